Source: an optimization exercise on an open RTL-to-GDS flow (aim: small area, a short achievable clock period and few clock cycles per item). Production flows keep margins and buffers that such runs may drop.
RTL that was checked went through simulation tests only; none was proved equivalent to the original.
Order is by start time. A run may have started before the one above it ended, and the first run may already hold edits.
Not every run is shown, and edits may drop behaviour that the tests do not exercise.
The RTL of runs 2 to 9, 12 to 15, 17, 18, 27, 28 and 34 was laid out without a check of its function.
No activity file was given, so power comes from the tool's default toggle rates.

$ cat flow/design.v
module hyperbolic_exp_cordic (
    input rstn,
    input clk,
    input signed [NUM_W - 1:0] z0,
    input in_valid,
    output reg in_ready,
    output reg signed [NUM_W - 1:0] w,
    output reg out_valid,
    input out_ready
);
    localparam NUM_W = 16;
    localparam ITERATION_COUNT = NUM_W;
    localparam NUM_W_BITS = $clog2(ITERATION_COUNT+1);
    localparam state_idle = 0;
    localparam state_iterating = 1;
    localparam state_done = 2;
    localparam signed CORDIC_FACTOR = 19784;
    reg [NUM_W_BITS-1:0] iteration_no;
    reg [1:0] state;
    reg signed [NUM_W-1:0] z;
    function [NUM_W - 1:0] STATE_INDEXES(input [NUM_W_BITS-1:0] k);
        case (k)
            0: STATE_INDEXES = 1;
            1: STATE_INDEXES = 2;
            2: STATE_INDEXES = 3;
            3: STATE_INDEXES = 4;
            4: STATE_INDEXES = 4;
            5: STATE_INDEXES = 5;
            6: STATE_INDEXES = 6;
            7: STATE_INDEXES = 7;
            8: STATE_INDEXES = 8;
            9: STATE_INDEXES = 9;
            10: STATE_INDEXES = 10;
            11: STATE_INDEXES = 11;
            12: STATE_INDEXES = 12;
            13: STATE_INDEXES = 13;
            14: STATE_INDEXES = 13;
            15: STATE_INDEXES = 14;
            default: STATE_INDEXES = 0;
        endcase
    endfunction
    function signed [NUM_W:1] ATANH_2_TO_THE_MINUS_I(input [NUM_W - 1:0] k);
        case (k)
            1: ATANH_2_TO_THE_MINUS_I = 9000;
            2: ATANH_2_TO_THE_MINUS_I = 4185;
            3: ATANH_2_TO_THE_MINUS_I = 2059;
            4: ATANH_2_TO_THE_MINUS_I = 1025;
            5: ATANH_2_TO_THE_MINUS_I = 512;
            6: ATANH_2_TO_THE_MINUS_I = 256;
            7: ATANH_2_TO_THE_MINUS_I = 128;
            8: ATANH_2_TO_THE_MINUS_I = 64;
            9: ATANH_2_TO_THE_MINUS_I = 32;
            10: ATANH_2_TO_THE_MINUS_I = 16;
            11: ATANH_2_TO_THE_MINUS_I = 8;
            12: ATANH_2_TO_THE_MINUS_I = 4;
            13: ATANH_2_TO_THE_MINUS_I = 2;
            14: ATANH_2_TO_THE_MINUS_I = 1;
            default: ATANH_2_TO_THE_MINUS_I = 0;
        endcase
    endfunction
    always @(posedge clk) begin
        if (!rstn) begin
            in_ready <= 1;
            out_valid <= 0;
            iteration_no <= 0;
            state <= state_idle;
            z <= 0;
            w <= 0;
        end else begin 
            if (state == state_idle) begin
                if (in_ready && in_valid) begin
                    z <= z0;
                    w <= CORDIC_FACTOR;
                    state <= state_iterating;
                    iteration_no <= 0;
                    in_ready <= 0;
                end
            end else if (state == state_iterating) begin
                iteration_no <= iteration_no + 1;
                z <= z - (({NUM_W{z[NUM_W-1]}} ^ ATANH_2_TO_THE_MINUS_I(STATE_INDEXES(iteration_no))) + z[NUM_W-1]);
                w <= w + ({NUM_W{z[NUM_W-1]}} ^ (w >> STATE_INDEXES(iteration_no))) + z[NUM_W-1];
                if (iteration_no == ITERATION_COUNT - 1) begin
                    state <= state_done;
                    out_valid <= 1;
                end
            end else if (state == state_done) begin
                if (out_ready && out_valid) begin
                    state <= state_idle;
                    out_valid <= 0;
                    in_ready <= 1;
                end
            end
        end
    end
endmodule
$ cat flow/run.sh
#!/bin/bash
# synth_recipe.tcl (not shown) runs the flow's synth.tcl, then flattens the netlist and writes it again
# the make line also repeats each setting of config.mk as NAME=value (left out here)
make -C /OpenROAD-flow-scripts/flow DESIGN_CONFIG=/design/flow/config.mk WORK_HOME=/design/flow/orfs CLKGATE_MAP_FILE= SYNTH_SCRIPT=/design/flow/synth_recipe.tcl finish
$ cat flow/config.mk
export PLATFORM = sky130hd
export DESIGN_NAME = hyperbolic_exp_cordic
export DESIGN_NICKNAME = hyperbolic_exp_cordic
export VERILOG_FILES = /design/flow/design.v
export SDC_FILE = /design/flow/constraint.sdc
export NUM_CORES = 4
export LEC_CHECK = 0
export CAP_MARGIN = 20
export CORE_MARGIN = 2
export CORE_UTILIZATION = 40
export SLEW_MARGIN = 20
$ cat flow/constraint.sdc
create_clock -name core_clock -period 5.5 [get_ports {clk}]
set_input_delay 1.1000 -clock core_clock [delete_from_list [all_inputs] [get_ports {clk}]]
set_output_delay 1.1000 -clock core_clock [all_outputs]
set_load 0.01 [all_outputs]
==> results by group, run 1 <==
Drt
  • WL/cell: 17.1 µm
  • WL met1: 6420 µm
  • Pre-antenna DRT Iters: 5
  • Routed wire length: 13,600 µm
  • Initial DRC Count: 341
  • Length of routed met2 wiring: 6250 µm
  • Post-route ant nets: 0
  • Metal3 WL: 688 µm
  • Post-route DRC violation count: 0
  • Via density: 5.77
  • Max Used Layer: met4
  • Vias: 4,576

Place
  • Dpl hpwl: 9950 µm
  • Routability congestion estimate: 0.945
  • I/O Buffers: 37

CTS
  • CTS tree: built
  • Clock transition at path regs: 0.07 ns
  • Root buffer cell: clkbuf_16
  • # hold bufs at CTS: 0
  • Cts bufs inserted: 5
  • H-tree depth: 2
  • Clock tree buffer depth: 2
  • Skew-Pair Late Insertion Delay: 0.31 ns
  • Clock sink total: 45
  • Post-CTS Setup Bufs: 0
  • Cts repair resizes: 0

GRT
  • Total GRT Usage: 21.8%
  • Largest net degree at the start of global routing: 35
  • Gr ovfl total: 0
  • Global-route wire length before repair: 22,200 µm
  • Number of global-route vias before repair: 4,367
  • Initial antenna violation count: 0

Final layout
  • Synthesis-to-layout area growth: 14.1%
  • Share of cells above drive strength 1: 5.23%
  • Most frequent cells in the layout: nand2_1, a21oi_1, nor2_1, inv_1, ha_1
  • NumNets Final: 720
  • Footprint of the multi-input gates: 3470 µm²
  • Layout filler cell count: 1,158
  • Antenna diode count: 0
  • Register area: 902 µm²
  • Commonest non-fill, non-tap cell in the layout: nand2_1

Worst setup path
  • CP max FO: 16
  • CP cell instances: nor2b_1 -> buf_4 -> mux4_2 -> nand2_1 -> o31ai_1 -> a221oi_1 -> xnor2_1 -> ha_1 -> a21o_1 -> a21oi_1 -> nor2b_1 -> o21a_1 -> o211ai_1 -> nand3b_1 -> a21oi_1 -> xor2_1 -> o32ai_1
  • Worst path max stage delay: 0.69 ns
  • Arrival @ worst endpoint: 4.77 ns
  • WP buf/inv: 1
  • Critical path type: reg2reg
  • Startpoint types: flop
  • Type of destination of the critical path: flop
  • Slowest-stage cell, CP: dfxtp_1
  • Req. time, crit path: 5.68 ns
  • Stages on the worst setup path: 17
  • Crit path max-delay family: compound AO/OA/AOI/OAI gates
  • Reg2Reg Depth: 17

Die
  • Initial Utilization: 41.0%
  • Core area: 11,500 µm²
  • Ports: 38
  • Die W: 112 µm
  • Die Area: 12,600 µm²
  • Row cnt: 39
  • Die H: 112 µm

Yosys
  • Post-synth ARST share: 0%
  • Yosys warns: 1
  • Ys flop type: dfxtp_1
  • Post-synth cell types: 61
  • Mapped Area: 4700 µm²
  • Post-Syn Nets: 696
  • Largest area contributor in the netlist: dfxtp_1
  • Cell count after synthesis: 625
  • Number of synthesized flops with an enable pin: 0
  • Yosys top cell area share: 19.2%
  • FF+latch count, synth: 45
  • Top post-synthesis cells by area: dfxtp_1, ha_1, a21oi_1, xnor2_1, nand2_1
  • Sequential area share after synthesis: 19.2%
  • Avg Inst Size Synth: 7.53 µm²

STA
  • Max-slew headroom: 34.5%
  • Final min period: 4.59 ns
  • Setup TNS: 0 ns
  • Period utilisation layout: 83.5%
  • Fin. Hold Viols: 0
  • Least-Margin Pin Slew: 0.980 ns
  • Max Slew Vio Count: 0
  • Worst Skew: 0.00670 ns
  • Fin Hold WS: 0.459 ns
  • RSZ-0062 raised after global routing: no
  • Count of final setup violators: 0
  • Fmax: 218 MHz

Flow run
  • Maxcap violations: 0

Power and ir drop
  • Leakage: 2.36 nW
  • PwrDens: 355 nW/µm²
  • Max IR drop VDD: 213 µV

Outcome
  • Outcome: no timing/DRC/antenna violations

Hold path
  • Hold Path Class: reg2reg
  • Number of cells on the worst hold path: 2
registers in the layout, indices dropped and copies added, names as in the netlist, named ones only:
| name | flops |
|---|---|
| w | 16 |
| z | 16 |
| iteration_no | 5 |
| state | 2 |
| in_ready | 1 |
| out_valid | 1 |
tightest hold or removal path, cell delays in order, from the launching register on:
cell	delay, ns
dfxtp_1	0.31
nand2_1	0.05
a21oi_1	0.05
routing by layer:
layer / track usage, % / vias up
li1: - / 2272
met1: 30.4 / 2154
met2: 35.0 / 128
met3: 3.24 / 22
met4: 6.67 / 0
met5: 0 / -
logic make-up (layout without fill, tap and decap cells):
family          count (synthesis)  count (layout)  share of synthesized area, %
mux                            26              26                          7.55
flops                          45              45                          19.2
buf+inv                        84             109                          7.10
fa+ha+maj                      51              51                          13.9
xor+xnor                       54              54                          10.1
simple gates                  190             190                          18.6
compound gates                175             175                          23.7
power breakdown:
part | switching [mW] | total, mW | internal, mW | leakage [nW]
Combinational | 0.618 | 1.12 | 0.499 | 1.91
Sequential | 0.0622 | 0.427 | 0.365 | 0.368
Clock | 0.145 | 0.361 | 0.216 | 0.0810
Total | 0.825 | 1.90 | 1.08 | 2.36
per-stage QoR:
stage                     instance area (µm²)  instances  total power, mW  setup slack [ns]  util, %
after CTS                                5370        793             1.91             0.980     46.8
after detailed placement                 5200        785             1.55             0.998     45.3
final                                    5370        793             1.90             0.907     46.8
after floorplan                          4700        625             1.29              1.56        -
after global routing                     5370        793             2.07             0.600     46.8
after global placement                   5200        785             1.52              1.20     45.3
Yosys cell counts, types with 3 or more instances:
cell / number
nand2_1: 66
a21oi_1: 58
nor2_1: 52
inv_1: 50
ha_1: 49
dfxtp_1: 45
o21ai_0: 35
xnor2_1: 30
xor2_1: 24
clkbuf_1: 22
a21o_1: 16
mux2i_1: 15
nand3_1: 15
nor3_1: 14
a31oi_1: 11
and3_1: 10
a211oi_1: 7
mux4_2: 7
nor4_1: 6
nand2b_1: 5
o21bai_1: 5
o31ai_1: 5
a221oi_1: 4
nor2b_1: 4
nor3b_1: 4
o211ai_1: 4
o21a_1: 4
or3_1: 4
a22oi_1: 3
a41oi_1: 3
and2_1: 3
buf_1: 3
buf_2: 3
nand4_1: 3
cell type report:
cell class / instances / share of cell area (%)
tap: 143 / 3.33
multi-input combinational: 496 / 64.6
clock buffer: 6 / 2.40
timing repair buffer: 47 / 8.30
sequential: 45 / 16.8
clock inverter: 2 / 0.723
inverter: 54 / 3.78
worst paths after layout:
kind         startpoint  slack [ns]  endpoint
max                flop        0.91     w[12]
min                z[0]        0.46      z[0]
max reg2reg        flop        0.91     w[12]
min reg2reg        z[0]        0.46      z[0]
Testbench counts, summed over its fixed seeds: cycles 18,432, items 1,024.
==> run 2: changes to the inputs <==
==> flow/design.v (replaced) <==
module hyperbolic_exp_cordic (
    input rstn,
    input clk,
    input signed [NUM_W - 1:0] z0,
    input in_valid,
    output in_ready,
    output reg signed [NUM_W - 1:0] w,
    output reg out_valid,
    input out_ready
);
    localparam NUM_W = 16;
    function [15:0] w_init(input [5:0] d);
        case (d)
            6'd0: w_init = 16'd48582;
            6'd1: w_init = 16'd16192;
            6'd2: w_init = 16'd29148;
            6'd3: w_init = 16'd9715;
            6'd4: w_init = 16'd37787;
            6'd5: w_init = 16'd12595;
            6'd6: w_init = 16'd22672;
            6'd7: w_init = 16'd7557;
            6'd8: w_init = 16'd42867;
            6'd9: w_init = 16'd14289;
            6'd10: w_init = 16'd25721;
            6'd11: w_init = 16'd8573;
            6'd12: w_init = 16'd33342;
            6'd13: w_init = 16'd11114;
            6'd14: w_init = 16'd20005;
            6'd15: w_init = 16'd6669;
            6'd16: w_init = 16'd42867;
            6'd17: w_init = 16'd14289;
            6'd18: w_init = 16'd25720;
            6'd19: w_init = 16'd8572;
            6'd20: w_init = 16'd33342;
            6'd21: w_init = 16'd11114;
            6'd22: w_init = 16'd20005;
            6'd23: w_init = 16'd6668;
            6'd24: w_init = 16'd37824;
            6'd25: w_init = 16'd12608;
            6'd26: w_init = 16'd22695;
            6'd27: w_init = 16'd7565;
            6'd28: w_init = 16'd29421;
            6'd29: w_init = 16'd9807;
            6'd30: w_init = 16'd17651;
            6'd31: w_init = 16'd5885;
            6'd32: w_init = 16'd45638;
            6'd33: w_init = 16'd15212;
            6'd34: w_init = 16'd27382;
            6'd35: w_init = 16'd9127;
            6'd36: w_init = 16'd35497;
            6'd37: w_init = 16'd11833;
            6'd38: w_init = 16'd21298;
            6'd39: w_init = 16'd7099;
            6'd40: w_init = 16'd40269;
            6'd41: w_init = 16'd13423;
            6'd42: w_init = 16'd24163;
            6'd43: w_init = 16'd8055;
            6'd44: w_init = 16'd31322;
            6'd45: w_init = 16'd10442;
            6'd46: w_init = 16'd18793;
            6'd47: w_init = 16'd6265;
            6'd48: w_init = 16'd40269;
            6'd49: w_init = 16'd13423;
            6'd50: w_init = 16'd24162;
            6'd51: w_init = 16'd8054;
            6'd52: w_init = 16'd31322;
            6'd53: w_init = 16'd10442;
            6'd54: w_init = 16'd18793;
            6'd55: w_init = 16'd6264;
            6'd56: w_init = 16'd35532;
            6'd57: w_init = 16'd11844;
            6'd58: w_init = 16'd21321;
            6'd59: w_init = 16'd7107;
            6'd60: w_init = 16'd27639;
            6'd61: w_init = 16'd9213;
            6'd62: w_init = 16'd16583;
            6'd63: w_init = 16'd5529;
            default: w_init = 16'd0;
        endcase
    endfunction
    wire adv = !out_valid || out_ready;
    assign in_ready = adv;
    wire s0_d0 = z0[15];
    wire [15:0] s0_z1 = s0_d0 ? z0 + 16'd9000 : z0 - 16'd9000;
    reg v_0;
    always @(posedge clk) if (!rstn) v_0 <= 1'b0; else if (adv) v_0 <= in_valid;
    reg [14:0] z_0;
    wire s0_ovf = s0_z1[15:14] != {2{s0_z1[15]}};
    wire [14:0] s0_zs = s0_ovf ? {s0_z1[15], {14{~s0_z1[15]}}} : s0_z1[14:0];
    always @(posedge clk) if (adv) z_0 <= s0_zs;
    reg [0:0] d_0;
    always @(posedge clk) if (adv) d_0 <= {s0_d0};
    wire s1_d1 = z_0[14];
    wire [14:0] s1_z2 = s1_d1 ? z_0 + 15'd4185 : z_0 - 15'd4185;
    reg v_1;
    always @(posedge clk) if (!rstn) v_1 <= 1'b0; else if (adv) v_1 <= v_0;
    reg [13:0] z_1;
    wire s1_ovf = s1_z2[14:13] != {2{s1_z2[14]}};
    wire [13:0] s1_zs = s1_ovf ? {s1_z2[14], {13{~s1_z2[14]}}} : s1_z2[13:0];
    always @(posedge clk) if (adv) z_1 <= s1_zs;
    reg [1:0] d_1;
    always @(posedge clk) if (adv) d_1 <= {s1_d1,d_0[0]};
    wire s2_d2 = z_1[13];
    wire [13:0] s2_z3 = s2_d2 ? z_1 + 14'd2059 : z_1 - 14'd2059;
    reg v_2;
    always @(posedge clk) if (!rstn) v_2 <= 1'b0; else if (adv) v_2 <= v_1;
    reg [12:0] z_2;
    wire s2_ovf = s2_z3[13:12] != {2{s2_z3[13]}};
    wire [12:0] s2_zs = s2_ovf ? {s2_z3[13], {12{~s2_z3[13]}}} : s2_z3[12:0];
    always @(posedge clk) if (adv) z_2 <= s2_zs;
    reg [2:0] d_2;
    always @(posedge clk) if (adv) d_2 <= {s2_d2,d_1[1],d_1[0]};
    wire s3_d3 = z_2[12];
    wire [12:0] s3_z4 = s3_d3 ? z_2 + 13'd1025 : z_2 - 13'd1025;
    reg v_3;
    always @(posedge clk) if (!rstn) v_3 <= 1'b0; else if (adv) v_3 <= v_2;
    reg [12:0] z_3;
    always @(posedge clk) if (adv) z_3 <= s3_z4;
    reg [3:0] d_3;
    always @(posedge clk) if (adv) d_3 <= {s3_d3,d_2[2],d_2[1],d_2[0]};
    wire s4_d4 = z_3[12];
    wire [12:0] s4_z5 = s4_d4 ? z_3 + 13'd1025 : z_3 - 13'd1025;
    wire s4_ok = s4_z5[12:10] == {3{s4_z5[12]}};
    wire s4_d5 = s4_z5[12];
    wire s4_d6 = s4_ok ? ~s4_z5[9] : s4_z5[12];
    wire s4_d7 = s4_ok ? ~s4_z5[8] : s4_z5[12];
    wire s4_d8 = s4_ok ? ~s4_z5[7] : s4_z5[12];
    wire s4_d9 = s4_ok ? ~s4_z5[6] : s4_z5[12];
    wire s4_d10 = s4_ok ? ~s4_z5[5] : s4_z5[12];
    wire s4_d11 = s4_ok ? ~s4_z5[4] : s4_z5[12];
    wire s4_d12 = s4_ok ? ~s4_z5[3] : s4_z5[12];
    wire s4_d13 = s4_ok ? ~s4_z5[2] : s4_z5[12];
    wire s4_d14 = s4_ok ? ~s4_z5[1] : s4_z5[12];
    wire s4_d15 = s4_ok ? s4_z5[1] : s4_z5[12];
    reg v_4;
    always @(posedge clk) if (!rstn) v_4 <= 1'b0; else if (adv) v_4 <= v_3;
    reg [15:0] d_4;
    always @(posedge clk) if (adv) d_4 <= {s4_d15,s4_d14,s4_d13,s4_d12,s4_d11,s4_d10,s4_d9,s4_d8,s4_d7,s4_d6,s4_d5,s4_d4,d_3[3],d_3[2],d_3[1],d_3[0]};
    wire [15:0] s5_w6 = w_init({d_4[5],d_4[4],d_4[3],d_4[2],d_4[1],d_4[0]});
    reg v_5;
    always @(posedge clk) if (!rstn) v_5 <= 1'b0; else if (adv) v_5 <= v_4;
    reg [9:0] d_5;
    always @(posedge clk) if (adv) d_5 <= {d_4[15],d_4[14],d_4[13],d_4[12],d_4[11],d_4[10],d_4[9],d_4[8],d_4[7],d_4[6]};
    reg [15:0] w_5;
    always @(posedge clk) if (adv) w_5 <= s5_w6;
    wire [15:0] s6_w7 = w_5 + ({16{d_5[0]}} ^ (w_5 >> 6)) + d_5[0];
    reg v_6;
    always @(posedge clk) if (!rstn) v_6 <= 1'b0; else if (adv) v_6 <= v_5;
    reg [8:0] d_6;
    always @(posedge clk) if (adv) d_6 <= {d_5[9],d_5[8],d_5[7],d_5[6],d_5[5],d_5[4],d_5[3],d_5[2],d_5[1]};
    reg [15:0] w_6;
    always @(posedge clk) if (adv) w_6 <= s6_w7;
    wire [15:0] s7_w8 = w_6 + ({16{d_6[0]}} ^ (w_6 >> 7)) + d_6[0];
    reg v_7;
    always @(posedge clk) if (!rstn) v_7 <= 1'b0; else if (adv) v_7 <= v_6;
    reg [7:0] d_7;
    always @(posedge clk) if (adv) d_7 <= {d_6[8],d_6[7],d_6[6],d_6[5],d_6[4],d_6[3],d_6[2],d_6[1]};
    reg [15:0] w_7;
    always @(posedge clk) if (adv) w_7 <= s7_w8;
    wire [15:0] s8_w9 = w_7 + ({16{d_7[0]}} ^ (w_7 >> 8)) + d_7[0];
    reg v_8;
    always @(posedge clk) if (!rstn) v_8 <= 1'b0; else if (adv) v_8 <= v_7;
    reg [6:0] d_8;
    always @(posedge clk) if (adv) d_8 <= {d_7[7],d_7[6],d_7[5],d_7[4],d_7[3],d_7[2],d_7[1]};
    reg [15:0] w_8;
    always @(posedge clk) if (adv) w_8 <= s8_w9;
    wire [15:0] s9_w10 = w_8 + ({16{d_8[0]}} ^ (w_8 >> 9)) + d_8[0];
    reg v_9;
    always @(posedge clk) if (!rstn) v_9 <= 1'b0; else if (adv) v_9 <= v_8;
    reg [5:0] d_9;
    always @(posedge clk) if (adv) d_9 <= {d_8[6],d_8[5],d_8[4],d_8[3],d_8[2],d_8[1]};
    reg [15:0] w_9;
    always @(posedge clk) if (adv) w_9 <= s9_w10;
    wire [15:0] s10_w11 = w_9 + ({16{d_9[0]}} ^ (w_9 >> 10)) + d_9[0];
    reg v_10;
    always @(posedge clk) if (!rstn) v_10 <= 1'b0; else if (adv) v_10 <= v_9;
    reg [4:0] d_10;
    always @(posedge clk) if (adv) d_10 <= {d_9[5],d_9[4],d_9[3],d_9[2],d_9[1]};
    reg [15:0] w_10;
    always @(posedge clk) if (adv) w_10 <= s10_w11;
    wire [15:0] s11_w12 = w_10 + ({16{d_10[0]}} ^ (w_10 >> 11)) + d_10[0];
    reg v_11;
    always @(posedge clk) if (!rstn) v_11 <= 1'b0; else if (adv) v_11 <= v_10;
    reg [3:0] d_11;
    always @(posedge clk) if (adv) d_11 <= {d_10[4],d_10[3],d_10[2],d_10[1]};
    reg [15:0] w_11;
    always @(posedge clk) if (adv) w_11 <= s11_w12;
    wire [15:0] s12_w13 = w_11 + ({16{d_11[0]}} ^ (w_11 >> 12)) + d_11[0];
    reg v_12;
    always @(posedge clk) if (!rstn) v_12 <= 1'b0; else if (adv) v_12 <= v_11;
    reg [2:0] d_12;
    always @(posedge clk) if (adv) d_12 <= {d_11[3],d_11[2],d_11[1]};
    reg [15:0] w_12;
    always @(posedge clk) if (adv) w_12 <= s12_w13;
    wire [15:0] s13_w14 = w_12 + ({16{d_12[0]}} ^ (w_12 >> 13)) + d_12[0];
    reg v_13;
    always @(posedge clk) if (!rstn) v_13 <= 1'b0; else if (adv) v_13 <= v_12;
    reg [1:0] d_13;
    always @(posedge clk) if (adv) d_13 <= {d_12[2],d_12[1]};
    reg [15:0] w_13;
    always @(posedge clk) if (adv) w_13 <= s13_w14;
    wire [15:0] s14_w15 = w_13 + ({16{d_13[0]}} ^ (w_13 >> 13)) + d_13[0];
    reg v_14;
    always @(posedge clk) if (!rstn) v_14 <= 1'b0; else if (adv) v_14 <= v_13;
    reg [0:0] d_14;
    always @(posedge clk) if (adv) d_14 <= {d_13[1]};
    reg [15:0] w_14;
    always @(posedge clk) if (adv) w_14 <= s14_w15;
    wire [15:0] s15_w16 = w_14 + ({16{d_14[0]}} ^ (w_14 >> 14)) + d_14[0];
    always @(posedge clk) if (adv) w <= s15_w16;
    always @(posedge clk) if (!rstn) out_valid <= 1'b0; else if (adv) out_valid <= v_14;
endmodule
==> run 2 against run 1 <==
  * Register-to-register slack gained 0.90 ns
  * Clock skew up 0.022 ns
  * Worst hold slack got worse by 0.060 ns
  * Sequential share of layout area is 22 points higher
  * Final area grew to 4.6 times the previous value
  * Non-clock buffer count down 3
  * Worst setup slack better by 0.32 ns
  * Final cell count grew to 3.8 times the previous value
  * Global-route usage decreased by 5.7 points
  * Area after synthesis grew to 4.8 times the previous value
  * First-iteration DRC count increased to 3.0 times the previous value
  * Critical path type is now in2reg
  * Highest routed layer unchanged
==> results by group, run 2 <==
STA
  • Least-Margin Pin Slew: 0.953 ns (-0.0274 ns)
  • Worst Skew: 0.0286 ns (+0.0219 ns)
  • Count of final setup violators: 0 (unchanged)
  • RSZ-0062 raised after global routing: no
  • Setup TNS: 0 ns (unchanged)
  • Max-slew headroom: 36.0% (+1.5 points)
  • Period utilisation layout: 77.7% (-5.8 points)
  • Final min period: 4.28 ns (-0.318 ns)
  • Fmax: 234 MHz (+7.4%)
  • Max Slew Vio Count: 0 (unchanged)
  • Fin. Hold Viols: 0 (unchanged)

Drt
  • WL met1: 21,000 µm (+230%)
  • Post-route DRC violation count: 0 (unchanged)
  • Routed wire length: 46,400 µm (+240%)
  • Post-route ant nets: 0 (unchanged)
  • Max Used Layer: met4
  • Vias: 16,619 (+260%)
  • Metal3 WL: 1590 µm (+130%)
  • Via density: 5.52 (-4.3%)
  • Pre-antenna DRT Iters: 6 (+1)
  • WL/cell: 15.4 µm (-10%)
  • Length of routed met2 wiring: 22,800 µm (+260%)
  • Initial DRC Count: 1,022 (+200%)

CTS
  • Clock sink total: 328 (+630%)
  • Cts repair resizes: 0 (unchanged)
  • # hold bufs at CTS: 0 (unchanged)
  • Cts bufs inserted: 40 (+35)
  • CTS tree: built
  • Post-CTS Setup Bufs: 0 (unchanged)
  • Clock transition at path regs: 0.06 ns (about the same)
  • Clock tree buffer depth: 3 (+1)
  • Root buffer cell: clkbuf_16
  • Skew-Pair Late Insertion Delay: 0.56 ns (+0.25 ns)
  • H-tree depth: 2 (unchanged)

GRT
  • Global-route wire length before repair: 77,000 µm (+250%)
  • Number of global-route vias before repair: 16,020 (+270%)
  • Total GRT Usage: 16.1% (-5.7 points)
  • Largest net degree at the start of global routing: 177 (+410%)
  • Initial antenna violation count: 0 (unchanged)
  • Gr ovfl total: 0 (unchanged)

Final layout
  • Non-filler cells, final: 3,010 (+280%)
  • Most frequent cells in the layout: edfxtp_1, ha_1, nor2_1, a21oi_1, nand2_1
  • Layout filler cell count: 5,121 (+340%)
  • Register area: 9690 µm² (+970%)
  • NumNets Final: 2,479 (+240%)
  • Commonest non-fill, non-tap cell in the layout: edfxtp_1
  • Share of cells above drive strength 1: 4.47% (-0.77 points)
  • Antenna diode count: 0 (unchanged)
  • Synthesis-to-layout area growth: 10.8%
  • Footprint of the multi-input gates: 12,100 µm² (+250%)

Yosys
  • Avg Inst Size Synth: 10.2 µm² (+35%)
  • Ys flop type: edfxtp_1
  • FF+latch count, synth: 328 (+630%)
  • Yosys top cell area share: 41.9% (+23 points)
  • Top post-synthesis cells by area: edfxtp_1, ha_1, xnor2_1, a21oi_1, o21ai_0
  • Count leader, synth: edfxtp_1
  • Synth top cells by count: edfxtp_1, ha_1, nor2_1
  • Mapped Area: 22,400 µm² (+380%)
  • Post-Syn Nets: 2,446 (+250%)
  • Sequential area share after synthesis: 43.3% (+24 points)
  • Cell count after synthesis: 2,199 (+250%)
  • Post-synth ARST share: 0% (unchanged)
  • Yosys warns: 1 (unchanged)
  • Post-synth cell types: 73 (+20%)
  • Largest area contributor in the netlist: edfxtp_1
  • Number of synthesized flops with an enable pin: 312 (+312)

Worst setup path
  • Arrival @ worst endpoint: 4.58 ns (-0.19 ns)
  • Critical path launch point: z0[15]
  • Critical path type: in2reg
  • Req. time, crit path: 5.81 ns (+0.13 ns)
  • Reg2Reg Launch Point: d_11[0]
  • Startpoint types: input port
  • Type of destination of the critical path: flop
  • CP max FO: 13 (-3)

Die
  • Row cnt: 86 (+120%)
  • Ports: 38 (unchanged)
  • Die H: 241 µm (+110%)
  • Core area: 55,200 µm² (+380%)
  • Die W: 241 µm (+110%)
  • Die Area: 57,900 µm² (+360%)
  • Initial Utilization: 40.6% (-0.46 points)

Flow run
  • Maxcap violations: 0 (unchanged)

Hold path
  • Hold Path Class: reg2reg
  • Hold Path Origin: d_8[4]

Outcome
  • Outcome: no timing/DRC/antenna violations

Place
  • Dpl hpwl: 33,900 µm (+240%)
  • Placed cell count: 2,938 (+270%)
  • Routability congestion estimate: 0.850 (-10%)
  • I/O Buffers: 37 (unchanged)
-- run 2: cell count changes in the layout (fill, tap and decap cells not counted), sizes merged, moves of 117 or more --
cell	before	now
a21oi	58	183
o21ai	36	153
edfxtp	0	312
ha	49	212
nor2	52	195
-- run 2: per-stage QoR --
step                instance area [µm²]  hold slack (ns)  setup slack (ns)  utilization (%)
floorplan                         22400            0.400             0.633                -
global placement                  23600            0.401             0.686             42.7
detailed placement                23600            0.405             0.608             42.7
CTS                               24800            0.396              1.20             44.9
global route                      24800            0.416             0.980             44.9
finish                            24800            0.399              1.22             44.9
-- run 2: cell type report --
type / count / share of cell area [%]
Multi-Input combinational cell: 1707 / 48.7
Sequential cell: 328 / 39.1
Clock buffer: 50 / 4.36
Tap cell: 748 / 3.77
Timing Repair Buffer: 44 / 1.76
Inverter: 111 / 1.71
Clock inverter: 22 / 0.631
-- run 2: per-layer routing --
| metal | vias up | track usage, % |
|---|---|---|
| met2 | 278 | 28.3 |
| met5 | - | 0 |
| met1 | 7881 | 20.4 |
| li1 | 8388 | - |
| met3 | 72 | 2.44 |
| met4 | 0 | 4.74 |
-- run 2: worst max-delay path: stages --
cell and delay [ns]:
clkdlybuf4s50_1 0.61, inv_1 0.24, ha_1 0.33, a21o_1 0.15
a21o_1 0.20, a2111o_1 0.49, a211o_2 0.36, a2111oi_0 0.55
a31oi_2 0.25, a31o_1 0.30
-- run 2: final timing paths --
check / endpoint / slack (ns) / cells past startpoint
min reg2reg: d_9[3] / 0.40 / 0
max reg2reg: w_12[14] / 1.81 / 10
max: z_0[12] / 1.22 / 10
min: d_9[3] / 0.40 / 0
-- run 2: cells by family after synthesis --
group	count (synthesis)	synth area share [%]
muxes	28	1.44
xor gates and xnor gates	157	6.14
and+or+nand+nor	580	12.0
DFF	328	43.3
adders and majority gates	244	14.0
AOI/OAI and AO/OA	698	20.4
buffers and inverters	164	2.76
Power of run 2 is not shown: default switching activity piles up to over one toggle a cycle in this logic, so the estimate is an artifact.
==> run 3: changes to the inputs <==
--- a/flow/config.mk
+++ b/flow/config.mk
@@ -8,4 +8,5 @@
 export CAP_MARGIN = 20
 export CORE_MARGIN = 2
 export CORE_UTILIZATION = 40
+export SETUP_SLACK_MARGIN = 2.0
 export SLEW_MARGIN = 20
==> run 3 against run 2 <==
  * Still clean
  * Worst hold slack worse by 0.0074 ns
  * Sequential cell count unchanged
  * Count of clock-buffer cells in the layout down 3
  * Clock skew down 0.00095 ns
  * First-iteration DRC count up 2.6%
  * Utilization up 1.0 points
  * Register-to-register slack better by 0.35 ns
  * Synthesized cell count unchanged
  * Critical endpoint is now z_0[3]
==> results by group, run 3 <==
Worst setup path
  • Worst path max stage delay: 0.48 ns (-0.13 ns)
  • Type of destination of the critical path: flop
  • CP max FO: 8 (-5)
  • CP cell instances: clkdlybuf4s50_1 -> ha_1 -> a21o_1 -> a2111o_1 -> a2111o_1 -> and3_4 -> a2111oi_4 -> buf_6 -> o21a_1
  • Slowest-stage cell, CP: a2111o_1
  • Arrival @ worst endpoint: 3.81 ns (-0.77 ns)
  • Most common cell on crit path: a2111o_1
  • Req. time, crit path: 5.92 ns (+0.11 ns)
  • Startpoint types: input port
  • Critical path type: in2reg

Die
  • Row cnt: 86 (unchanged)
  • Core area: 55,200 µm² (unchanged)
  • Ports: 38 (unchanged)
  • Die Area: 57,900 µm² (unchanged)
  • Die H: 241 µm (unchanged)
  • Initial Utilization: 40.6% (unchanged)
  • Die W: 241 µm (unchanged)

STA
  • Setup TNS: 0 ns (unchanged)
  • Fin. Hold Viols: 0 (unchanged)
  • Fmax: 296 MHz (+26%)
  • Max-slew headroom: 38.5% (+2.5 points)
  • Least-Margin Pin Slew: 0.922 ns (-0.0301 ns)
  • RSZ-0062 raised after global routing: yes
  • Count of final setup violators: 0 (unchanged)
  • Fin Hold WS: 0.392 ns (-0.00738 ns)
  • Final min period: 3.38 ns (-0.893 ns)
  • Max Slew Vio Count: 0 (unchanged)
  • Worst Skew: 0.0277 ns (-0.000948 ns)
  • Period utilisation layout: 61.5% (-16 points)

Drt
  • Post-route ant nets: 0 (unchanged)
  • Via density: 5.51 (-0.28%)
  • WL/cell: 15.8 µm (+2.7%)
  • Vias: 16,760 (+0.85%)
  • Initial DRC Count: 1,049 (+2.6%)
  • Routed wire length: 48,200 µm (+3.9%)
  • Pre-antenna DRT Iters: 6 (unchanged)
  • Post-route DRC violation count: 0 (unchanged)

Yosys
  • Largest area contributor in the netlist: edfxtp_1
  • Ys flop type: edfxtp_1
  • Yosys top cell area share: 41.9% (unchanged)
  • Synth top cells by count: edfxtp_1, ha_1, nor2_1
  • Post-synth ARST share: 0% (unchanged)
  • Yosys warns: 1 (unchanged)
  • Number of synthesized flops with an enable pin: 312 (unchanged)
  • Top post-synthesis cells by area: edfxtp_1, ha_1, xnor2_1, a21oi_1, o21ai_0
  • Avg Inst Size Synth: 10.2 µm² (unchanged)
  • Cell count after synthesis: 2,199 (unchanged)
  • Sequential area share after synthesis: 43.3% (unchanged)
  • Count leader, synth: edfxtp_1
  • FF+latch count, synth: 328 (unchanged)
  • Post-Syn Nets: 2,446 (unchanged)
  • Post-synth cell types: 73 (unchanged)
  • Mapped Area: 22,400 µm² (unchanged)

CTS
  • # hold bufs at CTS: 0 (unchanged)
  • Clock transition at path regs: 0.06 ns (about the same)
  • Clock tree buffer depth: 3 (unchanged)
  • Skew-Pair Late Insertion Delay: 0.56 ns (about the same)
  • Cts bufs inserted: 39 (-2.5%)
  • Clock sink total: 328 (unchanged)
  • H-tree depth: 2 (unchanged)
  • Root buffer cell: clkbuf_16
  • CTS tree: built

Final layout
  • Share of cells above drive strength 1: 7.36% (+2.9 points)
  • Commonest non-fill, non-tap cell in the layout: edfxtp_1
  • Synthesis-to-layout area growth: 13.3%
  • Most frequent cells in the layout: edfxtp_1, ha_1, nor2_1, a21oi_1, nand2_1
  • Antenna diode count: 0 (unchanged)
  • NumNets Final: 2,512 (+1.3%)
  • Layout filler cell count: 5,099 (-0.43%)

GRT
  • Largest net degree at the start of global routing: 134 (-24%)
  • Number of global-route vias before repair: 15,923 (-0.61%)
  • Total GRT Usage: 16.4% (+0.28 points)
  • Initial antenna violation count: 0 (unchanged)
  • Global-route wire length before repair: 78,100 µm (+1.4%)
  • Gr ovfl total: 0 (unchanged)

Flow run
  • Maxcap violations: 0 (unchanged)

Outcome
  • Outcome: no timing/DRC/antenna violations

Place
  • Routability congestion estimate: 0.850 (about the same)
  • Dpl hpwl: 34,200 µm (+0.84%)
  • I/O Buffers: 37 (unchanged)

Hold path
  • Hold Path Class: reg2reg
run 3: critical path, delay by kind of cell:
kind	cells	cell delay [ns]
buf+inv	2	0.59
compound gates	5	1.57
fa+ha+maj	1	0.33
simple gates	1	0.22
run 3: through the flow:
stage	instances	utilization [%]	worst slack, ns	cell area, µm²
floorplan	2199	-	1.94	22400
CTS	3022	45.5	1.97	25100
finish	3044	45.9	2.12	25400
global route	3044	45.9	1.91	25400
detailed placement	2938	42.7	0.497	23600
global placement	2938	42.7	0.623	23600
run 3: layout make-up:
cell class / instances / area (µm²) / share of cell area [%]
clock buffer: 47 / 1050 / 4.13
clock inverter: 25 / 278 / 1.10
inverter: 111 / 450 / 1.78
multi-input combinational: 1707 / 12300 / 48.4
sequential: 328 / 9690 / 38.2
tap: 748 / 936 / 3.69
timing repair buffer: 76 / 676 / 2.66
timing repair inverter: 2 / 17.5 / 0.0691
run 3: worst paths after layout:
check	slack, ns	cells past startpoint	endpoint	startpoint
min reg2reg	0.39	0	d_8[1]	d_7[2]
min	0.39	0	d_8[1]	d_7[2]
max reg2reg	2.16	10	w_8[12]	d_7[0]
max	2.12	9	z_0[3]	z0[5]
run 3: layer usage:
metal / track usage [%] / share of wire [%] / wire length [µm] / up-vias
li1: - / - / - / 8417
met1: 21.1 / 45 / 21700 / 7950
met2: 28.7 / 49 / 23800 / 334
met3: 2.07 / 3.6 / 1710 / 59
met4: 4.95 / 2.1 / 1020 / 0
met5: 0 / 0 / 0 / -
run 3: cells by family after synthesis:
| logic type | count (synthesis) | synth area share, % |
|---|---|---|
| AOI/OAI and AO/OA | 698 | 20.4 |
| and+or+nand+nor | 580 | 12.0 |
| DFF | 328 | 43.3 |
| adders and majority gates | 244 | 14.0 |
| buffers and inverters | 164 | 2.76 |
| xor gates and xnor gates | 157 | 6.14 |
| muxes | 28 | 1.44 |
run 3: repair_timing:
action	4_1_cts	5_1_grt
resized for setup	22	26
buffers inserted	10	22
gates cloned	2	0
pin swaps	1	4
setup endpoints to repair	40	62
Power of run 3 is left out for the same reason.
==> run 4: changes to the inputs <==
==> flow/design.v (replaced) <==
module hyperbolic_exp_cordic (
    input rstn,
    input clk,
    input signed [NUM_W - 1:0] z0,
    input in_valid,
    output in_ready,
    output reg signed [NUM_W - 1:0] w,
    output reg out_valid,
    input out_ready
);
    localparam NUM_W = 16;
    function [15:0] w_init(input [5:0] d);
        case (d)
            6'd0: w_init = 16'd48582;
            6'd1: w_init = 16'd16192;
            6'd2: w_init = 16'd29148;
            6'd3: w_init = 16'd9715;
            6'd4: w_init = 16'd37787;
            6'd5: w_init = 16'd12595;
            6'd6: w_init = 16'd22672;
            6'd7: w_init = 16'd7557;
            6'd8: w_init = 16'd42867;
            6'd9: w_init = 16'd14289;
            6'd10: w_init = 16'd25721;
            6'd11: w_init = 16'd8573;
            6'd12: w_init = 16'd33342;
            6'd13: w_init = 16'd11114;
            6'd14: w_init = 16'd20005;
            6'd15: w_init = 16'd6669;
            6'd16: w_init = 16'd42867;
            6'd17: w_init = 16'd14289;
            6'd18: w_init = 16'd25720;
            6'd19: w_init = 16'd8572;
            6'd20: w_init = 16'd33342;
            6'd21: w_init = 16'd11114;
            6'd22: w_init = 16'd20005;
            6'd23: w_init = 16'd6668;
            6'd24: w_init = 16'd37824;
            6'd25: w_init = 16'd12608;
            6'd26: w_init = 16'd22695;
            6'd27: w_init = 16'd7565;
            6'd28: w_init = 16'd29421;
            6'd29: w_init = 16'd9807;
            6'd30: w_init = 16'd17651;
            6'd31: w_init = 16'd5885;
            6'd32: w_init = 16'd45638;
            6'd33: w_init = 16'd15212;
            6'd34: w_init = 16'd27382;
            6'd35: w_init = 16'd9127;
            6'd36: w_init = 16'd35497;
            6'd37: w_init = 16'd11833;
            6'd38: w_init = 16'd21298;
            6'd39: w_init = 16'd7099;
            6'd40: w_init = 16'd40269;
            6'd41: w_init = 16'd13423;
            6'd42: w_init = 16'd24163;
            6'd43: w_init = 16'd8055;
            6'd44: w_init = 16'd31322;
            6'd45: w_init = 16'd10442;
            6'd46: w_init = 16'd18793;
            6'd47: w_init = 16'd6265;
            6'd48: w_init = 16'd40269;
            6'd49: w_init = 16'd13423;
            6'd50: w_init = 16'd24162;
            6'd51: w_init = 16'd8054;
            6'd52: w_init = 16'd31322;
            6'd53: w_init = 16'd10442;
            6'd54: w_init = 16'd18793;
            6'd55: w_init = 16'd6264;
            6'd56: w_init = 16'd35532;
            6'd57: w_init = 16'd11844;
            6'd58: w_init = 16'd21321;
            6'd59: w_init = 16'd7107;
            6'd60: w_init = 16'd27639;
            6'd61: w_init = 16'd9213;
            6'd62: w_init = 16'd16583;
            6'd63: w_init = 16'd5529;
            default: w_init = 16'd0;
        endcase
    endfunction
    wire adv = !out_valid || out_ready;
    assign in_ready = adv;
    reg v_0;
    always @(posedge clk) if (!rstn) v_0 <= 1'b0; else if (adv) v_0 <= in_valid;
    reg [15:0] z_0;
    always @(posedge clk) if (adv) z_0 <= z0;
    wire s1_d0 = z_0[15];
    wire [15:0] s1_z1 = s1_d0 ? z_0 + 16'd9000 : z_0 - 16'd9000;
    reg v_1;
    always @(posedge clk) if (!rstn) v_1 <= 1'b0; else if (adv) v_1 <= v_0;
    reg [14:0] z_1;
    wire s1_ovf = s1_z1[15:14] != {2{s1_z1[15]}};
    wire [14:0] s1_zs = s1_ovf ? {s1_z1[15], {14{~s1_z1[15]}}} : s1_z1[14:0];
    always @(posedge clk) if (adv) z_1 <= s1_zs;
    reg [0:0] d_1;
    always @(posedge clk) if (adv) d_1 <= {s1_d0};
    wire s2_d1 = z_1[14];
    wire [14:0] s2_z2 = s2_d1 ? z_1 + 15'd4185 : z_1 - 15'd4185;
    reg v_2;
    always @(posedge clk) if (!rstn) v_2 <= 1'b0; else if (adv) v_2 <= v_1;
    reg [13:0] z_2;
    wire s2_ovf = s2_z2[14:13] != {2{s2_z2[14]}};
    wire [13:0] s2_zs = s2_ovf ? {s2_z2[14], {13{~s2_z2[14]}}} : s2_z2[13:0];
    always @(posedge clk) if (adv) z_2 <= s2_zs;
    reg [1:0] d_2;
    always @(posedge clk) if (adv) d_2 <= {s2_d1,d_1[0]};
    wire s3_d2 = z_2[13];
    wire [13:0] s3_z3 = s3_d2 ? z_2 + 14'd2059 : z_2 - 14'd2059;
    reg v_3;
    always @(posedge clk) if (!rstn) v_3 <= 1'b0; else if (adv) v_3 <= v_2;
    reg [12:0] z_3;
    wire s3_ovf = s3_z3[13:12] != {2{s3_z3[13]}};
    wire [12:0] s3_zs = s3_ovf ? {s3_z3[13], {12{~s3_z3[13]}}} : s3_z3[12:0];
    always @(posedge clk) if (adv) z_3 <= s3_zs;
    reg [2:0] d_3;
    always @(posedge clk) if (adv) d_3 <= {s3_d2,d_2[1],d_2[0]};
    wire s4_d3 = z_3[12];
    wire [12:0] s4_z4 = s4_d3 ? z_3 + 13'd1025 : z_3 - 13'd1025;
    reg v_4;
    always @(posedge clk) if (!rstn) v_4 <= 1'b0; else if (adv) v_4 <= v_3;
    reg [12:0] z_4;
    always @(posedge clk) if (adv) z_4 <= s4_z4;
    reg [3:0] d_4;
    always @(posedge clk) if (adv) d_4 <= {s4_d3,d_3[2],d_3[1],d_3[0]};
    wire s5_d4 = z_4[12];
    wire [12:0] s5_z5 = s5_d4 ? z_4 + 13'd1025 : z_4 - 13'd1025;
    wire s5_ok = s5_z5[12:10] == {3{s5_z5[12]}};
    wire s5_d5 = s5_z5[12];
    wire s5_d6 = s5_ok ? ~s5_z5[9] : s5_z5[12];
    wire s5_d7 = s5_ok ? ~s5_z5[8] : s5_z5[12];
    wire s5_d8 = s5_ok ? ~s5_z5[7] : s5_z5[12];
    wire s5_d9 = s5_ok ? ~s5_z5[6] : s5_z5[12];
    wire s5_d10 = s5_ok ? ~s5_z5[5] : s5_z5[12];
    wire s5_d11 = s5_ok ? ~s5_z5[4] : s5_z5[12];
    wire s5_d12 = s5_ok ? ~s5_z5[3] : s5_z5[12];
    wire s5_d13 = s5_ok ? ~s5_z5[2] : s5_z5[12];
    wire s5_d14 = s5_ok ? ~s5_z5[1] : s5_z5[12];
    wire s5_d15 = s5_ok ? s5_z5[1] : s5_z5[12];
    reg v_5;
    always @(posedge clk) if (!rstn) v_5 <= 1'b0; else if (adv) v_5 <= v_4;
    reg [15:0] d_5;
    always @(posedge clk) if (adv) d_5 <= {s5_d15,s5_d14,s5_d13,s5_d12,s5_d11,s5_d10,s5_d9,s5_d8,s5_d7,s5_d6,s5_d5,s5_d4,d_4[3],d_4[2],d_4[1],d_4[0]};
    wire [15:0] s6_w6 = w_init({d_5[5],d_5[4],d_5[3],d_5[2],d_5[1],d_5[0]});
    reg v_6;
    always @(posedge clk) if (!rstn) v_6 <= 1'b0; else if (adv) v_6 <= v_5;
    reg [9:0] d_6;
    always @(posedge clk) if (adv) d_6 <= {d_5[15],d_5[14],d_5[13],d_5[12],d_5[11],d_5[10],d_5[9],d_5[8],d_5[7],d_5[6]};
    reg [15:0] w_6;
    always @(posedge clk) if (adv) w_6 <= s6_w6;
    wire [15:0] s7_w7 = w_6 + ({16{d_6[0]}} ^ (w_6 >> 6)) + d_6[0];
    reg v_7;
    always @(posedge clk) if (!rstn) v_7 <= 1'b0; else if (adv) v_7 <= v_6;
    reg [8:0] d_7;
    always @(posedge clk) if (adv) d_7 <= {d_6[9],d_6[8],d_6[7],d_6[6],d_6[5],d_6[4],d_6[3],d_6[2],d_6[1]};
    reg [15:0] w_7;
    always @(posedge clk) if (adv) w_7 <= s7_w7;
    wire [15:0] s8_w8 = w_7 + ({16{d_7[0]}} ^ (w_7 >> 7)) + d_7[0];
    reg v_8;
    always @(posedge clk) if (!rstn) v_8 <= 1'b0; else if (adv) v_8 <= v_7;
    reg [7:0] d_8;
    always @(posedge clk) if (adv) d_8 <= {d_7[8],d_7[7],d_7[6],d_7[5],d_7[4],d_7[3],d_7[2],d_7[1]};
    reg [15:0] w_8;
    always @(posedge clk) if (adv) w_8 <= s8_w8;
    wire [15:0] s9_w9 = w_8 + ({16{d_8[0]}} ^ (w_8 >> 8)) + d_8[0];
    reg v_9;
    always @(posedge clk) if (!rstn) v_9 <= 1'b0; else if (adv) v_9 <= v_8;
    reg [6:0] d_9;
    always @(posedge clk) if (adv) d_9 <= {d_8[7],d_8[6],d_8[5],d_8[4],d_8[3],d_8[2],d_8[1]};
    reg [15:0] w_9;
    always @(posedge clk) if (adv) w_9 <= s9_w9;
    wire [15:0] s10_w10 = w_9 + ({16{d_9[0]}} ^ (w_9 >> 9)) + d_9[0];
    reg v_10;
    always @(posedge clk) if (!rstn) v_10 <= 1'b0; else if (adv) v_10 <= v_9;
    reg [5:0] d_10;
    always @(posedge clk) if (adv) d_10 <= {d_9[6],d_9[5],d_9[4],d_9[3],d_9[2],d_9[1]};
    reg [15:0] w_10;
    always @(posedge clk) if (adv) w_10 <= s10_w10;
    wire [15:0] s11_w11 = w_10 + ({16{d_10[0]}} ^ (w_10 >> 10)) + d_10[0];
    reg v_11;
    always @(posedge clk) if (!rstn) v_11 <= 1'b0; else if (adv) v_11 <= v_10;
    reg [4:0] d_11;
    always @(posedge clk) if (adv) d_11 <= {d_10[5],d_10[4],d_10[3],d_10[2],d_10[1]};
    reg [15:0] w_11;
    always @(posedge clk) if (adv) w_11 <= s11_w11;
    wire [15:0] s12_w12 = w_11 + ({16{d_11[0]}} ^ (w_11 >> 11)) + d_11[0];
    reg v_12;
    always @(posedge clk) if (!rstn) v_12 <= 1'b0; else if (adv) v_12 <= v_11;
    reg [3:0] d_12;
    always @(posedge clk) if (adv) d_12 <= {d_11[4],d_11[3],d_11[2],d_11[1]};
    reg [15:0] w_12;
    always @(posedge clk) if (adv) w_12 <= s12_w12;
    wire [15:0] s13_w13 = w_12 + ({16{d_12[0]}} ^ (w_12 >> 12)) + d_12[0];
    reg v_13;
    always @(posedge clk) if (!rstn) v_13 <= 1'b0; else if (adv) v_13 <= v_12;
    reg [2:0] d_13;
    always @(posedge clk) if (adv) d_13 <= {d_12[3],d_12[2],d_12[1]};
    reg [15:0] w_13;
    always @(posedge clk) if (adv) w_13 <= s13_w13;
    wire [15:0] s14_w14 = w_13 + ({16{d_13[0]}} ^ (w_13 >> 13)) + d_13[0];
    reg v_14;
    always @(posedge clk) if (!rstn) v_14 <= 1'b0; else if (adv) v_14 <= v_13;
    reg [1:0] d_14;
    always @(posedge clk) if (adv) d_14 <= {d_13[2],d_13[1]};
    reg [15:0] w_14;
    always @(posedge clk) if (adv) w_14 <= s14_w14;
    wire [15:0] s15_w15 = w_14 + ({16{d_14[0]}} ^ (w_14 >> 13)) + d_14[0];
    reg v_15;
    always @(posedge clk) if (!rstn) v_15 <= 1'b0; else if (adv) v_15 <= v_14;
    reg [0:0] d_15;
    always @(posedge clk) if (adv) d_15 <= {d_14[1]};
    reg [15:0] w_15;
    always @(posedge clk) if (adv) w_15 <= s15_w15;
    wire [15:0] s16_w16 = w_15 + ({16{d_15[0]}} ^ (w_15 >> 14)) + d_15[0];
    always @(posedge clk) if (adv) w <= s16_w16;
    always @(posedge clk) if (!rstn) out_valid <= 1'b0; else if (adv) out_valid <= v_15;
endmodule
--- a/flow/config.mk
+++ b/flow/config.mk
@@ -8,5 +8,5 @@
 export CAP_MARGIN = 20
 export CORE_MARGIN = 2
 export CORE_UTILIZATION = 40
-export SETUP_SLACK_MARGIN = 2.0
+export SETUP_SLACK_MARGIN = 2.5
 export SLEW_MARGIN = 20
==> run 4 against run 3 <==
  * Still clean
  * Die area down 1.7%
  * Final cell count down 6.1%
  * Clock skew down 0.0042 ns
  * Critical path depth unchanged
  * Global-route usage down 0.37 points
  * Count of clock-buffer cells in the layout up 9
  * Final area up 1.1%
  * Sequential share of layout area up 1.5 points
  * Sequential cell count up 17
  * Fmax up 11%
  * First-iteration DRC count down 4.4%
  * Critical endpoint is now z_1[11]
  * Highest routed layer unchanged
==> results by group, run 4 <==
Worst setup path
  • CP max FO: 8 (unchanged)
  • Critical path type: reg2reg
  • Req. time, crit path: 5.79 ns (-0.13 ns)
  • R2r setup slk: 2.46 ns (+0.30 ns)
  • Arrival @ worst endpoint: 3.34 ns (-0.47 ns)
  • Startpoint types: flop
  • Type of destination of the critical path: flop

Drt
  • Vias: 15,619 (-6.8%)
  • Post-route ant nets: 0 (unchanged)
  • Routed wire length: 46,500 µm (-3.6%)
  • Via density: 5.46 (-0.78%)
  • WL/cell: 16.3 µm (+2.6%)
  • Post-route DRC violation count: 0 (unchanged)
  • Pre-antenna DRT Iters: 5 (-1)
  • Initial DRC Count: 1,003 (-4.4%)

Final layout
  • Commonest non-fill, non-tap cell in the layout: edfxtp_1
  • Most frequent cells in the layout: edfxtp_1, ha_1, a21oi_1, nor2_1, xnor2_1
  • Share of cells above drive strength 1: 12.5% (+5.1 points)
  • Utilization after layout: 47.4% (+1.4 points)
  • Fin area: 25,600 µm² (+1.1%)
  • Footprint of the multi-input gates: 12,000 µm² (-2.2%)
  • NumNets Final: 2,380 (-5.3%)
  • Antenna diode count: 0 (unchanged)
  • Register area: 10,200 µm² (+5.2%)
  • Synthesis-to-layout area growth: 16.6%
  • Layout filler cell count: 4,853 (-4.8%)

Place
  • Placed Instance Area: 23,100 µm² (-2.0%)
  • Routability congestion estimate: 0.825 (-2.9%)
  • Pre-CTS setup slack: 1.33 ns (+0.829 ns)
  • Dpl hpwl: 31,400 µm (-8.2%)
  • I/O Buffers: 37 (unchanged)

Die
  • Die W: 238 µm (-0.86%)
  • Initial Utilization: 40.6% (+0.076 points)
  • Die H: 238 µm (-0.86%)
  • Row cnt: 85 (-1.2%)
  • Die Area: 56,900 µm² (-1.7%)
  • Ports: 38 (unchanged)
  • Core area: 54,100 µm² (-1.9%)

Hold path
  • Hold Path Class: reg2reg

CTS
  • Clock transition at path regs: 0.06 ns (about the same)
  • Root buffer cell: clkbuf_16
  • # hold bufs at CTS: 0 (unchanged)
  • Clock sink total: 345 (+5.2%)
  • Skew-Pair Late Insertion Delay: 0.56 ns (about the same)
  • Clock tree buffer depth: 3 (unchanged)
  • H-tree depth: 2 (unchanged)
  • CTS tree: built
  • Cts bufs inserted: 41 (+5.1%)

Yosys
  • Number of synthesized flops with an enable pin: 328 (+5.1%)
  • Cell count after synthesis: 2,021 (-8.1%)
  • Post-synth ARST share: 0% (unchanged)
  • Avg Inst Size Synth: 10.9 µm² (+6.9%)
  • Synth top cells by count: edfxtp_1, ha_1, a21oi_1
  • Yosys warns: 1 (unchanged)
  • Largest area contributor in the netlist: edfxtp_1
  • Yosys top cell area share: 44.8% (+2.9 points)
  • Mapped Area: 22,000 µm² (-1.7%)
  • Sequential area share after synthesis: 46.3% (+3.0 points)
  • Top post-synthesis cells by area: edfxtp_1, ha_1, xnor2_1, a21oi_1, nor2_1
  • FF+latch count, synth: 345 (+5.2%)
  • Count leader, synth: edfxtp_1
  • Post-Syn Nets: 2,268 (-7.3%)
  • Post-synth cell types: 76 (+4.1%)
  • Ys flop type: edfxtp_1

GRT
  • Gr ovfl total: 0 (unchanged)
  • Initial antenna violation count: 0 (unchanged)
  • Global-route wire length before repair: 75,200 µm (-3.8%)
  • Total GRT Usage: 16.0% (-0.37 points)
  • Number of global-route vias before repair: 15,229 (-4.4%)
  • Largest net degree at the start of global routing: 204 (+52%)

STA
  • Fmax: 329 MHz (+11%)
  • Period utilisation layout: 55.3% (-6.2 points)
  • RSZ-0062 raised after global routing: yes
  • Least-Margin Pin Slew: 1.07 ns (+0.149 ns)
  • Fin. Hold Viols: 0 (unchanged)
  • Count of final setup violators: 0 (unchanged)
  • Final min period: 3.04 ns (-0.342 ns)
  • Worst Skew: 0.0235 ns (-0.00419 ns)
  • Setup TNS: 0 ns (unchanged)
  • Slack of the critical path: 2.46 ns (+0.342 ns)
  • Max-slew headroom: 28.6% (-9.9 points)
  • Max Slew Vio Count: 0 (unchanged)

Outcome
  • Outcome: no timing/DRC/antenna violations

Flow run
  • Maxcap violations: 0 (unchanged)
-- run 4: cell families (layout without fill, tap and decap cells) --
kind of cell    after synthesis  in the layout  share of synthesized area [%]
compound gates              618            618                           18.2
xor+xnor                    200            200                           7.96
fa+ha+maj                   242            242                           14.1
buf+inv                     141            279                           2.50
flops                       345            345                           46.3
mux                          25             25                           1.33
simple gates                450            454                           9.56
-- run 4: metal layers --
layer / vias to the layer above / GRT usage (%) / part of all wire [%]
met1: 7502 / 20.9 / 46
met4: 0 / 4.66 / 2.1
met5: - / 0 / 0
li1: 7801 / - / -
met3: 78 / 2.16 / 3.2
met2: 238 / 27.7 / 49
-- run 4: critical path, stage by stage (launching register included) --
cell and delay [ns]:
edfxtp_1 0.54, clkinvlp_4 0.31, fa_2 0.44, a211o_1 0.32, a21oi_2 0.16, o21bai_1 0.11, o31a_1 0.34, or2_4 0.34
a21oi_4 0.17, nor3_2 0.05
-- run 4: timing repair --
item                                    in CTS  in global routing
gates resized for setup                     49                126
buffers inserted                            29                 33
endpoints found under the setup margin      85                 81
gates cloned                                 2                  5
pin swaps                                    3                 36
-- run 4: final timing paths --
kind / startpoint / to / cells after the start
min reg2reg: d_8[3] / d_9[2] / 0
max reg2reg: z_0[15] / z_1[11] / 9
min: d_8[3] / d_9[2] / 0
max: z_0[15] / z_1[11] / 9
-- run 4: layout make-up --
cell class	count	share of cell area, %
Clock buffer	56	4.51
Clock inverter	17	0.332
Timing Repair inverter	2	0.0683
Sequential cell	345	39.7
Inverter	96	1.52
Timing Repair Buffer	108	3.64
Tap cell	696	3.40
Multi-Input combinational cell	1539	46.8
-- run 4: per-stage QoR --
step	instances	hold WS, ns
5_1_grt	2859	0.413
2_1_floorplan	2021	0.400
6_report	2859	0.409
3_5_place_dp	2717	0.405
4_1_cts	2821	0.404
3_3_place_gp	2717	0.400
Power of run 4 is left out for the same reason.
==> run 5: changes to the inputs <==
--- a/flow/config.mk
+++ b/flow/config.mk
@@ -8,5 +8,5 @@
 export CAP_MARGIN = 20
 export CORE_MARGIN = 2
 export CORE_UTILIZATION = 40
-export SETUP_SLACK_MARGIN = 2.5
+export SETUP_SLACK_MARGIN = 3.5
 export SLEW_MARGIN = 20
==> run 5 against run 4 <==
  * Count of clock-buffer cells in the layout increased by 1
  * Fmax increased by 8.6%
  * Worst hold slack improved by 0.0015 ns
  * Global-route usage increased by 2.2 points
  * Final area increased by 23%
  * Critical endpoint is now z_1[9]
  * Largest cell class unchanged
  * Highest routed layer unchanged
==> results by group, run 5 <==
Outcome
  • Outcome: no timing/DRC/antenna violations

Hold path
  • Hold Path Origin: d_4[0]
  • Hold Path Class: reg2reg
  • Hold Path End: d_5[0]
  • Number of cells on the worst hold path: 0 (unchanged)

Yosys
  • Top post-synthesis cells by area: edfxtp_1, ha_1, xnor2_1, a21oi_1, nor2_1
  • Avg Inst Size Synth: 10.9 µm² (unchanged)
  • Synth top cells by count: edfxtp_1, ha_1, a21oi_1
  • Largest area contributor in the netlist: edfxtp_1
  • FF+latch count, synth: 345 (unchanged)
  • Cell count after synthesis: 2,021 (unchanged)
  • Post-synth ARST share: 0% (unchanged)
  • Ys flop type: edfxtp_1
  • Post-Syn Nets: 2,268 (unchanged)
  • Mapped Area: 22,000 µm² (unchanged)
  • Number of synthesized flops with an enable pin: 328 (unchanged)
  • Count leader, synth: edfxtp_1
  • Sequential area share after synthesis: 46.3% (unchanged)
  • Yosys warns: 1 (unchanged)
  • Yosys top cell area share: 44.8% (unchanged)
  • Post-synth cell types: 76 (unchanged)

Die
  • Die Area: 56,900 µm² (unchanged)
  • Die H: 238 µm (unchanged)
  • Die W: 238 µm (unchanged)
  • Ports: 38 (unchanged)
  • Row cnt: 85 (unchanged)
  • Core area: 54,100 µm² (unchanged)
  • Initial Utilization: 40.6% (unchanged)

Worst setup path
  • Type of destination of the critical path: flop
  • CP cell instances: inv_4 -> fa_2 -> a211o_1 -> a21oi_2 -> o21bai_1 -> o31a_1 -> buf_4 -> or2_4 -> nor2_1 -> nor3_1
  • CP max FO: 6 (-2)
  • Arrival @ worst endpoint: 3.11 ns (-0.23 ns)
  • Startpoint types: flop
  • Worst path max stage delay: 0.54 ns (about the same)
  • RR Endpoint: z_1[9]
  • Critical path type: reg2reg
  • WP buf/inv: 2 (+1)
  • Slowest-stage cell, CP: edfxtp_1
  • Reg2Reg Depth: 10 (+1)
  • Reg2Reg Launch Point: z_0[15]
  • Crit path max-delay family: compound AO/OA/AOI/OAI gates
  • Critical path launch point: z_0[15]
  • R2r setup slk: 2.70 ns (+0.24 ns)
  • Req. time, crit path: 5.81 ns (+0.02 ns)

Drt
  • Routed wire length: 54,600 µm (+18%)
  • WL/cell: 17.4 µm (+7.2%)
  • Post-route DRC violation count: 0 (unchanged)
  • Pre-antenna DRT Iters: 5 (unchanged)
  • Initial DRC Count: 1,057 (+5.4%)
  • Via density: 5.46 (-0.12%)
  • Vias: 17,106 (+9.5%)
  • Post-route ant nets: 0 (unchanged)

CTS
  • Clock sink total: 345 (unchanged)
  • Cts bufs inserted: 40 (-2.4%)
  • Clock transition at path regs: 0.06 ns (about the same)
  • Root buffer cell: clkbuf_16
  • H-tree depth: 2 (unchanged)
  • CTS tree: built
  • Skew-Pair Late Insertion Delay: 0.56 ns (about the same)
  • Clock tree buffer depth: 3 (unchanged)

GRT
  • Largest net degree at the start of global routing: 94 (-54%)
  • Number of global-route vias before repair: 16,958 (+11%)
  • Global-route wire length before repair: 84,400 µm (+12%)
  • Gr ovfl total: 0 (unchanged)
  • Total GRT Usage: 18.2% (+2.2 points)
  • Initial antenna violation count: 0 (unchanged)

STA
  • Max-slew headroom: 52.1% (+24 points)
  • Count of final setup violators: 0 (unchanged)
  • Max Slew Vio Count: 0 (unchanged)
  • Fin. Hold Viols: 0 (unchanged)
  • Fmax: 357 MHz (+8.6%)
  • Worst Skew: 0.0287 ns (+0.00521 ns)
  • Period utilisation layout: 50.9% (-4.4 points)
  • Final min period: 2.80 ns (-0.240 ns)
  • Setup TNS: 0 ns (unchanged)
  • RSZ-0062 raised after global routing: yes
  • Least-Margin Pin Slew: 0.718 ns (-0.353 ns)

Flow run
  • Maxcap violations: 0 (unchanged)

Place
  • Dpl hpwl: 31,800 µm (+1.4%)
  • I/O Buffers: 37 (unchanged)
  • Routability congestion estimate: 0.845 (+2.4%)

Final layout
  • Most frequent cells in the layout: edfxtp_1, buf_4, nor2_1, xnor2_1, ha_4
  • Share of cells above drive strength 1: 40.1% (+28 points)
  • Synthesis-to-layout area growth: 43.1%
  • Register area: 10,200 µm² (about the same)
  • Commonest non-fill, non-tap cell in the layout: edfxtp_1
  • Layout filler cell count: 4,216 (-13%)
  • Footprint of the multi-input gates: 15,100 µm² (+26%)
  • Antenna diode count: 0 (unchanged)
  • NumNets Final: 2,658 (+12%)
==> run 5: cell counts after synthesis <==
No cell type changed its count.
==> run 5: final cells by class <==
type                    count  share of cell area, %
clock buffers              57                   3.52
clock inverters            13                  0.612
inverters                  96                   1.36
multi-input cells        1540                   47.9
flip-flops and latches    345                   32.4
well taps                 696                   2.77
repair buffers            383                   11.3
repair inverters            5                  0.151
==> run 5: metrics by stage <==
step                std cells  setup WS, ns  hold WS (ns)  util, %  area, µm²
floorplan                2021          2.15         0.400        -      23300
global placement         2717          1.35         0.401     45.0      24400
detailed placement       2717          1.35         0.405     45.0      24400
CTS                      3032          2.75         0.413     54.4      29500
global route             3135          2.63         0.419     58.1      31500
finish                   3135          2.70         0.411     58.1      31500
==> run 5: layer usage <==
metal	GRT usage, %	part of all wire, %	vias up
li1	-	-	8378
met2	32.6	51	288
met4	5.42	2.8	0
met5	0	0	-
met3	3.12	3.6	103
met1	22.3	42	8337
==> run 5: what timing repair did <==
item | 4_1_cts | 5_1_grt
pin swaps | 236 | 197
cloned | 14 | 1
buffers inserted | 231 | 102
hold buffers | 0 | 0
gates resized for setup | 460 | 248
endpoints found under the setup margin | 568 | 319
==> run 5: cells by family after synthesis <==
kind of cell               synth area share [%]
xor gates and xnor gates                   7.96
buffers and inverters                      2.50
DFF                                        46.3
and+or+nand+nor                            9.56
AOI/OAI and AO/OA                          18.2
muxes                                      1.33
adders and majority gates                  14.1
==> run 5: worst max-delay path by stage <==
stage | endpoint | slack (ns) | depth (start not counted)
after floorplan | in_ready | 2.15 | 4
after detailed placement | in_ready | 1.35 | 4
after global placement | in_ready | 1.35 | 4
after CTS | in_ready | 2.75 | 4
final | z_1[9] | 2.70 | 10
after global routing | z_1[1] | 2.63 | 10
Power of run 5 is left out for the same reason.
==> run 6: changes to the inputs <==
--- a/flow/config.mk
+++ b/flow/config.mk
@@ -8,5 +8,5 @@
 export CAP_MARGIN = 20
 export CORE_MARGIN = 2
 export CORE_UTILIZATION = 40
-export SETUP_SLACK_MARGIN = 3.5
+export SETUP_SLACK_MARGIN = 3.0
 export SLEW_MARGIN = 20
==> run 6 against run 5 <==
  * Still clean on timing, DRC and antenna
  * Fmax up 0.89%
  * Non-clock buffer count down 93
  * Via count down 2.9%
  * First-iteration DRC count down 3.9%
  * Die area unchanged
  * Critical path depth up 1
  * Utilization down 2.9 points
  * Register-to-register slack better by 0.02 ns
  * Worst setup slack better by 0.025 ns
  * Area after synthesis unchanged
  * Highest routed layer unchanged
==> results by group, run 6 <==
Outcome
  • Outcome: no timing/DRC/antenna violations

Yosys
  • Synth top cells by count: edfxtp_1, ha_1, a21oi_1
  • FF+latch count, synth: 345 (unchanged)
  • Avg Inst Size Synth: 10.9 µm² (unchanged)
  • Cell count after synthesis: 2,021 (unchanged)
  • Top post-synthesis cells by area: edfxtp_1, ha_1, xnor2_1, a21oi_1, nor2_1
  • Post-synth cell types: 76 (unchanged)
  • Count leader, synth: edfxtp_1
  • Largest area contributor in the netlist: edfxtp_1
  • Yosys warns: 1 (unchanged)
  • Number of synthesized flops with an enable pin: 328 (unchanged)
  • Sequential area share after synthesis: 46.3% (unchanged)
  • Ys flop type: edfxtp_1
  • Post-Syn Nets: 2,268 (unchanged)
  • Mapped Area: 22,000 µm² (unchanged)
  • Post-synth ARST share: 0% (unchanged)
  • Yosys top cell area share: 44.8% (unchanged)

Die
  • Initial Utilization: 40.6% (unchanged)
  • Die Area: 56,900 µm² (unchanged)
  • Ports: 38 (unchanged)
  • Die W: 238 µm (unchanged)
  • Die H: 238 µm (unchanged)
  • Row cnt: 85 (unchanged)
  • Core area: 54,100 µm² (unchanged)

GRT
  • Largest net degree at the start of global routing: 169 (+80%)
  • Initial antenna violation count: 0 (unchanged)
  • Gr ovfl total: 0 (unchanged)
  • Total GRT Usage: 17.5% (-0.66 points)
  • Number of global-route vias before repair: 16,329 (-3.7%)
  • Global-route wire length before repair: 81,800 µm (-3.1%)

Drt
  • Vias: 16,609 (-2.9%)
  • Post-route ant nets: 0 (unchanged)
  • WL/cell: 17.2 µm (-1.3%)
  • Via density: 5.45 (about the same)
  • Initial DRC Count: 1,016 (-3.9%)
  • Post-route DRC violation count: 0 (unchanged)
  • Routed wire length: 52,400 µm (-4.1%)
  • Pre-antenna DRT Iters: 5 (unchanged)

Worst setup path
  • Slowest-stage cell, CP: edfxtp_1
  • Req. time, crit path: 5.92 ns (+0.11 ns)
  • WP buf/inv: 3 (+1)
  • Type of destination of the critical path: flop
  • Worst path max stage delay: 0.48 ns (-0.06 ns)
  • CP max FO: 6 (unchanged)
  • CP cell instances: buf_6 -> inv_8 -> ha_2 -> nand2_1 -> a21oi_1 -> a2111oi_4 -> o21bai_1 -> xor2_2 -> buf_4 -> nand2_8 -> a21oi_2
  • Critical path type: reg2reg
  • Crit path max-delay family: compound AO/OA/AOI/OAI gates
  • Arrival @ worst endpoint: 3.19 ns (+0.08 ns)
  • Startpoint types: flop

Final layout
  • Share of cells above drive strength 1: 33.2% (-6.9 points)
  • Synthesis-to-layout area growth: 36.0%
  • Most frequent cells in the layout: edfxtp_1, buf_4, nor2_1, xnor2_1, a21oi_1
  • Commonest non-fill, non-tap cell in the layout: edfxtp_1
  • NumNets Final: 2,566 (-3.5%)
  • Utilization after layout: 55.3% (-2.9 points)
  • Antenna diode count: 0 (unchanged)

Place
  • Routability congestion estimate: 0.841 (-0.43%)
  • Pre-CTS setup slack: 1.30 ns (-0.0498 ns)
  • I/O Buffers: 37 (unchanged)
  • Dpl hpwl: 31,500 µm (-1.1%)

STA
  • Max-slew headroom: 33.9% (-18 points)
  • Fin. Hold Viols: 0 (unchanged)
  • Period utilisation layout: 50.5% (-0.45 points)
  • Least-Margin Pin Slew: 0.991 ns (+0.273 ns)
  • RSZ-0062 raised after global routing: yes
  • Final min period: 2.78 ns (-0.0246 ns)
  • Worst Skew: 0.0242 ns (-0.00452 ns)
  • Slack of the critical path: 2.72 ns (+0.0246 ns)
  • Count of final setup violators: 0 (unchanged)
  • Max Slew Vio Count: 0 (unchanged)
  • Setup TNS: 0 ns (unchanged)
  • Fmax: 360 MHz (+0.89%)

CTS
  • H-tree depth: 2 (unchanged)
  • Clock sink total: 345 (unchanged)
  • Root buffer cell: clkbuf_16
  • Cts bufs inserted: 40 (unchanged)
  • Clock transition at path regs: 0.07 ns (about the same)
  • CTS tree: built
  • Skew-Pair Late Insertion Delay: 0.57 ns (about the same)
  • Clock tree buffer depth: 3 (unchanged)

Flow run
  • Maxcap violations: 0 (unchanged)

Hold path
  • Hold Path Class: reg2reg
## run 6: cell counts after synthesis
Identical to the previous run, type by type.
## run 6: worst paths after layout
path           start  endpoint  slack (ns)  cells after the start
min           d_2[1]    d_3[1]        0.41                      0
max          z_1[14]    z_2[0]        2.72                     11
max reg2reg  z_1[14]    z_2[0]        2.72                     11
min reg2reg   d_2[1]    d_3[1]        0.41                      0
## run 6: area by class of cell
cell class / count / area (µm²)
timing repair inverter: 5 / 41.3
inverter: 96 / 415
tap: 696 / 871
fill: 4415 / 24200
clock inverter: 23 / 194
multi-input combinational: 1541 / 14500
timing repair buffer: 290 / 2610
clock buffer: 50 / 1130
sequential: 345 / 10200
## run 6: metrics by stage
step	std cells	hold WS [ns]	cell area (µm²)
finish	3046	0.411	29900
global route	3046	0.416	29900
CTS	2958	0.411	28000
detailed placement	2717	0.405	23900
global placement	2717	0.401	23900
floorplan	2021	0.400	22800
## run 6: repair_timing
item	in CTS	in global routing
setup buffers	155	87
hold buffers	0	0
gates cloned	13	1
pin swaps	137	202
gates resized for setup	311	242
endpoints found under the setup margin	418	185
## run 6: kinds of logic (layout without fill, tap and decap cells)
group	Yosys count	after routing	synth area share (%)
compound gates	618	618	18.2
flops	345	345	46.3
xor+xnor	200	200	7.96
fa+ha+maj	242	242	14.1
mux	25	25	1.33
buf+inv	141	464	2.50
simple gates	450	456	9.56
## run 6: layer usage
| metal | global-route usage, % | vias up | share of wire, % |
|---|---|---|---|
| met5 | 0 | - | 0 |
| met4 | 6.17 | 0 | 2.9 |
| met3 | 2.23 | 93 | 2.8 |
| li1 | - | 8181 | - |
| met1 | 22.2 | 8073 | 43 |
| met2 | 30.7 | 262 | 51 |
Power of run 6 is left out for the same reason.
==> run 7: changes to the inputs <==
==> flow/design.v (replaced) <==
module hyperbolic_exp_cordic (
    input rstn,
    input clk,
    input signed [NUM_W - 1:0] z0,
    input in_valid,
    output in_ready,
    output reg signed [NUM_W - 1:0] w,
    output reg out_valid,
    input out_ready
);
    localparam NUM_W = 16;
    wire adv = !out_valid || out_ready;
    assign in_ready = adv;
    function [15:0] w_init(input [5:0] d);
        case (d)
            6'd0: w_init = 16'd48582;
            6'd1: w_init = 16'd16192;
            6'd2: w_init = 16'd29148;
            6'd3: w_init = 16'd9715;
            6'd4: w_init = 16'd37787;
            6'd5: w_init = 16'd12595;
            6'd6: w_init = 16'd22672;
            6'd7: w_init = 16'd7557;
            6'd8: w_init = 16'd42867;
            6'd9: w_init = 16'd14289;
            6'd10: w_init = 16'd25721;
            6'd11: w_init = 16'd8573;
            6'd12: w_init = 16'd33342;
            6'd13: w_init = 16'd11114;
            6'd14: w_init = 16'd20005;
            6'd15: w_init = 16'd6669;
            6'd16: w_init = 16'd42867;
            6'd17: w_init = 16'd14289;
            6'd18: w_init = 16'd25720;
            6'd19: w_init = 16'd8572;
            6'd20: w_init = 16'd33342;
            6'd21: w_init = 16'd11114;
            6'd22: w_init = 16'd20005;
            6'd23: w_init = 16'd6668;
            6'd24: w_init = 16'd37824;
            6'd25: w_init = 16'd12608;
            6'd26: w_init = 16'd22695;
            6'd27: w_init = 16'd7565;
            6'd28: w_init = 16'd29421;
            6'd29: w_init = 16'd9807;
            6'd30: w_init = 16'd17651;
            6'd31: w_init = 16'd5885;
            6'd32: w_init = 16'd45638;
            6'd33: w_init = 16'd15212;
            6'd34: w_init = 16'd27382;
            6'd35: w_init = 16'd9127;
            6'd36: w_init = 16'd35497;
            6'd37: w_init = 16'd11833;
            6'd38: w_init = 16'd21298;
            6'd39: w_init = 16'd7099;
            6'd40: w_init = 16'd40269;
            6'd41: w_init = 16'd13423;
            6'd42: w_init = 16'd24163;
            6'd43: w_init = 16'd8055;
            6'd44: w_init = 16'd31322;
            6'd45: w_init = 16'd10442;
            6'd46: w_init = 16'd18793;
            6'd47: w_init = 16'd6265;
            6'd48: w_init = 16'd40269;
            6'd49: w_init = 16'd13423;
            6'd50: w_init = 16'd24162;
            6'd51: w_init = 16'd8054;
            6'd52: w_init = 16'd31322;
            6'd53: w_init = 16'd10442;
            6'd54: w_init = 16'd18793;
            6'd55: w_init = 16'd6264;
            6'd56: w_init = 16'd35532;
            6'd57: w_init = 16'd11844;
            6'd58: w_init = 16'd21321;
            6'd59: w_init = 16'd7107;
            6'd60: w_init = 16'd27639;
            6'd61: w_init = 16'd9213;
            6'd62: w_init = 16'd16583;
            6'd63: w_init = 16'd5529;
            default: w_init = 16'd0;
        endcase
    endfunction
    reg v0;
    reg [15:0] z_0;
    reg d1_0;
    wire s0_d1 = z0[15] ? ($signed(z0) < -16'sd9000) : ($signed(z0) < 16'sd9000);
    always @(posedge clk) if (!rstn) v0 <= 1'b0; else if (adv) v0 <= in_valid;
    always @(posedge clk) if (adv) begin z_0 <= z0; d1_0 <= s0_d1; end
    reg v1;
    reg [13:0] z_1;
    reg [1:0] d_1;
    wire s1_d0 = z_0[15];
    wire [15:0] s1_c = s1_d0 ? (d1_0 ? 16'd13185 : 16'd4815) : (d1_0 ? -16'd4815 : -16'd13185);
    wire [15:0] s1_z2 = z_0 + s1_c;
    wire s1_ovf = s1_z2[15:13] != {3{s1_z2[15]}};
    wire [13:0] s1_zs = s1_ovf ? {s1_z2[15], {13{~s1_z2[15]}}} : s1_z2[13:0];
    always @(posedge clk) if (!rstn) v1 <= 1'b0; else if (adv) v1 <= v0;
    always @(posedge clk) if (adv) begin z_1 <= s1_zs; d_1 <= {d1_0, s1_d0}; end
    reg v2;
    reg [12:0] z_2;
    reg [2:0] d_2;
    wire s2_d2 = z_1[13];
    wire [13:0] s2_z3 = s2_d2 ? z_1 + 14'd2059 : z_1 - 14'd2059;
    wire s2_ovf = s2_z3[13:12] != {2{s2_z3[13]}};
    wire [12:0] s2_zs = s2_ovf ? {s2_z3[13], {12{~s2_z3[13]}}} : s2_z3[12:0];
    always @(posedge clk) if (!rstn) v2 <= 1'b0; else if (adv) v2 <= v1;
    always @(posedge clk) if (adv) begin z_2 <= s2_zs; d_2 <= {s2_d2, d_1}; end
    reg v3;
    reg [12:0] z_3;
    reg [3:0] d_3;
    wire s3_d3 = z_2[12];
    wire [12:0] s3_z4 = s3_d3 ? z_2 + 13'd1025 : z_2 - 13'd1025;
    always @(posedge clk) if (!rstn) v3 <= 1'b0; else if (adv) v3 <= v2;
    always @(posedge clk) if (adv) begin z_3 <= s3_z4[12:0]; d_3 <= {s3_d3, d_2}; end
    reg v4;
    reg [15:0] w_4;
    reg [9:0] d_4;
    wire s4_d4 = z_3[12];
    wire [12:0] s4_z5 = s4_d4 ? z_3 + 13'd1025 : z_3 - 13'd1025;
    wire s4_sg = s4_z5[12];
    wire s4_ok = s4_z5[12:10] == {3{s4_sg}};
    wire [10:0] s4_d = s4_ok ? {s4_z5[1], ~s4_z5[1], ~s4_z5[2], ~s4_z5[3], ~s4_z5[4], ~s4_z5[5], ~s4_z5[6], ~s4_z5[7], ~s4_z5[8], ~s4_z5[9], s4_sg} : {11{s4_sg}};   
    always @(posedge clk) if (!rstn) v4 <= 1'b0; else if (adv) v4 <= v3;
    always @(posedge clk) if (adv) begin w_4 <= w_init({s4_d[0], s4_d4, d_3}); d_4 <= s4_d[10:1]; end
    reg v5;
    reg [15:0] w_5;
    reg [8:0] d_5;
    always @(posedge clk) if (!rstn) v5 <= 1'b0; else if (adv) v5 <= v4;
    always @(posedge clk) if (adv) begin w_5 <= w_4 + ({16{d_4[0]}} ^ (w_4 >> 6)) + d_4[0]; d_5 <= d_4[9:1]; end
    reg v6;
    reg [15:0] w_6;
    reg [7:0] d_6;
    always @(posedge clk) if (!rstn) v6 <= 1'b0; else if (adv) v6 <= v5;
    always @(posedge clk) if (adv) begin w_6 <= w_5 + ({16{d_5[0]}} ^ (w_5 >> 7)) + d_5[0]; d_6 <= d_5[8:1]; end
    reg v7;
    reg [15:0] w_7;
    reg [6:0] d_7;
    always @(posedge clk) if (!rstn) v7 <= 1'b0; else if (adv) v7 <= v6;
    always @(posedge clk) if (adv) begin w_7 <= w_6 + ({16{d_6[0]}} ^ (w_6 >> 8)) + d_6[0]; d_7 <= d_6[7:1]; end
    reg v8;
    reg [15:0] w_8;
    reg [5:0] d_8;
    always @(posedge clk) if (!rstn) v8 <= 1'b0; else if (adv) v8 <= v7;
    always @(posedge clk) if (adv) begin w_8 <= w_7 + ({16{d_7[0]}} ^ (w_7 >> 9)) + d_7[0]; d_8 <= d_7[6:1]; end
    reg v9;
    reg [15:0] w_9;
    reg [4:0] d_9;
    always @(posedge clk) if (!rstn) v9 <= 1'b0; else if (adv) v9 <= v8;
    always @(posedge clk) if (adv) begin w_9 <= w_8 + ({16{d_8[0]}} ^ (w_8 >> 10)) + d_8[0]; d_9 <= d_8[5:1]; end
    reg v10;
    reg [15:0] w_10;
    reg [3:0] d_10;
    always @(posedge clk) if (!rstn) v10 <= 1'b0; else if (adv) v10 <= v9;
    always @(posedge clk) if (adv) begin w_10 <= w_9 + ({16{d_9[0]}} ^ (w_9 >> 11)) + d_9[0]; d_10 <= d_9[4:1]; end
    reg v11;
    reg [15:0] w_11;
    reg [2:0] d_11;
    always @(posedge clk) if (!rstn) v11 <= 1'b0; else if (adv) v11 <= v10;
    always @(posedge clk) if (adv) begin w_11 <= w_10 + ({16{d_10[0]}} ^ (w_10 >> 12)) + d_10[0]; d_11 <= d_10[3:1]; end
    reg v12;
    reg [15:0] w_12;
    reg [1:0] d_12;
    always @(posedge clk) if (!rstn) v12 <= 1'b0; else if (adv) v12 <= v11;
    always @(posedge clk) if (adv) begin w_12 <= w_11 + ({16{d_11[0]}} ^ (w_11 >> 13)) + d_11[0]; d_12 <= d_11[2:1]; end
    reg v13;
    reg [15:0] w_13;
    reg [0:0] d_13;
    always @(posedge clk) if (!rstn) v13 <= 1'b0; else if (adv) v13 <= v12;
    always @(posedge clk) if (adv) begin w_13 <= w_12 + ({16{d_12[0]}} ^ (w_12 >> 13)) + d_12[0]; d_13 <= d_12[1:1]; end
    always @(posedge clk) if (!rstn) out_valid <= 1'b0; else if (adv) out_valid <= v13;
    always @(posedge clk) if (adv) w <= w_13 + ({16{d_13[0]}} ^ (w_13 >> 14)) + d_13[0];
endmodule
--- a/flow/config.mk
+++ b/flow/config.mk
@@ -8,5 +8,5 @@
 export CAP_MARGIN = 20
 export CORE_MARGIN = 2
 export CORE_UTILIZATION = 40
-export SETUP_SLACK_MARGIN = 3.0
+export SETUP_SLACK_MARGIN = 2.5
 export SLEW_MARGIN = 20
==> run 7 against run 6 <==
  * Register-to-register slack got worse by 0.14 ns
  * Utilization down 8.0 points
  * Area after synthesis is 11% lower
  * Worst setup slack worse by 0.14 ns
  * Clock skew is 0.0044 ns higher
  * Count of clock-buffer cells in the layout shrank 6
  * Die area shrank 10%
  * Critical path type unchanged
  * Largest cell class unchanged
==> results by group, run 7 <==
Outcome
  • Outcome: no timing/DRC/antenna violations

Yosys
  • Mapped Area: 19,600 µm² (-11%)
  • Synth top cells by count: edfxtp_1, ha_1, a21oi_1
  • Cell count after synthesis: 1,766 (-13%)
  • Sequential area share after synthesis: 46.9% (+0.59 points)
  • Largest area contributor in the netlist: edfxtp_1
  • Post-Syn Nets: 2,002 (-12%)
  • Post-synth cell types: 81 (+6.6%)
  • Count leader, synth: edfxtp_1
  • Ys flop type: edfxtp_1
  • Avg Inst Size Synth: 11.1 µm² (+2.2%)
  • Yosys warns: 1 (unchanged)
  • FF+latch count, synth: 312 (-9.6%)
  • Number of synthesized flops with an enable pin: 297 (-9.5%)
  • Post-synth ARST share: 0% (unchanged)
  • Top post-synthesis cells by area: edfxtp_1, ha_1, xnor2_1, a21oi_1, xor2_1
  • Yosys top cell area share: 45.4% (+0.61 points)

Final layout
  • Commonest non-fill, non-tap cell in the layout: edfxtp_1
  • Synthesis-to-layout area growth: 17.2%
  • Register area: 9220 µm² (-9.5%)
  • Share of cells above drive strength 1: 12.2% (-21 points)
  • Antenna diode count: 0 (unchanged)
  • NumNets Final: 2,130 (-17%)
  • Footprint of the multi-input gates: 10,300 µm² (-29%)
  • Most frequent cells in the layout: edfxtp_1, ha_1, a21oi_1, xnor2_1, nor2_1
  • Layout filler cell count: 4,387 (-0.63%)

CTS
  • CTS tree: built
  • Clock sink total: 312 (-9.6%)
  • Clock transition at path regs: 0.06 ns (about the same)
  • Clock tree buffer depth: 3 (unchanged)
  • Skew-Pair Late Insertion Delay: 0.55 ns (-0.02 ns)
  • Root buffer cell: clkbuf_16
  • H-tree depth: 2 (unchanged)
  • Cts bufs inserted: 37 (-7.5%)

STA
  • Period utilisation layout: 53.0% (+2.5 points)
  • Least-Margin Pin Slew: 0.756 ns (-0.235 ns)
  • RSZ-0062 raised after global routing: yes
  • Count of final setup violators: 0 (unchanged)
  • Fmax: 343 MHz (-4.7%)
  • Worst Skew: 0.0286 ns (+0.00439 ns)
  • Max Slew Vio Count: 0 (unchanged)
  • Max-slew headroom: 49.6% (+16 points)
  • Fin. Hold Viols: 0 (unchanged)
  • Final min period: 2.91 ns (+0.137 ns)
  • Setup TNS: 0 ns (unchanged)

Hold path
  • Hold Path Origin: d_4[8]
  • Hold Path Class: reg2reg
  • Number of cells on the worst hold path: 0 (unchanged)
  • Hold Path End: d_5[7]

Drt
  • Pre-antenna DRT Iters: 5 (unchanged)
  • Via density: 5.19 (-4.8%)
  • Post-route DRC violation count: 0 (unchanged)
  • Routed wire length: 38,600 µm (-26%)
  • Initial DRC Count: 676 (-33%)
  • WL/cell: 14.9 µm (-13%)
  • Vias: 13,414 (-19%)
  • Post-route ant nets: 0 (unchanged)

GRT
  • Largest net degree at the start of global routing: 209 (+24%)
  • Gr ovfl total: 0 (unchanged)
  • Global-route wire length before repair: 63,200 µm (-23%)
  • Total GRT Usage: 15.1% (-2.5 points)
  • Initial antenna violation count: 0 (unchanged)
  • Number of global-route vias before repair: 13,161 (-19%)

Worst setup path
  • CP max FO: 5 (-1)
  • Critical path type: reg2reg
  • Reg2Reg Depth: 12 (+1)
  • Worst path max stage delay: 0.41 ns (-0.07 ns)
  • WP buf/inv: 2 (-1)
  • Req. time, crit path: 5.80 ns (-0.12 ns)
  • Slowest-stage cell, CP: edfxtp_1
  • CP cell instances: buf_6 -> buf_6 -> ha_4 -> ha_4 -> nor2b_4 -> o21ai_2 -> nand2b_1 -> a21o_1 -> a31o_1 -> a221o_1 -> o41ai_2 -> xnor2_1
  • Type of destination of the critical path: flop
  • RR Endpoint: w_11[14]
  • Reg2Reg Launch Point: d_10[0]
  • Startpoint types: flop
  • Arrival @ worst endpoint: 3.21 ns (+0.02 ns)
  • Crit path max-delay family: compound AO/OA/AOI/OAI gates
  • R2r setup slk: 2.59 ns (-0.14 ns)

Place
  • Routability congestion estimate: 0.830 (-1.4%)
  • Dpl hpwl: 25,600 µm (-19%)
  • I/O Buffers: 37 (unchanged)

Die
  • Core area: 48,700 µm² (-9.9%)
  • Die Area: 50,900 µm² (-10%)
  • Row cnt: 81 (-4.7%)
  • Die W: 226 µm (-5.4%)
  • Initial Utilization: 40.3% (-0.32 points)
  • Die H: 226 µm (-5.4%)
  • Ports: 38 (unchanged)

Flow run
  • Maxcap violations: 0 (unchanged)
[run 7: worst max path at each step]
stage / start / endpoint / slack, ns / cells past startpoint
finish: d_10[0] / w_11[14] / 2.59 / 12
CTS: out_ready / in_ready / 2.39 / 5
detailed placement: out_ready / in_ready / 1.47 / 5
floorplan: out_ready / in_ready / 2.22 / 4
global route: z_2[12] / z_3[11] / 2.44 / 10
global placement: out_ready / in_ready / 1.46 / 5
[run 7: final cells by class]
| type | instances | share of cell area (%) |
|---|---|---|
| timing repair buffer | 115 | 4.54 |
| clock inverter | 21 | 0.821 |
| sequential | 312 | 40.0 |
| tap | 664 | 3.61 |
| clock buffer | 44 | 4.27 |
| inverter | 94 | 1.73 |
| multi-input combinational | 1331 | 44.8 |
| timing repair inverter | 3 | 0.212 |
[run 7: what timing repair did]
item	4_1_cts	5_1_grt
hold buffers	0	0
buffers inserted	32	38
hold endpoints to repair	0	0
setup endpoints to repair	77	64
gates cloned	4	1
pin swaps	7	29
gates resized for setup	48	54
[run 7: kinds of logic after synthesis]
group                    after synthesis  share of synthesized area, %
flip-flops                           312                          46.9
adder cells (fa/ha/maj)              221                          14.6
AND/OR/NAND/NOR                      380                          9.05
XOR/XNOR                             206                          9.22
multiplexers                          15                         0.866
AO/OA/AOI/OAI                        508                          16.9
buffers and inverters                124                          2.48
[run 7: metal layers]
layer | GRT usage, % | share of wire [%] | vias to the layer above
met5 | 0 | 0 | -
met4 | 5.34 | 2.5 | 0
met3 | 2.25 | 2.9 | 67
met2 | 25.9 | 49 | 192
met1 | 19.3 | 46 | 6360
li1 | - | - | 6795
[run 7: per-stage QoR]
step	worst slack, ns	instances	hold WS (ns)	instance area (µm²)	utilization, %
2_1_floorplan	2.22	1766	0.400	19700	-
3_3_place_gp	1.46	2443	0.402	20800	42.6
3_5_place_dp	1.47	2443	0.405	20800	42.6
4_1_cts	2.39	2544	0.415	22400	46.1
5_1_grt	2.44	2584	0.418	23000	47.2
6_report	2.59	2584	0.415	23000	47.2
Power of run 7 is left out for the same reason.
==> run 8: changes to the inputs <==
--- a/flow/config.mk
+++ b/flow/config.mk
@@ -8,5 +8,5 @@
 export CAP_MARGIN = 20
 export CORE_MARGIN = 2
 export CORE_UTILIZATION = 40
-export SETUP_SLACK_MARGIN = 2.5
+export SETUP_SLACK_MARGIN = 2.0
 export SLEW_MARGIN = 20
==> run 8 against run 7 <==
  * Highest routed layer unchanged
  * Wire length fell by 4.3%
  * Largest cell class unchanged
  * Synthesized cell count did not move
  * Area after synthesis did not move
  * Register-to-register slack got worse by 0.35 ns
  * Die area did not move
  * Final area fell by 2.6%
  * Fmax fell by 11%
  * Global-route usage fell by 0.39 points
  * Final cell count fell by 2.1%
  * Sequential share of layout area rose by 1.1 points
==> results by group, run 8 <==
STA
  • Fin. Hold Viols: 0 (unchanged)
  • RSZ-0062 raised after global routing: no
  • Worst Skew: 0.0223 ns (-0.00629 ns)
  • Period utilisation layout: 59.3% (+6.3 points)
  • Final min period: 3.26 ns (+0.349 ns)
  • Least-Margin Pin Slew: 0.997 ns (+0.241 ns)
  • Count of final setup violators: 0 (unchanged)
  • Setup TNS: 0 ns (unchanged)
  • Max-slew headroom: 33.5% (-16 points)
  • Max Slew Vio Count: 0 (unchanged)
  • Fmax: 307 MHz (-11%)

Drt
  • Post-route ant nets: 0 (unchanged)
  • Initial DRC Count: 755 (+12%)
  • WL/cell: 14.6 µm (-2.3%)
  • Post-route DRC violation count: 0 (unchanged)
  • Via density: 5.21 (+0.42%)
  • Vias: 13,194 (-1.6%)
  • Routed wire length: 36,900 µm (-4.3%)
  • Pre-antenna DRT Iters: 5 (unchanged)

Worst setup path
  • CP cell instances: ha_1 -> ha_1 -> nor2b_1 -> o21ai_1 -> nand2b_1 -> a21o_1 -> a31o_1 -> a221o_1 -> o41ai_2 -> xnor2_1
  • R2r setup slk: 2.24 ns (-0.35 ns)
  • Worst path max stage delay: 0.62 ns (+0.21 ns)
  • RR Endpoint: w_11[14]
  • Slowest-stage cell, CP: edfxtp_1
  • CP max FO: 14 (+9)
  • Type of destination of the critical path: flop
  • WP buf/inv: 0 (-2)
  • Reg2Reg Launch Point: d_10[0]
  • Critical path type: reg2reg
  • Req. time, crit path: 5.79 ns (about the same)
  • Crit path max-delay family: compound AO/OA/AOI/OAI gates
  • Most common cell on crit path: ha_1
  • Startpoint types: flop
  • Reg2Reg Depth: 10 (-2)
  • Arrival @ worst endpoint: 3.56 ns (+0.35 ns)

Hold path
  • Hold Path Origin: d_5[6]
  • Number of cells on the worst hold path: 0 (unchanged)
  • Hold Path End: d_6[5]
  • Hold Path Class: reg2reg

Yosys
  • Largest area contributor in the netlist: edfxtp_1
  • FF+latch count, synth: 312 (unchanged)
  • Post-synth ARST share: 0% (unchanged)
  • Post-synth cell types: 81 (unchanged)
  • Post-Syn Nets: 2,002 (unchanged)
  • Top post-synthesis cells by area: edfxtp_1, ha_1, xnor2_1, a21oi_1, xor2_1
  • Number of synthesized flops with an enable pin: 297 (unchanged)
  • Ys flop type: edfxtp_1
  • Mapped Area: 19,600 µm² (unchanged)
  • Sequential area share after synthesis: 46.9% (unchanged)
  • Cell count after synthesis: 1,766 (unchanged)
  • Avg Inst Size Synth: 11.1 µm² (unchanged)
  • Count leader, synth: edfxtp_1
  • Yosys warns: 1 (unchanged)
  • Synth top cells by count: edfxtp_1, ha_1, a21oi_1
  • Yosys top cell area share: 45.4% (unchanged)

Die
  • Die W: 226 µm (unchanged)
  • Core area: 48,700 µm² (unchanged)
  • Initial Utilization: 40.3% (unchanged)
  • Ports: 38 (unchanged)
  • Row cnt: 81 (unchanged)
  • Die Area: 50,900 µm² (unchanged)
  • Die H: 226 µm (unchanged)

CTS
  • Cts bufs inserted: 38 (+2.7%)
  • Root buffer cell: clkbuf_16
  • Skew-Pair Late Insertion Delay: 0.55 ns (about the same)
  • H-tree depth: 2 (unchanged)
  • Clock tree buffer depth: 3 (unchanged)
  • Clock transition at path regs: 0.06 ns (about the same)
  • CTS tree: built
  • Clock sink total: 312 (unchanged)

GRT
  • Number of global-route vias before repair: 12,778 (-2.9%)
  • Initial antenna violation count: 0 (unchanged)
  • Total GRT Usage: 14.7% (-0.39 points)
  • Global-route wire length before repair: 61,900 µm (-2.0%)
  • Gr ovfl total: 0 (unchanged)
  • Largest net degree at the start of global routing: 198 (-5.3%)

Place
  • Dpl hpwl: 25,900 µm (+0.93%)
  • Routability congestion estimate: 0.832 (+0.27%)
  • I/O Buffers: 37 (unchanged)

Flow run
  • Maxcap violations: 0 (unchanged)

Outcome
  • Outcome: no timing/DRC/antenna violations

Final layout
  • Layout filler cell count: 4,411 (+0.55%)
  • NumNets Final: 2,074 (-2.6%)
  • Synthesis-to-layout area growth: 14.1%
  • Share of cells above drive strength 1: 7.39% (-4.8 points)
  • Most frequent cells in the layout: edfxtp_1, ha_1, a21oi_1, xnor2_1, nor2_1
  • Commonest non-fill, non-tap cell in the layout: edfxtp_1
  • Antenna diode count: 0 (unchanged)
[run 8: stage by stage]
stage / setup WS, ns / hold slack [ns] / cell area (µm²) / instances / util, %
3_3_place_gp: 1.40 / 0.402 / 20800 / 2444 / 42.6
3_5_place_dp: 1.35 / 0.405 / 20800 / 2444 / 42.6
2_1_floorplan: 2.05 / 0.400 / 19700 / 1766 / -
6_report: 2.24 / 0.402 / 22400 / 2531 / 46.0
5_1_grt: 2.03 / 0.413 / 22400 / 2531 / 46.0
4_1_cts: 2.02 / 0.398 / 22300 / 2516 / 45.6
[run 8: metal layers]
layer  track usage [%]  vias up  routed length [µm]
met5                 0        -                   0
met4              3.95        0                 808
met3              2.62       63                1160
met2              25.1      157               17700
met1              19.2     6270               17300
li1                  -     6704                   -
[run 8: final cells by class]
| type | instances | area [µm²] | area share [%] |
|---|---|---|---|
| sequential | 312 | 9220 | 41.1 |
| clock buffer | 42 | 987 | 4.41 |
| inverter | 94 | 380 | 1.70 |
| timing repair inverter | 2 | 17.5 | 0.0782 |
| tap | 664 | 831 | 3.71 |
| timing repair buffer | 60 | 566 | 2.52 |
| clock inverter | 27 | 437 | 1.95 |
| multi-input combinational | 1330 | 9970 | 44.5 |
[run 8: worst max-delay path by stage]
stage               endpoint  startpoint  depth (start not counted)
finish              w_11[14]     d_10[0]                         10
detailed placement    w_5[5]   out_ready                          6
CTS                 in_ready   out_ready                          5
global placement     w_12[3]   out_ready                          6
global route         w_8[14]      d_7[0]                         10
floorplan           in_ready   out_ready                          4
[run 8: kinds of logic (layout without fill, tap and decap cells)]
kind of cell	after synthesis	after routing	synth area share, %
flops	312	312	46.9
buf+inv	124	225	2.48
mux	15	15	0.866
simple gates	380	380	9.05
compound gates	508	508	16.9
xor+xnor	206	206	9.22
fa+ha+maj	221	221	14.6
[run 8: timing repair]
action,CTS,global route
buffers inserted,1,15
gates cloned,2,0
hold buffers,0,0
resized for setup,5,12
endpoints found under the setup margin,216,43
Power of run 8 is not shown: the default activity estimate is doubtful for this run.
==> run 9: changes to the inputs <==
==> flow/flow/run.sh (new file) <==
#!/bin/bash
# Standard layout, logging each tool's output to its own file here.
set -euo pipefail
bash standard.sh > standard.log 2>&1
==> flow/standard.sh (new file) <==
#!/bin/bash
# synth_recipe.tcl (not shown) runs the flow's synth.tcl, then flattens the netlist and writes it again
# the make line also repeats each setting of config.mk as NAME=value (left out here)
make -C /OpenROAD-flow-scripts/flow DESIGN_CONFIG=/design/flow/config.mk WORK_HOME=/design/flow/orfs CLKGATE_MAP_FILE= SYNTH_SCRIPT=/design/flow/synth_recipe.tcl "${@:-finish}"
--- a/flow/config.mk
+++ b/flow/config.mk
@@ -8,5 +8,5 @@
 export CAP_MARGIN = 20
 export CORE_MARGIN = 2
 export CORE_UTILIZATION = 40
-export SETUP_SLACK_MARGIN = 2.0
+export SETUP_SLACK_MARGIN = 2.5
 export SLEW_MARGIN = 20
removed: flow/run.sh
==> run 9 against run 8 <==
  * Die area unchanged
  * Count of clock-buffer cells in the layout increased by 2
  * Highest routed layer unchanged
  * Final cell count increased by 2.1%
  * Sequential share of layout area decreased by 1.1 points
  * Utilization increased by 1.3 points
  * Register-to-register slack improved by 0.35 ns
  * Fmax increased by 12%
  * Via count increased by 1.7%
  * Still clean on timing, DRC and antenna
  * Synthesized cell count unchanged
==> results by group, run 9 <==
Outcome
  • Outcome: no timing/DRC/antenna violations

STA
  • Count of final setup violators: 0 (unchanged)
  • Fin. Hold Viols: 0 (unchanged)
  • Fmax: 343 MHz (+12%)
  • Worst Skew: 0.0286 ns (+0.00629 ns)
  • Max Slew Vio Count: 0 (unchanged)
  • Final min period: 2.91 ns (-0.349 ns)
  • Period utilisation layout: 53.0% (-6.3 points)
  • Max-slew headroom: 49.6% (+16 points)
  • RSZ-0062 raised after global routing: yes
  • Fin Hold WS: 0.415 ns (+0.0124 ns)
  • Least-Margin Pin Slew: 0.756 ns (-0.241 ns)
  • Setup TNS: 0 ns (unchanged)

Worst setup path
  • Reg2Reg Depth: 12 (+2)
  • Worst path max stage delay: 0.41 ns (-0.21 ns)
  • Startpoint types: flop
  • Reg2Reg Launch Point: d_10[0]
  • Critical path type: reg2reg
  • Crit path max-delay family: compound AO/OA/AOI/OAI gates
  • WP buf/inv: 2 (+2)
  • Arrival @ worst endpoint: 3.21 ns (-0.35 ns)
  • Req. time, crit path: 5.80 ns (about the same)
  • R2r setup slk: 2.59 ns (+0.35 ns)
  • Slowest-stage cell, CP: edfxtp_1
  • Critical path launch point: d_10[0]
  • RR Endpoint: w_11[14]
  • CP max FO: 5 (-9)
  • Type of destination of the critical path: flop
  • CP cell instances: buf_6 -> buf_6 -> ha_4 -> ha_4 -> nor2b_4 -> o21ai_2 -> nand2b_1 -> a21o_1 -> a31o_1 -> a221o_1 -> o41ai_2 -> xnor2_1

Yosys
  • Top post-synthesis cells by area: edfxtp_1, ha_1, xnor2_1, a21oi_1, xor2_1
  • Ys flop type: edfxtp_1
  • Post-synth cell types: 81 (unchanged)
  • Yosys warns: 1 (unchanged)
  • Avg Inst Size Synth: 11.1 µm² (unchanged)
  • Largest area contributor in the netlist: edfxtp_1
  • Cell count after synthesis: 1,766 (unchanged)
  • Yosys top cell area share: 45.4% (unchanged)
  • Post-Syn Nets: 2,002 (unchanged)
  • Count leader, synth: edfxtp_1
  • Number of synthesized flops with an enable pin: 297 (unchanged)
  • FF+latch count, synth: 312 (unchanged)
  • Post-synth ARST share: 0% (unchanged)
  • Mapped Area: 19,600 µm² (unchanged)
  • Synth top cells by count: edfxtp_1, ha_1, a21oi_1
  • Sequential area share after synthesis: 46.9% (unchanged)

Final layout
  • Antenna diode count: 0 (unchanged)
  • Most frequent cells in the layout: edfxtp_1, ha_1, a21oi_1, xnor2_1, nor2_1
  • Share of cells above drive strength 1: 12.2% (+4.8 points)
  • Commonest non-fill, non-tap cell in the layout: edfxtp_1
  • Synthesis-to-layout area growth: 17.2%
  • NumNets Final: 2,130 (+2.7%)

GRT
  • Gr ovfl total: 0 (unchanged)
  • Global-route wire length before repair: 63,200 µm (+2.1%)
  • Largest net degree at the start of global routing: 209 (+5.6%)
  • Initial antenna violation count: 0 (unchanged)
  • Total GRT Usage: 15.1% (+0.39 points)
  • Number of global-route vias before repair: 13,161 (+3.0%)

Drt
  • Length of routed met2 wiring: 18,900 µm (+6.7%)
  • Post-route DRC violation count: 0 (unchanged)
  • Vias: 13,414 (+1.7%)
  • Max Used Layer: met4
  • WL met1: 17,600 µm (+1.9%)
  • WL/cell: 14.9 µm (+2.4%)
  • Metal3 WL: 1120 µm (-3.1%)
  • Pre-antenna DRT Iters: 5 (unchanged)
  • Routed wire length: 38,600 µm (+4.5%)
  • Initial DRC Count: 676 (-10%)
  • Via density: 5.19 (-0.42%)
  • Post-route ant nets: 0 (unchanged)

Flow run
  • Maxcap violations: 0 (unchanged)

Place
  • Dpl hpwl: 25,600 µm (-0.92%)
  • I/O Buffers: 37 (unchanged)
  • Routability congestion estimate: 0.830 (-0.26%)

CTS
  • Clock tree buffer depth: 3 (unchanged)
  • Clock transition at path regs: 0.06 ns (about the same)
  • Root buffer cell: clkbuf_16
  • H-tree depth: 2 (unchanged)
  • # hold bufs at CTS: 0 (unchanged)
  • Clock sink total: 312 (unchanged)
  • Skew-Pair Late Insertion Delay: 0.55 ns (about the same)
  • Cts bufs inserted: 37 (-2.6%)
  • CTS tree: built

Hold path
  • Hold Path Origin: d_4[8]
  • Hold Path End: d_5[7]
  • Number of cells on the worst hold path: 0 (unchanged)
  • Hold Path Class: reg2reg

Die
  • Initial Utilization: 40.3% (unchanged)
  • Die W: 226 µm (unchanged)
  • Ports: 38 (unchanged)
  • Die H: 226 µm (unchanged)
  • Row cnt: 81 (unchanged)
  • Core area: 48,700 µm² (unchanged)
  • Die Area: 50,900 µm² (unchanged)
## run 9: layout make-up
class	count	area, µm²
fillers	4387	25700
multi-input cells	1331	10300
flip-flops and latches	312	9220
repair buffers	115	1040
clock buffers	44	983
well taps	664	831
inverters	94	398
clock inverters	21	189
repair inverters	3	48.8
## run 9: through the flow
stage / std cells / util (%) / instance area [µm²] / worst slack (ns)
floorplan: 1766 / - / 19700 / 2.22
global placement: 2443 / 42.6 / 20800 / 1.46
detailed placement: 2443 / 42.6 / 20800 / 1.47
CTS: 2544 / 46.1 / 22400 / 2.39
global route: 2584 / 47.2 / 23000 / 2.44
finish: 2584 / 47.2 / 23000 / 2.59
## run 9: cell families (layout without fill, tap and decap cells)
group	Yosys count	after routing	synth area share [%]
AO/OA/AOI/OAI	508	509	16.9
flip-flops	312	312	46.9
buffers and inverters	124	277	2.48
multiplexers	15	15	0.866
XOR/XNOR	206	206	9.22
AND/OR/NAND/NOR	380	380	9.05
adder cells (fa/ha/maj)	221	221	14.6
## run 9: worst max-delay path by stage
stage                          end  slack, ns  cells after the start
after global placement    in_ready       1.46                      5
after floorplan           in_ready       2.22                      4
final                     w_11[14]       2.59                     12
after detailed placement  in_ready       1.47                      5
after global routing       z_3[11]       2.44                     10
after CTS                 in_ready       2.39                      5
## run 9: layer usage
metal	up-vias	GRT usage (%)
met5	-	0
met4	0	5.34
met3	67	2.25
met2	192	25.9
met1	6360	19.3
li1	6795	-
## run 9: timing repair
action                                  4_1_cts  5_1_grt
pin swaps                                     7       29
endpoints found under the setup margin       77       64
buffers inserted                             32       38
cloned                                        4        1
gates resized for setup                      48       54
Power of run 9 is not shown: default switching activity piles up to over one toggle a cycle in this logic, so the estimate is an artifact.
==> run 10: changes to the inputs <==
--- a/flow/design.v
+++ b/flow/design.v
@@ -83,7 +83,7 @@
     reg v0;
     reg [15:0] z_0;
     reg d1_0;
-    wire s0_d1 = z0[15] ? ($signed(z0) < -16'sd9000) : ($signed(z0) < 16'sd9000);
+    wire s0_d1 = z0[15] ? (z0 < -16'sd9000) : (z0 < 16'sd9000);
     always @(posedge clk) if (!rstn) v0 <= 1'b0; else if (adv) v0 <= in_valid;
     always @(posedge clk) if (adv) begin z_0 <= z0; d1_0 <= s0_d1; end
     reg v1;
==> flow/run.sh (new file) <==
#!/bin/bash
# synth_recipe.tcl (not shown) runs the flow's synth.tcl, then flattens the netlist and writes it again
# the make line also repeats each setting of config.mk as NAME=value (left out here)
make -C /OpenROAD-flow-scripts/flow DESIGN_CONFIG=/design/flow/config.mk WORK_HOME=/design/flow/orfs CLKGATE_MAP_FILE= SYNTH_SCRIPT=/design/flow/synth_recipe.tcl finish
removed: flow/flow/run.sh
removed: flow/standard.sh
==> run 10 against run 9 <==
  * Still clean
  * Highest routed layer unchanged
  * Area after synthesis did not move
  * Global-route usage did not move
  * Sequential cell count did not move
==> results by group, run 10 <==
Outcome
  • Outcome: no timing/DRC/antenna violations

Yosys
  • Yosys warns: 1 (unchanged)
  • Synth top cells by count: edfxtp_1, ha_1, a21oi_1
  • Count leader, synth: edfxtp_1
  • Cell count after synthesis: 1,766 (unchanged)
  • Ys flop type: edfxtp_1
  • Simple-gate share of the synthesized area: 9.05% (unchanged)
  • Number of synthesized flops with an enable pin: 297 (unchanged)
  • Mapped Area: 19,600 µm² (unchanged)
  • Avg Inst Size Synth: 11.1 µm² (unchanged)
  • Yosys top cell area share: 45.4% (unchanged)
  • Sequential area share after synthesis: 46.9% (unchanged)
  • Synth Area in Adders: 14.6% (unchanged)
  • Mux cell area share after synthesis: 0.866% (unchanged)
  • Compound-Gate Fraction of Synth Area: 16.9% (unchanged)
  • Largest family of logic cells by synthesized area: compound AO/OA/AOI/OAI gates
  • Post-Syn Nets: 2,002 (unchanged)
  • Synth Area in XOR/XNOR: 9.22% (unchanged)
  • Largest area contributor in the netlist: edfxtp_1
  • Post-synth cell types: 81 (unchanged)
  • Top post-synthesis cells by area: edfxtp_1, ha_1, xnor2_1, a21oi_1, xor2_1
  • FF+latch count, synth: 312 (unchanged)
  • Post-synth ARST share: 0% (unchanged)

Worst setup path
  • R2r setup slk: 2.59 ns (about the same)
  • Arrival @ worst endpoint: 3.21 ns (about the same)
  • Startpoint types: flop
  • CP max FO: 5 (unchanged)
  • CP Capture Point: w_11[14]
  • RR Endpoint: w_11[14]
  • Reg2Reg Depth: 12 (unchanged)
  • Req. time, crit path: 5.80 ns (about the same)
  • Critical path type: reg2reg
  • Critical path launch point: d_10[0]
  • Reg2Reg Launch Point: d_10[0]
  • Type of destination of the critical path: flop

STA
  • Count of final setup violators: 0 (unchanged)
  • Worst Skew: 0.0286 ns (unchanged)
  • Fin Hold WS: 0.415 ns (unchanged)
  • Fin. Hold Viols: 0 (unchanged)
  • RSZ-0062 raised after global routing: yes
  • Fmax: 343 MHz (unchanged)
  • Period utilisation layout: 53.0% (unchanged)
  • Least-Margin Pin Slew: 0.756 ns (unchanged)
  • Final min period: 2.91 ns (unchanged)
  • Setup TNS: 0 ns (unchanged)
  • Max Slew Vio Count: 0 (unchanged)
  • Max-slew headroom: 49.6% (unchanged)

GRT
  • Number of global-route vias before repair: 13,161 (unchanged)
  • Gr ovfl total: 0 (unchanged)
  • Total GRT Usage: 15.1% (unchanged)
  • Global-route wire length before repair: 63,200 µm (unchanged)
  • Largest net degree at the start of global routing: 209 (unchanged)
  • Initial antenna violation count: 0 (unchanged)

CTS
  • Root buffer cell: clkbuf_16
  • # hold bufs at CTS: 0 (unchanged)
  • Clock sink total: 312 (unchanged)
  • Clock transition at path regs: 0.06 ns (about the same)
  • CTS tree: built
  • Clock tree buffer depth: 3 (unchanged)
  • Skew-Pair Late Insertion Delay: 0.55 ns (about the same)
  • H-tree depth: 2 (unchanged)
  • Cts bufs inserted: 37 (unchanged)

Final layout
  • Synthesis-to-layout area growth: 17.2% (unchanged)
  • Antenna diode count: 0 (unchanged)
  • Share of cells above drive strength 1: 12.2% (unchanged)
  • Non-filler cells, final: 2,584 (unchanged)
  • Commonest non-fill, non-tap cell in the layout: edfxtp_1
  • Layout filler cell count: 4,387 (unchanged)
  • NumNets Final: 2,130 (unchanged)
  • Most frequent cells in the layout: edfxtp_1, ha_1, a21oi_1, xnor2_1, nor2_1

Die
  • Initial Utilization: 40.3% (unchanged)
  • Die H: 226 µm (unchanged)
  • Die W: 226 µm (unchanged)
  • Ports: 38 (unchanged)
  • Row cnt: 81 (unchanged)
  • Die Area: 50,900 µm² (unchanged)
  • Core area: 48,700 µm² (unchanged)

Place
  • Placed cell count: 2,443 (unchanged)
  • Dpl hpwl: 25,600 µm (unchanged)
  • Routability congestion estimate: 0.830 (unchanged)
  • I/O Buffers: 37 (unchanged)

Flow run
  • Maxcap violations: 0 (unchanged)

Drt
  • WL/cell: 14.9 µm (unchanged)
  • Routed wire length: 38,600 µm (unchanged)
  • Post-route DRC violation count: 0 (unchanged)
  • Initial DRC Count: 676 (unchanged)
  • Via density: 5.19 (unchanged)
  • Pre-antenna DRT Iters: 5 (unchanged)
  • Post-route ant nets: 0 (unchanged)
  • Vias: 13,414 (unchanged)

Hold path
  • Hold Path Class: reg2reg
-- run 10: cell counts after synthesis --
No cell type changed its count.
-- run 10: how the worst min path moves through the flow --
stage	startpoint	to	slack (ns)	cells past startpoint
after floorplan	d_9[1]	d_10[0]	0.40	0
after global placement	d_2[0]	d_3[0]	0.40	0
after detailed placement	d_1[0]	d_2[0]	0.40	0
after CTS	d_4[5]	d_5[4]	0.42	0
after global routing	d_5[2]	d_6[1]	0.42	0
final	d_4[8]	d_5[7]	0.41	0
-- run 10: final cells by class --
| class | count | area (µm²) | area share, % |
|---|---|---|---|
| timing repair inverter | 3 | 48.8 | 0.212 |
| multi-input combinational | 1331 | 10300 | 44.8 |
| inverter | 94 | 398 | 1.73 |
| tap | 664 | 831 | 3.61 |
| clock buffer | 44 | 983 | 4.27 |
| timing repair buffer | 115 | 1040 | 4.54 |
| sequential | 312 | 9220 | 40.0 |
| clock inverter | 21 | 189 | 0.821 |
-- run 10: critical path: stages, from the launching register on --
cell      delay (ns)
edfxtp_1        0.41
buf_6           0.15
buf_6           0.11
ha_4            0.24
ha_4            0.26
nor2b_4         0.13
o21ai_2         0.13
nand2b_1        0.10
a21o_1          0.20
a31o_1          0.20
a221o_1         0.36
o41ai_2         0.27
xnor2_1         0.11
-- run 10: logic make-up (layout without fill, tap and decap cells) --
logic type      count (synthesis)  in the layout
mux                            15             15
compound gates                508            509
simple gates                  380            380
buf+inv                       124            277
xor+xnor                      206            206
fa+ha+maj                     221            221
flops                         312            312
-- run 10: stage by stage --
step | utilization (%) | setup WS (ns) | cell area [µm²]
4_1_cts | 46.1 | 2.39 | 22400
3_5_place_dp | 42.6 | 1.47 | 20800
6_report | 47.2 | 2.59 | 23000
2_1_floorplan | - | 2.22 | 19700
5_1_grt | 47.2 | 2.44 | 23000
3_3_place_gp | 42.6 | 1.46 | 20800
-- run 10: routing by layer --
metal / part of all wire (%) / global-route usage [%] / vias to the layer above
li1: - / - / 6795
met1: 46 / 19.3 / 6360
met2: 49 / 25.9 / 192
met3: 2.9 / 2.25 / 67
met4: 2.5 / 5.34 / 0
met5: 0 / 0 / -
-- run 10: timing repair --
| item | 4_1_cts | 5_1_grt |
|---|---|---|
| endpoints found under the setup margin | 77 | 64 |
| cloned | 4 | 1 |
| pin swaps | 7 | 29 |
| setup buffers | 32 | 38 |
| gates resized for setup | 48 | 54 |
Testbench counts for the RTL of run 10, summed over its fixed seeds: cycles 1,144, items 1,024.
Power of run 10 is left out for the same reason.
==> run 11: changes to the inputs <==
--- a/flow/config.mk
+++ b/flow/config.mk
@@ -8,5 +8,6 @@
 export CAP_MARGIN = 20
 export CORE_MARGIN = 2
 export CORE_UTILIZATION = 40
+export CTS_BUF_LIST = sky130_fd_sc_hd__clkbuf_4 sky130_fd_sc_hd__clkbuf_8
 export SETUP_SLACK_MARGIN = 2.5
 export SLEW_MARGIN = 20
==> run 11 against run 10 <==
  * Wire length up 0.51%
  * Fmax is 2.1% lower
  * Non-clock buffer count did not move
  * Sequential cell count stayed put
  * Clock skew up 0.013 ns
  * Sequential share of layout area barely moved
  * Worst hold slack got worse by 0.019 ns
  * Final cell count is 1.4% higher
  * Register-to-register slack lost 0.06 ns
  * Synthesized cell count stayed put
  * First-iteration DRC count increased by 11%
  * Count of clock-buffer cells in the layout grew 29
  * Critical path type unchanged
  * Critical endpoint unchanged
  * Highest routed layer unchanged
==> results by group, run 11 <==
Yosys
  • Largest area contributor in the netlist: edfxtp_1
  • Post-Syn Nets: 2,002 (unchanged)
  • Top post-synthesis cells by area: edfxtp_1, ha_1, xnor2_1, a21oi_1, xor2_1
  • Sequential area share after synthesis: 46.9% (unchanged)
  • Count leader, synth: edfxtp_1
  • Number of synthesized flops with an enable pin: 297 (unchanged)
  • FF+latch count, synth: 312 (unchanged)
  • Cell count after synthesis: 1,766 (unchanged)
  • Post-synth ARST share: 0% (unchanged)
  • Post-synth cell types: 81 (unchanged)
  • Ys flop type: edfxtp_1
  • Avg Inst Size Synth: 11.1 µm² (unchanged)
  • Yosys top cell area share: 45.4% (unchanged)
  • Yosys warns: 1 (unchanged)
  • Mapped Area: 19,600 µm² (unchanged)
  • Synth top cells by count: edfxtp_1, ha_1, a21oi_1

Drt
  • Metal3 WL: 1360 µm (+21%)
  • Pre-antenna DRT Iters: 5 (unchanged)
  • Max Used Layer: met4
  • Initial DRC Count: 747 (+11%)
  • Vias: 13,487 (+0.54%)
  • Length of routed met2 wiring: 18,800 µm (-0.30%)
  • WL met1: 17,500 µm (-0.56%)
  • Routed wire length: 38,800 µm (+0.51%)
  • Post-route DRC violation count: 0 (unchanged)
  • Via density: 5.15 (-0.88%)
  • Post-route ant nets: 0 (unchanged)
  • WL/cell: 14.8 µm (-0.91%)

CTS
  • Root buffer cell: clkbuf_8
  • H-tree depth: 2 (unchanged)
  • Skew-Pair Late Insertion Delay: 0.63 ns (+0.08 ns)
  • CTS tree: built
  • Clock sink total: 312 (unchanged)
  • Clock tree buffer depth: 3 (unchanged)
  • Clock transition at path regs: 0.06 ns (about the same)
  • Cts bufs inserted: 55 (+49%)

GRT
  • Largest net degree at the start of global routing: 209 (unchanged)
  • Gr ovfl total: 0 (unchanged)
  • Global-route wire length before repair: 63,700 µm (+0.90%)
  • Number of global-route vias before repair: 13,364 (+1.5%)
  • Total GRT Usage: 15.2% (+0.10 points)
  • Initial antenna violation count: 0 (unchanged)

Worst setup path
  • Req. time, crit path: 5.88 ns (+0.08 ns)
  • Type of destination of the critical path: flop
  • Critical path launch point: d_10[0]
  • Reg2Reg Launch Point: d_10[0]
  • R2r setup slk: 2.53 ns (-0.06 ns)
  • Startpoint types: flop
  • Arrival @ worst endpoint: 3.36 ns (+0.15 ns)
  • RR Endpoint: w_11[14]
  • Critical path type: reg2reg
  • CP max FO: 5 (unchanged)
  • Reg2Reg Depth: 11 (-1)
  • CP Capture Point: w_11[14]

Final layout
  • NumNets Final: 2,149 (+0.89%)
  • Most frequent cells in the layout: edfxtp_1, ha_1, a21oi_1, xnor2_1, nor2_1
  • Layout filler cell count: 4,387 (unchanged)
  • Non-filler cells, final: 2,621 (+1.4%)
  • Synthesis-to-layout area growth: 17.1% (about the same)
  • Register area: 9220 µm² (unchanged)
  • Antenna diode count: 0 (unchanged)
  • Commonest non-fill, non-tap cell in the layout: edfxtp_1
  • Share of cells above drive strength 1: 13.4% (+1.2 points)
  • Footprint of the multi-input gates: 10,300 µm² (-0.33%)

STA
  • Count of final setup violators: 0 (unchanged)
  • Fin Hold WS: 0.396 ns (-0.0189 ns)
  • Max Slew Vio Count: 0 (unchanged)
  • Max-slew headroom: 50.9% (+1.3 points)
  • Worst Skew: 0.0414 ns (+0.0128 ns)
  • RSZ-0062 raised after global routing: yes
  • Least-Margin Pin Slew: 0.737 ns (-0.0189 ns)
  • Fmax: 336 MHz (-2.1%)
  • Final min period: 2.97 ns (+0.0619 ns)
  • Setup TNS: 0 ns (unchanged)
  • Period utilisation layout: 54.1% (+1.1 points)
  • Fin. Hold Viols: 0 (unchanged)
  • Slack of the critical path: 2.53 ns (-0.0619 ns)

Flow run
  • Maxcap violations: 0 (unchanged)

Outcome
  • Outcome: no timing/DRC/antenna violations

Hold path
  • Hold Path Class: reg2reg

Die
  • Die W: 226 µm (unchanged)
  • Row cnt: 81 (unchanged)
  • Initial Utilization: 40.3% (unchanged)
  • Die Area: 50,900 µm² (unchanged)
  • Ports: 38 (unchanged)
  • Core area: 48,700 µm² (unchanged)
  • Die H: 226 µm (unchanged)

Place
  • Dpl hpwl: 25,600 µm (unchanged)
  • Pre-CTS setup slack: 1.47 ns (unchanged)
  • Placed cell count: 2,443 (unchanged)
  • Routability congestion estimate: 0.830 (unchanged)
  • I/O Buffers: 37 (unchanged)
[run 11: layer usage]
layer  global-route usage (%)  up-vias
li1                         -     6854
met1                     19.1     6344
met2                     26.0      203
met3                     2.62       86
met4                     5.75        0
met5                        0        -
[run 11: stage by stage]
step,utilization [%],area [µm²]
after floorplan,-,19700
after detailed placement,42.6,20800
final,47.2,23000
after CTS,46.1,22500
after global routing,47.2,23000
after global placement,42.6,20800
[run 11: final cells by class]
| cell class | instances | share of cell area [%] |
|---|---|---|
| inverters | 94 | 1.73 |
| repair buffers | 115 | 4.55 |
| clock inverters | 28 | 1.19 |
| clock buffers | 73 | 3.96 |
| flip-flops and latches | 312 | 40.1 |
| multi-input cells | 1331 | 44.6 |
| repair inverters | 4 | 0.261 |
| well taps | 664 | 3.61 |
[run 11: cells by family after synthesis]
| logic type | after synthesis | synth area share, % |
|---|---|---|
| xor+xnor | 206 | 9.22 |
| simple gates | 380 | 9.05 |
| fa+ha+maj | 221 | 14.6 |
| buf+inv | 124 | 2.48 |
| flops | 312 | 46.9 |
| compound gates | 508 | 16.9 |
| mux | 15 | 0.866 |
[run 11: how the worst min path moves through the flow]
stage	start	to	slack (ns)	cells past startpoint
after detailed placement	d_1[0]	d_2[0]	0.40	0
after global routing	d_5[2]	d_6[1]	0.40	0
after floorplan	d_9[1]	d_10[0]	0.40	0
final	d_4[5]	d_5[4]	0.40	0
after global placement	d_2[0]	d_3[0]	0.40	0
after CTS	d_5[5]	d_6[4]	0.38	0
[run 11: worst max-delay path, cell delays in order, from the launching register on]
cell      delay, ns
edfxtp_1       0.45
buf_4          0.18
ha_4           0.29
ha_4           0.22
nor2b_1        0.13
o21ai_1        0.14
nand2b_1       0.11
a21o_1         0.21
a31o_1         0.21
a221o_1        0.34
o41ai_2        0.34
xnor2_1        0.10
[run 11: repair_timing]
| action | 4_1_cts | 5_1_grt |
|---|---|---|
| cloned | 5 | 1 |
| hold endpoints to repair | 0 | 0 |
| buffers inserted | 31 | 39 |
| pin swaps | 8 | 12 |
| gates resized for setup | 46 | 44 |
| setup endpoints to repair | 78 | 72 |
| hold buffers | 0 | 0 |
Power of run 11 is not shown: the default activity estimate is doubtful for this run.
==> run 12: changes to the inputs <==
==> flow/design.v (replaced) <==
module hyperbolic_exp_cordic (
    input rstn,
    input clk,
    input signed [NUM_W - 1:0] z0,
    input in_valid,
    output in_ready,
    output reg signed [NUM_W - 1:0] w,
    output reg out_valid,
    input out_ready
);
    localparam NUM_W = 16;
    wire adv = !out_valid || out_ready;
    assign in_ready = adv;
    function [15:0] w_init(input [5:0] d);
        case (d)
            6'd0: w_init = 16'd48582;
            6'd1: w_init = 16'd16192;
            6'd2: w_init = 16'd29148;
            6'd3: w_init = 16'd9715;
            6'd4: w_init = 16'd37787;
            6'd5: w_init = 16'd12595;
            6'd6: w_init = 16'd22672;
            6'd7: w_init = 16'd7557;
            6'd8: w_init = 16'd42867;
            6'd9: w_init = 16'd14289;
            6'd10: w_init = 16'd25721;
            6'd11: w_init = 16'd8573;
            6'd12: w_init = 16'd33342;
            6'd13: w_init = 16'd11114;
            6'd14: w_init = 16'd20005;
            6'd15: w_init = 16'd6669;
            6'd16: w_init = 16'd42867;
            6'd17: w_init = 16'd14289;
            6'd18: w_init = 16'd25720;
            6'd19: w_init = 16'd8572;
            6'd20: w_init = 16'd33342;
            6'd21: w_init = 16'd11114;
            6'd22: w_init = 16'd20005;
            6'd23: w_init = 16'd6668;
            6'd24: w_init = 16'd37824;
            6'd25: w_init = 16'd12608;
            6'd26: w_init = 16'd22695;
            6'd27: w_init = 16'd7565;
            6'd28: w_init = 16'd29421;
            6'd29: w_init = 16'd9807;
            6'd30: w_init = 16'd17651;
            6'd31: w_init = 16'd5885;
            6'd32: w_init = 16'd45638;
            6'd33: w_init = 16'd15212;
            6'd34: w_init = 16'd27382;
            6'd35: w_init = 16'd9127;
            6'd36: w_init = 16'd35497;
            6'd37: w_init = 16'd11833;
            6'd38: w_init = 16'd21298;
            6'd39: w_init = 16'd7099;
            6'd40: w_init = 16'd40269;
            6'd41: w_init = 16'd13423;
            6'd42: w_init = 16'd24163;
            6'd43: w_init = 16'd8055;
            6'd44: w_init = 16'd31322;
            6'd45: w_init = 16'd10442;
            6'd46: w_init = 16'd18793;
            6'd47: w_init = 16'd6265;
            6'd48: w_init = 16'd40269;
            6'd49: w_init = 16'd13423;
            6'd50: w_init = 16'd24162;
            6'd51: w_init = 16'd8054;
            6'd52: w_init = 16'd31322;
            6'd53: w_init = 16'd10442;
            6'd54: w_init = 16'd18793;
            6'd55: w_init = 16'd6264;
            6'd56: w_init = 16'd35532;
            6'd57: w_init = 16'd11844;
            6'd58: w_init = 16'd21321;
            6'd59: w_init = 16'd7107;
            6'd60: w_init = 16'd27639;
            6'd61: w_init = 16'd9213;
            6'd62: w_init = 16'd16583;
            6'd63: w_init = 16'd5529;
            default: w_init = 16'd0;
        endcase
    endfunction
    reg v0;
    reg [15:0] z_0;
    reg [3:0] dc_0;   
    wire [14:0] s0_u = z0[14:0] ^ {15{z0[15]}};
    wire s0_e1 = (s0_u < 15'd9000);
    wire s0_e2 = (s0_e1 ? (s0_u < 15'd4815) : (s0_u < 15'd13185));
    wire s0_e3 = (s0_e1 ? (s0_e2 ? (s0_u < 15'd2756) : (s0_u < 15'd6874)) : (s0_e2 ? (s0_u < 15'd11126) : (s0_u < 15'd15244)));
    wire s0_e4 = (s0_e1 ? (s0_e2 ? (s0_e3 ? (s0_u < 15'd1731) : (s0_u < 15'd3781)) : (s0_e3 ? (s0_u < 15'd5849) : (s0_u < 15'd7899))) : (s0_e2 ? (s0_e3 ? (s0_u < 15'd10101) : (s0_u < 15'd12151)) : (s0_e3 ? (s0_u < 15'd14219) : (s0_u < 15'd16269))));
    always @(posedge clk) if (!rstn) v0 <= 1'b0; else if (adv) v0 <= in_valid;
    always @(posedge clk) if (adv) begin z_0 <= z0; dc_0 <= {s0_e4, s0_e3, s0_e2, s0_e1} ^ {4{z0[15]}}; end
    function [15:0] c5(input [4:0] d);   
        case (d)
            5'd0: c5 = 16'd48242;
            5'd1: c5 = 16'd706;
            5'd2: c5 = 16'd56612;
            5'd3: c5 = 16'd9076;
            5'd4: c5 = 16'd52360;
            5'd5: c5 = 16'd4824;
            5'd6: c5 = 16'd60730;
            5'd7: c5 = 16'd13194;
            5'd8: c5 = 16'd50292;
            5'd9: c5 = 16'd2756;
            5'd10: c5 = 16'd58662;
            5'd11: c5 = 16'd11126;
            5'd12: c5 = 16'd54410;
            5'd13: c5 = 16'd6874;
            5'd14: c5 = 16'd62780;
            5'd15: c5 = 16'd15244;
            5'd16: c5 = 16'd50292;
            5'd17: c5 = 16'd2756;
            5'd18: c5 = 16'd58662;
            5'd19: c5 = 16'd11126;
            5'd20: c5 = 16'd54410;
            5'd21: c5 = 16'd6874;
            5'd22: c5 = 16'd62780;
            5'd23: c5 = 16'd15244;
            5'd24: c5 = 16'd52342;
            5'd25: c5 = 16'd4806;
            5'd26: c5 = 16'd60712;
            5'd27: c5 = 16'd13176;
            5'd28: c5 = 16'd56460;
            5'd29: c5 = 16'd8924;
            5'd30: c5 = 16'd64830;
            5'd31: c5 = 16'd17294;
            default: c5 = 16'd0;
        endcase
    endfunction
    reg v2;
    reg [15:0] w_2;
    reg [9:0] d_2;
    wire [4:0] s1_dp = {dc_0, z_0[15]};   
    wire [15:0] s4_z5 = z_0 + c5(s1_dp);
    wire s4_sg = s4_z5[15];
    wire s4_ok = s4_z5[15:10] == {6{s4_sg}};
    wire [10:0] s4_d = s4_ok ? {s4_z5[1], ~s4_z5[1], ~s4_z5[2], ~s4_z5[3], ~s4_z5[4], ~s4_z5[5], ~s4_z5[6], ~s4_z5[7], ~s4_z5[8], ~s4_z5[9], s4_sg} : {11{s4_sg}};   
    always @(posedge clk) if (!rstn) v2 <= 1'b0; else if (adv) v2 <= v0;
    always @(posedge clk) if (adv) begin w_2 <= w_init({s4_d[0], s1_dp}); d_2 <= s4_d[10:1]; end
    reg v3;
    reg [15:0] w_3;
    reg [8:0] d_3;
    always @(posedge clk) if (!rstn) v3 <= 1'b0; else if (adv) v3 <= v2;
    always @(posedge clk) if (adv) begin w_3 <= w_2 + ({16{d_2[0]}} ^ (w_2 >> 6)) + d_2[0]; d_3 <= d_2[9:1]; end
    reg v4;
    reg [15:0] w_4;
    reg [7:0] d_4;
    always @(posedge clk) if (!rstn) v4 <= 1'b0; else if (adv) v4 <= v3;
    always @(posedge clk) if (adv) begin w_4 <= w_3 + ({16{d_3[0]}} ^ (w_3 >> 7)) + d_3[0]; d_4 <= d_3[8:1]; end
    reg v5;
    reg [15:0] w_5;
    reg [6:0] d_5;
    always @(posedge clk) if (!rstn) v5 <= 1'b0; else if (adv) v5 <= v4;
    always @(posedge clk) if (adv) begin w_5 <= w_4 + ({16{d_4[0]}} ^ (w_4 >> 8)) + d_4[0]; d_5 <= d_4[7:1]; end
    reg v6;
    reg [15:0] w_6;
    reg [5:0] d_6;
    always @(posedge clk) if (!rstn) v6 <= 1'b0; else if (adv) v6 <= v5;
    always @(posedge clk) if (adv) begin w_6 <= w_5 + ({16{d_5[0]}} ^ (w_5 >> 9)) + d_5[0]; d_6 <= d_5[6:1]; end
    reg v7;
    reg [15:0] w_7;
    reg [4:0] d_7;
    always @(posedge clk) if (!rstn) v7 <= 1'b0; else if (adv) v7 <= v6;
    always @(posedge clk) if (adv) begin w_7 <= w_6 + ({16{d_6[0]}} ^ (w_6 >> 10)) + d_6[0]; d_7 <= d_6[5:1]; end
    reg v8;
    reg [15:0] w_8;
    reg [3:0] d_8;
    always @(posedge clk) if (!rstn) v8 <= 1'b0; else if (adv) v8 <= v7;
    always @(posedge clk) if (adv) begin w_8 <= w_7 + ({16{d_7[0]}} ^ (w_7 >> 11)) + d_7[0]; d_8 <= d_7[4:1]; end
    reg v9;
    reg [15:0] w_9;
    reg [2:0] d_9;
    always @(posedge clk) if (!rstn) v9 <= 1'b0; else if (adv) v9 <= v8;
    always @(posedge clk) if (adv) begin w_9 <= w_8 + ({16{d_8[0]}} ^ (w_8 >> 12)) + d_8[0]; d_9 <= d_8[3:1]; end
    reg v10;
    reg [15:0] w_10;
    reg [1:0] d_10;
    always @(posedge clk) if (!rstn) v10 <= 1'b0; else if (adv) v10 <= v9;
    always @(posedge clk) if (adv) begin w_10 <= w_9 + ({16{d_9[0]}} ^ (w_9 >> 13)) + d_9[0]; d_10 <= d_9[2:1]; end
    reg v11;
    reg [15:0] w_11;
    reg [0:0] d_11;
    always @(posedge clk) if (!rstn) v11 <= 1'b0; else if (adv) v11 <= v10;
    always @(posedge clk) if (adv) begin w_11 <= w_10 + ({16{d_10[0]}} ^ (w_10 >> 13)) + d_10[0]; d_11 <= d_10[1:1]; end
    always @(posedge clk) if (!rstn) out_valid <= 1'b0; else if (adv) out_valid <= v11;
    always @(posedge clk) if (adv) w <= w_11 + ({16{d_11[0]}} ^ (w_11 >> 14)) + d_11[0];
endmodule
--- a/flow/config.mk
+++ b/flow/config.mk
@@ -8,6 +8,5 @@
 export CAP_MARGIN = 20
 export CORE_MARGIN = 2
 export CORE_UTILIZATION = 40
-export CTS_BUF_LIST = sky130_fd_sc_hd__clkbuf_4 sky130_fd_sc_hd__clkbuf_8
 export SETUP_SLACK_MARGIN = 2.5
 export SLEW_MARGIN = 20
==> run 12 against run 11 <==
  * Worst setup slack lost 0.53 ns
  * Die area shrank 7.3%
  * Non-clock buffer count grew 109
  * Wire length grew 15%
  * Sequential share of layout area shrank 5.8 points
  * Synthesized cell count shrank 3.9%
  * Fmax shrank 15%
  * Critical endpoint is now w_2[13]
  * Still clean on timing, DRC and antenna
  * Critical path depth grew 3
==> results by group, run 12 <==
Die
  • Die Area: 47,200 µm² (-7.3%)
  • Ports: 38 (unchanged)
  • Initial Utilization: 40.3% (+0.041 points)
  • Die H: 217 µm (-3.7%)
  • Row cnt: 78 (-3.7%)
  • Die W: 217 µm (-3.7%)
  • Core area: 45,100 µm² (-7.5%)

Yosys
  • Largest area contributor in the netlist: edfxtp_1
  • Post-synth ARST share: 0% (unchanged)
  • Mapped Area: 18,200 µm² (-7.4%)
  • Sequential area share after synthesis: 44.1% (-2.8 points)
  • Avg Inst Size Synth: 10.7 µm² (-3.7%)
  • Synth Area in Adders: 13.4% (-1.2 points)
  • Compound-Gate Fraction of Synth Area: 18.2% (+1.3 points)
  • Simple-gate share of the synthesized area: 10.3% (+1.3 points)
  • FF+latch count, synth: 276 (-12%)
  • Synth top cells by count: edfxtp_1, ha_1, a21oi_1
  • Post-synth cell types: 98 (+21%)
  • Synth Area in XOR/XNOR: 9.33% (+0.11 points)
  • Yosys top cell area share: 41.3% (-4.1 points)
  • Mux cell area share after synthesis: 1.55% (+0.68 points)
  • Top post-synthesis cells by area: edfxtp_1, ha_1, xnor2_1, a21oi_1, dfxtp_1
  • Ys flop type: edfxtp_1
  • Largest family of logic cells by synthesized area: compound AO/OA/AOI/OAI gates
  • Cell count after synthesis: 1,698 (-3.9%)
  • Number of synthesized flops with an enable pin: 250 (-16%)
  • Post-Syn Nets: 1,905 (-4.8%)
  • Yosys warns: 1 (unchanged)
  • Count leader, synth: edfxtp_1

CTS
  • Skew-Pair Late Insertion Delay: 0.54 ns (-0.09 ns)
  • Clock tree buffer depth: 3 (unchanged)
  • CTS tree: built
  • H-tree depth: 2 (unchanged)
  • Cts bufs inserted: 34 (-38%)
  • Root buffer cell: clkbuf_16
  • Clock sink total: 276 (-12%)
  • Clock transition at path regs: 0.06 ns (about the same)

STA
  • RSZ-0062 raised after global routing: yes
  • Max-slew headroom: 30.9% (-20 points)
  • Period utilisation layout: 63.7% (+9.7 points)
  • Fin. Hold Viols: 0 (unchanged)
  • Fin Hold WS: 0.411 ns (+0.0156 ns)
  • Slack of the critical path: 1.99 ns (-0.531 ns)
  • Least-Margin Pin Slew: 1.04 ns (+0.299 ns)
  • Count of final setup violators: 0 (unchanged)
  • Fmax: 285 MHz (-15%)
  • Max Slew Vio Count: 0 (unchanged)
  • Setup TNS: 0 ns (unchanged)
  • Final min period: 3.51 ns (+0.531 ns)
  • Worst Skew: 0.0124 ns (-0.0290 ns)

GRT
  • Largest net degree at the start of global routing: 89 (-57%)
  • Total GRT Usage: 18.6% (+3.4 points)
  • Initial antenna violation count: 1 (+1)
  • Number of global-route vias before repair: 13,542 (+1.3%)
  • Gr ovfl total: 0 (unchanged)
  • Global-route wire length before repair: 70,300 µm (+10%)

Drt
  • Post-route ant nets: 0 (unchanged)
  • Pre-antenna DRT Iters: 5 (unchanged)
  • WL/cell: 17.6 µm (+19%)
  • Initial DRC Count: 774 (+3.6%)
  • Routed wire length: 44,600 µm (+15%)
  • Vias: 13,697 (+1.6%)
  • Post-route DRC violation count: 0 (unchanged)
  • Via density: 5.42 (+5.3%)

Worst setup path
  • Arrival @ worst endpoint: 3.78 ns (+0.42 ns)
  • CP max FO: 3 (-2)
  • CP Capture Point: w_2[13]
  • Req. time, crit path: 5.77 ns (-0.11 ns)
  • RR Endpoint: w_2[13]
  • Startpoint types: flop
  • Type of destination of the critical path: flop
  • Reg2Reg Depth: 14 (+3)
  • Reg2Reg Launch Point: z_0[1]
  • R2r setup slk: 1.99 ns (-0.53 ns)
  • Critical path type: reg2reg
  • Critical path launch point: z_0[1]

Place
  • Pre-CTS setup slack: 0.837 ns (-0.630 ns)
  • Routability congestion estimate: 0.869 (+4.7%)
  • I/O Buffers: 37 (unchanged)
  • Dpl hpwl: 28,500 µm (+11%)

Final layout
  • Most frequent cells in the layout: edfxtp_1, buf_4, ha_1, xnor2_1, nand2_1
  • Commonest non-fill, non-tap cell in the layout: edfxtp_1
  • Share of cells above drive strength 1: 29.0% (+16 points)
  • NumNets Final: 2,112 (-1.7%)
  • Layout filler cell count: 3,895 (-11%)
  • Antenna diode count: 0 (unchanged)
  • Synthesis-to-layout area growth: 28.8%
  • Utilization after layout: 52.0% (+4.8 points)

Outcome
  • Outcome: no timing/DRC/antenna violations

Hold path
  • Hold Path Origin: d_5[4]
  • Hold Path Class: reg2reg

Flow run
  • Maxcap violations: 0 (unchanged)
[run 12: changes by cell type after synthesis, moves of 17 or more]
cell / delta
edfxtp_1: -47
clkbuf_1: +18
nand3_1: +18
nor2_1: -26
o21ai_1: -17
nor3_1: +19
ha_1: -26
inv_1: -17
nor2b_1: -25
[run 12: how the worst min path moves through the flow]
stage                     cells past startpoint  endpoint
after floorplan                               0   d_10[0]
after global placement                        0    d_7[0]
final                                         0    d_6[3]
after CTS                                     0    d_6[3]
after global routing                          0    d_7[2]
after detailed placement                      0      d_11
[run 12: what timing repair did]
item                                    4_1_cts  5_1_grt
pin swaps                                   103      125
endpoints found under the setup margin      219       74
setup buffers                               109       63
hold buffers                                  0        0
gates cloned                                  8        0
gates resized for setup                     255      115
[run 12: logic make-up (layout without fill, tap and decap cells)]
logic type	after synthesis	count (layout)
fa+ha+maj	188	188
xor+xnor	193	193
flops	276	276
simple gates	387	387
buf+inv	138	367
compound gates	491	493
mux	25	25
[run 12: area by class of cell]
class / count / area (µm²) / area share [%]
timing repair buffer: 224 / 2000 / 8.55
timing repair inverter: 3 / 26.3 / 0.112
multi-input combinational: 1286 / 11200 / 47.9
inverter: 80 / 322 / 1.37
clock inverter: 21 / 198 / 0.843
sequential: 276 / 8030 / 34.3
clock buffer: 39 / 890 / 3.80
tap: 600 / 751 / 3.20
[run 12: per-stage QoR]
stage               instance area (µm²)  instances
global route                      23400       2529
detailed placement                19600       2289
floorplan                         18800       1698
finish                            23400       2529
CTS                               22400       2466
global placement                  19600       2289
[run 12: critical path, stage by stage, from the launching register on]
cell	delay [ns]
edfxtp_1	0.44
ha_2	0.21
fa_2	0.36
a21oi_2	0.14
o21bai_2	0.11
a2111oi_4	0.36
o31ai_2	0.12
o41ai_2	0.20
buf_4	0.18
mux2i_4	0.25
a2111oi_2	0.07
buf_4	0.18
maj3_2	0.35
mux2i_1	0.18
a21oi_1	0.08
[run 12: per-layer routing]
| metal | up-vias | global-route usage (%) | routed length, µm |
|---|---|---|---|
| li1 | 6767 | - | - |
| met1 | 6569 | 23.2 | 19300 |
| met2 | 254 | 31.7 | 22000 |
| met3 | 105 | 2.91 | 1430 |
| met4 | 2 | 8.29 | 1870 |
| met5 | - | 0 | 10 |
Power of run 12 is not shown: the default activity estimate is doubtful for this run.
==> run 13: changes to the inputs <==
--- a/flow/config.mk
+++ b/flow/config.mk
@@ -7,6 +7,6 @@
 export LEC_CHECK = 0
 export CAP_MARGIN = 20
 export CORE_MARGIN = 2
-export CORE_UTILIZATION = 40
+export CORE_UTILIZATION = 60
 export SETUP_SLACK_MARGIN = 2.5
 export SLEW_MARGIN = 20
==> run 13 against run 12 <==
  * Critical endpoint is now w_2[9]
  * Clock skew grew 0.011 ns
  * Die area shrank 33%
  * Area after synthesis is the same
  * Count of clock-buffer cells in the layout grew 1
  * Register-to-register slack lost 0.05 ns
  * Fmax shrank 1.3%
  * Worst setup slack lost 0.047 ns
  * Wire length is essentially flat
  * Sequential cell count is the same
  * Final area grew 0.40%
  * First-iteration DRC count grew 36%
==> results by group, run 13 <==
Die
  • Initial Utilization: 61.2% (+21 points)
  • Row cnt: 63 (-19%)
  • Die Area: 31,700 µm² (-33%)
  • Core area: 29,700 µm² (-34%)
  • Die H: 178 µm (-18%)
  • Ports: 38 (unchanged)
  • Die W: 178 µm (-18%)

CTS
  • Clock transition at path regs: 0.06 ns (about the same)
  • Root buffer cell: clkbuf_16
  • CTS tree: built
  • H-tree depth: 1 (-1)
  • Skew-Pair Late Insertion Delay: 0.56 ns (+0.02 ns)
  • Clock tree buffer depth: 3 (unchanged)
  • Cts bufs inserted: 31 (-8.8%)
  • Clock sink total: 276 (unchanged)
  • # hold bufs at CTS: 0 (unchanged)

Yosys
  • Largest area contributor in the netlist: edfxtp_1
  • Mapped Area: 18,200 µm² (unchanged)
  • Post-Syn Nets: 1,905 (unchanged)
  • Post-synth cell types: 98 (unchanged)
  • Yosys warns: 1 (unchanged)
  • Ys flop type: edfxtp_1
  • Avg Inst Size Synth: 10.7 µm² (unchanged)
  • Post-synth ARST share: 0% (unchanged)
  • Number of synthesized flops with an enable pin: 250 (unchanged)
  • Sequential area share after synthesis: 44.1% (unchanged)
  • Synth top cells by count: edfxtp_1, ha_1, a21oi_1
  • Yosys top cell area share: 41.3% (unchanged)
  • Top post-synthesis cells by area: edfxtp_1, ha_1, xnor2_1, a21oi_1, dfxtp_1
  • FF+latch count, synth: 276 (unchanged)
  • Count leader, synth: edfxtp_1
  • Cell count after synthesis: 1,698 (unchanged)

Worst setup path
  • Req. time, crit path: 5.80 ns (+0.03 ns)
  • Critical path type: reg2reg
  • Reg2Reg Depth: 15 (+1)
  • Arrival @ worst endpoint: 3.85 ns (+0.07 ns)
  • Startpoint types: flop
  • CP max FO: 8 (+5)
  • Type of destination of the critical path: flop

Final layout
  • NumNets Final: 2,135 (+1.1%)
  • Share of cells above drive strength 1: 30.3% (+1.3 points)
  • Register area: 8030 µm² (unchanged)
  • Antenna diode count: 0 (unchanged)
  • Utilization after layout: 79.2% (+27 points)
  • Most frequent cells in the layout: edfxtp_1, buf_4, ha_1, xnor2_1, nand2_1
  • Synthesis-to-layout area growth: 29.4%
  • Layout filler cell count: 1,801 (-54%)
  • Commonest non-fill, non-tap cell in the layout: edfxtp_1
  • Footprint of the multi-input gates: 11,400 µm² (+1.2%)

STA
  • Count of final setup violators: 0 (unchanged)
  • Fin. Hold Viols: 0 (unchanged)
  • Final min period: 3.55 ns (+0.0468 ns)
  • Period utilisation layout: 64.6% (+0.85 points)
  • Max-slew headroom: 30.5% (-0.40 points)
  • Max Slew Vio Count: 0 (unchanged)
  • Worst Skew: 0.0238 ns (+0.0114 ns)
  • Setup TNS: 0 ns (unchanged)
  • RSZ-0062 raised after global routing: yes
  • Fin Hold WS: 0.408 ns (-0.00309 ns)
  • Least-Margin Pin Slew: 1.04 ns (+0.00599 ns)
  • Fmax: 282 MHz (-1.3%)

Drt
  • Post-route ant nets: 0 (unchanged)
  • Post-route DRC violation count: 0 (unchanged)
  • Vias: 14,149 (+3.3%)
  • Pre-antenna DRT Iters: 5 (unchanged)
  • WL/cell: 19.0 µm (+8.0%)
  • Via density: 6.04 (+12%)
  • Routed wire length: 44,600 µm (about the same)
  • Initial DRC Count: 1,049 (+36%)

Place
  • Routability congestion estimate: 0.921 (+6.0%)
  • Dpl hpwl: 26,600 µm (-6.8%)
  • I/O Buffers: 37 (unchanged)

GRT
  • GR peak layer: met2
  • Global-route wire length before repair: 68,700 µm (-2.2%)
  • Number of global-route vias before repair: 13,686 (+1.1%)
  • Met3 Use GR: 2.43% (-0.48 points)
  • M1 GR Usage: 35.0% (+12 points)
  • Met2 Use GR: 47.9% (+16 points)
  • Gr ovfl total: 0 (unchanged)
  • Total GRT Usage: 26.9% (+8.3 points)
  • Largest net degree at the start of global routing: 193 (+120%)
  • Initial antenna violation count: 0 (-1)

Hold path
  • Number of cells on the worst hold path: 0 (unchanged)
  • Hold Path Class: reg2reg

Flow run
  • Maxcap violations: 0 (unchanged)

Outcome
  • Outcome: no timing/DRC/antenna violations
[run 13: timing repair]
| item | CTS | global route |
|---|---|---|
| setup endpoints to repair | 98 | 79 |
| setup buffers | 117 | 75 |
| pin swaps | 103 | 139 |
| resized for setup | 231 | 151 |
| cloned | 12 | 1 |
[run 13: layer usage]
| layer | wire [µm] | part of all wire, % |
|---|---|---|
| met5 | 0 | 0 |
| met2 | 22700 | 51 |
| met3 | 1560 | 3.5 |
| met1 | 19100 | 43 |
| met4 | 1170 | 2.6 |
[run 13: cell families (layout without fill, tap and decap cells)]
group	count (synthesis)	in the layout	share of synthesized area (%)
buffers and inverters	138	389	3.16
adder cells (fa/ha/maj)	188	188	13.4
AO/OA/AOI/OAI	491	493	18.2
XOR/XNOR	193	193	9.33
AND/OR/NAND/NOR	387	387	10.3
multiplexers	25	25	1.55
flip-flops	276	276	44.1
[run 13: final timing paths]
| path | slack [ns] | endpoint | start |
|---|---|---|---|
| setup / recovery | 1.95 | w_2[9] | z_0[1] |
| hold / removal | 0.41 | d_7[2] | d_6[3] |
| setup reg to reg | 1.95 | w_2[9] | z_0[1] |
| hold reg to reg | 0.41 | d_7[2] | d_6[3] |
[run 13: metrics by stage]
stage	std cells	setup WS (ns)	area (µm²)
floorplan	1698	1.90	18800
global placement	2080	0.814	19400
CTS	2265	1.99	22200
finish	2341	1.95	23500
detailed placement	2080	0.796	19400
global route	2341	1.75	23500
[run 13: layout make-up]
type,count,share of cell area (%)
flip-flops and latches,276,34.1
multi-input cells,1286,48.3
repair inverters,2,0.0744
clock buffers,40,3.53
inverters,80,1.42
repair buffers,251,9.83
well taps,390,2.07
clock inverters,16,0.686
[run 13: worst max-delay path, cell delays in order (launching register included)]
cell	delay, ns
edfxtp_1	0.40
ha_2	0.21
fa_2	0.38
a21oi_4	0.17
o21bai_4	0.11
a2111oi_4	0.36
o31ai_2	0.14
o41ai_2	0.30
mux2i_1	0.33
a2111oi_2	0.08
buf_4	0.18
buf_4	0.13
buf_6	0.11
buf_12	0.13
a2111oi_4	0.23
a21oi_2	0.04
Power of run 13 is not shown: the default activity estimate is doubtful for this run.
==> run 14: changes to the inputs <==
==> flow/design.v (replaced) <==
module hyperbolic_exp_cordic (
    input rstn,
    input clk,
    input signed [NUM_W - 1:0] z0,
    input in_valid,
    output in_ready,
    output reg signed [NUM_W - 1:0] w,
    output reg out_valid,
    input out_ready
);
    localparam NUM_W = 16;
    wire adv = !out_valid || out_ready;
    assign in_ready = adv;
    reg v0;
    reg [15:0] z_0;
    reg [3:0] dc_0;   
    wire [14:0] s0_u = z0[14:0] ^ {15{z0[15]}};
    wire s0_e1 = (s0_u < 15'd9000);
    wire s0_e2 = (s0_e1 ? (s0_u < 15'd4815) : (s0_u < 15'd13185));
    wire s0_e3 = (s0_e1 ? (s0_e2 ? (s0_u < 15'd2756) : (s0_u < 15'd6874)) : (s0_e2 ? (s0_u < 15'd11126) : (s0_u < 15'd15244)));
    wire s0_e4 = (s0_e1 ? (s0_e2 ? (s0_e3 ? (s0_u < 15'd1731) : (s0_u < 15'd3781)) : (s0_e3 ? (s0_u < 15'd5849) : (s0_u < 15'd7899))) : (s0_e2 ? (s0_e3 ? (s0_u < 15'd10101) : (s0_u < 15'd12151)) : (s0_e3 ? (s0_u < 15'd14219) : (s0_u < 15'd16269))));
    always @(posedge clk) if (!rstn) v0 <= 1'b0; else if (adv) v0 <= in_valid;
    always @(posedge clk) if (adv) begin z_0 <= z0; dc_0 <= {s0_e4, s0_e3, s0_e2, s0_e1} ^ {4{z0[15]}}; end
    reg v1;
    reg [15:0] w_1;
    reg [9:0] d_1;   
    wire [15:0] s1_c = (dc_0[3] ? (dc_0[2] ? (dc_0[1] ? (dc_0[0] ? (z_0[15] ? 16'd17294 : 16'd64830) : (z_0[15] ? 16'd8924 : 16'd56460)) : (dc_0[0] ? (z_0[15] ? 16'd13176 : 16'd60712) : (z_0[15] ? 16'd4806 : 16'd52342))) : (dc_0[1] ? (dc_0[0] ? (z_0[15] ? 16'd15244 : 16'd62780) : (z_0[15] ? 16'd6874 : 16'd54410)) : (dc_0[0] ? (z_0[15] ? 16'd11126 : 16'd58662) : (z_0[15] ? 16'd2756 : 16'd50292)))) : (dc_0[2] ? (dc_0[1] ? (dc_0[0] ? (z_0[15] ? 16'd15244 : 16'd62780) : (z_0[15] ? 16'd6874 : 16'd54410)) : (dc_0[0] ? (z_0[15] ? 16'd11126 : 16'd58662) : (z_0[15] ? 16'd2756 : 16'd50292))) : (dc_0[1] ? (dc_0[0] ? (z_0[15] ? 16'd13194 : 16'd60730) : (z_0[15] ? 16'd4824 : 16'd52360)) : (dc_0[0] ? (z_0[15] ? 16'd9076 : 16'd56612) : (z_0[15] ? 16'd706 : 16'd48242)))));
    wire [15:0] s1_z5 = z_0 + s1_c;
    wire s1_d5 = s1_z5[15];
    wire s1_ok = s1_z5[15:10] == {6{s1_d5}};
    wire [9:0] s1_d = s1_ok ? {s1_z5[1], ~s1_z5[1], ~s1_z5[2], ~s1_z5[3], ~s1_z5[4], ~s1_z5[5], ~s1_z5[6], ~s1_z5[7], ~s1_z5[8], ~s1_z5[9]} : {10{s1_d5}};
    wire [15:0] s1_w6p = (dc_0[3] ? (dc_0[2] ? (dc_0[1] ? (dc_0[0] ? (z_0[15] ? 16'd5885 : 16'd17651) : (z_0[15] ? 16'd9807 : 16'd29421)) : (dc_0[0] ? (z_0[15] ? 16'd7565 : 16'd22695) : (z_0[15] ? 16'd12608 : 16'd37824))) : (dc_0[1] ? (dc_0[0] ? (z_0[15] ? 16'd6668 : 16'd20005) : (z_0[15] ? 16'd11114 : 16'd33342)) : (dc_0[0] ? (z_0[15] ? 16'd8572 : 16'd25720) : (z_0[15] ? 16'd14289 : 16'd42867)))) : (dc_0[2] ? (dc_0[1] ? (dc_0[0] ? (z_0[15] ? 16'd6669 : 16'd20005) : (z_0[15] ? 16'd11114 : 16'd33342)) : (dc_0[0] ? (z_0[15] ? 16'd8573 : 16'd25721) : (z_0[15] ? 16'd14289 : 16'd42867))) : (dc_0[1] ? (dc_0[0] ? (z_0[15] ? 16'd7557 : 16'd22672) : (z_0[15] ? 16'd12595 : 16'd37787)) : (dc_0[0] ? (z_0[15] ? 16'd9715 : 16'd29148) : (z_0[15] ? 16'd16192 : 16'd48582)))));   
    wire [15:0] s1_w6m = (dc_0[3] ? (dc_0[2] ? (dc_0[1] ? (dc_0[0] ? (z_0[15] ? 16'd5529 : 16'd16583) : (z_0[15] ? 16'd9213 : 16'd27639)) : (dc_0[0] ? (z_0[15] ? 16'd7107 : 16'd21321) : (z_0[15] ? 16'd11844 : 16'd35532))) : (dc_0[1] ? (dc_0[0] ? (z_0[15] ? 16'd6264 : 16'd18793) : (z_0[15] ? 16'd10442 : 16'd31322)) : (dc_0[0] ? (z_0[15] ? 16'd8054 : 16'd24162) : (z_0[15] ? 16'd13423 : 16'd40269)))) : (dc_0[2] ? (dc_0[1] ? (dc_0[0] ? (z_0[15] ? 16'd6265 : 16'd18793) : (z_0[15] ? 16'd10442 : 16'd31322)) : (dc_0[0] ? (z_0[15] ? 16'd8055 : 16'd24163) : (z_0[15] ? 16'd13423 : 16'd40269))) : (dc_0[1] ? (dc_0[0] ? (z_0[15] ? 16'd7099 : 16'd21298) : (z_0[15] ? 16'd11833 : 16'd35497)) : (dc_0[0] ? (z_0[15] ? 16'd9127 : 16'd27382) : (z_0[15] ? 16'd15212 : 16'd45638)))));   
    always @(posedge clk) if (!rstn) v1 <= 1'b0; else if (adv) v1 <= v0;
    always @(posedge clk) if (adv) begin w_1 <= s1_d5 ? s1_w6m : s1_w6p; d_1 <= s1_d; end
    reg v2;
    reg [15:0] w_2;
    reg [8:0] d_2;
    always @(posedge clk) if (!rstn) v2 <= 1'b0; else if (adv) v2 <= v1;
    always @(posedge clk) if (adv) begin w_2 <= w_1 + ({16{d_1[0]}} ^ (w_1 >> 6)) + d_1[0]; d_2 <= d_1[9:1]; end
    reg v3;
    reg [15:0] w_3;
    reg [7:0] d_3;
    always @(posedge clk) if (!rstn) v3 <= 1'b0; else if (adv) v3 <= v2;
    always @(posedge clk) if (adv) begin w_3 <= w_2 + ({16{d_2[0]}} ^ (w_2 >> 7)) + d_2[0]; d_3 <= d_2[8:1]; end
    reg v4;
    reg [15:0] w_4;
    reg [6:0] d_4;
    always @(posedge clk) if (!rstn) v4 <= 1'b0; else if (adv) v4 <= v3;
    always @(posedge clk) if (adv) begin w_4 <= w_3 + ({16{d_3[0]}} ^ (w_3 >> 8)) + d_3[0]; d_4 <= d_3[7:1]; end
    reg v5;
    reg [15:0] w_5;
    reg [5:0] d_5;
    always @(posedge clk) if (!rstn) v5 <= 1'b0; else if (adv) v5 <= v4;
    always @(posedge clk) if (adv) begin w_5 <= w_4 + ({16{d_4[0]}} ^ (w_4 >> 9)) + d_4[0]; d_5 <= d_4[6:1]; end
    reg v6;
    reg [15:0] w_6;
    reg [4:0] d_6;
    always @(posedge clk) if (!rstn) v6 <= 1'b0; else if (adv) v6 <= v5;
    always @(posedge clk) if (adv) begin w_6 <= w_5 + ({16{d_5[0]}} ^ (w_5 >> 10)) + d_5[0]; d_6 <= d_5[5:1]; end
    reg v7;
    reg [15:0] w_7;
    reg [3:0] d_7;
    always @(posedge clk) if (!rstn) v7 <= 1'b0; else if (adv) v7 <= v6;
    always @(posedge clk) if (adv) begin w_7 <= w_6 + ({16{d_6[0]}} ^ (w_6 >> 11)) + d_6[0]; d_7 <= d_6[4:1]; end
    reg v8;
    reg [15:0] w_8;
    reg [2:0] d_8;
    always @(posedge clk) if (!rstn) v8 <= 1'b0; else if (adv) v8 <= v7;
    always @(posedge clk) if (adv) begin w_8 <= w_7 + ({16{d_7[0]}} ^ (w_7 >> 12)) + d_7[0]; d_8 <= d_7[3:1]; end
    reg v9;
    reg [15:0] w_9;
    reg [1:0] d_9;
    always @(posedge clk) if (!rstn) v9 <= 1'b0; else if (adv) v9 <= v8;
    always @(posedge clk) if (adv) begin w_9 <= w_8 + ({16{d_8[0]}} ^ (w_8 >> 13)) + d_8[0]; d_9 <= d_8[2:1]; end
    reg v10;
    reg [15:0] w_10;
    reg [0:0] d_10;
    always @(posedge clk) if (!rstn) v10 <= 1'b0; else if (adv) v10 <= v9;
    always @(posedge clk) if (adv) begin w_10 <= w_9 + ({16{d_9[0]}} ^ (w_9 >> 13)) + d_9[0]; d_10 <= d_9[1:1]; end
    always @(posedge clk) if (!rstn) out_valid <= 1'b0; else if (adv) out_valid <= v10;
    always @(posedge clk) if (adv) w <= w_10 + ({16{d_10[0]}} ^ (w_10 >> 14)) + d_10[0];
endmodule
--- a/flow/config.mk
+++ b/flow/config.mk
@@ -7,6 +7,6 @@
 export LEC_CHECK = 0
 export CAP_MARGIN = 20
 export CORE_MARGIN = 2
-export CORE_UTILIZATION = 60
+export CORE_UTILIZATION = 40
 export SETUP_SLACK_MARGIN = 2.5
 export SLEW_MARGIN = 20
==> run 14 against run 13 <==
  * Area after synthesis shrank 2.2%
  * First-iteration DRC count shrank 0.19%
  * Sequential cell count decreased by 14
  * Clock skew is 0.0074 ns lower
==> results by group, run 14 <==
Place
  • I/O Buffers: 37 (unchanged)
  • Pre-CTS setup slack: 1.15 ns (+0.351 ns)
  • Dpl hpwl: 28,200 µm (+6.0%)
  • Placed Instance Area: 19,100 µm² (-1.6%)
  • Routability congestion estimate: 0.916 (-0.63%)

GRT
  • Gr ovfl total: 0 (unchanged)
  • Number of global-route vias before repair: 13,476 (-1.5%)
  • Total GRT Usage: 17.8% (-9.1 points)
  • Global-route wire length before repair: 68,200 µm (-0.72%)
  • Largest net degree at the start of global routing: 137 (-29%)
  • Initial antenna violation count: 0 (unchanged)

Worst setup path
  • Crit path max-delay family: simple AND/OR/NAND/NOR gates
  • Req. time, crit path: 5.82 ns (+0.02 ns)
  • WP buf/inv: 3 (-1)
  • Arrival @ worst endpoint: 4.12 ns (+0.27 ns)
  • RR Endpoint: d_1[5]
  • CP cell instances: clkinv_4 -> buf_6 -> ha_4 -> inv_2 -> ha_4 -> nor2_2 -> o21ai_1 -> nor2_1 -> a21oi_2 -> ha_4 -> nand3_2 -> or3_4 -> o21a_1 -> a2111oi_4 -> nor4_4 -> xnor2_2 -> and2_4 -> a21oi_1
  • Reg2Reg Launch Point: dc_0[0]
  • Startpoint types: flop
  • Type of destination of the critical path: flop
  • Slowest-stage cell, CP: edfxtp_1
  • Reg2Reg Depth: 18 (+3)
  • Most common cell on crit path: ha_4
  • CP max FO: 7 (-1)
  • R2r setup slk: 1.69 ns (-0.25 ns)
  • Critical path type: reg2reg
  • Worst path max stage delay: 0.48 ns (+0.08 ns)

Yosys
  • Count leader, synth: edfxtp_1
  • Avg Inst Size Synth: 10.4 µm² (-2.6%)
  • Yosys top cell area share: 42.2% (+0.92 points)
  • Post-synth ARST share: 0% (unchanged)
  • Mapped Area: 17,800 µm² (-2.2%)
  • Number of synthesized flops with an enable pin: 250 (unchanged)
  • Synth top cells by count: edfxtp_1, ha_1, a21oi_1
  • Largest area contributor in the netlist: edfxtp_1
  • Yosys warns: 1 (unchanged)
  • Ys flop type: edfxtp_1
  • Post-Syn Nets: 1,910 (+0.26%)
  • Sequential area share after synthesis: 43.5% (-0.59 points)
  • Post-synth cell types: 77 (-21%)
  • FF+latch count, synth: 262 (-5.1%)
  • Top post-synthesis cells by area: edfxtp_1, ha_1, xnor2_1, a21oi_1, nor2_1
  • Cell count after synthesis: 1,705 (+0.41%)

Hold path
  • Hold Path Class: reg2reg
  • Hold Path Origin: d_4[6]
  • Number of cells on the worst hold path: 0 (unchanged)
  • Hold Path End: d_5[5]

Die
  • Initial Utilization: 40.4% (-21 points)
  • Core area: 44,000 µm² (+48%)
  • Ports: 38 (unchanged)
  • Die Area: 46,200 µm² (+46%)
  • Row cnt: 77 (+22%)
  • Die H: 215 µm (+21%)
  • Die W: 215 µm (+21%)

Final layout
  • Register area: 7750 µm² (-3.5%)
  • NumNets Final: 2,075 (-2.8%)
  • Share of cells above drive strength 1: 23.2% (-7.1 points)
  • Footprint of the multi-input gates: 10,800 µm² (-5.0%)
  • Antenna diode count: 0 (unchanged)
  • Synthesis-to-layout area growth: 24.6%
  • Fin area: 22,200 µm² (-5.8%)
  • Layout filler cell count: 3,874 (+120%)
  • Commonest non-fill, non-tap cell in the layout: edfxtp_1
  • Most frequent cells in the layout: edfxtp_1, xnor2_1, ha_1, nor2_1, buf_4

Drt
  • Post-route ant nets: 0 (unchanged)
  • Via density: 5.56 (-8.1%)
  • Pre-antenna DRT Iters: 7 (+2)
  • Routed wire length: 42,200 µm (-5.4%)
  • WL/cell: 17.0 µm (-11%)
  • Vias: 13,819 (-2.3%)
  • Initial DRC Count: 1,047 (-0.19%)
  • Post-route DRC violation count: 0 (unchanged)

CTS
  • Clock sink total: 262 (-5.1%)
  • H-tree depth: 1 (unchanged)
  • Cts bufs inserted: 31 (unchanged)
  • Skew-Pair Late Insertion Delay: 0.57 ns (about the same)
  • Clock transition at path regs: 0.06 ns (about the same)
  • # hold bufs at CTS: 0 (unchanged)
  • Root buffer cell: clkbuf_16
  • Clock tree buffer depth: 3 (unchanged)
  • CTS tree: built

STA
  • RSZ-0062 raised after global routing: yes
  • Setup TNS: 0 ns (unchanged)
  • Worst Skew: 0.0164 ns (-0.00739 ns)
  • Fin. Hold Viols: 0 (unchanged)
  • Least-Margin Pin Slew: 0.814 ns (-0.228 ns)
  • Max Slew Vio Count: 0 (unchanged)
  • Fmax: 263 MHz (-6.7%)
  • Count of final setup violators: 0 (unchanged)
  • Final min period: 3.81 ns (+0.253 ns)
  • Slack of the critical path: 1.69 ns (-0.253 ns)
  • Max-slew headroom: 45.8% (+15 points)
  • Period utilisation layout: 69.2% (+4.6 points)

Outcome
  • Outcome: no timing/DRC/antenna violations

Flow run
  • Maxcap violations: 0 (unchanged)
==> run 14: worst reg2reg max path, stage by stage (launching register included) <==
cell and delay, ns:
edfxtp_1 0.48, clkinv_4 0.17, buf_6 0.16, ha_4 0.27
inv_2 0.04, ha_4 0.15, nor2_2 0.07, o21ai_1 0.06
nor2_1 0.15, a21oi_2 0.07, ha_4 0.29, nand3_2 0.07
or3_4 0.41, o21a_1 0.23, a2111oi_4 0.25, nor4_4 0.09
xnor2_2 0.27, and2_4 0.24, a21oi_1 0.07
==> run 14: cells by family after synthesis <==
logic type / count (synthesis) / share of synthesized area, %
adder cells (fa/ha/maj): 186 / 13.6
AO/OA/AOI/OAI: 486 / 17.7
AND/OR/NAND/NOR: 457 / 12.4
flip-flops: 262 / 43.5
multiplexers: 23 / 1.39
XOR/XNOR: 182 / 9.00
buffers and inverters: 109 / 2.39
==> run 14: cell type report <==
cell class | instances | share of cell area (%)
multi-input cells | 1334 | 48.7
clock buffers | 46 | 4.17
flip-flops and latches | 262 | 35.0
repair buffers | 184 | 7.25
well taps | 592 | 3.34
inverters | 55 | 1.07
clock inverters | 12 | 0.463
repair inverters | 2 | 0.0790
==> run 14: through the flow <==
step	utilization [%]	cells	hold slack (ns)
global route	50.3	2487	0.422
detailed placement	43.3	2294	0.405
CTS	48.6	2437	0.416
global placement	43.3	2294	0.405
finish	50.3	2487	0.414
floorplan	-	1705	0.400
==> run 14: routing by layer <==
layer | share of wire, % | vias to the layer above | GRT usage [%]
met5 | 0 | - | 0
met1 | 45 | 6648 | 23.9
li1 | - | 6755 | -
met2 | 48 | 322 | 29.8
met4 | 3.2 | 0 | 6.11
met3 | 4.2 | 94 | 2.07
==> run 14: worst max-delay path by stage <==
stage                     startpoint  endpoint  slack [ns]  cells past startpoint
after detailed placement      z0[15]   dc_0[3]        1.15                     11
after global routing         dc_0[0]    d_1[7]        1.59                     18
final                        dc_0[0]    d_1[5]        1.69                     18
after floorplan              dc_0[0]    d_1[0]        1.69                     17
after global placement       z_0[15]   w_1[13]        1.22                     15
after CTS                    dc_0[0]    d_1[4]        1.80                     14
==> run 14: what timing repair did <==
item                                    CTS  global route
setup buffers                            81            50
resized for setup                       193           103
endpoints found under the setup margin  142           119
pin swaps                                46            87
gates cloned                              4             0
Power of run 14 is not shown: the default activity estimate is doubtful for this run.
==> run 15: changes to the inputs <==
--- a/flow/config.mk
+++ b/flow/config.mk
@@ -5,6 +5,7 @@
 export SDC_FILE = /design/flow/constraint.sdc
 export NUM_CORES = 4
 export LEC_CHECK = 0
+export ABC_AREA = 1
 export CAP_MARGIN = 20
 export CORE_MARGIN = 2
 export CORE_UTILIZATION = 40
==> run 15 against run 14 <==
  * Utilization shrank 1.0 points
  * Critical path type unchanged
  * Area after synthesis is 1.8% lower
  * Sequential share of layout area increased by 1.5 points
  * Critical endpoint is now d_1[9]
  * Still clean on timing, DRC and antenna
==> results by group, run 15 <==
Outcome
  • Outcome: no timing/DRC/antenna violations

Drt
  • Routed wire length: 40,400 µm (-4.2%)
  • Via density: 5.12 (-7.9%)
  • Post-route DRC violation count: 0 (unchanged)
  • Post-route ant nets: 0 (unchanged)
  • Initial DRC Count: 1,001 (-4.4%)
  • WL/cell: 15.5 µm (-8.6%)
  • Vias: 13,337 (-3.5%)
  • Pre-antenna DRT Iters: 6 (-1)

Yosys
  • Largest area contributor in the netlist: edfxtp_1
  • Yosys warns: 1 (unchanged)
  • Ys flop type: edfxtp_1
  • Number of synthesized flops with an enable pin: 250 (unchanged)
  • Avg Inst Size Synth: 9.48 µm² (-9.2%)
  • Post-synth cell types: 51 (-34%)
  • Mapped Area: 17,500 µm² (-1.8%)
  • Yosys top cell area share: 42.9% (+0.75 points)
  • Synth top cells by count: nand2_1, edfxtp_1, ha_1
  • Count leader, synth: nand2_1
  • Cell count after synthesis: 1,845 (+8.2%)
  • Post-synth ARST share: 0% (unchanged)
  • FF+latch count, synth: 262 (unchanged)
  • Sequential area share after synthesis: 44.3% (+0.78 points)
  • Top post-synthesis cells by area: edfxtp_1, ha_1, xor2_1, nand2_1, a21oi_1
  • Post-Syn Nets: 2,050 (+7.3%)

STA
  • Final min period: 3.25 ns (-0.551 ns)
  • Least-Margin Pin Slew: 0.844 ns (+0.0300 ns)
  • Max-slew headroom: 43.8% (-2.0 points)
  • RSZ-0062 raised after global routing: yes
  • Fmax: 307 MHz (+17%)
  • Worst Skew: 0.0124 ns (-0.00402 ns)
  • Max Slew Vio Count: 0 (unchanged)
  • Fin. Hold Viols: 0 (unchanged)
  • Setup TNS: 0 ns (unchanged)
  • Count of final setup violators: 0 (unchanged)
  • Slack of the critical path: 2.25 ns (+0.551 ns)
  • Period utilisation layout: 59.2% (-10 points)

GRT
  • Global-route wire length before repair: 64,600 µm (-5.3%)
  • GR peak layer: met2
  • Met2 Use GR: 29.8% (+0.048 points)
  • Gr ovfl total: 0 (unchanged)
  • Largest net degree at the start of global routing: 153 (+12%)
  • Met3 Use GR: 2.54% (+0.48 points)
  • Total GRT Usage: 17.7% (-0.054 points)
  • M1 GR Usage: 23.4% (-0.56 points)
  • Initial antenna violation count: 1 (+1)
  • Number of global-route vias before repair: 13,016 (-3.4%)

Worst setup path
  • Critical path type: reg2reg
  • Reg2Reg Launch Point: dc_0[0]
  • Worst path max stage delay: 0.33 ns (-0.15 ns)
  • Type of destination of the critical path: flop
  • Critical path launch point: dc_0[0]
  • Arrival @ worst endpoint: 3.58 ns (-0.54 ns)
  • Req. time, crit path: 5.83 ns (about the same)
  • CP cell instances: buf_6 -> clkinv_8 -> ha_4 -> nor2_4 -> inv_4 -> nand2_2 -> inv_2 -> nor2_2 -> nor2_1 -> o22ai_1 -> inv_1 -> ha_4 -> a21oi_4 -> o31ai_4 -> a21oi_2 -> nand3b_1 -> nand2_4 -> buf_6 -> xnor2_4 -> buf_4 -> nand4_1 -> nand2_2
  • Slowest-stage cell, CP: edfxtp_1
  • Crit path max-delay family: buffers and inverters
  • R2r setup slk: 2.25 ns (+0.55 ns)
  • WP buf/inv: 7 (+4)
  • Startpoint types: flop
  • CP max FO: 10 (+3)

Die
  • Die H: 213 µm (-0.87%)
  • Core area: 43,100 µm² (-2.2%)
  • Initial Utilization: 40.6% (+0.17 points)
  • Die W: 213 µm (-0.87%)
  • Ports: 38 (unchanged)
  • Die Area: 45,400 µm² (-1.7%)
  • Row cnt: 76 (-1.3%)

CTS
  • # hold bufs at CTS: 0 (unchanged)
  • CTS tree: built
  • Root buffer cell: clkbuf_16
  • Skew-Pair Late Insertion Delay: 0.58 ns (about the same)
  • H-tree depth: 1 (unchanged)
  • Clock sink total: 262 (unchanged)
  • Clock transition at path regs: 0.06 ns (about the same)
  • Clock tree buffer depth: 3 (unchanged)
  • Cts bufs inserted: 31 (unchanged)

Final layout
  • Non-filler cells, final: 2,607 (+4.8%)
  • Most frequent cells in the layout: nand2_1, edfxtp_1, ha_1, inv_1, xor2_1
  • Commonest non-fill, non-tap cell in the layout: nand2_1
  • Synthesis-to-layout area growth: 21.6%
  • NumNets Final: 2,203 (+6.2%)
  • Share of cells above drive strength 1: 16.5% (-6.7 points)
  • Utilization after layout: 49.3% (-1.0 points)
  • Antenna diode count: 0 (unchanged)

Place
  • Routability congestion estimate: 0.912 (-0.43%)
  • Dpl hpwl: 28,300 µm (+0.61%)
  • Pre-CTS setup slack: 0.855 ns (-0.293 ns)
  • Placed cell count: 2,452 (+6.9%)
  • I/O Buffers: 37 (unchanged)

Flow run
  • Maxcap violations: 0 (unchanged)

Hold path
  • Hold Path Class: reg2reg
  • Hold Path Origin: d_3[4]
run 15: cell types whose count changed in the layout (fill, tap and decap cells not counted), moves of 25 or more:
cell     before  now
a21o_1       35   10
a21oi_1     101  142
a21oi_2      41   12
buf_4       122   81
inv_1        47  150
nand2_1     109  323
nand2_2       4   40
nand3_1      31   77
nor3_1       52   10
o21ai_0      68  104
xnor2_1     134   39
xor2_1       41  145
run 15: final timing paths:
kind | endpoint | cells after the start
worst min register to register | d_4[3] | 0
worst max-delay path | d_1[9] | 22
worst max register to register | d_1[9] | 22
worst min-delay path | d_4[3] | 0
run 15: logic make-up after synthesis:
group | Yosys count | synth area share, %
adder cells (fa/ha/maj) | 185 | 13.8
AND/OR/NAND/NOR | 632 | 15.5
XOR/XNOR | 195 | 9.90
AO/OA/AOI/OAI | 372 | 11.9
flip-flops | 262 | 44.3
buffers and inverters | 199 | 4.57
run 15: worst register-to-register path: stages, from the launching register on:
cell and delay, ns:
edfxtp_1 0.33, buf_6 0.16, clkinv_8 0.10, ha_4 0.18
nor2_4 0.14, inv_4 0.06, nand2_2 0.06, inv_2 0.04
nor2_2 0.09, nor2_1 0.05, o22ai_1 0.12, inv_1 0.10
ha_4 0.33, a21oi_4 0.09, o31ai_4 0.25, a21oi_2 0.06
nand3b_1 0.14, nand2_4 0.11, buf_6 0.14, xnor2_4 0.13
buf_4 0.18, nand4_1 0.09, nand2_2 0.05
run 15: cell type report:
cell class / instances / area [µm²]
clock inverters: 12 / 138
well taps: 585 / 732
clock buffers: 45 / 858
multi-input cells: 1385 / 9690
flip-flops and latches: 262 / 7750
repair inverters: 1 / 6.26
repair buffers: 142 / 1350
inverters: 175 / 727
fillers: 3920 / 21800
run 15: repair_timing:
item                                    4_1_cts  5_1_grt
gates cloned                                  3        2
endpoints found under the setup margin       41       43
pin swaps                                    45       17
setup buffers                                72       21
gates resized for setup                     132      104
endpoints found under the hold margin         0        0
run 15: stage by stage:
stage	instance area, µm²	hold slack, ns
6_report	21300	0.414
5_1_grt	21300	0.413
4_1_cts	20700	0.411
3_5_place_dp	18600	0.405
3_3_place_gp	18600	0.402
2_1_floorplan	17600	0.400
run 15: metal layers:
metal  part of all wire [%]  routed length [µm]
met5                      0                   0
met3                    4.3                1720
met2                     47               19000
met4                    3.4                1360
met1                     45               18300
Power of run 15 is not shown: the default activity estimate is doubtful for this run.
==> run 16: changes to the inputs <==
--- a/flow/design.v
+++ b/flow/design.v
@@ -22,22 +22,26 @@
     always @(posedge clk) if (!rstn) v0 <= 1'b0; else if (adv) v0 <= in_valid;
     always @(posedge clk) if (adv) begin z_0 <= z0; dc_0 <= {s0_e4, s0_e3, s0_e2, s0_e1} ^ {4{z0[15]}}; end
     reg v1;
-    reg [15:0] w_1;
-    reg [9:0] d_1;   
-    wire [15:0] s1_c = (dc_0[3] ? (dc_0[2] ? (dc_0[1] ? (dc_0[0] ? (z_0[15] ? 16'd17294 : 16'd64830) : (z_0[15] ? 16'd8924 : 16'd56460)) : (dc_0[0] ? (z_0[15] ? 16'd13176 : 16'd60712) : (z_0[15] ? 16'd4806 : 16'd52342))) : (dc_0[1] ? (dc_0[0] ? (z_0[15] ? 16'd15244 : 16'd62780) : (z_0[15] ? 16'd6874 : 16'd54410)) : (dc_0[0] ? (z_0[15] ? 16'd11126 : 16'd58662) : (z_0[15] ? 16'd2756 : 16'd50292)))) : (dc_0[2] ? (dc_0[1] ? (dc_0[0] ? (z_0[15] ? 16'd15244 : 16'd62780) : (z_0[15] ? 16'd6874 : 16'd54410)) : (dc_0[0] ? (z_0[15] ? 16'd11126 : 16'd58662) : (z_0[15] ? 16'd2756 : 16'd50292))) : (dc_0[1] ? (dc_0[0] ? (z_0[15] ? 16'd13194 : 16'd60730) : (z_0[15] ? 16'd4824 : 16'd52360)) : (dc_0[0] ? (z_0[15] ? 16'd9076 : 16'd56612) : (z_0[15] ? 16'd706 : 16'd48242)))));
-    wire [15:0] s1_z5 = z_0 + s1_c;
-    wire s1_d5 = s1_z5[15];
-    wire s1_ok = s1_z5[15:10] == {6{s1_d5}};
-    wire [9:0] s1_d = s1_ok ? {s1_z5[1], ~s1_z5[1], ~s1_z5[2], ~s1_z5[3], ~s1_z5[4], ~s1_z5[5], ~s1_z5[6], ~s1_z5[7], ~s1_z5[8], ~s1_z5[9]} : {10{s1_d5}};
-    wire [15:0] s1_w6p = (dc_0[3] ? (dc_0[2] ? (dc_0[1] ? (dc_0[0] ? (z_0[15] ? 16'd5885 : 16'd17651) : (z_0[15] ? 16'd9807 : 16'd29421)) : (dc_0[0] ? (z_0[15] ? 16'd7565 : 16'd22695) : (z_0[15] ? 16'd12608 : 16'd37824))) : (dc_0[1] ? (dc_0[0] ? (z_0[15] ? 16'd6668 : 16'd20005) : (z_0[15] ? 16'd11114 : 16'd33342)) : (dc_0[0] ? (z_0[15] ? 16'd8572 : 16'd25720) : (z_0[15] ? 16'd14289 : 16'd42867)))) : (dc_0[2] ? (dc_0[1] ? (dc_0[0] ? (z_0[15] ? 16'd6669 : 16'd20005) : (z_0[15] ? 16'd11114 : 16'd33342)) : (dc_0[0] ? (z_0[15] ? 16'd8573 : 16'd25721) : (z_0[15] ? 16'd14289 : 16'd42867))) : (dc_0[1] ? (dc_0[0] ? (z_0[15] ? 16'd7557 : 16'd22672) : (z_0[15] ? 16'd12595 : 16'd37787)) : (dc_0[0] ? (z_0[15] ? 16'd9715 : 16'd29148) : (z_0[15] ? 16'd16192 : 16'd48582)))));   
-    wire [15:0] s1_w6m = (dc_0[3] ? (dc_0[2] ? (dc_0[1] ? (dc_0[0] ? (z_0[15] ? 16'd5529 : 16'd16583) : (z_0[15] ? 16'd9213 : 16'd27639)) : (dc_0[0] ? (z_0[15] ? 16'd7107 : 16'd21321) : (z_0[15] ? 16'd11844 : 16'd35532))) : (dc_0[1] ? (dc_0[0] ? (z_0[15] ? 16'd6264 : 16'd18793) : (z_0[15] ? 16'd10442 : 16'd31322)) : (dc_0[0] ? (z_0[15] ? 16'd8054 : 16'd24162) : (z_0[15] ? 16'd13423 : 16'd40269)))) : (dc_0[2] ? (dc_0[1] ? (dc_0[0] ? (z_0[15] ? 16'd6265 : 16'd18793) : (z_0[15] ? 16'd10442 : 16'd31322)) : (dc_0[0] ? (z_0[15] ? 16'd8055 : 16'd24163) : (z_0[15] ? 16'd13423 : 16'd40269))) : (dc_0[1] ? (dc_0[0] ? (z_0[15] ? 16'd7099 : 16'd21298) : (z_0[15] ? 16'd11833 : 16'd35497)) : (dc_0[0] ? (z_0[15] ? 16'd9127 : 16'd27382) : (z_0[15] ? 16'd15212 : 16'd45638)))));   
+    reg [4:0] d_1;    
+    reg [8:0] y_1;    
+    reg ok_1, sg_1;
+    wire [15:0] s1_c = (dc_0[3] ? (dc_0[2] ? (dc_0[1] ? (dc_0[0] ? (z_0[15] ? 16'd18318 : 16'd318) : (z_0[15] ? 16'd9948 : 16'd57484)) : (dc_0[0] ? (z_0[15] ? 16'd14200 : 16'd61736) : (z_0[15] ? 16'd5830 : 16'd53366))) : (dc_0[1] ? (dc_0[0] ? (z_0[15] ? 16'd16268 : 16'd63804) : (z_0[15] ? 16'd7898 : 16'd55434)) : (dc_0[0] ? (z_0[15] ? 16'd12150 : 16'd59686) : (z_0[15] ? 16'd3780 : 16'd51316)))) : (dc_0[2] ? (dc_0[1] ? (dc_0[0] ? (z_0[15] ? 16'd16268 : 16'd63804) : (z_0[15] ? 16'd7898 : 16'd55434)) : (dc_0[0] ? (z_0[15] ? 16'd12150 : 16'd59686) : (z_0[15] ? 16'd3780 : 16'd51316))) : (dc_0[1] ? (dc_0[0] ? (z_0[15] ? 16'd14218 : 16'd61754) : (z_0[15] ? 16'd5848 : 16'd53384)) : (dc_0[0] ? (z_0[15] ? 16'd10100 : 16'd57636) : (z_0[15] ? 16'd1730 : 16'd49266)))));
+    wire [15:0] s1_y = z_0 + s1_c;
+    wire s1_ok = ~|s1_y[15:11];
     always @(posedge clk) if (!rstn) v1 <= 1'b0; else if (adv) v1 <= v0;
-    always @(posedge clk) if (adv) begin w_1 <= s1_d5 ? s1_w6m : s1_w6p; d_1 <= s1_d; end
+    always @(posedge clk) if (adv) begin
+        d_1 <= {dc_0, z_0[15]};
+        y_1 <= s1_y[9:1];
+        ok_1 <= s1_ok;
+        sg_1 <= s1_ok ? ~s1_y[10] : s1_y[15];
+    end
     reg v2;
     reg [15:0] w_2;
-    reg [8:0] d_2;
+    reg [8:0] d_2;   
+    wire [10:0] s2_d = ok_1 ? {y_1[0], ~y_1[0], ~y_1[1], ~y_1[2], ~y_1[3], ~y_1[4], ~y_1[5], ~y_1[6], ~y_1[7], ~y_1[8], sg_1} : {11{sg_1}};   
+    wire [15:0] s2_w = (s2_d[1] ? (s2_d[0] ? (d_1[4] ? (d_1[3] ? (d_1[2] ? (d_1[1] ? (d_1[0] ? 16'd5443 : 16'd16324) : (d_1[0] ? 16'd9070 : 16'd27208)) : (d_1[1] ? (d_1[0] ? 16'd6996 : 16'd20988) : (d_1[0] ? 16'd11659 : 16'd34977))) : (d_1[2] ? (d_1[1] ? (d_1[0] ? 16'd6167 : 16'd18500) : (d_1[0] ? 16'd10279 : 16'd30833)) : (d_1[1] ? (d_1[0] ? 16'd7929 : 16'd23785) : (d_1[0] ? 16'd13214 : 16'd39640)))) : (d_1[3] ? (d_1[2] ? (d_1[1] ? (d_1[0] ? 16'd6168 : 16'd18500) : (d_1[0] ? 16'd10279 : 16'd30833)) : (d_1[1] ? (d_1[0] ? 16'd7930 : 16'd23786) : (d_1[0] ? 16'd13214 : 16'd39640))) : (d_1[2] ? (d_1[1] ? (d_1[0] ? 16'd6989 : 16'd20966) : (d_1[0] ? 16'd11649 : 16'd34943)) : (d_1[1] ? (d_1[0] ? 16'd8985 : 16'd26955) : (d_1[0] ? 16'd14975 : 16'd44925))))) : (d_1[4] ? (d_1[3] ? (d_1[2] ? (d_1[1] ? (d_1[0] ? 16'd5794 : 16'd17376) : (d_1[0] ? 16'd9654 : 16'd28962)) : (d_1[1] ? (d_1[0] ? 16'd7447 : 16'd22341) : (d_1[0] ? 16'd12411 : 16'd37233))) : (d_1[2] ? (d_1[1] ? (d_1[0] ? 16'd6564 : 16'd19693) : (d_1[0] ? 16'd10941 : 16'd32822)) : (d_1[1] ? (d_1[0] ? 16'd8439 : 16'd25319) : (d_1[0] ? 16'd14066 : 16'd42198)))) : (d_1[3] ? (d_1[2] ? (d_1[1] ? (d_1[0] ? 16'd6565 : 16'd19693) : (d_1[0] ? 16'd10941 : 16'd32822)) : (d_1[1] ? (d_1[0] ? 16'd8440 : 16'd25320) : (d_1[0] ? 16'd14066 : 16'd42198))) : (d_1[2] ? (d_1[1] ? (d_1[0] ? 16'd7439 : 16'd22318) : (d_1[0] ? 16'd12399 : 16'd37197)) : (d_1[1] ? (d_1[0] ? 16'd9564 : 16'd28693) : (d_1[0] ? 16'd15939 : 16'd47823)))))) : (s2_d[0] ? (d_1[4] ? (d_1[3] ? (d_1[2] ? (d_1[1] ? (d_1[0] ? 16'd5615 : 16'd16842) : (d_1[0] ? 16'd9356 : 16'd28070)) : (d_1[1] ? (d_1[0] ? 16'd7218 : 16'd21654) : (d_1[0] ? 16'd12029 : 16'd36087))) : (d_1[2] ? (d_1[1] ? (d_1[0] ? 16'd6361 : 16'd19086) : (d_1[0] ? 16'd10605 : 16'd31811)) : (d_1[1] ? (d_1[0] ? 16'd8179 : 16'd24539) : (d_1[0] ? 16'd13632 : 16'd40898)))) : (d_1[3] ? (d_1[2] ? (d_1[1] ? (d_1[0] ? 16'd6362 : 16'd19086) : (d_1[0] ? 16'd10605 : 16'd31811)) : (d_1[1] ? (d_1[0] ? 16'd8180 : 16'd24540) : (d_1[0] ? 16'd13632 : 16'd40898))) : (d_1[2] ? (d_1[1] ? (d_1[0] ? 16'd7209 : 16'd21630) : (d_1[0] ? 16'd12017 : 16'd36051)) : (d_1[1] ? (d_1[0] ? 16'd9269 : 16'd27809) : (d_1[0] ? 16'd15449 : 16'd46351))))) : (d_1[4] ? (d_1[3] ? (d_1[2] ? (d_1[1] ? (d_1[0] ? 16'd5976 : 16'd17926) : (d_1[0] ? 16'd9960 : 16'd29880)) : (d_1[1] ? (d_1[0] ? 16'd7683 : 16'd23049) : (d_1[0] ? 16'd12805 : 16'd38415))) : (d_1[2] ? (d_1[1] ? (d_1[0] ? 16'd6772 : 16'd20317) : (d_1[0] ? 16'd11287 : 16'd33862)) : (d_1[1] ? (d_1[0] ? 16'd8705 : 16'd26121) : (d_1[0] ? 16'd14512 : 16'd43536)))) : (d_1[3] ? (d_1[2] ? (d_1[1] ? (d_1[0] ? 16'd6773 : 16'd20317) : (d_1[0] ? 16'd11287 : 16'd33862)) : (d_1[1] ? (d_1[0] ? 16'd8706 : 16'd26122) : (d_1[0] ? 16'd14512 : 16'd43536))) : (d_1[2] ? (d_1[1] ? (d_1[0] ? 16'd7675 : 16'd23026) : (d_1[0] ? 16'd12791 : 16'd38377)) : (d_1[1] ? (d_1[0] ? 16'd9866 : 16'd29603) : (d_1[0] ? 16'd16445 : 16'd49341)))))));
     always @(posedge clk) if (!rstn) v2 <= 1'b0; else if (adv) v2 <= v1;
-    always @(posedge clk) if (adv) begin w_2 <= w_1 + ({16{d_1[0]}} ^ (w_1 >> 6)) + d_1[0]; d_2 <= d_1[9:1]; end
+    always @(posedge clk) if (adv) begin w_2 <= s2_w; d_2 <= s2_d[10:2]; end
     reg v3;
     reg [15:0] w_3;
     reg [7:0] d_3;
--- a/flow/config.mk
+++ b/flow/config.mk
@@ -5,7 +5,6 @@
 export SDC_FILE = /design/flow/constraint.sdc
 export NUM_CORES = 4
 export LEC_CHECK = 0
-export ABC_AREA = 1
 export CAP_MARGIN = 20
 export CORE_MARGIN = 2
 export CORE_UTILIZATION = 40
==> run 16 against run 15 <==
  * Still clean on timing, DRC and antenna
  * Synthesized cell count grew 0.60%
  * Sequential share of layout area down 3.3 points
  * Area after synthesis rose by 3.3%
  * Fmax fell by 5.0%
  * Sequential cell count decreased by 10
  * Utilization rose by 1.3 points
  * Clock skew up 0.025 ns
  * Via count grew 12%
  * Critical path depth fell by 7
  * Largest cell class unchanged
==> results by group, run 16 <==
STA
  • Count of final setup violators: 0 (unchanged)
  • Fin. Hold Viols: 0 (unchanged)
  • Period utilisation layout: 62.3% (+3.1 points)
  • Max Slew Vio Count: 0 (unchanged)
  • Setup TNS: 0 ns (unchanged)
  • Max-slew headroom: 31.2% (-13 points)
  • RSZ-0062 raised after global routing: yes
  • Worst Skew: 0.0371 ns (+0.0247 ns)
  • Least-Margin Pin Slew: 1.03 ns (+0.189 ns)
  • Fmax: 292 MHz (-5.0%)
  • Final min period: 3.42 ns (+0.170 ns)

CTS
  • Clock transition at path regs: 0.06 ns (about the same)
  • Cts bufs inserted: 30 (-3.2%)
  • H-tree depth: 1 (unchanged)
  • Skew-Pair Late Insertion Delay: 0.60 ns (+0.02 ns)
  • Clock tree buffer depth: 3 (unchanged)
  • Root buffer cell: clkbuf_16
  • # hold bufs at CTS: 0 (unchanged)
  • Clock sink total: 252 (-3.8%)
  • CTS tree: built

Die
  • Core area: 44,400 µm² (+3.1%)
  • Die W: 216 µm (+1.6%)
  • Die H: 216 µm (+1.6%)
  • Row cnt: 77 (+1.3%)
  • Die Area: 46,800 µm² (+3.2%)
  • Initial Utilization: 40.6% (+0.065 points)
  • Ports: 38 (unchanged)

Drt
  • Initial DRC Count: 1,229 (+23%)
  • Routed wire length: 46,900 µm (+16%)
  • Post-route ant nets: 0 (unchanged)
  • Post-route DRC violation count: 0 (unchanged)
  • Pre-antenna DRT Iters: 6 (unchanged)
  • Vias: 14,997 (+12%)
  • Via density: 5.72 (+12%)
  • WL/cell: 17.9 µm (+15%)

Yosys
  • Largest area contributor in the netlist: edfxtp_1
  • Mapped Area: 18,100 µm² (+3.3%)
  • Sequential area share after synthesis: 41.3% (-3.1 points)
  • Avg Inst Size Synth: 9.73 µm² (+2.7%)
  • Post-synth cell types: 85 (+67%)
  • Top post-synthesis cells by area: edfxtp_1, ha_1, xnor2_1, a21oi_1, nand2_1
  • FF+latch count, synth: 252 (-3.8%)
  • Post-synth ARST share: 0% (unchanged)
  • Count leader, synth: edfxtp_1
  • Yosys warns: 1 (unchanged)
  • Cell count after synthesis: 1,856 (+0.60%)
  • Synth top cells by count: edfxtp_1, ha_1, a21oi_1
  • Yosys top cell area share: 39.9% (-3.0 points)
  • Post-Syn Nets: 2,048 (-0.098%)
  • Ys flop type: edfxtp_1
  • Number of synthesized flops with an enable pin: 240 (-4.0%)

Worst setup path
  • Critical path type: reg2reg
  • Startpoint types: flop
  • Type of destination of the critical path: flop
  • Req. time, crit path: 5.82 ns (about the same)
  • CP max FO: 4 (-6)
  • Arrival @ worst endpoint: 3.74 ns (+0.16 ns)

GRT
  • Total GRT Usage: 19.0% (+1.3 points)
  • Global-route wire length before repair: 73,600 µm (+14%)
  • Largest net degree at the start of global routing: 195 (+27%)
  • Initial antenna violation count: 0 (-1)
  • Number of global-route vias before repair: 14,481 (+11%)
  • Gr ovfl total: 0 (unchanged)

Final layout
  • Most frequent cells in the layout: edfxtp_1, nand2_1, nor2_1, buf_4, ha_1
  • Synthesis-to-layout area growth: 24.5%
  • NumNets Final: 2,196 (-0.32%)
  • Commonest non-fill, non-tap cell in the layout: edfxtp_1
  • Share of cells above drive strength 1: 22.4% (+5.9 points)
  • Antenna diode count: 0 (unchanged)

Hold path
  • Hold Path Class: reg2reg

Outcome
  • Outcome: no timing/DRC/antenna violations

Place
  • Dpl hpwl: 29,200 µm (+3.0%)
  • I/O Buffers: 37 (unchanged)
  • Routability congestion estimate: 0.931 (+2.1%)

Flow run
  • Maxcap violations: 0 (unchanged)
## run 16: changes by cell type in the layout (fill, tap and decap cells not counted), sizes merged, moves of 19 or more
cell    previous run  this run
xor2             151        36
buf              103       172
a21o              10        33
a31oi             13        34
nand2            373       154
nor3              14        56
inv              173        63
nand3             89        52
o21bai             8        27
nor2             121       153
xnor2             44       120
o211ai             5        27
nand4             32         9
## run 16: path summary, 6_finish.rpt
path | from | end | slack (ns) | depth (start not counted)
max reg2reg | dc_0[1] | sg_1 | 2.08 | 15
min reg2reg | d_2[8] | d_3[7] | 0.39 | 0
max | dc_0[1] | sg_1 | 2.08 | 15
min | d_2[8] | d_3[7] | 0.39 | 0
## run 16: critical path, cell delays in order (launching register included)
cell and delay (ns):
edfxtp_1 0.50, inv_6 0.12, ha_4 0.21, xnor2_2 0.16, ha_2 0.21, inv_2 0.04, fa_2 0.37, nor2b_2 0.13
o21ai_2 0.07, a21boi_2 0.19, o31ai_2 0.10, a211o_1 0.37, and2_4 0.18, nor4b_4 0.13, o311ai_2 0.28, o21bai_1 0.11
## run 16: area by class of cell
| cell class | count | area (µm²) |
|---|---|---|
| fillers | 3951 | 21900 |
| multi-input cells | 1444 | 11200 |
| flip-flops and latches | 252 | 7450 |
| repair buffers | 207 | 1780 |
| clock buffers | 36 | 773 |
| well taps | 592 | 741 |
| inverters | 67 | 285 |
| clock inverters | 20 | 194 |
| repair inverters | 2 | 17.5 |
## run 16: stage by stage
| step | worst slack [ns] | hold slack (ns) | cell area [µm²] | instances | utilization (%) |
|---|---|---|---|---|---|
| finish | 2.08 | 0.391 | 22500 | 2620 | 50.6 |
| global route | 1.95 | 0.400 | 22500 | 2620 | 50.6 |
| CTS | 2.11 | 0.394 | 21600 | 2568 | 48.5 |
| detailed placement | 1.00 | 0.405 | 19200 | 2412 | 43.2 |
| global placement | 1.04 | 0.402 | 19200 | 2412 | 43.2 |
| floorplan | 2.00 | 0.400 | 18300 | 1856 | - |
## run 16: routing by layer
layer | global-route usage [%] | up-vias | part of all wire [%]
met5 | 0 | - | 0
met4 | 6.46 | 0 | 3.1
met3 | 2.32 | 88 | 4.9
met2 | 32.4 | 417 | 48
met1 | 24.9 | 7196 | 44
li1 | - | 7296 | -
## run 16: cell families (layout without fill, tap and decap cells)
| kind of cell | Yosys count | after routing | synth area share [%] |
|---|---|---|---|
| AOI/OAI and AO/OA | 572 | 572 | 20.7 |
| xor gates and xnor gates | 156 | 156 | 7.57 |
| adders and majority gates | 173 | 173 | 12.4 |
| buffers and inverters | 160 | 332 | 3.44 |
| DFF | 252 | 252 | 41.3 |
| muxes | 15 | 15 | 1.05 |
| and+or+nand+nor | 528 | 528 | 13.6 |
## run 16: what timing repair did
item | in CTS | in global routing
gates cloned | 5 | 2
pin swaps | 62 | 89
gates resized for setup | 154 | 134
setup endpoints to repair | 62 | 45
setup buffers | 95 | 50
Testbench counts for the RTL of run 16, summed over its fixed seeds: cycles 1,120, items 1,024.
Power of run 16 is not shown: the default activity estimate is doubtful for this run.
==> run 17: changes to the inputs <==
==> flow/design.v (replaced) <==
module hyperbolic_exp_cordic (
    input rstn,
    input clk,
    input signed [NUM_W - 1:0] z0,
    input in_valid,
    output in_ready,
    output reg signed [NUM_W - 1:0] w,
    output reg out_valid,
    input out_ready
);
    localparam NUM_W = 16;
    wire adv = !out_valid || out_ready;
    assign in_ready = adv;
    reg v0;
    reg [15:0] z_0;
    reg [3:0] dc_0;   
    wire [14:0] s0_u = z0[14:0] ^ {15{z0[15]}};
    wire s0_e1 = (s0_u < 15'd9000);
    wire s0_e2 = (s0_e1 ? (s0_u < 15'd4815) : (s0_u < 15'd13185));
    wire s0_e3 = (s0_e1 ? (s0_e2 ? (s0_u < 15'd2756) : (s0_u < 15'd6874)) : (s0_e2 ? (s0_u < 15'd11126) : (s0_u < 15'd15244)));
    wire s0_e4 = (s0_e1 ? (s0_e2 ? (s0_e3 ? (s0_u < 15'd1731) : (s0_u < 15'd3781)) : (s0_e3 ? (s0_u < 15'd5849) : (s0_u < 15'd7899))) : (s0_e2 ? (s0_e3 ? (s0_u < 15'd10101) : (s0_u < 15'd12151)) : (s0_e3 ? (s0_u < 15'd14219) : (s0_u < 15'd16269))));
    always @(posedge clk) if (!rstn) v0 <= 1'b0; else if (adv) v0 <= in_valid;
    always @(posedge clk) if (adv) begin z_0 <= z0; dc_0 <= {s0_e4, s0_e3, s0_e2, s0_e1} ^ {4{z0[15]}}; end
    reg v1;
    reg [4:0] d_1;    
    reg [8:0] y_1;    
    reg ok_1, sg_1;
    wire [15:0] s1_c = (dc_0[3] ? (dc_0[2] ? (dc_0[1] ? (dc_0[0] ? (z_0[15] ? 16'd18318 : 16'd318) : (z_0[15] ? 16'd9948 : 16'd57484)) : (dc_0[0] ? (z_0[15] ? 16'd14200 : 16'd61736) : (z_0[15] ? 16'd5830 : 16'd53366))) : (dc_0[1] ? (dc_0[0] ? (z_0[15] ? 16'd16268 : 16'd63804) : (z_0[15] ? 16'd7898 : 16'd55434)) : (dc_0[0] ? (z_0[15] ? 16'd12150 : 16'd59686) : (z_0[15] ? 16'd3780 : 16'd51316)))) : (dc_0[2] ? (dc_0[1] ? (dc_0[0] ? (z_0[15] ? 16'd16268 : 16'd63804) : (z_0[15] ? 16'd7898 : 16'd55434)) : (dc_0[0] ? (z_0[15] ? 16'd12150 : 16'd59686) : (z_0[15] ? 16'd3780 : 16'd51316))) : (dc_0[1] ? (dc_0[0] ? (z_0[15] ? 16'd14218 : 16'd61754) : (z_0[15] ? 16'd5848 : 16'd53384)) : (dc_0[0] ? (z_0[15] ? 16'd10100 : 16'd57636) : (z_0[15] ? 16'd1730 : 16'd49266)))));
    wire [15:0] s1_y = z_0 + s1_c;
    wire s1_ok = ~|s1_y[15:11];
    always @(posedge clk) if (!rstn) v1 <= 1'b0; else if (adv) v1 <= v0;
    always @(posedge clk) if (adv) begin
        d_1 <= {dc_0, z_0[15]};
        y_1 <= s1_y[9:1];
        ok_1 <= s1_ok;
        sg_1 <= s1_ok ? ~s1_y[10] : s1_y[15];
    end
    reg v2;
    reg [15:0] w_2;
    reg [9:0] d_2;   
    wire [10:0] s2_d = ok_1 ? {y_1[0], ~y_1[0], ~y_1[1], ~y_1[2], ~y_1[3], ~y_1[4], ~y_1[5], ~y_1[6], ~y_1[7], ~y_1[8], sg_1} : {11{sg_1}};   
    wire [15:0] s2_w = (s2_d[0] ? (d_1[4] ? (d_1[3] ? (d_1[2] ? (d_1[1] ? (d_1[0] ? 16'd5529 : 16'd16583) : (d_1[0] ? 16'd9213 : 16'd27639)) : (d_1[1] ? (d_1[0] ? 16'd7107 : 16'd21321) : (d_1[0] ? 16'd11844 : 16'd35532))) : (d_1[2] ? (d_1[1] ? (d_1[0] ? 16'd6264 : 16'd18793) : (d_1[0] ? 16'd10442 : 16'd31322)) : (d_1[1] ? (d_1[0] ? 16'd8054 : 16'd24162) : (d_1[0] ? 16'd13423 : 16'd40269)))) : (d_1[3] ? (d_1[2] ? (d_1[1] ? (d_1[0] ? 16'd6265 : 16'd18793) : (d_1[0] ? 16'd10442 : 16'd31322)) : (d_1[1] ? (d_1[0] ? 16'd8055 : 16'd24163) : (d_1[0] ? 16'd13423 : 16'd40269))) : (d_1[2] ? (d_1[1] ? (d_1[0] ? 16'd7099 : 16'd21298) : (d_1[0] ? 16'd11833 : 16'd35497)) : (d_1[1] ? (d_1[0] ? 16'd9127 : 16'd27382) : (d_1[0] ? 16'd15212 : 16'd45638))))) : (d_1[4] ? (d_1[3] ? (d_1[2] ? (d_1[1] ? (d_1[0] ? 16'd5885 : 16'd17651) : (d_1[0] ? 16'd9807 : 16'd29421)) : (d_1[1] ? (d_1[0] ? 16'd7565 : 16'd22695) : (d_1[0] ? 16'd12608 : 16'd37824))) : (d_1[2] ? (d_1[1] ? (d_1[0] ? 16'd6668 : 16'd20005) : (d_1[0] ? 16'd11114 : 16'd33342)) : (d_1[1] ? (d_1[0] ? 16'd8572 : 16'd25720) : (d_1[0] ? 16'd14289 : 16'd42867)))) : (d_1[3] ? (d_1[2] ? (d_1[1] ? (d_1[0] ? 16'd6669 : 16'd20005) : (d_1[0] ? 16'd11114 : 16'd33342)) : (d_1[1] ? (d_1[0] ? 16'd8573 : 16'd25721) : (d_1[0] ? 16'd14289 : 16'd42867))) : (d_1[2] ? (d_1[1] ? (d_1[0] ? 16'd7557 : 16'd22672) : (d_1[0] ? 16'd12595 : 16'd37787)) : (d_1[1] ? (d_1[0] ? 16'd9715 : 16'd29148) : (d_1[0] ? 16'd16192 : 16'd48582))))));
    always @(posedge clk) if (!rstn) v2 <= 1'b0; else if (adv) v2 <= v1;
    always @(posedge clk) if (adv) begin w_2 <= s2_w; d_2 <= s2_d[10:1]; end
    reg v3;
    reg [15:0] w_3;
    reg [8:0] d_3;
    always @(posedge clk) if (!rstn) v3 <= 1'b0; else if (adv) v3 <= v2;
    always @(posedge clk) if (adv) begin w_3 <= w_2 + ({16{d_2[0]}} ^ (w_2 >> 6)) + d_2[0]; d_3 <= d_2[9:1]; end
    reg v4;
    reg [15:0] w_4;
    reg [7:0] d_4;
    always @(posedge clk) if (!rstn) v4 <= 1'b0; else if (adv) v4 <= v3;
    always @(posedge clk) if (adv) begin w_4 <= w_3 + ({16{d_3[0]}} ^ (w_3 >> 7)) + d_3[0]; d_4 <= d_3[8:1]; end
    reg v5;
    reg [15:0] w_5;
    reg [6:0] d_5;
    always @(posedge clk) if (!rstn) v5 <= 1'b0; else if (adv) v5 <= v4;
    always @(posedge clk) if (adv) begin w_5 <= w_4 + ({16{d_4[0]}} ^ (w_4 >> 8)) + d_4[0]; d_5 <= d_4[7:1]; end
    reg v6;
    reg [15:0] w_6;
    reg [5:0] d_6;
    always @(posedge clk) if (!rstn) v6 <= 1'b0; else if (adv) v6 <= v5;
    always @(posedge clk) if (adv) begin w_6 <= w_5 + ({16{d_5[0]}} ^ (w_5 >> 9)) + d_5[0]; d_6 <= d_5[6:1]; end
    reg v7;
    reg [15:0] w_7;
    reg [4:0] d_7;
    always @(posedge clk) if (!rstn) v7 <= 1'b0; else if (adv) v7 <= v6;
    always @(posedge clk) if (adv) begin w_7 <= w_6 + ({16{d_6[0]}} ^ (w_6 >> 10)) + d_6[0]; d_7 <= d_6[5:1]; end
    reg v8;
    reg [15:0] w_8;
    reg [3:0] d_8;
    always @(posedge clk) if (!rstn) v8 <= 1'b0; else if (adv) v8 <= v7;
    always @(posedge clk) if (adv) begin w_8 <= w_7 + ({16{d_7[0]}} ^ (w_7 >> 11)) + d_7[0]; d_8 <= d_7[4:1]; end
    reg v9;
    reg [15:0] w_9;
    reg [2:0] d_9;
    always @(posedge clk) if (!rstn) v9 <= 1'b0; else if (adv) v9 <= v8;
    always @(posedge clk) if (adv) begin w_9 <= w_8 + ({16{d_8[0]}} ^ (w_8 >> 12)) + d_8[0]; d_9 <= d_8[3:1]; end
    reg v10;
    reg [15:0] w_10;
    reg [1:0] d_10;
    always @(posedge clk) if (!rstn) v10 <= 1'b0; else if (adv) v10 <= v9;
    always @(posedge clk) if (adv) begin w_10 <= w_9 + ({16{d_9[0]}} ^ (w_9 >> 13)) + d_9[0]; d_10 <= d_9[2:1]; end
    reg v11;
    reg [15:0] w_11;
    reg [0:0] d_11;
    always @(posedge clk) if (!rstn) v11 <= 1'b0; else if (adv) v11 <= v10;
    always @(posedge clk) if (adv) begin w_11 <= w_10 + ({16{d_10[0]}} ^ (w_10 >> 13)) + d_10[0]; d_11 <= d_10[1:1]; end
    always @(posedge clk) if (!rstn) out_valid <= 1'b0; else if (adv) out_valid <= v11;
    always @(posedge clk) if (adv) w <= w_11 + ({16{d_11[0]}} ^ (w_11 >> 14)) + d_11[0];
endmodule
--- a/flow/config.mk
+++ b/flow/config.mk
@@ -5,6 +5,7 @@
 export SDC_FILE = /design/flow/constraint.sdc
 export NUM_CORES = 4
 export LEC_CHECK = 0
+export ABC_AREA = 1
 export CAP_MARGIN = 20
 export CORE_MARGIN = 2
 export CORE_UTILIZATION = 40
==> run 17 against run 16 <==
  * Wire length decreased by 17%
  * Non-clock buffer count is 110 lower
  * Sequential cell count increased by 27
  * Largest cell class unchanged
  * Register-to-register slack better by 0.35 ns
  * Final cell count fell by 4.0%
==> results by group, run 17 <==
Final layout
  • Commonest non-fill, non-tap cell in the layout: nand2_1
  • Utilization after layout: 47.6% (-3.0 points)
  • Antenna diode count: 0 (unchanged)
  • Most frequent cells in the layout: nand2_1, edfxtp_1, a21oi_1, ha_1, inv_1
  • Non-filler cells, final: 2,515 (-4.0%)
  • Share of cells above drive strength 1: 10.2% (-12 points)
  • NumNets Final: 2,118 (-3.6%)
  • Layout filler cell count: 4,079 (+3.2%)
  • Synthesis-to-layout area growth: 17.0%

Yosys
  • Top post-synthesis cells by area: edfxtp_1, ha_1, nand2_1, xor2_1, a21oi_1
  • Number of synthesized flops with an enable pin: 266 (+11%)
  • Synth top cells by count: nand2_1, edfxtp_1, a21oi_1, ha_1, inv_1
  • Avg Inst Size Synth: 9.82 µm² (+0.98%)
  • Post-Syn Nets: 1,999 (-2.4%)
  • FF+latch count, synth: 279 (+11%)
  • Largest area contributor in the netlist: edfxtp_1
  • Mapped Area: 17,600 µm² (-2.6%)
  • Yosys warns: 1 (unchanged)
  • Ys flop type: edfxtp_1
  • Post-synth ARST share: 0% (unchanged)
  • Count leader, synth: nand2_1
  • Post-synth cell types: 48 (-44%)
  • Yosys top cell area share: 45.4% (+5.5 points)
  • Sequential area share after synthesis: 46.9% (+5.6 points)
  • Cell count after synthesis: 1,791 (-3.5%)

Hold path
  • Hold Path Class: reg2reg
  • Hold Path End: d_4[4]
  • Number of cells on the worst hold path: 0 (unchanged)
  • Hold Path Origin: d_3[5]

STA
  • Fmax: 326 MHz (+11%)
  • Period utilisation layout: 55.9% (-6.4 points)
  • Final min period: 3.07 ns (-0.352 ns)
  • Least-Margin Pin Slew: 0.915 ns (-0.117 ns)
  • Fin. Hold Viols: 0 (unchanged)
  • Count of final setup violators: 0 (unchanged)
  • Setup TNS: 0 ns (unchanged)
  • RSZ-0062 raised after global routing: yes
  • Worst Skew: 0.0109 ns (-0.0262 ns)
  • Max-slew headroom: 39.0% (+7.8 points)
  • Max Slew Vio Count: 0 (unchanged)
  • Slack of the critical path: 2.43 ns (+0.352 ns)

Drt
  • Post-route ant nets: 0 (unchanged)
  • Routed wire length: 39,100 µm (-17%)
  • Vias: 12,813 (-15%)
  • Post-route DRC violation count: 0 (unchanged)
  • Via density: 5.09 (-11%)
  • Initial DRC Count: 909 (-26%)
  • WL/cell: 15.5 µm (-13%)
  • Pre-antenna DRT Iters: 5 (-1)

CTS
  • Clock transition at path regs: 0.06 ns (about the same)
  • H-tree depth: 2 (+1)
  • Root buffer cell: clkbuf_16
  • # hold bufs at CTS: 0 (unchanged)
  • Clock tree buffer depth: 3 (unchanged)
  • CTS tree: built
  • Clock sink total: 279 (+11%)
  • Cts bufs inserted: 35 (+17%)
  • Skew-Pair Late Insertion Delay: 0.52 ns (-0.08 ns)

Place
  • Routability congestion estimate: 0.843 (-9.4%)
  • Placed cell count: 2,401 (-0.46%)
  • I/O Buffers: 37 (unchanged)
  • Pre-CTS setup slack: 1.33 ns (+0.329 ns)
  • Dpl hpwl: 27,400 µm (-6.2%)

Worst setup path
  • CP max FO: 2 (-2)
  • Critical path type: reg2reg
  • Arrival @ worst endpoint: 3.41 ns (-0.33 ns)
  • Req. time, crit path: 5.84 ns (+0.02 ns)
  • RR Endpoint: sg_1
  • Reg2Reg Depth: 15 (unchanged)
  • Type of destination of the critical path: flop
  • Startpoint types: flop
  • Reg2Reg Launch Point: dc_0[1]
  • R2r setup slk: 2.43 ns (+0.35 ns)

Die
  • Die H: 214 µm (-1.3%)
  • Die W: 214 µm (-1.3%)
  • Ports: 38 (unchanged)
  • Row cnt: 76 (-1.3%)
  • Core area: 43,300 µm² (-2.6%)
  • Die Area: 45,700 µm² (-2.5%)
  • Initial Utilization: 40.7% (about the same)

Outcome
  • Outcome: no timing/DRC/antenna violations

GRT
  • Total GRT Usage: 17.3% (-1.7 points)
  • Number of global-route vias before repair: 12,600 (-13%)
  • Initial antenna violation count: 1 (+1)
  • Global-route wire length before repair: 63,100 µm (-14%)
  • Gr ovfl total: 0 (unchanged)
  • Largest net degree at the start of global routing: 165 (-15%)

Flow run
  • Maxcap violations: 0 (unchanged)
## run 17: cell count changes after synthesis, sizes merged, moves of 31 or more
cell    delta
nand3     +31
nor3      -42
xor2     +104
clkbuf    -58
nand2    +169
inv       +94
xnor2     -61
## run 17: cell type report
type	count	area [µm²]	area share, %
clock inverter	12	114	0.553
inverter	158	606	2.94
timing repair buffer	97	872	4.24
multi-input combinational	1337	9000	43.7
tap	585	732	3.56
clock buffer	45	987	4.80
timing repair inverter	2	17.5	0.0851
sequential	279	8250	40.1
## run 17: repair_timing
item | CTS | global route
gates resized for setup | 39 | 92
endpoints found under the hold margin | 0 | 0
endpoints found under the setup margin | 37 | 37
pin swaps | 14 | 25
gates cloned | 2 | 0
buffers inserted | 45 | 10
## run 17: layer usage
| metal | GRT usage, % | part of all wire [%] |
|---|---|---|
| met2 | 30.2 | 48 |
| met5 | 0 | 0 |
| met4 | 5.44 | 2.2 |
| met1 | 22.3 | 46 |
| met3 | 2.48 | 3.5 |
## run 17: how the worst max path moves through the flow
stage	start	endpoint	slack, ns	depth (start not counted)
global placement	z0[15]	dc_0[3]	1.33	18
CTS	out_ready	in_ready	2.24	4
finish	dc_0[1]	sg_1	2.43	15
floorplan	out_ready	in_ready	2.44	3
detailed placement	z0[15]	dc_0[3]	1.33	18
global route	dc_0[1]	sg_1	2.26	15
## run 17: kinds of logic (layout without fill, tap and decap cells)
kind of cell	count (synthesis)	after routing	share of synthesized area, %
DFF	279	279	46.9
adders and majority gates	188	188	13.8
buffers and inverters	175	314	3.89
AOI/OAI and AO/OA	371	371	11.9
xor gates and xnor gates	199	199	10.1
and+or+nand+nor	579	579	13.4
## run 17: worst max-delay path, cell delays in order, from the launching register on
cell and delay (ns):
edfxtp_1 0.49, inv_2 0.14, ha_4 0.22, xnor2_2 0.15, ha_2 0.22, inv_2 0.04, fa_2 0.33, nand3b_1 0.18
nand2_2 0.12, a21boi_4 0.07, o21ai_2 0.14, nand2_1 0.09, a21oi_2 0.15, xnor2_1 0.15, nand4_1 0.17, o21bai_1 0.25
## run 17: stage by stage
| step | hold WS, ns | cell area (µm²) |
|---|---|---|
| 4_1_cts | 0.415 | 20200 |
| 3_3_place_gp | 0.400 | 18700 |
| 5_1_grt | 0.421 | 20600 |
| 2_1_floorplan | 0.400 | 17600 |
| 3_5_place_dp | 0.405 | 18700 |
| 6_report | 0.412 | 20600 |
Power of run 17 is not shown: default switching activity piles up to over one toggle a cycle in this logic, so the estimate is an artifact.
==> run 18: changes to the inputs <==
--- a/flow/design.v
+++ b/flow/design.v
@@ -23,22 +23,17 @@
     always @(posedge clk) if (adv) begin z_0 <= z0; dc_0 <= {s0_e4, s0_e3, s0_e2, s0_e1} ^ {4{z0[15]}}; end
     reg v1;
     reg [4:0] d_1;    
-    reg [8:0] y_1;    
-    reg ok_1, sg_1;
+    reg [15:1] y_1;
     wire [15:0] s1_c = (dc_0[3] ? (dc_0[2] ? (dc_0[1] ? (dc_0[0] ? (z_0[15] ? 16'd18318 : 16'd318) : (z_0[15] ? 16'd9948 : 16'd57484)) : (dc_0[0] ? (z_0[15] ? 16'd14200 : 16'd61736) : (z_0[15] ? 16'd5830 : 16'd53366))) : (dc_0[1] ? (dc_0[0] ? (z_0[15] ? 16'd16268 : 16'd63804) : (z_0[15] ? 16'd7898 : 16'd55434)) : (dc_0[0] ? (z_0[15] ? 16'd12150 : 16'd59686) : (z_0[15] ? 16'd3780 : 16'd51316)))) : (dc_0[2] ? (dc_0[1] ? (dc_0[0] ? (z_0[15] ? 16'd16268 : 16'd63804) : (z_0[15] ? 16'd7898 : 16'd55434)) : (dc_0[0] ? (z_0[15] ? 16'd12150 : 16'd59686) : (z_0[15] ? 16'd3780 : 16'd51316))) : (dc_0[1] ? (dc_0[0] ? (z_0[15] ? 16'd14218 : 16'd61754) : (z_0[15] ? 16'd5848 : 16'd53384)) : (dc_0[0] ? (z_0[15] ? 16'd10100 : 16'd57636) : (z_0[15] ? 16'd1730 : 16'd49266)))));
     wire [15:0] s1_y = z_0 + s1_c;
-    wire s1_ok = ~|s1_y[15:11];
     always @(posedge clk) if (!rstn) v1 <= 1'b0; else if (adv) v1 <= v0;
-    always @(posedge clk) if (adv) begin
-        d_1 <= {dc_0, z_0[15]};
-        y_1 <= s1_y[9:1];
-        ok_1 <= s1_ok;
-        sg_1 <= s1_ok ? ~s1_y[10] : s1_y[15];
-    end
+    always @(posedge clk) if (adv) begin d_1 <= {dc_0, z_0[15]}; y_1 <= s1_y[15:1]; end
     reg v2;
     reg [15:0] w_2;
     reg [9:0] d_2;   
-    wire [10:0] s2_d = ok_1 ? {y_1[0], ~y_1[0], ~y_1[1], ~y_1[2], ~y_1[3], ~y_1[4], ~y_1[5], ~y_1[6], ~y_1[7], ~y_1[8], sg_1} : {11{sg_1}};   
+    wire s2_ok = ~|y_1[15:11];
+    wire s2_sg = s2_ok ? ~y_1[10] : y_1[15];
+    wire [10:0] s2_d = s2_ok ? {y_1[1], ~y_1[1], ~y_1[2], ~y_1[3], ~y_1[4], ~y_1[5], ~y_1[6], ~y_1[7], ~y_1[8], ~y_1[9], s2_sg} : {11{s2_sg}};   
     wire [15:0] s2_w = (s2_d[0] ? (d_1[4] ? (d_1[3] ? (d_1[2] ? (d_1[1] ? (d_1[0] ? 16'd5529 : 16'd16583) : (d_1[0] ? 16'd9213 : 16'd27639)) : (d_1[1] ? (d_1[0] ? 16'd7107 : 16'd21321) : (d_1[0] ? 16'd11844 : 16'd35532))) : (d_1[2] ? (d_1[1] ? (d_1[0] ? 16'd6264 : 16'd18793) : (d_1[0] ? 16'd10442 : 16'd31322)) : (d_1[1] ? (d_1[0] ? 16'd8054 : 16'd24162) : (d_1[0] ? 16'd13423 : 16'd40269)))) : (d_1[3] ? (d_1[2] ? (d_1[1] ? (d_1[0] ? 16'd6265 : 16'd18793) : (d_1[0] ? 16'd10442 : 16'd31322)) : (d_1[1] ? (d_1[0] ? 16'd8055 : 16'd24163) : (d_1[0] ? 16'd13423 : 16'd40269))) : (d_1[2] ? (d_1[1] ? (d_1[0] ? 16'd7099 : 16'd21298) : (d_1[0] ? 16'd11833 : 16'd35497)) : (d_1[1] ? (d_1[0] ? 16'd9127 : 16'd27382) : (d_1[0] ? 16'd15212 : 16'd45638))))) : (d_1[4] ? (d_1[3] ? (d_1[2] ? (d_1[1] ? (d_1[0] ? 16'd5885 : 16'd17651) : (d_1[0] ? 16'd9807 : 16'd29421)) : (d_1[1] ? (d_1[0] ? 16'd7565 : 16'd22695) : (d_1[0] ? 16'd12608 : 16'd37824))) : (d_1[2] ? (d_1[1] ? (d_1[0] ? 16'd6668 : 16'd20005) : (d_1[0] ? 16'd11114 : 16'd33342)) : (d_1[1] ? (d_1[0] ? 16'd8572 : 16'd25720) : (d_1[0] ? 16'd14289 : 16'd42867)))) : (d_1[3] ? (d_1[2] ? (d_1[1] ? (d_1[0] ? 16'd6669 : 16'd20005) : (d_1[0] ? 16'd11114 : 16'd33342)) : (d_1[1] ? (d_1[0] ? 16'd8573 : 16'd25721) : (d_1[0] ? 16'd14289 : 16'd42867))) : (d_1[2] ? (d_1[1] ? (d_1[0] ? 16'd7557 : 16'd22672) : (d_1[0] ? 16'd12595 : 16'd37787)) : (d_1[1] ? (d_1[0] ? 16'd9715 : 16'd29148) : (d_1[0] ? 16'd16192 : 16'd48582))))));
     always @(posedge clk) if (!rstn) v2 <= 1'b0; else if (adv) v2 <= v1;
     always @(posedge clk) if (adv) begin w_2 <= s2_w; d_2 <= s2_d[10:1]; end
==> run 18 against run 17 <==
  * Largest cell class unchanged
  * Count of clock-buffer cells in the layout is 5 lower
  * First-iteration DRC count up 5.7%
  * Final area up 0.66%
  * Final cell count increased by 0.56%
  * Clock skew increased by 0.0091 ns
  * Non-clock buffer count down 1
  * Worst setup slack improved by 0.027 ns
  * Wire length decreased by 2.7%
  * Synthesized cell count rose by 0.39%
  * Highest routed layer unchanged
  * Utilization down 0.52 points
==> results by group, run 18 <==
Final layout
  • NumNets Final: 2,122 (+0.19%)
  • Most frequent cells in the layout: nand2_1, edfxtp_1, ha_1, a21oi_1, inv_1
  • Register area: 8370 µm² (+1.5%)
  • Antenna diode count: 0 (unchanged)
  • Commonest non-fill, non-tap cell in the layout: nand2_1
  • Layout filler cell count: 4,064 (-0.37%)
  • Share of cells above drive strength 1: 9.45% (-0.71 points)
  • Synthesis-to-layout area growth: 16.4%
  • Footprint of the multi-input gates: 8970 µm² (-0.29%)

Worst setup path
  • Startpoint types: flop
  • Req. time, crit path: 5.76 ns (-0.08 ns)
  • Most common cell on crit path: nand3_2
  • CP max FO: 3 (+1)
  • CP cell instances: inv_2 -> ha_4 -> xnor2_4 -> xor2_2 -> ha_2 -> fa_2 -> nand3_2 -> nand3_2 -> nand4_1 -> o211ai_1 -> nand2_1 -> nand2_2 -> a21oi_4 -> o31ai_4 -> xor2_1
  • Arrival @ worst endpoint: 3.31 ns (-0.10 ns)
  • Slowest-stage cell, CP: edfxtp_1
  • Worst path max stage delay: 0.49 ns (about the same)
  • WP buf/inv: 1 (-1)
  • Crit path max-delay family: adder cells
  • Type of destination of the critical path: flop
  • Critical path type: reg2reg

STA
  • Worst Skew: 0.0199 ns (+0.00906 ns)
  • Period utilisation layout: 55.4% (-0.50 points)
  • Least-Margin Pin Slew: 1.01 ns (+0.0906 ns)
  • Count of final setup violators: 0 (unchanged)
  • Max Slew Vio Count: 0 (unchanged)
  • Max-slew headroom: 33.0% (-6.0 points)
  • RSZ-0062 raised after global routing: yes
  • Setup TNS: 0 ns (unchanged)
  • Fmax: 328 MHz (+0.90%)
  • Final min period: 3.04 ns (-0.0273 ns)
  • Fin. Hold Viols: 0 (unchanged)

Yosys
  • Largest area contributor in the netlist: edfxtp_1
  • Number of synthesized flops with an enable pin: 270 (+1.5%)
  • FF+latch count, synth: 283 (+1.4%)
  • Post-Syn Nets: 2,006 (+0.35%)
  • Post-synth cell types: 52 (+8.3%)
  • Top post-synthesis cells by area: edfxtp_1, ha_1, xor2_1, nand2_1, a21oi_1
  • Synth top cells by count: nand2_1, edfxtp_1, ha_1
  • Post-synth ARST share: 0% (unchanged)
  • Cell count after synthesis: 1,798 (+0.39%)
  • Count leader, synth: nand2_1
  • Yosys top cell area share: 45.6% (+0.16 points)
  • Avg Inst Size Synth: 9.90 µm² (+0.75%)
  • Sequential area share after synthesis: 47.0% (+0.14 points)
  • Yosys warns: 1 (unchanged)
  • Mapped Area: 17,800 µm² (+1.1%)
  • Ys flop type: edfxtp_1

GRT
  • Initial antenna violation count: 0 (-1)
  • Met2 Use GR: 27.6% (-2.5 points)
  • Global-route wire length before repair: 62,400 µm (-1.1%)
  • Total GRT Usage: 16.5% (-0.85 points)
  • Number of global-route vias before repair: 12,625 (+0.20%)
  • Met3 Use GR: 2.96% (+0.48 points)
  • M1 GR Usage: 21.6% (-0.74 points)
  • Gr ovfl total: 0 (unchanged)
  • GR peak layer: met2
  • Largest net degree at the start of global routing: 83 (-50%)

Outcome
  • Outcome: no timing/DRC/antenna violations

Drt
  • Routed wire length: 38,000 µm (-2.7%)
  • Post-route DRC violation count: 0 (unchanged)
  • Pre-antenna DRT Iters: 5 (unchanged)
  • Post-route ant nets: 0 (unchanged)
  • Vias: 12,890 (+0.60%)
  • Via density: 5.10 (about the same)
  • WL/cell: 15.0 µm (-3.2%)
  • Initial DRC Count: 961 (+5.7%)

CTS
  • Cts bufs inserted: 35 (unchanged)
  • # hold bufs at CTS: 0 (unchanged)
  • H-tree depth: 2 (unchanged)
  • Clock tree buffer depth: 3 (unchanged)
  • Skew-Pair Late Insertion Delay: 0.54 ns (+0.02 ns)
  • CTS tree: built
  • Clock transition at path regs: 0.05 ns (about the same)
  • Root buffer cell: clkbuf_16
  • Clock sink total: 283 (+1.4%)

Die
  • Row cnt: 77 (+1.3%)
  • Die W: 215 µm (+0.56%)
  • Die Area: 46,200 µm² (+1.1%)
  • Die H: 215 µm (+0.56%)
  • Initial Utilization: 40.4% (-0.25 points)
  • Ports: 38 (unchanged)
  • Core area: 44,000 µm² (+1.8%)

Flow run
  • Maxcap violations: 0 (unchanged)

Place
  • Dpl hpwl: 26,500 µm (-3.0%)
  • Routability congestion estimate: 0.852 (+1.0%)
  • I/O Buffers: 37 (unchanged)

Hold path
  • Hold Path Class: reg2reg
run 18: changes by cell type after synthesis, sizes merged, moves of 10 or more:
cell / delta
nor2: -43
o21ai: +28
o211ai: -10
nand2: +13
nand3: -11
xnor2: -13
a21oi: -10
xor2: +15
run 18: repair_timing:
item                                    CTS  global route
pin swaps                                11            17
setup buffers                            33            19
cloned                                    5             0
resized for setup                        42            69
endpoints found under the setup margin   17            29
run 18: worst register-to-register path, delay by kind of cell, from the launching register on:
kind,cells,cell delay (ns)
fa+ha+maj,3,0.81
xor+xnor,3,0.50
flops,1,0.49
simple gates,5,0.44
compound gates,3,0.42
buf+inv,1,0.14
run 18: cell families after synthesis:
family,Yosys count,synth area share [%]
AND/OR/NAND/NOR,551,12.8
AO/OA/AOI/OAI,392,12.3
flip-flops,283,47.0
XOR/XNOR,201,10.1
adder cells (fa/ha/maj),188,13.7
buffers and inverters,183,4.06
run 18: worst paths after layout:
check	start	slack, ns	to	depth (start not counted)
max	dc_0[1]	2.46	y_1[15]	15
max reg2reg	dc_0[1]	2.46	y_1[15]	15
min	d_4[7]	0.40	d_5[6]	0
min reg2reg	d_4[7]	0.40	d_5[6]	0
run 18: through the flow:
step	worst slack (ns)	hold WS, ns	cells	utilization, %	cell area, µm²
5_1_grt	2.35	0.420	2529	47.0	20700
3_3_place_gp	1.56	0.402	2412	42.8	18800
6_report	2.46	0.403	2529	47.0	20700
3_5_place_dp	1.53	0.405	2412	42.8	18800
4_1_cts	2.35	0.403	2510	46.3	20400
2_1_floorplan	2.43	0.400	1798	-	17800
run 18: cell type report:
cell class,instances,area share [%]
multi-input cells,1332,43.3
well taps,592,3.58
clock buffers,40,4.32
flip-flops and latches,283,40.4
repair inverters,3,0.127
repair buffers,96,4.39
inverters,163,3.06
clock inverters,20,0.803
run 18: metal layers:
| metal | vias to the layer above | part of all wire [%] |
|---|---|---|
| met5 | - | 0 |
| met4 | 0 | 2.2 |
| met3 | 57 | 4.5 |
| met2 | 287 | 48 |
| met1 | 5986 | 45 |
| li1 | 6560 | - |
Power of run 18 is not shown: the default activity estimate is doubtful for this run.
==> run 19: changes to the inputs <==
==> flow/design.v: back to that of run 16 <==
==> run 19 against run 18 <==
  * Die area fell by 3.1%
  * Worst setup slack improved by 0.15 ns
  * Synthesized cell count rose by 5.6%
  * Sequential cell count fell by 31
  * Global-route usage rose by 2.0 points
  * Count of clock-buffer cells in the layout fell by 7
  * Register-to-register slack improved by 0.15 ns
  * Wire length rose by 10%
==> results by group, run 19 <==
Yosys
  • Top post-synthesis cells by area: edfxtp_1, ha_1, nand2_1, xor2_1, a21oi_1
  • Yosys warns: 1 (unchanged)
  • Number of synthesized flops with an enable pin: 240 (-11%)
  • Largest area contributor in the netlist: edfxtp_1
  • Post-Syn Nets: 2,090 (+4.2%)
  • Sequential area share after synthesis: 43.2% (-3.8 points)
  • Yosys top cell area share: 41.8% (-3.7 points)
  • Post-synth cell types: 54 (+3.8%)
  • Synth top cells by count: nand2_1, edfxtp_1, inv_1
  • Post-synth ARST share: 0% (unchanged)
  • FF+latch count, synth: 252 (-11%)
  • Ys flop type: edfxtp_1
  • Count leader, synth: nand2_1
  • Cell count after synthesis: 1,898 (+5.6%)
  • Mapped Area: 17,200 µm² (-3.2%)
  • Avg Inst Size Synth: 9.08 µm² (-8.3%)

Worst setup path
  • Reg2Reg Launch Point: d_1[4]
  • CP Capture Point: w_2[5]
  • Type of destination of the critical path: flop
  • RR Endpoint: w_2[5]
  • Critical path launch point: d_1[4]
  • Most common cell on crit path: nand2_1
  • CP cell instances: buf_4 -> nand2_1 -> clkinv_1 -> a21oi_1 -> o211ai_1 -> o221ai_1 -> nand2_1
  • CP max FO: 36 (+33)
  • Worst path max stage delay: 0.48 ns (about the same)
  • Req. time, crit path: 5.77 ns (about the same)
  • R2r setup slk: 2.61 ns (+0.15 ns)
  • Startpoint types: flop
  • Slowest-stage cell, CP: clkinv_1
  • Reg2Reg Depth: 7 (-8)
  • Critical path type: reg2reg
  • Arrival @ worst endpoint: 3.16 ns (-0.15 ns)

CTS
  • Skew-Pair Late Insertion Delay: 0.55 ns (about the same)
  • Clock tree buffer depth: 3 (unchanged)
  • Root buffer cell: clkbuf_16
  • # hold bufs at CTS: 0 (unchanged)
  • Clock sink total: 252 (-11%)
  • Clock transition at path regs: 0.06 ns (about the same)
  • CTS tree: built
  • Cts bufs inserted: 27 (-23%)
  • H-tree depth: 1 (-1)

Flow run
  • Maxcap violations: 0 (unchanged)

Outcome
  • Outcome: no timing/DRC/antenna violations

STA
  • Max-slew headroom: 31.0% (-1.9 points)
  • Period utilisation layout: 52.5% (-2.8 points)
  • Slack of the critical path: 2.61 ns (+0.155 ns)
  • Fin. Hold Viols: 0 (unchanged)
  • Count of final setup violators: 0 (unchanged)
  • Setup TNS: 0 ns (unchanged)
  • Final min period: 2.89 ns (-0.155 ns)
  • Worst Skew: 0.0160 ns (-0.00397 ns)
  • RSZ-0062 raised after global routing: yes
  • Least-Margin Pin Slew: 1.03 ns (+0.0286 ns)
  • Max Slew Vio Count: 0 (unchanged)
  • Fmax: 346 MHz (+5.4%)

Hold path
  • Hold Path Class: reg2reg
  • Hold Path Origin: d_2[7]

Final layout
  • NumNets Final: 2,190 (+3.2%)
  • Most frequent cells in the layout: nand2_1, edfxtp_1, inv_1, a21oi_1, nor2_1
  • Commonest non-fill, non-tap cell in the layout: nand2_1
  • Synthesis-to-layout area growth: 16.1%
  • Utilization after layout: 46.7% (-0.32 points)
  • Layout filler cell count: 4,085 (+0.52%)
  • Register area: 7450 µm² (-11%)
  • Footprint of the multi-input gates: 9170 µm² (+2.2%)
  • Share of cells above drive strength 1: 9.01% (-0.43 points)
  • Antenna diode count: 0 (unchanged)
  • Non-filler cells, final: 2,565 (+1.4%)

Place
  • Routability congestion estimate: 0.929 (+9.0%)
  • Placed cell count: 2,461 (+2.0%)
  • Dpl hpwl: 30,000 µm (+13%)
  • I/O Buffers: 37 (unchanged)
  • Pre-CTS setup slack: 1.34 ns (-0.181 ns)

Drt
  • WL/cell: 16.3 µm (+8.8%)
  • Post-route ant nets: 0 (unchanged)
  • Vias: 13,630 (+5.7%)
  • Routed wire length: 41,900 µm (+10%)
  • Pre-antenna DRT Iters: 6 (+1)
  • Via density: 5.31 (+4.3%)
  • Post-route DRC violation count: 0 (unchanged)
  • Initial DRC Count: 1,206 (+25%)

GRT
  • Gr ovfl total: 0 (unchanged)
  • Global-route wire length before repair: 67,000 µm (+7.3%)
  • Initial antenna violation count: 0 (unchanged)
  • Total GRT Usage: 18.5% (+2.0 points)
  • Number of global-route vias before repair: 13,244 (+4.9%)
  • Largest net degree at the start of global routing: 183 (+120%)

Die
  • Die W: 212 µm (-1.6%)
  • Row cnt: 76 (-1.3%)
  • Core area: 42,800 µm² (-2.8%)
  • Initial Utilization: 40.3% (-0.16 points)
  • Ports: 38 (unchanged)
  • Die H: 212 µm (-1.6%)
  • Die Area: 44,700 µm² (-3.1%)
## run 19: worst min-delay path by stage
stage                        end  slack (ns)  cells past startpoint
after global routing      d_3[6]        0.42                      0
after global placement    d_6[0]        0.40                      0
after CTS                 d_3[6]        0.42                      0
after floorplan             d_10        0.40                      0
after detailed placement  d_3[6]        0.40                      0
final                     d_3[6]        0.42                      0
## run 19: cell families (layout without fill, tap and decap cells)
logic type	after synthesis	after routing	synth area share (%)
compound gates	434	434	14.5
xor+xnor	181	181	9.38
fa+ha+maj	172	172	12.9
buf+inv	229	350	5.14
flops	252	252	43.2
simple gates	630	630	14.8
## run 19: cell type report
class	count	share of cell area [%]
Clock buffer	33	3.49
Clock inverter	17	1.55
Inverter	196	3.79
Multi-Input combinational cell	1417	45.9
Sequential cell	252	37.2
Tap cell	546	3.42
Timing Repair Buffer	102	4.54
Timing Repair inverter	2	0.0876
## run 19: through the flow
step	area (µm²)	hold WS (ns)
detailed placement	18200	0.405
global route	20000	0.422
CTS	19500	0.419
global placement	18200	0.402
finish	20000	0.417
floorplan	17200	0.400
## run 19: worst max-delay path, delay by kind of cell, from the launching register on
| family | cells | cell delay [ns] |
|---|---|---|
| AO/OA/AOI/OAI | 3 | 0.87 |
| buffers and inverters | 2 | 0.74 |
| AND/OR/NAND/NOR | 2 | 0.60 |
| flip-flops | 1 | 0.36 |
## run 19: what timing repair did
item                       4_1_cts  5_1_grt
pin swaps                        3       21
buffers inserted                19       33
gates resized for setup         29       89
setup endpoints to repair       20       35
gates cloned                     2        0
## run 19: routing by layer
| layer | up-vias | wire [µm] | track usage (%) |
|---|---|---|---|
| li1 | 6846 | - | - |
| met4 | 0 | 1440 | 6.92 |
| met5 | - | 0 | 0 |
| met2 | 364 | 19600 | 31.6 |
| met1 | 6316 | 18900 | 24.2 |
| met3 | 104 | 2000 | 2.08 |
Testbench counts for the RTL of run 19, summed over its fixed seeds: cycles 1,120, items 1,024.
Power of run 19 is not shown: the default activity estimate is doubtful for this run.
==> run 20: changes to the inputs <==
--- a/flow/config.mk
+++ b/flow/config.mk
@@ -9,5 +9,5 @@
 export CAP_MARGIN = 20
 export CORE_MARGIN = 2
 export CORE_UTILIZATION = 40
-export SETUP_SLACK_MARGIN = 2.5
+export SETUP_SLACK_MARGIN = 2.7
 export SLEW_MARGIN = 20
==> run 20 against run 19 <==
  * Worst hold slack lost 0.0042 ns
  * Clock skew about the same
  * Via count rose by 3.8%
  * Global-route usage increased by 0.62 points
  * Critical path depth is 7 higher
  * Worst setup slack better by 0.12 ns
  * Largest cell class unchanged
==> results by group, run 20 <==
Outcome
  • Outcome: no timing/DRC/antenna violations

Place
  • Routability congestion estimate: 0.947 (+1.9%)
  • Dpl hpwl: 30,300 µm (+1.1%)
  • I/O Buffers: 37 (unchanged)

Die
  • Initial Utilization: 40.3% (unchanged)
  • Die W: 212 µm (unchanged)
  • Ports: 38 (unchanged)
  • Core area: 42,800 µm² (unchanged)
  • Row cnt: 76 (unchanged)
  • Die H: 212 µm (unchanged)
  • Die Area: 44,700 µm² (unchanged)

Yosys
  • Yosys top cell area share: 41.8% (unchanged)
  • Sequential area share after synthesis: 43.2% (unchanged)
  • Simple-gate share of the synthesized area: 14.8% (unchanged)
  • Post-synth cell types: 54 (unchanged)
  • Mux cell area share after synthesis: 0% (unchanged)
  • Compound-Gate Fraction of Synth Area: 14.5% (unchanged)
  • Top post-synthesis cells by area: edfxtp_1, ha_1, nand2_1, xor2_1, a21oi_1
  • Cell count after synthesis: 1,898 (unchanged)
  • Synth Area in Adders: 12.9% (unchanged)
  • Count leader, synth: nand2_1
  • Synth top cells by count: nand2_1, edfxtp_1, inv_1
  • Ys flop type: edfxtp_1
  • Synth Area in XOR/XNOR: 9.38% (unchanged)
  • Number of synthesized flops with an enable pin: 240 (unchanged)
  • Mapped Area: 17,200 µm² (unchanged)
  • Largest area contributor in the netlist: edfxtp_1
  • FF+latch count, synth: 252 (unchanged)
  • Yosys warns: 1 (unchanged)
  • Largest family of logic cells by synthesized area: simple AND/OR/NAND/NOR gates
  • Post-synth ARST share: 0% (unchanged)
  • Post-Syn Nets: 2,090 (unchanged)
  • Avg Inst Size Synth: 9.08 µm² (unchanged)

STA
  • Fin. Hold Viols: 0 (unchanged)
  • Period utilisation layout: 50.3% (-2.2 points)
  • Max-slew headroom: 28.6% (-2.4 points)
  • Max Slew Vio Count: 0 (unchanged)
  • Fmax: 361 MHz (+4.4%)
  • Least-Margin Pin Slew: 1.07 ns (+0.0365 ns)
  • Count of final setup violators: 0 (unchanged)
  • RSZ-0062 raised after global routing: yes
  • Setup TNS: 0 ns (unchanged)
  • Final min period: 2.77 ns (-0.122 ns)
  • Worst Skew: 0.0164 ns (+0.000407 ns)

Worst setup path
  • CP cell instances: inv_2 -> ha_4 -> xnor2_2 -> ha_2 -> inv_2 -> fa_2 -> o21ai_4 -> a21oi_4 -> o21ai_2 -> nand2_1 -> nand2_2 -> a21oi_2 -> o211ai_1 -> o21bai_1
  • Type of destination of the critical path: flop
  • Worst path max stage delay: 0.43 ns (-0.05 ns)
  • RR Endpoint: sg_1
  • Arrival @ worst endpoint: 3.07 ns (-0.09 ns)
  • Critical path type: reg2reg
  • Slowest-stage cell, CP: edfxtp_1
  • CP max FO: 3 (-92%)
  • Reg2Reg Depth: 14 (+7)
  • Startpoint types: flop
  • CP Capture Point: sg_1
  • Req. time, crit path: 5.80 ns (+0.03 ns)
  • R2r setup slk: 2.73 ns (+0.12 ns)
  • Most common cell on crit path: inv_2
  • Reg2Reg Launch Point: dc_0[1]
  • Critical path launch point: dc_0[1]

Drt
  • Post-route DRC violation count: 0 (unchanged)
  • WL/cell: 16.9 µm (+3.3%)
  • Post-route ant nets: 0 (unchanged)
  • Pre-antenna DRT Iters: 6 (unchanged)
  • Routed wire length: 44,200 µm (+5.4%)
  • Initial DRC Count: 1,085 (-10%)
  • Via density: 5.40 (+1.6%)
  • Vias: 14,143 (+3.8%)

Final layout
  • Antenna diode count: 0 (unchanged)
  • Synthesis-to-layout area growth: 22.8%
  • NumNets Final: 2,243 (+2.4%)
  • Footprint of the multi-input gates: 9970 µm² (+8.6%)
  • Register area: 7450 µm² (unchanged)
  • Share of cells above drive strength 1: 17.4% (+8.4 points)
  • Most frequent cells in the layout: nand2_1, edfxtp_1, inv_1, a21oi_1, nor2_1
  • Commonest non-fill, non-tap cell in the layout: nand2_1
  • Layout filler cell count: 3,914 (-4.2%)

CTS
  • Cts bufs inserted: 28 (+3.7%)
  • Root buffer cell: clkbuf_16
  • CTS tree: built
  • Clock tree buffer depth: 3 (unchanged)
  • Clock sink total: 252 (unchanged)
  • # hold bufs at CTS: 0 (unchanged)
  • Clock transition at path regs: 0.06 ns (about the same)
  • Skew-Pair Late Insertion Delay: 0.56 ns (about the same)
  • H-tree depth: 1 (unchanged)

GRT
  • Total GRT Usage: 19.1% (+0.62 points)
  • Gr ovfl total: 0 (unchanged)
  • Largest net degree at the start of global routing: 205 (+12%)
  • Initial antenna violation count: 0 (unchanged)
  • Global-route wire length before repair: 68,900 µm (+2.9%)
  • Number of global-route vias before repair: 13,641 (+3.0%)

Flow run
  • Maxcap violations: 0 (unchanged)

Hold path
  • Hold Path Class: reg2reg
run 20: cell counts after synthesis:
Identical to the previous run, type by type.
run 20: cells by family after synthesis:
group,after synthesis
compound gates,434
xor+xnor,181
fa+ha+maj,172
buf+inv,229
flops,252
simple gates,630
run 20: final cells by class:
cell class,instances,share of cell area (%)
multi-input combinational,1417,47.1
sequential,252,35.2
timing repair buffer,154,6.45
inverter,196,3.60
clock inverter,20,0.935
clock buffer,32,3.38
timing repair inverter,2,0.0828
tap,546,3.23
run 20: worst max-delay path, delay by kind of cell, from the launching register on:
| family | cells | cell delay [ns] |
|---|---|---|
| and+or+nand+nor | 2 | 0.16 |
| xor gates and xnor gates | 1 | 0.15 |
| AOI/OAI and AO/OA | 6 | 0.78 |
| adders and majority gates | 3 | 0.81 |
| DFF | 1 | 0.43 |
| buffers and inverters | 2 | 0.18 |
run 20: timing repair:
item | CTS | global route
buffers inserted | 54 | 51
gates resized for setup | 75 | 186
endpoints found under the setup margin | 54 | 51
pin swaps | 13 | 43
cloned | 2 | 1
run 20: metrics by stage:
| step | std cells | worst slack [ns] | utilization, % | cell area, µm² | hold slack [ns] |
|---|---|---|---|---|---|
| after floorplan | 1898 | 2.52 | - | 17400 | 0.400 |
| after global placement | 2458 | 1.83 | 42.8 | 18300 | 0.401 |
| after detailed placement | 2459 | 1.80 | 42.9 | 18300 | 0.405 |
| after CTS | 2567 | 2.65 | 46.5 | 19900 | 0.411 |
| after global routing | 2619 | 2.56 | 49.4 | 21200 | 0.417 |
| final | 2619 | 2.73 | 49.4 | 21200 | 0.413 |
run 20: how the worst min path moves through the flow:
| stage | depth (start not counted) | startpoint | slack, ns | end |
|---|---|---|---|---|
| 5_1_grt | 0 | d_6[1] | 0.42 | d_7[0] |
| 2_1_floorplan | 0 | d_9[1] | 0.40 | d_10 |
| 3_5_place_dp | 0 | d_8[1] | 0.40 | d_9[0] |
| 3_3_place_gp | 0 | d_3[6] | 0.40 | d_4[5] |
| 6_report | 0 | d_6[1] | 0.41 | d_7[0] |
| 4_1_cts | 0 | d_6[1] | 0.41 | d_7[0] |
run 20: metal layers:
metal / track usage (%) / up-vias / part of all wire, %
met3: 2.58 / 142 / 5.5
met4: 8.79 / 0 / 4.6
met1: 24.8 / 6611 / 43
met2: 31.8 / 453 / 47
li1: - / 6937 / -
met5: 0 / - / 0
Power of run 20 is not shown: the default activity estimate is doubtful for this run.
==> run 21: changes to the inputs <==
==> flow/flow/run.sh (new file) <==
#!/bin/bash
# Standard layout, except that every port gets a sky130_fd_sc_hd__buf_2 as its
# buffer instead of the default delay buffer.
set -euo pipefail
bash standard.sh "BUFFER_PORTS_ARGS=-buffer_cell sky130_fd_sc_hd__buf_2" finish > standard.log 2>&1
==> flow/standard.sh (new file) <==
#!/bin/bash
# synth_recipe.tcl (not shown) runs the flow's synth.tcl, then flattens the netlist and writes it again
# the make line also repeats each setting of config.mk as NAME=value (left out here)
make -C /OpenROAD-flow-scripts/flow DESIGN_CONFIG=/design/flow/config.mk WORK_HOME=/design/flow/orfs CLKGATE_MAP_FILE= SYNTH_SCRIPT=/design/flow/synth_recipe.tcl "${@:-finish}"
--- a/flow/config.mk
+++ b/flow/config.mk
@@ -9,5 +9,5 @@
 export CAP_MARGIN = 20
 export CORE_MARGIN = 2
 export CORE_UTILIZATION = 40
-export SETUP_SLACK_MARGIN = 2.7
+export SETUP_SLACK_MARGIN = 2.5
 export SLEW_MARGIN = 20
removed: flow/run.sh
==> run 21 against run 20 <==
  * Largest cell class unchanged
  * Final area down 7.0%
  * Area after synthesis unchanged
  * Utilization down 3.5 points
==> results by group, run 21 <==
Die
  • Initial Utilization: 40.3% (unchanged)
  • Die W: 212 µm (unchanged)
  • Row cnt: 76 (unchanged)
  • Die Area: 44,700 µm² (unchanged)
  • Die H: 212 µm (unchanged)
  • Core area: 42,800 µm² (unchanged)
  • Ports: 38 (unchanged)

Yosys
  • Largest area contributor in the netlist: edfxtp_1
  • Count leader, synth: nand2_1
  • Yosys warns: 1 (unchanged)
  • Compound-Gate Fraction of Synth Area: 14.5% (unchanged)
  • Mapped Area: 17,200 µm² (unchanged)
  • Post-synth cell types: 54 (unchanged)
  • Yosys top cell area share: 41.8% (unchanged)
  • Synth Area in Adders: 12.9% (unchanged)
  • FF+latch count, synth: 252 (unchanged)
  • Post-synth ARST share: 0% (unchanged)
  • Cell count after synthesis: 1,898 (unchanged)
  • Avg Inst Size Synth: 9.08 µm² (unchanged)
  • Mux cell area share after synthesis: 0% (unchanged)
  • Simple-gate share of the synthesized area: 14.8% (unchanged)
  • Top post-synthesis cells by area: edfxtp_1, ha_1, nand2_1, xor2_1, a21oi_1
  • Sequential area share after synthesis: 43.2% (unchanged)
  • Synth top cells by count: nand2_1, edfxtp_1, inv_1
  • Ys flop type: edfxtp_1
  • Synth Area in XOR/XNOR: 9.38% (unchanged)
  • Post-Syn Nets: 2,090 (unchanged)
  • Largest family of logic cells by synthesized area: simple AND/OR/NAND/NOR gates
  • Number of synthesized flops with an enable pin: 240 (unchanged)

Final layout
  • Footprint of the multi-input gates: 9160 µm² (-8.1%)
  • NumNets Final: 2,188 (-2.5%)
  • Synthesis-to-layout area growth: 14.2%
  • Register area: 7450 µm² (unchanged)
  • Antenna diode count: 0 (unchanged)
  • Share of cells above drive strength 1: 10.6% (-6.9 points)
  • Most frequent cells in the layout: nand2_1, edfxtp_1, inv_1, a21oi_1, nor2_1
  • Layout filler cell count: 4,087 (+4.4%)
  • Commonest non-fill, non-tap cell in the layout: nand2_1

CTS
  • H-tree depth: 1 (unchanged)
  • Skew-Pair Late Insertion Delay: 0.56 ns (about the same)
  • Cts bufs inserted: 28 (unchanged)
  • Clock tree buffer depth: 3 (unchanged)
  • Clock sink total: 252 (unchanged)
  • Clock transition at path regs: 0.06 ns (about the same)
  • Root buffer cell: clkbuf_16
  • CTS tree: built

Drt
  • Metal3 WL: 2540 µm (+4.8%)
  • Routed wire length: 42,100 µm (-4.8%)
  • Via density: 5.38 (-0.45%)
  • Vias: 13,784 (-2.5%)
  • WL/cell: 16.4 µm (-2.8%)
  • Length of routed met2 wiring: 19,500 µm (-6.1%)
  • Pre-antenna DRT Iters: 5 (-1)
  • Post-route ant nets: 0 (unchanged)
  • Initial DRC Count: 935 (-14%)
  • Post-route DRC violation count: 0 (unchanged)
  • Max Used Layer: met4
  • WL met1: 18,500 µm (-2.6%)

STA
  • Max Slew Vio Count: 0 (unchanged)
  • Final min period: 2.95 ns (+0.186 ns)
  • Fin. Hold Viols: 0 (unchanged)
  • Least-Margin Pin Slew: 0.977 ns (-0.0935 ns)
  • RSZ-0062 raised after global routing: yes
  • Count of final setup violators: 0 (unchanged)
  • Period utilisation layout: 53.7% (+3.4 points)
  • Fmax: 339 MHz (-6.3%)
  • Setup TNS: 0 ns (unchanged)
  • Worst Skew: 0.0219 ns (+0.00555 ns)
  • Max-slew headroom: 34.8% (+6.2 points)
  • Fin Hold WS: 0.415 ns (+0.00256 ns)

Place
  • Routability congestion estimate: 0.987 (+4.2%)
  • I/O Buffers: 37 (unchanged)
  • Dpl hpwl: 30,200 µm (-0.61%)

GRT
  • Initial antenna violation count: 0 (unchanged)
  • Total GRT Usage: 18.5% (-0.69 points)
  • Number of global-route vias before repair: 13,190 (-3.3%)
  • Largest net degree at the start of global routing: 181 (-12%)
  • Gr ovfl total: 0 (unchanged)
  • Global-route wire length before repair: 66,400 µm (-3.6%)

Worst setup path
  • Startpoint types: input port
  • Slowest-stage cell, CP: inv_16
  • Type of destination of the critical path: output port
  • Req. time, crit path: 4.40 ns (-1.40 ns)
  • CP max FO: 72 (+69)
  • Worst path max stage delay: 0.22 ns (-0.21 ns)
  • WP buf/inv: 4 (+2)
  • Arrival @ worst endpoint: 1.85 ns (-1.22 ns)
  • Most common cell on crit path: buf_2
  • CP cell instances: buf_2 -> nor2_4 -> buf_12 -> inv_16 -> buf_2
  • Crit path max-delay family: buffers and inverters
  • Critical path type: in2out

Flow run
  • Maxcap violations: 0 (unchanged)

Hold path
  • Hold Path Class: reg2reg

Outcome
  • Outcome: no timing/DRC/antenna violations
==> run 21: cell counts after synthesis <==
No cell type changed its count.
==> run 21: cell families after synthesis <==
logic type / count (synthesis)
AO/OA/AOI/OAI: 434
XOR/XNOR: 181
adder cells (fa/ha/maj): 172
buffers and inverters: 229
flip-flops: 252
AND/OR/NAND/NOR: 630
==> run 21: area by class of cell <==
cell class | count | area share (%)
Multi-Input combinational cell | 1417 | 46.6
Sequential cell | 252 | 37.9
Inverter | 196 | 3.84
Clock buffer | 34 | 3.78
Timing Repair Buffer | 101 | 3.53
Tap cell | 546 | 3.47
Clock inverter | 18 | 0.960
==> run 21: worst reg2reg max path: stages, from the launching register on <==
cell      delay [ns]
edfxtp_1        0.50
buf_4           0.19
xor2_1          0.36
ha_1            0.37
nand2_1         0.11
inv_1           0.05
nand4_1         0.08
o211ai_1        0.14
a21boi_1        0.29
o21ai_2         0.11
a21oi_1         0.16
nor2_1          0.06
nor2_1          0.11
xnor2_1         0.08
==> run 21: metal layers <==
layer,track usage [%],vias to the layer above
li1,-,6831
met1,24.0,6449
met2,30.5,390
met3,3.29,114
met4,7.60,0
met5,0,-
==> run 21: repair_timing <==
item                                    CTS  global route
hold buffers                              0             0
gates resized for setup                  21            61
hold endpoints to repair                  0             0
buffers inserted                         19            36
endpoints found under the setup margin   26            32
pin swaps                                 1            12
==> run 21: final timing paths <==
path	from	end	slack [ns]	cells past startpoint
worst max register to register	d_3[0]	w_4[14]	2.62	13
worst min register to register	d_6[1]	d_7[0]	0.42	0
worst max-delay path	out_ready	in_ready	2.55	5
worst min-delay path	d_6[1]	d_7[0]	0.42	0
==> run 21: stage by stage <==
stage               instances  util [%]  worst slack, ns  instance area (µm²)
floorplan                1898         -             2.45                17200
global placement         2457      42.1             1.82                18000
detailed placement       2457      42.1             1.81                18000
CTS                      2528      44.8             2.42                19200
global route             2564      46.0             2.39                19700
finish                   2564      46.0             2.55                19700
Power of run 21 is not shown: the default activity estimate is doubtful for this run.
==> run 22: changes to the inputs <==
==> flow/flow/run.sh (replaced) <==
#!/bin/bash
# Standard layout, except that the resizer may swap cells for ones with a
# different footprint (the platform sets MATCH_CELL_FOOTPRINT=1), so the port
# buffers and other cells on critical paths can be upsized freely.
set -euo pipefail
bash standard.sh MATCH_CELL_FOOTPRINT=0 finish > standard.log 2>&1
==> run 22 against run 21 <==
  * Final cell count up 0.16%
  * Highest routed layer unchanged
  * Synthesized cell count unchanged
  * Still clean on timing, DRC and antenna
  * Final area up 1.6%
  * Register-to-register slack worse by 0.03 ns
  * Critical path type is now reg2reg
  * Clock skew down 0.0053 ns
  * Sequential cell count unchanged
  * Fmax up 1.5%
  * Global-route usage up 0.095 points
  * Sequential share of layout area down 0.59 points
  * Die area unchanged
==> results by group, run 22 <==
Outcome
  • Outcome: no timing/DRC/antenna violations

Place
  • Routability congestion estimate: 0.929 (-5.8%)
  • Placed Instance Area: 18,200 µm² (+1.2%)
  • Dpl hpwl: 30,000 µm (-0.48%)
  • I/O Buffers: 37 (unchanged)

Yosys
  • Number of synthesized flops with an enable pin: 240 (unchanged)
  • Mapped Area: 17,200 µm² (unchanged)
  • Yosys warns: 1 (unchanged)
  • Yosys top cell area share: 41.8% (unchanged)
  • Top post-synthesis cells by area: edfxtp_1, ha_1, nand2_1, xor2_1, a21oi_1
  • Count leader, synth: nand2_1
  • Sequential area share after synthesis: 43.2% (unchanged)
  • Avg Inst Size Synth: 9.08 µm² (unchanged)
  • Post-Syn Nets: 2,090 (unchanged)
  • Cell count after synthesis: 1,898 (unchanged)
  • Synth Area in XOR/XNOR: 9.38% (unchanged)
  • Synth top cells by count: nand2_1, edfxtp_1, inv_1
  • Post-synth ARST share: 0% (unchanged)
  • Largest area contributor in the netlist: edfxtp_1
  • Post-synth cell types: 54 (unchanged)
  • Largest family of logic cells by synthesized area: simple AND/OR/NAND/NOR gates
  • FF+latch count, synth: 252 (unchanged)
  • Ys flop type: edfxtp_1
  • Synth Area in Adders: 12.9% (unchanged)
  • Mux cell area share after synthesis: 0% (unchanged)
  • Compound-Gate Fraction of Synth Area: 14.5% (unchanged)
  • Simple-gate share of the synthesized area: 14.8% (unchanged)

Die
  • Ports: 38 (unchanged)
  • Die Area: 44,700 µm² (unchanged)
  • Row cnt: 76 (unchanged)
  • Die H: 212 µm (unchanged)
  • Initial Utilization: 40.3% (unchanged)
  • Core area: 42,800 µm² (unchanged)
  • Die W: 212 µm (unchanged)

Worst setup path
  • RR Endpoint: w_2[5]
  • Arrival @ worst endpoint: 3.17 ns (+1.32 ns)
  • Critical path launch point: d_1[4]
  • Critical path type: reg2reg
  • CP max FO: 36 (-50%)
  • Type of destination of the critical path: flop
  • Reg2Reg Launch Point: d_1[4]
  • R2r setup slk: 2.59 ns (-0.03 ns)
  • Req. time, crit path: 5.76 ns (+1.36 ns)
  • Startpoint types: flop
  • Reg2Reg Depth: 7 (-6)

Drt
  • Routed wire length: 42,100 µm (about the same)
  • Initial DRC Count: 1,166 (+25%)
  • Via density: 5.33 (-0.81%)
  • WL/cell: 16.4 µm (-0.24%)
  • Post-route DRC violation count: 0 (unchanged)
  • Pre-antenna DRT Iters: 6 (+1)
  • Vias: 13,693 (-0.66%)
  • Post-route ant nets: 0 (unchanged)

CTS
  • CTS tree: built
  • # hold bufs at CTS: 0 (unchanged)
  • Root buffer cell: clkbuf_16
  • Skew-Pair Late Insertion Delay: 0.55 ns (about the same)
  • Clock sink total: 252 (unchanged)
  • Cts bufs inserted: 27 (-3.6%)
  • Clock tree buffer depth: 3 (unchanged)
  • Clock transition at path regs: 0.06 ns (about the same)
  • H-tree depth: 1 (unchanged)

STA
  • Fin. Hold Viols: 0 (unchanged)
  • RSZ-0062 raised after global routing: yes
  • Worst Skew: 0.0166 ns (-0.00529 ns)
  • Count of final setup violators: 0 (unchanged)
  • Setup TNS: 0 ns (unchanged)
  • Period utilisation layout: 52.9% (-0.80 points)
  • Fmax: 344 MHz (+1.5%)
  • Fin Hold WS: 0.418 ns (+0.00237 ns)
  • Final min period: 2.91 ns (-0.0437 ns)
  • Max-slew headroom: 30.5% (-4.4 points)
  • Max Slew Vio Count: 0 (unchanged)
  • Least-Margin Pin Slew: 1.04 ns (+0.0657 ns)

Hold path
  • Hold Path End: d_3[6]
  • Hold Path Class: reg2reg
  • Number of cells on the worst hold path: 0 (unchanged)
  • Hold Path Origin: d_2[7]

GRT
  • Number of global-route vias before repair: 13,260 (+0.53%)
  • Total GRT Usage: 18.6% (+0.095 points)
  • Largest net degree at the start of global routing: 183 (+1.1%)
  • Gr ovfl total: 0 (unchanged)
  • Initial antenna violation count: 0 (unchanged)
  • Global-route wire length before repair: 67,000 µm (+0.96%)

Final layout
  • NumNets Final: 2,193 (+0.23%)
  • Share of cells above drive strength 1: 8.80% (-1.8 points)
  • Antenna diode count: 0 (unchanged)
  • Fin area: 20,000 µm² (+1.6%)
  • Commonest non-fill, non-tap cell in the layout: nand2_1
  • Synthesis-to-layout area growth: 16.0%
  • Most frequent cells in the layout: nand2_1, edfxtp_1, inv_1, a21oi_1, nor2_1

Flow run
  • Maxcap violations: 0 (unchanged)
[run 22: cell counts after synthesis]
No cell type changed its count.
[run 22: repair_timing]
item / 4_1_cts / 5_1_grt
pin swaps: 3 / 15
resized for setup: 23 / 76
cloned: 2 / 0
buffers inserted: 19 / 36
endpoints found under the setup margin: 20 / 36
[run 22: how the worst max path moves through the flow]
stage | slack [ns] | endpoint | depth (start not counted)
finish | 2.59 | w_2[5] | 7
global placement | 1.32 | dc_0[3] | 18
CTS | 2.38 | in_ready | 5
floorplan | 2.45 | in_ready | 3
global route | 2.37 | dc_0[3] | 15
detailed placement | 1.34 | dc_0[3] | 19
[run 22: area by class of cell]
class,count,area (µm²)
multi-input combinational,1417,9140
timing repair buffer,105,916
tap,546,683
sequential,252,7450
clock buffer,33,698
clock inverter,17,310
fill,4087,22800
timing repair inverter,2,22.5
inverter,196,764
[run 22: routing by layer]
metal  part of all wire [%]  up-vias  global-route usage [%]
met1                     45     6343                    24.2
met3                    4.9      106                    2.08
li1                       -     6845                       -
met4                    3.6        0                    6.92
met2                     47      399                    31.8
met5                      0        -                       0
[run 22: logic make-up after synthesis]
family / after synthesis
simple gates: 630
buf+inv: 229
fa+ha+maj: 172
compound gates: 434
flops: 252
xor+xnor: 181
[run 22: critical path, cell delays in order, from the launching register on]
cell      delay, ns
edfxtp_1       0.36
buf_4          0.26
nand2_1        0.46
clkinv_1       0.48
a21oi_1        0.42
o211ai_1       0.15
o221ai_1       0.29
nand2_1        0.16
[run 22: through the flow]
stage	std cells	util, %	setup WS, ns
after floorplan	1898	-	2.45
after global placement	2461	42.6	1.32
after detailed placement	2461	42.6	1.34
after CTS	2532	45.5	2.38
after global routing	2568	46.7	2.37
final	2568	46.7	2.59
Power of run 22 is not shown: the default activity estimate is doubtful for this run.
==> run 23: changes to the inputs <==
==> flow/run.sh (new file) <==
#!/bin/bash
# synth_recipe.tcl (not shown) runs the flow's synth.tcl, then flattens the netlist and writes it again
# the make line also repeats each setting of config.mk as NAME=value (left out here)
make -C /OpenROAD-flow-scripts/flow DESIGN_CONFIG=/design/flow/config.mk WORK_HOME=/design/flow/orfs CLKGATE_MAP_FILE= SYNTH_SCRIPT=/design/flow/synth_recipe.tcl finish
--- a/flow/config.mk
+++ b/flow/config.mk
@@ -9,5 +9,5 @@
 export CAP_MARGIN = 20
 export CORE_MARGIN = 2
 export CORE_UTILIZATION = 40
-export SETUP_SLACK_MARGIN = 2.5
+export SETUP_SLACK_MARGIN = 2.2
 export SLEW_MARGIN = 20
removed: flow/flow/run.sh
removed: flow/standard.sh
==> run 23 against run 22 <==
  * Count of clock-buffer cells in the layout unchanged
  * Synthesized cell count unchanged
  * Utilization down 1.3 points
  * Worst setup slack worse by 0.32 ns
  * Critical path depth down 2
  * Area after synthesis unchanged
  * Non-clock buffer count down 37
  * Register-to-register slack worse by 0.26 ns
  * Wire length down 3.0%
  * Worst hold slack about the same
  * Sequential share of layout area up 1.1 points
  * Critical path type is now in2out
  * Critical endpoint is now in_ready
==> results by group, run 23 <==
Worst setup path
  • R2r setup slk: 2.33 ns (-0.26 ns)
  • Type of destination of the critical path: output port
  • Worst path max stage delay: 0.40 ns (-0.08 ns)
  • Slowest-stage cell, CP: clkdlybuf4s50_1
  • Startpoint types: input port
  • Critical path launch point: out_ready
  • Req. time, crit path: 4.40 ns (-1.36 ns)
  • Reg2Reg Depth: 8 (+1)
  • CP max FO: 12 (-67%)
  • Arrival @ worst endpoint: 2.13 ns (-1.04 ns)
  • RR Endpoint: w_2[4]
  • Critical path type: in2out
  • CP cell instances: clkdlybuf4s50_1 -> nor2_1 -> buf_6 -> inv_16 -> dlygate4sd2_1
  • Reg2Reg Launch Point: sg_1

STA
  • Count of final setup violators: 0 (unchanged)
  • Worst Skew: 0.0118 ns (-0.00484 ns)
  • Fmax: 310 MHz (-9.9%)
  • Fin. Hold Viols: 0 (unchanged)
  • Least-Margin Pin Slew: 0.932 ns (-0.111 ns)
  • Max Slew Vio Count: 0 (unchanged)
  • Period utilisation layout: 58.7% (+5.8 points)
  • Max-slew headroom: 37.4% (+7.0 points)
  • RSZ-0062 raised after global routing: yes
  • Final min period: 3.23 ns (+0.320 ns)
  • Setup TNS: 0 ns (unchanged)

Die
  • Row cnt: 76 (unchanged)
  • Ports: 38 (unchanged)
  • Die Area: 44,700 µm² (unchanged)
  • Initial Utilization: 40.3% (unchanged)
  • Die H: 212 µm (unchanged)
  • Core area: 42,800 µm² (unchanged)
  • Die W: 212 µm (unchanged)

GRT
  • Gr ovfl total: 0 (unchanged)
  • Global-route wire length before repair: 65,900 µm (-1.6%)
  • Largest net degree at the start of global routing: 206 (+13%)
  • Number of global-route vias before repair: 13,033 (-1.7%)
  • Initial antenna violation count: 0 (unchanged)
  • Total GRT Usage: 18.2% (-0.34 points)

Yosys
  • Avg Inst Size Synth: 9.08 µm² (unchanged)
  • Number of synthesized flops with an enable pin: 240 (unchanged)
  • Sequential area share after synthesis: 43.2% (unchanged)
  • Post-Syn Nets: 2,090 (unchanged)
  • Synth Area in Adders: 12.9% (unchanged)
  • Yosys top cell area share: 41.8% (unchanged)
  • Simple-gate share of the synthesized area: 14.8% (unchanged)
  • Compound-Gate Fraction of Synth Area: 14.5% (unchanged)
  • Mux cell area share after synthesis: 0% (unchanged)
  • Synth top cells by count: nand2_1, edfxtp_1, inv_1
  • Top post-synthesis cells by area: edfxtp_1, ha_1, nand2_1, xor2_1, a21oi_1
  • Count leader, synth: nand2_1
  • Post-synth cell types: 54 (unchanged)
  • Cell count after synthesis: 1,898 (unchanged)
  • Synth Area in XOR/XNOR: 9.38% (unchanged)
  • Post-synth ARST share: 0% (unchanged)
  • FF+latch count, synth: 252 (unchanged)
  • Ys flop type: edfxtp_1
  • Mapped Area: 17,200 µm² (unchanged)
  • Yosys warns: 1 (unchanged)
  • Largest area contributor in the netlist: edfxtp_1
  • Largest family of logic cells by synthesized area: simple AND/OR/NAND/NOR gates

Final layout
  • Synthesis-to-layout area growth: 12.8%
  • Commonest non-fill, non-tap cell in the layout: nand2_1
  • NumNets Final: 2,157 (-1.6%)
  • Most frequent cells in the layout: nand2_1, edfxtp_1, inv_1, a21oi_1, nor2_1
  • Share of cells above drive strength 1: 5.18% (-3.6 points)
  • Utilization after layout: 45.4% (-1.3 points)
  • Antenna diode count: 0 (unchanged)

Place
  • I/O Buffers: 37 (unchanged)
  • Dpl hpwl: 30,000 µm (about the same)
  • Routability congestion estimate: 0.988 (+6.3%)

Flow run
  • Maxcap violations: 0 (unchanged)

Drt
  • Vias: 13,642 (-0.37%)
  • Via density: 5.39 (+1.0%)
  • WL/cell: 16.1 µm (-1.7%)
  • Pre-antenna DRT Iters: 6 (unchanged)
  • Routed wire length: 40,800 µm (-3.0%)
  • Post-route DRC violation count: 0 (unchanged)
  • Initial DRC Count: 1,262 (+8.2%)
  • Post-route ant nets: 0 (unchanged)

Hold path
  • Number of cells on the worst hold path: 0 (unchanged)
  • Hold Path Class: reg2reg
  • Hold Path Origin: d_4[4]
  • Hold Path End: d_5[3]

CTS
  • Cts bufs inserted: 28 (+3.7%)
  • Clock transition at path regs: 0.06 ns (about the same)
  • Clock sink total: 252 (unchanged)
  • H-tree depth: 1 (unchanged)
  • # hold bufs at CTS: 0 (unchanged)
  • CTS tree: built
  • Skew-Pair Late Insertion Delay: 0.55 ns (about the same)
  • Root buffer cell: clkbuf_16
  • Clock tree buffer depth: 3 (unchanged)

Outcome
  • Outcome: no timing/DRC/antenna violations
run 23: cell counts after synthesis:
No cell type changed its count.
run 23: area by class of cell:
| type | instances | area [µm²] |
|---|---|---|
| tap | 546 | 683 |
| timing repair inverter | 2 | 17.5 |
| clock buffer | 33 | 741 |
| sequential | 252 | 7450 |
| clock inverter | 19 | 226 |
| multi-input combinational | 1417 | 8920 |
| fill | 4033 | 23400 |
| timing repair buffer | 68 | 636 |
| inverter | 196 | 752 |
run 23: worst max-delay path by stage:
stage / end / slack [ns] / depth (start not counted)
3_3_place_gp: dc_0[3] / 1.15 / 17
4_1_cts: sg_1 / 2.28 / 15
2_1_floorplan: sg_1 / 2.43 / 14
3_5_place_dp: dc_0[3] / 1.17 / 17
6_report: in_ready / 2.27 / 5
5_1_grt: w[14] / 2.08 / 15
run 23: per-stage QoR:
stage	instances	setup WS [ns]	cell area, µm²	hold slack (ns)
after floorplan	1898	2.43	17200	0.400
after global placement	2460	1.15	18200	0.404
after detailed placement	2460	1.17	18200	0.406
after CTS	2517	2.28	19300	0.413
after global routing	2533	2.08	19400	0.423
final	2533	2.27	19400	0.418
run 23: cell families (layout without fill, tap and decap cells):
| kind of cell | Yosys count | in the layout |
|---|---|---|
| simple gates | 630 | 630 |
| compound gates | 434 | 434 |
| flops | 252 | 252 |
| buf+inv | 229 | 318 |
| xor+xnor | 181 | 181 |
| fa+ha+maj | 172 | 172 |
run 23: layer usage:
metal,global-route usage (%),wire [µm]
met5,0,0
met4,5.97,1230
met3,2.66,2400
met2,29.7,18800
met1,25.0,18400
run 23: what timing repair did:
action	in CTS	in global routing
hold endpoints to repair	0	0
endpoints found under the setup margin	6	13
buffers inserted	3	15
gates resized for setup	9	15
gates cloned	2	0
run 23: worst max-delay path: cells and delay by family:
family	cells	cell delay, ns
buffers and inverters	4	0.89
AND/OR/NAND/NOR	1	0.14
Power of run 23 is not shown: the default activity estimate is doubtful for this run.
==> run 24: changes to the inputs <==
--- a/flow/config.mk
+++ b/flow/config.mk
@@ -9,5 +9,8 @@
 export CAP_MARGIN = 20
 export CORE_MARGIN = 2
 export CORE_UTILIZATION = 40
-export SETUP_SLACK_MARGIN = 2.2
+export CTS_BUF_LIST = sky130_fd_sc_hd__clkbuf_16
+export CTS_CLUSTER_DIAMETER = 80
+export CTS_CLUSTER_SIZE = 40
+export SETUP_SLACK_MARGIN = 2.5
 export SLEW_MARGIN = 20
==> run 24 against run 23 <==
  * Largest cell class unchanged
  * Critical path type is now reg2reg
  * Wire length up 1.7%
  * Highest routed layer unchanged
  * Final area up 0.91%
  * Still clean on timing, DRC and antenna
  * Worst setup slack better by 0.36 ns
  * Die area unchanged
  * Sequential cell count unchanged
  * Synthesized cell count unchanged
==> results by group, run 24 <==
Final layout
  • NumNets Final: 2,181 (+1.1%)
  • Antenna diode count: 0 (unchanged)
  • Share of cells above drive strength 1: 9.36% (+4.2 points)
  • Footprint of the multi-input gates: 9230 µm² (+3.4%)
  • Register area: 7450 µm² (unchanged)
  • Synthesis-to-layout area growth: 13.8%
  • Fin area: 19,600 µm² (+0.91%)
  • Commonest non-fill, non-tap cell in the layout: nand2_1
  • Most frequent cells in the layout: nand2_1, edfxtp_1, inv_1, a21oi_1, nor2_1
  • Layout filler cell count: 4,135 (+2.5%)

STA
  • Max-slew headroom: 30.5% (-6.9 points)
  • Worst Skew: 0.0361 ns (+0.0243 ns)
  • Fmax: 348 MHz (+12%)
  • Least-Margin Pin Slew: 1.04 ns (+0.110 ns)
  • RSZ-0062 raised after global routing: yes
  • Setup TNS: 0 ns (unchanged)
  • Fin. Hold Viols: 0 (unchanged)
  • Max Slew Vio Count: 0 (unchanged)
  • Count of final setup violators: 0 (unchanged)
  • Fin Hold WS: 0.421 ns (+0.00340 ns)
  • Final min period: 2.87 ns (-0.357 ns)
  • Period utilisation layout: 52.2% (-6.5 points)

Yosys
  • Sequential area share after synthesis: 43.2% (unchanged)
  • Post-Syn Nets: 2,090 (unchanged)
  • Top post-synthesis cells by area: edfxtp_1, ha_1, nand2_1, xor2_1, a21oi_1
  • Ys flop type: edfxtp_1
  • Avg Inst Size Synth: 9.08 µm² (unchanged)
  • Mapped Area: 17,200 µm² (unchanged)
  • Synth top cells by count: nand2_1, edfxtp_1, inv_1
  • Yosys warns: 1 (unchanged)
  • Post-synth ARST share: 0% (unchanged)
  • Cell count after synthesis: 1,898 (unchanged)
  • FF+latch count, synth: 252 (unchanged)
  • Largest area contributor in the netlist: edfxtp_1
  • Yosys top cell area share: 41.8% (unchanged)
  • Number of synthesized flops with an enable pin: 240 (unchanged)
  • Post-synth cell types: 54 (unchanged)
  • Count leader, synth: nand2_1

Worst setup path
  • Startpoint types: flop
  • Critical path launch point: d_1[4]
  • R2r setup slk: 2.63 ns (+0.30 ns)
  • Critical path type: reg2reg
  • Reg2Reg Launch Point: d_1[4]
  • Req. time, crit path: 5.83 ns (+1.43 ns)
  • Type of destination of the critical path: flop
  • Arrival @ worst endpoint: 3.20 ns (+1.07 ns)
  • CP max FO: 36 (+24)

Drt
  • Post-route DRC violation count: 0 (unchanged)
  • Pre-antenna DRT Iters: 6 (unchanged)
  • Vias: 13,546 (-0.70%)
  • Initial DRC Count: 1,237 (-2.0%)
  • Routed wire length: 41,500 µm (+1.7%)
  • Via density: 5.33 (-1.1%)
  • Post-route ant nets: 0 (unchanged)
  • WL/cell: 16.3 µm (+1.3%)

Place
  • Dpl hpwl: 30,000 µm (about the same)
  • I/O Buffers: 37 (unchanged)
  • Placed Instance Area: 18,200 µm² (about the same)
  • Routability congestion estimate: 0.929 (-6.0%)

Hold path
  • Hold Path Class: reg2reg
  • Hold Path Origin: d_3[1]

CTS
  • Clock tree buffer depth: 3 (unchanged)
  • Clock sink total: 252 (unchanged)
  • Skew-Pair Late Insertion Delay: 0.50 ns (-0.05 ns)
  • H-tree depth: 1 (unchanged)
  • CTS tree: built
  • # hold bufs at CTS: 0 (unchanged)
  • Cts bufs inserted: 15 (-46%)
  • Root buffer cell: clkbuf_16
  • Clock transition at path regs: 0.12 ns (+0.06 ns)

GRT
  • Number of global-route vias before repair: 13,091 (+0.45%)
  • Largest net degree at the start of global routing: 183 (-11%)
  • M1 GR Usage: 23.9% (-1.0 points)
  • Total GRT Usage: 18.2% (+0.025 points)
  • Met2 Use GR: 31.2% (+1.5 points)
  • Global-route wire length before repair: 66,200 µm (+0.36%)
  • Met3 Use GR: 1.99% (-0.67 points)
  • Initial antenna violation count: 0 (unchanged)
  • Gr ovfl total: 0 (unchanged)
  • GR peak layer: met2

Flow run
  • Maxcap violations: 0 (unchanged)

Die
  • Core area: 42,800 µm² (unchanged)
  • Ports: 38 (unchanged)
  • Row cnt: 76 (unchanged)
  • Die Area: 44,700 µm² (unchanged)
  • Die W: 212 µm (unchanged)
  • Initial Utilization: 40.3% (unchanged)
  • Die H: 212 µm (unchanged)

Outcome
  • Outcome: no timing/DRC/antenna violations
[run 24: cell counts after synthesis]
No cell type changed its count.
[run 24: final cells by class]
type                            instances  share of cell area [%]
Tap cell                              546                    3.49
Multi-Input combinational cell       1417                    47.1
Sequential cell                       252                    38.0
Clock inverter                          9                   0.670
Inverter                              196                    3.89
Timing Repair Buffer                  105                    4.76
Timing Repair inverter                  2                  0.0894
Clock buffer                           16                    2.04
[run 24: worst paths after layout]
| check | to | depth (start not counted) |
|---|---|---|
| worst max-delay path | w_2[9] | 8 |
| worst min-delay path | d_4[0] | 0 |
| worst max register to register | w_2[9] | 8 |
| worst min register to register | d_4[0] | 0 |
[run 24: logic make-up (layout without fill, tap and decap cells)]
kind of cell	Yosys count	after routing	share of synthesized area, %
fa+ha+maj	172	172	12.9
buf+inv	229	328	5.14
xor+xnor	181	181	9.38
compound gates	434	434	14.5
simple gates	630	630	14.8
flops	252	252	43.2
[run 24: worst max-delay path, cell delays in order (launching register included)]
cell and delay, ns:
edfxtp_1 0.39, buf_4 0.27, nand2_1 0.50, clkinvlp_4 0.43
nor2_2 0.34, o21ai_0 0.20, o2111ai_1 0.12, o21ai_0 0.21
o21ai_0 0.21
[run 24: repair_timing]
item / in CTS / in global routing
endpoints found under the setup margin: 21 / 38
gates resized for setup: 30 / 112
setup buffers: 20 / 35
pin swaps: 3 / 22
gates cloned: 2 / 0
[run 24: per-layer routing]
metal  up-vias  wire length [µm]
met4         0              1380
met3        95              1840
met2       370             19700
li1       6809                 -
met5         -                 0
met1      6272             18600
[run 24: metrics by stage]
stage               std cells  util, %  worst slack, ns
floorplan                1898        -             2.45
detailed placement       2461     42.6             1.34
global route             2543     45.8             2.44
global placement         2461     42.6             1.32
CTS                      2508     44.4             2.38
finish                   2543     45.8             2.63
Power of run 24 is not shown: the default activity estimate is doubtful for this run.
==> run 25: changes to the inputs <==
--- a/flow/config.mk
+++ b/flow/config.mk
@@ -9,8 +9,7 @@
 export CAP_MARGIN = 20
 export CORE_MARGIN = 2
 export CORE_UTILIZATION = 40
-export CTS_BUF_LIST = sky130_fd_sc_hd__clkbuf_16
-export CTS_CLUSTER_DIAMETER = 80
-export CTS_CLUSTER_SIZE = 40
+export CTS_CLUSTER_DIAMETER = 100
+export CTS_CLUSTER_SIZE = 30
 export SETUP_SLACK_MARGIN = 2.5
 export SLEW_MARGIN = 20
==> run 25 against run 24 <==
  * Still clean on timing, DRC and antenna
  * Area after synthesis unchanged
  * Sequential cell count unchanged
  * Non-clock buffer count up 2
  * Via count hardly changed
  * Utilization decreased by 0.21 points
  * Count of clock-buffer cells in the layout grew 1
  * Register-to-register slack hardly changed
  * Critical path type unchanged
==> results by group, run 25 <==
STA
  • Max-slew headroom: 31.3% (+0.78 points)
  • Count of final setup violators: 0 (unchanged)
  • Period utilisation layout: 52.2% (-0.077 points)
  • Final min period: 2.87 ns (-0.00424 ns)
  • Fmax: 349 MHz (+0.15%)
  • Fin Hold WS: 0.425 ns (+0.00432 ns)
  • Max Slew Vio Count: 0 (unchanged)
  • Fin. Hold Viols: 0 (unchanged)
  • RSZ-0062 raised after global routing: yes
  • Worst Skew: 0.0430 ns (+0.00698 ns)
  • Least-Margin Pin Slew: 1.03 ns (-0.0117 ns)
  • Setup TNS: 0 ns (unchanged)

Final layout
  • Most frequent cells in the layout: nand2_1, edfxtp_1, inv_1, a21oi_1, nor2_1
  • Layout filler cell count: 4,138 (+0.073%)
  • Register area: 7450 µm² (unchanged)
  • Antenna diode count: 0 (unchanged)
  • Share of cells above drive strength 1: 9.02% (-0.35 points)
  • Utilization after layout: 45.6% (-0.21 points)
  • NumNets Final: 2,181 (unchanged)
  • Synthesis-to-layout area growth: 13.3%
  • Footprint of the multi-input gates: 9240 µm² (about the same)
  • Commonest non-fill, non-tap cell in the layout: nand2_1

Drt
  • Vias: 13,559 (+0.096%)
  • WL/cell: 16.3 µm (about the same)
  • Routed wire length: 41,500 µm (about the same)
  • Initial DRC Count: 1,188 (-4.0%)
  • Pre-antenna DRT Iters: 6 (unchanged)
  • Post-route ant nets: 0 (unchanged)
  • Via density: 5.33 (+0.14%)
  • Post-route DRC violation count: 0 (unchanged)

Worst setup path
  • Crit path max-delay family: simple AND/OR/NAND/NOR gates
  • Critical path type: reg2reg
  • Most common cell on crit path: o21ai_0
  • CP max FO: 36 (unchanged)
  • Slowest-stage cell, CP: nand2_1
  • Startpoint types: flop
  • Type of destination of the critical path: flop
  • WP buf/inv: 2 (unchanged)
  • Worst path max stage delay: 0.48 ns (-0.02 ns)
  • Req. time, crit path: 5.82 ns (about the same)
  • Arrival @ worst endpoint: 3.19 ns (about the same)
  • CP cell instances: buf_4 -> nand2_1 -> clkinvlp_4 -> nor2_2 -> o21ai_0 -> o2111ai_1 -> o21ai_0 -> o21ai_0

Yosys
  • Yosys top cell area share: 41.8% (unchanged)
  • Post-synth ARST share: 0% (unchanged)
  • Synth top cells by count: nand2_1, edfxtp_1, inv_1
  • Largest area contributor in the netlist: edfxtp_1
  • Cell count after synthesis: 1,898 (unchanged)
  • Post-synth cell types: 54 (unchanged)
  • FF+latch count, synth: 252 (unchanged)
  • Count leader, synth: nand2_1
  • Post-Syn Nets: 2,090 (unchanged)
  • Top post-synthesis cells by area: edfxtp_1, ha_1, nand2_1, xor2_1, a21oi_1
  • Avg Inst Size Synth: 9.08 µm² (unchanged)
  • Ys flop type: edfxtp_1
  • Sequential area share after synthesis: 43.2% (unchanged)
  • Mapped Area: 17,200 µm² (unchanged)
  • Yosys warns: 1 (unchanged)
  • Number of synthesized flops with an enable pin: 240 (unchanged)

GRT
  • Number of global-route vias before repair: 13,056 (-0.27%)
  • Largest net degree at the start of global routing: 183 (unchanged)
  • Global-route wire length before repair: 66,000 µm (-0.23%)
  • Initial antenna violation count: 0 (unchanged)
  • Total GRT Usage: 18.2% (-0.030 points)
  • Gr ovfl total: 0 (unchanged)

CTS
  • H-tree depth: 1 (unchanged)
  • Clock tree buffer depth: 3 (unchanged)
  • Cts bufs inserted: 13 (-2)
  • Skew-Pair Late Insertion Delay: 0.51 ns (about the same)
  • CTS tree: built
  • Clock sink total: 252 (unchanged)
  • Root buffer cell: clkbuf_16
  • Clock transition at path regs: 0.11 ns (about the same)

Die
  • Die Area: 44,700 µm² (unchanged)
  • Core area: 42,800 µm² (unchanged)
  • Die H: 212 µm (unchanged)
  • Initial Utilization: 40.3% (unchanged)
  • Ports: 38 (unchanged)
  • Die W: 212 µm (unchanged)
  • Row cnt: 76 (unchanged)

Hold path
  • Hold Path Class: reg2reg

Place
  • Dpl hpwl: 30,000 µm (unchanged)
  • Routability congestion estimate: 0.929 (unchanged)
  • I/O Buffers: 37 (unchanged)

Flow run
  • Maxcap violations: 0 (unchanged)

Outcome
  • Outcome: no timing/DRC/antenna violations
==> run 25: cell counts after synthesis <==
Identical to the previous run, type by type.
==> run 25: path summary, 6_finish.rpt <==
| path | startpoint | slack [ns] | to | cells after the start |
|---|---|---|---|---|
| setup / recovery | d_1[4] | 2.63 | w_2[9] | 8 |
| hold / removal | d_2[6] | 0.43 | d_3[5] | 0 |
| setup reg to reg | d_1[4] | 2.63 | w_2[9] | 8 |
| hold reg to reg | d_2[6] | 0.43 | d_3[5] | 0 |
==> run 25: layout make-up <==
class | instances | area share, %
timing repair inverter | 2 | 0.0898
sequential | 252 | 38.2
inverter | 196 | 3.91
clock inverter | 5 | 0.346
clock buffer | 17 | 1.80
multi-input combinational | 1417 | 47.3
timing repair buffer | 107 | 4.85
tap | 546 | 3.50
==> run 25: metal layers <==
layer	global-route usage, %	vias up	wire length (µm)
li1	-	6801	-
met1	23.8	6310	18600
met2	31.4	357	19700
met3	1.91	91	1810
met4	6.39	0	1380
met5	0	-	0
==> run 25: cell families (layout without fill, tap and decap cells) <==
group           after synthesis  in the layout  share of synthesized area, %
simple gates                630            630                          14.8
compound gates              434            434                          14.5
flops                       252            252                          43.2
buf+inv                     229            327                          5.14
xor+xnor                    181            181                          9.38
fa+ha+maj                   172            172                          12.9
==> run 25: worst reg2reg max path: cells and delay by family, from the launching register on <==
kind	cells	cell delay (ns)
and+or+nand+nor	2	0.85
DFF	1	0.38
buffers and inverters	2	0.69
AOI/OAI and AO/OA	4	0.76
==> run 25: what timing repair did <==
item / CTS / global route
gates cloned: 2 / 0
gates resized for setup: 30 / 109
setup buffers: 21 / 36
endpoints found under the setup margin: 20 / 39
hold buffers: 0 / 0
endpoints found under the hold margin: 0 / 0
pin swaps: 3 / 25
==> run 25: through the flow <==
stage / setup WS, ns / instance area, µm² / instances
finish: 2.63 / 19500 / 2542
global route: 2.44 / 19500 / 2542
CTS: 2.38 / 18900 / 2506
detailed placement: 1.34 / 18200 / 2461
global placement: 1.32 / 18200 / 2461
floorplan: 2.45 / 17200 / 1898
Power of run 25 is not shown: the default activity estimate is doubtful for this run.
==> run 26: changes to the inputs <==
==> flow/flow/run.sh (new file) <==
#!/bin/bash
# Standard layout, except that every port gets a sky130_fd_sc_hd__buf_2 as its
# buffer instead of the default delay buffer.
set -euo pipefail
bash standard.sh "BUFFER_PORTS_ARGS=-buffer_cell sky130_fd_sc_hd__buf_2" finish > standard.log 2>&1
==> flow/standard.sh (new file) <==
#!/bin/bash
# synth_recipe.tcl (not shown) runs the flow's synth.tcl, then flattens the netlist and writes it again
# the make line also repeats each setting of config.mk as NAME=value (left out here)
make -C /OpenROAD-flow-scripts/flow DESIGN_CONFIG=/design/flow/config.mk WORK_HOME=/design/flow/orfs CLKGATE_MAP_FILE= SYNTH_SCRIPT=/design/flow/synth_recipe.tcl "${@:-finish}"
removed: flow/run.sh
==> run 26 against run 25 <==
  * Still clean
  * Critical path depth shrank 4
  * Worst hold slack got worse by 0.026 ns
  * Worst setup slack got worse by 0.069 ns
  * Global-route usage is 0.083 points lower
==> results by group, run 26 <==
Outcome
  • Outcome: no timing/DRC/antenna violations

Yosys
  • Top post-synthesis cells by area: edfxtp_1, ha_1, nand2_1, xor2_1, a21oi_1
  • Yosys top cell area share: 41.8% (unchanged)
  • Cell count after synthesis: 1,898 (unchanged)
  • Post-synth cell types: 54 (unchanged)
  • Mapped Area: 17,200 µm² (unchanged)
  • Sequential area share after synthesis: 43.2% (unchanged)
  • Number of synthesized flops with an enable pin: 240 (unchanged)
  • Ys flop type: edfxtp_1
  • Largest area contributor in the netlist: edfxtp_1
  • Synth top cells by count: nand2_1, edfxtp_1, inv_1
  • Yosys warns: 1 (unchanged)
  • Avg Inst Size Synth: 9.08 µm² (unchanged)
  • Post-synth ARST share: 0% (unchanged)
  • Count leader, synth: nand2_1
  • Post-Syn Nets: 2,090 (unchanged)
  • FF+latch count, synth: 252 (unchanged)

STA
  • Max-slew headroom: 36.1% (+4.8 points)
  • Fmax: 340 MHz (-2.4%)
  • Count of final setup violators: 0 (unchanged)
  • Worst Skew: 0.0261 ns (-0.0170 ns)
  • Final min period: 2.94 ns (+0.0692 ns)
  • Fin. Hold Viols: 0 (unchanged)
  • Slack of the critical path: 2.56 ns (-0.0692 ns)
  • Least-Margin Pin Slew: 0.959 ns (-0.0723 ns)
  • Setup TNS: 0 ns (unchanged)
  • Period utilisation layout: 53.4% (+1.3 points)
  • Max Slew Vio Count: 0 (unchanged)
  • RSZ-0062 raised after global routing: yes

CTS
  • Clock tree buffer depth: 3 (unchanged)
  • Cts bufs inserted: 14 (+1)
  • Clock transition at path regs: 0.12 ns (about the same)
  • Clock sink total: 252 (unchanged)
  • H-tree depth: 1 (unchanged)
  • Root buffer cell: clkbuf_16
  • CTS tree: built
  • Skew-Pair Late Insertion Delay: 0.50 ns (about the same)

Die
  • Die W: 212 µm (unchanged)
  • Row cnt: 76 (unchanged)
  • Die Area: 44,700 µm² (unchanged)
  • Core area: 42,800 µm² (unchanged)
  • Die H: 212 µm (unchanged)
  • Ports: 38 (unchanged)
  • Initial Utilization: 40.3% (unchanged)

Drt
  • Post-route DRC violation count: 0 (unchanged)
  • Post-route ant nets: 0 (unchanged)
  • Vias: 13,722 (+1.2%)
  • Via density: 5.40 (+1.3%)
  • Routed wire length: 41,600 µm (+0.34%)
  • WL/cell: 16.4 µm (+0.42%)
  • Initial DRC Count: 1,006 (-15%)
  • Pre-antenna DRT Iters: 6 (unchanged)

GRT
  • Gr ovfl total: 0 (unchanged)
  • Global-route wire length before repair: 65,600 µm (-0.71%)
  • Total GRT Usage: 18.1% (-0.083 points)
  • Largest net degree at the start of global routing: 181 (-1.1%)
  • Number of global-route vias before repair: 12,991 (-0.50%)
  • Initial antenna violation count: 0 (unchanged)

Worst setup path
  • Req. time, crit path: 4.40 ns (-1.42 ns)
  • CP max FO: 18 (-50%)
  • Type of destination of the critical path: output port
  • Startpoint types: input port
  • Critical path type: in2out
  • Arrival @ worst endpoint: 1.84 ns (-1.35 ns)

Final layout
  • Commonest non-fill, non-tap cell in the layout: nand2_1
  • NumNets Final: 2,179 (-0.092%)
  • Layout filler cell count: 4,142 (+0.097%)
  • Synthesis-to-layout area growth: 11.8%
  • Fin area: 19,300 µm² (-1.3%)
  • Share of cells above drive strength 1: 10.0% (+1.0 points)
  • Utilization after layout: 45.0% (-0.58 points)
  • Most frequent cells in the layout: nand2_1, edfxtp_1, inv_1, a21oi_1, nor2_1
  • Antenna diode count: 0 (unchanged)

Place
  • Pre-CTS setup slack: 1.81 ns (+0.463 ns)
  • I/O Buffers: 37 (unchanged)
  • Placed Instance Area: 18,000 µm² (-1.2%)
  • Routability congestion estimate: 0.987 (+6.2%)
  • Dpl hpwl: 30,200 µm (+0.49%)

Hold path
  • Hold Path Class: reg2reg

Flow run
  • Maxcap violations: 0 (unchanged)
## run 26: path summary, 6_finish.rpt
path | slack, ns | startpoint | end | cells past startpoint
worst min register to register | 0.40 | d_6[1] | d_7[0] | 0
worst min-delay path | 0.40 | d_6[1] | d_7[0] | 0
worst max register to register | 2.63 | d_4[0] | w_5[13] | 14
worst max-delay path | 2.56 | out_ready | in_ready | 4
## run 26: routing by layer
| metal | track usage, % | part of all wire, % | up-vias |
|---|---|---|---|
| met5 | 0 | 0 | - |
| met2 | 30.1 | 46 | 390 |
| met3 | 2.88 | 5.6 | 101 |
| met1 | 23.9 | 45 | 6427 |
| li1 | - | - | 6804 |
| met4 | 6.53 | 3.3 | 0 |
## run 26: logic make-up after synthesis
logic type                 synth area share (%)
adders and majority gates                  12.9
DFF                                        43.2
buffers and inverters                      5.14
and+or+nand+nor                            14.8
AOI/OAI and AO/OA                          14.5
xor gates and xnor gates                   9.38
## run 26: repair_timing
item                       in CTS  in global routing
hold buffers                    0                  0
gates cloned                    0                  2
setup endpoints to repair      30                 35
pin swaps                       1                 13
gates resized for setup        20                 65
setup buffers                  21                 37
## run 26: critical path, stage by stage
cell      delay (ns)
buf_2           0.11
nor2_4          0.26
clkinv_8        0.18
buf_2           0.18
## run 26: final cells by class
| type | count | area, µm² | area share [%] |
|---|---|---|---|
| clock buffers | 16 | 379 | 1.97 |
| clock inverters | 7 | 95.1 | 0.494 |
| inverters | 196 | 752 | 3.90 |
| multi-input cells | 1417 | 9180 | 47.7 |
| flip-flops and latches | 252 | 7450 | 38.7 |
| repair inverters | 2 | 17.5 | 0.0909 |
| well taps | 546 | 683 | 3.55 |
| repair buffers | 104 | 708 | 3.68 |
## run 26: per-stage QoR
stage	hold slack [ns]	std cells
floorplan	0.400	1898
global placement	0.403	2457
detailed placement	0.405	2457
CTS	0.406	2501
global route	0.405	2540
finish	0.399	2540
Power of run 26 is not shown: the default activity estimate is doubtful for this run.
==> run 27: changes to the inputs <==
--- a/flow/design.v
+++ b/flow/design.v
@@ -57,31 +57,61 @@
     reg [5:0] d_5;
     always @(posedge clk) if (!rstn) v5 <= 1'b0; else if (adv) v5 <= v4;
     always @(posedge clk) if (adv) begin w_5 <= w_4 + ({16{d_4[0]}} ^ (w_4 >> 9)) + d_4[0]; d_5 <= d_4[6:1]; end
+    wire [6:0] t6_lo = {1'b0, w_5[5:0]} + {1'b0, {6{d_5[0]}} ^ w_5[15:10]} + d_5[0];
+    wire t6_inc = t6_lo[6] & ~d_5[0];
+    wire t6_dec = d_5[0] & ~t6_lo[6];
+    wire [9:0] t6_hi = w_5[15:6];
+    wire [9:0] t6_tog = {(t6_inc & (&t6_hi[8:0])) | (t6_dec & ~(|t6_hi[8:0])), (t6_inc & (&t6_hi[7:0])) | (t6_dec & ~(|t6_hi[7:0])), (t6_inc & (&t6_hi[6:0])) | (t6_dec & ~(|t6_hi[6:0])), (t6_inc & (&t6_hi[5:0])) | (t6_dec & ~(|t6_hi[5:0])), (t6_inc & (&t6_hi[4:0])) | (t6_dec & ~(|t6_hi[4:0])), (t6_inc & (&t6_hi[3:0])) | (t6_dec & ~(|t6_hi[3:0])), (t6_inc & (&t6_hi[2:0])) | (t6_dec & ~(|t6_hi[2:0])), (t6_inc & (&t6_hi[1:0])) | (t6_dec & ~(|t6_hi[1:0])), (t6_inc & (&t6_hi[0:0])) | (t6_dec & ~(|t6_hi[0:0])), t6_inc | t6_dec};
     reg v6;
     reg [15:0] w_6;
     reg [4:0] d_6;
     always @(posedge clk) if (!rstn) v6 <= 1'b0; else if (adv) v6 <= v5;
-    always @(posedge clk) if (adv) begin w_6 <= w_5 + ({16{d_5[0]}} ^ (w_5 >> 10)) + d_5[0]; d_6 <= d_5[5:1]; end
+    always @(posedge clk) if (adv) begin w_6 <= {t6_hi ^ t6_tog, t6_lo[5:0]}; d_6 <= d_5[5:1]; end
+    wire [5:0] t7_lo = {1'b0, w_6[4:0]} + {1'b0, {5{d_6[0]}} ^ w_6[15:11]} + d_6[0];
+    wire t7_inc = t7_lo[5] & ~d_6[0];
+    wire t7_dec = d_6[0] & ~t7_lo[5];
+    wire [10:0] t7_hi = w_6[15:5];
+    wire [10:0] t7_tog = {(t7_inc & (&t7_hi[9:0])) | (t7_dec & ~(|t7_hi[9:0])), (t7_inc & (&t7_hi[8:0])) | (t7_dec & ~(|t7_hi[8:0])), (t7_inc & (&t7_hi[7:0])) | (t7_dec & ~(|t7_hi[7:0])), (t7_inc & (&t7_hi[6:0])) | (t7_dec & ~(|t7_hi[6:0])), (t7_inc & (&t7_hi[5:0])) | (t7_dec & ~(|t7_hi[5:0])), (t7_inc & (&t7_hi[4:0])) | (t7_dec & ~(|t7_hi[4:0])), (t7_inc & (&t7_hi[3:0])) | (t7_dec & ~(|t7_hi[3:0])), (t7_inc & (&t7_hi[2:0])) | (t7_dec & ~(|t7_hi[2:0])), (t7_inc & (&t7_hi[1:0])) | (t7_dec & ~(|t7_hi[1:0])), (t7_inc & (&t7_hi[0:0])) | (t7_dec & ~(|t7_hi[0:0])), t7_inc | t7_dec};
     reg v7;
     reg [15:0] w_7;
     reg [3:0] d_7;
     always @(posedge clk) if (!rstn) v7 <= 1'b0; else if (adv) v7 <= v6;
-    always @(posedge clk) if (adv) begin w_7 <= w_6 + ({16{d_6[0]}} ^ (w_6 >> 11)) + d_6[0]; d_7 <= d_6[4:1]; end
+    always @(posedge clk) if (adv) begin w_7 <= {t7_hi ^ t7_tog, t7_lo[4:0]}; d_7 <= d_6[4:1]; end
+    wire [4:0] t8_lo = {1'b0, w_7[3:0]} + {1'b0, {4{d_7[0]}} ^ w_7[15:12]} + d_7[0];
+    wire t8_inc = t8_lo[4] & ~d_7[0];
+    wire t8_dec = d_7[0] & ~t8_lo[4];
+    wire [11:0] t8_hi = w_7[15:4];
+    wire [11:0] t8_tog = {(t8_inc & (&t8_hi[10:0])) | (t8_dec & ~(|t8_hi[10:0])), (t8_inc & (&t8_hi[9:0])) | (t8_dec & ~(|t8_hi[9:0])), (t8_inc & (&t8_hi[8:0])) | (t8_dec & ~(|t8_hi[8:0])), (t8_inc & (&t8_hi[7:0])) | (t8_dec & ~(|t8_hi[7:0])), (t8_inc & (&t8_hi[6:0])) | (t8_dec & ~(|t8_hi[6:0])), (t8_inc & (&t8_hi[5:0])) | (t8_dec & ~(|t8_hi[5:0])), (t8_inc & (&t8_hi[4:0])) | (t8_dec & ~(|t8_hi[4:0])), (t8_inc & (&t8_hi[3:0])) | (t8_dec & ~(|t8_hi[3:0])), (t8_inc & (&t8_hi[2:0])) | (t8_dec & ~(|t8_hi[2:0])), (t8_inc & (&t8_hi[1:0])) | (t8_dec & ~(|t8_hi[1:0])), (t8_inc & (&t8_hi[0:0])) | (t8_dec & ~(|t8_hi[0:0])), t8_inc | t8_dec};
     reg v8;
     reg [15:0] w_8;
     reg [2:0] d_8;
     always @(posedge clk) if (!rstn) v8 <= 1'b0; else if (adv) v8 <= v7;
-    always @(posedge clk) if (adv) begin w_8 <= w_7 + ({16{d_7[0]}} ^ (w_7 >> 12)) + d_7[0]; d_8 <= d_7[3:1]; end
+    always @(posedge clk) if (adv) begin w_8 <= {t8_hi ^ t8_tog, t8_lo[3:0]}; d_8 <= d_7[3:1]; end
+    wire [3:0] t9_lo = {1'b0, w_8[2:0]} + {1'b0, {3{d_8[0]}} ^ w_8[15:13]} + d_8[0];
+    wire t9_inc = t9_lo[3] & ~d_8[0];
+    wire t9_dec = d_8[0] & ~t9_lo[3];
+    wire [12:0] t9_hi = w_8[15:3];
+    wire [12:0] t9_tog = {(t9_inc & (&t9_hi[11:0])) | (t9_dec & ~(|t9_hi[11:0])), (t9_inc & (&t9_hi[10:0])) | (t9_dec & ~(|t9_hi[10:0])), (t9_inc & (&t9_hi[9:0])) | (t9_dec & ~(|t9_hi[9:0])), (t9_inc & (&t9_hi[8:0])) | (t9_dec & ~(|t9_hi[8:0])), (t9_inc & (&t9_hi[7:0])) | (t9_dec & ~(|t9_hi[7:0])), (t9_inc & (&t9_hi[6:0])) | (t9_dec & ~(|t9_hi[6:0])), (t9_inc & (&t9_hi[5:0])) | (t9_dec & ~(|t9_hi[5:0])), (t9_inc & (&t9_hi[4:0])) | (t9_dec & ~(|t9_hi[4:0])), (t9_inc & (&t9_hi[3:0])) | (t9_dec & ~(|t9_hi[3:0])), (t9_inc & (&t9_hi[2:0])) | (t9_dec & ~(|t9_hi[2:0])), (t9_inc & (&t9_hi[1:0])) | (t9_dec & ~(|t9_hi[1:0])), (t9_inc & (&t9_hi[0:0])) | (t9_dec & ~(|t9_hi[0:0])), t9_inc | t9_dec};
     reg v9;
     reg [15:0] w_9;
     reg [1:0] d_9;
     always @(posedge clk) if (!rstn) v9 <= 1'b0; else if (adv) v9 <= v8;
-    always @(posedge clk) if (adv) begin w_9 <= w_8 + ({16{d_8[0]}} ^ (w_8 >> 13)) + d_8[0]; d_9 <= d_8[2:1]; end
+    always @(posedge clk) if (adv) begin w_9 <= {t9_hi ^ t9_tog, t9_lo[2:0]}; d_9 <= d_8[2:1]; end
+    wire [3:0] t10_lo = {1'b0, w_9[2:0]} + {1'b0, {3{d_9[0]}} ^ w_9[15:13]} + d_9[0];
+    wire t10_inc = t10_lo[3] & ~d_9[0];
+    wire t10_dec = d_9[0] & ~t10_lo[3];
+    wire [12:0] t10_hi = w_9[15:3];
+    wire [12:0] t10_tog = {(t10_inc & (&t10_hi[11:0])) | (t10_dec & ~(|t10_hi[11:0])), (t10_inc & (&t10_hi[10:0])) | (t10_dec & ~(|t10_hi[10:0])), (t10_inc & (&t10_hi[9:0])) | (t10_dec & ~(|t10_hi[9:0])), (t10_inc & (&t10_hi[8:0])) | (t10_dec & ~(|t10_hi[8:0])), (t10_inc & (&t10_hi[7:0])) | (t10_dec & ~(|t10_hi[7:0])), (t10_inc & (&t10_hi[6:0])) | (t10_dec & ~(|t10_hi[6:0])), (t10_inc & (&t10_hi[5:0])) | (t10_dec & ~(|t10_hi[5:0])), (t10_inc & (&t10_hi[4:0])) | (t10_dec & ~(|t10_hi[4:0])), (t10_inc & (&t10_hi[3:0])) | (t10_dec & ~(|t10_hi[3:0])), (t10_inc & (&t10_hi[2:0])) | (t10_dec & ~(|t10_hi[2:0])), (t10_inc & (&t10_hi[1:0])) | (t10_dec & ~(|t10_hi[1:0])), (t10_inc & (&t10_hi[0:0])) | (t10_dec & ~(|t10_hi[0:0])), t10_inc | t10_dec};
     reg v10;
     reg [15:0] w_10;
     reg [0:0] d_10;
     always @(posedge clk) if (!rstn) v10 <= 1'b0; else if (adv) v10 <= v9;
-    always @(posedge clk) if (adv) begin w_10 <= w_9 + ({16{d_9[0]}} ^ (w_9 >> 13)) + d_9[0]; d_10 <= d_9[1:1]; end
+    always @(posedge clk) if (adv) begin w_10 <= {t10_hi ^ t10_tog, t10_lo[2:0]}; d_10 <= d_9[1:1]; end
+    wire [2:0] t11_lo = {1'b0, w_10[1:0]} + {1'b0, {2{d_10[0]}} ^ w_10[15:14]} + d_10[0];
+    wire t11_inc = t11_lo[2] & ~d_10[0];
+    wire t11_dec = d_10[0] & ~t11_lo[2];
+    wire [13:0] t11_hi = w_10[15:2];
+    wire [13:0] t11_tog = {(t11_inc & (&t11_hi[12:0])) | (t11_dec & ~(|t11_hi[12:0])), (t11_inc & (&t11_hi[11:0])) | (t11_dec & ~(|t11_hi[11:0])), (t11_inc & (&t11_hi[10:0])) | (t11_dec & ~(|t11_hi[10:0])), (t11_inc & (&t11_hi[9:0])) | (t11_dec & ~(|t11_hi[9:0])), (t11_inc & (&t11_hi[8:0])) | (t11_dec & ~(|t11_hi[8:0])), (t11_inc & (&t11_hi[7:0])) | (t11_dec & ~(|t11_hi[7:0])), (t11_inc & (&t11_hi[6:0])) | (t11_dec & ~(|t11_hi[6:0])), (t11_inc & (&t11_hi[5:0])) | (t11_dec & ~(|t11_hi[5:0])), (t11_inc & (&t11_hi[4:0])) | (t11_dec & ~(|t11_hi[4:0])), (t11_inc & (&t11_hi[3:0])) | (t11_dec & ~(|t11_hi[3:0])), (t11_inc & (&t11_hi[2:0])) | (t11_dec & ~(|t11_hi[2:0])), (t11_inc & (&t11_hi[1:0])) | (t11_dec & ~(|t11_hi[1:0])), (t11_inc & (&t11_hi[0:0])) | (t11_dec & ~(|t11_hi[0:0])), t11_inc | t11_dec};
     always @(posedge clk) if (!rstn) out_valid <= 1'b0; else if (adv) out_valid <= v10;
-    always @(posedge clk) if (adv) w <= w_10 + ({16{d_10[0]}} ^ (w_10 >> 14)) + d_10[0];
+    always @(posedge clk) if (adv) w <= {t11_hi ^ t11_tog, t11_lo[1:0]};
 endmodule
==> flow/run.sh (new file) <==
#!/bin/bash
# synth_recipe.tcl (not shown) runs the flow's synth.tcl, then flattens the netlist and writes it again
# the make line also repeats each setting of config.mk as NAME=value (left out here)
make -C /OpenROAD-flow-scripts/flow DESIGN_CONFIG=/design/flow/config.mk WORK_HOME=/design/flow/orfs CLKGATE_MAP_FILE= SYNTH_SCRIPT=/design/flow/synth_recipe.tcl finish
removed: flow/flow/run.sh
removed: flow/standard.sh
==> run 27 against run 26 <==
  * Area after synthesis shrank 5.7%
  * Global-route usage rose by 1.7 points
  * Synthesized cell count fell by 3.8%
  * Via count fell by 1.4%
  * Final cell count grew 1.8%
  * Sequential cell count is the same
  * Clock skew rose by 0.014 ns
  * Worst hold slack better by 0.018 ns
  * Die area is 5.6% lower
  * Critical path type is now reg2reg
  * Largest cell class unchanged
  * Highest routed layer unchanged
==> results by group, run 27 <==
Outcome
  • Outcome: no timing/DRC/antenna violations

CTS
  • Skew-Pair Late Insertion Delay: 0.52 ns (+0.02 ns)
  • Clock tree buffer depth: 3 (unchanged)
  • Clock sink total: 252 (unchanged)
  • CTS tree: built
  • Root buffer cell: clkbuf_16
  • # hold bufs at CTS: 0 (unchanged)
  • Clock transition at path regs: 0.11 ns (about the same)
  • Cts bufs inserted: 14 (unchanged)
  • H-tree depth: 1 (unchanged)

Place
  • Placed Instance Area: 17,200 µm² (-4.4%)
  • Dpl hpwl: 28,800 µm (-4.5%)
  • Pre-CTS setup slack: 1.23 ns (-0.577 ns)
  • Routability congestion estimate: 0.932 (-5.5%)
  • I/O Buffers: 37 (unchanged)

Final layout
  • Most frequent cells in the layout: nand2_1, edfxtp_1, inv_1, nor2_1, buf_4
  • Footprint of the multi-input gates: 8800 µm² (-4.1%)
  • Commonest non-fill, non-tap cell in the layout: nand2_1
  • Synthesis-to-layout area growth: 26.1%
  • Share of cells above drive strength 1: 22.7% (+13 points)
  • NumNets Final: 2,189 (+0.46%)
  • Layout filler cell count: 3,593 (-13%)
  • Register area: 7450 µm² (unchanged)
  • Fin area: 20,500 µm² (+6.4%)
  • Antenna diode count: 0 (unchanged)

Worst setup path
  • R2r setup slk: 1.93 ns (-0.70 ns)
  • CP Capture Point: w_7[3]
  • Critical path launch point: d_6[0]
  • Req. time, crit path: 5.77 ns (+1.37 ns)
  • RR Endpoint: w_7[3]
  • Startpoint types: flop
  • CP max FO: 5 (-13)
  • Reg2Reg Depth: 21 (+7)
  • Arrival @ worst endpoint: 3.84 ns (+2.00 ns)
  • Reg2Reg Launch Point: d_6[0]
  • Slowest-stage cell, CP: edfxtp_1
  • Type of destination of the critical path: flop
  • CP cell instances: xor2_1 -> ha_1 -> a21oi_2 -> nand2_2 -> buf_4 -> buf_6 -> buf_4 -> buf_4 -> buf_4 -> buf_6 -> buf_6 -> buf_6 -> buf_6 -> buf_4 -> buf_4 -> buf_6 -> buf_6 -> buf_6 -> buf_4 -> buf_4 -> xor2_1
  • Critical path type: reg2reg
  • Worst path max stage delay: 0.52 ns (+0.26 ns)

Yosys
  • Synth top cells by count: nand2_1, edfxtp_1, inv_1
  • Number of synthesized flops with an enable pin: 240 (unchanged)
  • Yosys top cell area share: 44.4% (+2.5 points)
  • Ys flop type: edfxtp_1
  • Avg Inst Size Synth: 8.90 µm² (-1.9%)
  • Largest area contributor in the netlist: edfxtp_1
  • Post-synth ARST share: 0% (unchanged)
  • Cell count after synthesis: 1,825 (-3.8%)
  • Yosys warns: 1 (unchanged)
  • FF+latch count, synth: 252 (unchanged)
  • Count leader, synth: nand2_1
  • Mapped Area: 16,200 µm² (-5.7%)
  • Post-synth cell types: 54 (unchanged)
  • Post-Syn Nets: 1,962 (-6.1%)
  • Top post-synthesis cells by area: edfxtp_1, ha_1, nand2_1, xor2_1, inv_1
  • Sequential area share after synthesis: 45.8% (+2.6 points)

Hold path
  • Hold Path Class: reg2reg
  • Number of cells on the worst hold path: 0 (unchanged)

Flow run
  • Maxcap violations: 0 (unchanged)

GRT
  • Global-route wire length before repair: 66,600 µm (+1.6%)
  • Total GRT Usage: 19.8% (+1.7 points)
  • Initial antenna violation count: 0 (unchanged)
  • Number of global-route vias before repair: 13,097 (+0.82%)
  • Largest net degree at the start of global routing: 89 (-51%)
  • Gr ovfl total: 0 (unchanged)

Drt
  • Post-route DRC violation count: 0 (unchanged)
  • Routed wire length: 43,500 µm (+4.5%)
  • WL/cell: 16.8 µm (+2.7%)
  • Via density: 5.23 (-3.1%)
  • Post-route ant nets: 0 (unchanged)
  • Pre-antenna DRT Iters: 5 (-1)
  • Vias: 13,526 (-1.4%)
  • Initial DRC Count: 890 (-12%)

STA
  • Max-slew headroom: 45.4% (+9.3 points)
  • RSZ-0062 raised after global routing: yes
  • Max Slew Vio Count: 0 (unchanged)
  • Fmax: 280 MHz (-18%)
  • Period utilisation layout: 64.9% (+12 points)
  • Final min period: 3.57 ns (+0.633 ns)
  • Slack of the critical path: 1.93 ns (-0.633 ns)
  • Fin. Hold Viols: 0 (unchanged)
  • Least-Margin Pin Slew: 0.819 ns (-0.140 ns)
  • Worst Skew: 0.0401 ns (+0.0140 ns)
  • Count of final setup violators: 0 (unchanged)
  • Setup TNS: 0 ns (unchanged)

Die
  • Ports: 38 (unchanged)
  • Row cnt: 73 (-3.9%)
  • Initial Utilization: 40.7% (+0.45 points)
  • Die W: 206 µm (-2.8%)
  • Die Area: 42,200 µm² (-5.6%)
  • Die H: 206 µm (-2.8%)
  • Core area: 39,900 µm² (-6.7%)
[run 27: changes by cell type after synthesis, moves of 6 or more]
cell / change
a21oi_1: -63
a31oi_1: +22
ha_1: -55
inv_1: +40
nor2_2: +6
xor2_1: -9
clkbuf_1: +6
nor2_1: +34
o21ai_1: -7
nand2_1: -6
xnor2_1: -14
o21ai_0: +16
nand3_1: -20
[run 27: final cells by class]
class	count	share of cell area, %
timing repair buffer	249	10.8
tap	525	3.21
clock buffer	19	1.90
sequential	252	36.3
multi-input combinational	1300	42.9
inverter	235	4.34
clock inverter	5	0.470
[run 27: how the worst min path moves through the flow]
stage                     slack [ns]    from     end
final                           0.42  d_4[5]  d_5[4]
after global routing            0.43  d_4[1]  d_5[0]
after CTS                       0.43  d_4[5]  d_5[4]
after detailed placement        0.40  d_9[1]    d_10
after global placement          0.40  d_6[1]  d_7[0]
after floorplan                 0.40  d_9[1]    d_10
[run 27: per-layer routing]
| layer | global-route usage [%] | share of wire [%] | vias up |
|---|---|---|---|
| met5 | 0 | 0 | - |
| met4 | 6.73 | 3.6 | 0 |
| met3 | 2.25 | 3.9 | 94 |
| met2 | 34.5 | 49 | 346 |
| met1 | 25.4 | 43 | 6430 |
| li1 | - | - | 6656 |
[run 27: worst max-delay path, delay by kind of cell (launching register included)]
family                     cells  cell delay, ns
buffers and inverters         16            1.80
adders and majority gates      1            0.35
AOI/OAI and AO/OA              1            0.18
xor gates and xnor gates       2            0.36
DFF                            1            0.52
and+or+nand+nor                1            0.09
[run 27: per-stage QoR]
step | utilization, % | cells | hold WS (ns)
floorplan | - | 1825 | 0.400
global placement | 43.2 | 2364 | 0.401
detailed placement | 43.2 | 2364 | 0.405
CTS | 48.1 | 2519 | 0.427
global route | 51.3 | 2585 | 0.434
finish | 51.3 | 2585 | 0.417
[run 27: cells by family (layout without fill, tap and decap cells)]
logic type / Yosys count / in the layout / synth area share [%]
compound gates: 383 / 383 / 13.6
simple gates: 643 / 643 / 16.0
xor+xnor: 157 / 157 / 8.67
buf+inv: 273 / 508 / 6.50
flops: 252 / 252 / 45.8
fa+ha+maj: 117 / 117 / 9.47
[run 27: repair_timing]
item                                    in CTS  in global routing
endpoints found under the setup margin     200                151
resized for setup                          144                236
buffers inserted                           131                 66
pin swaps                                   83                111
Power of run 27 is not shown: the default activity estimate is doubtful for this run.
==> run 28: changes to the inputs <==
--- a/flow/design.v
+++ b/flow/design.v
@@ -47,16 +47,26 @@
     reg [7:0] d_3;
     always @(posedge clk) if (!rstn) v3 <= 1'b0; else if (adv) v3 <= v2;
     always @(posedge clk) if (adv) begin w_3 <= w_2 + ({16{d_2[0]}} ^ (w_2 >> 7)) + d_2[0]; d_3 <= d_2[8:1]; end
+    wire [8:0] t4_lo = {1'b0, w_3[7:0]} + {1'b0, {8{d_3[0]}} ^ w_3[15:8]} + d_3[0];
+    wire t4_inc = t4_lo[8] & ~d_3[0];
+    wire t4_dec = d_3[0] & ~t4_lo[8];
+    wire [7:0] t4_hi = w_3[15:8];
+    wire [7:0] t4_tog = {(t4_inc & (&t4_hi[6:0])) | (t4_dec & ~(|t4_hi[6:0])), (t4_inc & (&t4_hi[5:0])) | (t4_dec & ~(|t4_hi[5:0])), (t4_inc & (&t4_hi[4:0])) | (t4_dec & ~(|t4_hi[4:0])), (t4_inc & (&t4_hi[3:0])) | (t4_dec & ~(|t4_hi[3:0])), (t4_inc & (&t4_hi[2:0])) | (t4_dec & ~(|t4_hi[2:0])), (t4_inc & (&t4_hi[1:0])) | (t4_dec & ~(|t4_hi[1:0])), (t4_inc & (&t4_hi[0:0])) | (t4_dec & ~(|t4_hi[0:0])), t4_inc | t4_dec};
     reg v4;
     reg [15:0] w_4;
     reg [6:0] d_4;
     always @(posedge clk) if (!rstn) v4 <= 1'b0; else if (adv) v4 <= v3;
-    always @(posedge clk) if (adv) begin w_4 <= w_3 + ({16{d_3[0]}} ^ (w_3 >> 8)) + d_3[0]; d_4 <= d_3[7:1]; end
+    always @(posedge clk) if (adv) begin w_4 <= {t4_hi ^ t4_tog, t4_lo[7:0]}; d_4 <= d_3[7:1]; end
+    wire [7:0] t5_lo = {1'b0, w_4[6:0]} + {1'b0, {7{d_4[0]}} ^ w_4[15:9]} + d_4[0];
+    wire t5_inc = t5_lo[7] & ~d_4[0];
+    wire t5_dec = d_4[0] & ~t5_lo[7];
+    wire [8:0] t5_hi = w_4[15:7];
+    wire [8:0] t5_tog = {(t5_inc & (&t5_hi[7:0])) | (t5_dec & ~(|t5_hi[7:0])), (t5_inc & (&t5_hi[6:0])) | (t5_dec & ~(|t5_hi[6:0])), (t5_inc & (&t5_hi[5:0])) | (t5_dec & ~(|t5_hi[5:0])), (t5_inc & (&t5_hi[4:0])) | (t5_dec & ~(|t5_hi[4:0])), (t5_inc & (&t5_hi[3:0])) | (t5_dec & ~(|t5_hi[3:0])), (t5_inc & (&t5_hi[2:0])) | (t5_dec & ~(|t5_hi[2:0])), (t5_inc & (&t5_hi[1:0])) | (t5_dec & ~(|t5_hi[1:0])), (t5_inc & (&t5_hi[0:0])) | (t5_dec & ~(|t5_hi[0:0])), t5_inc | t5_dec};
     reg v5;
     reg [15:0] w_5;
     reg [5:0] d_5;
     always @(posedge clk) if (!rstn) v5 <= 1'b0; else if (adv) v5 <= v4;
-    always @(posedge clk) if (adv) begin w_5 <= w_4 + ({16{d_4[0]}} ^ (w_4 >> 9)) + d_4[0]; d_5 <= d_4[6:1]; end
+    always @(posedge clk) if (adv) begin w_5 <= {t5_hi ^ t5_tog, t5_lo[6:0]}; d_5 <= d_4[6:1]; end
     wire [6:0] t6_lo = {1'b0, w_5[5:0]} + {1'b0, {6{d_5[0]}} ^ w_5[15:10]} + d_5[0];
     wire t6_inc = t6_lo[6] & ~d_5[0];
     wire t6_dec = d_5[0] & ~t6_lo[6];
==> run 28 against run 27 <==
  * Worst hold slack worse by 0.0052 ns
  * Worst setup slack lost 0.14 ns
  * Critical path type unchanged
  * Critical endpoint is now w_5[15]
  * Sequential share of layout area is 0.57 points lower
  * Still clean on timing, DRC and antenna
  * Highest routed layer unchanged
==> results by group, run 28 <==
Outcome
  • Outcome: no timing/DRC/antenna violations

GRT
  • Met3 Use GR: 1.79% (-0.46 points)
  • M1 GR Usage: 24.9% (-0.54 points)
  • Number of global-route vias before repair: 13,066 (-0.24%)
  • Largest net degree at the start of global routing: 213 (+140%)
  • Gr ovfl total: 0 (unchanged)
  • Met2 Use GR: 33.8% (-0.72 points)
  • GR peak layer: met2
  • Initial antenna violation count: 0 (unchanged)
  • Total GRT Usage: 19.3% (-0.49 points)
  • Global-route wire length before repair: 65,600 µm (-1.5%)

STA
  • Final min period: 3.71 ns (+0.136 ns)
  • Fmax: 270 MHz (-3.7%)
  • Least-Margin Pin Slew: 0.694 ns (-0.126 ns)
  • Count of final setup violators: 0 (unchanged)
  • Max-slew headroom: 53.6% (+8.2 points)
  • Period utilisation layout: 67.4% (+2.5 points)
  • Fin. Hold Viols: 0 (unchanged)
  • RSZ-0062 raised after global routing: yes
  • Worst Skew: 0.0362 ns (-0.00386 ns)
  • Max Slew Vio Count: 0 (unchanged)
  • Setup TNS: 0 ns (unchanged)

Final layout
  • NumNets Final: 2,195 (+0.27%)
  • Register area: 7450 µm² (unchanged)
  • Share of cells above drive strength 1: 24.9% (+2.2 points)
  • Most frequent cells in the layout: nand2_1, edfxtp_1, inv_1, nor2_1, buf_4
  • Antenna diode count: 0 (unchanged)
  • Commonest non-fill, non-tap cell in the layout: nand2_1
  • Footprint of the multi-input gates: 8800 µm² (unchanged)
  • Layout filler cell count: 3,479 (-3.2%)
  • Synthesis-to-layout area growth: 28.1%

Drt
  • Post-route ant nets: 0 (unchanged)
  • Routed wire length: 43,200 µm (-0.71%)
  • Initial DRC Count: 1,013 (+14%)
  • Vias: 13,678 (+1.1%)
  • Post-route DRC violation count: 0 (unchanged)
  • Pre-antenna DRT Iters: 5 (unchanged)
  • Via density: 5.26 (+0.46%)
  • WL/cell: 16.6 µm (-1.4%)

Worst setup path
  • Critical path launch point: w_4[11]
  • R2r setup slk: 1.79 ns (-0.14 ns)
  • Crit path max-delay family: simple AND/OR/NAND/NOR gates
  • WP buf/inv: 5 (-11)
  • RR Endpoint: w_5[15]
  • CP cell instances: xor2_2 -> ha_1 -> a21oi_2 -> nand2_1 -> a21oi_1 -> nor2_1 -> nor2_1 -> inv_1 -> a21oi_2 -> inv_1 -> a21oi_2 -> ha_2 -> inv_2 -> nor3_2 -> inv_1 -> or3_4 -> nor2_4 -> inv_2 -> nor2_4 -> nand2_2 -> o21ai_2 -> xor2_1
  • Req. time, crit path: 5.76 ns (about the same)
  • Stages on the worst setup path: 22 (+4.8%)
  • CP Capture Point: w_5[15]
  • Arrival @ worst endpoint: 3.96 ns (+0.12 ns)
  • Startpoint types: flop
  • Reg2Reg Depth: 22 (+4.8%)
  • Reg2Reg Launch Point: w_4[11]
  • Type of destination of the critical path: flop
  • CP max FO: 4 (-1)
  • Worst path max stage delay: 0.54 ns (+0.02 ns)
  • Critical path type: reg2reg
  • Slowest-stage cell, CP: edfxtp_1

Yosys
  • Compound-Gate Fraction of Synth Area: 12.7% (-0.92 points)
  • Count leader, synth: nand2_1
  • Mapped Area: 16,300 µm² (about the same)
  • Mux cell area share after synthesis: 0% (unchanged)
  • Synth Area in XOR/XNOR: 9.41% (+0.73 points)
  • Synth top cells by count: nand2_1, inv_1, edfxtp_1
  • Cell count after synthesis: 1,828 (+0.16%)
  • Post-synth cell types: 58 (+7.4%)
  • Post-Syn Nets: 1,954 (-0.41%)
  • Yosys warns: 1 (unchanged)
  • Largest area contributor in the netlist: edfxtp_1
  • Avg Inst Size Synth: 8.89 µm² (-0.11%)
  • Ys flop type: edfxtp_1
  • Synth Area in Adders: 8.62% (-0.85 points)
  • Yosys top cell area share: 44.3% (about the same)
  • Sequential area share after synthesis: 45.8% (about the same)
  • Largest family of logic cells by synthesized area: simple AND/OR/NAND/NOR gates
  • Post-synth ARST share: 0% (unchanged)
  • Top post-synthesis cells by area: edfxtp_1, ha_1, nand2_1, xor2_1, inv_1
  • Simple-gate share of the synthesized area: 16.4% (+0.45 points)
  • Number of synthesized flops with an enable pin: 240 (unchanged)
  • FF+latch count, synth: 252 (unchanged)

CTS
  • H-tree depth: 1 (unchanged)
  • Clock sink total: 252 (unchanged)
  • CTS tree: built
  • Clock transition at path regs: 0.11 ns (about the same)
  • # hold bufs at CTS: 0 (unchanged)
  • Cts bufs inserted: 14 (unchanged)
  • Clock tree buffer depth: 3 (unchanged)
  • Skew-Pair Late Insertion Delay: 0.50 ns (-0.02 ns)
  • Root buffer cell: clkbuf_16

Hold path
  • Hold Path Class: reg2reg

Place
  • Dpl hpwl: 27,100 µm (-5.8%)
  • Routability congestion estimate: 0.963 (+3.3%)
  • I/O Buffers: 37 (unchanged)

Die
  • Die W: 206 µm (about the same)
  • Core area: 39,900 µm² (unchanged)
  • Die Area: 42,300 µm² (about the same)
  • Die H: 206 µm (about the same)
  • Ports: 38 (unchanged)
  • Initial Utilization: 40.7% (about the same)
  • Row cnt: 73 (unchanged)

Flow run
  • Maxcap violations: 0 (unchanged)
run 28: cell count changes after synthesis, sizes merged, moves of 4 or more:
cell	change
o2111ai	-4
nand4	+6
xor2	+14
a31oi	+4
a21oi	-4
inv	+22
nand2	-22
o311ai	-4
nand3	+4
ha	-11
xnor2	-5
a21boi	-4
run 28: how the worst min path moves through the flow:
stage,startpoint,endpoint,slack (ns),cells after the start
final,d_3[3],d_4[2],0.41,0
after global routing,d_2[3],d_3[2],0.43,0
after CTS,d_3[3],d_4[2],0.41,0
after detailed placement,d_2[2],d_3[1],0.40,0
after global placement,d_5[1],d_6[0],0.40,0
after floorplan,d_9[1],d_10,0.40,0
run 28: what timing repair did:
action / 4_1_cts / 5_1_grt
setup buffers: 141 / 74
pin swaps: 69 / 119
gates cloned: 1 / 1
resized for setup: 107 / 287
endpoints found under the setup margin: 44 / 68
run 28: worst reg2reg max path, stage by stage, from the launching register on:
cell and delay, ns:
edfxtp_1 0.54, xor2_2 0.20, ha_1 0.35, a21oi_2 0.16, nand2_1 0.08, a21oi_1 0.14, nor2_1 0.05, nor2_1 0.13
inv_1 0.09, a21oi_2 0.14, inv_1 0.07, a21oi_2 0.16, ha_2 0.19, inv_2 0.04, nor3_2 0.10, inv_1 0.08
or3_4 0.35, nor2_4 0.11, inv_2 0.06, nor2_4 0.12, nand2_2 0.09, o21ai_2 0.16, xor2_1 0.08
run 28: cell families after synthesis:
logic type	count (synthesis)
flops	252
compound gates	364
xor+xnor	166
simple gates	642
buf+inv	298
fa+ha+maj	106
run 28: through the flow:
step	cells	instance area, µm²	worst slack [ns]	hold WS (ns)	utilization [%]
finish	2602	20800	1.79	0.412	52.2
global route	2602	20800	1.59	0.433	52.2
CTS	2526	19200	2.03	0.413	48.1
detailed placement	2360	17300	1.34	0.405	43.3
global placement	2360	17300	1.36	0.402	43.3
floorplan	1828	16400	2.13	0.400	-
run 28: metal layers:
layer,routed length [µm],share of wire (%)
met5,0,0
met4,1510,3.5
met3,1990,4.6
met2,21700,50
met1,18000,42
run 28: final cells by class:
type | instances | share of cell area, %
inverters | 258 | 4.76
repair inverters | 2 | 0.0841
clock inverters | 5 | 0.427
repair buffers | 263 | 11.6
flip-flops and latches | 252 | 35.8
clock buffers | 19 | 1.88
multi-input cells | 1278 | 42.3
well taps | 525 | 3.16
Power of run 28 is not shown: the default activity estimate is doubtful for this run.
==> run 29: changes to the inputs <==
==> flow/design.v: back to that of run 16 <==
--- a/flow/config.mk
+++ b/flow/config.mk
@@ -13,3 +13,4 @@
 export CTS_CLUSTER_SIZE = 30
 export SETUP_SLACK_MARGIN = 2.5
 export SLEW_MARGIN = 20
+export TNS_END_PERCENT = 20
==> run 29 against run 28 <==
  * Still clean on timing, DRC and antenna
  * Utilization shrank 6.6 points
  * Fmax grew 22%
  * Count of clock-buffer cells in the layout shrank 2
  * Die area grew 5.8%
  * Sequential share of layout area grew 2.4 points
  * Global-route usage shrank 1.2 points
  * Worst setup slack gained 0.66 ns
  * Register-to-register slack gained 0.73 ns
==> results by group, run 29 <==
Drt
  • Post-route ant nets: 0 (unchanged)
  • WL/cell: 16.4 µm (-1.3%)
  • Vias: 13,588 (-0.66%)
  • Routed wire length: 41,700 µm (-3.5%)
  • Via density: 5.34 (+1.6%)
  • Pre-antenna DRT Iters: 5 (unchanged)
  • Post-route DRC violation count: 0 (unchanged)
  • Initial DRC Count: 1,107 (+9.3%)

Yosys
  • Yosys top cell area share: 41.8% (-2.5 points)
  • Yosys warns: 1 (unchanged)
  • Cell count after synthesis: 1,898 (+3.8%)
  • Count leader, synth: nand2_1
  • Largest area contributor in the netlist: edfxtp_1
  • Post-Syn Nets: 2,090 (+7.0%)
  • Mapped Area: 17,200 µm² (+6.0%)
  • Number of synthesized flops with an enable pin: 240 (unchanged)
  • Ys flop type: edfxtp_1
  • Post-synth cell types: 54 (-6.9%)
  • Synth top cells by count: nand2_1, edfxtp_1, inv_1
  • Post-synth ARST share: 0% (unchanged)
  • Sequential area share after synthesis: 43.2% (-2.6 points)
  • Avg Inst Size Synth: 9.08 µm² (+2.0%)
  • FF+latch count, synth: 252 (unchanged)
  • Top post-synthesis cells by area: edfxtp_1, ha_1, nand2_1, xor2_1, a21oi_1

CTS
  • Clock sink total: 252 (unchanged)
  • CTS tree: built
  • H-tree depth: 1 (unchanged)
  • Root buffer cell: clkbuf_16
  • Skew-Pair Late Insertion Delay: 0.51 ns (about the same)
  • Clock transition at path regs: 0.11 ns (about the same)
  • Cts bufs inserted: 13 (-1)
  • Clock tree buffer depth: 3 (unchanged)

Final layout
  • Synthesis-to-layout area growth: 13.3%
  • NumNets Final: 2,183 (-0.55%)
  • Antenna diode count: 0 (unchanged)
  • Share of cells above drive strength 1: 8.86% (-16 points)
  • Commonest non-fill, non-tap cell in the layout: nand2_1
  • Most frequent cells in the layout: nand2_1, edfxtp_1, inv_1, a21oi_1, nor2_1

STA
  • RSZ-0062 raised after global routing: yes
  • Worst Skew: 0.0418 ns (+0.00551 ns)
  • Count of final setup violators: 0 (unchanged)
  • Period utilisation layout: 55.4% (-12 points)
  • Setup TNS: 0 ns (unchanged)
  • Fmax: 328 MHz (+22%)
  • Max-slew headroom: 32.6% (-21 points)
  • Max Slew Vio Count: 0 (unchanged)
  • Least-Margin Pin Slew: 1.01 ns (+0.318 ns)
  • Fin. Hold Viols: 0 (unchanged)
  • Final min period: 3.05 ns (-0.658 ns)

Worst setup path
  • RR Endpoint: w_2[5]
  • Reg2Reg Launch Point: d_1[4]
  • Critical path type: in2out
  • CP max FO: 2 (-2)
  • Startpoint types: input port
  • Arrival @ worst endpoint: 1.95 ns (-2.01 ns)
  • Req. time, crit path: 4.40 ns (-1.36 ns)
  • Type of destination of the critical path: output port
  • Reg2Reg Depth: 7 (-68%)
  • R2r setup slk: 2.52 ns (+0.73 ns)

Flow run
  • Maxcap violations: 0 (unchanged)

Place
  • I/O Buffers: 37 (unchanged)
  • Dpl hpwl: 30,000 µm (+11%)
  • Routability congestion estimate: 0.929 (-3.5%)

Hold path
  • Hold Path Class: reg2reg
  • Hold Path Origin: d_2[6]
  • Hold Path End: d_3[5]
  • Number of cells on the worst hold path: 0 (unchanged)

Die
  • Ports: 38 (unchanged)
  • Row cnt: 76 (+4.1%)
  • Die H: 212 µm (+2.9%)
  • Core area: 42,800 µm² (+7.2%)
  • Initial Utilization: 40.3% (-0.47 points)
  • Die Area: 44,700 µm² (+5.8%)
  • Die W: 212 µm (+2.9%)

GRT
  • Number of global-route vias before repair: 13,004 (-0.47%)
  • Gr ovfl total: 0 (unchanged)
  • Initial antenna violation count: 0 (unchanged)
  • Global-route wire length before repair: 65,800 µm (+0.27%)
  • Largest net degree at the start of global routing: 183 (-14%)
  • Total GRT Usage: 18.1% (-1.2 points)

Outcome
  • Outcome: no timing/DRC/antenna violations
==> run 29: cell count changes after synthesis, sizes merged, moves of 16 or more <==
cell / delta
nand3: +16
a21oi: +67
nand2: +28
a31oi: -26
inv: -61
nor2: -42
xnor2: +19
ha: +66
==> run 29: cells by family after synthesis <==
family,Yosys count,synth area share [%]
xor+xnor,181,9.38
compound gates,434,14.5
buf+inv,229,5.14
simple gates,630,14.8
flops,252,43.2
fa+ha+maj,172,12.9
==> run 29: through the flow <==
step | std cells | cell area (µm²) | setup slack [ns] | hold slack [ns] | util (%)
finish | 2544 | 19500 | 2.45 | 0.427 | 45.6
global route | 2544 | 19500 | 2.41 | 0.434 | 45.6
CTS | 2498 | 18800 | 2.36 | 0.426 | 44.0
detailed placement | 2461 | 18200 | 1.34 | 0.405 | 42.6
global placement | 2461 | 18200 | 1.32 | 0.402 | 42.6
floorplan | 1898 | 17200 | 2.45 | 0.400 | -
==> run 29: timing repair <==
action | CTS | global route
setup buffers | 13 | 46
resized for setup | 26 | 107
pin swaps | 3 | 23
endpoints found under the hold margin | 0 | 0
hold buffers | 0 | 0
cloned | 2 | 0
endpoints found under the setup margin | 20 | 48
==> run 29: cell type report <==
| type | count | area (µm²) |
|---|---|---|
| multi-input combinational | 1417 | 9240 |
| sequential | 252 | 7450 |
| clock inverter | 5 | 67.6 |
| fill | 4137 | 23300 |
| clock buffer | 17 | 350 |
| inverter | 196 | 759 |
| timing repair buffer | 109 | 948 |
| tap | 546 | 683 |
| timing repair inverter | 2 | 17.5 |
==> run 29: critical path, cell delays in order <==
cell	delay, ns
clkdlybuf4s50_1	0.40
nor2_1	0.13
buf_6	0.15
inv_16	0.04
buf_2	0.13
==> run 29: how the worst max path moves through the flow <==
stage              start       end  slack, ns  cells past startpoint
2_1_floorplan  out_ready  in_ready       2.45                      3
3_3_place_gp      z0[15]   dc_0[3]       1.32                     18
3_5_place_dp      z0[15]   dc_0[3]       1.34                     19
4_1_cts           d_3[0]   w_4[14]       2.36                     12
5_1_grt           d_8[0]   w_9[14]       2.41                     14
6_report       out_ready  in_ready       2.45                      5
==> run 29: routing by layer <==
layer	vias up	track usage (%)	routed length, µm
met5	-	0	0
met4	0	6.39	1430
met3	94	1.91	1990
met2	367	31.2	19800
met1	6323	23.7	18500
li1	6804	-	-
Testbench counts for the RTL of run 29, summed over its fixed seeds: cycles 1,120, items 1,024.
Power of run 29 is not shown: the default activity estimate is doubtful for this run.
==> run 30: changes to the inputs <==
--- a/flow/config.mk
+++ b/flow/config.mk
@@ -13,4 +13,4 @@
 export CTS_CLUSTER_SIZE = 30
 export SETUP_SLACK_MARGIN = 2.5
 export SLEW_MARGIN = 20
-export TNS_END_PERCENT = 20
+export TNS_END_PERCENT = 5
==> run 30 against run 29 <==
  * Via count fell by 0.82%
  * Utilization fell by 0.45 points
  * Largest cell class unchanged
  * Highest routed layer unchanged
  * Fmax barely moved
  * Non-clock buffer count fell by 8
  * Sequential share of layout area rose by 0.38 points
  * Still clean on timing, DRC and antenna
  * Count of clock-buffer cells in the layout did not move
  * Critical endpoint unchanged
  * Synthesized cell count did not move
  * Global-route usage barely moved
  * Area after synthesis did not move
  * First-iteration DRC count rose by 2.9%
==> results by group, run 30 <==
Worst setup path
  • Type of destination of the critical path: output port
  • Worst path max stage delay: 0.40 ns (about the same)
  • Slowest-stage cell, CP: clkdlybuf4s50_1
  • Reg2Reg Launch Point: d_1[4]
  • R2r setup slk: 2.57 ns (+0.05 ns)
  • Req. time, crit path: 4.40 ns (about the same)
  • CP cell instances: clkdlybuf4s50_1 -> nor2_1 -> buf_6 -> inv_16 -> buf_2
  • Crit path max-delay family: buffers and inverters
  • Startpoint types: input port
  • RR Endpoint: w_2[9]
  • CP max FO: 2 (unchanged)
  • Critical path type: in2out
  • WP buf/inv: 4 (unchanged)
  • Reg2Reg Depth: 8 (+1)
  • Arrival @ worst endpoint: 1.95 ns (about the same)

CTS
  • Root buffer cell: clkbuf_16
  • # hold bufs at CTS: 0 (unchanged)
  • Cts bufs inserted: 13 (unchanged)
  • Skew-Pair Late Insertion Delay: 0.51 ns (about the same)
  • CTS tree: built
  • H-tree depth: 1 (unchanged)
  • Clock tree buffer depth: 3 (unchanged)
  • Clock transition at path regs: 0.11 ns (about the same)
  • Clock sink total: 252 (unchanged)

Die
  • Initial Utilization: 40.3% (unchanged)
  • Ports: 38 (unchanged)
  • Row cnt: 76 (unchanged)
  • Core area: 42,800 µm² (unchanged)
  • Die H: 212 µm (unchanged)
  • Die W: 212 µm (unchanged)
  • Die Area: 44,700 µm² (unchanged)

GRT
  • Global-route wire length before repair: 65,600 µm (-0.27%)
  • Largest net degree at the start of global routing: 183 (unchanged)
  • Initial antenna violation count: 0 (unchanged)
  • Gr ovfl total: 0 (unchanged)
  • Number of global-route vias before repair: 12,950 (-0.42%)
  • Total GRT Usage: 18.1% (-0.042 points)

Drt
  • Post-route DRC violation count: 0 (unchanged)
  • Post-route ant nets: 0 (unchanged)
  • Routed wire length: 41,300 µm (-0.96%)
  • WL/cell: 16.3 µm (-0.65%)
  • Initial DRC Count: 1,139 (+2.9%)
  • Via density: 5.31 (-0.51%)
  • Vias: 13,476 (-0.82%)
  • Pre-antenna DRT Iters: 5 (unchanged)

STA
  • Fmax: 328 MHz (about the same)
  • Worst Skew: 0.0411 ns (-0.000648 ns)
  • Count of final setup violators: 0 (unchanged)
  • Max-slew headroom: 32.5% (-0.059 points)
  • RSZ-0062 raised after global routing: yes
  • Final min period: 3.05 ns (+0.000160 ns)
  • Least-Margin Pin Slew: 1.01 ns (+0.000887 ns)
  • Fin. Hold Viols: 0 (unchanged)
  • Max Slew Vio Count: 0 (unchanged)
  • Setup TNS: 0 ns (unchanged)
  • Period utilisation layout: 55.4% (about the same)

Outcome
  • Outcome: no timing/DRC/antenna violations

Yosys
  • Top post-synthesis cells by area: edfxtp_1, ha_1, nand2_1, xor2_1, a21oi_1
  • Largest area contributor in the netlist: edfxtp_1
  • Avg Inst Size Synth: 9.08 µm² (unchanged)
  • Number of synthesized flops with an enable pin: 240 (unchanged)
  • Cell count after synthesis: 1,898 (unchanged)
  • Post-synth cell types: 54 (unchanged)
  • Sequential area share after synthesis: 43.2% (unchanged)
  • Yosys top cell area share: 41.8% (unchanged)
  • Post-Syn Nets: 2,090 (unchanged)
  • Yosys warns: 1 (unchanged)
  • FF+latch count, synth: 252 (unchanged)
  • Ys flop type: edfxtp_1
  • Synth top cells by count: nand2_1, edfxtp_1, inv_1
  • Post-synth ARST share: 0% (unchanged)
  • Mapped Area: 17,200 µm² (unchanged)
  • Count leader, synth: nand2_1

Place
  • I/O Buffers: 37 (unchanged)
  • Dpl hpwl: 30,000 µm (unchanged)
  • Routability congestion estimate: 0.929 (unchanged)
  • Placed Instance Area: 18,200 µm² (unchanged)

Hold path
  • Number of cells on the worst hold path: 0 (unchanged)
  • Hold Path Origin: d_2[6]
  • Hold Path Class: reg2reg
  • Hold Path End: d_3[5]

Final layout
  • Commonest non-fill, non-tap cell in the layout: nand2_1
  • NumNets Final: 2,175 (-0.37%)
  • Synthesis-to-layout area growth: 12.2%
  • Layout filler cell count: 4,153 (+0.39%)
  • Antenna diode count: 0 (unchanged)
  • Most frequent cells in the layout: nand2_1, edfxtp_1, inv_1, a21oi_1, nor2_1
  • Footprint of the multi-input gates: 9110 µm² (-1.3%)
  • Share of cells above drive strength 1: 7.24% (-1.6 points)
  • Register area: 7450 µm² (unchanged)
  • Fin area: 19,300 µm² (-0.98%)

Flow run
  • Maxcap violations: 0 (unchanged)
[run 30: cell counts after synthesis]
No cell type changed its count.
[run 30: how the worst max path moves through the flow]
stage | from | slack [ns] | endpoint | cells past startpoint
after CTS | d_3[0] | 2.36 | w_4[14] | 12
after floorplan | out_ready | 2.45 | in_ready | 3
after global routing | d_9[0] | 2.35 | w_10[14] | 12
after detailed placement | z0[15] | 1.34 | dc_0[3] | 19
after global placement | z0[15] | 1.32 | dc_0[3] | 18
final | out_ready | 2.45 | in_ready | 5
[run 30: logic make-up after synthesis]
kind of cell | after synthesis | share of synthesized area (%)
buffers and inverters | 229 | 5.14
AND/OR/NAND/NOR | 630 | 14.8
flip-flops | 252 | 43.2
adder cells (fa/ha/maj) | 172 | 12.9
AO/OA/AOI/OAI | 434 | 14.5
XOR/XNOR | 181 | 9.38
[run 30: layout make-up]
class,count,area share [%]
Multi-Input combinational cell,1417,47.2
Sequential cell,252,38.5
Timing Repair Buffer,101,4.58
Inverter,196,3.91
Tap cell,546,3.54
Clock buffer,17,1.81
Clock inverter,5,0.350
Timing Repair inverter,2,0.0907
[run 30: per-stage QoR]
stage | hold slack (ns) | setup WS, ns | util, % | cells
global route | 0.434 | 2.35 | 45.1 | 2536
finish | 0.428 | 2.45 | 45.1 | 2536
detailed placement | 0.405 | 1.34 | 42.6 | 2461
CTS | 0.426 | 2.36 | 43.9 | 2494
floorplan | 0.400 | 2.45 | - | 1898
global placement | 0.402 | 1.32 | 42.6 | 2461
[run 30: metal layers]
layer	global-route usage, %	part of all wire (%)	vias to the layer above
li1	-	-	6783
met1	23.7	45	6265
met2	31.0	47	344
met3	1.91	4.5	84
met4	6.48	3.3	0
met5	0	0	-
[run 30: what timing repair did]
item,in CTS,in global routing
gates resized for setup,14,80
buffers inserted,9,42
endpoints found under the setup margin,20,48
pin swaps,1,11
cloned,2,0
Power of run 30 is not shown: the default activity estimate is doubtful for this run.
==> run 31: changes to the inputs <==
--- a/flow/config.mk
+++ b/flow/config.mk
@@ -11,6 +11,5 @@
 export CORE_UTILIZATION = 40
 export CTS_CLUSTER_DIAMETER = 100
 export CTS_CLUSTER_SIZE = 30
-export SETUP_SLACK_MARGIN = 2.5
+export SETUP_SLACK_MARGIN = 2.6
 export SLEW_MARGIN = 20
-export TNS_END_PERCENT = 5
==> run 31 against run 30 <==
  * Non-clock buffer count grew 14
  * Clock skew shrank 0.012 ns
  * Final cell count grew 0.67%
  * Still clean on timing, DRC and antenna
  * Critical endpoint unchanged
==> results by group, run 31 <==
GRT
  • Gr ovfl total: 0 (unchanged)
  • Total GRT Usage: 18.4% (+0.29 points)
  • Met3 Use GR: 1.93% (+0.015 points)
  • M1 GR Usage: 25.0% (+1.3 points)
  • Met2 Use GR: 31.2% (+0.15 points)
  • Global-route wire length before repair: 66,400 µm (+1.2%)
  • Largest net degree at the start of global routing: 175 (-4.4%)
  • GR peak layer: met2
  • Number of global-route vias before repair: 12,790 (-1.2%)
  • Initial antenna violation count: 0 (unchanged)

Yosys
  • Ys flop type: edfxtp_1
  • Avg Inst Size Synth: 9.08 µm² (unchanged)
  • Post-Syn Nets: 2,090 (unchanged)
  • Cell count after synthesis: 1,898 (unchanged)
  • Largest area contributor in the netlist: edfxtp_1
  • Yosys warns: 1 (unchanged)
  • Count leader, synth: nand2_1
  • Synth top cells by count: nand2_1, edfxtp_1, inv_1
  • FF+latch count, synth: 252 (unchanged)
  • Post-synth ARST share: 0% (unchanged)
  • Mapped Area: 17,200 µm² (unchanged)
  • Post-synth cell types: 54 (unchanged)
  • Yosys top cell area share: 41.8% (unchanged)
  • Top post-synthesis cells by area: edfxtp_1, ha_1, nand2_1, xor2_1, a21oi_1
  • Number of synthesized flops with an enable pin: 240 (unchanged)
  • Sequential area share after synthesis: 43.2% (unchanged)

Worst setup path
  • Slowest-stage cell, CP: dlygate4sd2_1
  • Reg2Reg Depth: 14 (+6)
  • Critical path type: in2out
  • Type of destination of the critical path: output port
  • CP cell instances: dlygate4sd2_1 -> nor2_4 -> inv_16 -> buf_6
  • Arrival @ worst endpoint: 1.74 ns (-0.21 ns)
  • Req. time, crit path: 4.40 ns (about the same)
  • Startpoint types: input port
  • CP max FO: 2 (unchanged)
  • Worst path max stage delay: 0.25 ns (-0.15 ns)

CTS
  • Cts bufs inserted: 14 (+1)
  • Clock sink total: 252 (unchanged)
  • # hold bufs at CTS: 0 (unchanged)
  • Root buffer cell: clkbuf_16
  • CTS tree: built
  • Clock tree buffer depth: 3 (unchanged)
  • Skew-Pair Late Insertion Delay: 0.51 ns (about the same)
  • Clock transition at path regs: 0.11 ns (about the same)
  • H-tree depth: 1 (unchanged)

Final layout
  • Layout filler cell count: 4,094 (-1.4%)
  • Most frequent cells in the layout: nand2_1, edfxtp_1, inv_1, a21oi_1, nor2_1
  • Antenna diode count: 0 (unchanged)
  • Commonest non-fill, non-tap cell in the layout: nand2_1
  • Share of cells above drive strength 1: 10.8% (+3.6 points)
  • NumNets Final: 2,191 (+0.74%)
  • Utilization after layout: 46.2% (+1.0 points)
  • Footprint of the multi-input gates: 9340 µm² (+2.5%)
  • Synthesis-to-layout area growth: 14.7%
  • Register area: 7450 µm² (unchanged)

STA
  • Max Slew Vio Count: 0 (unchanged)
  • Max-slew headroom: 39.8% (+7.3 points)
  • Final min period: 2.84 ns (-0.203 ns)
  • Setup TNS: 0 ns (unchanged)
  • Least-Margin Pin Slew: 0.902 ns (-0.110 ns)
  • RSZ-0062 raised after global routing: yes
  • Fin. Hold Viols: 0 (unchanged)
  • Count of final setup violators: 0 (unchanged)
  • Slack of the critical path: 2.66 ns (+0.203 ns)
  • Worst Skew: 0.0294 ns (-0.0117 ns)
  • Fmax: 352 MHz (+7.1%)
  • Period utilisation layout: 51.7% (-3.7 points)

Drt
  • Routed wire length: 41,700 µm (+0.99%)
  • WL/cell: 16.3 µm (+0.32%)
  • Post-route DRC violation count: 0 (unchanged)
  • Vias: 13,652 (+1.3%)
  • Via density: 5.35 (+0.63%)
  • Post-route ant nets: 0 (unchanged)
  • Pre-antenna DRT Iters: 6 (+1)
  • Initial DRC Count: 1,173 (+3.0%)

Die
  • Die W: 212 µm (unchanged)
  • Initial Utilization: 40.3% (unchanged)
  • Row cnt: 76 (unchanged)
  • Die H: 212 µm (unchanged)
  • Core area: 42,800 µm² (unchanged)
  • Die Area: 44,700 µm² (unchanged)
  • Ports: 38 (unchanged)

Hold path
  • Number of cells on the worst hold path: 0 (unchanged)
  • Hold Path Class: reg2reg

Place
  • Routability congestion estimate: 0.979 (+5.4%)
  • Dpl hpwl: 29,700 µm (-0.98%)
  • I/O Buffers: 37 (unchanged)
  • Pre-CTS setup slack: 1.17 ns (-0.172 ns)

Flow run
  • Maxcap violations: 0 (unchanged)

Outcome
  • Outcome: no timing/DRC/antenna violations
[run 31: cell count changes in the layout (fill, tap and decap cells not counted), moves of 8 or more]
| cell | change |
|---|---|
| nand2_1 | -9 |
| ha_2 | +12 |
| buf_4 | +15 |
| ha_1 | -13 |
| o21ai_0 | -8 |
[run 31: worst paths after layout]
| check | start | end | slack [ns] |
|---|---|---|---|
| min | d_2[5] | d_3[4] | 0.42 |
| max reg2reg | d_3[0] | w_4[13] | 2.67 |
| max | out_ready | in_ready | 2.66 |
| min reg2reg | d_2[5] | d_3[4] | 0.42 |
[run 31: layer usage]
metal	routed length, µm	share of wire, %
met1	19100	46
met2	19800	47
met3	1760	4.2
met4	1050	2.5
met5	0	0
[run 31: repair_timing]
action	CTS	global route
pin swaps	6	23
cloned	3	0
endpoints found under the setup margin	38	42
resized for setup	48	114
setup buffers	32	33
[run 31: final cells by class]
| cell class | instances | share of cell area, % |
|---|---|---|
| timing repair buffer | 115 | 5.07 |
| timing repair inverter | 3 | 0.133 |
| clock buffer | 17 | 1.94 |
| sequential | 252 | 37.7 |
| clock inverter | 7 | 0.620 |
| multi-input combinational | 1417 | 47.3 |
| inverter | 196 | 3.83 |
| tap | 546 | 3.46 |
[run 31: worst max-delay path: cells and delay by family]
| family | cells | cell delay [ns] |
|---|---|---|
| AND/OR/NAND/NOR | 1 | 0.23 |
| buffers and inverters | 3 | 0.41 |
[run 31: cells by family after synthesis]
kind of cell	Yosys count	share of synthesized area [%]
adder cells (fa/ha/maj)	172	12.9
XOR/XNOR	181	9.38
AO/OA/AOI/OAI	434	14.5
flip-flops	252	43.2
buffers and inverters	229	5.14
AND/OR/NAND/NOR	630	14.8
[run 31: stage by stage]
stage	cell area, µm²	hold WS [ns]	instances
3_3_place_gp	18300	0.404	2461
5_1_grt	19800	0.432	2553
4_1_cts	19100	0.427	2520
3_5_place_dp	18300	0.405	2461
6_report	19800	0.423	2553
2_1_floorplan	17300	0.400	1898
Power of run 31 is not shown: the default activity estimate is doubtful for this run.
==> run 32: changes to the inputs <==
--- a/flow/config.mk
+++ b/flow/config.mk
@@ -10,6 +10,6 @@
 export CORE_MARGIN = 2
 export CORE_UTILIZATION = 40
 export CTS_CLUSTER_DIAMETER = 100
-export CTS_CLUSTER_SIZE = 30
-export SETUP_SLACK_MARGIN = 2.6
+export CTS_CLUSTER_SIZE = 25
+export SETUP_SLACK_MARGIN = 2.5
 export SLEW_MARGIN = 20
==> run 32 against run 31 <==
  * Register-to-register slack got worse by 0.07 ns
  * Sequential share of layout area up 0.64 points
  * Count of clock-buffer cells in the layout grew 3
  * Worst hold slack lost 0.0059 ns
  * Critical path depth increased by 11
  * Global-route usage is 0.15 points lower
  * Area after synthesis is the same
  * Worst setup slack lost 0.099 ns
  * Via count shrank 0.92%
  * Final area is 1.7% lower
  * Die area stayed put
==> results by group, run 32 <==
Yosys
  • FF+latch count, synth: 252 (unchanged)
  • Top post-synthesis cells by area: edfxtp_1, ha_1, nand2_1, xor2_1, a21oi_1
  • Yosys warns: 1 (unchanged)
  • Yosys top cell area share: 41.8% (unchanged)
  • Number of synthesized flops with an enable pin: 240 (unchanged)
  • Avg Inst Size Synth: 9.08 µm² (unchanged)
  • Ys flop type: edfxtp_1
  • Synth top cells by count: nand2_1, edfxtp_1, inv_1
  • Post-synth ARST share: 0% (unchanged)
  • Sequential area share after synthesis: 43.2% (unchanged)
  • Post-synth cell types: 54 (unchanged)
  • Largest area contributor in the netlist: edfxtp_1
  • Post-Syn Nets: 2,090 (unchanged)
  • Cell count after synthesis: 1,898 (unchanged)
  • Count leader, synth: nand2_1
  • Mapped Area: 17,200 µm² (unchanged)

Worst setup path
  • CP max FO: 5 (+3)
  • Req. time, crit path: 5.76 ns (+1.36 ns)
  • Reg2Reg Launch Point: d_1[4]
  • Critical path launch point: z0[13]
  • R2r setup slk: 2.60 ns (-0.07 ns)
  • Reg2Reg Depth: 8 (-6)
  • RR Endpoint: w_2[9]
  • Type of destination of the critical path: flop
  • Arrival @ worst endpoint: 3.21 ns (+1.47 ns)
  • Critical path type: in2reg
  • CP Capture Point: dc_0[3]
  • Startpoint types: input port

Drt
  • WL/cell: 16.3 µm (-0.26%)
  • Routed wire length: 41,400 µm (-0.69%)
  • Initial DRC Count: 1,164 (-0.77%)
  • Post-route DRC violation count: 0 (unchanged)
  • Pre-antenna DRT Iters: 8 (+2)
  • Post-route ant nets: 0 (unchanged)
  • Vias: 13,527 (-0.92%)
  • Via density: 5.32 (-0.49%)

Final layout
  • Share of cells above drive strength 1: 8.07% (-2.7 points)
  • Antenna diode count: 0 (unchanged)
  • Most frequent cells in the layout: nand2_1, edfxtp_1, inv_1, a21oi_1, nor2_1
  • Layout filler cell count: 4,166 (+1.8%)
  • Register area: 7450 µm² (unchanged)
  • Commonest non-fill, non-tap cell in the layout: nand2_1
  • Synthesis-to-layout area growth: 12.8%
  • NumNets Final: 2,181 (-0.46%)
  • Utilization after layout: 45.4% (-0.77 points)
  • Footprint of the multi-input gates: 9160 µm² (-2.0%)

Die
  • Initial Utilization: 40.3% (unchanged)
  • Die Area: 44,700 µm² (unchanged)
  • Core area: 42,800 µm² (unchanged)
  • Ports: 38 (unchanged)
  • Row cnt: 76 (unchanged)
  • Die H: 212 µm (unchanged)
  • Die W: 212 µm (unchanged)

STA
  • Period utilisation layout: 53.5% (+1.8 points)
  • Max-slew headroom: 31.6% (-8.2 points)
  • RSZ-0062 raised after global routing: yes
  • Count of final setup violators: 0 (unchanged)
  • Fin. Hold Viols: 0 (unchanged)
  • Final min period: 2.94 ns (+0.0987 ns)
  • Worst Skew: 0.0221 ns (-0.00729 ns)
  • Least-Margin Pin Slew: 1.03 ns (+0.123 ns)
  • Setup TNS: 0 ns (unchanged)
  • Fmax: 340 MHz (-3.4%)
  • Max Slew Vio Count: 0 (unchanged)

GRT
  • Global-route wire length before repair: 66,100 µm (-0.46%)
  • Number of global-route vias before repair: 13,003 (+1.7%)
  • Total GRT Usage: 18.2% (-0.15 points)
  • Largest net degree at the start of global routing: 183 (+4.6%)
  • Gr ovfl total: 0 (unchanged)
  • Initial antenna violation count: 0 (unchanged)

CTS
  • Clock tree buffer depth: 3 (unchanged)
  • CTS tree: built
  • Cts bufs inserted: 14 (unchanged)
  • Root buffer cell: clkbuf_16
  • Skew-Pair Late Insertion Delay: 0.49 ns (-0.02 ns)
  • # hold bufs at CTS: 0 (unchanged)
  • Clock sink total: 252 (unchanged)
  • Clock transition at path regs: 0.09 ns (-0.02 ns)
  • H-tree depth: 1 (unchanged)

Outcome
  • Outcome: no timing/DRC/antenna violations

Place
  • I/O Buffers: 37 (unchanged)
  • Dpl hpwl: 30,000 µm (+0.99%)
  • Routability congestion estimate: 0.929 (-5.1%)

Flow run
  • Maxcap violations: 0 (unchanged)

Hold path
  • Hold Path Class: reg2reg
[run 32: area by class of cell]
| type | count | share of cell area [%] |
|---|---|---|
| Clock buffer | 20 | 2.08 |
| Clock inverter | 3 | 0.277 |
| Inverter | 196 | 3.88 |
| Multi-Input combinational cell | 1417 | 47.1 |
| Sequential cell | 252 | 38.3 |
| Tap cell | 546 | 3.52 |
| Timing Repair Buffer | 106 | 4.71 |
| Timing Repair inverter | 2 | 0.0901 |
[run 32: how the worst min path moves through the flow]
stage,start,endpoint,slack [ns],cells after the start
after CTS,d_3[1],d_4[0],0.42,0
final,d_3[1],d_4[0],0.42,0
after floorplan,d_9[1],d_10,0.40,0
after global routing,d_3[1],d_4[0],0.42,0
after global placement,d_5[1],d_6[0],0.40,0
after detailed placement,d_2[7],d_3[6],0.40,0
[run 32: routing by layer]
metal	GRT usage [%]	up-vias	wire length [µm]	share of wire, %
li1	-	6804	-	-
met1	24.1	6312	18800	45
met2	31.6	342	19800	48
met3	1.85	69	1790	4.3
met4	5.42	0	1040	2.5
met5	0	-	0	0
[run 32: cell families after synthesis]
family / synth area share, %
and+or+nand+nor: 14.8
AOI/OAI and AO/OA: 14.5
DFF: 43.2
buffers and inverters: 5.14
xor gates and xnor gates: 9.38
adders and majority gates: 12.9
[run 32: critical path, stage by stage]
cell and delay (ns):
clkdlybuf4s50_1 0.58, xor2_2 0.24, nand2_1 0.14, nor2_1 0.20, nand2_1 0.08, nor2_1 0.10
nor2_1 0.05, nand2_1 0.07, nand2_1 0.13, a21oi_1 0.18, nand2_1 0.07, nand3_1 0.09
nand3_1 0.08, nand2_1 0.06, nand2_1 0.04
[run 32: stage by stage]
stage / hold slack (ns) / instances / worst slack [ns] / area [µm²]
2_1_floorplan: 0.400 / 1898 / 2.45 / 17200
3_3_place_gp: 0.402 / 2461 / 1.32 / 18200
3_5_place_dp: 0.405 / 2461 / 1.34 / 18200
4_1_cts: 0.417 / 2506 / 2.37 / 18900
5_1_grt: 0.421 / 2542 / 2.32 / 19400
6_report: 0.417 / 2542 / 2.56 / 19400
[run 32: timing repair]
action / CTS / global route
cloned: 2 / 0
endpoints found under the setup margin: 21 / 36
pin swaps: 3 / 15
resized for setup: 29 / 77
buffers inserted: 20 / 36
Power of run 32 is not shown: the default activity estimate is doubtful for this run.
==> run 33: changes to the inputs <==
--- a/flow/config.mk
+++ b/flow/config.mk
@@ -8,8 +8,8 @@
 export ABC_AREA = 1
 export CAP_MARGIN = 20
 export CORE_MARGIN = 2
-export CORE_UTILIZATION = 40
+export CORE_UTILIZATION = 50
 export CTS_CLUSTER_DIAMETER = 100
-export CTS_CLUSTER_SIZE = 25
+export CTS_CLUSTER_SIZE = 30
 export SETUP_SLACK_MARGIN = 2.5
 export SLEW_MARGIN = 20
==> run 33 against run 32 <==
  * Wire length is 1.9% lower
  * Sequential share of layout area is 0.22 points lower
  * Largest cell class unchanged
  * Utilization grew 13 points
  * Die area fell by 20%
  * Via count is 0.40% higher
  * Non-clock buffer count up 4
  * Critical path depth unchanged
  * Count of clock-buffer cells in the layout decreased by 4
  * Highest routed layer unchanged
  * Clock skew grew 0.018 ns
  * Worst setup slack worse by 0.050 ns
==> results by group, run 33 <==
Place
  • Routability congestion estimate: 0.938 (+0.90%)
  • Placed cell count: 2,362 (-4.0%)
  • I/O Buffers: 37 (unchanged)
  • Placed Instance Area: 18,100 µm² (-0.71%)
  • Dpl hpwl: 29,200 µm (-2.8%)

Worst setup path
  • RR Endpoint: sg_1
  • Arrival @ worst endpoint: 3.25 ns (+0.04 ns)
  • Startpoint types: flop
  • Type of destination of the critical path: flop
  • Reg2Reg Depth: 15 (+7)
  • Critical path type: reg2reg
  • Reg2Reg Launch Point: dc_0[2]
  • CP max FO: 4 (-1)
  • R2r setup slk: 2.51 ns (-0.09 ns)
  • Req. time, crit path: 5.75 ns (about the same)

STA
  • Fmax: 334 MHz (-1.7%)
  • Max Slew Vio Count: 0 (unchanged)
  • Final min period: 2.99 ns (+0.0498 ns)
  • Period utilisation layout: 54.4% (+0.91 points)
  • Fin. Hold Viols: 0 (unchanged)
  • Max-slew headroom: 26.6% (-5.0 points)
  • Least-Margin Pin Slew: 1.10 ns (+0.0751 ns)
  • Worst Skew: 0.0404 ns (+0.0182 ns)
  • RSZ-0062 raised after global routing: yes
  • Count of final setup violators: 0 (unchanged)
  • Setup TNS: 0 ns (unchanged)

Drt
  • WL/cell: 16.6 µm (+1.9%)
  • Post-route ant nets: 0 (unchanged)
  • Routed wire length: 40,700 µm (-1.9%)
  • Post-route DRC violation count: 0 (unchanged)
  • Pre-antenna DRT Iters: 6 (-2)
  • Initial DRC Count: 1,059 (-9.0%)
  • Vias: 13,581 (+0.40%)
  • Via density: 5.55 (+4.2%)

GRT
  • Number of global-route vias before repair: 12,904 (-0.76%)
  • Largest net degree at the start of global routing: 203 (+11%)
  • Global-route wire length before repair: 65,500 µm (-0.89%)
  • Total GRT Usage: 22.4% (+4.2 points)
  • Gr ovfl total: 0 (unchanged)
  • Initial antenna violation count: 0 (unchanged)

Yosys
  • Sequential area share after synthesis: 43.2% (unchanged)
  • Count leader, synth: nand2_1
  • Avg Inst Size Synth: 9.08 µm² (unchanged)
  • Cell count after synthesis: 1,898 (unchanged)
  • FF+latch count, synth: 252 (unchanged)
  • Number of synthesized flops with an enable pin: 240 (unchanged)
  • Top post-synthesis cells by area: edfxtp_1, ha_1, nand2_1, xor2_1, a21oi_1
  • Mapped Area: 17,200 µm² (unchanged)
  • Post-Syn Nets: 2,090 (unchanged)
  • Yosys top cell area share: 41.8% (unchanged)
  • Synth top cells by count: nand2_1, edfxtp_1, inv_1
  • Yosys warns: 1 (unchanged)
  • Largest area contributor in the netlist: edfxtp_1
  • Ys flop type: edfxtp_1
  • Post-synth cell types: 54 (unchanged)
  • Post-synth ARST share: 0% (unchanged)

Hold path
  • Hold Path Origin: d_5[1]
  • Hold Path Class: reg2reg
  • Number of cells on the worst hold path: 0 (unchanged)
  • Hold Path End: d_6[0]

CTS
  • CTS tree: built
  • Root buffer cell: clkbuf_16
  • Skew-Pair Late Insertion Delay: 0.50 ns (about the same)
  • Clock tree buffer depth: 3 (unchanged)
  • Clock sink total: 252 (unchanged)
  • H-tree depth: 1 (unchanged)
  • # hold bufs at CTS: 0 (unchanged)
  • Cts bufs inserted: 14 (unchanged)
  • Clock transition at path regs: 0.11 ns (+0.02 ns)

Flow run
  • Maxcap violations: 0 (unchanged)

Final layout
  • Most frequent cells in the layout: nand2_1, edfxtp_1, inv_1, a21oi_1, nor2_1
  • Synthesis-to-layout area growth: 13.5%
  • Non-filler cells, final: 2,449 (-3.7%)
  • Commonest non-fill, non-tap cell in the layout: nand2_1
  • Share of cells above drive strength 1: 9.50% (+1.4 points)
  • Antenna diode count: 0 (unchanged)
  • NumNets Final: 2,185 (+0.18%)
  • Fin area: 19,500 µm² (+0.59%)

Outcome
  • Outcome: no timing/DRC/antenna violations

Die
  • Ports: 38 (unchanged)
  • Row cnt: 67 (-12%)
  • Initial Utilization: 51.1% (+11 points)
  • Die H: 190 µm (-10%)
  • Core area: 33,700 µm² (-21%)
  • Die Area: 36,000 µm² (-20%)
  • Die W: 190 µm (-10%)
## run 33: changes by cell type in the layout (fill, tap and decap cells not counted), moves of 5 or more
cell             previous run  this run
clkdlybuf4s50_1            30        20
dlymetal6s2s_1              3        14
nand2_1                   335       327
nand2_2                     5        12
nor2_1                    163       158
o21ai_1                    27        20
o21ai_2                     1         7
## run 33: through the flow
stage | util (%) | worst slack, ns | hold slack, ns
finish | 58.0 | 2.51 | 0.412
global route | 58.0 | 2.37 | 0.418
CTS | 56.1 | 2.32 | 0.413
detailed placement | 53.8 | 1.46 | 0.405
global placement | 53.8 | 1.46 | 0.400
floorplan | - | 2.45 | 0.400
## run 33: worst max-delay path by stage
stage               from       end  slack, ns  cells past startpoint
2_1_floorplan  out_ready  in_ready       2.45                      3
5_1_grt          dc_0[2]      sg_1       2.37                     15
6_report         dc_0[2]      sg_1       2.51                     15
3_5_place_dp      z0[15]   dc_0[3]       1.46                     16
3_3_place_gp      z0[15]   dc_0[3]       1.46                     16
4_1_cts        out_ready  in_ready       2.32                      5
## run 33: worst max-delay path: stages, from the launching register on
cell	delay, ns
edfxtp_1	0.48
nand2_2	0.17
inv_4	0.06
nor2_4	0.15
xnor2_2	0.13
ha_2	0.21
inv_2	0.05
fa_2	0.42
o21ai_4	0.22
a21oi_2	0.10
o21ai_2	0.15
nand2_1	0.09
nand2_2	0.08
a21oi_2	0.05
o211ai_1	0.26
o21bai_1	0.13
## run 33: final cells by class
type	instances	area (µm²)
fill	2962	14200
clock buffer	16	379
inverter	196	762
tap	448	561
timing repair inverter	2	17.5
clock inverter	8	124
sequential	252	7450
timing repair buffer	110	987
multi-input combinational	1417	9270
## run 33: cell families after synthesis
logic type | synth area share [%]
AND/OR/NAND/NOR | 14.8
AO/OA/AOI/OAI | 14.5
flip-flops | 43.2
buffers and inverters | 5.14
XOR/XNOR | 9.38
adder cells (fa/ha/maj) | 12.9
## run 33: routing by layer
metal / track usage (%) / part of all wire [%] / vias up
met2: 37.6 / 46 / 403
met4: 7.90 / 3.6 / 0
met3: 2.10 / 5.1 / 108
met5: 0 / 0 / -
li1: - / - / 6801
met1: 30.5 / 45 / 6269
## run 33: timing repair
action                                  4_1_cts  5_1_grt
gates cloned                                  2        0
pin swaps                                     5       19
resized for setup                            29      120
setup buffers                                28       33
endpoints found under the setup margin       27       32
Power of run 33 is not shown: the default activity estimate is doubtful for this run.
==> run 34: changes to the inputs <==
==> flow/design.v (replaced) <==
module hyperbolic_exp_cordic (
    input rstn,
    input clk,
    input signed [NUM_W - 1:0] z0,
    input in_valid,
    output in_ready,
    output reg signed [NUM_W - 1:0] w,
    output reg out_valid,
    input out_ready
);
    localparam NUM_W = 16;
    wire adv = !out_valid || out_ready;
    assign in_ready = adv;
    reg v0;
    reg [15:0] z_0;
    reg [3:0] dc_0;   
    wire [14:0] s0_u = z0[14:0] ^ {15{z0[15]}};
    wire s0_e1 = (s0_u < 15'd9000);
    wire s0_e2 = (s0_e1 ? (s0_u < 15'd4815) : (s0_u < 15'd13185));
    wire s0_e3 = (s0_e1 ? (s0_e2 ? (s0_u < 15'd2756) : (s0_u < 15'd6874)) : (s0_e2 ? (s0_u < 15'd11126) : (s0_u < 15'd15244)));
    wire s0_e4 = (s0_e1 ? (s0_e2 ? (s0_e3 ? (s0_u < 15'd1731) : (s0_u < 15'd3781)) : (s0_e3 ? (s0_u < 15'd5849) : (s0_u < 15'd7899))) : (s0_e2 ? (s0_e3 ? (s0_u < 15'd10101) : (s0_u < 15'd12151)) : (s0_e3 ? (s0_u < 15'd14219) : (s0_u < 15'd16269))));
    always @(posedge clk) if (!rstn) v0 <= 1'b0; else if (adv) v0 <= in_valid;
    always @(posedge clk) if (adv) begin z_0 <= z0; dc_0 <= {s0_e4, s0_e3, s0_e2, s0_e1} ^ {4{z0[15]}}; end
    reg v1;
    reg [4:0] d_1;    
    reg [8:0] y_1;    
    reg ok_1, sg_1;
    wire [15:0] s1_c = (dc_0[3] ? (dc_0[2] ? (dc_0[1] ? (dc_0[0] ? (z_0[15] ? 16'd18318 : 16'd318) : (z_0[15] ? 16'd9948 : 16'd57484)) : (dc_0[0] ? (z_0[15] ? 16'd14200 : 16'd61736) : (z_0[15] ? 16'd5830 : 16'd53366))) : (dc_0[1] ? (dc_0[0] ? (z_0[15] ? 16'd16268 : 16'd63804) : (z_0[15] ? 16'd7898 : 16'd55434)) : (dc_0[0] ? (z_0[15] ? 16'd12150 : 16'd59686) : (z_0[15] ? 16'd3780 : 16'd51316)))) : (dc_0[2] ? (dc_0[1] ? (dc_0[0] ? (z_0[15] ? 16'd16268 : 16'd63804) : (z_0[15] ? 16'd7898 : 16'd55434)) : (dc_0[0] ? (z_0[15] ? 16'd12150 : 16'd59686) : (z_0[15] ? 16'd3780 : 16'd51316))) : (dc_0[1] ? (dc_0[0] ? (z_0[15] ? 16'd14218 : 16'd61754) : (z_0[15] ? 16'd5848 : 16'd53384)) : (dc_0[0] ? (z_0[15] ? 16'd10100 : 16'd57636) : (z_0[15] ? 16'd1730 : 16'd49266)))));
    wire [15:0] s1_y = z_0 + s1_c;
    wire s1_ok = ~|s1_y[15:11];
    always @(posedge clk) if (!rstn) v1 <= 1'b0; else if (adv) v1 <= v0;
    always @(posedge clk) if (adv) begin
        d_1 <= {dc_0, z_0[15]};
        y_1 <= s1_y[9:1];
        ok_1 <= s1_ok;
        sg_1 <= s1_ok ? ~s1_y[10] : s1_y[15];
    end
    reg v2;
    reg [15:0] w_2;
    reg [7:0] d_2;   
    wire [10:0] s2_d = ok_1 ? {y_1[0], ~y_1[0], ~y_1[1], ~y_1[2], ~y_1[3], ~y_1[4], ~y_1[5], ~y_1[6], ~y_1[7], ~y_1[8], sg_1} : {11{sg_1}};   
    wire [15:0] s2_w = (s2_d[2] ? (s2_d[1] ? (s2_d[0] ? (d_1[4] ? (d_1[3] ? (d_1[2] ? (d_1[1] ? (d_1[0] ? 16'd5401 : 16'd16197) : (d_1[0] ? 16'd9000 : 16'd26996)) : (d_1[1] ? (d_1[0] ? 16'd6942 : 16'd20825) : (d_1[0] ? 16'd11568 : 16'd34704))) : (d_1[2] ? (d_1[1] ? (d_1[0] ? 16'd6119 : 16'd18356) : (d_1[0] ? 16'd10199 : 16'd30593)) : (d_1[1] ? (d_1[0] ? 16'd7868 : 16'd23600) : (d_1[0] ? 16'd13111 : 16'd39331)))) : (d_1[3] ? (d_1[2] ? (d_1[1] ? (d_1[0] ? 16'd6120 : 16'd18356) : (d_1[0] ? 16'd10199 : 16'd30593)) : (d_1[1] ? (d_1[0] ? 16'd7869 : 16'd23601) : (d_1[0] ? 16'd13111 : 16'd39331))) : (d_1[2] ? (d_1[1] ? (d_1[0] ? 16'd6935 : 16'd20803) : (d_1[0] ? 16'd11558 : 16'd34671)) : (d_1[1] ? (d_1[0] ? 16'd8915 : 16'd26745) : (d_1[0] ? 16'd14859 : 16'd44575))))) : (d_1[4] ? (d_1[3] ? (d_1[2] ? (d_1[1] ? (d_1[0] ? 16'd5749 : 16'd17241) : (d_1[0] ? 16'd9579 : 16'd28736)) : (d_1[1] ? (d_1[0] ? 16'd7389 : 16'd22167) : (d_1[0] ? 16'd12315 : 16'd36943))) : (d_1[2] ? (d_1[1] ? (d_1[0] ? 16'd6513 : 16'd19540) : (d_1[0] ? 16'd10856 : 16'd32566)) : (d_1[1] ? (d_1[0] ? 16'd8374 : 16'd25122) : (d_1[0] ? 16'd13957 : 16'd41869)))) : (d_1[3] ? (d_1[2] ? (d_1[1] ? (d_1[0] ? 16'd6514 : 16'd19540) : (d_1[0] ? 16'd10856 : 16'd32566)) : (d_1[1] ? (d_1[0] ? 16'd8375 : 16'd25123) : (d_1[0] ? 16'd13957 : 16'd41869))) : (d_1[2] ? (d_1[1] ? (d_1[0] ? 16'd7381 : 16'd22144) : (d_1[0] ? 16'd12303 : 16'd36907)) : (d_1[1] ? (d_1[0] ? 16'd9490 : 16'd28469) : (d_1[0] ? 16'd15815 : 16'd47450)))))) : (s2_d[0] ? (d_1[4] ? (d_1[3] ? (d_1[2] ? (d_1[1] ? (d_1[0] ? 16'd5572 : 16'd16711) : (d_1[0] ? 16'd9283 : 16'd27851)) : (d_1[1] ? (d_1[0] ? 16'd7162 : 16'd21485) : (d_1[0] ? 16'd11936 : 16'd35806))) : (d_1[2] ? (d_1[1] ? (d_1[0] ? 16'd6312 : 16'd18937) : (d_1[0] ? 16'd10523 : 16'd31563)) : (d_1[1] ? (d_1[0] ? 16'd8116 : 16'd24348) : (d_1[0] ? 16'd13526 : 16'd40579)))) : (d_1[3] ? (d_1[2] ? (d_1[1] ? (d_1[0] ? 16'd6313 : 16'd18937) : (d_1[0] ? 16'd10523 : 16'd31563)) : (d_1[1] ? (d_1[0] ? 16'd8117 : 16'd24349) : (d_1[0] ? 16'd13526 : 16'd40579))) : (d_1[2] ? (d_1[1] ? (d_1[0] ? 16'd7153 : 16'd21462) : (d_1[0] ? 16'd11924 : 16'd35770)) : (d_1[1] ? (d_1[0] ? 16'd9197 : 16'd27592) : (d_1[0] ? 16'd15329 : 16'd45989))))) : (d_1[4] ? (d_1[3] ? (d_1[2] ? (d_1[1] ? (d_1[0] ? 16'd5930 : 16'd17786) : (d_1[0] ? 16'd9883 : 16'd29647)) : (d_1[1] ? (d_1[0] ? 16'd7623 : 16'd22869) : (d_1[0] ? 16'd12705 : 16'd38115))) : (d_1[2] ? (d_1[1] ? (d_1[0] ? 16'd6720 : 16'd20159) : (d_1[0] ? 16'd11199 : 16'd33598)) : (d_1[1] ? (d_1[0] ? 16'd8637 : 16'd25917) : (d_1[0] ? 16'd14399 : 16'd43196)))) : (d_1[3] ? (d_1[2] ? (d_1[1] ? (d_1[0] ? 16'd6721 : 16'd20159) : (d_1[0] ? 16'd11199 : 16'd33598)) : (d_1[1] ? (d_1[0] ? 16'd8638 : 16'd25918) : (d_1[0] ? 16'd14399 : 16'd43196))) : (d_1[2] ? (d_1[1] ? (d_1[0] ? 16'd7616 : 16'd22847) : (d_1[0] ? 16'd12692 : 16'd38078)) : (d_1[1] ? (d_1[0] ? 16'd9789 : 16'd29372) : (d_1[0] ? 16'd16317 : 16'd48956))))))) : (s2_d[1] ? (s2_d[0] ? (d_1[4] ? (d_1[3] ? (d_1[2] ? (d_1[1] ? (d_1[0] ? 16'd5485 : 16'd16451) : (d_1[0] ? 16'd9140 : 16'd27420)) : (d_1[1] ? (d_1[0] ? 16'd7050 : 16'd21151) : (d_1[0] ? 16'd11750 : 16'd35250))) : (d_1[2] ? (d_1[1] ? (d_1[0] ? 16'd6215 : 16'd18644) : (d_1[0] ? 16'd10359 : 16'd31073)) : (d_1[1] ? (d_1[0] ? 16'd7990 : 16'd23970) : (d_1[0] ? 16'd13317 : 16'd39949)))) : (d_1[3] ? (d_1[2] ? (d_1[1] ? (d_1[0] ? 16'd6216 : 16'd18644) : (d_1[0] ? 16'd10359 : 16'd31073)) : (d_1[1] ? (d_1[0] ? 16'd7991 : 16'd23971) : (d_1[0] ? 16'd13317 : 16'd39949))) : (d_1[2] ? (d_1[1] ? (d_1[0] ? 16'd7043 : 16'd21129) : (d_1[0] ? 16'd11740 : 16'd35215)) : (d_1[1] ? (d_1[0] ? 16'd9055 : 16'd27165) : (d_1[0] ? 16'd15091 : 16'd45275))))) : (d_1[4] ? (d_1[3] ? (d_1[2] ? (d_1[1] ? (d_1[0] ? 16'd5839 : 16'd17511) : (d_1[0] ? 16'd9729 : 16'd29188)) : (d_1[1] ? (d_1[0] ? 16'd7505 : 16'd22515) : (d_1[0] ? 16'd12507 : 16'd37523))) : (d_1[2] ? (d_1[1] ? (d_1[0] ? 16'd6615 : 16'd19846) : (d_1[0] ? 16'd11026 : 16'd33078)) : (d_1[1] ? (d_1[0] ? 16'd8504 : 16'd25516) : (d_1[0] ? 16'd14175 : 16'd42527)))) : (d_1[3] ? (d_1[2] ? (d_1[1] ? (d_1[0] ? 16'd6616 : 16'd19846) : (d_1[0] ? 16'd11026 : 16'd33078)) : (d_1[1] ? (d_1[0] ? 16'd8505 : 16'd25517) : (d_1[0] ? 16'd14175 : 16'd42527))) : (d_1[2] ? (d_1[1] ? (d_1[0] ? 16'd7497 : 16'd22492) : (d_1[0] ? 16'd12495 : 16'd37487)) : (d_1[1] ? (d_1[0] ? 16'd9638 : 16'd28917) : (d_1[0] ? 16'd16063 : 16'd48196)))))) : (s2_d[0] ? (d_1[4] ? (d_1[3] ? (d_1[2] ? (d_1[1] ? (d_1[0] ? 16'd5658 : 16'd16973) : (d_1[0] ? 16'd9429 : 16'd28289)) : (d_1[1] ? (d_1[0] ? 16'd7274 : 16'd21823) : (d_1[0] ? 16'd12122 : 16'd36368))) : (d_1[2] ? (d_1[1] ? (d_1[0] ? 16'd6410 : 16'd19235) : (d_1[0] ? 16'd10687 : 16'd32059)) : (d_1[1] ? (d_1[0] ? 16'd8242 : 16'd24730) : (d_1[0] ? 16'd13738 : 16'd41217)))) : (d_1[3] ? (d_1[2] ? (d_1[1] ? (d_1[0] ? 16'd6411 : 16'd19235) : (d_1[0] ? 16'd10687 : 16'd32059)) : (d_1[1] ? (d_1[0] ? 16'd8243 : 16'd24731) : (d_1[0] ? 16'd13738 : 16'd41217))) : (d_1[2] ? (d_1[1] ? (d_1[0] ? 16'd7265 : 16'd21798) : (d_1[0] ? 16'd12110 : 16'd36332)) : (d_1[1] ? (d_1[0] ? 16'd9341 : 16'd28026) : (d_1[0] ? 16'd15569 : 16'd46713))))) : (d_1[4] ? (d_1[3] ? (d_1[2] ? (d_1[1] ? (d_1[0] ? 16'd6022 : 16'd18066) : (d_1[0] ? 16'd10037 : 16'd30113)) : (d_1[1] ? (d_1[0] ? 16'd7743 : 16'd23229) : (d_1[0] ? 16'd12905 : 16'd38715))) : (d_1[2] ? (d_1[1] ? (d_1[0] ? 16'd6824 : 16'd20475) : (d_1[0] ? 16'd11375 : 16'd34126)) : (d_1[1] ? (d_1[0] ? 16'd8773 : 16'd26325) : (d_1[0] ? 16'd14625 : 16'd43876)))) : (d_1[3] ? (d_1[2] ? (d_1[1] ? (d_1[0] ? 16'd6825 : 16'd20475) : (d_1[0] ? 16'd11375 : 16'd34126)) : (d_1[1] ? (d_1[0] ? 16'd8774 : 16'd26326) : (d_1[0] ? 16'd14625 : 16'd43876))) : (d_1[2] ? (d_1[1] ? (d_1[0] ? 16'd7734 : 16'd23205) : (d_1[0] ? 16'd12890 : 16'd38676)) : (d_1[1] ? (d_1[0] ? 16'd9943 : 16'd29834) : (d_1[0] ? 16'd16573 : 16'd49726))))))));
    always @(posedge clk) if (!rstn) v2 <= 1'b0; else if (adv) v2 <= v1;
    always @(posedge clk) if (adv) begin w_2 <= s2_w; d_2 <= s2_d[10:3]; end
    reg v3;
    reg [15:0] w_3;
    reg [6:0] d_3;
    always @(posedge clk) if (!rstn) v3 <= 1'b0; else if (adv) v3 <= v2;
    always @(posedge clk) if (adv) begin w_3 <= w_2 + ({16{d_2[0]}} ^ (w_2 >> 8)) + d_2[0]; d_3 <= d_2[7:1]; end
    reg v4;
    reg [15:0] w_4;
    reg [5:0] d_4;
    always @(posedge clk) if (!rstn) v4 <= 1'b0; else if (adv) v4 <= v3;
    always @(posedge clk) if (adv) begin w_4 <= w_3 + ({16{d_3[0]}} ^ (w_3 >> 9)) + d_3[0]; d_4 <= d_3[6:1]; end
    reg v5;
    reg [15:0] w_5;
    reg [4:0] d_5;
    always @(posedge clk) if (!rstn) v5 <= 1'b0; else if (adv) v5 <= v4;
    always @(posedge clk) if (adv) begin w_5 <= w_4 + ({16{d_4[0]}} ^ (w_4 >> 10)) + d_4[0]; d_5 <= d_4[5:1]; end
    reg v6;
    reg [15:0] w_6;
    reg [3:0] d_6;
    always @(posedge clk) if (!rstn) v6 <= 1'b0; else if (adv) v6 <= v5;
    always @(posedge clk) if (adv) begin w_6 <= w_5 + ({16{d_5[0]}} ^ (w_5 >> 11)) + d_5[0]; d_6 <= d_5[4:1]; end
    reg v7;
    reg [15:0] w_7;
    reg [2:0] d_7;
    always @(posedge clk) if (!rstn) v7 <= 1'b0; else if (adv) v7 <= v6;
    always @(posedge clk) if (adv) begin w_7 <= w_6 + ({16{d_6[0]}} ^ (w_6 >> 12)) + d_6[0]; d_7 <= d_6[3:1]; end
    reg v8;
    reg [15:0] w_8;
    reg [1:0] d_8;
    always @(posedge clk) if (!rstn) v8 <= 1'b0; else if (adv) v8 <= v7;
    always @(posedge clk) if (adv) begin w_8 <= w_7 + ({16{d_7[0]}} ^ (w_7 >> 13)) + d_7[0]; d_8 <= d_7[2:1]; end
    reg v9;
    reg [15:0] w_9;
    reg [0:0] d_9;
    always @(posedge clk) if (!rstn) v9 <= 1'b0; else if (adv) v9 <= v8;
    always @(posedge clk) if (adv) begin w_9 <= w_8 + ({16{d_8[0]}} ^ (w_8 >> 13)) + d_8[0]; d_9 <= d_8[1:1]; end
    always @(posedge clk) if (!rstn) out_valid <= 1'b0; else if (adv) out_valid <= v9;
    always @(posedge clk) if (adv) w <= w_9 + ({16{d_9[0]}} ^ (w_9 >> 14)) + d_9[0];
endmodule
--- a/flow/config.mk
+++ b/flow/config.mk
@@ -8,7 +8,7 @@
 export ABC_AREA = 1
 export CAP_MARGIN = 20
 export CORE_MARGIN = 2
-export CORE_UTILIZATION = 50
+export CORE_UTILIZATION = 40
 export CTS_CLUSTER_DIAMETER = 100
 export CTS_CLUSTER_SIZE = 30
 export SETUP_SLACK_MARGIN = 2.5
==> run 34 against run 33 <==
  * Clock skew decreased by 0.016 ns
  * Count of clock-buffer cells in the layout decreased by 1
  * Synthesized cell count increased by 15%
  * Sequential share of layout area decreased by 4.6 points
  * Area after synthesis increased by 3.4%
  * Still clean on timing, DRC and antenna
  * Fmax increased by 1.3%
  * First-iteration DRC count increased by 37%
  * Sequential cell count decreased by 26
==> results by group, run 34 <==
Yosys
  • Number of synthesized flops with an enable pin: 215 (-10%)
  • Yosys top cell area share: 36.2% (-5.6 points)
  • Count leader, synth: nand2_1
  • Yosys warns: 1 (unchanged)
  • FF+latch count, synth: 226 (-10%)
  • Mapped Area: 17,800 µm² (+3.4%)
  • Avg Inst Size Synth: 8.18 µm² (-9.8%)
  • Post-synth ARST share: 0% (unchanged)
  • Cell count after synthesis: 2,177 (+15%)
  • Top post-synthesis cells by area: edfxtp_1, ha_1, nand2_1, xor2_1, a21oi_1
  • Ys flop type: edfxtp_1
  • Sequential area share after synthesis: 37.5% (-5.8 points)
  • Post-Syn Nets: 2,360 (+13%)
  • Largest area contributor in the netlist: edfxtp_1
  • Post-synth cell types: 55 (+1.9%)
  • Synth top cells by count: nand2_1, edfxtp_1, inv_1

STA
  • Least-Margin Pin Slew: 1.20 ns (+0.0955 ns)
  • Worst Skew: 0.0243 ns (-0.0161 ns)
  • Period utilisation layout: 53.7% (-0.69 points)
  • Setup TNS: 0 ns (unchanged)
  • Fmax: 338 MHz (+1.3%)
  • Fin. Hold Viols: 0 (unchanged)
  • Final min period: 2.96 ns (-0.0380 ns)
  • Count of final setup violators: 0 (unchanged)
  • Fin Hold WS: 0.419 ns (+0.00730 ns)
  • Max Slew Vio Count: 0 (unchanged)
  • Max-slew headroom: 20.2% (-6.4 points)
  • RSZ-0062 raised after global routing: yes

Die
  • Ports: 38 (unchanged)
  • Die H: 215 µm (+13%)
  • Initial Utilization: 40.4% (-11 points)
  • Die W: 215 µm (+13%)
  • Die Area: 46,200 µm² (+29%)
  • Core area: 44,100 µm² (+31%)
  • Row cnt: 77 (+15%)

CTS
  • Clock sink total: 226 (-10%)
  • Cts bufs inserted: 13 (-1)
  • # hold bufs at CTS: 0 (unchanged)
  • Clock tree buffer depth: 3 (unchanged)
  • CTS tree: built
  • H-tree depth: 1 (unchanged)
  • Skew-Pair Late Insertion Delay: 0.50 ns (about the same)
  • Clock transition at path regs: 0.10 ns (about the same)
  • Root buffer cell: clkbuf_16

Drt
  • Pre-antenna DRT Iters: 6 (unchanged)
  • Post-route DRC violation count: 0 (unchanged)
  • Initial DRC Count: 1,456 (+37%)
  • Vias: 15,965 (+18%)
  • WL/cell: 19.8 µm (+20%)
  • Routed wire length: 56,400 µm (+39%)
  • Post-route ant nets: 0 (unchanged)
  • Via density: 5.62 (+1.3%)

Worst setup path
  • Type of destination of the critical path: flop
  • Most common cell on crit path: nand2_1
  • Slowest-stage cell, CP: a32oi_1
  • Startpoint types: flop
  • Crit path max-delay family: simple AND/OR/NAND/NOR gates
  • Critical path type: reg2reg
  • Worst path max stage delay: 0.42 ns (-0.06 ns)
  • Req. time, crit path: 5.77 ns (+0.02 ns)
  • CP cell instances: buf_6 -> clkinvlp_4 -> buf_12 -> ha_1 -> nand2_1 -> nand2_1 -> nor2_1 -> o21ai_0 -> o2111ai_1 -> nand3_1 -> a32oi_1
  • WP buf/inv: 3 (+1)
  • Arrival @ worst endpoint: 3.23 ns (-0.02 ns)
  • CP max FO: 11 (+7)

Final layout
  • Most frequent cells in the layout: nand2_1, edfxtp_1, inv_1, nor2_1, a21oi_1
  • Share of cells above drive strength 1: 8.80% (-0.70 points)
  • Synthesis-to-layout area growth: 11.9%
  • Commonest non-fill, non-tap cell in the layout: nand2_1
  • NumNets Final: 2,426 (+11%)

Place
  • Routability congestion estimate: 1.02 (+9.1%)
  • Dpl hpwl: 41,800 µm (+43%)
  • I/O Buffers: 37 (unchanged)

GRT
  • Largest net degree at the start of global routing: 196 (-3.4%)
  • Initial antenna violation count: 2 (+2)
  • Total GRT Usage: 23.9% (+1.5 points)
  • Gr ovfl total: 0 (unchanged)
  • Number of global-route vias before repair: 15,522 (+20%)
  • Global-route wire length before repair: 87,000 µm (+33%)

Flow run
  • Maxcap violations: 0 (unchanged)

Hold path
  • Hold Path Class: reg2reg

Outcome
  • Outcome: no timing/DRC/antenna violations
==> run 34: cell count changes after synthesis, moves of 12 or more <==
| cell | previous run | this run |
|---|---|---|
| a21oi_1 | 187 | 167 |
| a31oi_1 | 10 | 22 |
| buf_2 | 0 | 18 |
| edfxtp_1 | 240 | 215 |
| inv_1 | 190 | 210 |
| nand2_1 | 338 | 457 |
| nand2_2 | 2 | 22 |
| nand3_1 | 84 | 117 |
| nor2_1 | 170 | 193 |
| o211ai_1 | 18 | 30 |
| o21ai_0 | 122 | 149 |
| xnor2_1 | 53 | 40 |
==> run 34: metrics by stage <==
step	instances	util [%]	worst slack, ns	instance area (µm²)
floorplan	2177	-	2.52	17800
global placement	2773	42.7	1.50	18900
detailed placement	2773	42.7	1.47	18900
CTS	2819	44.3	2.29	19600
global route	2842	45.2	2.48	19900
finish	2843	45.2	2.54	19900
==> run 34: final timing paths <==
| kind | slack (ns) | to | startpoint | cells past startpoint |
|---|---|---|---|---|
| setup / recovery | 2.54 | w_2[1] | d_1[0] | 11 |
| hold / removal | 0.42 | d_5[1] | d_4[2] | 0 |
| setup reg to reg | 2.54 | w_2[1] | d_1[0] | 11 |
| hold reg to reg | 0.42 | d_5[1] | d_4[2] | 0 |
==> run 34: timing repair <==
action / CTS / global route
setup endpoints to repair: 32 / 33
gates resized for setup: 34 / 60
pin swaps: 2 / 9
cloned: 1 / 0
buffers inserted: 23 / 23
==> run 34: cell families (layout without fill, tap and decap cells) <==
group           count (synthesis)  count (layout)  share of synthesized area, %
fa+ha+maj                     163             163                          11.8
buf+inv                       274             347                          6.10
xor+xnor                      155             155                          7.62
compound gates                515             515                          17.3
simple gates                  844             844                          19.7
other cells                     0               1                             0
flops                         226             226                          37.5
==> run 34: cell type report <==
class,count,area (µm²)
sequential,226,6680
antenna,1,2.50
clock inverter,7,120
fill,4439,24200
inverter,217,843
timing repair inverter,1,6.26
clock buffer,15,333
tap,592,741
multi-input combinational,1677,10300
timing repair buffer,107,948
==> run 34: per-layer routing <==
| layer | global-route usage (%) | part of all wire, % | wire length [µm] | vias up |
|---|---|---|---|---|
| met3 | 3.95 | 7.1 | 4020 | 182 |
| met4 | 12.6 | 5.6 | 3170 | 2 |
| met5 | 0 | 0.023 | 13 | - |
| met2 | 38.1 | 44 | 25000 | 642 |
| met1 | 31.2 | 43 | 24200 | 7418 |
| li1 | - | - | - | 7721 |
Power of run 34 is not shown: the default activity estimate is doubtful for this run.

[afterwards: timing with drivers on the ports]
How much do the figures lean on ideal ports? The routed layouts below were timed once more, with nothing changed but the port constraints. Step 1 assumes that a clkbuf_16 drives the clock port and a buf_2 every other input. Step 2 adds t to the input delays and takes it off the output delays; t is the mean of the earliest and latest rising clock arrival at the registers after step 1. Input paths then give back, and output paths get back, about the clock's delay inside the block. Three values: ideal, step 1, step 2; two values: the first two.
run | t, ns | setup slack, ns | clock arrival spread, ns
run 1 | 0.342 | 0.907 / 0.907 / 0.907 | 0.007 / 0.007
run 2 | 0.595 | 1.225 / 1.255 / 0.661 | 0.034 / 0.035
run 3 | 0.604 | 2.117 / 2.109 / 1.548 | 0.032 / 0.032
run 4 | 0.595 | 2.459 / 2.459 / 2.459 | 0.024 / 0.023
run 5 | 0.599 | 2.699 / 2.699 / 2.699 | 0.031 / 0.032
run 6 | 0.615 | 2.724 / 2.724 / 2.489 | 0.027 / 0.027
run 7 | 0.589 | 2.587 / 2.587 / 2.301 | 0.030 / 0.031
run 8 | 0.591 | 2.239 / 2.239 / 1.721 | 0.024 / 0.025
run 9 | 0.589 | 2.587 / 2.587 / 2.301 | 0.030 / 0.031
run 10 | 0.589 | 2.587 / 2.587 / 2.301 | 0.030 / 0.031
run 11 | 0.663 | 2.525 / 2.525 / 2.525 | 0.047 / 0.047
run 12 | 0.592 | 1.994 / 1.994 / 1.474 | 0.016 / 0.016
run 13 | 0.599 | 1.948 / 1.948 / 1.356 | 0.024 / 0.023
run 14 | 0.619 | 1.694 / 1.694 / 1.694 | 0.019 / 0.020
run 15 | 0.633 | 2.245 / 2.245 / 2.077 | 0.012 / 0.013
run 16 | 0.631 | 2.076 / 2.076 / 1.731 | 0.038 / 0.037
run 17 | 0.573 | 2.428 / 2.428 / 2.151 | 0.012 / 0.011
run 18 | 0.591 | 2.455 / 2.455 / 2.143 | 0.025 / 0.025
run 19 | 0.587 | 2.610 / 2.610 / 2.093 | 0.021 / 0.020
run 20 | 0.599 | 2.732 / 2.713 / 2.273 | 0.019 / 0.019
run 21 | 0.605 | 2.546 / 2.521 / 2.144 | 0.023 / 0.023
run 22 | 0.587 | 2.590 / 2.590 / 2.026 | 0.021 / 0.022
run 23 | 0.593 | 2.270 / 2.248 / 1.839 | 0.014 / 0.015
run 24 | 0.533 | 2.627 / 2.627 / 2.164 | 0.037 / 0.038
run 25 | 0.538 | 2.631 / 2.631 / 2.152 | 0.044 / 0.043
run 26 | 0.544 | 2.562 / 2.540 / 2.235 | 0.027 / 0.027
run 27 | 0.552 | 1.930 / 1.930 / 1.930 | 0.044 / 0.043
run 28 | 0.536 | 1.794 / 1.794 / 1.794 | 0.041 / 0.041
run 29 | 0.538 | 2.452 / 2.431 / 2.153 | 0.043 / 0.043
run 30 | 0.538 | 2.452 / 2.431 / 2.114 | 0.041 / 0.042
run 31 | 0.544 | 2.655 / 2.638 / 2.201 | 0.029 / 0.030
run 32 | 0.533 | 2.556 / 2.579 / 2.046 | 0.026 / 0.026
run 33 | 0.535 | 2.507 / 2.507 / 2.231 | 0.046 / 0.046
run 34 | 0.547 | 2.545 / 2.545 / 2.144 | 0.036 / 0.035
After both steps setup and hold are still met in every run listed. For run 13, which loses most, drivers alone change the setup slack by 0.000 ns; drivers and shift together by -0.592 ns.
